Source: an optimization exercise on an open RTL-to-GDS flow (aim: small area, a short achievable clock period and few clock cycles). Production flows keep margins and buffers that such runs may drop. Where RTL was checked, it was by simulation tests only, not by an equivalence proof against the original. Order is by start time. A run may have started before the one above it ended, and the first run may already hold edits. The series may have gaps, and a smaller design here may also do less where the tests do not look. The RTL of runs 1 to 8, 10, 14, 15, 17 to 22, 28 and 29 was laid out without a check of its function.

==> flow/design.v <==
`timescale 1ps/1ps
module exponent (clock, reset_n, enable, x, a, p, ready); 
    input logic clock, reset_n, enable;
    input logic [31:0] x, a;
    output logic [31:0] p;
    output logic ready;
    logic [31:0] base, exp;
    enum {IDLE, COMPUTE, DONE} state;
    always @(posedge clock) begin
        if (!reset_n) begin
            state <= IDLE;
            p <= 1;
            ready <= 0;
        end else case (state)
            IDLE: begin
                ready <= 1;
                base <= 32'd0;
                exp <= 32'd0;
                if (enable) begin
                    ready <= 0;  
                    state <= COMPUTE;
                    p <= 1;
                    base <= x;
                    exp <= a;
                end else begin
                    state <= IDLE;
                end
            end
            COMPUTE: begin
                if (exp != 0) begin
                    p <= p * base;
                    exp <= exp - 32'd1;
                    state <= COMPUTE;
                end else begin
                    state <= DONE;
                end
            end
            DONE: begin
                if (!ready) begin
                    ready <= 1; 
                    state <= DONE;
                end else begin
                    state <= IDLE;
                end 
            end
        endcase
    end
endmodule
==> flow/run.sh <==
#!/bin/bash
# synth_recipe.tcl (not shown) runs the flow's synth.tcl, then flattens the netlist and writes it again
# the make line also repeats each setting of config.mk as NAME=value (left out here)
make -C /OpenROAD-flow-scripts/flow DESIGN_CONFIG=/design/flow/config.mk WORK_HOME=/design/flow/orfs CLKGATE_MAP_FILE= SYNTH_SCRIPT=/design/flow/synth_recipe.tcl finish
==> flow/config.mk <==
export PLATFORM = sky130hd
export DESIGN_NAME = exponent
export DESIGN_NICKNAME = exponent
export VERILOG_FILES = /design/flow/design.v
export SDC_FILE = /design/flow/constraint.sdc
export NUM_CORES = 4
export LEC_CHECK = 0
export CAP_MARGIN = 20
export CORE_MARGIN = 2
export CORE_UTILIZATION = 40
export PLACE_DENSITY = 0.6
export SLEW_MARGIN = 20
==> flow/constraint.sdc <==
create_clock -name core_clock -period 10.0 [get_ports {clock}]
set_input_delay 2.0000 -clock core_clock [delete_from_list [all_inputs] [get_ports {clock}]]
set_output_delay 2.0000 -clock core_clock [all_outputs]
set_load 0.01 [all_outputs]
==> results of run 1 <==
state kept, by name, summed over array words and instances (netlist names):
register and cells:
base 32, exp 32, p 32, ready 1, state 2
stage by stage:
stage,hold slack [ns],instances,area (um^2),util (%),setup WS (ns)
2_1_floorplan,0.508,2122,20000,-,2.60
3_3_place_gp,0.453,2807,21600,43.5,1.82
3_5_place_dp,0.463,2807,21600,43.5,1.71
4_1_cts,0.475,2823,21900,44.1,1.71
5_1_grt,0.518,2824,22000,44.1,1.32
6_report,0.469,2825,22000,44.1,1.76
final timing paths:
kind | from | end | slack (ns) | depth (start not counted)
setup reg to reg | base[3] | p[30] | 1.76 | 23
setup / recovery | base[3] | p[30] | 1.76 | 23
hold reg to reg | p[5] | p[5] | 0.47 | 2
hold / removal | p[5] | p[5] | 0.47 | 2
area by class of cell:
type / count / area [um^2] / area share (%)
Antenna cell: 1 / 2.50 / 0.0114
Clock buffer: 9 / 225 / 1.03
Clock inverter: 7 / 88.8 / 0.404
Inverter: 388 / 1460 / 6.63
Multi-Input combinational cell: 1523 / 15500 / 70.7
Sequential cell: 99 / 2620 / 11.9
Tap cell: 672 / 841 / 3.83
Timing Repair Buffer: 126 / 1200 / 5.47
placed cells by master (no fill, tap or decap), drive strengths merged, types with 3 or more instances in the layout:
master         netlist  layout
a21boi              22      22
a21o                10      10
a21oi               25      25
a22o                14      14
a31o                 3       3
and2               346     346
and3                 6       6
buf                  7      27
clkbuf             105       9
clkdlybuf4s50        0      99
clkinv               0       5
dfxtp               35      35
edfxtp              64      64
fa                 408     408
ha                 128     128
inv                388     390
nand2              279     279
nand2b               6       6
nand3               23      23
nor2                24      24
nor2b                7       7
nor3                16      16
nor4                 7       7
o21a                 7       7
o21ai               42      42
o21bai               3       3
or3                  4       4
or4                  4       4
xnor2               85      85
xor2                26      26
cells by family (layout without fill, tap and decap cells):
family,count (synthesis),after routing,synth area share [%]
muxes,2,2,0.0999
xor gates and xnor gates,111,111,4.85
and+or+nand+nor,732,732,19.1
other,0,1,0
buffers and inverters,500,530,9.43
DFF,99,99,13.1
AOI/OAI and AO/OA,142,142,4.67
adders and majority gates,536,536,48.7
layer usage:
metal	track usage, %	share of wire [%]	routed length (um)
met5	0	0	0
met4	9.35	4.2	2350
met3	3.56	6.0	3330
met2	38.5	49	27100
met1	29.0	41	23100
worst max-delay path: stages, from the launching register on:
cell and delay [ns]:
edfxtp_1 1.03, and2_1 0.27, fa_1 0.42, inv_1 0.08, fa_1 0.42, fa_1 0.47
fa_1 0.54, inv_1 0.05, fa_1 0.50, inv_1 0.06, fa_1 0.53, inv_1 0.05
fa_1 0.49, fa_1 0.41, ha_1 0.34, and3_1 0.23, a221o_1 0.29, a31o_2 0.25
a221oi_1 0.66, o21ai_0 0.28, a21oi_1 0.27, o21ai_0 0.14, xor2_1 0.15, a22o_1 0.19
==> impl_metrics.json, run 1 <==
{
  "firstDrtPassIters": 5,
  "worst_setup_path_start_kind": "register",
  "coreArea_um2": 49800,
  "totalNegativeSetupSlack_ns": 0,
  "async_reset_ff_share_pct": 0,
  "ctsResizeCount": 0,
  "dieWidth_um": 228,
  "numClockSinks": 99,
  "antenna_found_initial": 1,
  "post_cts_buffers": 0,
  "cap_violations": 0,
  "gp_congestion": 0.898,
  "num_rows": 82,
  "outcome": "timing/DRC/antenna clean",
  "grt_pass1_vias": 16100,
  "path_class": "register to register",
  "drc_errors": 0,
  "synthCells": 2122,
  "cts_tree": "built",
  "synth_most_common_cell": "fa_1",
  "clk_latency_ns": 0.40,
  "place.port_buffers": 99,
  "grt.total_usage_pct": 22.7,
  "grt_pass1_wl_um": 90700,
  "yosys.area.top_type_share_pct": 40.8,
  "avgRoutedWirePerCell_um": 19.8,
  "grt_overflow": 0,
  "arrival_ns": 8.53,
  "required_ns": 10.29,
  "final_antenna_net_count": 0,
  "final.min_clock_period_ns": 8.24,
  "cp_max_fo": 29,
  "dr.first_iter.drc_count": 812,
  "drive_gt1_share_pct": 2.56,
  "synth_top_cell_by_area": "fa_1",
  "synth_area_leaders": "fa_1 (41%), and2_1 (11%), edfxtp_1 (9.6%), ha_1 (8.0%), inv_1 (7.3%)",
  "slew-limit-headroom_pct": 24.6,
  "cp-end-kind": "register",
  "route.vias.total": 14300,
  "die_y_um": 228,
  "dieArea_um2": 51900,
  "hpwl_um": 43900,
  "synth_cell_type_count": 54,
  "maxSlewViolCount": 0,
  "clockBufferDepth": 2,
  "cts_hold_buffers": 0,
  "setup_viol": 0,
  "grt_setup_unrepaired": "no",
  "fill_cells": 4820,
  "synthToLayoutAreaGrowth_pct": 9.61,
  "start_util_pct": 40.3,
  "avgSynthCellArea_um2": 9.44,
  "fmax_mhz": 121,
  "syn-cell-area_um2": 20000,
  "synth_edf_count": 64,
  "ios": 100,
  "yosys-top-cells-count": "fa_1 (408), inv_1 (388), and2_1 (346), nand2_1 (279), ha_1 (128)",
  "clkSlewWorstSetupHoldPaths_ns": 0.08,
  "ys_seq_area_share_pct": 13.1,
  "fin_crit_sh_pct": 82.4,
  "holdCritPathClass": "register to register",
  "yosys_warnings": 1,
  "cts_buffers": 9,
  "cts.htree.levels": 3,
  "layout.nets": 2750,
  "hold_viol_final": 0,
  "clock_skew_ns": 0.0197,
  "grt_max_degree": 38,
  "ys_ff_latch": 99,
  "vias_per_cell": 5.05,
  "max_slew.worst_pin.slew_ns": 1.13,
  "ys.flop_type": "edfxtp_1",
  "wl_um": 55900,
  "cts_root_buf": "clkbuf_16"
}
Power of run 1 is not shown: the default activity estimate is doubtful for this run.
==> run 2, diff against run 1 <==
==> flow/design.v (replaced) <==
`timescale 1ps/1ps
module exponent (clock, reset_n, enable, x, a, p, ready);
    input logic clock, reset_n, enable;
    input logic [31:0] x, a;
    output logic [31:0] p;
    output logic ready;
    logic [31:0] b;       
    logic [30:0] e;       
    logic busy, mulph;
    wire [31:0] m = (mulph ? p : b) * b;
    always @(posedge clock) begin
        if (!reset_n) begin
            busy <= 1'b0;
            ready <= 1'b0;
        end else if (busy) begin
            if (mulph) begin
                p <= m;
                e <= e >> 1;
                mulph <= 1'b0;
                if (e[30:1] == 31'd0) begin
                    busy <= 1'b0;
                    ready <= 1'b1;
                end
            end else if (e == 31'd0) begin
                busy <= 1'b0;
                ready <= 1'b1;
            end else begin
                b <= m;
                if (e[0]) mulph <= 1'b1;
                else e <= e >> 1;
            end
        end else if (!ready) begin
            ready <= 1'b1;
        end else if (enable) begin
            ready <= 1'b0;
            busy <= 1'b1;
            mulph <= 1'b0;
            p <= a[0] ? x : 32'd1;
            b <= x;
            e <= a[31:1];
        end
    end
endmodule
==> impl_metrics.json, run 2 <==
{
  "coreArea_um2": 50200,
  "layout.nets": 2723,
  "cap_violations": 0,
  "required_ns": 10.11,
  "synth_most_common_cell": "fa_1",
  "dpl_cell_area_um2": 22000,
  "met3_usage_pct": 3.60,
  "vias_per_cell": 5.17,
  "final_antenna_net_count": 0,
  "cts.htree.levels": 3,
  "whs_ns": 0.482,
  "post_cts_buffers": 0,
  "synthToLayoutAreaGrowth_pct": 9.63,
  "critPathMaxStageDelay_ns": 0.85,
  "path_class": "register to register",
  "startpoint": "mulph",
  "arrival_ns": 8.97,
  "cts_root_buf": "clkbuf_16",
  "design_area_um2": 22300,
  "avgSynthCellArea_um2": 9.71,
  "clock_skew_ns": 0.0129,
  "worst-r2r-cell-count": 23,
  "totalNegativeSetupSlack_ns": 0,
  "largest_registers": "b x32, p x32, e x31",
  "crit_slowest_cell": "edfxtp_1",
  "final_cells": 2804,
  "final_common_cell": "fa_1",
  "ys_ff_latch": 98,
  "worst_setup_path_start_kind": "register",
  "worstReg2RegStart": "mulph",
  "synth_top_cell_by_area": "fa_1",
  "cp_max_fo": 30,
  "clkSlewWorstSetupHoldPaths_ns": 0.08,
  "fmax_mhz": 113,
  "hold_viol_final": 0,
  "multi_input_area_um2": 15500,
  "cp_num_buf_inv": 3,
  "async_reset_ff_share_pct": 0,
  "cp-end-kind": "register",
  "grtUsageMet2_pct": 38.6,
  "worstReg2RegEnd": "b[23]",
  "cts_tree": "built",
  "cpMostUsedCell": "fa_1",
  "fill_cells": 4855,
  "syn-cell-area_um2": 20400,
  "grt_setup_unrepaired": "no",
  "ys.flop_type": "edfxtp_1",
  "avgRoutedWirePerCell_um": 21.4,
  "synthCells": 2096,
  "grt_max_degree": 57,
  "setup_viol": 0,
  "grt_busiest_layer": "met2",
  "cp.depth": 23,
  "firstDrtPassIters": 5,
  "reg2reg_slack_ns": 1.13,
  "fin_crit_sh_pct": 88.7,
  "ios": 100,
  "ctsResizeCount": 0,
  "cp_top_family": "adder cells",
  "cts_buffers": 9,
  "final.min_clock_period_ns": 8.87,
  "ys_seq_area_share_pct": 14.4,
  "maxSlewViolCount": 0,
  "start_util_pct": 40.6,
  "crit_path_cell_trace": "buf_4 -> mux2_2 -> and2_1 -> fa_1 -> fa_1 -> inv_1 -> fa_1 -> fa_1 -> inv_1 -> ha_1 -> ha_1 -> fa_1 -> fa_1 -> ha_1 -> a21o_1 -> a221oi_1 -> nand2_1 -> nor2_1 -> o21ai_0 -> a21boi_0 -> o21ai_0 -> xnor2_1 -> o21ai_0",
  "dr.first_iter.drc_count": 1096,
  "slew-limit-headroom_pct": 39.7,
  "outcome": "timing/DRC/antenna clean",
  "num_rows": 82,
  "clk_latency_ns": 0.36,
  "dieWidth_um": 230,
  "die_y_um": 230,
  "critPathCapture": "b[23]",
  "yosys.area.top_type_share_pct": 40.1,
  "yosys_warnings": 1,
  "grt_pass1_wl_um": 94600,
  "synth_edf_count": 96,
  "synth_area_leaders": "fa_1 (40%), edfxtp_1 (14%), and2_1 (9.3%), ha_1 (7.6%), inv_1 (7.4%)",
  "max_slew.worst_pin.slew_ns": 0.904,
  "cts_hold_buffers": 0,
  "place.port_buffers": 99,
  "holdCritPathClass": "register to register",
  "synth_cell_type_count": 57,
  "grt.total_usage_pct": 23.7,
  "dieArea_um2": 52700,
  "drive_gt1_share_pct": 4.32,
  "yosys-top-cells-count": "fa_1 (408), inv_1 (402), and2_1 (302), nand2_1 (274), ha_1 (123)",
  "dp.cells": 2786,
  "grt_overflow": 0,
  "hpwl_um": 45800,
  "seqCellArea_um2": 2930,
  "wl_um": 60100,
  "drc_errors": 0,
  "clockBufferDepth": 2,
  "gp_congestion": 0.921,
  "final_cell_mix": "fa_1 (408), inv_1 (402), and2_1 (302)",
  "grtUsageMet1_pct": 33.2,
  "route.vias.total": 14500,
  "antenna_found_initial": 3,
  "grt_pass1_vias": 15800,
  "numClockSinks": 98
}
==> run 2: cell types whose count changed in the layout (fill, tap and decap cells not counted), moves of 15 or more <==
cell	previous run	this run
xnor2_1	85	63
nor2_1	24	45
mux2i_1	2	30
and2_1	346	302
mux2_2	0	30
a21boi_0	22	1
edfxtp_1	64	96
inv_1	387	402
dfxtp_1	35	1
==> run 2: final cells by class <==
class | instances | share of cell area, %
Tap cell | 672 | 3.77
Clock buffer | 9 | 1.01
Antenna cell | 2 | 0.0224
Inverter | 404 | 6.80
Clock inverter | 7 | 0.426
Multi-Input combinational cell | 1490 | 69.5
Sequential cell | 98 | 13.1
Timing Repair Buffer | 122 | 5.33
==> run 2: kinds of logic (layout without fill, tap and decap cells) <==
kind of cell	after synthesis	after routing	share of synthesized area, %
and+or+nand+nor	669	669	16.6
adders and majority gates	531	531	47.7
other	0	2	0
buffers and inverters	508	542	9.51
DFF	98	98	14.4
AOI/OAI and AO/OA	140	140	4.51
muxes	66	66	3.58
xor gates and xnor gates	84	84	3.76
==> run 2: per-stage QoR <==
| step | setup WS (ns) | utilization [%] |
|---|---|---|
| after floorplan | 2.59 | - |
| after global placement | 1.49 | 43.8 |
| after detailed placement | 1.37 | 43.8 |
| after CTS | 1.31 | 44.5 |
| after global routing | 0.954 | 44.5 |
| final | 1.13 | 44.5 |
==> run 2: metal layers <==
layer | vias up | wire, um
met2 | 548 | 27700
li1 | 6365 | -
met4 | 2 | 1520
met5 | - | 13
met1 | 7506 | 26400
met3 | 88 | 4500
==> run 2: worst min-delay path, stage by stage (launching register included) <==
cell	delay, ns
dfxtp_1	0.34
inv_1	0.05
a21oi_1	0.05
==> run 2: worst min path at each step <==
| stage | start | endpoint | slack (ns) | cells past startpoint |
|---|---|---|---|---|
| after CTS | ready | ready | 0.49 | 2 |
| after global routing | ready | ready | 0.51 | 2 |
| after global placement | ready | ready | 0.47 | 2 |
| after floorplan | ready | ready | 0.48 | 2 |
| final | ready | ready | 0.48 | 2 |
| after detailed placement | ready | ready | 0.47 | 2 |
Power of run 2 is not shown: default switching activity piles up to over one toggle a cycle in this logic, so the estimate is an artifact.
==> run 3, diff against run 2 <==
==> flow/design.v (replaced) <==
`timescale 1ps/1ps
module exponent (clock, reset_n, enable, x, a, p, ready);
    input logic clock, reset_n, enable;
    input logic [31:0] x, a;
    output logic [31:0] p;
    output logic ready;
    logic [31:0] b;       
    logic [30:0] e;       
    logic busy;
    wire [31:0] sq_in = busy ? b : x;
    wire [31:0] sq = sq_in * sq_in;
    wire [31:0] pr = p * b;
    always @(posedge clock) begin
        if (!reset_n) begin
            busy <= 1'b0;
            ready <= 1'b0;
        end else if (busy) begin
            if (e[0]) p <= pr;
            b <= sq;
            e <= e >> 1;
            if (e[30:1] == 31'd0) begin
                busy <= 1'b0;
                ready <= 1'b1;
            end
        end else if (!ready) begin
            ready <= 1'b1;
        end else if (enable) begin
            ready <= 1'b0;
            busy <= 1'b1;
            p <= a[0] ? x : 32'd1;
            b <= sq;
            e <= a[31:1];
        end
    end
endmodule
==> impl_metrics.json, run 3 <==
{
  "cp-end-kind": "register",
  "vias_per_cell": 5.02,
  "largest_register_ffs": 32,
  "cts_buffers": 9,
  "cts_hold_buffers": 0,
  "synth_top_cell_by_area": "fa_1",
  "n_antenna_cell": 0,
  "min_delay_worst_endpoint": "e[8]",
  "holdCritPathClass": "register to register",
  "grt_setup_unrepaired": "no",
  "synthToLayoutAreaGrowth_pct": 9.35,
  "clockBufferDepth": 2,
  "clk_latency_ns": 0.37,
  "largest_registers": "p x32, b x31, e x31",
  "fmax_mhz": 104,
  "antenna_found_initial": 3,
  "crit_slowest_cell": "fa_1",
  "avgSynthCellArea_um2": 9.68,
  "gp_congestion": 0.929,
  "synth_most_common_cell": "inv_1",
  "wl_um": 92200,
  "clock_skew_ns": 0.0195,
  "reg2reg_slack_ns": 1.54,
  "ys_ff_latch": 96,
  "arrival_ns": 9.70,
  "whs_path_depth": 1,
  "cpMostUsedCell": "fa_1",
  "required_ns": 10.11,
  "yosys-top-cells-count": "inv_1 (836), fa_1 (747), nand2_1 (327), and2_1 (322), ha_1 (273)",
  "ys_seq_area_share_pct": 8.87,
  "cp_top_family": "adder cells",
  "regMostFlops": "p",
  "clkSlewWorstSetupHoldPaths_ns": 0.08,
  "ys.flop_type": "edfxtp_1",
  "drive_gt1_share_pct": 5.85,
  "slew-limit-headroom_pct": 28.3,
  "setup_viol": 0,
  "multi_input_area_um2": 25800,
  "worst-r2r-cell-count": 25,
  "seqCellArea_um2": 2870,
  "final_antenna_net_count": 0,
  "cts.htree.levels": 3,
  "grt_overflow": 0,
  "path_class": "primary input to register",
  "whs_ns": 0.581,
  "ios": 100,
  "cp_num_buf_inv": 7,
  "max_slew.worst_pin.slew_ns": 1.07,
  "critPathMaxStageDelay_ns": 0.54,
  "grt_pass1_wl_um": 147000,
  "layout.nets": 4517,
  "drc_errors": 0,
  "worstReg2RegEnd": "b[31]",
  "totalNegativeSetupSlack_ns": 0,
  "worst_setup_path_start_kind": "primary input",
  "synthCells": 3333,
  "die_y_um": 288,
  "maxSlewViolCount": 0,
  "grt.total_usage_pct": 23.4,
  "numClockSinks": 96,
  "firstDrtPassIters": 7,
  "post_cts_buffers": 0,
  "cap_violations": 0,
  "dr.first_iter.drc_count": 1497,
  "grt_max_degree": 63,
  "syn-cell-area_um2": 32300,
  "yosys.area.top_type_share_pct": 46.3,
  "yosys_warnings": 1,
  "cp_max_fo": 6,
  "worstReg2RegStart": "busy",
  "synth_cell_type_count": 66,
  "dieArea_um2": 83000,
  "start_util_pct": 40.3,
  "fill_cells": 7926,
  "synth_edf_count": 94,
  "avgRoutedWirePerCell_um": 20.5,
  "synth_area_leaders": "fa_1 (46%), ha_1 (11%), inv_1 (9.7%), edfxtp_1 (8.7%), and2_1 (6.2%)",
  "dieWidth_um": 288,
  "ctsResizeCount": 0,
  "final_cell_mix": "inv_1 (835), fa_1 (747), nand2_1 (327)",
  "async_reset_ff_share_pct": 0,
  "hpwl_um": 77100,
  "outcome": "timing/DRC/antenna clean",
  "fin_crit_sh_pct": 95.9,
  "final.min_clock_period_ns": 9.59,
  "final_common_cell": "inv_1",
  "place.port_buffers": 99,
  "cts_root_buf": "clkbuf_16",
  "hold_start": "e[9]",
  "num_rows": 104,
  "grt_pass1_vias": 24700,
  "route.vias.total": 22600,
  "coreArea_um2": 80200,
  "cts_tree": "built",
  "hold_viol_final": 0
}
run 3: cell types whose count changed after synthesis, sizes merged, moves of 20 or more:
cell	previous run	this run
fa	408	747
and2	302	322
nor2	46	139
inv	403	836
nand2	276	327
ha	123	273
xnor2	63	106
run 3: layout make-up:
type	count	share of cell area, %
Clock inverter	7	0.230
Sequential cell	96	8.12
Timing Repair Buffer	209	5.20
Clock buffer	9	0.638
Tap cell	1060	3.76
Multi-Input combinational cell	2270	73.1
Inverter	844	8.98
run 3: logic make-up (layout without fill, tap and decap cells):
logic type                 after synthesis  count (layout)  share of synthesized area, %
AOI/OAI and AO/OA                      182             182                          3.92
xor gates and xnor gates               136             136                          3.69
adders and majority gates             1020            1020                          56.9
buffers and inverters                  967            1069                          11.3
DFF                                     96              96                          8.87
muxes                                   64              64                          2.14
other                                    2               2                        0.0233
and+or+nand+nor                        866             866                          13.2
run 3: metal layers:
layer  vias to the layer above  GRT usage (%)  share of wire (%)
li1                      10000              -                  -
met1                     11700           33.5                 45
met2                       781           38.3                 46
met3                        97           2.70                6.9
met4                         0           5.49                2.2
met5                         -              0                  0
run 3: worst register-to-register path: cells and delay by family (launching register included):
family | cells | cell delay, ns
adder cells (fa/ha/maj) | 9 | 4.24
AO/OA/AOI/OAI | 6 | 1.23
flip-flops | 1 | 0.88
buffers and inverters | 5 | 0.60
multiplexers | 1 | 0.60
AND/OR/NAND/NOR | 3 | 0.58
XOR/XNOR | 1 | 0.08
run 3: worst max path at each step:
stage / start / endpoint / slack, ns / depth (start not counted)
after floorplan: x[6] / b[31] / 0.96 / 25
after global placement: x[17] / b[31] / 0.18 / 25
after detailed placement: x[6] / b[31] / 0.09 / 28
after CTS: x[6] / b[31] / 0.46 / 28
after global routing: x[6] / b[31] / 0.03 / 28
final: x[6] / b[31] / 0.41 / 28
run 3: through the flow:
step / utilization, % / instance area (um^2) / setup slack, ns / cells
after floorplan: - / 32300 / 0.962 / 3333
after global placement: 43.6 / 35000 / 0.179 / 4478
after detailed placement: 43.6 / 35000 / 0.0930 / 4478
after CTS: 44.0 / 35300 / 0.459 / 4494
after global routing: 44.0 / 35300 / 0.0331 / 4495
final: 44.0 / 35300 / 0.406 / 4495
Power of run 3 is left out for the same reason.
==> run 4, diff against run 3 <==
--- a/flow/design.v
+++ b/flow/design.v
@@ -7,9 +7,41 @@
     logic [31:0] b;       
     logic [30:0] e;       
     logic busy;
-    wire [31:0] sq_in = busy ? b : x;
-    wire [31:0] sq = sq_in * sq_in;
-    wire [31:0] pr = p * b;
+    wire [31:0] s = busy ? b : x;
+    logic [31:0] sq_diag;
+    logic [31:0] sq_rows [0:14];
+    logic [31:0] sq;
+    always_comb begin
+        for (int i = 0; i < 16; i++) begin
+            sq_diag[2*i] = s[i];
+            sq_diag[2*i+1] = 1'b0;
+        end
+        for (int i = 0; i < 15; i++) sq_rows[i] = ((s >> (i+1)) & {32{s[i]}}) << (2*i+2);
+        sq = sq_diag;
+        for (int i = 0; i < 15; i++) sq = sq + sq_rows[i];
+    end
+    logic [31:0] pr_rows [0:15];
+    logic [31:0] pr_neg;
+    logic [31:0] pr;
+    always_comb begin
+        pr_neg = 32'd0;
+        for (int k = 0; k < 16; k++) begin
+            logic [2:0] d;
+            logic [31:0] m;
+            d = {b[2*k+1], b[2*k], (k == 0) ? 1'b0 : b[2*k-1]};
+            case (d)
+                3'b001, 3'b010: m = p;
+                3'b011:         m = p << 1;
+                3'b100:         m = ~(p << 1);
+                3'b101, 3'b110: m = ~p;
+                default:        m = 32'd0;
+            endcase
+            pr_rows[k] = m << (2*k);
+            pr_neg[2*k] = d[2] & ~(d[1] & d[0]);
+        end
+        pr = pr_neg;
+        for (int k = 0; k < 16; k++) pr = pr + pr_rows[k];
+    end
     always @(posedge clock) begin
         if (!reset_n) begin
             busy <= 1'b0;
==> impl_metrics.json, run 4 <==
{
  "outcome": "timing/DRC/antenna clean",
  "grt_overflow": 0,
  "clockBufferDepth": 2,
  "numClockSinks": 96,
  "die_y_um": 254,
  "required_ns": 10.12,
  "ys.flop_type": "edfxtp_1",
  "ys_ff_latch": 96,
  "hold_start": "e[13]",
  "final_cell_mix": "fa_1 (378), inv_1 (359), nand2_1 (338)",
  "drc_errors": 0,
  "synthCells": 2780,
  "avgRoutedWirePerCell_um": 23.0,
  "ys_seq_area_share_pct": 11.5,
  "post_cts_buffers": 0,
  "dieArea_um2": 64500,
  "dr.first_iter.drc_count": 1845,
  "async_reset_ff_share_pct": 0,
  "largest_register_ffs": 32,
  "worst_setup_path_start_kind": "primary input",
  "wl_um": 82100,
  "min_delay_worst_endpoint": "e[12]",
  "reg2reg_slack_ns": 1.63,
  "clk_latency_ns": 0.36,
  "yosys_warnings": 3,
  "cap_violations": 0,
  "yosys.area.top_type_share_pct": 30.3,
  "dieWidth_um": 254,
  "drive_gt1_share_pct": 8.34,
  "synth_cell_type_count": 70,
  "path_class": "primary input to register",
  "synth_most_common_cell": "fa_1",
  "max_slew.worst_pin.slew_ns": 1.15,
  "largest_registers": "p x32, b x31, e x31",
  "arrival_ns": 9.18,
  "gp_congestion": 0.943,
  "hpwl_um": 63700,
  "cp-end-kind": "register",
  "grt_pass1_wl_um": 128000,
  "holdCritPathClass": "register to register",
  "clkSlewWorstSetupHoldPaths_ns": 0.07,
  "antenna_found_initial": 1,
  "syn-cell-area_um2": 25000,
  "layout.nets": 3360,
  "final_antenna_net_count": 0,
  "synth_area_leaders": "fa_1 (30%), edfxtp_1 (11%), ha_1 (9.3%), xnor2_1 (7.1%), inv_1 (5.4%)",
  "ctsResizeCount": 0,
  "start_util_pct": 40.5,
  "slew-limit-headroom_pct": 23.2,
  "worstReg2RegEnd": "b[31]",
  "cts_buffers": 9,
  "worst-r2r-cell-count": 21,
  "totalNegativeSetupSlack_ns": 0,
  "final.min_clock_period_ns": 9.06,
  "grt_pass1_vias": 20900,
  "whs_path_depth": 1,
  "hold_viol_final": 0,
  "clock_skew_ns": 0.0125,
  "maxSlewViolCount": 0,
  "final_common_cell": "fa_1",
  "synth_top_cell_by_area": "fa_1",
  "synthToLayoutAreaGrowth_pct": 8.16,
  "regMostFlops": "p",
  "route.vias.total": 20200,
  "grt.total_usage_pct": 26.1,
  "setup_viol": 0,
  "avgSynthCellArea_um2": 8.99,
  "fin_crit_sh_pct": 90.6,
  "cts_tree": "built",
  "place.port_buffers": 99,
  "fmax_mhz": 110,
  "grt_setup_unrepaired": "no",
  "vias_per_cell": 5.67,
  "firstDrtPassIters": 7,
  "cts.htree.levels": 3,
  "yosys-top-cells-count": "fa_1 (378), inv_1 (360), nand2_1 (339), xnor2_1 (202), ha_1 (186)",
  "cp_max_fo": 10,
  "cts_root_buf": "clkbuf_16",
  "cts_hold_buffers": 0,
  "grt_max_degree": 70,
  "coreArea_um2": 61700,
  "n_antenna_cell": 0,
  "num_rows": 91,
  "synth_edf_count": 94,
  "ios": 100,
  "fin_util_pct": 43.8,
  "worstReg2RegStart": "busy"
}
## run 4: stage by stage
step / hold WS, ns / instances / setup WS [ns] / instance area [um^2]
floorplan: 0.551 / 2780 / 2.11 / 25000
global placement: 0.559 / 3553 / 0.691 / 26700
detailed placement: 0.564 / 3553 / 0.640 / 26700
CTS: 0.588 / 3569 / 1.03 / 27000
global route: 0.609 / 3571 / 0.646 / 27000
finish: 0.582 / 3571 / 0.937 / 27000
## run 4: worst max-delay path by stage
| stage | from | end |
|---|---|---|
| detailed placement | x[13] | b[31] |
| floorplan | x[7] | b[31] |
| global placement | x[13] | b[31] |
| CTS | x[13] | b[31] |
| global route | x[13] | b[31] |
| finish | x[13] | b[31] |
## run 4: area by class of cell
class / count / area, um^2
clock inverters: 6 / 73.8
inverters: 368 / 1380
well taps: 837 / 1050
repair buffers: 161 / 1500
fillers: 6097 / 34700
multi-input cells: 2093 / 19900
flip-flops and latches: 96 / 2870
clock buffers: 10 / 229
## run 4: per-layer routing
layer	routed length [um]	track usage [%]	up-vias
li1	-	-	9060
met1	35200	36.0	10200
met2	38400	42.9	824
met3	6260	3.31	122
met4	2270	7.45	0
met5	0	0	-
## run 4: cell families (layout without fill, tap and decap cells)
family                   count (synthesis)  after routing  synth area share (%)
AND/OR/NAND/NOR                        704            704                  12.5
buffers and inverters                  591            545                  9.09
adder cells (fa/ha/maj)                564            564                  39.6
AO/OA/AOI/OAI                          480            480                  14.8
XOR/XNOR                               301            301                  10.7
flip-flops                              96             96                  11.5
multiplexers                            44             44                  1.93
## run 4: critical path, stage by stage
cell             delay [ns]
clkdlybuf4s50_1        0.48
nor2b_1                0.20
a21oi_2                0.62
clkinv_1               0.67
nand2_1                0.27
fa_1                   0.48
fa_1                   0.50
fa_1                   0.50
fa_1                   0.51
inv_1                  0.05
fa_1                   0.44
ha_1                   0.30
ha_1                   0.37
a2111oi_0              0.45
o311ai_0               0.28
a31o_2                 0.31
a21o_1                 0.19
nand2_1                0.13
a31o_2                 0.18
o21ai_0                0.10
xnor2_1                0.13
Power of run 4 is left out for the same reason.
==> run 5, diff against run 4 <==
==> flow/design.v (replaced) <==
`timescale 1ps/1ps
module exponent (clock, reset_n, enable, x, a, p, ready);
    input logic clock, reset_n, enable;
    input logic [31:0] x, a;
    output logic [31:0] p;
    output logic ready;
    logic [31:0] b;       
    logic [30:0] e;       
    logic busy, mulph;
    wire [31:0] mi = mulph ? p : b;
    logic [31:0] m_o_rows [0:15];
    logic [31:0] m_o_neg;
    logic [31:0] m_o;
    always_comb begin
        m_o_neg = 32'd0;
        for (int k = 0; k < 16; k++) begin
            logic [2:0] d;
            logic [31:0] m;
            d = {b[2*k+1], b[2*k], (k == 0) ? 1'b0 : b[2*k-1]};
            case (d)
                3'b001, 3'b010: m = mi;
                3'b011:         m = mi << 1;
                3'b100:         m = ~(mi << 1);
                3'b101, 3'b110: m = ~mi;
                default:        m = 32'd0;
            endcase
            m_o_rows[k] = m << (2*k);
            m_o_neg[2*k] = d[2] & ~(d[1] & d[0]);
        end
        m_o = m_o_neg;
        for (int k = 0; k < 16; k++) m_o = m_o + m_o_rows[k];
    end
    always @(posedge clock) begin
        if (!reset_n) begin
            busy <= 1'b0;
            ready <= 1'b0;
        end else if (busy) begin
            if (mulph) begin
                p <= m_o;
                e <= e >> 1;
                mulph <= 1'b0;
                if (e[30:1] == 31'd0) begin
                    busy <= 1'b0;
                    ready <= 1'b1;
                end
            end else if (e == 31'd0) begin
                busy <= 1'b0;
                ready <= 1'b1;
            end else begin
                b <= m_o;
                if (e[0]) mulph <= 1'b1;
                else e <= e >> 1;
            end
        end else if (!ready) begin
            ready <= 1'b1;
        end else if (enable) begin
            ready <= 1'b0;
            busy <= 1'b1;
            mulph <= 1'b0;
            p <= a[0] ? x : 32'd1;
            b <= x;
            e <= a[31:1];
        end
    end
endmodule
==> impl_metrics.json, run 5 <==
{
  "dr.first_iter.drc_count": 1746,
  "yosys-top-cells-count": "nor2_1 (238), xnor2_1 (219), inv_1 (204), fa_1 (202), clkbuf_1 (175)",
  "slew-limit-headroom_pct": 23.2,
  "crit_slowest_cell": "mux2i_4",
  "fin_util_pct": 44.9,
  "final_antenna_net_count": 0,
  "cpMostUsedCell": "fa_1",
  "synth_most_common_cell": "nor2_1",
  "totalNegativeSetupSlack_ns": 0,
  "ctsResizeCount": 0,
  "synthToLayoutAreaGrowth_pct": 10.7,
  "drive_gt1_share_pct": 7.12,
  "drc_errors": 0,
  "grt_overflow": 0,
  "yosys.area.top_type_share_pct": 21.5,
  "grt.total_usage_pct": 26.4,
  "vias_per_cell": 6.03,
  "synth_edf_count": 96,
  "gp_congestion": 0.901,
  "syn-cell-area_um2": 18800,
  "fmax_mhz": 126,
  "setup_viol": 0,
  "critPathMaxStageDelay_ns": 0.93,
  "final.min_clock_period_ns": 7.95,
  "synth_cell_type_count": 65,
  "arrival_ns": 8.07,
  "grt_setup_unrepaired": "no",
  "hpwl_um": 47600,
  "firstDrtPassIters": 8,
  "holdCritPathClass": "register to register",
  "ys_ff_latch": 98,
  "wl_um": 64200,
  "cp_top_family": "adder cells",
  "clockBufferDepth": 2,
  "coreArea_um2": 46500,
  "ios": 100,
  "max_slew.worst_pin.slew_ns": 1.14,
  "cts_tree": "built",
  "final_cell_mix": "nor2_1 (236), xnor2_1 (217), inv_1 (204)",
  "ys.flop_type": "edfxtp_1",
  "ys_seq_area_share_pct": 15.5,
  "synth_area_leaders": "fa_1 (21%), edfxtp_1 (15%), xnor2_1 (10%), a221oi_1 (6.7%), ha_1 (6.6%)",
  "place.port_buffers": 99,
  "grt_max_degree": 75,
  "worst_setup_path_start_kind": "register",
  "synth_top_cell_by_area": "fa_1",
  "maxSlewViolCount": 0,
  "antenna_found_initial": 0,
  "numClockSinks": 98,
  "yosys_warnings": 2,
  "clkSlewWorstSetupHoldPaths_ns": 0.08,
  "start_util_pct": 40.5,
  "whs_ns": 0.497,
  "cts_root_buf": "clkbuf_16",
  "cp_max_fo": 20,
  "avgRoutedWirePerCell_um": 24.0,
  "outcome": "timing/DRC/antenna clean",
  "cts.htree.levels": 3,
  "num_rows": 79,
  "avgSynthCellArea_um2": 8.99,
  "largest_registers": "b x32, p x32, e x31",
  "cap_violations": 0,
  "path_class": "register to register",
  "hold_viol_final": 0,
  "async_reset_ff_share_pct": 0,
  "clk_latency_ns": 0.37,
  "cp_num_buf_inv": 2,
  "route.vias.total": 16100,
  "dieWidth_um": 221,
  "layout.nets": 2429,
  "required_ns": 10.12,
  "dieArea_um2": 48800,
  "final_common_cell": "nor2_1",
  "die_y_um": 221,
  "synthCells": 2093,
  "cts_buffers": 9,
  "grt_pass1_wl_um": 99800,
  "cp-end-kind": "register",
  "clock_skew_ns": 0.0160,
  "fin_crit_sh_pct": 79.5,
  "crit_path_cell_trace": "mux2i_4 -> buf_4 -> xnor2_1 -> a221oi_1 -> fa_1 -> fa_1 -> fa_1 -> inv_1 -> fa_1 -> fa_1 -> ha_1 -> ha_1 -> a21o_1 -> a21o_1 -> a221o_1 -> a21oi_1 -> o21ai_0 -> a21oi_1 -> or4_1 -> nand3_1",
  "grt_pass1_vias": 16200,
  "cts_hold_buffers": 0,
  "post_cts_buffers": 0
}
==> run 5: changes by cell type in the layout (fill, tap and decap cells not counted), sizes merged, moves of 24 or more <==
cell    previous run  this run
a21oi             70        46
o221a             90         0
nor2             172       238
mux2i             11        82
nand2            339       134
and2              39        10
fa               378       202
ha               186       100
a221oi            44       149
nor2b             44         5
inv              364       207
a22oi             29         5
==> run 5: worst reg2reg max path, cell delays in order (launching register included) <==
cell and delay (ns):
edfxtp_1 0.84, mux2i_4 0.94, buf_4 0.41, xnor2_1 0.11
a221oi_1 0.37, fa_1 0.51, fa_1 0.46, fa_1 0.51
inv_1 0.06, fa_1 0.56, fa_1 0.43, ha_1 0.29
ha_1 0.40, a21o_1 0.20, a21o_1 0.16, a221o_1 0.34
a21oi_1 0.45, o21ai_0 0.23, a21oi_1 0.23, or4_1 0.15
nand3_1 0.07
==> run 5: area by class of cell <==
| cell class | count | area (um^2) |
|---|---|---|
| diodes | 1 | 2.50 |
| clock buffers | 11 | 243 |
| clock inverters | 5 | 85.1 |
| fillers | 4484 | 25600 |
| inverters | 205 | 769 |
| multi-input cells | 1585 | 14500 |
| flip-flops and latches | 98 | 2930 |
| well taps | 607 | 759 |
| repair buffers | 161 | 1510 |
==> run 5: through the flow <==
stage,area [um^2],setup WS [ns],instances
global route,20800,1.77,2672
detailed placement,20500,2.15,2655
CTS,20800,2.13,2671
global placement,20500,2.24,2655
finish,20800,2.05,2673
floorplan,18800,3.05,2093
==> run 5: cell families after synthesis <==
logic type,share of synthesized area (%)
simple gates,10.5
compound gates,17.2
buf+inv,8.48
fa+ha+maj,28.1
xor+xnor,14.1
mux,6.06
flops,15.5
==> run 5: per-layer routing <==
metal  part of all wire [%]  global-route usage [%]  vias to the layer above
met5                      0                       0                        -
met4                    4.1                    10.3                        0
met3                    8.8                    3.85                      173
met2                     46                    41.8                      906
met1                     41                    36.3                     7882
li1                       -                       -                     7170
==> run 5: final timing paths <==
check	to	start	slack, ns	depth (start not counted)
max	p[29]	b[7]	2.05	20
min	ready	ready	0.50	2
max reg2reg	p[29]	b[7]	2.05	20
min reg2reg	ready	ready	0.50	2
Power of run 5 is left out for the same reason.
## Run 6: large edit since run 5, in outline
flow/design.v: 65 -> 2649 lines; modules unchanged: 0
  exponent: edited, 64 -> 2648 lines, shown in part
==> module exponent, changes in run 6, first 77 of 2683 lines <==
@@ -5,59 +5,2643 @@
     output logic ready;
     logic [31:0] b;       
     logic [30:0] e;       
-    logic busy, mulph;
-    wire [31:0] mi = mulph ? p : b;
-    logic [31:0] m_o_rows [0:15];
-    logic [31:0] m_o_neg;
-    logic [31:0] m_o;
-    always_comb begin
-        m_o_neg = 32'd0;
-        for (int k = 0; k < 16; k++) begin
-            logic [2:0] d;
-            logic [31:0] m;
-            d = {b[2*k+1], b[2*k], (k == 0) ? 1'b0 : b[2*k-1]};
-            case (d)
-                3'b001, 3'b010: m = mi;
-                3'b011:         m = mi << 1;
-                3'b100:         m = ~(mi << 1);
-                3'b101, 3'b110: m = ~mi;
-                default:        m = 32'd0;
-            endcase
-            m_o_rows[k] = m << (2*k);
-            m_o_neg[2*k] = d[2] & ~(d[1] & d[0]);
-        end
-        m_o = m_o_neg;
-        for (int k = 0; k < 16; k++) m_o = m_o + m_o_rows[k];
-    end
+    logic busy;
+    wire [31:0] s = busy ? b : x;
+    wire [31:0] sq;       
+    wire [31:0] pr;       
+    wire sq_1;
+    wire sq_2;
+    wire sq_3;
+    wire sq_4;
+    wire sq_5;
+    wire sq_6;
+    wire sq_7;
+    wire sq_8;
+    wire sq_9;
+    wire sq_10;
+    wire sq_11;
+    wire sq_12;
+    wire sq_13;
+    wire sq_14;
+    wire sq_15;
+    wire sq_16;
+    wire sq_17;
+    wire sq_18;
+    wire sq_19;
+    wire sq_20;
+    wire sq_21;
+    wire sq_22;
+    wire sq_23;
+    wire sq_24;
+    wire sq_25;
+    wire sq_26;
+    wire sq_27;
+    wire sq_28;
+    wire sq_29;
+    wire sq_30;
+    wire sq_31;
+    wire sq_32;
+    wire sq_33;
+    wire sq_34;
+    wire sq_35;
+    wire sq_36;
+    wire sq_37;
+    wire sq_38;
+    wire sq_39;
+    wire sq_40;
+    wire sq_41;
+    wire sq_42;
+    wire sq_43;
+    wire sq_44;
+    wire sq_45;
==> impl_metrics.json, run 6 <==
{
  "outcome": "finished with violations",
  "check-failures": "negative setup slack",
  "max_slew.worst_pin.slew_ns": 0.872,
  "final_antenna_net_count": 0,
  "path_class": "primary input to register",
  "grt_pass1_vias": 20300,
  "ios": 100,
  "dp.cells": 3458,
  "cts_tree": "built",
  "ys_ff_latch": 96,
  "min_delay_worst_endpoint": "e[3]",
  "syn-cell-area_um2": 24100,
  "cap_violations": 0,
  "clock_skew_ns": 0.00712,
  "numClockSinks": 96,
  "yosys_warnings": 1,
  "synthToLayoutAreaGrowth_pct": 16.2,
  "firstDrtPassIters": 5,
  "synthCells": 2477,
  "final.min_clock_period_ns": 12.18,
  "reg2reg_slack_ns": -1.05,
  "cts_buffers": 9,
  "synth_area_leaders": "fa_1 (50%), edfxtp_1 (12%), and2_1 (9.3%), inv_1 (9.0%), nand2_1 (3.8%)",
  "dpl_cell_area_um2": 27400,
  "synth_edf_count": 94,
  "hold_start": "e[4]",
  "gp_congestion": 0.950,
  "place_ws_ns": -3.19,
  "drive_gt1_share_pct": 15.1,
  "crit_slowest_cell": "fa_2",
  "hpwl_um": 65900,
  "fin_crit_sh_pct": 122,
  "cts_hold_buffers": 0,
  "final_cell_mix": "inv_1 (564), fa_1 (548), and2_1 (358)",
  "largest_register_ffs": 32,
  "antenna_found_initial": 4,
  "grt_pass1_wl_um": 125000,
  "clkSlewWorstSetupHoldPaths_ns": 0.08,
  "avgSynthCellArea_um2": 9.74,
  "critPathMaxStageDelay_ns": 0.39,
  "grt_setup_unrepaired": "yes",
  "whs_path_depth": 1,
  "cts.htree.levels": 3,
  "setup_slack_ns": -2.18,
  "clockBufferDepth": 2,
  "fill_cells": 5692,
  "required_ns": 10.12,
  "async_reset_ff_share_pct": 0,
  "cp_max_fo": 2,
  "fmax_mhz": 82.1,
  "final_cells": 3505,
  "synth_most_common_cell": "fa_1",
  "worstReg2RegEnd": "b[31]",
  "yosys-top-cells-count": "fa_1 (601), inv_1 (581), and2_1 (360), nand2_1 (245), nor2_1 (154)",
  "holdCritPathClass": "register to register",
  "worst_setup_path_start_kind": "primary input",
  "largest_registers": "p x32, b x31, e x31",
  "vias_per_cell": 5.08,
  "hold_viol_final": 0,
  "wl_um": 79900,
  "grt_overflow": 0,
  "start_util_pct": 40.2,
  "synth_cell_type_count": 42,
  "slew-limit-headroom_pct": 41.9,
  "worst-r2r-cell-count": 49,
  "avgRoutedWirePerCell_um": 22.8,
  "grt.total_usage_pct": 26.9,
  "layout.nets": 3416,
  "dieArea_um2": 62300,
  "die_y_um": 250,
  "yosys.area.top_type_share_pct": 49.9,
  "cpMostUsedCell": "fa_2",
  "synth_top_cell_by_area": "fa_1",
  "design_area_um2": 28000,
  "whs_ns": 0.584,
  "maxSlewViolCount": 0,
  "clk_latency_ns": 0.37,
  "worstReg2RegStart": "b[3]",
  "num_rows": 90,
  "regMostFlops": "p",
  "ys.flop_type": "edfxtp_1",
  "cp-end-kind": "register",
  "setup_viol": 7,
  "arrival_ns": 12.29,
  "ys_seq_area_share_pct": 11.9,
  "route.vias.total": 17800,
  "final_common_cell": "inv_1",
  "grt_max_degree": 64,
  "dieWidth_um": 250,
  "cts_root_buf": "clkbuf_16",
  "dr.first_iter.drc_count": 1338,
  "drc_errors": 0,
  "place.port_buffers": 99,
  "coreArea_um2": 60000
}
## run 6: cell count changes after synthesis, moves of 43 or more
cell / change
fa_1: +399
inv_1: +377
and2_1: +350
a221oi_1: -143
xnor2_1: -133
nand2_1: +111
nor2_1: -84
clkbuf_1: -71
ha_1: -69
mux2i_1: -53
o221ai_1: -51
xor2_1: -51
o21ai_0: -43
## run 6: critical path: cells and delay by family
family / cells / cell delay, ns
XOR/XNOR: 6 / 0.94
buffers and inverters: 13 / 0.75
adder cells (fa/ha/maj): 27 / 8.17
AO/OA/AOI/OAI: 1 / 0.13
AND/OR/NAND/NOR: 1 / 0.03
multiplexers: 1 / 0.28
## run 6: through the flow
step | setup TNS, ns | utilization, %
finish | -7.97 | 46.7
global route | -10.08 | 46.7
CTS | -7.94 | 46.5
detailed placement | -16.00 | 45.6
global placement | -14.49 | 45.6
floorplan | -7.55 | -
## run 6: kinds of logic after synthesis
family          after synthesis  share of synthesized area (%)
mux                          55                           2.58
simple gates                822                           17.2
fa+ha+maj                   632                           51.5
xor+xnor                    115                           4.23
compound gates               50                           1.45
flops                        96                           11.9
buf+inv                     707                           11.2
## run 6: layout make-up
type / count / area, um^2 / area share (%)
Timing Repair Buffer: 347 / 2890 / 10.3
Antenna cell: 1 / 2.50 / 0.00892
Inverter: 589 / 2210 / 7.90
Clock inverter: 7 / 73.8 / 0.263
Tap cell: 782 / 978 / 3.49
Multi-Input combinational cell: 1674 / 18800 / 67.0
Sequential cell: 96 / 2870 / 10.2
Clock buffer: 9 / 225 / 0.803
## run 6: how the worst max path moves through the flow
stage / from / to / depth (start not counted)
2_1_floorplan: x[3] / b[31] / 49
3_3_place_gp: x[0] / b[31] / 47
3_5_place_dp: x[0] / b[31] / 47
4_1_cts: x[3] / b[31] / 49
5_1_grt: x[3] / b[31] / 49
6_report: x[3] / b[31] / 49
## run 6: timing repair
action	4_1_cts	5_1_grt
buffers inserted	20	12
resized for setup	53	23
gates cloned	0	1
setup endpoints to repair	11	9
pin swaps	16	5
## run 6: metal layers
metal	GRT usage (%)	wire, um	up-vias
li1	-	-	7551
met1	36.1	33100	9385
met2	45.3	38600	746
met3	4.08	5840	134
met4	7.88	2330	2
met5	0	13	-
Power of run 6 is left out for the same reason.
==> run 7, diff against run 6 <==
--- a/flow/design.v
+++ b/flow/design.v
@@ -822,7 +822,262 @@
     assign sq_404 = sq_401 ^ sq_402 ^ sq_386;
     assign sq_405 = sq_403 ^ sq_388 ^ sq_404;
     assign sq_406 = sq_390 ^ sq_405 ^ sq_392;
-    assign sq = {sq_406, sq_391, sq_363, sq_337, sq_311, sq_287, sq_263, sq_241, sq_219, sq_199, sq_179, sq_161, sq_143, sq_127, sq_111, sq_97, sq_83, sq_71, sq_59, sq_49, sq_39, sq_31, sq_23, sq_17, sq_11, sq_7, sq_3, sq_1, (s[0] & s[2]), s[1], 1'b0, s[0]} + {1'b0, 1'b0, 1'b0, 1'b0, 1'b0, 1'b0, 1'b0, 1'b0, 1'b0, 1'b0, 1'b0, 1'b0, 1'b0, 1'b0, 1'b0, 1'b0, 1'b0, 1'b0, 1'b0, 1'b0, 1'b0, 1'b0, 1'b0, 1'b0, 1'b0, 1'b0, 1'b0, 1'b0, 1'b0, (s[0] & s[1]), 1'b0, 1'b0};
+    wire sq_g0_0 = s[0] & 1'b0;
+    wire sq_p0_0 = s[0] ^ 1'b0;
+    wire sq_g0_1 = 1'b0 & 1'b0;
+    wire sq_p0_1 = 1'b0 ^ 1'b0;
+    wire sq_g0_2 = s[1] & (s[0] & s[1]);
+    wire sq_p0_2 = s[1] ^ (s[0] & s[1]);
+    wire sq_g0_3 = (s[0] & s[2]) & 1'b0;
+    wire sq_p0_3 = (s[0] & s[2]) ^ 1'b0;
+    wire sq_g0_4 = sq_1 & 1'b0;
+    wire sq_p0_4 = sq_1 ^ 1'b0;
+    wire sq_g0_5 = sq_3 & 1'b0;
+    wire sq_p0_5 = sq_3 ^ 1'b0;
+    wire sq_g0_6 = sq_7 & 1'b0;
+    wire sq_p0_6 = sq_7 ^ 1'b0;
+    wire sq_g0_7 = sq_11 & 1'b0;
+    wire sq_p0_7 = sq_11 ^ 1'b0;
+    wire sq_g0_8 = sq_17 & 1'b0;
+    wire sq_p0_8 = sq_17 ^ 1'b0;
+    wire sq_g0_9 = sq_23 & 1'b0;
+    wire sq_p0_9 = sq_23 ^ 1'b0;
+    wire sq_g0_10 = sq_31 & 1'b0;
+    wire sq_p0_10 = sq_31 ^ 1'b0;
+    wire sq_g0_11 = sq_39 & 1'b0;
+    wire sq_p0_11 = sq_39 ^ 1'b0;
+    wire sq_g0_12 = sq_49 & 1'b0;
+    wire sq_p0_12 = sq_49 ^ 1'b0;
+    wire sq_g0_13 = sq_59 & 1'b0;
+    wire sq_p0_13 = sq_59 ^ 1'b0;
+    wire sq_g0_14 = sq_71 & 1'b0;
+    wire sq_p0_14 = sq_71 ^ 1'b0;
+    wire sq_g0_15 = sq_83 & 1'b0;
+    wire sq_p0_15 = sq_83 ^ 1'b0;
+    wire sq_g0_16 = sq_97 & 1'b0;
+    wire sq_p0_16 = sq_97 ^ 1'b0;
+    wire sq_g0_17 = sq_111 & 1'b0;
+    wire sq_p0_17 = sq_111 ^ 1'b0;
+    wire sq_g0_18 = sq_127 & 1'b0;
+    wire sq_p0_18 = sq_127 ^ 1'b0;
+    wire sq_g0_19 = sq_143 & 1'b0;
+    wire sq_p0_19 = sq_143 ^ 1'b0;
+    wire sq_g0_20 = sq_161 & 1'b0;
+    wire sq_p0_20 = sq_161 ^ 1'b0;
+    wire sq_g0_21 = sq_179 & 1'b0;
+    wire sq_p0_21 = sq_179 ^ 1'b0;
+    wire sq_g0_22 = sq_199 & 1'b0;
+    wire sq_p0_22 = sq_199 ^ 1'b0;
+    wire sq_g0_23 = sq_219 & 1'b0;
+    wire sq_p0_23 = sq_219 ^ 1'b0;
+    wire sq_g0_24 = sq_241 & 1'b0;
+    wire sq_p0_24 = sq_241 ^ 1'b0;
+    wire sq_g0_25 = sq_263 & 1'b0;
+    wire sq_p0_25 = sq_263 ^ 1'b0;
+    wire sq_g0_26 = sq_287 & 1'b0;
+    wire sq_p0_26 = sq_287 ^ 1'b0;
+    wire sq_g0_27 = sq_311 & 1'b0;
+    wire sq_p0_27 = sq_311 ^ 1'b0;
+    wire sq_g0_28 = sq_337 & 1'b0;
+    wire sq_p0_28 = sq_337 ^ 1'b0;
+    wire sq_g0_29 = sq_363 & 1'b0;
+    wire sq_p0_29 = sq_363 ^ 1'b0;
+    wire sq_g0_30 = sq_391 & 1'b0;
+    wire sq_p0_30 = sq_391 ^ 1'b0;
+    wire sq_g0_31 = sq_406 & 1'b0;
+    wire sq_p0_31 = sq_406 ^ 1'b0;
+    wire sq_g1_1 = sq_g0_1 | (sq_p0_1 & sq_g0_0);
+    wire sq_pp1_1 = sq_p0_1 & sq_p0_0;
+    wire sq_g1_3 = sq_g0_3 | (sq_p0_3 & sq_g0_2);
+    wire sq_pp1_3 = sq_p0_3 & sq_p0_2;
+    wire sq_g1_5 = sq_g0_5 | (sq_p0_5 & sq_g0_4);
+    wire sq_pp1_5 = sq_p0_5 & sq_p0_4;
+    wire sq_g1_7 = sq_g0_7 | (sq_p0_7 & sq_g0_6);
+    wire sq_pp1_7 = sq_p0_7 & sq_p0_6;
+    wire sq_g1_9 = sq_g0_9 | (sq_p0_9 & sq_g0_8);
+    wire sq_pp1_9 = sq_p0_9 & sq_p0_8;
+    wire sq_g1_11 = sq_g0_11 | (sq_p0_11 & sq_g0_10);
+    wire sq_pp1_11 = sq_p0_11 & sq_p0_10;
+    wire sq_g1_13 = sq_g0_13 | (sq_p0_13 & sq_g0_12);
+    wire sq_pp1_13 = sq_p0_13 & sq_p0_12;
+    wire sq_g1_15 = sq_g0_15 | (sq_p0_15 & sq_g0_14);
+    wire sq_pp1_15 = sq_p0_15 & sq_p0_14;
+    wire sq_g1_17 = sq_g0_17 | (sq_p0_17 & sq_g0_16);
+    wire sq_pp1_17 = sq_p0_17 & sq_p0_16;
+    wire sq_g1_19 = sq_g0_19 | (sq_p0_19 & sq_g0_18);
+    wire sq_pp1_19 = sq_p0_19 & sq_p0_18;
+    wire sq_g1_21 = sq_g0_21 | (sq_p0_21 & sq_g0_20);
+    wire sq_pp1_21 = sq_p0_21 & sq_p0_20;
+    wire sq_g1_23 = sq_g0_23 | (sq_p0_23 & sq_g0_22);
+    wire sq_pp1_23 = sq_p0_23 & sq_p0_22;
+    wire sq_g1_25 = sq_g0_25 | (sq_p0_25 & sq_g0_24);
+    wire sq_pp1_25 = sq_p0_25 & sq_p0_24;
+    wire sq_g1_27 = sq_g0_27 | (sq_p0_27 & sq_g0_26);
+    wire sq_pp1_27 = sq_p0_27 & sq_p0_26;
+    wire sq_g1_29 = sq_g0_29 | (sq_p0_29 & sq_g0_28);
+    wire sq_pp1_29 = sq_p0_29 & sq_p0_28;
+    wire sq_g1_31 = sq_g0_31 | (sq_p0_31 & sq_g0_30);
+    wire sq_pp1_31 = sq_p0_31 & sq_p0_30;
+    wire sq_g2_2 = sq_g0_2 | (sq_p0_2 & sq_g1_1);
+    wire sq_pp2_2 = sq_p0_2 & sq_pp1_1;
+    wire sq_g2_3 = sq_g1_3 | (sq_pp1_3 & sq_g1_1);
+    wire sq_pp2_3 = sq_pp1_3 & sq_pp1_1;
+    wire sq_g2_6 = sq_g0_6 | (sq_p0_6 & sq_g1_5);
+    wire sq_pp2_6 = sq_p0_6 & sq_pp1_5;
+    wire sq_g2_7 = sq_g1_7 | (sq_pp1_7 & sq_g1_5);
+    wire sq_pp2_7 = sq_pp1_7 & sq_pp1_5;
+    wire sq_g2_10 = sq_g0_10 | (sq_p0_10 & sq_g1_9);
+    wire sq_pp2_10 = sq_p0_10 & sq_pp1_9;
+    wire sq_g2_11 = sq_g1_11 | (sq_pp1_11 & sq_g1_9);
+    wire sq_pp2_11 = sq_pp1_11 & sq_pp1_9;
+    wire sq_g2_14 = sq_g0_14 | (sq_p0_14 & sq_g1_13);
+    wire sq_pp2_14 = sq_p0_14 & sq_pp1_13;
+    wire sq_g2_15 = sq_g1_15 | (sq_pp1_15 & sq_g1_13);
+    wire sq_pp2_15 = sq_pp1_15 & sq_pp1_13;
+    wire sq_g2_18 = sq_g0_18 | (sq_p0_18 & sq_g1_17);
+    wire sq_pp2_18 = sq_p0_18 & sq_pp1_17;
+    wire sq_g2_19 = sq_g1_19 | (sq_pp1_19 & sq_g1_17);
+    wire sq_pp2_19 = sq_pp1_19 & sq_pp1_17;
+    wire sq_g2_22 = sq_g0_22 | (sq_p0_22 & sq_g1_21);
+    wire sq_pp2_22 = sq_p0_22 & sq_pp1_21;
+    wire sq_g2_23 = sq_g1_23 | (sq_pp1_23 & sq_g1_21);
+    wire sq_pp2_23 = sq_pp1_23 & sq_pp1_21;
+    wire sq_g2_26 = sq_g0_26 | (sq_p0_26 & sq_g1_25);
+    wire sq_pp2_26 = sq_p0_26 & sq_pp1_25;
+    wire sq_g2_27 = sq_g1_27 | (sq_pp1_27 & sq_g1_25);
+    wire sq_pp2_27 = sq_pp1_27 & sq_pp1_25;
+    wire sq_g2_30 = sq_g0_30 | (sq_p0_30 & sq_g1_29);
+    wire sq_pp2_30 = sq_p0_30 & sq_pp1_29;
+    wire sq_g2_31 = sq_g1_31 | (sq_pp1_31 & sq_g1_29);
+    wire sq_pp2_31 = sq_pp1_31 & sq_pp1_29;
+    wire sq_g3_4 = sq_g0_4 | (sq_p0_4 & sq_g2_3);
+    wire sq_pp3_4 = sq_p0_4 & sq_pp2_3;
+    wire sq_g3_5 = sq_g1_5 | (sq_pp1_5 & sq_g2_3);
+    wire sq_pp3_5 = sq_pp1_5 & sq_pp2_3;
+    wire sq_g3_6 = sq_g2_6 | (sq_pp2_6 & sq_g2_3);
+    wire sq_pp3_6 = sq_pp2_6 & sq_pp2_3;
+    wire sq_g3_7 = sq_g2_7 | (sq_pp2_7 & sq_g2_3);
+    wire sq_pp3_7 = sq_pp2_7 & sq_pp2_3;
+    wire sq_g3_12 = sq_g0_12 | (sq_p0_12 & sq_g2_11);
+    wire sq_pp3_12 = sq_p0_12 & sq_pp2_11;
+    wire sq_g3_13 = sq_g1_13 | (sq_pp1_13 & sq_g2_11);
+    wire sq_pp3_13 = sq_pp1_13 & sq_pp2_11;
+    wire sq_g3_14 = sq_g2_14 | (sq_pp2_14 & sq_g2_11);
+    wire sq_pp3_14 = sq_pp2_14 & sq_pp2_11;
+    wire sq_g3_15 = sq_g2_15 | (sq_pp2_15 & sq_g2_11);
+    wire sq_pp3_15 = sq_pp2_15 & sq_pp2_11;
+    wire sq_g3_20 = sq_g0_20 | (sq_p0_20 & sq_g2_19);
+    wire sq_pp3_20 = sq_p0_20 & sq_pp2_19;
+    wire sq_g3_21 = sq_g1_21 | (sq_pp1_21 & sq_g2_19);
+    wire sq_pp3_21 = sq_pp1_21 & sq_pp2_19;
+    wire sq_g3_22 = sq_g2_22 | (sq_pp2_22 & sq_g2_19);
+    wire sq_pp3_22 = sq_pp2_22 & sq_pp2_19;
+    wire sq_g3_23 = sq_g2_23 | (sq_pp2_23 & sq_g2_19);
+    wire sq_pp3_23 = sq_pp2_23 & sq_pp2_19;
+    wire sq_g3_28 = sq_g0_28 | (sq_p0_28 & sq_g2_27);
+    wire sq_pp3_28 = sq_p0_28 & sq_pp2_27;
+    wire sq_g3_29 = sq_g1_29 | (sq_pp1_29 & sq_g2_27);
+    wire sq_pp3_29 = sq_pp1_29 & sq_pp2_27;
+    wire sq_g3_30 = sq_g2_30 | (sq_pp2_30 & sq_g2_27);
+    wire sq_pp3_30 = sq_pp2_30 & sq_pp2_27;
+    wire sq_g3_31 = sq_g2_31 | (sq_pp2_31 & sq_g2_27);
+    wire sq_pp3_31 = sq_pp2_31 & sq_pp2_27;
+    wire sq_g4_8 = sq_g0_8 | (sq_p0_8 & sq_g3_7);
+    wire sq_pp4_8 = sq_p0_8 & sq_pp3_7;
+    wire sq_g4_9 = sq_g1_9 | (sq_pp1_9 & sq_g3_7);
+    wire sq_pp4_9 = sq_pp1_9 & sq_pp3_7;
+    wire sq_g4_10 = sq_g2_10 | (sq_pp2_10 & sq_g3_7);
+    wire sq_pp4_10 = sq_pp2_10 & sq_pp3_7;
+    wire sq_g4_11 = sq_g2_11 | (sq_pp2_11 & sq_g3_7);
+    wire sq_pp4_11 = sq_pp2_11 & sq_pp3_7;
+    wire sq_g4_12 = sq_g3_12 | (sq_pp3_12 & sq_g3_7);
+    wire sq_pp4_12 = sq_pp3_12 & sq_pp3_7;
+    wire sq_g4_13 = sq_g3_13 | (sq_pp3_13 & sq_g3_7);
+    wire sq_pp4_13 = sq_pp3_13 & sq_pp3_7;
+    wire sq_g4_14 = sq_g3_14 | (sq_pp3_14 & sq_g3_7);
+    wire sq_pp4_14 = sq_pp3_14 & sq_pp3_7;
+    wire sq_g4_15 = sq_g3_15 | (sq_pp3_15 & sq_g3_7);
+    wire sq_pp4_15 = sq_pp3_15 & sq_pp3_7;
+    wire sq_g4_24 = sq_g0_24 | (sq_p0_24 & sq_g3_23);
+    wire sq_pp4_24 = sq_p0_24 & sq_pp3_23;
+    wire sq_g4_25 = sq_g1_25 | (sq_pp1_25 & sq_g3_23);
+    wire sq_pp4_25 = sq_pp1_25 & sq_pp3_23;
+    wire sq_g4_26 = sq_g2_26 | (sq_pp2_26 & sq_g3_23);
+    wire sq_pp4_26 = sq_pp2_26 & sq_pp3_23;
+    wire sq_g4_27 = sq_g2_27 | (sq_pp2_27 & sq_g3_23);
+    wire sq_pp4_27 = sq_pp2_27 & sq_pp3_23;
+    wire sq_g4_28 = sq_g3_28 | (sq_pp3_28 & sq_g3_23);
+    wire sq_pp4_28 = sq_pp3_28 & sq_pp3_23;
+    wire sq_g4_29 = sq_g3_29 | (sq_pp3_29 & sq_g3_23);
+    wire sq_pp4_29 = sq_pp3_29 & sq_pp3_23;
+    wire sq_g4_30 = sq_g3_30 | (sq_pp3_30 & sq_g3_23);
+    wire sq_pp4_30 = sq_pp3_30 & sq_pp3_23;
+    wire sq_g4_31 = sq_g3_31 | (sq_pp3_31 & sq_g3_23);
+    wire sq_pp4_31 = sq_pp3_31 & sq_pp3_23;
+    wire sq_g5_16 = sq_g0_16 | (sq_p0_16 & sq_g4_15);
+    wire sq_pp5_16 = sq_p0_16 & sq_pp4_15;
+    wire sq_g5_17 = sq_g1_17 | (sq_pp1_17 & sq_g4_15);
+    wire sq_pp5_17 = sq_pp1_17 & sq_pp4_15;
+    wire sq_g5_18 = sq_g2_18 | (sq_pp2_18 & sq_g4_15);
+    wire sq_pp5_18 = sq_pp2_18 & sq_pp4_15;
+    wire sq_g5_19 = sq_g2_19 | (sq_pp2_19 & sq_g4_15);
+    wire sq_pp5_19 = sq_pp2_19 & sq_pp4_15;
+    wire sq_g5_20 = sq_g3_20 | (sq_pp3_20 & sq_g4_15);
+    wire sq_pp5_20 = sq_pp3_20 & sq_pp4_15;
+    wire sq_g5_21 = sq_g3_21 | (sq_pp3_21 & sq_g4_15);
+    wire sq_pp5_21 = sq_pp3_21 & sq_pp4_15;
+    wire sq_g5_22 = sq_g3_22 | (sq_pp3_22 & sq_g4_15);
+    wire sq_pp5_22 = sq_pp3_22 & sq_pp4_15;
+    wire sq_g5_23 = sq_g3_23 | (sq_pp3_23 & sq_g4_15);
+    wire sq_pp5_23 = sq_pp3_23 & sq_pp4_15;
+    wire sq_g5_24 = sq_g4_24 | (sq_pp4_24 & sq_g4_15);
+    wire sq_pp5_24 = sq_pp4_24 & sq_pp4_15;
+    wire sq_g5_25 = sq_g4_25 | (sq_pp4_25 & sq_g4_15);
+    wire sq_pp5_25 = sq_pp4_25 & sq_pp4_15;
+    wire sq_g5_26 = sq_g4_26 | (sq_pp4_26 & sq_g4_15);
+    wire sq_pp5_26 = sq_pp4_26 & sq_pp4_15;
+    wire sq_g5_27 = sq_g4_27 | (sq_pp4_27 & sq_g4_15);
+    wire sq_pp5_27 = sq_pp4_27 & sq_pp4_15;
+    wire sq_g5_28 = sq_g4_28 | (sq_pp4_28 & sq_g4_15);
+    wire sq_pp5_28 = sq_pp4_28 & sq_pp4_15;
+    wire sq_g5_29 = sq_g4_29 | (sq_pp4_29 & sq_g4_15);
+    wire sq_pp5_29 = sq_pp4_29 & sq_pp4_15;
+    wire sq_g5_30 = sq_g4_30 | (sq_pp4_30 & sq_g4_15);
+    wire sq_pp5_30 = sq_pp4_30 & sq_pp4_15;
+    wire sq_g5_31 = sq_g4_31 | (sq_pp4_31 & sq_g4_15);
+    wire sq_pp5_31 = sq_pp4_31 & sq_pp4_15;
+    assign sq[0] = sq_p0_0;
+    assign sq[1] = sq_p0_1 ^ sq_g0_0;
+    assign sq[2] = sq_p0_2 ^ sq_g1_1;
+    assign sq[3] = sq_p0_3 ^ sq_g2_2;
+    assign sq[4] = sq_p0_4 ^ sq_g2_3;
+    assign sq[5] = sq_p0_5 ^ sq_g3_4;
+    assign sq[6] = sq_p0_6 ^ sq_g3_5;
+    assign sq[7] = sq_p0_7 ^ sq_g3_6;
+    assign sq[8] = sq_p0_8 ^ sq_g3_7;
+    assign sq[9] = sq_p0_9 ^ sq_g4_8;
+    assign sq[10] = sq_p0_10 ^ sq_g4_9;
+    assign sq[11] = sq_p0_11 ^ sq_g4_10;
+    assign sq[12] = sq_p0_12 ^ sq_g4_11;
+    assign sq[13] = sq_p0_13 ^ sq_g4_12;
+    assign sq[14] = sq_p0_14 ^ sq_g4_13;
+    assign sq[15] = sq_p0_15 ^ sq_g4_14;
+    assign sq[16] = sq_p0_16 ^ sq_g4_15;
+    assign sq[17] = sq_p0_17 ^ sq_g5_16;
+    assign sq[18] = sq_p0_18 ^ sq_g5_17;
+    assign sq[19] = sq_p0_19 ^ sq_g5_18;
+    assign sq[20] = sq_p0_20 ^ sq_g5_19;
+    assign sq[21] = sq_p0_21 ^ sq_g5_20;
+    assign sq[22] = sq_p0_22 ^ sq_g5_21;
+    assign sq[23] = sq_p0_23 ^ sq_g5_22;
+    assign sq[24] = sq_p0_24 ^ sq_g5_23;
+    assign sq[25] = sq_p0_25 ^ sq_g5_24;
+    assign sq[26] = sq_p0_26 ^ sq_g5_25;
+    assign sq[27] = sq_p0_27 ^ sq_g5_26;
+    assign sq[28] = sq_p0_28 ^ sq_g5_27;
+    assign sq[29] = sq_p0_29 ^ sq_g5_28;
+    assign sq[30] = sq_p0_30 ^ sq_g5_29;
+    assign sq[31] = sq_p0_31 ^ sq_g5_30;
     wire pm_1;
     wire pm_2;
     wire pm_3;
@@ -2623,7 +2878,262 @@
     assign pm_898 = pm_862 ^ pm_896 ^ pm_864;
     assign pm_899 = pm_897 ^ pm_866 ^ pm_898;
     assign pm_900 = pm_868 ^ pm_899 ^ pm_870;
-    assign pr = {pm_900, pm_869, pm_811, pm_755, pm_701, pm_649, pm_599, pm_551, pm_505, pm_461, pm_419, pm_379, pm_341, pm_305, pm_271, pm_239, pm_209, pm_181, pm_155, pm_131, pm_109, pm_89, pm_71, pm_55, pm_41, pm_29, pm_19, pm_11, pm_5, pm_1, (p[1] & b[0]), (p[0] & b[0])} + {1'b0, 1'b0, 1'b0, 1'b0, 1'b0, 1'b0, 1'b0, 1'b0, 1'b0, 1'b0, 1'b0, 1'b0, 1'b0, 1'b0, 1'b0, 1'b0, 1'b0, 1'b0, 1'b0, 1'b0, 1'b0, 1'b0, 1'b0, 1'b0, 1'b0, 1'b0, 1'b0, 1'b0, 1'b0, 1'b0, (p[0] & b[1]), 1'b0};
+    wire pm_g0_0 = (p[0] & b[0]) & 1'b0;
+    wire pm_p0_0 = (p[0] & b[0]) ^ 1'b0;
+    wire pm_g0_1 = (p[1] & b[0]) & (p[0] & b[1]);
+    wire pm_p0_1 = (p[1] & b[0]) ^ (p[0] & b[1]);
+    wire pm_g0_2 = pm_1 & 1'b0;
+    wire pm_p0_2 = pm_1 ^ 1'b0;
+    wire pm_g0_3 = pm_5 & 1'b0;
+    wire pm_p0_3 = pm_5 ^ 1'b0;
+    wire pm_g0_4 = pm_11 & 1'b0;
+    wire pm_p0_4 = pm_11 ^ 1'b0;
+    wire pm_g0_5 = pm_19 & 1'b0;
+    wire pm_p0_5 = pm_19 ^ 1'b0;
+    wire pm_g0_6 = pm_29 & 1'b0;
+    wire pm_p0_6 = pm_29 ^ 1'b0;
+    wire pm_g0_7 = pm_41 & 1'b0;
+    wire pm_p0_7 = pm_41 ^ 1'b0;
+    wire pm_g0_8 = pm_55 & 1'b0;
+    wire pm_p0_8 = pm_55 ^ 1'b0;
+    wire pm_g0_9 = pm_71 & 1'b0;
+    wire pm_p0_9 = pm_71 ^ 1'b0;
+    wire pm_g0_10 = pm_89 & 1'b0;
+    wire pm_p0_10 = pm_89 ^ 1'b0;
+    wire pm_g0_11 = pm_109 & 1'b0;
+    wire pm_p0_11 = pm_109 ^ 1'b0;
+    wire pm_g0_12 = pm_131 & 1'b0;
+    wire pm_p0_12 = pm_131 ^ 1'b0;
+    wire pm_g0_13 = pm_155 & 1'b0;
+    wire pm_p0_13 = pm_155 ^ 1'b0;
+    wire pm_g0_14 = pm_181 & 1'b0;
+    wire pm_p0_14 = pm_181 ^ 1'b0;
+    wire pm_g0_15 = pm_209 & 1'b0;
+    wire pm_p0_15 = pm_209 ^ 1'b0;
+    wire pm_g0_16 = pm_239 & 1'b0;
+    wire pm_p0_16 = pm_239 ^ 1'b0;
+    wire pm_g0_17 = pm_271 & 1'b0;
+    wire pm_p0_17 = pm_271 ^ 1'b0;
+    wire pm_g0_18 = pm_305 & 1'b0;
+    wire pm_p0_18 = pm_305 ^ 1'b0;
+    wire pm_g0_19 = pm_341 & 1'b0;
+    wire pm_p0_19 = pm_341 ^ 1'b0;
+    wire pm_g0_20 = pm_379 & 1'b0;
+    wire pm_p0_20 = pm_379 ^ 1'b0;
+    wire pm_g0_21 = pm_419 & 1'b0;
+    wire pm_p0_21 = pm_419 ^ 1'b0;
+    wire pm_g0_22 = pm_461 & 1'b0;
+    wire pm_p0_22 = pm_461 ^ 1'b0;
+    wire pm_g0_23 = pm_505 & 1'b0;
+    wire pm_p0_23 = pm_505 ^ 1'b0;
+    wire pm_g0_24 = pm_551 & 1'b0;
+    wire pm_p0_24 = pm_551 ^ 1'b0;
+    wire pm_g0_25 = pm_599 & 1'b0;
+    wire pm_p0_25 = pm_599 ^ 1'b0;
+    wire pm_g0_26 = pm_649 & 1'b0;
+    wire pm_p0_26 = pm_649 ^ 1'b0;
+    wire pm_g0_27 = pm_701 & 1'b0;
+    wire pm_p0_27 = pm_701 ^ 1'b0;
+    wire pm_g0_28 = pm_755 & 1'b0;
+    wire pm_p0_28 = pm_755 ^ 1'b0;
+    wire pm_g0_29 = pm_811 & 1'b0;
+    wire pm_p0_29 = pm_811 ^ 1'b0;
+    wire pm_g0_30 = pm_869 & 1'b0;
+    wire pm_p0_30 = pm_869 ^ 1'b0;
+    wire pm_g0_31 = pm_900 & 1'b0;
+    wire pm_p0_31 = pm_900 ^ 1'b0;
+    wire pm_g1_1 = pm_g0_1 | (pm_p0_1 & pm_g0_0);
+    wire pm_pp1_1 = pm_p0_1 & pm_p0_0;
+    wire pm_g1_3 = pm_g0_3 | (pm_p0_3 & pm_g0_2);
+    wire pm_pp1_3 = pm_p0_3 & pm_p0_2;
+    wire pm_g1_5 = pm_g0_5 | (pm_p0_5 & pm_g0_4);
+    wire pm_pp1_5 = pm_p0_5 & pm_p0_4;
+    wire pm_g1_7 = pm_g0_7 | (pm_p0_7 & pm_g0_6);
+    wire pm_pp1_7 = pm_p0_7 & pm_p0_6;
+    wire pm_g1_9 = pm_g0_9 | (pm_p0_9 & pm_g0_8);
+    wire pm_pp1_9 = pm_p0_9 & pm_p0_8;
+    wire pm_g1_11 = pm_g0_11 | (pm_p0_11 & pm_g0_10);
+    wire pm_pp1_11 = pm_p0_11 & pm_p0_10;
+    wire pm_g1_13 = pm_g0_13 | (pm_p0_13 & pm_g0_12);
+    wire pm_pp1_13 = pm_p0_13 & pm_p0_12;
+    wire pm_g1_15 = pm_g0_15 | (pm_p0_15 & pm_g0_14);
+    wire pm_pp1_15 = pm_p0_15 & pm_p0_14;
+    wire pm_g1_17 = pm_g0_17 | (pm_p0_17 & pm_g0_16);
+    wire pm_pp1_17 = pm_p0_17 & pm_p0_16;
+    wire pm_g1_19 = pm_g0_19 | (pm_p0_19 & pm_g0_18);
+    wire pm_pp1_19 = pm_p0_19 & pm_p0_18;
+    wire pm_g1_21 = pm_g0_21 | (pm_p0_21 & pm_g0_20);
+    wire pm_pp1_21 = pm_p0_21 & pm_p0_20;
+    wire pm_g1_23 = pm_g0_23 | (pm_p0_23 & pm_g0_22);
+    wire pm_pp1_23 = pm_p0_23 & pm_p0_22;
+    wire pm_g1_25 = pm_g0_25 | (pm_p0_25 & pm_g0_24);
+    wire pm_pp1_25 = pm_p0_25 & pm_p0_24;
+    wire pm_g1_27 = pm_g0_27 | (pm_p0_27 & pm_g0_26);
+    wire pm_pp1_27 = pm_p0_27 & pm_p0_26;
+    wire pm_g1_29 = pm_g0_29 | (pm_p0_29 & pm_g0_28);
+    wire pm_pp1_29 = pm_p0_29 & pm_p0_28;
+    wire pm_g1_31 = pm_g0_31 | (pm_p0_31 & pm_g0_30);
+    wire pm_pp1_31 = pm_p0_31 & pm_p0_30;
+    wire pm_g2_2 = pm_g0_2 | (pm_p0_2 & pm_g1_1);
+    wire pm_pp2_2 = pm_p0_2 & pm_pp1_1;
+    wire pm_g2_3 = pm_g1_3 | (pm_pp1_3 & pm_g1_1);
+    wire pm_pp2_3 = pm_pp1_3 & pm_pp1_1;
+    wire pm_g2_6 = pm_g0_6 | (pm_p0_6 & pm_g1_5);
+    wire pm_pp2_6 = pm_p0_6 & pm_pp1_5;
+    wire pm_g2_7 = pm_g1_7 | (pm_pp1_7 & pm_g1_5);
+    wire pm_pp2_7 = pm_pp1_7 & pm_pp1_5;
+    wire pm_g2_10 = pm_g0_10 | (pm_p0_10 & pm_g1_9);
+    wire pm_pp2_10 = pm_p0_10 & pm_pp1_9;
+    wire pm_g2_11 = pm_g1_11 | (pm_pp1_11 & pm_g1_9);
+    wire pm_pp2_11 = pm_pp1_11 & pm_pp1_9;
+    wire pm_g2_14 = pm_g0_14 | (pm_p0_14 & pm_g1_13);
+    wire pm_pp2_14 = pm_p0_14 & pm_pp1_13;
+    wire pm_g2_15 = pm_g1_15 | (pm_pp1_15 & pm_g1_13);
+    wire pm_pp2_15 = pm_pp1_15 & pm_pp1_13;
+    wire pm_g2_18 = pm_g0_18 | (pm_p0_18 & pm_g1_17);
+    wire pm_pp2_18 = pm_p0_18 & pm_pp1_17;
+    wire pm_g2_19 = pm_g1_19 | (pm_pp1_19 & pm_g1_17);
+    wire pm_pp2_19 = pm_pp1_19 & pm_pp1_17;
+    wire pm_g2_22 = pm_g0_22 | (pm_p0_22 & pm_g1_21);
+    wire pm_pp2_22 = pm_p0_22 & pm_pp1_21;
+    wire pm_g2_23 = pm_g1_23 | (pm_pp1_23 & pm_g1_21);
+    wire pm_pp2_23 = pm_pp1_23 & pm_pp1_21;
+    wire pm_g2_26 = pm_g0_26 | (pm_p0_26 & pm_g1_25);
+    wire pm_pp2_26 = pm_p0_26 & pm_pp1_25;
+    wire pm_g2_27 = pm_g1_27 | (pm_pp1_27 & pm_g1_25);
+    wire pm_pp2_27 = pm_pp1_27 & pm_pp1_25;
+    wire pm_g2_30 = pm_g0_30 | (pm_p0_30 & pm_g1_29);
+    wire pm_pp2_30 = pm_p0_30 & pm_pp1_29;
+    wire pm_g2_31 = pm_g1_31 | (pm_pp1_31 & pm_g1_29);
+    wire pm_pp2_31 = pm_pp1_31 & pm_pp1_29;
+    wire pm_g3_4 = pm_g0_4 | (pm_p0_4 & pm_g2_3);
+    wire pm_pp3_4 = pm_p0_4 & pm_pp2_3;
+    wire pm_g3_5 = pm_g1_5 | (pm_pp1_5 & pm_g2_3);
+    wire pm_pp3_5 = pm_pp1_5 & pm_pp2_3;
+    wire pm_g3_6 = pm_g2_6 | (pm_pp2_6 & pm_g2_3);
+    wire pm_pp3_6 = pm_pp2_6 & pm_pp2_3;
+    wire pm_g3_7 = pm_g2_7 | (pm_pp2_7 & pm_g2_3);
+    wire pm_pp3_7 = pm_pp2_7 & pm_pp2_3;
+    wire pm_g3_12 = pm_g0_12 | (pm_p0_12 & pm_g2_11);
+    wire pm_pp3_12 = pm_p0_12 & pm_pp2_11;
+    wire pm_g3_13 = pm_g1_13 | (pm_pp1_13 & pm_g2_11);
+    wire pm_pp3_13 = pm_pp1_13 & pm_pp2_11;
+    wire pm_g3_14 = pm_g2_14 | (pm_pp2_14 & pm_g2_11);
+    wire pm_pp3_14 = pm_pp2_14 & pm_pp2_11;
+    wire pm_g3_15 = pm_g2_15 | (pm_pp2_15 & pm_g2_11);
+    wire pm_pp3_15 = pm_pp2_15 & pm_pp2_11;
+    wire pm_g3_20 = pm_g0_20 | (pm_p0_20 & pm_g2_19);
+    wire pm_pp3_20 = pm_p0_20 & pm_pp2_19;
+    wire pm_g3_21 = pm_g1_21 | (pm_pp1_21 & pm_g2_19);
+    wire pm_pp3_21 = pm_pp1_21 & pm_pp2_19;
+    wire pm_g3_22 = pm_g2_22 | (pm_pp2_22 & pm_g2_19);
+    wire pm_pp3_22 = pm_pp2_22 & pm_pp2_19;
+    wire pm_g3_23 = pm_g2_23 | (pm_pp2_23 & pm_g2_19);
+    wire pm_pp3_23 = pm_pp2_23 & pm_pp2_19;
+    wire pm_g3_28 = pm_g0_28 | (pm_p0_28 & pm_g2_27);
+    wire pm_pp3_28 = pm_p0_28 & pm_pp2_27;
+    wire pm_g3_29 = pm_g1_29 | (pm_pp1_29 & pm_g2_27);
+    wire pm_pp3_29 = pm_pp1_29 & pm_pp2_27;
+    wire pm_g3_30 = pm_g2_30 | (pm_pp2_30 & pm_g2_27);
+    wire pm_pp3_30 = pm_pp2_30 & pm_pp2_27;
+    wire pm_g3_31 = pm_g2_31 | (pm_pp2_31 & pm_g2_27);
+    wire pm_pp3_31 = pm_pp2_31 & pm_pp2_27;
+    wire pm_g4_8 = pm_g0_8 | (pm_p0_8 & pm_g3_7);
+    wire pm_pp4_8 = pm_p0_8 & pm_pp3_7;
+    wire pm_g4_9 = pm_g1_9 | (pm_pp1_9 & pm_g3_7);
+    wire pm_pp4_9 = pm_pp1_9 & pm_pp3_7;
+    wire pm_g4_10 = pm_g2_10 | (pm_pp2_10 & pm_g3_7);
+    wire pm_pp4_10 = pm_pp2_10 & pm_pp3_7;
+    wire pm_g4_11 = pm_g2_11 | (pm_pp2_11 & pm_g3_7);
+    wire pm_pp4_11 = pm_pp2_11 & pm_pp3_7;
+    wire pm_g4_12 = pm_g3_12 | (pm_pp3_12 & pm_g3_7);
+    wire pm_pp4_12 = pm_pp3_12 & pm_pp3_7;
+    wire pm_g4_13 = pm_g3_13 | (pm_pp3_13 & pm_g3_7);
+    wire pm_pp4_13 = pm_pp3_13 & pm_pp3_7;
+    wire pm_g4_14 = pm_g3_14 | (pm_pp3_14 & pm_g3_7);
+    wire pm_pp4_14 = pm_pp3_14 & pm_pp3_7;
+    wire pm_g4_15 = pm_g3_15 | (pm_pp3_15 & pm_g3_7);
+    wire pm_pp4_15 = pm_pp3_15 & pm_pp3_7;
+    wire pm_g4_24 = pm_g0_24 | (pm_p0_24 & pm_g3_23);
+    wire pm_pp4_24 = pm_p0_24 & pm_pp3_23;
+    wire pm_g4_25 = pm_g1_25 | (pm_pp1_25 & pm_g3_23);
+    wire pm_pp4_25 = pm_pp1_25 & pm_pp3_23;
+    wire pm_g4_26 = pm_g2_26 | (pm_pp2_26 & pm_g3_23);
+    wire pm_pp4_26 = pm_pp2_26 & pm_pp3_23;
+    wire pm_g4_27 = pm_g2_27 | (pm_pp2_27 & pm_g3_23);
+    wire pm_pp4_27 = pm_pp2_27 & pm_pp3_23;
+    wire pm_g4_28 = pm_g3_28 | (pm_pp3_28 & pm_g3_23);
+    wire pm_pp4_28 = pm_pp3_28 & pm_pp3_23;
+    wire pm_g4_29 = pm_g3_29 | (pm_pp3_29 & pm_g3_23);
+    wire pm_pp4_29 = pm_pp3_29 & pm_pp3_23;
+    wire pm_g4_30 = pm_g3_30 | (pm_pp3_30 & pm_g3_23);
+    wire pm_pp4_30 = pm_pp3_30 & pm_pp3_23;
+    wire pm_g4_31 = pm_g3_31 | (pm_pp3_31 & pm_g3_23);
+    wire pm_pp4_31 = pm_pp3_31 & pm_pp3_23;
+    wire pm_g5_16 = pm_g0_16 | (pm_p0_16 & pm_g4_15);
+    wire pm_pp5_16 = pm_p0_16 & pm_pp4_15;
+    wire pm_g5_17 = pm_g1_17 | (pm_pp1_17 & pm_g4_15);
+    wire pm_pp5_17 = pm_pp1_17 & pm_pp4_15;
+    wire pm_g5_18 = pm_g2_18 | (pm_pp2_18 & pm_g4_15);
+    wire pm_pp5_18 = pm_pp2_18 & pm_pp4_15;
+    wire pm_g5_19 = pm_g2_19 | (pm_pp2_19 & pm_g4_15);
+    wire pm_pp5_19 = pm_pp2_19 & pm_pp4_15;
+    wire pm_g5_20 = pm_g3_20 | (pm_pp3_20 & pm_g4_15);
+    wire pm_pp5_20 = pm_pp3_20 & pm_pp4_15;
+    wire pm_g5_21 = pm_g3_21 | (pm_pp3_21 & pm_g4_15);
+    wire pm_pp5_21 = pm_pp3_21 & pm_pp4_15;
+    wire pm_g5_22 = pm_g3_22 | (pm_pp3_22 & pm_g4_15);
+    wire pm_pp5_22 = pm_pp3_22 & pm_pp4_15;
+    wire pm_g5_23 = pm_g3_23 | (pm_pp3_23 & pm_g4_15);
+    wire pm_pp5_23 = pm_pp3_23 & pm_pp4_15;
+    wire pm_g5_24 = pm_g4_24 | (pm_pp4_24 & pm_g4_15);
+    wire pm_pp5_24 = pm_pp4_24 & pm_pp4_15;
+    wire pm_g5_25 = pm_g4_25 | (pm_pp4_25 & pm_g4_15);
+    wire pm_pp5_25 = pm_pp4_25 & pm_pp4_15;
+    wire pm_g5_26 = pm_g4_26 | (pm_pp4_26 & pm_g4_15);
+    wire pm_pp5_26 = pm_pp4_26 & pm_pp4_15;
+    wire pm_g5_27 = pm_g4_27 | (pm_pp4_27 & pm_g4_15);
+    wire pm_pp5_27 = pm_pp4_27 & pm_pp4_15;
+    wire pm_g5_28 = pm_g4_28 | (pm_pp4_28 & pm_g4_15);
+    wire pm_pp5_28 = pm_pp4_28 & pm_pp4_15;
+    wire pm_g5_29 = pm_g4_29 | (pm_pp4_29 & pm_g4_15);
+    wire pm_pp5_29 = pm_pp4_29 & pm_pp4_15;
+    wire pm_g5_30 = pm_g4_30 | (pm_pp4_30 & pm_g4_15);
+    wire pm_pp5_30 = pm_pp4_30 & pm_pp4_15;
+    wire pm_g5_31 = pm_g4_31 | (pm_pp4_31 & pm_g4_15);
+    wire pm_pp5_31 = pm_pp4_31 & pm_pp4_15;
+    assign pr[0] = pm_p0_0;
+    assign pr[1] = pm_p0_1 ^ pm_g0_0;
+    assign pr[2] = pm_p0_2 ^ pm_g1_1;
+    assign pr[3] = pm_p0_3 ^ pm_g2_2;
+    assign pr[4] = pm_p0_4 ^ pm_g2_3;
+    assign pr[5] = pm_p0_5 ^ pm_g3_4;
+    assign pr[6] = pm_p0_6 ^ pm_g3_5;
+    assign pr[7] = pm_p0_7 ^ pm_g3_6;
+    assign pr[8] = pm_p0_8 ^ pm_g3_7;
+    assign pr[9] = pm_p0_9 ^ pm_g4_8;
+    assign pr[10] = pm_p0_10 ^ pm_g4_9;
+    assign pr[11] = pm_p0_11 ^ pm_g4_10;
+    assign pr[12] = pm_p0_12 ^ pm_g4_11;
+    assign pr[13] = pm_p0_13 ^ pm_g4_12;
+    assign pr[14] = pm_p0_14 ^ pm_g4_13;
+    assign pr[15] = pm_p0_15 ^ pm_g4_14;
+    assign pr[16] = pm_p0_16 ^ pm_g4_15;
+    assign pr[17] = pm_p0_17 ^ pm_g5_16;
+    assign pr[18] = pm_p0_18 ^ pm_g5_17;
+    assign pr[19] = pm_p0_19 ^ pm_g5_18;
+    assign pr[20] = pm_p0_20 ^ pm_g5_19;
+    assign pr[21] = pm_p0_21 ^ pm_g5_20;
+    assign pr[22] = pm_p0_22 ^ pm_g5_21;
+    assign pr[23] = pm_p0_23 ^ pm_g5_22;
+    assign pr[24] = pm_p0_24 ^ pm_g5_23;
+    assign pr[25] = pm_p0_25 ^ pm_g5_24;
+    assign pr[26] = pm_p0_26 ^ pm_g5_25;
+    assign pr[27] = pm_p0_27 ^ pm_g5_26;
+    assign pr[28] = pm_p0_28 ^ pm_g5_27;
+    assign pr[29] = pm_p0_29 ^ pm_g5_28;
+    assign pr[30] = pm_p0_30 ^ pm_g5_29;
+    assign pr[31] = pm_p0_31 ^ pm_g5_30;
     always @(posedge clock) begin
         if (!reset_n) begin
             busy <= 1'b0;
==> impl_metrics.json, run 7 <==
{
  "final.min_clock_period_ns": 12.73,
  "cp-end-kind": "register",
  "ys.flop_type": "edfxtp_1",
  "cts.htree.levels": 3,
  "critPathMaxStageDelay_ns": 0.56,
  "final_common_cell": "inv_1",
  "place.port_buffers": 99,
  "path_class": "primary input to register",
  "numClockSinks": 96,
  "final_antenna_net_count": 0,
  "dp.cells": 3428,
  "route.vias.total": 17500,
  "synth_edf_count": 94,
  "coreArea_um2": 60000,
  "dieArea_um2": 62400,
  "drive_gt1_share_pct": 14.3,
  "synth_cell_type_count": 47,
  "clockBufferDepth": 2,
  "outcome": "finished with violations",
  "wl_um": 78600,
  "worst_setup_path_start_kind": "primary input",
  "drc_errors": 0,
  "start_util_pct": 40.3,
  "cts_root_buf": "clkbuf_16",
  "n_antenna_cell": 0,
  "avgSynthCellArea_um2": 9.78,
  "firstDrtPassIters": 5,
  "die_y_um": 250,
  "hpwl_um": 63100,
  "grt_max_degree": 63,
  "antenna_found_initial": 1,
  "worstReg2RegEnd": "b[31]",
  "grt_setup_unrepaired": "yes",
  "cp_max_fo": 5,
  "vias_per_cell": 5.06,
  "ios": 100,
  "setup_slack_ns": -2.73,
  "check-failures": "negative setup slack",
  "crit_slowest_cell": "fa_2",
  "yosys_warnings": 1,
  "final_cells": 3457,
  "layout.nets": 3372,
  "setup_viol": 10,
  "worstReg2RegStart": "busy",
  "fin_crit_sh_pct": 127,
  "cp_num_buf_inv": 3,
  "arrival_ns": 12.85,
  "yosys.area.top_type_share_pct": 49.8,
  "avgRoutedWirePerCell_um": 22.7,
  "required_ns": 10.12,
  "min_delay_worst_endpoint": "e[16]",
  "hold_start": "e[17]",
  "synth_top_cell_by_area": "fa_1",
  "grt_pass1_vias": 20200,
  "grt_pass1_wl_um": 123000,
  "num_rows": 90,
  "cts_tree": "built",
  "ys_ff_latch": 96,
  "synthCells": 2473,
  "cpMostUsedCell": "fa_2",
  "cp_top_family": "adder cells",
  "ys_seq_area_share_pct": 11.8,
  "maxSlewViolCount": 0,
  "synth_area_leaders": "fa_1 (50%), edfxtp_1 (12%), and2_1 (9.9%), inv_1 (9.2%), nand2_1 (3.0%)",
  "worst-r2r-cell-count": 37,
  "clkSlewWorstSetupHoldPaths_ns": 0.09,
  "grt_overflow": 0,
  "clk_latency_ns": 0.38,
  "yosys-top-cells-count": "fa_1 (601), inv_1 (595), and2_1 (384), nand2_1 (196), nor2_1 (164)",
  "hold_viol_final": 0,
  "holdCritPathClass": "register to register",
  "clock_skew_ns": 0.0177,
  "reg2reg_slack_ns": -1.73,
  "syn-cell-area_um2": 24200,
  "cts_buffers": 9,
  "dieWidth_um": 250,
  "dr.first_iter.drc_count": 1229,
  "slew-limit-headroom_pct": 41.9,
  "dpl_cell_area_um2": 27300,
  "fmax_mhz": 78.6,
  "async_reset_ff_share_pct": 0,
  "grt.total_usage_pct": 26.4,
  "max_slew.worst_pin.slew_ns": 0.871,
  "final_cell_mix": "inv_1 (584), fa_1 (546), and2_1 (381)",
  "whs_path_depth": 1,
  "cap_violations": 0,
  "synth_most_common_cell": "fa_1",
  "regMostFlops": "p",
  "synthToLayoutAreaGrowth_pct": 15.5,
  "design_area_um2": 27900,
  "largest_register_ffs": 32,
  "largest_registers": "p x32, b x31, e x31",
  "gp_congestion": 0.923
}
## run 7: changes by cell type after synthesis, moves of 4 or more
cell      delta
nand2_1     -49
and2_1      +24
inv_1       +14
nor2_1      +10
or2_2        +7
mux2i_1      +6
nand3_1      -6
xnor2_1      -6
and3_1       -5
clkbuf_1     +4
clkinv_1     -4
mux2_2       -4
## run 7: repair_timing
action	in CTS	in global routing
endpoints found under the setup margin	14	14
gates cloned	1	0
setup buffers	11	3
hold buffers	0	0
gates resized for setup	65	14
hold endpoints to repair	0	0
pin swaps	20	14
## run 7: kinds of logic (layout without fill, tap and decap cells)
kind of cell,after synthesis,in the layout,share of synthesized area [%]
xor gates and xnor gates,109,109,4.09
adders and majority gates,635,635,51.5
and+or+nand+nor,809,809,17.4
buffers and inverters,719,921,11.3
muxes,53,53,2.37
DFF,96,96,11.8
AOI/OAI and AO/OA,52,52,1.50
## run 7: how the worst max path moves through the flow
stage / startpoint / end / cells after the start
finish: x[0] / b[31] / 37
global route: x[0] / b[31] / 37
CTS: x[3] / b[31] / 37
detailed placement: x[0] / b[31] / 40
global placement: x[0] / b[31] / 40
floorplan: x[0] / b[31] / 37
## run 7: final cells by class
type	instances	area, um^2
clock inverter	7	98.8
fill	5721	32100
timing repair buffer	307	2630
inverter	598	2240
tap	782	978
clock buffer	9	225
sequential	96	2870
multi-input combinational	1658	18900
## run 7: routing by layer
layer / up-vias / share of wire (%) / global-route usage (%)
met5: - / 0.017 / 0
met4: 2 / 2.7 / 7.04
met3: 122 / 6.6 / 3.64
met2: 652 / 48 / 44.0
met1: 9293 / 43 / 36.2
li1: 7435 / - / -
## run 7: stage by stage
step                      setup slack (ns)  hold WS (ns)  TNS, ns  utilization [%]
after floorplan                      -2.68         0.551    -9.32                -
after global placement               -3.59         0.557   -19.43             45.5
after detailed placement             -3.60         0.562   -19.73             45.5
after CTS                            -2.70         0.583   -10.64             46.4
after global routing                 -3.08         0.607   -13.49             46.5
final                                -2.73         0.582   -10.77             46.5
Power of run 7 is left out for the same reason.
## Run 8: large edit since run 7, in outline
flow/design.v: 3159 -> 2100 lines; modules unchanged: 0
  exponent: edited, 3158 -> 2099 lines, shown in part
==> module exponent as of run 8, first 103 of 2099 lines <==
module exponent (clock, reset_n, enable, x, a, p, ready);
    input logic clock, reset_n, enable;
    input logic [31:0] x, a;
    output logic [31:0] p;
    output logic ready;
    logic [31:0] b;       
    logic [30:0] e;       
    logic busy, mulph;
    wire [31:0] mi = mulph ? p : b;
    wire [31:0] m;        
    wire pm_1;
    wire pm_2;
    wire pm_3;
    wire pm_4;
    wire pm_5;
    wire pm_6;
    wire pm_7;
    wire pm_8;
    wire pm_9;
    wire pm_10;
    wire pm_11;
    wire pm_12;
    wire pm_13;
    wire pm_14;
    wire pm_15;
    wire pm_16;
    wire pm_17;
    wire pm_18;
    wire pm_19;
    wire pm_20;
    wire pm_21;
    wire pm_22;
    wire pm_23;
    wire pm_24;
    wire pm_25;
    wire pm_26;
    wire pm_27;
    wire pm_28;
    wire pm_29;
    wire pm_30;
    wire pm_31;
    wire pm_32;
    wire pm_33;
    wire pm_34;
    wire pm_35;
    wire pm_36;
    wire pm_37;
    wire pm_38;
    wire pm_39;
    wire pm_40;
    wire pm_41;
    wire pm_42;
    wire pm_43;
    wire pm_44;
    wire pm_45;
    wire pm_46;
    wire pm_47;
    wire pm_48;
    wire pm_49;
    wire pm_50;
    wire pm_51;
    wire pm_52;
    wire pm_53;
    wire pm_54;
    wire pm_55;
    wire pm_56;
    wire pm_57;
    wire pm_58;
    wire pm_59;
    wire pm_60;
    wire pm_61;
    wire pm_62;
    wire pm_63;
    wire pm_64;
    wire pm_65;
    wire pm_66;
    wire pm_67;
    wire pm_68;
    wire pm_69;
    wire pm_70;
    wire pm_71;
    wire pm_72;
    wire pm_73;
    wire pm_74;
    wire pm_75;
    wire pm_76;
    wire pm_77;
    wire pm_78;
    wire pm_79;
    wire pm_80;
    wire pm_81;
    wire pm_82;
    wire pm_83;
    wire pm_84;
    wire pm_85;
    wire pm_86;
    wire pm_87;
    wire pm_88;
    wire pm_89;
    wire pm_90;
    wire pm_91;
    wire pm_92;
    wire pm_93;
==> impl_metrics.json, run 8 <==
{
  "hold_start": "ready",
  "worstReg2RegStart": "mulph",
  "firstDrtPassIters": 5,
  "setup_slack_ns": -2.05,
  "cap_violations": 0,
  "vias_per_cell": 5.28,
  "min_delay_worst_endpoint": "ready",
  "synth_most_common_cell": "fa_1",
  "dr.first_iter.drc_count": 1282,
  "cp_num_buf_inv": 12,
  "antenna_found_initial": 1,
  "worst-r2r-cell-count": 51,
  "synthCells": 1978,
  "arrival_ns": 12.15,
  "place.port_buffers": 99,
  "grt_max_degree": 57,
  "holdCritPathClass": "register to register",
  "ys.flop_type": "edfxtp_1",
  "ys_ff_latch": 98,
  "cts_hold_buffers": 0,
  "numClockSinks": 98,
  "start_util_pct": 40.4,
  "largest_registers": "b x32, p x32, e x31",
  "slew-limit-headroom_pct": 38.9,
  "path_class": "register to register",
  "synthToLayoutAreaGrowth_pct": 16.6,
  "grt_pass1_vias": 16300,
  "required_ns": 10.11,
  "cp-end-kind": "register",
  "startpoint": "mulph",
  "synth_top_cell_by_area": "fa_1",
  "die_y_um": 223,
  "cp_top_family": "adder cells",
  "synth_area_leaders": "fa_1 (45%), edfxtp_1 (15%), inv_1 (8.5%), and2_1 (5.0%), nor2_1 (3.9%)",
  "met3_usage_pct": 7.27,
  "ys_seq_area_share_pct": 15.2,
  "worstReg2RegEnd": "b[31]",
  "final.min_clock_period_ns": 12.05,
  "yosys-top-cells-count": "fa_1 (435), inv_1 (433), nor2_1 (200), nand2_1 (192), and2_1 (153)",
  "async_reset_ff_share_pct": 0,
  "synth_edf_count": 96,
  "grtUsageMet2_pct": 43.1,
  "cts_buffers": 9,
  "final_antenna_net_count": 0,
  "clock_skew_ns": 0.0122,
  "clockBufferDepth": 2,
  "layout.nets": 2657,
  "outcome": "finished with violations",
  "grt_busiest_layer": "met2",
  "yosys.area.top_type_share_pct": 45.4,
  "cp_max_fo": 7,
  "avgSynthCellArea_um2": 9.70,
  "yosys_warnings": 1,
  "crit_slowest_cell": "fa_2",
  "drive_gt1_share_pct": 14.0,
  "route.vias.total": 14600,
  "gp_congestion": 0.943,
  "reg2reg_slack_ns": -2.05,
  "dieWidth_um": 223,
  "synth_cell_type_count": 52,
  "maxSlewViolCount": 0,
  "dieArea_um2": 49700,
  "clkSlewWorstSetupHoldPaths_ns": 0.08,
  "setup_viol": 12,
  "worst_setup_path_start_kind": "register",
  "cts_root_buf": "clkbuf_16",
  "final_cell_mix": "inv_1 (422), fa_1 (403), nor2_1 (195)",
  "fin_crit_sh_pct": 120,
  "grt_pass1_wl_um": 101000,
  "num_rows": 80,
  "hpwl_um": 52700,
  "fmax_mhz": 83.0,
  "hold_viol_final": 0,
  "n_antenna_cell": 0,
  "check-failures": "negative setup slack",
  "drc_errors": 0,
  "grt_overflow": 0,
  "final_common_cell": "inv_1",
  "dp.cells": 2747,
  "cts.htree.levels": 3,
  "cts_tree": "built",
  "syn-cell-area_um2": 19200,
  "whs_path_depth": 2,
  "grt.total_usage_pct": 27.7,
  "clk_latency_ns": 0.38,
  "coreArea_um2": 47500,
  "critPathMaxStageDelay_ns": 0.47,
  "final_cells": 2770,
  "avgRoutedWirePerCell_um": 23.9,
  "ios": 100,
  "grt_setup_unrepaired": "yes",
  "cpMostUsedCell": "fa_2",
  "grtUsageMet1_pct": 36.1,
  "wl_um": 66100,
  "max_slew.worst_pin.slew_ns": 0.913
}
## run 8: cell types whose count changed in the layout (fill, tap and decap cells not counted), moves of 23 or more
cell | before | now
buf_4 | 194 | 148
ha_1 | 34 | 5
nor2_1 | 160 | 195
and2_1 | 381 | 152
xnor2_1 | 74 | 38
mux2i_1 | 17 | 54
inv_1 | 584 | 422
fa_2 | 55 | 32
fa_1 | 546 | 403
nor2b_1 | 9 | 47
## run 8: worst reg2reg max path, delay by kind of cell, from the launching register on
kind	cells	cell delay (ns)
xor gates and xnor gates	6	1.04
buffers and inverters	12	0.79
and+or+nand+nor	1	0.12
AOI/OAI and AO/OA	2	0.26
muxes	1	0.19
DFF	1	0.42
adders and majority gates	29	8.96
## run 8: what timing repair did
item	CTS	global route
gates resized for setup	24	21
pin swaps	12	7
setup buffers	4	1
endpoints found under the setup margin	14	17
## run 8: cell type report
class	count	area (um^2)
multi-input cells	1347	14500
repair buffers	259	2280
inverters	435	1640
clock buffers	9	225
well taps	615	769
clock inverters	7	81.3
flip-flops and latches	98	2930
fillers	4511	25200
## run 8: how the worst max path moves through the flow
stage               cells past startpoint  slack (ns)     to
finish                                 51       -2.05  b[31]
global route                           51       -2.46  b[31]
CTS                                    51       -2.09  p[31]
detailed placement                     50       -2.25  p[31]
global placement                       51       -2.06  b[31]
floorplan                              55       -1.91  b[31]
## run 8: metrics by stage
step	util, %	TNS [ns]	setup WS, ns	hold slack [ns]	instance area [um^2]
after global placement	45.9	-15.81	-2.06	0.458	21800
after global routing	47.1	-19.32	-2.46	0.515	22400
after detailed placement	45.9	-17.15	-2.25	0.464	21800
after CTS	46.8	-15.10	-2.09	0.481	22200
after floorplan	-	-12.20	-1.91	0.479	19400
final	47.1	-15.08	-2.05	0.482	22400
## run 8: logic make-up (layout without fill, tap and decap cells)
group                      Yosys count  in the layout  share of synthesized area (%)
and+or+nand+nor                    640            640                           15.9
buffers and inverters              533            710                           10.9
DFF                                 98             98                           15.2
xor gates and xnor gates            54             54                           2.50
muxes                               95             95                           5.18
adders and majority gates          440            440                           45.7
AOI/OAI and AO/OA                  118            118                           4.64
## run 8: per-layer routing
metal / wire, um / vias up
met5: 0 / -
met4: 3930 / 0
met3: 6860 / 209
met2: 29200 / 763
met1: 26100 / 7435
li1: - / 6216
Power of run 8 is left out for the same reason.
## Run 9: large edit since run 8, in outline
flow/design.v: 2100 -> 2927 lines; modules unchanged: 0
  exponent: edited, 2099 -> 2926 lines, shown in part
==> module exponent, changes in run 9, first 99 of 3124 lines <==
@@ -5,9 +5,1078 @@
     output logic ready;
     logic [31:0] b;       
     logic [30:0] e;       
-    logic busy, mulph;
-    wire [31:0] mi = mulph ? p : b;
-    wire [31:0] m;        
+    logic busy;
+    wire [31:0] s = busy ? b : x;
+    wire [31:0] sq;       
+    wire [31:0] pr;       
+    wire sq_1;
+    wire sq_2;
+    wire sq_3;
+    wire sq_4;
+    wire sq_5;
+    wire sq_6;
+    wire sq_7;
+    wire sq_8;
+    wire sq_9;
+    wire sq_10;
+    wire sq_11;
+    wire sq_12;
+    wire sq_13;
+    wire sq_14;
+    wire sq_15;
+    wire sq_16;
+    wire sq_17;
+    wire sq_18;
+    wire sq_19;
+    wire sq_20;
+    wire sq_21;
+    wire sq_22;
+    wire sq_23;
+    wire sq_24;
+    wire sq_25;
+    wire sq_26;
+    wire sq_27;
+    wire sq_28;
+    wire sq_29;
+    wire sq_30;
+    wire sq_31;
+    wire sq_32;
+    wire sq_33;
+    wire sq_34;
+    wire sq_35;
+    wire sq_36;
+    wire sq_37;
+    wire sq_38;
+    wire sq_39;
+    wire sq_40;
+    wire sq_41;
+    wire sq_42;
+    wire sq_43;
+    wire sq_44;
+    wire sq_45;
+    wire sq_46;
+    wire sq_47;
+    wire sq_48;
+    wire sq_49;
+    wire sq_50;
+    wire sq_51;
+    wire sq_52;
+    wire sq_53;
+    wire sq_54;
+    wire sq_55;
+    wire sq_56;
+    wire sq_57;
+    wire sq_58;
+    wire sq_59;
+    wire sq_60;
+    wire sq_61;
+    wire sq_62;
+    wire sq_63;
+    wire sq_64;
+    wire sq_65;
+    wire sq_66;
+    wire sq_67;
+    wire sq_68;
+    wire sq_69;
+    wire sq_70;
+    wire sq_71;
+    wire sq_72;
+    wire sq_73;
+    wire sq_74;
+    wire sq_75;
+    wire sq_76;
+    wire sq_77;
+    wire sq_78;
+    wire sq_79;
+    wire sq_80;
+    wire sq_81;
+    wire sq_82;
+    wire sq_83;
+    wire sq_84;
+    wire sq_85;
+    wire sq_86;
+    wire sq_87;
+    wire sq_88;
==> impl_metrics.json, run 9 <==
{
  "final_cells": 3321,
  "cp_num_buf_inv": 4,
  "largest_register_ffs": 32,
  "hold_viol_final": 0,
  "avgRoutedWirePerCell_um": 24.1,
  "min_delay_worst_endpoint": "e[6]",
  "syn-cell-area_um2": 23400,
  "setup_viol": 0,
  "coreArea_um2": 57800,
  "crit_slowest_cell": "fa_1",
  "grt_pass1_wl_um": 123000,
  "final.min_clock_period_ns": 7.47,
  "clk_latency_ns": 0.38,
  "worst_setup_path_start_kind": "primary input",
  "dieWidth_um": 246,
  "required_ns": 10.27,
  "yosys_warnings": 1,
  "route.vias.total": 17900,
  "antenna_found_initial": 4,
  "layout.nets": 3253,
  "place.port_buffers": 99,
  "cap_violations": 0,
  "final_cell_mix": "inv_1 (526), fa_1 (526), and2_1 (326)",
  "met3_usage_pct": 5.00,
  "ys_seq_area_share_pct": 9.57,
  "design_area_um2": 25700,
  "grt.total_usage_pct": 27.7,
  "post_cts_buffers": 0,
  "grt_pass1_vias": 19800,
  "fmax_mhz": 134,
  "maxSlewViolCount": 0,
  "synth_top_cell_by_area": "fa_1",
  "cts_root_buf": "clkbuf_16",
  "start_util_pct": 40.5,
  "critPathMaxStageDelay_ns": 0.53,
  "gp_congestion": 0.990,
  "drive_gt1_share_pct": 5.75,
  "synthAdderAreaFrac_pct": 50.8,
  "regMostFlops": "p",
  "firstDrtPassIters": 6,
  "drc_errors": 0,
  "final_antenna_net_count": 0,
  "whs_path_depth": 1,
  "arrival_ns": 7.75,
  "grt_max_degree": 52,
  "ios": 100,
  "wl_um": 80100,
  "ys.flop_type": "dfxtp_1",
  "yosys.area.top_type_share_pct": 44.9,
  "reg2reg_slack_ns": 2.75,
  "cts.htree.levels": 3,
  "worstReg2RegEnd": "p[29]",
  "clkSlewWorstSetupHoldPaths_ns": 0.09,
  "vias_per_cell": 5.39,
  "synth-xor-area-share_pct": 4.82,
  "num_rows": 88,
  "cp_max_fo": 28,
  "cp-end-kind": "register",
  "crit_path_cell_trace": "clkdlybuf4s50_1 -> mux2i_4 -> buf_4 -> nor2_1 -> fa_1 -> fa_1 -> inv_1 -> fa_1 -> fa_1 -> fa_1 -> inv_1 -> ha_1 -> a21o_1 -> a21oi_1 -> and2b_1 -> a311oi_2 -> o21ai_1 -> o21ba_4 -> nor2_2 -> a2111oi_4 -> xnor2_1",
  "dp.cells": 3304,
  "grt_overflow": 0,
  "grt_setup_unrepaired": "no",
  "grtUsageMet1_pct": 37.8,
  "whs_ns": 0.486,
  "synth-compound-area-share_pct": 4.42,
  "yosys.area_share.simple_pct": 16.6,
  "synth_edf_count": 32,
  "synth_area_leaders": "fa_1 (45%), and2_1 (8.7%), inv_1 (8.4%), ha_1 (5.9%), dfxtp_1 (5.5%)",
  "cpMostUsedCell": "fa_1",
  "cts_hold_buffers": 0,
  "totalNegativeSetupSlack_ns": 0,
  "ys_ff_latch": 96,
  "dieArea_um2": 60500,
  "synthToLayoutAreaGrowth_pct": 9.70,
  "slew-limit-headroom_pct": 26.5,
  "clock_skew_ns": 0.0113,
  "fin_crit_sh_pct": 74.7,
  "dr.first_iter.drc_count": 1542,
  "ctsResizeCount": 0,
  "synth_cell_type_count": 64,
  "outcome": "timing/DRC/antenna clean",
  "dpl_cell_area_um2": 25400,
  "cts_buffers": 9,
  "worst-r2r-cell-count": 20,
  "clockBufferDepth": 2,
  "cts_tree": "built",
  "avgSynthCellArea_um2": 9.39,
  "grt_busiest_layer": "met2",
  "path_class": "primary input to register",
  "hold_start": "e[7]",
  "synthCells": 2497,
  "die_y_um": 246,
  "numClockSinks": 96,
  "worstReg2RegStart": "b[4]",
  "grtUsageMet2_pct": 43.6,
  "hpwl_um": 60400,
  "fill_cells": 5658,
  "async_reset_ff_share_pct": 0,
  "largest_registers": "p x32, b x31, e x31",
  "holdCritPathClass": "register to register",
  "max_slew.worst_pin.slew_ns": 1.10,
  "cp_top_family": "adder cells",
  "synthMuxAreaShare_pct": 3.26,
  "yosys-top-cells-count": "fa_1 (526), inv_1 (526), and2_1 (326), nand2_1 (210), nor2_1 (184)",
  "synth_top_family_by_area": "adder cells",
  "cp.depth": 21
}
## run 9: cell count changes after synthesis, sizes merged, moves of 19 or more
cell	previous run	this run
fa	435	526
nand2	192	211
and2	155	326
a22oi	0	19
ha	5	110
edfxtp	96	32
inv	434	527
mux2i	61	28
dfxtp	2	64
clkbuf	85	110
xnor2	43	102
nor2b	50	7
## run 9: cell type report
| type | instances | area (um^2) | share of cell area, % |
|---|---|---|---|
| multi-input cells | 1753 | 18700 | 72.9 |
| flip-flops and latches | 96 | 2250 | 8.74 |
| inverters | 528 | 1980 | 7.71 |
| repair buffers | 162 | 1460 | 5.69 |
| well taps | 765 | 957 | 3.72 |
| clock buffers | 9 | 225 | 0.876 |
| clock inverters | 7 | 88.8 | 0.346 |
| diodes | 1 | 2.50 | 0.00973 |
## run 9: worst max path at each step
stage,startpoint,to,slack [ns]
global route,x[2],b[30],2.25
detailed placement,x[2],b[30],2.12
CTS,x[2],b[30],2.52
global placement,x[0],b[31],2.23
floorplan,x[1],b[31],2.89
finish,x[0],b[31],2.53
## run 9: metrics by stage
stage | setup WS [ns] | util [%]
5_1_grt | 2.25 | 44.5
2_1_floorplan | 2.89 | -
4_1_cts | 2.52 | 44.5
6_report | 2.53 | 44.5
3_5_place_dp | 2.12 | 43.9
3_3_place_gp | 2.23 | 43.9
## run 9: worst reg2reg max path, cell delays in order, from the launching register on
cell and delay [ns]:
dfxtp_1 1.05, buf_4 0.41, nand2_1 0.11, fa_1 0.52, inv_1 0.06, fa_1 0.53
inv_1 0.05, fa_1 0.47, inv_1 0.05, fa_1 0.38, fa_1 0.56, fa_1 0.45
ha_1 0.35, a21oi_1 0.17, o21ai_0 0.16, a221oi_1 0.50, o22ai_1 0.15, or3_1 0.42
a21oi_1 0.19, xor2_1 0.33, o21ai_1 0.09
## run 9: metal layers
metal  up-vias  wire [um]
met3       214       7960
met4         0       3610
li1       7452          -
met1      9303      32100
met2       936      36400
met5         -          0
## run 9: cell families (layout without fill, tap and decap cells)
logic type / after synthesis / after routing
compound gates: 145 / 145
flops: 96 / 96
mux: 62 / 62
buf+inv: 648 / 706
fa+ha+maj: 636 / 636
xor+xnor: 129 / 129
other cells: 0 / 1
simple gates: 781 / 781
Testbench counts for the RTL of run 9, summed over its fixed seeds: cycles 3,115.
Power of run 9 is left out for the same reason.
--- run 10: outline of the changes from run 9 ---
flow/design.v: 2927 -> 2100 lines; modules unchanged: 0
  exponent: edited, 2926 -> 2099 lines, shown in part
==> module exponent as of run 10, first 103 of 2099 lines <==
module exponent (clock, reset_n, enable, x, a, p, ready);
    input logic clock, reset_n, enable;
    input logic [31:0] x, a;
    output logic [31:0] p;
    output logic ready;
    logic [31:0] b;       
    logic [30:0] e;       
    logic busy, mulph;
    wire [31:0] mi = mulph ? p : b;
    wire [31:0] m;        
    wire pm_1;
    wire pm_2;
    wire pm_3;
    wire pm_4;
    wire pm_5;
    wire pm_6;
    wire pm_7;
    wire pm_8;
    wire pm_9;
    wire pm_10;
    wire pm_11;
    wire pm_12;
    wire pm_13;
    wire pm_14;
    wire pm_15;
    wire pm_16;
    wire pm_17;
    wire pm_18;
    wire pm_19;
    wire pm_20;
    wire pm_21;
    wire pm_22;
    wire pm_23;
    wire pm_24;
    wire pm_25;
    wire pm_26;
    wire pm_27;
    wire pm_28;
    wire pm_29;
    wire pm_30;
    wire pm_31;
    wire pm_32;
    wire pm_33;
    wire pm_34;
    wire pm_35;
    wire pm_36;
    wire pm_37;
    wire pm_38;
    wire pm_39;
    wire pm_40;
    wire pm_41;
    wire pm_42;
    wire pm_43;
    wire pm_44;
    wire pm_45;
    wire pm_46;
    wire pm_47;
    wire pm_48;
    wire pm_49;
    wire pm_50;
    wire pm_51;
    wire pm_52;
    wire pm_53;
    wire pm_54;
    wire pm_55;
    wire pm_56;
    wire pm_57;
    wire pm_58;
    wire pm_59;
    wire pm_60;
    wire pm_61;
    wire pm_62;
    wire pm_63;
    wire pm_64;
    wire pm_65;
    wire pm_66;
    wire pm_67;
    wire pm_68;
    wire pm_69;
    wire pm_70;
    wire pm_71;
    wire pm_72;
    wire pm_73;
    wire pm_74;
    wire pm_75;
    wire pm_76;
    wire pm_77;
    wire pm_78;
    wire pm_79;
    wire pm_80;
    wire pm_81;
    wire pm_82;
    wire pm_83;
    wire pm_84;
    wire pm_85;
    wire pm_86;
    wire pm_87;
    wire pm_88;
    wire pm_89;
    wire pm_90;
    wire pm_91;
    wire pm_92;
    wire pm_93;
==> impl_metrics.json, run 10 <==
{
  "min_delay_worst_endpoint": "ready",
  "numClockSinks": 98,
  "grt.total_usage_pct": 26.1,
  "synthToLayoutAreaGrowth_pct": 10.1,
  "max_slew.worst_pin.slew_ns": 1.03,
  "drive_gt1_share_pct": 4.93,
  "clock_skew_ns": 0.0108,
  "grt_max_degree": 65,
  "fin_crit_sh_pct": 84.5,
  "firstDrtPassIters": 6,
  "num_rows": 80,
  "n_antenna_cell": 0,
  "fmax_mhz": 118,
  "clockBufferDepth": 2,
  "grt_pass1_wl_um": 96600,
  "clkSlewWorstSetupHoldPaths_ns": 0.08,
  "final_common_cell": "fa_1",
  "synth_edf_count": 96,
  "arrival_ns": 8.57,
  "yosys.area.top_type_share_pct": 42.3,
  "grt_overflow": 0,
  "worst_setup_path_start_kind": "register",
  "cts_root_buf": "clkbuf_16",
  "synth_top_cell_by_area": "fa_1",
  "synth-compound-area-share_pct": 3.54,
  "path_class": "register to register",
  "yosys.area_share.simple_pct": 18.0,
  "synth_top_family_by_area": "adder cells",
  "grt_setup_unrepaired": "no",
  "final_cell_mix": "fa_1 (410), inv_1 (382), and2_1 (257)",
  "avgSynthCellArea_um2": 9.89,
  "outcome": "timing/DRC/antenna clean",
  "final_antenna_net_count": 0,
  "synthCells": 1964,
  "dieArea_um2": 50300,
  "route.vias.total": 14000,
  "start_util_pct": 40.6,
  "syn-cell-area_um2": 19400,
  "reg2reg_slack_ns": 1.55,
  "cts_hold_buffers": 0,
  "synth_most_common_cell": "fa_1",
  "hpwl_um": 46100,
  "die_y_um": 224,
  "worst-r2r-cell-count": 22,
  "largest_registers": "b x32, p x32, e x31",
  "cp_num_buf_inv": 3,
  "synth_cell_type_count": 53,
  "dr.first_iter.drc_count": 1097,
  "cts_tree": "built",
  "holdCritPathClass": "register to register",
  "required_ns": 10.13,
  "coreArea_um2": 47800,
  "cap_violations": 0,
  "gp_congestion": 0.908,
  "clk_latency_ns": 0.37,
  "hold_viol_final": 0,
  "antenna_found_initial": 5,
  "crit_slowest_cell": "mux2i_1",
  "cts.htree.levels": 3,
  "totalNegativeSetupSlack_ns": 0,
  "synth_area_leaders": "fa_1 (42%), edfxtp_1 (15%), and2_1 (8.3%), inv_1 (7.4%), ha_1 (3.8%)",
  "async_reset_ff_share_pct": 0,
  "worstReg2RegStart": "mulph",
  "layout.nets": 2540,
  "cts_buffers": 9,
  "post_cts_buffers": 0,
  "vias_per_cell": 5.33,
  "ctsResizeCount": 0,
  "yosys-top-cells-count": "fa_1 (410), inv_1 (382), and2_1 (257), nand2_1 (190), edfxtp_1 (96)",
  "grt_pass1_vias": 15600,
  "setup_viol": 0,
  "dieWidth_um": 224,
  "cp_top_family": "adder cells",
  "ios": 100,
  "worstReg2RegEnd": "b[30]",
  "avgRoutedWirePerCell_um": 23.9,
  "ys_ff_latch": 98,
  "slew-limit-headroom_pct": 29.7,
  "synthAdderAreaFrac_pct": 46.1,
  "maxSlewViolCount": 0,
  "wl_um": 62800,
  "ys_seq_area_share_pct": 15.0,
  "whs_path_depth": 2,
  "cp-end-kind": "register",
  "fill_cells": 4554,
  "hold_start": "ready",
  "synthMuxAreaShare_pct": 4.23,
  "ys.flop_type": "edfxtp_1",
  "yosys_warnings": 1,
  "critPathMaxStageDelay_ns": 0.81,
  "synth-xor-area-share_pct": 3.58,
  "place.port_buffers": 99,
  "drc_errors": 0,
  "final.min_clock_period_ns": 8.45,
  "cpMostUsedCell": "fa_1",
  "cp_max_fo": 25,
  "crit_path_cell_trace": "buf_4 -> mux2i_1 -> and2b_1 -> fa_1 -> inv_1 -> fa_1 -> fa_1 -> fa_1 -> inv_1 -> fa_1 -> fa_1 -> fa_1 -> ha_1 -> nand3_1 -> nor3_1 -> o21ai_0 -> a31oi_1 -> nor2_1 -> o21ai_0 -> a21oi_1 -> xnor2_1 -> mux2_2"
}
run 10: per-layer routing:
layer  up-vias  track usage, %  wire [um]
li1       5928               -          -
met3       154            5.50       5230
met2       665            42.9      29600
met4         6            10.1       2840
met1      7239            33.8      25100
met5         -               0         37
run 10: worst max path at each step:
stage,startpoint,end,cells past startpoint,slack [ns]
after floorplan,mulph,b[31],25,3.26
after global placement,mulph,b[30],22,1.67
after detailed placement,mulph,b[30],22,1.60
after CTS,mulph,b[30],22,1.57
after global routing,mulph,b[30],22,1.21
final,mulph,b[30],22,1.55
run 10: logic make-up after synthesis:
family                   Yosys count
buffers and inverters            484
multiplexers                      75
AND/OR/NAND/NOR                  656
AO/OA/AOI/OAI                    105
XOR/XNOR                          77
adder cells (fa/ha/maj)          469
flip-flops                        98
run 10: layout make-up:
class	count	area (um^2)	area share [%]
Clock buffer	9	225	1.05
Clock inverter	7	93.8	0.439
Inverter	382	1430	6.71
Multi-Input combinational cell	1382	14700	68.6
Sequential cell	98	2930	13.7
Tap cell	615	769	3.60
Timing Repair Buffer	131	1260	5.91
run 10: per-stage QoR:
step,hold slack (ns),cells,utilization (%),cell area (um^2),worst slack (ns)
3_5_place_dp,0.464,2606,43.9,21000,1.60
5_1_grt,0.518,2624,44.7,21400,1.21
2_1_floorplan,0.479,1964,-,19400,3.26
3_3_place_gp,0.451,2606,43.9,21000,1.67
6_report,0.486,2624,44.7,21400,1.55
4_1_cts,0.484,2622,44.6,21300,1.57
run 10: worst min-delay path, cell delays in order (launching register included):
cell	delay (ns)
dfxtp_1	0.33
inv_1	0.06
a21oi_1	0.06
Power of run 10 is left out for the same reason.
==> run 11, diff against run 10 <==
==> flow/design.v: back to that of run 9 <==
--- a/flow/config.mk
+++ b/flow/config.mk
@@ -5,8 +5,10 @@
 export SDC_FILE = /design/flow/constraint.sdc
 export NUM_CORES = 4
 export LEC_CHECK = 0
+export ABC_CLOCK_PERIOD_IN_PS = 5000
 export CAP_MARGIN = 20
 export CORE_MARGIN = 2
 export CORE_UTILIZATION = 40
 export PLACE_DENSITY = 0.6
+export SETUP_SLACK_MARGIN = 3.5
 export SLEW_MARGIN = 20
==> impl_metrics.json, run 11 <==
{
  "outcome": "timing/DRC/antenna clean",
  "drc_errors": 0,
  "final_common_cell": "inv_1",
  "syn-cell-area_um2": 23400,
  "avgRoutedWirePerCell_um": 24.4,
  "layout.nets": 3377,
  "vias_per_cell": 5.43,
  "ys_ff_latch": 96,
  "synthCells": 2497,
  "gp_congestion": 0.985,
  "route.vias.total": 18700,
  "cp-end-kind": "register",
  "coreArea_um2": 57800,
  "place.port_buffers": 99,
  "clk_latency_ns": 0.38,
  "yosys.area.top_type_share_pct": 44.9,
  "arrival_ns": 6.81,
  "antenna_found_initial": 4,
  "final_cell_mix": "inv_1 (511), fa_1 (494), and2_1 (325)",
  "crit_slowest_cell": "fa_1",
  "clock_skew_ns": 0.0132,
  "regMostFlops": "p",
  "hold_start": "e[4]",
  "final.min_clock_period_ns": 6.52,
  "largest_registers": "p x32, b x31, e x31",
  "grt_pass1_wl_um": 126000,
  "grt.total_usage_pct": 28.5,
  "crit_path_cell_trace": "dlygate4sd2_1 -> mux2i_4 -> buf_8 -> clkinvlp_4 -> nand2_1 -> fa_1 -> fa_2 -> fa_1 -> fa_1 -> fa_1 -> inv_1 -> ha_4 -> a21o_1 -> a21o_1 -> a21oi_2 -> o21ai_1 -> o21ba_4 -> nor2_4 -> a2111oi_4 -> xnor2_1",
  "wl_um": 84000,
  "cp_num_buf_inv": 4,
  "cts_buffers": 9,
  "fin_crit_sh_pct": 65.2,
  "cts.htree.levels": 3,
  "setup_viol": 0,
  "path_class": "primary input to register",
  "synth_cell_type_count": 64,
  "maxSlewViolCount": 0,
  "grt_overflow": 0,
  "cts_tree": "built",
  "cp_max_fo": 5,
  "clockBufferDepth": 2,
  "hold_viol_final": 0,
  "slew-limit-headroom_pct": 27.1,
  "ys_seq_area_share_pct": 9.57,
  "fin_util_pct": 47.8,
  "hpwl_um": 58100,
  "async_reset_ff_share_pct": 0,
  "required_ns": 10.29,
  "drive_gt1_share_pct": 14.4,
  "critPathMaxStageDelay_ns": 0.50,
  "cpMostUsedCell": "fa_1",
  "grt_pass1_vias": 20600,
  "die_y_um": 246,
  "firstDrtPassIters": 6,
  "synth_edf_count": 32,
  "dr.first_iter.drc_count": 1783,
  "yosys_warnings": 1,
  "totalNegativeSetupSlack_ns": 0,
  "avgSynthCellArea_um2": 9.39,
  "grt_setup_unrepaired": "yes",
  "synth_area_leaders": "fa_1 (45%), and2_1 (8.7%), inv_1 (8.4%), ha_1 (5.9%), dfxtp_1 (5.5%)",
  "ys.flop_type": "dfxtp_1",
  "n_antenna_cell": 0,
  "startpoint": "x[6]",
  "dieArea_um2": 60500,
  "num_rows": 88,
  "largest_register_ffs": 32,
  "fmax_mhz": 153,
  "cap_violations": 0,
  "final_antenna_net_count": 0,
  "clkSlewWorstSetupHoldPaths_ns": 0.08,
  "dieWidth_um": 246,
  "yosys-top-cells-count": "fa_1 (526), inv_1 (526), and2_1 (326), nand2_1 (210), nor2_1 (184)",
  "holdCritPathClass": "register to register",
  "grt_max_degree": 59,
  "start_util_pct": 40.5,
  "cts_root_buf": "clkbuf_16",
  "synthToLayoutAreaGrowth_pct": 18.0,
  "cp_top_family": "adder cells",
  "ios": 100,
  "worstReg2RegStart": "busy",
  "worst_setup_path_start_kind": "primary input",
  "max_slew.worst_pin.slew_ns": 1.09,
  "numClockSinks": 96,
  "synth_top_cell_by_area": "fa_1"
}
[run 11: cell count changes after synthesis, sizes merged, moves of 20 or more]
cell / delta
fa: +116
and2: +69
nand2: +20
nor2: +132
edfxtp: -64
inv: +145
xnor2: +38
ha: +51
dfxtp: +62
nor2b: -87
[run 11: worst register-to-register path, cell delays in order, from the launching register on]
cell,delay [ns]
dfxtp_4,0.79
buf_6,0.64
mux2i_4,0.61
buf_4,0.19
nor2_1,0.04
ha_1,0.30
fa_2,0.55
inv_2,0.04
fa_2,0.38
fa_1,0.47
fa_1,0.56
inv_2,0.05
ha_4,0.25
a21oi_4,0.14
and2b_1,0.19
a311oi_2,0.28
o21ai_1,0.09
o21ba_4,0.30
nor2_4,0.07
a2111oi_4,0.19
xnor2_1,0.17
[run 11: per-stage QoR]
step                area, um^2  hold WS [ns]  setup slack (ns)  cells
finish                   27700         0.487              3.48   3444
detailed placement       25400         0.471              1.86   3297
CTS                      27200         0.488              3.42   3415
global placement         25400         0.464              2.07   3297
floorplan                23600         0.457              3.40   2497
global route             27700         0.507              3.35   3444
[run 11: timing repair]
item	4_1_cts	5_1_grt
hold buffers	0	0
cloned	6	1
setup endpoints to repair	26	15
pin swaps	25	42
hold endpoints to repair	0	0
buffers inserted	96	28
resized for setup	175	76
[run 11: logic make-up after synthesis]
logic type / after synthesis / share of synthesized area, %
buf+inv: 648 / 10.6
fa+ha+maj: 636 / 50.8
flops: 96 / 9.57
simple gates: 781 / 16.6
xor+xnor: 129 / 4.82
mux: 62 / 3.26
compound gates: 145 / 4.42
[run 11: cell type report]
class | count | area, um^2
Clock buffer | 9 | 225
Sequential cell | 96 | 2260
Tap cell | 765 | 957
Multi-Input combinational cell | 1755 | 19300
Inverter | 528 | 2010
Clock inverter | 7 | 91.3
Timing Repair Buffer | 284 | 2820
Fill cell | 5389 | 30200
[run 11: worst paths after layout]
check / endpoint / slack (ns) / cells past startpoint
setup reg to reg: b[31] / 3.60 / 20
hold reg to reg: e[3] / 0.49 / 1
hold / removal: e[3] / 0.49 / 1
setup / recovery: b[31] / 3.48 / 20
[run 11: metal layers]
metal,part of all wire (%),up-vias,track usage [%]
met2,45,1131,44.7
met1,38,9566,36.8
li1,-,7722,-
met4,5.3,2,13.1
met5,0.020,-,0
met3,11,288,7.35
Testbench counts for the RTL of run 11, summed over its fixed seeds: cycles 3,115.
Power of run 11 is left out for the same reason.
==> run 12, diff against run 11 <==
==> flow/config.mk (replaced) <==
export PLATFORM = sky130hd
export DESIGN_NAME = exponent
export DESIGN_NICKNAME = exponent
export VERILOG_FILES = /design/flow/design.v
export SDC_FILE = /design/flow/constraint.sdc
export NUM_CORES = 4
export LEC_CHECK = 0
export CAP_MARGIN = 20
export CORE_MARGIN = 2
export CORE_UTILIZATION = 40
export PLACE_DENSITY = 0.6
export SETUP_SLACK_MARGIN = 4.5
export SLEW_MARGIN = 20
==> impl_metrics.json, run 12 <==
{
  "outcome": "timing/DRC/antenna clean",
  "cts_root_buf": "clkbuf_16",
  "layout.nets": 3497,
  "gp_congestion": 0.957,
  "num_rows": 88,
  "ys.flop_type": "dfxtp_1",
  "drive_gt1_share_pct": 24.3,
  "place.port_buffers": 99,
  "drc_errors": 0,
  "numClockSinks": 96,
  "synth_cell_type_count": 64,
  "ys_ff_latch": 96,
  "cts_hold_buffers": 0,
  "hold_viol_final": 0,
  "cts.htree.levels": 3,
  "grt_setup_unrepaired": "yes",
  "slew-limit-headroom_pct": 29.9,
  "dr.first_iter.drc_count": 1853,
  "fmax_mhz": 153,
  "totalNegativeSetupSlack_ns": 0,
  "synth_area_leaders": "fa_1 (45%), and2_1 (8.7%), inv_1 (8.4%), ha_1 (5.9%), dfxtp_1 (5.5%)",
  "async_reset_ff_share_pct": 0,
  "synthToLayoutAreaGrowth_pct": 28.5,
  "synthCells": 2497,
  "largest_register_ffs": 32,
  "final.min_clock_period_ns": 6.54,
  "hpwl_um": 57600,
  "final_antenna_net_count": 0,
  "clock_skew_ns": 0.0101,
  "firstDrtPassIters": 6,
  "grt_max_degree": 34,
  "holdCritPathClass": "register to register",
  "cp-end-kind": "register",
  "clk_latency_ns": 0.38,
  "die_y_um": 246,
  "avgSynthCellArea_um2": 9.39,
  "yosys_warnings": 1,
  "yosys.area.top_type_share_pct": 44.9,
  "cp_max_fo": 5,
  "fin_crit_sh_pct": 65.4,
  "antenna_found_initial": 7,
  "path_class": "primary input to register",
  "max_slew.worst_pin.slew_ns": 1.05,
  "grt_pass1_wl_um": 134000,
  "maxSlewViolCount": 0,
  "fill_cells": 5142,
  "route.vias.total": 19400,
  "synth_edf_count": 32,
  "ys_seq_area_share_pct": 9.57,
  "cts_buffers": 9,
  "final_common_cell": "inv_1",
  "syn-cell-area_um2": 23400,
  "vias_per_cell": 5.45,
  "required_ns": 10.28,
  "clkSlewWorstSetupHoldPaths_ns": 0.09,
  "start_util_pct": 40.5,
  "avgRoutedWirePerCell_um": 25.1,
  "dieArea_um2": 60500,
  "worst_setup_path_start_kind": "primary input",
  "dieWidth_um": 246,
  "arrival_ns": 6.81,
  "cap_violations": 0,
  "cts_tree": "built",
  "grt.total_usage_pct": 30.4,
  "ios": 100,
  "setup_viol": 0,
  "grt_overflow": 0,
  "synth_top_cell_by_area": "fa_1",
  "regMostFlops": "p",
  "grt_pass1_vias": 21200,
  "yosys-top-cells-count": "fa_1 (526), inv_1 (526), and2_1 (326), nand2_1 (210), nor2_1 (184)",
  "largest_registers": "p x32, b x31, e x31",
  "clockBufferDepth": 2,
  "wl_um": 89700,
  "coreArea_um2": 57800,
  "final_cell_mix": "inv_1 (482), fa_1 (450), and2_1 (303)"
}
-- run 12: changes by cell type in the layout (fill, tap and decap cells not counted), moves of 22 or more --
cell | previous run | this run
buf_4 | 128 | 174
fa_1 | 494 | 450
fa_2 | 32 | 76
buf_6 | 29 | 68
inv_2 | 9 | 39
inv_1 | 511 | 482
buf_12 | 20 | 45
and2_1 | 325 | 303
and2_4 | 1 | 23
-- run 12: path summary, 6_finish.rpt --
| path | startpoint | endpoint | slack [ns] | cells past startpoint |
|---|---|---|---|---|
| worst max-delay path | x[0] | b[30] | 3.46 | 20 |
| worst min-delay path | e[18] | e[17] | 0.49 | 1 |
| worst max register to register | busy | b[30] | 3.68 | 20 |
| worst min register to register | e[18] | e[17] | 0.49 | 1 |
-- run 12: final cells by class --
class                           count  area, um^2  share of cell area [%]
Antenna cell                        3        7.51                  0.0249
Clock buffer                        9         225                   0.748
Clock inverter                      7        91.3                   0.303
Inverter                          528        2010                    6.69
Multi-Input combinational cell   1754       20100                    66.8
Sequential cell                    96        2270                    7.53
Tap cell                          765         957                    3.18
Timing Repair Buffer              405        4430                    14.7
-- run 12: cell families (layout without fill, tap and decap cells) --
family / count (synthesis) / count (layout) / synth area share, %
and+or+nand+nor: 781 / 782 / 16.6
muxes: 62 / 62 / 3.26
other: 0 / 3 / 0
buffers and inverters: 648 / 949 / 10.6
adders and majority gates: 636 / 636 / 50.8
AOI/OAI and AO/OA: 145 / 145 / 4.42
DFF: 96 / 96 / 9.57
xor gates and xnor gates: 129 / 129 / 4.82
-- run 12: repair_timing --
item,in CTS,in global routing
endpoints found under the hold margin,0,0
endpoints found under the setup margin,36,36
pin swaps,141,117
gates resized for setup,377,122
buffers inserted,200,38
cloned,13,0
-- run 12: through the flow --
stage	util (%)	hold WS [ns]	setup slack (ns)	cell area, um^2	std cells
3_5_place_dp	44.5	0.469	2.22	25700	3297
3_3_place_gp	44.5	0.465	2.33	25700	3297
5_1_grt	52.1	0.506	3.33	30100	3564
6_report	52.1	0.494	3.46	30100	3567
4_1_cts	50.9	0.493	3.31	29400	3526
2_1_floorplan	-	0.457	3.40	24200	2497
-- run 12: per-layer routing --
metal	share of wire [%]	global-route usage (%)	vias up	wire length, um
met5	0.067	0	-	60
met4	6.1	15.3	10	5500
met3	12	8.41	327	10400
met2	44	46.9	1164	39800
met1	38	39.1	9962	33900
li1	-	-	7970	-
-- run 12: critical path, stage by stage --
cell      delay [ns]
buf_8           0.08
mux2i_4         0.06
buf_12          0.16
buf_6           0.11
buf_6           0.12
or2_4           0.22
fa_1            0.49
fa_2            0.36
fa_1            0.58
fa_1            0.45
fa_1            0.53
inv_2           0.05
ha_4            0.28
nand3_2         0.05
or4_1           0.40
o22a_1          0.25
o21ba_4         0.28
o21bai_4        0.14
a21oi_2         0.08
xnor2_1         0.12
Power of run 12 is left out for the same reason.
==> run 13, diff against run 12 <==
--- a/flow/config.mk
+++ b/flow/config.mk
@@ -9,5 +9,5 @@
 export CORE_MARGIN = 2
 export CORE_UTILIZATION = 40
 export PLACE_DENSITY = 0.6
-export SETUP_SLACK_MARGIN = 4.5
+export SETUP_SLACK_MARGIN = 5
 export SLEW_MARGIN = 20
==> impl_metrics.json, run 13 <==
{
  "outcome": "timing/DRC/antenna clean",
  "cts_hold_buffers": 0,
  "syn-cell-area_um2": 23400,
  "drc_errors": 0,
  "grt_overflow": 0,
  "die_y_um": 246,
  "async_reset_ff_share_pct": 0,
  "ys_ff_latch": 96,
  "worstReg2RegEnd": "p[29]",
  "cap_violations": 0,
  "met3_usage_pct": 6.51,
  "max_slew.worst_pin.slew_ns": 0.863,
  "dp.cells": 3296,
  "worst-r2r-cell-count": 19,
  "largest_registers": "p x32, b x31, e x31",
  "worst_setup_path_start_kind": "primary input",
  "slew-limit-headroom_pct": 42.4,
  "dieArea_um2": 60500,
  "yosys.area.top_type_share_pct": 44.9,
  "route.vias.total": 18800,
  "wl_um": 86100,
  "num_rows": 88,
  "grt_max_degree": 32,
  "grt_busiest_layer": "met2",
  "drive_gt1_share_pct": 19.8,
  "clock_skew_ns": 0.0111,
  "critPathCapture": "b[30]",
  "totalNegativeSetupSlack_ns": 0,
  "synth_edf_count": 32,
  "cts_buffers": 9,
  "synthCells": 2497,
  "final_antenna_net_count": 0,
  "clockBufferDepth": 2,
  "cp_max_fo": 5,
  "worstReg2RegStart": "b[0]",
  "dieWidth_um": 246,
  "synth_cell_type_count": 64,
  "clkSlewWorstSetupHoldPaths_ns": 0.08,
  "firstDrtPassIters": 5,
  "grtUsageMet2_pct": 46.3,
  "place.port_buffers": 99,
  "yosys-top-cells-count": "fa_1 (526), inv_1 (526), and2_1 (326), nand2_1 (210), nor2_1 (184)",
  "vias_per_cell": 5.38,
  "hold_viol_final": 0,
  "arrival_ns": 6.83,
  "numClockSinks": 96,
  "grt.total_usage_pct": 29.0,
  "ios": 100,
  "gp_congestion": 0.999,
  "synthToLayoutAreaGrowth_pct": 22.3,
  "cts.htree.levels": 3,
  "synth_top_cell_by_area": "fa_1",
  "fin_crit_sh_pct": 65.7,
  "antenna_found_initial": 2,
  "dpl_cell_area_um2": 25800,
  "final_common_cell": "inv_1",
  "path_class": "primary input to register",
  "start_util_pct": 40.5,
  "final_cell_mix": "inv_1 (501), fa_1 (472), and2_1 (311)",
  "yosys_warnings": 1,
  "grt_setup_unrepaired": "yes",
  "reg2reg_slack_ns": 3.60,
  "final_cells": 3492,
  "cts_tree": "built",
  "avgSynthCellArea_um2": 9.39,
  "ys.flop_type": "dfxtp_1",
  "ys_seq_area_share_pct": 9.57,
  "grtUsageMet1_pct": 37.8,
  "hpwl_um": 60200,
  "holdCritPathClass": "register to register",
  "grt_pass1_vias": 20700,
  "fin_util_pct": 49.6,
  "largest_register_ffs": 32,
  "clk_latency_ns": 0.37,
  "coreArea_um2": 57800,
  "regMostFlops": "p",
  "required_ns": 10.26,
  "synth_area_leaders": "fa_1 (45%), and2_1 (8.7%), inv_1 (8.4%), ha_1 (5.9%), dfxtp_1 (5.5%)",
  "cp-end-kind": "register",
  "final.min_clock_period_ns": 6.57,
  "setup_viol": 0,
  "design_area_um2": 28700,
  "avgRoutedWirePerCell_um": 24.7,
  "fmax_mhz": 152,
  "startpoint": "x[0]",
  "cts_root_buf": "clkbuf_16",
  "dr.first_iter.drc_count": 1591,
  "grt_pass1_wl_um": 129000,
  "layout.nets": 3424,
  "maxSlewViolCount": 0
}
## run 13: final cells by class
class	instances	area (um^2)
well taps	765	957
clock buffers	9	225
inverters	528	2010
flip-flops and latches	96	2250
multi-input cells	1754	19800
diodes	1	2.50
clock inverters	7	88.8
repair buffers	332	3290
fillers	5360	29200
## run 13: what timing repair did
action	4_1_cts	5_1_grt
setup buffers	142	35
resized for setup	208	120
pin swaps	41	67
endpoints found under the setup margin	44	40
cloned	2	0
## run 13: worst min path at each step
stage	startpoint	end	slack, ns	cells after the start
floorplan	e[26]	e[25]	0.46	1
global placement	e[9]	e[8]	0.46	1
detailed placement	e[4]	e[3]	0.48	1
CTS	e[4]	e[3]	0.50	1
global route	e[4]	e[3]	0.51	1
finish	e[4]	e[3]	0.49	1
## run 13: critical path, cell delays in order
cell and delay, ns:
buf_4 0.13, mux2i_4 0.21, buf_8 0.17, nor2_2 0.05, fa_1 0.49, fa_2 0.55
inv_2 0.04, fa_2 0.32, fa_1 0.48, fa_1 0.56, inv_2 0.04, ha_4 0.26
buf_4 0.13, nand3_2 0.10, or4_1 0.42, o22a_1 0.24, o21ba_4 0.27, o21bai_4 0.15
a21oi_2 0.08, xnor2_1 0.12
## run 13: through the flow
step | worst slack, ns | hold slack, ns
after floorplan | 3.40 | 0.457
after global placement | 2.14 | 0.464
after detailed placement | 2.02 | 0.476
after CTS | 3.37 | 0.496
after global routing | 3.34 | 0.508
final | 3.43 | 0.492
## run 13: logic make-up (layout without fill, tap and decap cells)
kind of cell | Yosys count | after routing | synth area share, %
simple gates | 781 | 782 | 16.6
buf+inv | 648 | 876 | 10.6
fa+ha+maj | 636 | 636 | 50.8
compound gates | 145 | 145 | 4.42
xor+xnor | 129 | 129 | 4.82
flops | 96 | 96 | 9.57
mux | 62 | 62 | 3.26
other cells | 0 | 1 | 0
## run 13: per-layer routing
metal | vias to the layer above | part of all wire [%]
li1 | 7817 | -
met3 | 252 | 10
met4 | 2 | 5.1
met1 | 9683 | 39
met5 | - | 0.013
met2 | 1027 | 46
Power of run 13 is left out for the same reason.
==> run 14, diff against run 13 <==
--- a/flow/design.v
+++ b/flow/design.v
@@ -7,7 +7,9 @@
     logic [31:0] b;       
     logic [30:0] e;       
     logic busy;
-    wire [31:0] s = busy ? b : x;
+    wire [31:0] s = b | (x & {32{~busy}});
+    wire last = (e[30:1] == 31'd0);
+    wire keep = reset_n & (busy ? ~last : (ready & enable));
     wire [31:0] sq;       
     wire [31:0] pr;       
     wire sq_1;
@@ -2903,7 +2905,7 @@
     assign pr[30] = pm_p0_30 ^ pm_g5_29;
     assign pr[31] = pm_p0_31 ^ pm_g5_30;
     always @(posedge clock) begin
-        b <= sq;
+        b <= sq & {32{keep}};
         e <= busy ? (e >> 1) : a[31:1];
     end
     always @(posedge clock) begin
@@ -2912,7 +2914,7 @@
             ready <= 1'b0;
         end else if (busy) begin
             if (e[0]) p <= pr;
-            if (e[30:1] == 31'd0) begin
+            if (last) begin
                 busy <= 1'b0;
                 ready <= 1'b1;
             end
--- a/flow/config.mk
+++ b/flow/config.mk
@@ -9,5 +9,4 @@
 export CORE_MARGIN = 2
 export CORE_UTILIZATION = 40
 export PLACE_DENSITY = 0.6
-export SETUP_SLACK_MARGIN = 5
 export SLEW_MARGIN = 20
==> impl_metrics.json, run 14 <==
{
  "outcome": "timing/DRC/antenna clean",
  "drive_gt1_share_pct": 5.06,
  "whs_path_depth": 1,
  "grt_max_degree": 44,
  "reg2reg_slack_ns": 2.69,
  "synth_most_common_cell": "fa_1",
  "worst-r2r-cell-count": 19,
  "hold_viol_final": 0,
  "start_util_pct": 40.3,
  "cts_tree": "built",
  "synth_edf_count": 32,
  "post_cts_buffers": 0,
  "hpwl_um": 58400,
  "drc_errors": 0,
  "ys_ff_latch": 96,
  "hold_start": "e[20]",
  "cp-end-kind": "register",
  "ys_seq_area_share_pct": 9.68,
  "cts_hold_buffers": 0,
  "dieArea_um2": 59800,
  "setup_viol": 0,
  "final_antenna_net_count": 0,
  "wl_um": 77400,
  "yosys_warnings": 1,
  "cts_root_buf": "clkbuf_16",
  "num_rows": 88,
  "path_class": "primary input to register",
  "largest_register_ffs": 32,
  "cp_max_fo": 9,
  "die_y_um": 245,
  "synth_cell_type_count": 53,
  "crit_path_cell_trace": "clkdlybuf4s50_1 -> a21o_1 -> clkinv_1 -> nor2_1 -> fa_1 -> fa_1 -> fa_1 -> fa_1 -> ha_1 -> and3_1 -> nor2b_1 -> a221oi_1 -> nand3_1 -> nand3_1 -> a21oi_1 -> nor3_1 -> a21oi_1 -> nor3_1",
  "clock_skew_ns": 0.00856,
  "whs_ns": 0.486,
  "synthToLayoutAreaGrowth_pct": 9.83,
  "regMostFlops": "p",
  "synth_area_leaders": "fa_1 (45%), inv_1 (8.0%), and2_1 (7.9%), ha_1 (5.9%), dfxtp_1 (5.5%)",
  "gp_congestion": 0.944,
  "grt_pass1_vias": 19400,
  "holdCritPathClass": "register to register",
  "clockBufferDepth": 2,
  "grt_pass1_wl_um": 119000,
  "maxSlewViolCount": 0,
  "place.port_buffers": 99,
  "yosys.area.top_type_share_pct": 45.5,
  "cpMostUsedCell": "fa_1",
  "crit_slowest_cell": "fa_1",
  "fmax_mhz": 131,
  "grt_overflow": 0,
  "arrival_ns": 7.91,
  "antenna_found_initial": 4,
  "clkSlewWorstSetupHoldPaths_ns": 0.07,
  "critPathMaxStageDelay_ns": 0.53,
  "dieWidth_um": 245,
  "final_common_cell": "fa_1",
  "yosys-top-cells-count": "fa_1 (526), inv_1 (495), and2_1 (293), nand2_1 (243), nor2_1 (204)",
  "final.min_clock_period_ns": 7.64,
  "coreArea_um2": 57500,
  "ios": 100,
  "avgRoutedWirePerCell_um": 23.2,
  "worst_setup_path_start_kind": "primary input",
  "synth_top_cell_by_area": "fa_1",
  "synthCells": 2518,
  "grt_setup_unrepaired": "no",
  "final_cell_mix": "fa_1 (526), inv_1 (495), and2_1 (293)",
  "clk_latency_ns": 0.35,
  "dr.first_iter.drc_count": 1729,
  "cap_violations": 0,
  "totalNegativeSetupSlack_ns": 0,
  "grt.total_usage_pct": 26.7,
  "syn-cell-area_um2": 23200,
  "max_slew.worst_pin.slew_ns": 1.11,
  "vias_per_cell": 5.33,
  "worstReg2RegEnd": "p[30]",
  "largest_registers": "p x32, b x31, e x31",
  "fill_cells": 5606,
  "ys.flop_type": "dfxtp_1",
  "route.vias.total": 17800,
  "async_reset_ff_share_pct": 0,
  "cts.htree.levels": 3,
  "worstReg2RegStart": "b[8]",
  "avgSynthCellArea_um2": 9.20,
  "numClockSinks": 96,
  "min_delay_worst_endpoint": "e[19]",
  "layout.nets": 3268,
  "cts_buffers": 9,
  "ctsResizeCount": 0,
  "fin_crit_sh_pct": 76.4,
  "firstDrtPassIters": 6,
  "slew-limit-headroom_pct": 26.1,
  "required_ns": 10.27
}
## run 14: cell count changes after synthesis, moves of 8 or more
cell	change
nand2b_1	+12
nor3_1	+10
inv_1	-31
xnor2_1	-8
and2_1	-33
mux2i_1	-16
nor2_1	+20
nand2_1	+33
o21ai_0	+12
a21oi_1	+24
## run 14: logic make-up after synthesis
kind of cell,after synthesis,synth area share (%)
AO/OA/AOI/OAI,175,4.99
AND/OR/NAND/NOR,829,17.4
buffers and inverters,627,10.2
flip-flops,96,9.68
XOR/XNOR,125,4.82
multiplexers,30,1.46
adder cells (fa/ha/maj),636,51.4
## run 14: through the flow
step                      cell area (um^2)  worst slack (ns)  std cells  util, %
final                                25400              2.36       3335     44.2
after global routing                 25400              2.17       3334     44.2
after CTS                            25400              2.46       3334     44.2
after detailed placement             25100              2.11       3319     43.7
after global placement               25100              2.20       3319     43.7
after floorplan                      23200              3.18       2518        -
## run 14: how the worst max path moves through the flow
stage,cells after the start,to,from,slack [ns]
finish,18,b[30],x[15],2.36
global route,18,b[29],x[15],2.17
CTS,18,b[30],x[15],2.46
detailed placement,18,b[30],x[15],2.11
global placement,18,b[30],x[15],2.20
floorplan,20,b[31],x[4],3.18
## run 14: layer usage
| layer | track usage, % | vias up | share of wire [%] |
|---|---|---|---|
| met4 | 9.88 | 2 | 4.1 |
| met5 | 0 | - | 0.017 |
| met1 | 35.6 | 9149 | 40 |
| li1 | - | 7535 | - |
| met3 | 5.44 | 189 | 10 |
| met2 | 42.9 | 897 | 46 |
## run 14: area by class of cell
cell class	count	area [um^2]	area share (%)
Tap cell	765	957	3.76
Clock buffer	10	250	0.984
Inverter	504	1890	7.44
Timing Repair Buffer	159	1440	5.67
Antenna cell	1	2.50	0.00984
Clock inverter	5	60.1	0.236
Sequential cell	96	2240	8.83
Multi-Input combinational cell	1795	18600	73.1
## run 14: worst max-delay path: cells and delay by family
kind	cells	cell delay, ns
fa+ha+maj	5	2.24
simple gates	7	1.61
compound gates	4	1.11
buf+inv	2	0.94
Power of run 14 is not shown: the default activity estimate is doubtful for this run.
==> run 15, diff against run 14 <==
--- a/flow/config.mk
+++ b/flow/config.mk
@@ -9,4 +9,5 @@
 export CORE_MARGIN = 2
 export CORE_UTILIZATION = 40
 export PLACE_DENSITY = 0.6
+export SETUP_SLACK_MARGIN = 3.5
 export SLEW_MARGIN = 20
==> impl_metrics.json, run 15 <==
{
  "cp_max_fo": 9,
  "clock_skew_ns": 0.00739,
  "clockBufferDepth": 2,
  "dr.first_iter.drc_count": 1665,
  "grt_overflow": 0,
  "synth_area_leaders": "fa_1 (45%), inv_1 (8.0%), and2_1 (7.9%), ha_1 (5.9%), dfxtp_1 (5.5%)",
  "outcome": "timing/DRC/antenna clean",
  "layout.nets": 3402,
  "hold_start": "e[3]",
  "yosys_warnings": 1,
  "multi_input_area_um2": 19300,
  "worst-r2r-cell-count": 24,
  "largest_registers": "p x32, b x31, e x31",
  "async_reset_ff_share_pct": 0,
  "die_y_um": 245,
  "cpMostUsedCell": "xnor2_1",
  "synth_cell_type_count": 53,
  "ys.flop_type": "dfxtp_1",
  "grt_pass1_vias": 20700,
  "ys_ff_latch": 96,
  "start_util_pct": 40.3,
  "grt_setup_unrepaired": "yes",
  "crit_slowest_cell": "fa_1",
  "yosys-top-cells-count": "fa_1 (526), inv_1 (495), and2_1 (293), nand2_1 (243), nor2_1 (204)",
  "num_rows": 88,
  "path_class": "primary input to register",
  "min_delay_worst_endpoint": "e[2]",
  "avgSynthCellArea_um2": 9.20,
  "critPathMaxStageDelay_ns": 0.56,
  "arrival_ns": 6.86,
  "cts_buffers": 9,
  "worstReg2RegStart": "busy",
  "cts_root_buf": "clkbuf_16",
  "avgRoutedWirePerCell_um": 25.0,
  "whs_path_depth": 1,
  "gp_congestion": 1.00,
  "antenna_found_initial": 6,
  "route.vias.total": 18900,
  "dieArea_um2": 59800,
  "grt_max_degree": 50,
  "final_antenna_net_count": 0,
  "synthToLayoutAreaGrowth_pct": 19.6,
  "ios": 100,
  "numClockSinks": 96,
  "grt_pass1_wl_um": 129000,
  "fill_cells": 5392,
  "coreArea_um2": 57500,
  "cts.htree.levels": 3,
  "cp-end-kind": "register",
  "cts_tree": "built",
  "slew-limit-headroom_pct": 35.6,
  "setup_viol": 0,
  "hpwl_um": 59100,
  "grt.total_usage_pct": 29.3,
  "hold_viol_final": 0,
  "worstReg2RegEnd": "b[31]",
  "final.min_clock_period_ns": 6.65,
  "vias_per_cell": 5.43,
  "totalNegativeSetupSlack_ns": 0,
  "firstDrtPassIters": 7,
  "synthCells": 2518,
  "dieWidth_um": 245,
  "crit_path_cell_trace": "clkdlybuf4s15_1 -> a21o_4 -> clkinv_4 -> fa_1 -> inv_1 -> fa_1 -> inv_1 -> fa_1 -> inv_1 -> fa_1 -> inv_1 -> fa_2 -> xor2_1 -> xnor2_1 -> xnor2_1 -> xnor2_1 -> xnor2_1 -> xnor3_1 -> xnor2_2 -> xnor2_1 -> nor2_1",
  "final_cell_mix": "fa_1 (504), inv_1 (482), and2_1 (291)",
  "largest_register_ffs": 32,
  "required_ns": 10.21,
  "maxSlewViolCount": 0,
  "fmax_mhz": 150,
  "drive_gt1_share_pct": 15.2,
  "holdCritPathClass": "register to register",
  "synth_top_cell_by_area": "fa_1",
  "synth_most_common_cell": "fa_1",
  "cap_violations": 0,
  "reg2reg_slack_ns": 3.51,
  "place.port_buffers": 99,
  "synth_edf_count": 32,
  "max_slew.worst_pin.slew_ns": 0.963,
  "final_common_cell": "fa_1",
  "fin_crit_sh_pct": 66.5,
  "ys_seq_area_share_pct": 9.68,
  "clkSlewWorstSetupHoldPaths_ns": 0.07,
  "syn-cell-area_um2": 23200,
  "clk_latency_ns": 0.36,
  "worst_setup_path_start_kind": "primary input",
  "regMostFlops": "p",
  "drc_errors": 0,
  "wl_um": 86800,
  "seqCellArea_um2": 2270,
  "yosys.area.top_type_share_pct": 45.5
}
==> run 15: cell counts after synthesis <==
No cell type changed its count.
==> run 15: layer usage <==
metal | wire length (um) | vias to the layer above | part of all wire (%) | global-route usage (%)
li1 | - | 7832 | - | -
met1 | 32700 | 9617 | 38 | 37.7
met2 | 39300 | 1109 | 45 | 46.2
met3 | 9820 | 305 | 11 | 7.24
met4 | 5030 | 2 | 5.8 | 14.0
met5 | 13 | - | 0.015 | 0
==> run 15: per-stage QoR <==
stage	instance area, um^2	util [%]	std cells	hold slack [ns]	setup WS, ns
after detailed placement	25100	43.7	3314	0.474	2.00
final	27700	48.2	3472	0.485	3.35
after CTS	26800	46.7	3436	0.491	3.43
after global routing	27700	48.2	3469	0.500	3.14
after global placement	25100	43.7	3314	0.467	2.09
after floorplan	23200	-	2518	0.457	3.50
==> run 15: final cells by class <==
cell class                 count  area share, %
multi-input combinational   1801           69.7
timing repair buffer         287           10.6
sequential                    96           8.20
inverter                     504           7.01
tap                          765           3.46
clock buffer                  10          0.827
clock inverter                 6          0.185
antenna                        3         0.0271
==> run 15: critical path, delay by kind of cell <==
family | cells | cell delay [ns]
compound gates | 1 | 0.18
xor+xnor | 8 | 1.46
fa+ha+maj | 5 | 2.51
buf+inv | 6 | 0.64
simple gates | 1 | 0.05
==> run 15: how the worst max path moves through the flow <==
stage                     startpoint  endpoint  slack (ns)  depth (start not counted)
after floorplan                x[19]     b[30]        3.50                         17
after global placement          x[0]     b[31]        2.09                         21
after detailed placement        x[0]     b[31]        2.00                         21
after CTS                       x[0]     b[31]        3.43                         21
after global routing           x[15]     b[31]        3.14                         21
final                          x[15]     b[31]        3.35                         21
==> run 15: logic make-up after synthesis <==
logic type | count (synthesis) | share of synthesized area, %
mux | 30 | 1.46
simple gates | 829 | 17.4
fa+ha+maj | 636 | 51.4
compound gates | 175 | 4.99
xor+xnor | 125 | 4.82
buf+inv | 627 | 10.2
flops | 96 | 9.68
==> run 15: repair_timing <==
item,4_1_cts,5_1_grt
gates resized for setup,202,143
endpoints found under the setup margin,28,21
hold buffers,0,0
pin swaps,43,73
cloned,7,5
setup buffers,99,27
Power of run 15 is not shown: the default activity estimate is doubtful for this run.
==> run 16, diff against run 15 <==
--- a/flow/design.v
+++ b/flow/design.v
@@ -7,9 +7,7 @@
     logic [31:0] b;       
     logic [30:0] e;       
     logic busy;
-    wire [31:0] s = b | (x & {32{~busy}});
-    wire last = (e[30:1] == 31'd0);
-    wire keep = reset_n & (busy ? ~last : (ready & enable));
+    wire [31:0] s = busy ? b : x;
     wire [31:0] sq;       
     wire [31:0] pr;       
     wire sq_1;
@@ -2905,7 +2903,7 @@
     assign pr[30] = pm_p0_30 ^ pm_g5_29;
     assign pr[31] = pm_p0_31 ^ pm_g5_30;
     always @(posedge clock) begin
-        b <= sq & {32{keep}};
+        b <= sq;
         e <= busy ? (e >> 1) : a[31:1];
     end
     always @(posedge clock) begin
@@ -2914,7 +2912,7 @@
             ready <= 1'b0;
         end else if (busy) begin
             if (e[0]) p <= pr;
-            if (last) begin
+            if (e[30:1] == 31'd0) begin
                 busy <= 1'b0;
                 ready <= 1'b1;
             end
==> impl_metrics.json, run 16 <==
{
  "num_rows": 88,
  "cts.htree.levels": 3,
  "synthToLayoutAreaGrowth_pct": 18.0,
  "route.vias.total": 18700,
  "worst-r2r-cell-count": 20,
  "drc_errors": 0,
  "critPathMaxStageDelay_ns": 0.50,
  "ys.flop_type": "dfxtp_1",
  "whs_path_depth": 1,
  "worstReg2RegEnd": "b[31]",
  "crit_path_cell_trace": "dlygate4sd2_1 -> mux2i_4 -> buf_8 -> clkinvlp_4 -> nand2_1 -> fa_1 -> fa_2 -> fa_1 -> fa_1 -> fa_1 -> inv_1 -> ha_4 -> a21o_1 -> a21o_1 -> a21oi_2 -> o21ai_1 -> o21ba_4 -> nor2_4 -> a2111oi_4 -> xnor2_1",
  "setup_slack_ns": 3.48,
  "yosys.area.top_type_share_pct": 44.9,
  "yosys_warnings": 1,
  "dr.max_layer_used": "met5",
  "dieWidth_um": 246,
  "cts_root_buf": "clkbuf_16",
  "crit_slowest_cell": "fa_1",
  "die_y_um": 246,
  "ios": 100,
  "fmax_mhz": 153,
  "coreArea_um2": 57800,
  "min_delay_worst_endpoint": "e[3]",
  "grt_pass1_vias": 20600,
  "layout.nets": 3377,
  "synthCells": 2497,
  "ys_seq_area_share_pct": 9.57,
  "slew-limit-headroom_pct": 27.1,
  "async_reset_ff_share_pct": 0,
  "totalNegativeSetupSlack_ns": 0,
  "numClockSinks": 96,
  "hpwl_um": 58100,
  "dr.first_iter.drc_count": 1783,
  "synth_top_cell_by_area": "fa_1",
  "worst_setup_path_start_kind": "primary input",
  "place_ws_ns": 1.86,
  "largest_register_ffs": 32,
  "worstReg2RegStart": "busy",
  "wl_um": 84000,
  "setup_viol": 0,
  "maxSlewViolCount": 0,
  "yosys-top-cells-count": "fa_1 (526), inv_1 (526), and2_1 (326), nand2_1 (210), nor2_1 (184)",
  "wl_met3_um": 9300,
  "n_antenna_cell": 0,
  "final_common_cell": "inv_1",
  "synth_area_leaders": "fa_1 (45%), and2_1 (8.7%), inv_1 (8.4%), ha_1 (5.9%), dfxtp_1 (5.5%)",
  "synth_edf_count": 32,
  "cts_buffers": 9,
  "ys_ff_latch": 96,
  "final_antenna_net_count": 0,
  "clkSlewWorstSetupHoldPaths_ns": 0.08,
  "syn-cell-area_um2": 23400,
  "grt_setup_unrepaired": "yes",
  "path_class": "primary input to register",
  "startpoint": "x[6]",
  "hold_start": "e[4]",
  "cap_violations": 0,
  "avgSynthCellArea_um2": 9.39,
  "required_ns": 10.29,
  "wl_met2_um": 38200,
  "largest_registers": "p x32, b x31, e x31",
  "fin_crit_sh_pct": 65.2,
  "place.port_buffers": 99,
  "vias_per_cell": 5.43,
  "dieArea_um2": 60500,
  "reg2reg_slack_ns": 3.60,
  "start_util_pct": 40.5,
  "clock_skew_ns": 0.0132,
  "cp_max_fo": 5,
  "grt_pass1_wl_um": 126000,
  "hold_viol_final": 0,
  "grt_overflow": 0,
  "antenna_found_initial": 4,
  "cts_hold_buffers": 0,
  "cpMostUsedCell": "fa_1",
  "final_cell_mix": "inv_1 (511), fa_1 (494), and2_1 (325)",
  "gp_congestion": 0.985,
  "clockBufferDepth": 2,
  "avgRoutedWirePerCell_um": 24.4,
  "clk_latency_ns": 0.38,
  "drive_gt1_share_pct": 14.4,
  "max_slew.worst_pin.slew_ns": 1.09,
  "outcome": "timing/DRC/antenna clean",
  "firstDrtPassIters": 6,
  "regMostFlops": "p",
  "cp-end-kind": "register",
  "holdCritPathClass": "register to register",
  "grt_max_degree": 59,
  "arrival_ns": 6.81,
  "cts_tree": "built",
  "final.min_clock_period_ns": 6.52,
  "grt.total_usage_pct": 28.5,
  "synth_cell_type_count": 64,
  "wl_met1_um": 32100
}
==> run 16: changes by cell type in the layout (fill, tap and decap cells not counted), moves of 16 or more <==
cell	delta
nor2_1	-17
a21oi_4	-16
mux2i_4	+21
and2_1	+34
inv_1	+29
nand2_1	-32
==> run 16: cell type report <==
class | count | area (um^2)
inverter | 528 | 2010
multi-input combinational | 1755 | 19300
tap | 765 | 957
clock inverter | 7 | 91.3
sequential | 96 | 2260
fill | 5389 | 30200
clock buffer | 9 | 225
timing repair buffer | 284 | 2820
==> run 16: layer usage <==
metal / vias to the layer above / GRT usage [%]
li1: 7722 / -
met1: 9566 / 36.8
met2: 1131 / 44.7
met3: 288 / 7.35
met4: 2 / 13.1
met5: - / 0
==> run 16: repair_timing <==
| item | in CTS | in global routing |
|---|---|---|
| gates cloned | 6 | 1 |
| pin swaps | 25 | 42 |
| resized for setup | 175 | 76 |
| setup endpoints to repair | 26 | 15 |
| setup buffers | 96 | 28 |
==> run 16: kinds of logic after synthesis <==
group,share of synthesized area [%]
AO/OA/AOI/OAI,4.42
XOR/XNOR,4.82
adder cells (fa/ha/maj),50.8
buffers and inverters,10.6
flip-flops,9.57
multiplexers,3.26
AND/OR/NAND/NOR,16.6
==> run 16: worst max path at each step <==
stage               slack (ns)     to  depth (start not counted)
global placement          2.07  b[30]                         20
floorplan                 3.40  b[30]                         21
global route              3.35  b[31]                         21
detailed placement        1.86  b[30]                         20
CTS                       3.42  b[31]                         20
finish                    3.48  b[31]                         20
==> run 16: worst max-delay path: cells and delay by family <==
kind	cells	cell delay [ns]
xor+xnor	1	0.17
compound gates	6	1.08
simple gates	2	0.19
mux	1	0.20
fa+ha+maj	6	2.45
buf+inv	4	0.70
==> run 16: metrics by stage <==
stage / util (%) / instance area [um^2] / hold WS [ns] / instances
after floorplan: - / 23600 / 0.457 / 2497
final: 47.8 / 27700 / 0.487 / 3444
after detailed placement: 44.0 / 25400 / 0.471 / 3297
after CTS: 47.0 / 27200 / 0.488 / 3415
after global routing: 47.8 / 27700 / 0.507 / 3444
after global placement: 44.0 / 25400 / 0.464 / 3297
Testbench counts for the RTL of run 16, summed over its fixed seeds: cycles 3,115.
Power of run 16 is left out: the tool's default activity adds up to more than one toggle a clock period on the data nets, which glitch-free logic cannot reach.
--- run 17: outline of the changes from run 16 ---
flow/design.v: 2927 -> 3777 lines; modules unchanged: 0
  exponent: edited, 2926 -> 3768 lines, shown in part
  exp_fa: new, 4 lines
  exp_ha: new, 4 lines
==> module exponent as of run 17, first 98 of 3768 lines <==
module exponent (clock, reset_n, enable, x, a, p, ready);
    input logic clock, reset_n, enable;
    input logic [31:0] x, a;
    output logic [31:0] p;
    output logic ready;
    logic [31:0] b;       
    logic [30:0] e;       
    logic busy;
    wire [31:0] s = b | (x & {32{~busy}});
    wire last = (e[30:1] == 31'd0);
    wire keep = reset_n & (busy ? ~last : (ready & enable));
    wire [31:0] sq;       
    wire [31:0] pr;       
    wire sq_1;
    wire sq_2;
    wire sq_3;
    wire sq_4;
    wire sq_5;
    wire sq_6;
    wire sq_7;
    wire sq_8;
    wire sq_9;
    wire sq_10;
    wire sq_11;
    wire sq_12;
    wire sq_13;
    wire sq_14;
    wire sq_15;
    wire sq_16;
    wire sq_17;
    wire sq_18;
    wire sq_19;
    wire sq_20;
    wire sq_21;
    wire sq_22;
    wire sq_23;
    wire sq_24;
    wire sq_25;
    wire sq_26;
    wire sq_27;
    wire sq_28;
    wire sq_29;
    wire sq_30;
    wire sq_31;
    wire sq_32;
    wire sq_33;
    wire sq_34;
    wire sq_35;
    wire sq_36;
    wire sq_37;
    wire sq_38;
    wire sq_39;
    wire sq_40;
    wire sq_41;
    wire sq_42;
    wire sq_43;
    wire sq_44;
    wire sq_45;
    wire sq_46;
    wire sq_47;
    wire sq_48;
    wire sq_49;
    wire sq_50;
    wire sq_51;
    wire sq_52;
    wire sq_53;
    wire sq_54;
    wire sq_55;
    wire sq_56;
    wire sq_57;
    wire sq_58;
    wire sq_59;
    wire sq_60;
    wire sq_61;
    wire sq_62;
    wire sq_63;
    wire sq_64;
    wire sq_65;
    wire sq_66;
    wire sq_67;
    wire sq_68;
    wire sq_69;
    wire sq_70;
    wire sq_71;
    wire sq_72;
    wire sq_73;
    wire sq_74;
    wire sq_75;
    wire sq_76;
    wire sq_77;
    wire sq_78;
    wire sq_79;
    wire sq_80;
    wire sq_81;
    wire sq_82;
    wire sq_83;
    wire sq_84;
    wire sq_85;
==> module exp_fa as of run 17 <==
module exp_fa (input a, input b, input c, output s, output co);
    assign s = a ^ b ^ c;
    assign co = (a & b) | (a & c) | (b & c);
endmodule
==> module exp_ha as of run 17 <==
module exp_ha (input a, input b, output s, output co);
    assign s = a ^ b;
    assign co = a & b;
endmodule
--- a/flow/config.mk
+++ b/flow/config.mk
@@ -11,3 +11,4 @@
 export PLACE_DENSITY = 0.6
 export SETUP_SLACK_MARGIN = 3.5
 export SLEW_MARGIN = 20
+export SYNTH_HIERARCHICAL = 1
==> impl_metrics.json, run 17 <==
{
  "outcome": "timing/DRC/antenna clean",
  "final_antenna_net_count": 0,
  "ys_ff_latch": 96,
  "synth_cell_type_count": 64,
  "cts_tree": "built",
  "synth_edf_count": 32,
  "vias_per_cell": 5.76,
  "route.vias.total": 16700,
  "clock_skew_ns": 0.00993,
  "antenna_found_initial": 3,
  "firstDrtPassIters": 6,
  "slew-limit-headroom_pct": 25.7,
  "yosys.area.top_type_share_pct": 48.4,
  "die_y_um": 237,
  "hpwl_um": 54000,
  "synthToLayoutAreaGrowth_pct": 17.6,
  "grt_busiest_layer": "met2",
  "ys.flop_type": "dfxtp_1",
  "drive_gt1_share_pct": 15.0,
  "cp_max_fo": 5,
  "cap_violations": 0,
  "maxSlewViolCount": 0,
  "fin_util_pct": 47.5,
  "gp_congestion": 0.951,
  "startpoint": "x[18]",
  "grt_pass1_vias": 18600,
  "yosys-top-cells-count": "fa_1 (526), and2_1 (407), nor2_1 (283), clkbuf_1 (123), ha_1 (110)",
  "totalNegativeSetupSlack_ns": 0,
  "yosys_warnings": 7,
  "avgSynthCellArea_um2": 10.6,
  "drc_errors": 0,
  "largest_registers": "p x32, b x31, e x31",
  "synthCells": 2054,
  "clkSlewWorstSetupHoldPaths_ns": 0.08,
  "synth_top_cell_by_area": "fa_1",
  "hold_viol_final": 0,
  "hold_start": "e[9]",
  "setup_viol": 0,
  "regMostFlops": "p",
  "grt_max_degree": 62,
  "synth_area_leaders": "fa_1 (48%), and2_1 (12%), ha_1 (6.3%), dfxtp_1 (5.9%), nor2_1 (4.9%)",
  "cts.htree.levels": 3,
  "grt_overflow": 0,
  "path_class": "primary input to register",
  "dieWidth_um": 237,
  "cts_buffers": 9,
  "clockBufferDepth": 2,
  "fill_cells": 4884,
  "layout.nets": 2894,
  "fmax_mhz": 152,
  "grt.total_usage_pct": 28.3,
  "met3_usage_pct": 5.84,
  "clk_latency_ns": 0.36,
  "max_slew.worst_pin.slew_ns": 1.11,
  "async_reset_ff_share_pct": 0,
  "avgRoutedWirePerCell_um": 27.0,
  "dieArea_um2": 56200,
  "dr.first_iter.drc_count": 1490,
  "numClockSinks": 96,
  "grtUsageMet1_pct": 37.7,
  "required_ns": 10.25,
  "place.port_buffers": 99,
  "grtUsageMet2_pct": 45.3,
  "holdCritPathClass": "register to register",
  "cp-end-kind": "register",
  "synth_most_common_cell": "fa_1",
  "coreArea_um2": 53800,
  "syn-cell-area_um2": 21700,
  "fin_crit_sh_pct": 65.7,
  "final_common_cell": "fa_1",
  "ios": 100,
  "largest_register_ffs": 32,
  "arrival_ns": 6.81,
  "final.min_clock_period_ns": 6.57,
  "worst_setup_path_start_kind": "primary input",
  "final_cell_mix": "fa_1 (504), and2_1 (407), nor2_1 (270)",
  "worstReg2RegStart": "p[20]",
  "wl_um": 78300,
  "ys_seq_area_share_pct": 10.3,
  "cts_root_buf": "clkbuf_16",
  "num_rows": 85,
  "grt_setup_unrepaired": "yes",
  "grt_pass1_wl_um": 117000,
  "start_util_pct": 40.4
}
[run 17: what timing repair did]
item,CTS,global route
pin swaps,39,53
buffers inserted,72,26
resized for setup,117,117
endpoints found under the setup margin,24,16
hold buffers,0,0
gates cloned,5,0
[run 17: area by class of cell]
cell class	count	area (um^2)	area share, %
Multi-Input combinational cell	1790	19400	76.0
Timing Repair Buffer	259	2560	10.0
Clock inverter	6	62.6	0.245
Antenna cell	4	10.0	0.0392
Inverter	35	134	0.524
Tap cell	696	871	3.41
Sequential cell	96	2260	8.83
Clock buffer	10	229	0.896
[run 17: cell families after synthesis]
| kind of cell | count (synthesis) | synth area share (%) |
|---|---|---|
| and+or+nand+nor | 818 | 19.4 |
| adders and majority gates | 636 | 54.8 |
| DFF | 96 | 10.3 |
| buffers and inverters | 169 | 3.09 |
| muxes | 30 | 1.55 |
| AOI/OAI and AO/OA | 182 | 5.88 |
| xor gates and xnor gates | 123 | 5.02 |
[run 17: final timing paths]
kind	depth (start not counted)	slack, ns	endpoint
max reg2reg	18	3.72	p[31]
min	1	0.49	e[8]
max	20	3.43	b[28]
min reg2reg	1	0.49	e[8]
[run 17: critical path, stage by stage]
cell           delay, ns
dlygate4sd2_1       0.27
a21oi_1             0.21
buf_6               0.17
nor2_4              0.04
fa_1                0.49
fa_2                0.36
fa_1                0.55
fa_1                0.45
fa_1                0.59
ha_4                0.22
a21oi_2             0.16
nor2b_1             0.07
o21ai_1             0.13
o211ai_1            0.15
o2111ai_2           0.32
buf_4               0.17
nand2_1             0.06
a21oi_1             0.17
xor2_1              0.17
nor2_1              0.05
[run 17: per-layer routing]
metal	wire length, um	vias up
met5	8	-
met4	3650	2
met3	7090	196
met2	36100	942
met1	31400	8737
li1	-	6803
[run 17: per-module statistics from Yosys (local to each module, per instance)]
module,cells inside,times used
exp_fa,1,520
exp_ha,1,54
exponent,1480,1
[run 17: stage by stage]
| step | instances | area, um^2 | setup WS, ns | hold slack (ns) |
|---|---|---|---|---|
| 2_1_floorplan | 2054 | 21800 | 3.45 | 0.457 |
| 3_3_place_gp | 2773 | 23600 | 2.17 | 0.463 |
| 3_5_place_dp | 2773 | 23600 | 2.13 | 0.467 |
| 4_1_cts | 2866 | 25000 | 3.45 | 0.490 |
| 5_1_grt | 2892 | 25500 | 3.30 | 0.504 |
| 6_report | 2896 | 25600 | 3.43 | 0.489 |
Power of run 17 is not shown: the default activity estimate is doubtful for this run.
==> run 18, diff against run 17 <==
--- a/flow/config.mk
+++ b/flow/config.mk
@@ -7,8 +7,8 @@
 export LEC_CHECK = 0
 export CAP_MARGIN = 20
 export CORE_MARGIN = 2
-export CORE_UTILIZATION = 40
-export PLACE_DENSITY = 0.6
+export CORE_UTILIZATION = 60
+export PLACE_DENSITY = 0.75
 export SETUP_SLACK_MARGIN = 3.5
 export SLEW_MARGIN = 20
 export SYNTH_HIERARCHICAL = 1
==> impl_metrics.json, run 18 <==
{
  "clk_latency_ns": 0.37,
  "ys.flop_type": "dfxtp_1",
  "clock_skew_ns": 0.0179,
  "regMostFlops": "p",
  "final_cell_mix": "fa_1 (506), and2_1 (407), nor2_1 (271)",
  "synth-compound-area-share_pct": 5.88,
  "crit_path_cell_trace": "dlygate4sd2_1 -> a21oi_4 -> buf_4 -> buf_2 -> nor2_1 -> ha_1 -> fa_1 -> fa_1 -> fa_1 -> ha_1 -> nand4_1 -> nor2_1 -> nand3_2 -> a211oi_4 -> o2111ai_2 -> a31oi_4 -> a31oi_2 -> xnor2_1 -> nor2_1",
  "clkSlewWorstSetupHoldPaths_ns": 0.07,
  "antenna_found_initial": 4,
  "ys_seq_area_share_pct": 10.3,
  "grt_pass1_vias": 18900,
  "grt_setup_unrepaired": "yes",
  "clockBufferDepth": 2,
  "worst-r2r-cell-count": 18,
  "async_reset_ff_share_pct": 0,
  "drive_gt1_share_pct": 16.0,
  "synth_edf_count": 32,
  "cts_tree": "built",
  "synthToLayoutAreaGrowth_pct": 17.5,
  "wl_um": 75600,
  "final_common_cell": "fa_1",
  "grt_busiest_layer": "met2",
  "hpwl_um": 50300,
  "layout.nets": 2910,
  "yosys_warnings": 7,
  "grtUsageMet1_pct": 51.3,
  "numClockSinks": 96,
  "crit_slowest_cell": "fa_1",
  "cp_max_fo": 10,
  "cts.htree.levels": 3,
  "required_ns": 10.24,
  "whs_ns": 0.485,
  "cp-end-kind": "register",
  "cp_top_family": "adder cells",
  "fill_cells": 2467,
  "firstDrtPassIters": 22,
  "outcome": "timing/DRC/antenna clean",
  "num_rows": 69,
  "grt.total_usage_pct": 40.0,
  "final_cells": 2674,
  "synth_top_family_by_area": "adder cells",
  "dr.first_iter.drc_count": 1829,
  "critPathMaxStageDelay_ns": 0.53,
  "synth_most_common_cell": "fa_1",
  "synth_cell_type_count": 64,
  "ys_ff_latch": 96,
  "max_slew.worst_pin.slew_ns": 1.14,
  "die_y_um": 194,
  "grtUsageMet2_pct": 62.2,
  "route.vias.total": 17600,
  "synthCells": 2054,
  "yosys-top-cells-count": "fa_1 (526), and2_1 (407), nor2_1 (283), clkbuf_1 (123), ha_1 (110)",
  "slew-limit-headroom_pct": 24.3,
  "synth_top_cell_by_area": "fa_1",
  "holdCritPathClass": "register to register",
  "cap_violations": 0,
  "synthMuxAreaShare_pct": 1.55,
  "cp.depth": 19,
  "largest_registers": "p x32, b x31, e x31",
  "synth_area_leaders": "fa_1 (48%), and2_1 (12%), ha_1 (6.3%), dfxtp_1 (5.9%), nor2_1 (4.9%)",
  "vias_per_cell": 6.60,
  "setup_viol": 0,
  "grt_overflow": 0,
  "final_antenna_net_count": 0,
  "cts_buffers": 9,
  "coreArea_um2": 35700,
  "fmax_mhz": 153,
  "dpl_cell_area_um2": 23200,
  "final.min_clock_period_ns": 6.54,
  "dieArea_um2": 37800,
  "cts_root_buf": "clkbuf_16",
  "synthAdderAreaFrac_pct": 54.8,
  "fin_crit_sh_pct": 65.4,
  "ios": 100,
  "maxSlewViolCount": 0,
  "place.port_buffers": 99,
  "hold_viol_final": 0,
  "syn-cell-area_um2": 21700,
  "synth-xor-area-share_pct": 5.02,
  "dp.cells": 2533,
  "cp_num_buf_inv": 3,
  "largest_register_ffs": 32,
  "yosys.area_share.simple_pct": 19.4,
  "grt_pass1_wl_um": 113000,
  "arrival_ns": 6.78,
  "avgSynthCellArea_um2": 10.6,
  "drc_errors": 0,
  "yosys.area.top_type_share_pct": 48.4,
  "cts_hold_buffers": 0,
  "start_util_pct": 61.0,
  "dieWidth_um": 194,
  "avgRoutedWirePerCell_um": 28.3,
  "grt_max_degree": 61,
  "gp_congestion": 0.998,
  "path_class": "primary input to register",
  "design_area_um2": 25500,
  "totalNegativeSetupSlack_ns": 0,
  "worst_setup_path_start_kind": "primary input",
  "met3_usage_pct": 12.1,
  "whs_path_depth": 1
}
==> run 18: cell counts after synthesis <==
No cell type changed its count.
==> run 18: per-stage QoR <==
step	setup slack, ns	utilization [%]
after floorplan	3.45	-
after global placement	2.20	65.1
after detailed placement	2.34	65.1
after CTS	3.47	69.3
after global routing	3.41	71.6
final	3.46	71.6
==> run 18: cell type report <==
class	instances	area (um^2)	area share [%]
multi-input combinational	1789	19500	76.2
timing repair buffer	276	2810	11.0
sequential	96	2270	8.90
tap	461	577	2.26
clock buffer	12	246	0.965
inverter	35	134	0.524
clock inverter	4	27.5	0.108
antenna	1	2.50	0.00980
==> run 18: metal layers <==
layer,vias up,wire (um)
met3,385,10200
met1,8923,26600
met2,1495,34100
li1,6838,-
met5,-,11
met4,2,4750
==> run 18: modules after synthesis (local to each module, per instance) <==
module	cells	copies in the design	flip-flops and latches	cell area, um^2
exp_ha	1	54	0	12.5
exponent	1480	1	96	10700
exp_fa	1	520	0	20.0
==> run 18: path summary, 6_finish.rpt <==
path / slack, ns / start / end
setup / recovery: 3.46 / x[11] / b[31]
hold / removal: 0.48 / e[7] / e[6]
setup reg to reg: 3.55 / p[8] / p[26]
hold reg to reg: 0.48 / e[7] / e[6]
==> run 18: cell families after synthesis <==
family	count (synthesis)
flip-flops	96
multiplexers	30
AND/OR/NAND/NOR	818
XOR/XNOR	123
AO/OA/AOI/OAI	182
buffers and inverters	169
adder cells (fa/ha/maj)	636
==> run 18: timing repair <==
| action | 4_1_cts | 5_1_grt |
|---|---|---|
| resized for setup | 130 | 126 |
| cloned | 4 | 7 |
| pin swaps | 49 | 63 |
| endpoints found under the setup margin | 23 | 17 |
| buffers inserted | 80 | 33 |
Power of run 18 is not shown: the default activity estimate is doubtful for this run.
==> run 19, diff against run 18 <==
--- a/flow/config.mk
+++ b/flow/config.mk
@@ -7,8 +7,8 @@
 export LEC_CHECK = 0
 export CAP_MARGIN = 20
 export CORE_MARGIN = 2
-export CORE_UTILIZATION = 60
-export PLACE_DENSITY = 0.75
-export SETUP_SLACK_MARGIN = 3.5
+export CORE_UTILIZATION = 40
+export PLACE_DENSITY = 0.6
+export SETUP_SLACK_MARGIN = 2.5
 export SLEW_MARGIN = 20
 export SYNTH_HIERARCHICAL = 1
==> impl_metrics.json, run 19 <==
{
  "cp_max_fo": 11,
  "arrival_ns": 7.60,
  "clk_latency_ns": 0.37,
  "drc_errors": 0,
  "n_antenna_cell": 0,
  "hold_viol_final": 0,
  "ios": 100,
  "synth_most_common_cell": "fa_1",
  "yosys-top-cells-count": "fa_1 (526), and2_1 (407), nor2_1 (283), clkbuf_1 (123), ha_1 (110)",
  "dieArea_um2": 56200,
  "largest_registers": "p x32, b x31, e x31",
  "required_ns": 10.25,
  "ys_seq_area_share_pct": 10.3,
  "avgSynthCellArea_um2": 10.6,
  "final_cells": 2793,
  "layout.nets": 2795,
  "multi_input_area_um2": 18900,
  "regMostFlops": "p",
  "fmax_mhz": 136,
  "largest_register_ffs": 32,
  "num_rows": 85,
  "gp_congestion": 0.924,
  "grt_setup_unrepaired": "yes",
  "route.vias.total": 16200,
  "ys_ff_latch": 96,
  "wl_met2_um": 34400,
  "dpl_cell_area_um2": 23500,
  "seqCellArea_um2": 2250,
  "clkSlewWorstSetupHoldPaths_ns": 0.08,
  "grt_pass1_wl_um": 112000,
  "vias_per_cell": 5.80,
  "design_area_um2": 23900,
  "critPathMaxStageDelay_ns": 0.66,
  "cts_root_buf": "clkbuf_16",
  "dr.max_layer_used": "met4",
  "synth_area_leaders": "fa_1 (48%), and2_1 (12%), ha_1 (6.3%), dfxtp_1 (5.9%), nor2_1 (4.9%)",
  "yosys.area.top_type_share_pct": 48.4,
  "maxSlewViolCount": 0,
  "dieWidth_um": 237,
  "clock_skew_ns": 0.0103,
  "ys.flop_type": "dfxtp_1",
  "cp-end-kind": "register",
  "max_slew.worst_pin.slew_ns": 1.09,
  "wl_met1_um": 30700,
  "path_class": "primary input to register",
  "cts_tree": "built",
  "cts_hold_buffers": 0,
  "holdCritPathClass": "register to register",
  "die_y_um": 237,
  "drive_gt1_share_pct": 6.91,
  "cap_violations": 0,
  "crit_slowest_cell": "a21oi_2",
  "grt_max_degree": 61,
  "fill_cells": 5062,
  "yosys_warnings": 7,
  "fin_crit_sh_pct": 73.5,
  "cpMostUsedCell": "fa_1",
  "synthCells": 2054,
  "coreArea_um2": 53800,
  "synth_edf_count": 32,
  "clockBufferDepth": 2,
  "final.min_clock_period_ns": 7.35,
  "antenna_found_initial": 0,
  "worst_setup_path_start_kind": "primary input",
  "place.port_buffers": 99,
  "final_antenna_net_count": 0,
  "synthToLayoutAreaGrowth_pct": 10.2,
  "synth_top_cell_by_area": "fa_1",
  "dr.first_iter.drc_count": 1451,
  "grt.total_usage_pct": 26.9,
  "start_util_pct": 40.4,
  "final_common_cell": "fa_1",
  "wl_met3_um": 6500,
  "numClockSinks": 96,
  "hpwl_um": 53900,
  "outcome": "timing/DRC/antenna clean",
  "firstDrtPassIters": 5,
  "dp.cells": 2770,
  "grt_pass1_vias": 17900,
  "final_cell_mix": "fa_1 (526), and2_1 (407), nor2_1 (283)",
  "wl_um": 74100,
  "cts.htree.levels": 3,
  "slew-limit-headroom_pct": 27.4,
  "totalNegativeSetupSlack_ns": 0,
  "synth_cell_type_count": 64,
  "crit_path_cell_trace": "clkdlybuf4s50_1 -> a21oi_2 -> nor2_1 -> fa_1 -> fa_1 -> fa_1 -> fa_1 -> fa_1 -> ha_1 -> nor2b_1 -> o21ai_0 -> o211ai_1 -> o2111ai_1 -> a31oi_1 -> a21oi_1 -> xor2_1 -> nor2_1",
  "grt_overflow": 0,
  "reg2reg_slack_ns": 2.95,
  "cts_buffers": 9,
  "avgRoutedWirePerCell_um": 26.5,
  "syn-cell-area_um2": 21700,
  "async_reset_ff_share_pct": 0,
  "setup_viol": 0
}
-- run 19: area by class of cell --
cell class	count	area share [%]
Timing Repair Buffer	161	6.28
Sequential cell	96	9.39
Multi-Input combinational cell	1789	78.9
Tap cell	696	3.64
Clock buffer	9	0.940
Clock inverter	7	0.340
Inverter	35	0.559
-- run 19: stage by stage --
stage	util, %	hold slack (ns)	worst slack (ns)
6_report	44.5	0.490	2.65
5_1_grt	44.5	0.505	2.41
4_1_cts	44.3	0.491	2.54
3_5_place_dp	43.7	0.471	1.95
3_3_place_gp	43.7	0.467	2.03
2_1_floorplan	-	0.457	3.09
-- run 19: what timing repair did --
item | CTS | global route
setup buffers | 0 | 6
pin swaps | 0 | 1
gates resized for setup | 1 | 9
endpoints found under the setup margin | 3 | 14
-- run 19: routing by layer --
metal	track usage (%)	vias up
met2	43.1	832
li1	-	6597
met3	6.18	144
met4	8.92	0
met1	36.2	8619
met5	0	-
-- run 19: Yosys stat by module, one instance, submodules excluded --
| module | cells | flip-flops and latches | times used | area, um^2 |
|---|---|---|---|---|
| exp_fa | 1 | 0 | 520 | 20.0 |
| exponent | 1480 | 96 | 1 | 10700 |
| exp_ha | 1 | 0 | 54 | 12.5 |
-- run 19: path summary, 6_finish.rpt --
kind	startpoint	end	depth (start not counted)
setup / recovery	x[20]	b[30]	17
hold / removal	e[19]	e[18]	1
setup reg to reg	b[3]	p[28]	19
hold reg to reg	e[19]	e[18]	1
-- run 19: worst max-delay path, delay by kind of cell --
kind                       cells  cell delay, ns
AOI/OAI and AO/OA              6            1.82
xor gates and xnor gates       1            0.16
and+or+nand+nor                3            0.35
adders and majority gates      6            2.72
buffers and inverters          1            0.55
-- run 19: cells by family (layout without fill, tap and decap cells) --
logic type	Yosys count	count (layout)	share of synthesized area, %
buffers and inverters	169	212	3.09
muxes	30	30	1.55
xor gates and xnor gates	123	123	5.02
DFF	96	96	10.3
and+or+nand+nor	818	818	19.4
adders and majority gates	636	636	54.8
AOI/OAI and AO/OA	182	182	5.88
Power of run 19 is not shown: the default activity estimate is doubtful for this run.
==> run 20, diff against run 19 <==
--- a/flow/config.mk
+++ b/flow/config.mk
@@ -9,6 +9,6 @@
 export CORE_MARGIN = 2
 export CORE_UTILIZATION = 40
 export PLACE_DENSITY = 0.6
-export SETUP_SLACK_MARGIN = 2.5
+export SETUP_SLACK_MARGIN = 4.0
 export SLEW_MARGIN = 20
 export SYNTH_HIERARCHICAL = 1
==> impl_metrics.json, run 20 <==
{
  "place.port_buffers": 99,
  "hold_viol_final": 0,
  "cap_violations": 0,
  "whs_path_depth": 1,
  "grt_pass1_vias": 19000,
  "final.min_clock_period_ns": 6.45,
  "avgRoutedWirePerCell_um": 26.6,
  "fill_cells": 4765,
  "layout.nets": 2960,
  "cts_root_buf": "clkbuf_16",
  "yosys_warnings": 7,
  "drc_errors": 0,
  "dr.first_iter.drc_count": 1704,
  "largest_registers": "p x32, b x31, e x31",
  "synthToLayoutAreaGrowth_pct": 23.1,
  "coreArea_um2": 53800,
  "regMostFlops": "p",
  "final_antenna_net_count": 0,
  "cp-end-kind": "register",
  "vias_per_cell": 5.78,
  "max_slew.worst_pin.slew_ns": 0.973,
  "critPathMaxStageDelay_ns": 0.55,
  "die_y_um": 237,
  "route.vias.total": 17100,
  "setup_viol": 0,
  "crit_slowest_cell": "fa_1",
  "dieWidth_um": 237,
  "gp_congestion": 0.913,
  "fmax_mhz": 155,
  "cts_hold_buffers": 0,
  "yosys.area.top_type_share_pct": 48.4,
  "ys_ff_latch": 96,
  "numClockSinks": 96,
  "grt_overflow": 0,
  "slew-limit-headroom_pct": 35.1,
  "final_common_cell": "fa_1",
  "required_ns": 10.26,
  "cp_top_family": "adder cells",
  "synth_cell_type_count": 64,
  "wl_um": 78700,
  "antenna_found_initial": 4,
  "drive_gt1_share_pct": 21.4,
  "start_util_pct": 40.4,
  "cts_tree": "built",
  "hpwl_um": 54800,
  "cts_buffers": 9,
  "worst_setup_path_start_kind": "primary input",
  "clk_latency_ns": 0.38,
  "cts.htree.levels": 3,
  "grt_max_degree": 65,
  "final_cell_mix": "fa_1 (476), and2_1 (400), nor2_1 (264)",
  "maxSlewViolCount": 0,
  "worst-r2r-cell-count": 20,
  "ys.flop_type": "dfxtp_1",
  "firstDrtPassIters": 6,
  "synth_area_leaders": "fa_1 (48%), and2_1 (12%), ha_1 (6.3%), dfxtp_1 (5.9%), nor2_1 (4.9%)",
  "grt_pass1_wl_um": 118000,
  "largest_register_ffs": 32,
  "yosys-top-cells-count": "fa_1 (526), and2_1 (407), nor2_1 (283), clkbuf_1 (123), ha_1 (110)",
  "outcome": "timing/DRC/antenna clean",
  "cp.depth": 21,
  "crit_path_cell_trace": "buf_6 -> a21oi_4 -> buf_4 -> buf_6 -> buf_4 -> buf_12 -> nor2_4 -> fa_2 -> fa_1 -> fa_1 -> fa_1 -> ha_4 -> nand4_1 -> nor2_1 -> nand3_2 -> a211oi_2 -> o2111ai_2 -> a31oi_4 -> a31oi_1 -> xnor2_1 -> nor2_1",
  "clock_skew_ns": 0.0109,
  "path_class": "primary input to register",
  "async_reset_ff_share_pct": 0,
  "cp_num_buf_inv": 5,
  "synth_top_cell_by_area": "fa_1",
  "ios": 100,
  "grt.total_usage_pct": 28.5,
  "grt_setup_unrepaired": "yes",
  "synth_edf_count": 32,
  "synth_most_common_cell": "fa_1",
  "dieArea_um2": 56200,
  "arrival_ns": 6.71,
  "fin_crit_sh_pct": 64.5,
  "syn-cell-area_um2": 21700,
  "clkSlewWorstSetupHoldPaths_ns": 0.08,
  "totalNegativeSetupSlack_ns": 0,
  "clockBufferDepth": 2,
  "synthCells": 2054,
  "cp_max_fo": 10,
  "num_rows": 85,
  "holdCritPathClass": "register to register",
  "avgSynthCellArea_um2": 10.6,
  "cpMostUsedCell": "fa_1",
  "ys_seq_area_share_pct": 10.3
}
-- run 20: path summary, 6_finish.rpt --
kind         slack [ns]    end  startpoint
max reg2reg        3.71  p[31]       p[16]
max                3.55  b[31]        x[0]
min                0.49  e[29]       e[30]
min reg2reg        0.49  e[29]       e[30]
-- run 20: metal layers --
layer | vias to the layer above | GRT usage, % | part of all wire (%)
met5 | - | 1.13 | 0.14
met4 | 6 | 10.1 | 3.5
met3 | 223 | 7.23 | 10
met2 | 1051 | 45.8 | 46
met1 | 8871 | 37.5 | 40
li1 | 6963 | - | -
-- run 20: kinds of logic after synthesis --
| family | share of synthesized area (%) |
|---|---|
| flip-flops | 10.3 |
| XOR/XNOR | 5.02 |
| AO/OA/AOI/OAI | 5.88 |
| multiplexers | 1.55 |
| adder cells (fa/ha/maj) | 54.8 |
| AND/OR/NAND/NOR | 19.4 |
| buffers and inverters | 3.09 |
-- run 20: cell type report --
cell class | count | area [um^2] | area share, %
multi-input combinational | 1793 | 19900 | 74.4
timing repair buffer | 322 | 3240 | 12.1
clock buffer | 9 | 225 | 0.842
inverter | 35 | 136 | 0.510
sequential | 96 | 2270 | 8.48
clock inverter | 7 | 91.3 | 0.341
antenna | 2 | 5.00 | 0.0187
tap | 696 | 871 | 3.25
-- run 20: Yosys stat by module (local to each module, per instance) --
module	times used	flip-flops and latches
exponent	1	96
exp_fa	520	0
exp_ha	54	0
-- run 20: through the flow --
stage | std cells | utilization (%) | worst slack, ns | hold slack [ns] | area [um^2]
2_1_floorplan | 2054 | - | 3.55 | 0.457 | 22100
6_report | 2960 | 49.7 | 3.55 | 0.493 | 26800
5_1_grt | 2958 | 49.7 | 3.39 | 0.508 | 26800
3_3_place_gp | 2761 | 43.9 | 2.33 | 0.463 | 23600
4_1_cts | 2917 | 48.4 | 3.61 | 0.495 | 26000
3_5_place_dp | 2761 | 43.9 | 2.27 | 0.478 | 23600
-- run 20: repair_timing --
action | 4_1_cts | 5_1_grt
gates resized for setup | 256 | 96
buffers inserted | 132 | 38
setup endpoints to repair | 33 | 23
pin swaps | 90 | 87
cloned | 8 | 3
Power of run 20 is not shown: the default activity estimate is doubtful for this run.
==> run 21, diff against run 20 <==
--- a/flow/design.v
+++ b/flow/design.v
@@ -7,6 +7,9 @@
     logic [31:0] b;       
     logic [30:0] e;       
     logic busy;
+    logic [31:0] np, nb;
+    assign p = ~np;
+    assign b = ~nb;
     wire [31:0] s = b | (x & {32{~busy}});
     wire last = (e[30:1] == 31'd0);
     wire keep = reset_n & (busy ? ~last : (ready & enable));
@@ -3745,7 +3748,7 @@
     assign pr[30] = pm_p0_30 ^ pm_g5_29;
     assign pr[31] = pm_p0_31 ^ pm_g5_30;
     always @(posedge clock) begin
-        b <= sq & {32{keep}};
+        nb <= ~(sq & {32{keep}});
         e <= busy ? (e >> 1) : a[31:1];
     end
     always @(posedge clock) begin
@@ -3753,7 +3756,7 @@
             busy <= 1'b0;
             ready <= 1'b0;
         end else if (busy) begin
-            if (e[0]) p <= pr;
+            if (e[0]) np <= ~pr;
             if (last) begin
                 busy <= 1'b0;
                 ready <= 1'b1;
@@ -3763,7 +3766,7 @@
         end else if (enable) begin
             ready <= 1'b0;
             busy <= 1'b1;
-            p <= a[0] ? x : 32'd1;
+            np <= ~(a[0] ? x : 32'd1);
         end
     end
 endmodule
--- a/flow/config.mk
+++ b/flow/config.mk
@@ -9,6 +9,6 @@
 export CORE_MARGIN = 2
 export CORE_UTILIZATION = 40
 export PLACE_DENSITY = 0.6
-export SETUP_SLACK_MARGIN = 4.0
+export SETUP_SLACK_MARGIN = 3.5
 export SLEW_MARGIN = 20
 export SYNTH_HIERARCHICAL = 1
==> impl_metrics.json, run 21 <==
{
  "cts_buffers": 9,
  "drive_gt1_share_pct": 16.8,
  "cts_tree": "built",
  "ys_ff_latch": 96,
  "cp-end-kind": "register",
  "final_common_cell": "nor2_1",
  "coreArea_um2": 51500,
  "synthToLayoutAreaGrowth_pct": 19.8,
  "wl_um": 78500,
  "die_y_um": 233,
  "ys.flop_type": "dfxtp_1",
  "ios": 100,
  "numClockSinks": 96,
  "syn-cell-area_um2": 21000,
  "gp_congestion": 0.922,
  "n_antenna_cell": 0,
  "synthMuxAreaShare_pct": 1.61,
  "met3_usage_pct": 7.40,
  "synthAdderAreaFrac_pct": 56.8,
  "drc_errors": 0,
  "start_util_pct": 40.7,
  "cts_root_buf": "clkbuf_16",
  "synth_top_family_by_area": "adder cells",
  "largest_register_ffs": 32,
  "fin_crit_sh_pct": 64.8,
  "clk_latency_ns": 0.36,
  "regMostFlops": "np",
  "hpwl_um": 52500,
  "ys_seq_area_share_pct": 10.7,
  "synth_edf_count": 32,
  "synth_most_common_cell": "nor2_1",
  "design_area_um2": 25100,
  "clockBufferDepth": 2,
  "grt_setup_unrepaired": "yes",
  "holdCritPathClass": "register to register",
  "required_ns": 10.24,
  "dieWidth_um": 233,
  "synthCells": 2093,
  "antenna_found_initial": 2,
  "maxSlewViolCount": 0,
  "slew-limit-headroom_pct": 38.2,
  "yosys-top-cells-count": "nor2_1 (687), fa_1 (526), clkbuf_1 (128), ha_1 (110), xnor2_1 (82)",
  "cap_violations": 0,
  "yosys.area_share.simple_pct": 15.2,
  "totalNegativeSetupSlack_ns": 0,
  "final.min_clock_period_ns": 6.48,
  "grt_pass1_vias": 18900,
  "worst_setup_path_start_kind": "primary input",
  "synth-compound-area-share_pct": 6.65,
  "yosys.area.top_type_share_pct": 50.2,
  "grt_pass1_wl_um": 116000,
  "path_class": "primary input to register",
  "synth_cell_type_count": 57,
  "dieArea_um2": 54200,
  "grtUsageMet2_pct": 45.2,
  "grt_max_degree": 37,
  "grt_busiest_layer": "met2",
  "cts_hold_buffers": 0,
  "max_slew.worst_pin.slew_ns": 0.926,
  "place.port_buffers": 99,
  "outcome": "timing/DRC/antenna clean",
  "synth_top_cell_by_area": "fa_1",
  "num_rows": 83,
  "final_antenna_net_count": 0,
  "route.vias.total": 17600,
  "yosys_warnings": 7,
  "clock_skew_ns": 0.00807,
  "fmax_mhz": 154,
  "dr.first_iter.drc_count": 2110,
  "largest_registers": "np x32, e x31, nb x31",
  "dpl_cell_area_um2": 22700,
  "grt.total_usage_pct": 28.9,
  "vias_per_cell": 6.00,
  "cts.htree.levels": 3,
  "grtUsageMet1_pct": 38.1,
  "layout.nets": 2954,
  "arrival_ns": 6.72,
  "hold_viol_final": 0,
  "final_cell_mix": "nor2_1 (670), fa_1 (492), buf_4 (151)",
  "cp_max_fo": 6,
  "synth-xor-area-share_pct": 4.92,
  "setup_viol": 0,
  "grt_overflow": 0,
  "firstDrtPassIters": 8,
  "synth_area_leaders": "fa_1 (50%), nor2_1 (12%), ha_1 (6.6%), dfxtp_1 (6.1%), edfxtp_1 (4.6%)",
  "avgRoutedWirePerCell_um": 26.7,
  "clkSlewWorstSetupHoldPaths_ns": 0.08,
  "avgSynthCellArea_um2": 10.0,
  "async_reset_ff_share_pct": 0
}
## run 21: cell types whose count changed after synthesis, sizes merged, moves of 21 or more
cell / change
a21boi: +26
a22o: -32
and2: -403
inv: +38
nand2: -36
nor2: +404
o21ai: -21
o22ai: +29
## run 21: repair_timing
| action | CTS | global route |
|---|---|---|
| pin swaps | 35 | 67 |
| gates resized for setup | 117 | 112 |
| buffers inserted | 91 | 39 |
| gates cloned | 7 | 6 |
| endpoints found under the setup margin | 22 | 17 |
## run 21: per-module statistics from Yosys (local to each module, per instance)
module	cell area, um^2	cells inside	flip-flops and latches
exponent	9870	1519	96
exp_fa	20.0	1	0
exp_ha	12.5	1	0
## run 21: path summary, 6_finish.rpt
kind | start | endpoint | slack, ns | depth (start not counted)
setup / recovery | x[12] | nb[28] | 3.52 | 19
hold / removal | e[30] | e[29] | 0.49 | 1
setup reg to reg | nb[19] | np[29] | 3.66 | 15
hold reg to reg | e[30] | e[29] | 0.49 | 1
## run 21: logic make-up (layout without fill, tap and decap cells)
family	count (synthesis)	count (layout)
AOI/OAI and AO/OA	199	200
DFF	96	96
and+or+nand+nor	796	798
xor gates and xnor gates	110	110
adders and majority gates	636	636
muxes	30	30
buffers and inverters	226	386
## run 21: stage by stage
stage / utilization [%] / setup WS, ns / hold WS (ns) / instances
2_1_floorplan: - / 3.49 / 0.457 / 2093
3_3_place_gp: 44.1 / 2.00 / 0.462 / 2777
3_5_place_dp: 44.1 / 2.17 / 0.468 / 2777
4_1_cts: 47.3 / 3.49 / 0.486 / 2891
5_1_grt: 48.7 / 3.39 / 0.504 / 2936
6_report: 48.7 / 3.52 / 0.485 / 2936
## run 21: cell type report
cell class / instances / area (um^2)
Clock buffer: 10 / 250
Clock inverter: 6 / 65.1
Fill cell: 4673 / 26400
Inverter: 73 / 278
Multi-Input combinational cell: 1774 / 18500
Sequential cell: 96 / 2250
Tap cell: 680 / 851
Timing Repair Buffer: 296 / 2930
Timing Repair inverter: 1 / 5.00
## run 21: critical path, stage by stage
cell and delay, ns:
dlygate4sd2_1 0.27, a21boi_4 0.22, buf_8 0.15, buf_12 0.11, nor2_1 0.05, fa_2 0.36, fa_2 0.55, fa_1 0.45
fa_2 0.52, ha_4 0.31, nand4_1 0.22, o211ai_1 0.42, buf_4 0.18, o211ai_1 0.09, buf_4 0.17, a21oi_4 0.24
o21a_1 0.19, nor3_1 0.05, nand3b_1 0.15
## run 21: layer usage
| metal | wire (um) | part of all wire [%] | vias to the layer above |
|---|---|---|---|
| met3 | 9630 | 12 | 253 |
| met2 | 35400 | 45 | 1331 |
| met5 | 0 | 0 | - |
| met4 | 3600 | 4.6 | 0 |
| li1 | - | - | 6964 |
| met1 | 29900 | 38 | 9066 |
Power of run 21 is not shown: the default activity estimate is doubtful for this run.
==> run 22, diff against run 21 <==
--- a/flow/design.v
+++ b/flow/design.v
@@ -13,6 +13,21 @@
     wire [31:0] s = b | (x & {32{~busy}});
     wire last = (e[30:1] == 31'd0);
     wire keep = reset_n & (busy ? ~last : (ready & enable));
+    wire a_ge32 = |a[31:5];
+    wire a_ge16 = |a[31:4];
+    wire a_ge11 = a_ge16 | (a[3] & (a[2] | (a[1] & a[0])));
+    wire a_ge8 = |a[31:3];
+    wire a_ge7 = a_ge8 | (&a[2:0]);
+    wire a_ge6 = a_ge8 | (&a[2:1]);
+    wire a_ge5 = a_ge8 | (a[2] & (a[1] | a[0]));
+    wire a_ge4 = |a[31:2];
+    wire a_ge3 = a_ge4 | (&a[1:0]);
+    wire a_ge2 = |a[31:1];
+    wire a_ge1 = |a;
+    wire zero = (~x[0] & a_ge32) | (~|x[1:0] & a_ge16) | (~|x[2:0] & a_ge11)
+              | (~|x[3:0] & a_ge8) | (~|x[4:0] & a_ge7) | (~|x[5:0] & a_ge6)
+              | (~|x[6:0] & a_ge5) | (~|x[7:0] & a_ge4) | (~|x[10:0] & a_ge3)
+              | (~|x[15:0] & a_ge2) | (~|x & a_ge1);
     wire [31:0] sq;       
     wire [31:0] pr;       
     wire sq_1;
@@ -3765,8 +3780,8 @@
             ready <= 1'b1;
         end else if (enable) begin
             ready <= 1'b0;
-            busy <= 1'b1;
-            np <= ~(a[0] ? x : 32'd1);
+            busy <= ~zero;
+            np <= ~(zero ? 32'd0 : a[0] ? x : 32'd1);
         end
     end
 endmodule
==> impl_metrics.json, run 22 <==
{
  "outcome": "timing/DRC/antenna clean",
  "worstReg2RegEnd": "np[27]",
  "avgSynthCellArea_um2": 9.96,
  "path_class": "primary input to register",
  "synth_most_common_cell": "nor2_1",
  "layout.nets": 2964,
  "cts_hold_buffers": 0,
  "cts_root_buf": "clkbuf_16",
  "grt_max_degree": 62,
  "fin_crit_sh_pct": 64.4,
  "cap_violations": 0,
  "antenna_found_initial": 0,
  "avgRoutedWirePerCell_um": 26.0,
  "syn-cell-area_um2": 21100,
  "coreArea_um2": 52400,
  "drive_gt1_share_pct": 14.2,
  "ys_ff_latch": 96,
  "hpwl_um": 51800,
  "max_slew.worst_pin.slew_ns": 0.904,
  "fmax_mhz": 155,
  "regMostFlops": "np",
  "worst_setup_path_start_kind": "primary input",
  "ios": 100,
  "reg2reg_slack_ns": 3.78,
  "whs_path_depth": 1,
  "vias_per_cell": 5.89,
  "wl_um": 76800,
  "synth_cell_type_count": 61,
  "synthCells": 2123,
  "cts.htree.levels": 3,
  "cts_buffers": 9,
  "setup_viol": 0,
  "numClockSinks": 96,
  "cp_max_fo": 4,
  "min_delay_worst_endpoint": "e[14]",
  "die_y_um": 234,
  "synth_edf_count": 32,
  "grt_pass1_vias": 19100,
  "arrival_ns": 6.67,
  "dieArea_um2": 54700,
  "clock_skew_ns": 0.0112,
  "totalNegativeSetupSlack_ns": 0,
  "yosys_warnings": 7,
  "synthToLayoutAreaGrowth_pct": 17.8,
  "synth_area_leaders": "fa_1 (50%), nor2_1 (12%), ha_1 (6.5%), dfxtp_1 (6.1%), edfxtp_1 (4.5%)",
  "drc_errors": 0,
  "ys.flop_type": "dfxtp_1",
  "required_ns": 10.24,
  "grt.total_usage_pct": 28.7,
  "clk_latency_ns": 0.36,
  "num_rows": 84,
  "ys_seq_area_share_pct": 10.6,
  "holdCritPathClass": "register to register",
  "worst-r2r-cell-count": 18,
  "grt_overflow": 0,
  "slew-limit-headroom_pct": 39.7,
  "cts_tree": "built",
  "final.min_clock_period_ns": 6.44,
  "clockBufferDepth": 2,
  "dieWidth_um": 234,
  "cp-end-kind": "register",
  "largest_register_ffs": 32,
  "worstReg2RegStart": "nb[4]",
  "place.port_buffers": 99,
  "firstDrtPassIters": 5,
  "async_reset_ff_share_pct": 0,
  "dr.first_iter.drc_count": 1756,
  "hold_viol_final": 0,
  "hold_start": "e[15]",
  "grt_setup_unrepaired": "yes",
  "synth_top_cell_by_area": "fa_1",
  "start_util_pct": 40.3,
  "maxSlewViolCount": 0,
  "yosys-top-cells-count": "nor2_1 (689), fa_1 (526), clkbuf_1 (122), ha_1 (110), xnor2_1 (102)",
  "final_cell_mix": "nor2_1 (681), fa_1 (510), buf_4 (135)",
  "route.vias.total": 17400,
  "grt_pass1_wl_um": 116000,
  "yosys.area.top_type_share_pct": 49.8,
  "gp_congestion": 0.936,
  "final_common_cell": "nor2_1",
  "clkSlewWorstSetupHoldPaths_ns": 0.08,
  "final_antenna_net_count": 0,
  "n_antenna_cell": 0,
  "largest_registers": "np x32, e x31, nb x31"
}
## run 22: changes by cell type in the layout (fill, tap and decap cells not counted), sizes merged, moves of 5 or more
cell,change
dlygate4sd2,+7
nor3,+6
and2,-5
nor4,+8
nand2,+10
xnor2,+20
dlymetal6s2s,-9
buf,-12
## run 22: cell type report
type | count | area [um^2]
Timing Repair Buffer | 279 | 2830
Tap cell | 688 | 861
Sequential cell | 96 | 2250
Fill cell | 4794 | 27500
Multi-Input combinational cell | 1801 | 18400
Clock inverter | 6 | 55.1
Clock buffer | 10 | 239
Inverter | 74 | 280
## run 22: cell families after synthesis
group	Yosys count	share of synthesized area, %
buf+inv	227	4.17
xor+xnor	124	5.20
fa+ha+maj	636	56.3
simple gates	808	15.2
compound gates	202	6.96
flops	96	10.6
mux	30	1.60
## run 22: Yosys stat by module (local to each module, per instance)
module	cells	flip-flops and latches	copies in the design
exp_fa	1	0	520
exp_ha	1	0	54
exponent	1549	96	1
## run 22: metrics by stage
step / hold slack, ns / instances / area, um^2 / util [%] / setup WS, ns
floorplan: 0.457 / 2123 / 21200 / - / 3.52
global placement: 0.465 / 2813 / 22900 / 43.6 / 2.46
detailed placement: 0.469 / 2814 / 22900 / 43.7 / 2.40
CTS: 0.484 / 2914 / 24400 / 46.5 / 3.49
global route: 0.494 / 2954 / 24900 / 47.5 / 3.40
finish: 0.482 / 2954 / 24900 / 47.5 / 3.56
## run 22: worst max-delay path by stage
stage               slack [ns]     end  start  cells past startpoint
floorplan                 3.52  nb[31]  x[20]                     16
global placement          2.46  nb[31]  x[14]                     18
detailed placement        2.40  nb[31]   x[3]                     19
CTS                       3.49  nb[31]   x[2]                     19
global route              3.40  nb[30]   x[9]                     19
finish                    3.56  nb[31]  x[19]                     17
## run 22: routing by layer
layer	vias to the layer above	part of all wire, %	GRT usage, %
li1	7023	-	-
met1	8879	38	36.7
met2	1225	46	46.1
met3	271	11	7.20
met4	0	5.1	12.6
met5	-	0	0
## run 22: repair_timing
action                     in CTS  in global routing
setup endpoints to repair      22                 13
gates cloned                    7                  4
pin swaps                      23                 24
gates resized for setup       105                 81
setup buffers                  77                 36
## run 22: worst max-delay path, cell delays in order
cell and delay, ns:
buf_2 0.20, a21boi_2 0.09, buf_4 0.20, nor2_1 0.14, fa_1 0.49, fa_1 0.51, fa_2 0.42, fa_1 0.55
fa_1 0.47, ha_4 0.32, and3_1 0.15, nand3_1 0.07, o31a_1 0.39, o21a_1 0.26, a21o_1 0.18, xnor2_1 0.15
nand2_1 0.06
Power of run 22 is not shown: the default activity estimate is doubtful for this run.
==> run 23, diff against run 22 <==
--- a/flow/design.v
+++ b/flow/design.v
@@ -5,13 +5,13 @@
     output logic [31:0] p;
     output logic ready;
     logic [31:0] b;       
-    logic [30:0] e;       
+    logic [28:0] e;       
     logic busy;
     logic [31:0] np, nb;
     assign p = ~np;
     assign b = ~nb;
     wire [31:0] s = b | (x & {32{~busy}});
-    wire last = (e[30:1] == 31'd0);
+    wire last = (e[28:1] == 28'd0);
     wire keep = reset_n & (busy ? ~last : (ready & enable));
     wire a_ge32 = |a[31:5];
     wire a_ge16 = |a[31:4];
@@ -3764,7 +3764,7 @@
     assign pr[31] = pm_p0_31 ^ pm_g5_30;
     always @(posedge clock) begin
         nb <= ~(sq & {32{keep}});
-        e <= busy ? (e >> 1) : a[31:1];
+        e <= busy ? (e >> 1) : a[29:1];
     end
     always @(posedge clock) begin
         if (!reset_n) begin
==> impl_metrics.json, run 23 <==
{
  "async_reset_ff_share_pct": 0,
  "grt_pass1_wl_um": 118000,
  "drive_gt1_share_pct": 16.7,
  "grt.total_usage_pct": 29.2,
  "cts_root_buf": "clkbuf_16",
  "synthMuxAreaShare_pct": 1.44,
  "avgRoutedWirePerCell_um": 26.4,
  "dieArea_um2": 54600,
  "n_antenna_cell": 0,
  "synth_most_common_cell": "nor2_1",
  "avgSynthCellArea_um2": 9.94,
  "place.port_buffers": 99,
  "maxSlewViolCount": 0,
  "worst-r2r-cell-count": 17,
  "synthToLayoutAreaGrowth_pct": 20.3,
  "reg2reg_slack_ns": 3.52,
  "num_rows": 84,
  "numClockSinks": 94,
  "totalNegativeSetupSlack_ns": 0,
  "min_delay_worst_endpoint": "e[9]",
  "synth_top_cell_by_area": "fa_1",
  "final_antenna_net_count": 0,
  "outcome": "timing/DRC/antenna clean",
  "final_cell_mix": "nor2_1 (683), fa_1 (490), buf_4 (132)",
  "clkSlewWorstSetupHoldPaths_ns": 0.08,
  "antenna_found_initial": 0,
  "startpoint": "x[12]",
  "route.vias.total": 17600,
  "whs_path_depth": 1,
  "ys_seq_area_share_pct": 10.4,
  "cts.htree.levels": 3,
  "arrival_ns": 6.74,
  "wl_um": 78500,
  "vias_per_cell": 5.92,
  "grt_overflow": 0,
  "largest_registers": "np x32, nb x31, e x29",
  "cts_hold_buffers": 0,
  "yosys-top-cells-count": "nor2_1 (692), fa_1 (526), clkbuf_1 (121), ha_1 (110), xnor2_1 (100)",
  "grt_pass1_vias": 19000,
  "fin_crit_sh_pct": 65.0,
  "cap_violations": 0,
  "path_class": "primary input to register",
  "grt_max_degree": 62,
  "synth-compound-area-share_pct": 6.78,
  "final_common_cell": "nor2_1",
  "yosys.area.top_type_share_pct": 49.9,
  "synth-xor-area-share_pct": 5.34,
  "slew-limit-headroom_pct": 25.7,
  "final.min_clock_period_ns": 6.50,
  "coreArea_um2": 52300,
  "yosys_warnings": 7,
  "synthCells": 2121,
  "cp_max_fo": 4,
  "clockBufferDepth": 2,
  "synth_top_family_by_area": "adder cells",
  "cts_tree": "built",
  "required_ns": 10.25,
  "cts_buffers": 9,
  "firstDrtPassIters": 8,
  "worst_setup_path_start_kind": "primary input",
  "hpwl_um": 53500,
  "hold_start": "e[10]",
  "synth_area_leaders": "fa_1 (50%), nor2_1 (12%), ha_1 (6.5%), dfxtp_1 (5.9%), edfxtp_1 (4.6%)",
  "layout.nets": 2979,
  "regMostFlops": "np",
  "clk_latency_ns": 0.36,
  "cp-end-kind": "register",
  "setup_viol": 0,
  "yosys.area_share.simple_pct": 15.3,
  "drc_errors": 0,
  "ios": 100,
  "synth_cell_type_count": 64,
  "start_util_pct": 40.3,
  "clock_skew_ns": 0.00792,
  "gp_congestion": 0.993,
  "holdCritPathClass": "register to register",
  "max_slew.worst_pin.slew_ns": 1.11,
  "largest_register_ffs": 32,
  "worstReg2RegStart": "np[17]",
  "ys_ff_latch": 94,
  "hold_viol_final": 0,
  "dr.first_iter.drc_count": 1997,
  "fmax_mhz": 154,
  "die_y_um": 234,
  "syn-cell-area_um2": 21100,
  "grt_setup_unrepaired": "yes",
  "dieWidth_um": 234,
  "worstReg2RegEnd": "np[31]",
  "ys.flop_type": "dfxtp_1",
  "synth_edf_count": 32,
  "synthAdderAreaFrac_pct": 56.5
}
[run 23: cell families (layout without fill, tap and decap cells)]
group | count (synthesis) | in the layout
AND/OR/NAND/NOR | 814 | 814
adder cells (fa/ha/maj) | 636 | 636
buffers and inverters | 225 | 383
AO/OA/AOI/OAI | 198 | 200
XOR/XNOR | 127 | 127
flip-flops | 94 | 94
multiplexers | 27 | 27
[run 23: worst max-delay path, stage by stage]
cell and delay [ns]:
clkdlybuf4s15_1 0.25, a21boi_4 0.19, buf_12 0.15, inv_1 0.06, fa_1 0.58, fa_2 0.47
fa_2 0.38, fa_1 0.47, fa_1 0.56, ha_4 0.22, a21o_1 0.18, a21o_1 0.20
a21o_1 0.19, a21oi_2 0.12, inv_1 0.08, or3_1 0.32, o22ai_2 0.11, xnor2_1 0.13
nand2_1 0.06
[run 23: area by class of cell]
cell class / instances / area (um^2)
Clock inverter: 5 / 42.5
Multi-Input combinational cell: 1804 / 18600
Sequential cell: 94 / 2220
Timing Repair Buffer: 295 / 3100
Clock buffer: 11 / 264
Tap cell: 688 / 861
Fill cell: 4762 / 27000
Inverter: 72 / 270
[run 23: Yosys stat by module (local to each module, per instance)]
module	area, um^2	flops+latches	copies in the design
exp_ha	12.5	0	54
exp_fa	20.0	0	520
exponent	10000	94	1
[run 23: worst max path at each step]
stage                  end  depth (start not counted)
floorplan           nb[31]                         18
global placement    nb[28]                         18
detailed placement  nb[27]                         18
CTS                 nb[31]                         20
global route        np[31]                         17
finish              nb[31]                         19
[run 23: per-layer routing]
| layer | GRT usage (%) | part of all wire (%) | wire (um) | up-vias |
|---|---|---|---|---|
| met1 | 40.0 | 40 | 31200 | 9055 |
| li1 | - | - | - | 7039 |
| met5 | 0 | 0 | 0 | - |
| met3 | 7.12 | 12 | 9170 | 199 |
| met4 | 11.9 | 4.2 | 3260 | 0 |
| met2 | 44.5 | 44 | 34800 | 1284 |
[run 23: per-stage QoR]
step / instances / util, % / instance area [um^2] / hold slack [ns] / setup slack [ns]
after floorplan: 2121 / - / 21400 / 0.429 / 3.50
after global placement: 2806 / 43.7 / 22900 / 0.463 / 2.15
after detailed placement: 2806 / 43.7 / 22900 / 0.472 / 2.05
after CTS: 2924 / 47.1 / 24700 / 0.491 / 3.50
after global routing: 2969 / 48.5 / 25400 / 0.501 / 3.34
final: 2969 / 48.5 / 25400 / 0.489 / 3.50
[run 23: what timing repair did]
action	CTS	global route
gates resized for setup	166	97
pin swaps	43	64
setup buffers	95	41
setup endpoints to repair	23	15
gates cloned	7	3
Testbench counts for the RTL of run 23, summed over its fixed seeds: cycles 2,126.
Power of run 23 is not shown: the default activity estimate is doubtful for this run.
==> run 24, diff against run 23 <==
--- a/flow/config.mk
+++ b/flow/config.mk
@@ -12,3 +12,4 @@
 export SETUP_SLACK_MARGIN = 3.5
 export SLEW_MARGIN = 20
 export SYNTH_HIERARCHICAL = 1
+export TNS_END_PERCENT = 100
==> impl_metrics.json, run 24 <==
{
  "synth_edf_count": 32,
  "grt.total_usage_pct": 29.2,
  "synthToLayoutAreaGrowth_pct": 20.3,
  "final.min_clock_period_ns": 6.50,
  "place.port_buffers": 99,
  "gp_congestion": 0.993,
  "grt_pass1_vias": 19000,
  "grt_setup_unrepaired": "yes",
  "cp-end-kind": "register",
  "synth_most_common_cell": "nor2_1",
  "dp.cells": 2806,
  "fmax_mhz": 154,
  "layout.nets": 2979,
  "largest_registers": "np x32, nb x31, e x29",
  "antenna_found_initial": 0,
  "largest_register_ffs": 32,
  "clkSlewWorstSetupHoldPaths_ns": 0.08,
  "synth_cell_type_count": 64,
  "slew-limit-headroom_pct": 25.7,
  "synth_top_cell_by_area": "fa_1",
  "hold_viol_final": 0,
  "ios": 100,
  "required_ns": 10.25,
  "grt_max_degree": 62,
  "cts_hold_buffers": 0,
  "wl_um": 78500,
  "cp_top_family": "adder cells",
  "setup_viol": 0,
  "final_cell_mix": "nor2_1 (683), fa_1 (490), buf_4 (132)",
  "worst_setup_path_start_kind": "primary input",
  "cts.htree.levels": 3,
  "numClockSinks": 94,
  "dr.first_iter.drc_count": 1997,
  "arrival_ns": 6.74,
  "clock_skew_ns": 0.00792,
  "ys_seq_area_share_pct": 10.4,
  "dieWidth_um": 234,
  "cts_tree": "built",
  "synthCells": 2121,
  "regMostFlops": "np",
  "ys_ff_latch": 94,
  "grt_overflow": 0,
  "clockBufferDepth": 2,
  "cp_num_buf_inv": 4,
  "syn-cell-area_um2": 21100,
  "dieArea_um2": 54600,
  "final_cells": 2969,
  "vias_per_cell": 5.92,
  "n_antenna_cell": 0,
  "cts_root_buf": "clkbuf_16",
  "maxSlewViolCount": 0,
  "reg2reg_slack_ns": 3.52,
  "final_antenna_net_count": 0,
  "avgRoutedWirePerCell_um": 26.4,
  "crit_path_cell_trace": "clkdlybuf4s15_1 -> a21boi_4 -> buf_12 -> inv_1 -> fa_1 -> fa_2 -> fa_2 -> fa_1 -> fa_1 -> ha_4 -> a21o_1 -> a21o_1 -> a21o_1 -> a21oi_2 -> inv_1 -> or3_1 -> o22ai_2 -> xnor2_1 -> nand2_1",
  "num_rows": 84,
  "critPathMaxStageDelay_ns": 0.58,
  "grt_pass1_wl_um": 118000,
  "yosys.area.top_type_share_pct": 49.9,
  "route.vias.total": 17600,
  "final_common_cell": "nor2_1",
  "totalNegativeSetupSlack_ns": 0,
  "yosys-top-cells-count": "nor2_1 (692), fa_1 (526), clkbuf_1 (121), ha_1 (110), xnor2_1 (100)",
  "async_reset_ff_share_pct": 0,
  "avgSynthCellArea_um2": 9.94,
  "firstDrtPassIters": 8,
  "ys.flop_type": "dfxtp_1",
  "drive_gt1_share_pct": 16.7,
  "die_y_um": 234,
  "max_slew.worst_pin.slew_ns": 1.11,
  "outcome": "timing/DRC/antenna clean",
  "coreArea_um2": 52300,
  "yosys_warnings": 7,
  "drc_errors": 0,
  "whs_ns": 0.489,
  "hpwl_um": 53500,
  "cp_max_fo": 4,
  "fin_util_pct": 48.5,
  "cts_buffers": 9,
  "holdCritPathClass": "register to register",
  "start_util_pct": 40.3,
  "cap_violations": 0,
  "synth_area_leaders": "fa_1 (50%), nor2_1 (12%), ha_1 (6.5%), dfxtp_1 (5.9%), edfxtp_1 (4.6%)",
  "crit_slowest_cell": "fa_1",
  "clk_latency_ns": 0.36,
  "path_class": "primary input to register",
  "fin_crit_sh_pct": 65.0
}
[run 24: cell counts in the layout (fill, tap and decap cells not counted)]
Identical to the previous run, type by type.
[run 24: stage by stage]
step,worst slack [ns],area [um^2]
floorplan,3.50,21400
global placement,2.15,22900
detailed placement,2.05,22900
CTS,3.50,24700
global route,3.34,25400
finish,3.50,25400
[run 24: layout make-up]
cell class | count | area [um^2]
timing repair buffer | 295 | 3100
clock buffer | 11 | 264
clock inverter | 5 | 42.5
multi-input combinational | 1804 | 18600
tap | 688 | 861
inverter | 72 | 270
sequential | 94 | 2220
fill | 4762 | 27000
[run 24: Yosys stat by module, one instance, submodules excluded]
module	flops+latches	cell area, um^2
exp_ha	0	12.5
exp_fa	0	20.0
exponent	94	10000
[run 24: kinds of logic (layout without fill, tap and decap cells)]
kind of cell | after synthesis | after routing | share of synthesized area [%]
flops | 94 | 94 | 10.4
compound gates | 198 | 200 | 6.78
fa+ha+maj | 636 | 636 | 56.5
xor+xnor | 127 | 127 | 5.34
mux | 27 | 27 | 1.44
buf+inv | 225 | 383 | 4.21
simple gates | 814 | 814 | 15.3
[run 24: per-layer routing]
layer | global-route usage, % | wire (um) | up-vias
met5 | 0 | 0 | -
met4 | 11.9 | 3260 | 0
met3 | 7.12 | 9170 | 199
met2 | 44.5 | 34800 | 1284
met1 | 40.0 | 31200 | 9055
li1 | - | - | 7039
[run 24: path summary, 6_finish.rpt]
path,start,cells past startpoint,to
setup / recovery,x[12],19,nb[31]
hold / removal,e[10],1,e[9]
setup reg to reg,np[17],17,np[31]
hold reg to reg,e[10],1,e[9]
[run 24: worst reg2reg max path, stage by stage (launching register included)]
cell and delay (ns):
edfxtp_1 0.86, nor2_1 0.18, fa_1 0.53, fa_1 0.43
fa_1 0.59, fa_1 0.44, fa_1 0.40, fa_1 0.54
fa_1 0.44, ha_1 0.37, a21o_1 0.18, a21o_1 0.19
a21o_1 0.19, a21oi_1 0.15, o21ai_1 0.15, a31o_2 0.29
xnor2_1 0.18, a22oi_1 0.09
[run 24: timing repair]
item / in CTS / in global routing
gates cloned: 7 / 3
pin swaps: 43 / 64
setup endpoints to repair: 23 / 15
setup buffers: 95 / 41
resized for setup: 166 / 97
Power of run 24 is not shown: the default activity estimate is doubtful for this run.
==> run 25, diff against run 24 <==
--- a/flow/config.mk
+++ b/flow/config.mk
@@ -9,7 +9,6 @@
 export CORE_MARGIN = 2
 export CORE_UTILIZATION = 40
 export PLACE_DENSITY = 0.6
-export SETUP_SLACK_MARGIN = 3.5
+export SETUP_SLACK_MARGIN = 3.0
 export SLEW_MARGIN = 20
 export SYNTH_HIERARCHICAL = 1
-export TNS_END_PERCENT = 100
==> impl_metrics.json, run 25 <==
{
  "worst-r2r-cell-count": 17,
  "avgSynthCellArea_um2": 9.94,
  "hpwl_um": 52700,
  "clockBufferDepth": 2,
  "cts.htree.levels": 3,
  "synth_cell_type_count": 64,
  "yosys.area.top_type_share_pct": 49.9,
  "clk_latency_ns": 0.36,
  "reg2reg_slack_ns": 3.20,
  "cap_violations": 0,
  "worstReg2RegStart": "np[15]",
  "synth_most_common_cell": "nor2_1",
  "design_area_um2": 23800,
  "wl_um": 73300,
  "path_class": "primary input to register",
  "drive_gt1_share_pct": 8.48,
  "fin_crit_sh_pct": 70.6,
  "final.min_clock_period_ns": 7.06,
  "cts_tree": "built",
  "avgRoutedWirePerCell_um": 25.6,
  "startpoint": "x[7]",
  "firstDrtPassIters": 7,
  "dr.first_iter.drc_count": 1954,
  "yosys_warnings": 7,
  "grt_max_degree": 62,
  "dieArea_um2": 54600,
  "final_antenna_net_count": 0,
  "ios": 100,
  "maxSlewViolCount": 0,
  "whs_path_depth": 2,
  "dpl_cell_area_um2": 22800,
  "drc_errors": 0,
  "fmax_mhz": 142,
  "fin_util_pct": 45.5,
  "coreArea_um2": 52300,
  "yosys-top-cells-count": "nor2_1 (692), fa_1 (526), clkbuf_1 (121), ha_1 (110), xnor2_1 (100)",
  "grt_setup_unrepaired": "yes",
  "outcome": "timing/DRC/antenna clean",
  "final_common_cell": "nor2_1",
  "numClockSinks": 94,
  "setup_viol": 0,
  "regMostFlops": "np",
  "vias_per_cell": 5.85,
  "synth_edf_count": 32,
  "max_slew.worst_pin.slew_ns": 1.14,
  "synth_top_cell_by_area": "fa_1",
  "hold_start": "e[1]",
  "cts_buffers": 9,
  "antenna_found_initial": 1,
  "cp-end-kind": "register",
  "holdCritPathClass": "register to register",
  "cts_hold_buffers": 0,
  "gp_congestion": 0.898,
  "largest_registers": "np x32, nb x31, e x29",
  "worstReg2RegEnd": "np[31]",
  "ys_ff_latch": 94,
  "hold_viol_final": 0,
  "worst_setup_path_start_kind": "primary input",
  "required_ns": 10.24,
  "min_delay_worst_endpoint": "e[0]",
  "grt.total_usage_pct": 27.6,
  "ys_seq_area_share_pct": 10.4,
  "place.port_buffers": 99,
  "start_util_pct": 40.3,
  "grt_overflow": 0,
  "clock_skew_ns": 0.00951,
  "synthCells": 2121,
  "final_cell_mix": "nor2_1 (691), fa_1 (523), ha_1 (110)",
  "async_reset_ff_share_pct": 0,
  "grt_pass1_wl_um": 112000,
  "slew-limit-headroom_pct": 24.3,
  "totalNegativeSetupSlack_ns": 0,
  "route.vias.total": 16800,
  "layout.nets": 2880,
  "syn-cell-area_um2": 21100,
  "num_rows": 84,
  "dieWidth_um": 234,
  "die_y_um": 234,
  "synth_area_leaders": "fa_1 (50%), nor2_1 (12%), ha_1 (6.5%), dfxtp_1 (5.9%), edfxtp_1 (4.6%)",
  "clkSlewWorstSetupHoldPaths_ns": 0.08,
  "synthToLayoutAreaGrowth_pct": 13.0,
  "ys.flop_type": "dfxtp_1",
  "cp_max_fo": 4,
  "cts_root_buf": "clkbuf_16",
  "grt_pass1_vias": 18100,
  "largest_register_ffs": 32,
  "arrival_ns": 7.30,
  "n_antenna_cell": 0
}
## run 25: cell count changes in the layout (fill, tap and decap cells not counted), sizes merged, moves of 3 or more
| cell | before | now |
|---|---|---|
| buf | 204 | 96 |
| clkdlybuf4s50 | 69 | 81 |
| clkbuf | 21 | 11 |
| dlygate4sd2 | 6 | 12 |
| dlymetal6s2s | 0 | 6 |
| clkinv | 1 | 6 |
| bufbuf | 4 | 1 |
| inv | 76 | 73 |
## run 25: what timing repair did
item / 4_1_cts / 5_1_grt
gates cloned: 1 / 2
setup buffers: 32 / 3
endpoints found under the setup margin: 12 / 12
pin swaps: 14 / 6
resized for setup: 55 / 14
## run 25: critical path, stage by stage
cell and delay (ns):
clkdlybuf4s50_1 0.52, a21boi_4 0.28, buf_4 0.24, nor2_1 0.08
fa_1 0.47, fa_1 0.51, fa_1 0.42, fa_1 0.54
fa_1 0.42, ha_1 0.35, a21o_1 0.21, a21o_1 0.21
a21o_1 0.18, a21oi_1 0.14, inv_1 0.07, or3_1 0.30
o22ai_1 0.16, xnor2_1 0.14, nand2_1 0.07
## run 25: kinds of logic after synthesis
logic type      after synthesis  synth area share [%]
simple gates                814                  15.3
fa+ha+maj                   636                  56.5
buf+inv                     225                  4.21
compound gates              198                  6.78
xor+xnor                    127                  5.34
flops                        94                  10.4
mux                          27                  1.44
## run 25: how the worst max path moves through the flow
stage	to	slack, ns
6_report	nb[31]	2.94
5_1_grt	nb[31]	2.76
4_1_cts	nb[31]	2.99
3_5_place_dp	nb[31]	2.00
3_3_place_gp	nb[31]	2.02
2_1_floorplan	nb[31]	3.07
## run 25: modules after synthesis (local to each module, per instance)
| module | area [um^2] | cells inside | flops+latches | copies in the design |
|---|---|---|---|---|
| exponent | 10000 | 1547 | 94 | 1 |
| exp_fa | 20.0 | 1 | 0 | 520 |
| exp_ha | 12.5 | 1 | 0 | 54 |
## run 25: layout make-up
class	count	area, um^2
clock buffer	9	225
clock inverter	7	91.3
fill	4877	28500
inverter	72	272
multi-input combinational	1802	18200
sequential	94	2210
tap	688	861
timing repair buffer	198	1980
## run 25: metal layers
layer	track usage, %	vias to the layer above	part of all wire, %
met5	0	-	0
met4	10.9	0	4.2
met1	37.3	8663	40
met2	42.9	1084	45
met3	6.47	222	11
li1	-	6833	-
## run 25: through the flow
step / setup WS (ns) / cells / hold slack [ns]
floorplan: 3.07 / 2121 / 0.429
global placement: 2.02 / 2814 / 0.454
detailed placement: 2.00 / 2814 / 0.458
CTS: 2.99 / 2863 / 0.470
global route: 2.76 / 2870 / 0.487
finish: 2.94 / 2870 / 0.467
Power of run 25 is not shown: the default activity estimate is doubtful for this run.
==> run 26, diff against run 25 <==
--- a/flow/config.mk
+++ b/flow/config.mk
@@ -9,6 +9,6 @@
 export CORE_MARGIN = 2
 export CORE_UTILIZATION = 40
 export PLACE_DENSITY = 0.6
-export SETUP_SLACK_MARGIN = 3.0
+export SETUP_SLACK_MARGIN = 3.75
 export SLEW_MARGIN = 20
 export SYNTH_HIERARCHICAL = 1
==> impl_metrics.json, run 26 <==
{
  "final_cell_mix": "nor2_1 (671), fa_1 (483), buf_4 (159)",
  "clk_latency_ns": 0.37,
  "wl_um": 78300,
  "cap_violations": 0,
  "outcome": "timing/DRC/antenna clean",
  "grt_pass1_wl_um": 118000,
  "ys.flop_type": "dfxtp_1",
  "avgSynthCellArea_um2": 9.94,
  "fin_crit_sh_pct": 64.6,
  "place.port_buffers": 99,
  "synthToLayoutAreaGrowth_pct": 21.1,
  "final.min_clock_period_ns": 6.46,
  "cts_hold_buffers": 0,
  "worst-r2r-cell-count": 18,
  "ys_seq_area_share_pct": 10.4,
  "final_cells": 2994,
  "synth_most_common_cell": "nor2_1",
  "grt_max_degree": 63,
  "cp_max_fo": 4,
  "crit_slowest_cell": "fa_1",
  "synth_edf_count": 32,
  "route.vias.total": 17600,
  "cts_root_buf": "clkbuf_16",
  "clock_skew_ns": 0.0132,
  "arrival_ns": 6.71,
  "largest_registers": "np x32, nb x31, e x29",
  "dieWidth_um": 234,
  "start_util_pct": 40.3,
  "whs_path_depth": 1,
  "yosys.area_share.simple_pct": 15.3,
  "cp_top_family": "adder cells",
  "cts_tree": "built",
  "cp-end-kind": "register",
  "layout.nets": 3002,
  "hold_viol_final": 0,
  "setup_slack_ns": 3.54,
  "die_y_um": 234,
  "syn-cell-area_um2": 21100,
  "cts_buffers": 9,
  "fmax_mhz": 155,
  "antenna_found_initial": 2,
  "numClockSinks": 94,
  "ys_ff_latch": 94,
  "worstReg2RegStart": "nb[4]",
  "crit_path_cell_trace": "dlygate4sd2_1 -> a21boi_4 -> nor2_1 -> fa_1 -> fa_1 -> fa_1 -> fa_1 -> fa_1 -> ha_4 -> a21o_1 -> a21o_1 -> a21oi_2 -> inv_1 -> or3_1 -> o22ai_2 -> xnor2_1 -> nand2_1",
  "synthCells": 2121,
  "critPathMaxStageDelay_ns": 0.59,
  "reg2reg_slack_ns": 3.58,
  "yosys-top-cells-count": "nor2_1 (692), fa_1 (526), clkbuf_1 (121), ha_1 (110), xnor2_1 (100)",
  "final_antenna_net_count": 0,
  "totalNegativeSetupSlack_ns": 0,
  "startpoint": "x[24]",
  "grt_overflow": 0,
  "ios": 100,
  "cp_num_buf_inv": 2,
  "design_area_um2": 25500,
  "regMostFlops": "np",
  "yosys.area.top_type_share_pct": 49.9,
  "grt.total_usage_pct": 29.5,
  "grt_pass1_vias": 19200,
  "async_reset_ff_share_pct": 0,
  "gp_congestion": 0.969,
  "cpMostUsedCell": "fa_1",
  "yosys_warnings": 7,
  "coreArea_um2": 52300,
  "dpl_cell_area_um2": 22900,
  "dr.first_iter.drc_count": 2027,
  "synthAdderAreaFrac_pct": 56.5,
  "worst_setup_path_start_kind": "primary input",
  "path_class": "primary input to register",
  "synth_area_leaders": "fa_1 (50%), nor2_1 (12%), ha_1 (6.5%), dfxtp_1 (5.9%), edfxtp_1 (4.6%)",
  "cts.htree.levels": 3,
  "dieArea_um2": 54600,
  "hpwl_um": 53200,
  "final_common_cell": "nor2_1",
  "holdCritPathClass": "register to register",
  "dp.cells": 2806,
  "max_slew.worst_pin.slew_ns": 0.965,
  "num_rows": 84,
  "synth-compound-area-share_pct": 6.78,
  "setup_viol": 0,
  "vias_per_cell": 5.89,
  "required_ns": 10.25,
  "hold_start": "e[7]",
  "grt_setup_unrepaired": "yes",
  "synth_top_family_by_area": "adder cells",
  "largest_register_ffs": 32,
  "place_ws_ns": 2.17,
  "worstReg2RegEnd": "np[31]",
  "firstDrtPassIters": 7,
  "synth-xor-area-share_pct": 5.34,
  "slew-limit-headroom_pct": 35.7,
  "drive_gt1_share_pct": 19.0,
  "synth_top_cell_by_area": "fa_1",
  "min_delay_worst_endpoint": "e[6]",
  "clkSlewWorstSetupHoldPaths_ns": 0.08,
  "clockBufferDepth": 2,
  "drc_errors": 0,
  "avgRoutedWirePerCell_um": 26.2,
  "maxSlewViolCount": 0,
  "synthMuxAreaShare_pct": 1.44,
  "synth_cell_type_count": 64
}
==> run 26: metal layers <==
| layer | vias up | track usage [%] | share of wire (%) | routed length (um) |
|---|---|---|---|---|
| met3 | 274 | 6.45 | 11 | 8500 |
| met1 | 9099 | 39.9 | 39 | 30600 |
| met5 | - | 0 | 0 | 0 |
| li1 | 7082 | - | - | - |
| met2 | 1179 | 45.1 | 45 | 34900 |
| met4 | 0 | 14.2 | 5.5 | 4330 |
==> run 26: cells by family after synthesis <==
| family | after synthesis |
|---|---|
| compound gates | 198 |
| xor+xnor | 127 |
| fa+ha+maj | 636 |
| buf+inv | 225 |
| flops | 94 |
| mux | 27 |
| simple gates | 814 |
==> run 26: final cells by class <==
type | instances | area (um^2)
Antenna cell | 2 | 5.00
Clock buffer | 9 | 225
Clock inverter | 7 | 67.6
Fill cell | 4729 | 26800
Inverter | 72 | 273
Multi-Input combinational cell | 1804 | 18700
Sequential cell | 94 | 2220
Tap cell | 688 | 861
Timing Repair Buffer | 318 | 3150
==> run 26: worst register-to-register path, stage by stage, from the launching register on <==
cell,delay (ns)
dfxtp_2,0.68
buf_4,0.43
nor2_1,0.11
fa_1,0.58
fa_1,0.45
fa_1,0.54
fa_1,0.44
fa_1,0.40
fa_1,0.48
fa_1,0.42
xor2_1,0.17
xnor2_1,0.20
xnor2_1,0.12
xnor2_1,0.28
xnor2_1,0.13
xnor2_1,0.29
xnor2_1,0.17
xnor2_1,0.16
a22oi_1,0.09
==> run 26: how the worst max path moves through the flow <==
stage	endpoint	slack, ns	cells past startpoint
6_report	nb[31]	3.54	17
5_1_grt	nb[31]	3.38	20
4_1_cts	nb[31]	3.52	19
3_5_place_dp	nb[31]	2.17	18
3_3_place_gp	nb[31]	2.15	18
2_1_floorplan	nb[31]	3.53	18
==> run 26: what timing repair did <==
item,CTS,global route
cloned,7,0
gates resized for setup,222,72
setup buffers,150,12
endpoints found under the setup margin,28,25
pin swaps,69,42
==> run 26: metrics by stage <==
stage	hold WS, ns	utilization, %
floorplan	0.429	-
global placement	0.462	43.8
detailed placement	0.471	43.8
CTS	0.490	48.2
global route	0.501	48.8
finish	0.490	48.8
==> run 26: Yosys stat by module, one instance, submodules excluded <==
| module | cells | flip-flops and latches |
|---|---|---|
| exponent | 1547 | 94 |
| exp_fa | 1 | 0 |
| exp_ha | 1 | 0 |
Power of run 26 is not shown: the default activity estimate is doubtful for this run.
==> run 27, diff against run 26 <==
--- a/flow/config.mk
+++ b/flow/config.mk
@@ -7,8 +7,8 @@
 export LEC_CHECK = 0
 export CAP_MARGIN = 20
 export CORE_MARGIN = 2
-export CORE_UTILIZATION = 40
-export PLACE_DENSITY = 0.6
-export SETUP_SLACK_MARGIN = 3.75
+export CORE_UTILIZATION = 50
+export PLACE_DENSITY = 0.65
+export SETUP_SLACK_MARGIN = 3.5
 export SLEW_MARGIN = 20
 export SYNTH_HIERARCHICAL = 1
==> impl_metrics.json, run 27 <==
{
  "outcome": "timing/DRC/antenna clean",
  "route.vias.total": 17900,
  "avgRoutedWirePerCell_um": 27.7,
  "slew-limit-headroom_pct": 34.9,
  "largest_registers": "np x32, nb x31, e x29",
  "grt_max_degree": 63,
  "vias_per_cell": 6.34,
  "yosys.area_share.simple_pct": 15.3,
  "numClockSinks": 94,
  "fmax_mhz": 153,
  "final_cell_mix": "nor2_1 (684), fa_1 (483), buf_4 (131)",
  "final_cells": 2815,
  "ys_seq_area_share_pct": 10.4,
  "die_y_um": 209,
  "clkSlewWorstSetupHoldPaths_ns": 0.07,
  "cts_buffers": 9,
  "start_util_pct": 50.5,
  "firstDrtPassIters": 6,
  "layout.nets": 2972,
  "hold_viol_final": 0,
  "regMostFlops": "np",
  "async_reset_ff_share_pct": 0,
  "dpl_cell_area_um2": 22700,
  "dieArea_um2": 43800,
  "grt_overflow": 0,
  "clockBufferDepth": 2,
  "wl_um": 78000,
  "gp_congestion": 1.01,
  "dp.cells": 2655,
  "arrival_ns": 6.77,
  "clock_skew_ns": 0.0101,
  "avgSynthCellArea_um2": 9.94,
  "yosys.area.top_type_share_pct": 49.9,
  "cp-end-kind": "register",
  "hpwl_um": 51200,
  "drive_gt1_share_pct": 16.4,
  "clk_latency_ns": 0.37,
  "synth_top_cell_by_area": "fa_1",
  "cap_violations": 0,
  "totalNegativeSetupSlack_ns": 0,
  "dr.first_iter.drc_count": 2228,
  "num_rows": 75,
  "synth-xor-area-share_pct": 5.34,
  "final_common_cell": "nor2_1",
  "ys_ff_latch": 94,
  "setup_viol": 0,
  "synthToLayoutAreaGrowth_pct": 18.5,
  "synthCells": 2121,
  "synth_area_leaders": "fa_1 (50%), nor2_1 (12%), ha_1 (6.5%), dfxtp_1 (5.9%), edfxtp_1 (4.6%)",
  "holdCritPathClass": "register to register",
  "synth_most_common_cell": "nor2_1",
  "path_class": "primary input to register",
  "max_slew.worst_pin.slew_ns": 0.977,
  "design_area_um2": 25000,
  "yosys_warnings": 7,
  "cts_root_buf": "clkbuf_16",
  "grt_pass1_wl_um": 118000,
  "grt_setup_unrepaired": "yes",
  "synth_top_family_by_area": "adder cells",
  "place.port_buffers": 99,
  "synth_edf_count": 32,
  "cp_max_fo": 5,
  "worst_setup_path_start_kind": "primary input",
  "grt_pass1_vias": 19400,
  "maxSlewViolCount": 0,
  "cts.htree.levels": 3,
  "ios": 100,
  "antenna_found_initial": 2,
  "final_antenna_net_count": 0,
  "required_ns": 10.24,
  "fill_cells": 3484,
  "dieWidth_um": 209,
  "synth-compound-area-share_pct": 6.78,
  "fin_crit_sh_pct": 65.2,
  "synthAdderAreaFrac_pct": 56.5,
  "grt.total_usage_pct": 36.5,
  "drc_errors": 0,
  "synth_cell_type_count": 64,
  "final.min_clock_period_ns": 6.52,
  "synthMuxAreaShare_pct": 1.44,
  "cts_tree": "built",
  "largest_register_ffs": 32,
  "ys.flop_type": "dfxtp_1",
  "syn-cell-area_um2": 21100,
  "coreArea_um2": 41800,
  "yosys-top-cells-count": "nor2_1 (692), fa_1 (526), clkbuf_1 (121), ha_1 (110), xnor2_1 (100)"
}
==> run 27: logic make-up (layout without fill, tap and decap cells) <==
group / count (synthesis) / in the layout
other: 0 / 2
buffers and inverters: 225 / 376
multiplexers: 27 / 27
flip-flops: 94 / 94
XOR/XNOR: 127 / 127
AND/OR/NAND/NOR: 814 / 814
AO/OA/AOI/OAI: 198 / 200
adder cells (fa/ha/maj): 636 / 636
==> run 27: per-layer routing <==
layer / vias to the layer above / track usage, % / wire, um
met2: 1400 / 55.4 / 34700
met5: - / 0 / 25
met1: 9114 / 48.4 / 29100
met4: 2 / 18.4 / 4550
met3: 317 / 10.1 / 9670
li1: 7027 / - / -
==> run 27: final timing paths <==
check                            start     end  slack [ns]  cells past startpoint
worst min-delay path             e[27]   e[26]        0.49                      1
worst min register to register   e[27]   e[26]        0.49                      1
worst max-delay path              x[0]  nb[28]        3.48                     20
worst max register to register  np[21]  np[31]        3.66                     16
==> run 27: cell type report <==
class / count / area, um^2 / share of cell area [%]
diodes: 2 / 5.00 / 0.0200
multi-input cells: 1804 / 18600 / 74.4
flip-flops and latches: 94 / 2210 / 8.84
well taps: 539 / 674 / 2.70
clock buffers: 10 / 229 / 0.916
clock inverters: 6 / 50.0 / 0.200
inverters: 72 / 273 / 1.09
repair buffers: 288 / 2950 / 11.8
==> run 27: through the flow <==
stage | util (%) | worst slack [ns] | hold WS (ns)
3_3_place_gp | 54.3 | 2.17 | 0.463
6_report | 59.8 | 3.48 | 0.485
5_1_grt | 59.8 | 3.33 | 0.492
2_1_floorplan | - | 3.50 | 0.429
4_1_cts | 59.0 | 3.50 | 0.485
3_5_place_dp | 54.3 | 2.09 | 0.471
==> run 27: worst max-delay path: stages <==
cell	delay, ns
buf_6	0.12
a21boi_4	0.20
buf_12	0.18
buf_12	0.12
nor2_2	0.04
ha_1	0.31
fa_2	0.37
fa_1	0.53
fa_1	0.43
fa_1	0.55
ha_4	0.22
a21o_1	0.21
a2111oi_4	0.29
nand2_1	0.14
a31oi_4	0.25
o21ai_4	0.12
a211o_1	0.30
a31oi_2	0.20
xnor2_1	0.14
nand2_1	0.06
==> run 27: per-module statistics from Yosys, one instance, submodules excluded <==
module / cell area [um^2] / times used / cells / flip-flops and latches
exponent: 10000 / 1 / 1547 / 94
exp_ha: 12.5 / 54 / 1 / 0
exp_fa: 20.0 / 520 / 1 / 0
==> run 27: timing repair <==
| action | CTS | global route |
|---|---|---|
| pin swaps | 46 | 32 |
| cloned | 9 | 1 |
| buffers inserted | 118 | 13 |
| setup endpoints to repair | 21 | 12 |
| hold buffers | 0 | 0 |
| gates resized for setup | 157 | 97 |
Power of run 27 is not shown: the default activity estimate is doubtful for this run.
--- run 28: outline of the changes from run 27 ---
flow/design.v: 3795 -> 3950 lines; modules unchanged: 2
  exponent: edited, 3786 -> 3934 lines, shown in part
  exp_gp: new, 4 lines
  exp_g: new, 3 lines
==> module exponent, changes in run 28, first 46 of 1186 lines <==
@@ -1125,262 +1125,336 @@
     exp_fa sq_642_fa (.a(sq_533), .b(sq_586), .c(sq_587), .s(sq_642), .co(sq_643));
     exp_fa sq_644_fa (.a(sq_537), .b(sq_588), .c(sq_589), .s(sq_644), .co(sq_645));
     assign sq_646 = sq_540 ^ sq_590 ^ sq_591;
-    wire sq_g0_0 = s[0] & 1'b0;
-    wire sq_p0_0 = s[0] ^ 1'b0;
-    wire sq_g0_1 = 1'b0 & 1'b0;
-    wire sq_p0_1 = 1'b0 ^ 1'b0;
-    wire sq_g0_2 = s[1] & sq_1;
-    wire sq_p0_2 = s[1] ^ sq_1;
-    wire sq_g0_3 = sq_2 & 1'b0;
-    wire sq_p0_3 = sq_2 ^ 1'b0;
-    wire sq_g0_4 = sq_31 & sq_592;
-    wire sq_p0_4 = sq_31 ^ sq_592;
-    wire sq_g0_5 = sq_593 & sq_594;
-    wire sq_p0_5 = sq_593 ^ sq_594;
-    wire sq_g0_6 = sq_595 & sq_596;
-    wire sq_p0_6 = sq_595 ^ sq_596;
-    wire sq_g0_7 = sq_597 & sq_598;
-    wire sq_p0_7 = sq_597 ^ sq_598;
-    wire sq_g0_8 = sq_599 & sq_600;
-    wire sq_p0_8 = sq_599 ^ sq_600;
-    wire sq_g0_9 = sq_601 & sq_602;
-    wire sq_p0_9 = sq_601 ^ sq_602;
-    wire sq_g0_10 = sq_603 & sq_604;
-    wire sq_p0_10 = sq_603 ^ sq_604;
-    wire sq_g0_11 = sq_605 & sq_606;
-    wire sq_p0_11 = sq_605 ^ sq_606;
-    wire sq_g0_12 = sq_607 & sq_608;
-    wire sq_p0_12 = sq_607 ^ sq_608;
-    wire sq_g0_13 = sq_609 & sq_610;
-    wire sq_p0_13 = sq_609 ^ sq_610;
-    wire sq_g0_14 = sq_611 & sq_612;
-    wire sq_p0_14 = sq_611 ^ sq_612;
-    wire sq_g0_15 = sq_613 & sq_614;
-    wire sq_p0_15 = sq_613 ^ sq_614;
-    wire sq_g0_16 = sq_615 & sq_616;
-    wire sq_p0_16 = sq_615 ^ sq_616;
-    wire sq_g0_17 = sq_617 & sq_618;
-    wire sq_p0_17 = sq_617 ^ sq_618;
-    wire sq_g0_18 = sq_619 & sq_620;
-    wire sq_p0_18 = sq_619 ^ sq_620;
-    wire sq_g0_19 = sq_621 & sq_622;
-    wire sq_p0_19 = sq_621 ^ sq_622;
-    wire sq_g0_20 = sq_623 & sq_624;
-    wire sq_p0_20 = sq_623 ^ sq_624;
==> module exp_gp as of run 28 <==
module exp_gp (input gh, input ph, input gl, input pl, output g, output p);
    assign g = gh | (ph & gl);
    assign p = ph & pl;
endmodule
==> module exp_g as of run 28 <==
module exp_g (input gh, input ph, input gl, output g);
    assign g = gh | (ph & gl);
endmodule
--- a/flow/config.mk
+++ b/flow/config.mk
@@ -7,8 +7,8 @@
 export LEC_CHECK = 0
 export CAP_MARGIN = 20
 export CORE_MARGIN = 2
-export CORE_UTILIZATION = 50
-export PLACE_DENSITY = 0.65
+export CORE_UTILIZATION = 40
+export PLACE_DENSITY = 0.6
 export SETUP_SLACK_MARGIN = 3.5
 export SLEW_MARGIN = 20
 export SYNTH_HIERARCHICAL = 1
==> impl_metrics.json, run 28 <==
{
  "outcome": "timing/DRC/antenna clean",
  "largest_register_ffs": 32,
  "dieArea_um2": 59900,
  "synthCells": 2407,
  "avgSynthCellArea_um2": 9.63,
  "grt_overflow": 0,
  "drc_errors": 0,
  "slew-limit-headroom_pct": 32.5,
  "holdCritPathClass": "register to register",
  "max_slew.worst_pin.slew_ns": 1.01,
  "cp-end-kind": "register",
  "cts_root_buf": "clkbuf_16",
  "antenna_found_initial": 6,
  "totalNegativeSetupSlack_ns": 0,
  "fin_crit_sh_pct": 65.0,
  "place.port_buffers": 99,
  "coreArea_um2": 57500,
  "clockBufferDepth": 2,
  "setup_viol": 0,
  "largest_registers": "np x32, nb x31, e x29",
  "layout.nets": 3234,
  "fill_cells": 5333,
  "cts_hold_buffers": 0,
  "hpwl_um": 59500,
  "worst_setup_path_start_kind": "primary input",
  "dr.first_iter.drc_count": 1924,
  "clk_latency_ns": 0.37,
  "final_common_cell": "nor2_1",
  "cp_max_fo": 6,
  "route.vias.total": 19600,
  "cap_violations": 0,
  "path_class": "primary input to register",
  "final.min_clock_period_ns": 6.50,
  "final_cell_mix": "nor2_1 (661), fa_1 (478), a21o_1 (231)",
  "yosys_warnings": 7,
  "gp_congestion": 0.917,
  "required_ns": 10.23,
  "syn-cell-area_um2": 23200,
  "grt_max_degree": 61,
  "synthToLayoutAreaGrowth_pct": 17.8,
  "hold_viol_final": 0,
  "place_ws_ns": 2.07,
  "clock_skew_ns": 0.0128,
  "cts_buffers": 9,
  "final_antenna_net_count": 0,
  "ios": 100,
  "grt.total_usage_pct": 28.9,
  "regMostFlops": "np",
  "numClockSinks": 94,
  "fmax_mhz": 154,
  "drive_gt1_share_pct": 15.8,
  "clkSlewWorstSetupHoldPaths_ns": 0.07,
  "wl_um": 86000,
  "firstDrtPassIters": 8,
  "dieWidth_um": 245,
  "num_rows": 88,
  "arrival_ns": 6.74,
  "grt_setup_unrepaired": "yes",
  "cts.htree.levels": 3,
  "start_util_pct": 40.3,
  "avgRoutedWirePerCell_um": 26.0,
  "maxSlewViolCount": 0,
  "cts_tree": "built",
  "die_y_um": 245,
  "grt_pass1_wl_um": 130000,
  "setup_slack_ns": 3.50,
  "grt_pass1_vias": 21500,
  "vias_per_cell": 5.91
}
-- run 28: cell types whose count changed in the layout (fill, tap and decap cells not counted), moves of 17 or more --
cell      before  now
a21o_1        17  231
and2_1         0  158
xor2_1        26   62
nor2b_4        0   35
xnor2_1       98   64
a21boi_4      26    2
nor2_1       684  661
a21oi_1       29    7
a22oi_1       25    3
a32oi_1        3   25
and2_4         0   17
-- run 28: final cells by class --
cell class | instances | area, um^2 | share of cell area [%]
inverter | 55 | 206 | 0.756
sequential | 94 | 2230 | 8.16
clock buffer | 10 | 239 | 0.875
antenna | 6 | 15.0 | 0.0550
tap | 765 | 957 | 3.50
clock inverter | 6 | 62.6 | 0.229
multi-input combinational | 2094 | 20900 | 76.4
timing repair buffer | 281 | 2750 | 10.1
-- run 28: per-stage QoR --
step | instance area [um^2] | utilization [%] | hold WS (ns) | std cells
after detailed placement | 25000 | 43.4 | 0.470 | 3158
final | 27300 | 47.5 | 0.485 | 3311
after global routing | 27300 | 47.5 | 0.504 | 3310
after floorplan | 23300 | - | 0.457 | 2412
after CTS | 26800 | 46.7 | 0.489 | 3280
after global placement | 25000 | 43.4 | 0.461 | 3158
-- run 28: per-layer routing --
layer	track usage, %	vias to the layer above	wire [um]
li1	-	7965	-
met1	36.2	9950	32700
met2	47.3	1295	40300
met3	6.00	357	8110
met4	15.2	0	4900
met5	0	-	0
-- run 28: path summary, 6_finish.rpt --
kind	start	endpoint	slack (ns)	cells past startpoint
max	x[21]	nb[26]	3.50	18
min	e[10]	e[9]	0.48	1
max reg2reg	np[10]	np[26]	3.60	16
min reg2reg	e[10]	e[9]	0.48	1
-- run 28: critical path, cell delays in order --
cell	delay [ns]
dlygate4sd2_1	0.28
nor2b_2	0.19
nor2b_2	0.17
buf_6	0.16
nor2_1	0.07
fa_1	0.50
fa_2	0.41
fa_2	0.55
fa_2	0.44
fa_2	0.63
ha_4	0.23
and2_1	0.16
a21o_1	0.23
a21o_1	0.17
a21o_1	0.15
a21o_1	0.17
xor2_1	0.15
nand2_1	0.09
-- run 28: repair_timing --
action,4_1_cts,5_1_grt
cloned,6,2
pin swaps,64,42
endpoints found under the setup margin,25,18
setup buffers,100,22
gates resized for setup,234,69
Power of run 28 is not shown: the default activity estimate is doubtful for this run.
--- run 29: outline of the changes from run 28 ---
flow/design.v: 3950 -> 3384 lines; modules unchanged: 2
  exponent: edited, 3934 -> 3375 lines, shown in part
  removed: exp_gp, exp_g
==> module exponent, changes in run 29, first 66 of 2214 lines <==
@@ -29,6 +29,22 @@
               | (~|x[15:0] & a_ge2) | (~|x & a_ge1);
     wire [31:0] sq;       
     wire [31:0] pr;       
+    wire sq_one0 = s[0] ^ 1'b0;
+    wire sq_two0 = (s[1] & ~s[0] & ~1'b0) | (~s[1] & s[0] & 1'b0);
+    wire sq_one1 = s[2] ^ s[1];
+    wire sq_two1 = (s[3] & ~s[2] & ~s[1]) | (~s[3] & s[2] & s[1]);
+    wire sq_one2 = s[4] ^ s[3];
+    wire sq_two2 = (s[5] & ~s[4] & ~s[3]) | (~s[5] & s[4] & s[3]);
+    wire sq_one3 = s[6] ^ s[5];
+    wire sq_two3 = (s[7] & ~s[6] & ~s[5]) | (~s[7] & s[6] & s[5]);
+    wire sq_one4 = s[8] ^ s[7];
+    wire sq_two4 = (s[9] & ~s[8] & ~s[7]) | (~s[9] & s[8] & s[7]);
+    wire sq_one5 = s[10] ^ s[9];
+    wire sq_two5 = (s[11] & ~s[10] & ~s[9]) | (~s[11] & s[10] & s[9]);
+    wire sq_one6 = s[12] ^ s[11];
+    wire sq_two6 = (s[13] & ~s[12] & ~s[11]) | (~s[13] & s[12] & s[11]);
+    wire sq_one7 = s[14] ^ s[13];
+    wire sq_two7 = (s[15] & ~s[14] & ~s[13]) | (~s[15] & s[14] & s[13]);
     wire sq_1;
     wire sq_2;
     wire sq_3;
@@ -409,1052 +425,551 @@
     wire sq_378;
     wire sq_379;
     wire sq_380;
-    wire sq_381;
-    wire sq_382;
-    wire sq_383;
-    wire sq_384;
-    wire sq_385;
-    wire sq_386;
-    wire sq_387;
-    wire sq_388;
-    wire sq_389;
-    wire sq_390;
-    wire sq_391;
-    wire sq_392;
-    wire sq_393;
-    wire sq_394;
-    wire sq_395;
-    wire sq_396;
-    wire sq_397;
-    wire sq_398;
-    wire sq_399;
-    wire sq_400;
-    wire sq_401;
-    wire sq_402;
-    wire sq_403;
-    wire sq_404;
-    wire sq_405;
-    wire sq_406;
-    wire sq_407;
-    wire sq_408;
-    wire sq_409;
-    wire sq_410;
-    wire sq_411;
-    wire sq_412;
-    wire sq_413;
-    wire sq_414;
-    wire sq_415;
-    wire sq_416;
-    wire sq_417;
-    wire sq_418;
-    wire sq_419;
==> impl_metrics.json, run 29 <==
{
  "syn-cell-area_um2": 23700,
  "wl_um": 101000,
  "grt_pass1_vias": 23700,
  "synth_area_leaders": "fa_1 (37%), nor2_1 (8.0%), ha_1 (5.9%), dfxtp_1 (5.2%), a21oi_1 (4.6%)",
  "synthCells": 2747,
  "dr.first_iter.drc_count": 3141,
  "arrival_ns": 6.74,
  "drc_errors": 0,
  "place_ws_ns": 1.93,
  "critPathCapture": "nb[29]",
  "num_rows": 89,
  "holdCritPathClass": "register to register",
  "route.vias.total": 23500,
  "yosys_warnings": 7,
  "synthToLayoutAreaGrowth_pct": 16.1,
  "grt.total_usage_pct": 32.3,
  "n_antenna_cell": 0,
  "firstDrtPassIters": 8,
  "ys_seq_area_share_pct": 9.30,
  "crit_path_cell_trace": "clkdlybuf4s15_1 -> a21boi_2 -> buf_6 -> nor3_1 -> a311oi_1 -> o22ai_1 -> fa_1 -> fa_1 -> fa_1 -> ha_4 -> a21o_1 -> a21o_1 -> a21o_1 -> a31o_2 -> o21ai_4 -> a21boi_2 -> or3_1 -> nand3_1",
  "required_ns": 10.30,
  "largest_register_ffs": 32,
  "final_common_cell": "nor2_1",
  "yosys.area.top_type_share_pct": 36.9,
  "setup_slack_ns": 3.55,
  "avgSynthCellArea_um2": 8.62,
  "grtUsageMet2_pct": 50.4,
  "gp_congestion": 0.951,
  "crit_slowest_cell": "fa_1",
  "clkSlewWorstSetupHoldPaths_ns": 0.07,
  "fin_crit_sh_pct": 64.5,
  "regMostFlops": "np",
  "worstReg2RegStart": "np[21]",
  "cp_max_fo": 21,
  "clk_latency_ns": 0.36,
  "avgRoutedWirePerCell_um": 28.4,
  "start_util_pct": 40.3,
  "maxSlewViolCount": 0,
  "synth_edf_count": 32,
  "cts.htree.levels": 3,
  "hold_viol_final": 0,
  "grt_pass1_wl_um": 148000,
  "setup_viol": 0,
  "path_class": "primary input to register",
  "largest_registers": "np x32, nb x31, e x29",
  "synth_most_common_cell": "nor2_1",
  "cts_buffers": 9,
  "whs_path_depth": 2,
  "startpoint": "x[16]",
  "synth_top_cell_by_area": "fa_1",
  "async_reset_ff_share_pct": 0,
  "dieWidth_um": 247,
  "grt_busiest_layer": "met2",
  "worst-r2r-cell-count": 17,
  "grt_max_degree": 64,
  "worst_setup_path_start_kind": "primary input",
  "vias_per_cell": 6.64,
  "final.min_clock_period_ns": 6.45,
  "hpwl_um": 64400,
  "die_y_um": 247,
  "cts_root_buf": "clkbuf_16",
  "slew-limit-headroom_pct": 31.6,
  "fill_cells": 5540,
  "ys.flop_type": "dfxtp_1",
  "yosys-top-cells-count": "nor2_1 (504), fa_1 (436), a21oi_1 (220), clkbuf_1 (219), inv_1 (141)",
  "clock_skew_ns": 0.0141,
  "final_cell_mix": "nor2_1 (499), fa_1 (433), a21oi_1 (217)",
  "cp-end-kind": "register",
  "clockBufferDepth": 2,
  "grtUsageMet1_pct": 40.8,
  "ios": 100,
  "cts_tree": "built",
  "place.port_buffers": 99,
  "fmax_mhz": 155,
  "met3_usage_pct": 8.80,
  "totalNegativeSetupSlack_ns": 0,
  "ys_ff_latch": 94,
  "critPathMaxStageDelay_ns": 0.57,
  "final_antenna_net_count": 0,
  "worstReg2RegEnd": "np[30]",
  "numClockSinks": 94,
  "synth_cell_type_count": 80,
  "layout.nets": 3375,
  "max_slew.worst_pin.slew_ns": 1.02,
  "dieArea_um2": 61200,
  "drive_gt1_share_pct": 13.0,
  "coreArea_um2": 58800,
  "antenna_found_initial": 1,
  "grt_setup_unrepaired": "yes",
  "reg2reg_slack_ns": 3.71,
  "grt_overflow": 0,
  "outcome": "timing/DRC/antenna clean",
  "cap_violations": 0
}
run 29: stage by stage:
step / area, um^2 / cells / utilization (%) / hold WS (ns)
2_1_floorplan: 23700 / 2747 / - / 0.429
3_3_place_gp: 25300 / 3423 / 43.1 / 0.462
5_1_grt: 27500 / 3539 / 46.8 / 0.504
4_1_cts: 26700 / 3499 / 45.5 / 0.481
3_5_place_dp: 25300 / 3423 / 43.1 / 0.463
6_report: 27500 / 3539 / 46.8 / 0.475
run 29: logic make-up after synthesis:
kind of cell | Yosys count | share of synthesized area (%)
fa+ha+maj | 548 | 42.8
flops | 94 | 9.30
simple gates | 799 | 14.6
mux | 32 | 1.49
compound gates | 736 | 20.5
xor+xnor | 110 | 4.30
buf+inv | 428 | 7.07
run 29: how the worst min path moves through the flow:
stage / start / slack, ns / endpoint
after floorplan: e[1] / 0.43 / e[0]
after global placement: e[25] / 0.46 / e[24]
after detailed placement: e[1] / 0.46 / e[0]
after CTS: e[1] / 0.48 / e[0]
after global routing: e[1] / 0.50 / e[0]
final: e[1] / 0.48 / e[0]
run 29: critical path, delay by kind of cell:
family	cells	cell delay, ns
buffers and inverters	2	0.64
adders and majority gates	4	1.79
AOI/OAI and AO/OA	9	1.81
and+or+nand+nor	3	0.46
run 29: per-layer routing:
layer	wire length [um]	vias up
met2	44600	1863
met1	36400	11700
met3	13200	432
li1	-	9536
met5	12	-
met4	6330	2
run 29: layout make-up:
class                   instances  area, um^2  share of cell area (%)
clock inverters                 6         100                   0.364
well taps                     773         967                    3.52
inverters                     143         552                    2.01
repair buffers                275        2910                    10.6
clock buffers                  10         229                   0.833
multi-input cells            2238       20500                    74.6
flip-flops and latches         94        2230                    8.10
run 29: what timing repair did:
action | 4_1_cts | 5_1_grt
hold buffers | 0 | 0
gates cloned | 17 | 7
gates resized for setup | 143 | 104
setup endpoints to repair | 23 | 19
buffers inserted | 43 | 32
pin swaps | 24 | 20
run 29: per-module statistics from Yosys (local to each module, per instance):
module,flops+latches,cells inside,copies in the design
exp_fa,0,1,431
exp_ha,0,1,38
exponent,94,2278,1
Power of run 29 is not shown: the default activity estimate is doubtful for this run.
==> run 30, diff against run 29 <==
==> flow/design.v: back to that of run 23 <==
--- a/flow/config.mk
+++ b/flow/config.mk
@@ -5,6 +5,7 @@
 export SDC_FILE = /design/flow/constraint.sdc
 export NUM_CORES = 4
 export LEC_CHECK = 0
+export ABC_AREA = 1
 export CAP_MARGIN = 20
 export CORE_MARGIN = 2
 export CORE_UTILIZATION = 40
==> impl_metrics.json, run 30 <==
{
  "yosys-top-cells-count": "nand2_1 (637), nor2_1 (529), fa_1 (526), inv_1 (446), ha_1 (110)",
  "arrival_ns": 6.63,
  "avgRoutedWirePerCell_um": 22.3,
  "synth_edf_count": 32,
  "yosys_warnings": 7,
  "layout.nets": 3758,
  "fill_cells": 5543,
  "seqCellArea_um2": 2220,
  "firstDrtPassIters": 7,
  "hold_viol_final": 0,
  "grt_max_degree": 58,
  "place.port_buffers": 99,
  "antenna_found_initial": 5,
  "final_antenna_net_count": 0,
  "final_cell_mix": "nand2_1 (623), nor2_1 (519), fa_1 (492)",
  "dieWidth_um": 245,
  "hpwl_um": 59200,
  "place_ws_ns": 2.07,
  "synth-compound-area-share_pct": 4.60,
  "synth_top_cell_by_area": "fa_1",
  "regMostFlops": "np",
  "yosys.area.top_type_share_pct": 45.2,
  "dieArea_um2": 60200,
  "gp_congestion": 0.931,
  "clockBufferDepth": 2,
  "fin_crit_sh_pct": 64.1,
  "cts_hold_buffers": 0,
  "dpl_cell_area_um2": 25100,
  "clkSlewWorstSetupHoldPaths_ns": 0.07,
  "largest_register_ffs": 32,
  "start_util_pct": 40.4,
  "grt_overflow": 0,
  "drc_errors": 0,
  "cp_top_family": "adder cells",
  "synth-xor-area-share_pct": 1.91,
  "grt.total_usage_pct": 29.1,
  "crit_path_cell_trace": "dlygate4sd2_1 -> inv_1 -> o21ai_4 -> buf_6 -> buf_2 -> nand2_1 -> inv_1 -> fa_1 -> fa_1 -> fa_1 -> fa_1 -> ha_1 -> a21oi_2 -> o21ai_2 -> a211oi_4 -> a21boi_4 -> nor2_2 -> nand2_1 -> nand4_1",
  "final_common_cell": "nand2_1",
  "clk_latency_ns": 0.37,
  "drive_gt1_share_pct": 12.3,
  "ys_seq_area_share_pct": 9.45,
  "synth_most_common_cell": "nand2_1",
  "synthAdderAreaFrac_pct": 51.1,
  "largest_registers": "np x32, nb x31, e x29",
  "clock_skew_ns": 0.0244,
  "cp_num_buf_inv": 5,
  "crit_slowest_cell": "fa_1",
  "cts.htree.levels": 3,
  "cp_max_fo": 6,
  "holdCritPathClass": "register to register",
  "synthMuxAreaShare_pct": 0,
  "dr.first_iter.drc_count": 2042,
  "coreArea_um2": 57700,
  "cts_root_buf": "clkbuf_16",
  "synth_top_family_by_area": "adder cells",
  "grt_setup_unrepaired": "yes",
  "synth_area_leaders": "fa_1 (45%), nand2_1 (10%), nor2_1 (8.5%), inv_1 (7.2%), ha_1 (5.9%)",
  "slew-limit-headroom_pct": 30.2,
  "maxSlewViolCount": 0,
  "setup_slack_ns": 3.59,
  "syn-cell-area_um2": 23300,
  "async_reset_ff_share_pct": 0,
  "ys.flop_type": "dfxtp_1",
  "totalNegativeSetupSlack_ns": 0,
  "outcome": "timing/DRC/antenna clean",
  "ios": 100,
  "synth_cell_type_count": 43,
  "final.min_clock_period_ns": 6.41,
  "ys_ff_latch": 94,
  "die_y_um": 245,
  "critPathMaxStageDelay_ns": 0.55,
  "setup_viol": 0,
  "cap_violations": 0,
  "path_class": "primary input to register",
  "required_ns": 10.22,
  "multi_input_area_um2": 19300,
  "synthCells": 2913,
  "num_rows": 88,
  "fmax_mhz": 156,
  "cts_tree": "built",
  "design_area_um2": 27400,
  "vias_per_cell": 5.44,
  "numClockSinks": 94,
  "cpMostUsedCell": "fa_1",
  "wl_um": 85500,
  "synthToLayoutAreaGrowth_pct": 17.4,
  "max_slew.worst_pin.slew_ns": 1.05,
  "cp-end-kind": "register",
  "grt_pass1_wl_um": 133000,
  "grt_pass1_vias": 22000,
  "avgSynthCellArea_um2": 8.00,
  "worst_setup_path_start_kind": "primary input",
  "route.vias.total": 20800,
  "yosys.area_share.simple_pct": 22.9,
  "cts_buffers": 9
}
==> run 30: area by class of cell <==
cell class / count / area share, %
Sequential cell: 94 / 8.09
Clock buffer: 10 / 0.914
Inverter: 450 / 6.23
Tap cell: 765 / 3.50
Antenna cell: 5 / 0.0457
Timing Repair Buffer: 293 / 10.3
Clock inverter: 6 / 0.247
Multi-Input combinational cell: 2206 / 70.6
Timing Repair inverter: 1 / 0.0320
==> run 30: stage by stage <==
step / utilization, % / instances / hold WS [ns]
5_1_grt: 47.4 / 3830 / 0.483
3_3_place_gp: 43.4 / 3668 / 0.435
4_1_cts: 46.9 / 3800 / 0.456
2_1_floorplan: - / 2913 / 0.423
6_report: 47.4 / 3830 / 0.453
3_5_place_dp: 43.5 / 3670 / 0.443
==> run 30: kinds of logic after synthesis <==
kind of cell    after synthesis
simple gates               1337
fa+ha+maj                   636
buf+inv                     613
compound gates              184
flops                        94
xor+xnor                     49
==> run 30: worst paths after layout <==
kind,start,end,slack (ns),cells after the start
max reg2reg,np[11],np[31],3.76,20
max,x[11],nb[25],3.59,19
min reg2reg,e[26],e[25],0.45,2
min,e[26],e[25],0.45,2
==> run 30: modules after synthesis (local to each module, per instance) <==
| module | copies in the design | area, um^2 |
|---|---|---|
| exp_ha | 54 | 12.5 |
| exp_fa | 520 | 20.0 |
| exponent | 1 | 12200 |
==> run 30: worst register-to-register path, stage by stage, from the launching register on <==
cell and delay [ns]:
edfxtp_1 0.66, buf_16 0.28, nor2_1 0.18, fa_1 0.46, fa_1 0.43, fa_1 0.59
fa_1 0.47, fa_1 0.43, fa_1 0.55, fa_1 0.44, ha_1 0.34, a21oi_1 0.25
o21ai_0 0.17, nand2_1 0.09, nand3_1 0.08, a21oi_2 0.20, inv_1 0.06, nand3_1 0.08
nand2_1 0.09, nand2_1 0.07, nand2_1 0.07
==> run 30: timing repair <==
item                       in CTS  in global routing
pin swaps                      65                 54
buffers inserted              108                 24
setup endpoints to repair      17                 14
gates cloned                    6                  0
gates resized for setup       195                 74
==> run 30: layer usage <==
| metal | part of all wire (%) | vias up | wire (um) | GRT usage (%) |
|---|---|---|---|---|
| met5 | 0 | - | 0 | 0 |
| met3 | 9.8 | 206 | 8410 | 5.84 |
| met1 | 40 | 10400 | 34600 | 39.2 |
| met2 | 46 | 1238 | 39400 | 46.6 |
| li1 | - | 9003 | - | - |
| met4 | 3.5 | 0 | 3000 | 10.6 |
Testbench counts for the RTL of run 30, summed over its fixed seeds: cycles 2,126.
Power of run 30 is not shown: the default activity estimate is doubtful for this run.
==> run 31, diff against run 30 <==
==> flow/flow/run.sh (new file) <==
#!/bin/bash
# The standard layout (standard.sh, unchanged synthesis), except that
# buffer_ports is told to use buf_2 for the port buffers instead of the
# delay-type buffer it picks on its own. Each step's output goes to its log.
set -euo pipefail
bash standard.sh synth > synth.log 2>&1
BUFFER_PORTS_ARGS="-buffer_cell sky130_fd_sc_hd__buf_2" bash standard.sh finish > finish.log 2>&1
==> flow/standard.sh (new file) <==
#!/bin/bash
# synth_recipe.tcl (not shown) runs the flow's synth.tcl, then flattens the netlist and writes it again
# the make line also repeats each setting of config.mk as NAME=value (left out here)
make -C /OpenROAD-flow-scripts/flow DESIGN_CONFIG=/design/flow/config.mk WORK_HOME=/design/flow/orfs CLKGATE_MAP_FILE= SYNTH_SCRIPT=/design/flow/synth_recipe.tcl "${@:-finish}"
--- a/flow/config.mk
+++ b/flow/config.mk
@@ -5,7 +5,6 @@
 export SDC_FILE = /design/flow/constraint.sdc
 export NUM_CORES = 4
 export LEC_CHECK = 0
-export ABC_AREA = 1
 export CAP_MARGIN = 20
 export CORE_MARGIN = 2
 export CORE_UTILIZATION = 40
removed: flow/run.sh
==> impl_metrics.json, run 31 <==
{
  "outcome": "timing/DRC/antenna clean",
  "synth_most_common_cell": "nor2_1",
  "holdCritPathClass": "register to register",
  "avgRoutedWirePerCell_um": 25.5,
  "maxSlewViolCount": 0,
  "synth_top_cell_by_area": "fa_1",
  "whs_ns": 0.488,
  "grt_setup_unrepaired": "yes",
  "final_cell_mix": "nor2_1 (690), fa_1 (508), buf_4 (112)",
  "fin_crit_sh_pct": 65.5,
  "async_reset_ff_share_pct": 0,
  "clkSlewWorstSetupHoldPaths_ns": 0.07,
  "worst-r2r-cell-count": 18,
  "arrival_ns": 6.79,
  "grt.total_usage_pct": 28.2,
  "reg2reg_slack_ns": 3.57,
  "slew-limit-headroom_pct": 48.3,
  "cts_hold_buffers": 0,
  "cts_root_buf": "clkbuf_16",
  "clk_latency_ns": 0.36,
  "path_class": "primary input to register",
  "synthCells": 2121,
  "worstReg2RegEnd": "np[31]",
  "ys.flop_type": "dfxtp_1",
  "cap_violations": 0,
  "yosys-top-cells-count": "nor2_1 (692), fa_1 (526), clkbuf_1 (121), ha_1 (110), xnor2_1 (100)",
  "cpMostUsedCell": "fa_1",
  "grt_overflow": 0,
  "coreArea_um2": 52300,
  "yosys_warnings": 7,
  "grt_max_degree": 63,
  "ys_seq_area_share_pct": 10.4,
  "final.min_clock_period_ns": 6.55,
  "whs_path_depth": 1,
  "avgSynthCellArea_um2": 9.94,
  "largest_registers": "np x32, nb x31, e x29",
  "clockBufferDepth": 2,
  "final_common_cell": "nor2_1",
  "grt_pass1_wl_um": 114000,
  "firstDrtPassIters": 5,
  "ys_ff_latch": 94,
  "min_delay_worst_endpoint": "e[1]",
  "dr.first_iter.drc_count": 1813,
  "critPathMaxStageDelay_ns": 0.56,
  "largest_register_ffs": 32,
  "totalNegativeSetupSlack_ns": 0,
  "crit_slowest_cell": "fa_1",
  "worstReg2RegStart": "nb[4]",
  "cp-end-kind": "register",
  "ios": 100,
  "clock_skew_ns": 0.0115,
  "crit_path_cell_trace": "buf_2 -> a21boi_4 -> buf_6 -> nor2_1 -> fa_1 -> fa_1 -> fa_1 -> fa_1 -> fa_1 -> ha_4 -> a21o_1 -> a21o_1 -> a21o_1 -> a21oi_1 -> inv_1 -> or3_1 -> o22ai_1 -> xnor2_1 -> nand2_1",
  "hold_start": "e[2]",
  "route.vias.total": 17100,
  "layout.nets": 2930,
  "setup_viol": 0,
  "synthToLayoutAreaGrowth_pct": 13.8,
  "required_ns": 10.23,
  "hpwl_um": 51700,
  "drc_errors": 0,
  "syn-cell-area_um2": 21100,
  "yosys.area.top_type_share_pct": 49.9,
  "vias_per_cell": 5.85,
  "wl_um": 74300,
  "cp_num_buf_inv": 3,
  "gp_congestion": 0.903,
  "cp_top_family": "adder cells",
  "cts_buffers": 9,
  "place.port_buffers": 99,
  "drive_gt1_share_pct": 16.1,
  "die_y_um": 234,
  "worst_setup_path_start_kind": "primary input",
  "antenna_found_initial": 2,
  "max_slew.worst_pin.slew_ns": 0.776,
  "synth_cell_type_count": 64,
  "synth_edf_count": 32,
  "dieWidth_um": 234,
  "fmax_mhz": 153,
  "hold_viol_final": 0,
  "start_util_pct": 40.3,
  "cts.htree.levels": 3,
  "cp_max_fo": 5,
  "cts_tree": "built",
  "synth_area_leaders": "fa_1 (50%), nor2_1 (12%), ha_1 (6.5%), dfxtp_1 (5.9%), edfxtp_1 (4.6%)",
  "dieArea_um2": 54600,
  "numClockSinks": 94,
  "regMostFlops": "np",
  "grt_pass1_vias": 18900,
  "num_rows": 84,
  "final_antenna_net_count": 0
}
run 31: cell types whose count changed after synthesis, moves of 14 or more:
cell	change
nand2_1	-592
a21o_1	+15
o21ai_0	-39
xnor2_1	+82
mux2_2	+27
a22oi_1	+25
clkbuf_1	+14
nand3_1	-88
nand3b_1	-24
a21oi_1	-21
buf_1	-16
nor2_1	+163
inv_1	-375
run 31: cell type report:
| type | count | area [um^2] |
|---|---|---|
| multi-input cells | 1802 | 18300 |
| inverters | 72 | 273 |
| well taps | 688 | 861 |
| repair buffers | 248 | 2030 |
| fillers | 4969 | 28300 |
| clock inverters | 3 | 28.8 |
| flip-flops and latches | 94 | 2210 |
| diodes | 1 | 2.50 |
| clock buffers | 12 | 300 |
run 31: kinds of logic after synthesis:
| kind of cell | after synthesis | synth area share, % |
|---|---|---|
| simple gates | 814 | 15.3 |
| fa+ha+maj | 636 | 56.5 |
| buf+inv | 225 | 4.21 |
| compound gates | 198 | 6.78 |
| xor+xnor | 127 | 5.34 |
| flops | 94 | 10.4 |
| mux | 27 | 1.44 |
run 31: timing repair:
action                                  in CTS  in global routing
pin swaps                                   20                  2
setup buffers                               60                 31
gates resized for setup                     47                 15
cloned                                       4                  0
endpoints found under the setup margin      15                 18
run 31: stage by stage:
step           setup WS [ns]  utilization [%]  cell area (um^2)  cells
6_report                3.45             45.8             24000   2920
3_5_place_dp            2.36             42.8             22400   2808
3_3_place_gp            2.42             42.7             22400   2807
5_1_grt                 3.29             45.8             24000   2920
2_1_floorplan           3.50                -             21400   2121
4_1_cts                 3.50             45.2             23600   2887
run 31: worst max path at each step:
stage,start,endpoint,slack [ns],cells after the start
floorplan,x[19],nb[31],3.50,18
global placement,x[2],nb[28],2.42,18
detailed placement,x[2],nb[27],2.36,18
CTS,x[4],nb[31],3.50,19
global route,x[17],nb[31],3.29,19
finish,x[17],nb[31],3.45,19
run 31: Yosys stat by module (local to each module, per instance):
module    cells  flip-flops and latches  times used
exponent   1547                      94           1
exp_fa        1                       0         520
exp_ha        1                       0          54
run 31: metal layers:
| layer | global-route usage (%) | wire (um) | up-vias |
|---|---|---|---|
| met4 | 11.1 | 2910 | 2 |
| met3 | 7.37 | 8160 | 202 |
| met5 | 0 | 13 | - |
| met1 | 37.6 | 29800 | 8934 |
| met2 | 43.7 | 33400 | 1037 |
| li1 | - | - | 6921 |
Power of run 31 is not shown: the default activity estimate is doubtful for this run.
==> run 32, diff against run 31 <==
--- a/flow/config.mk
+++ b/flow/config.mk
@@ -9,6 +9,6 @@
 export CORE_MARGIN = 2
 export CORE_UTILIZATION = 40
 export PLACE_DENSITY = 0.6
-export SETUP_SLACK_MARGIN = 3.5
+export SETUP_SLACK_MARGIN = 3.25
 export SLEW_MARGIN = 20
 export SYNTH_HIERARCHICAL = 1
==> impl_metrics.json, run 32 <==
{
  "grt_pass1_wl_um": 113000,
  "hpwl_um": 53000,
  "grt_pass1_vias": 18400,
  "grt_setup_unrepaired": "yes",
  "cts_hold_buffers": 0,
  "yosys-top-cells-count": "nor2_1 (692), fa_1 (526), clkbuf_1 (121), ha_1 (110), xnor2_1 (100)",
  "path_class": "primary input to register",
  "reg2reg_slack_ns": 3.48,
  "start_util_pct": 40.3,
  "clkSlewWorstSetupHoldPaths_ns": 0.09,
  "dieWidth_um": 234,
  "cts_buffers": 9,
  "dpl_cell_area_um2": 22300,
  "cp-end-kind": "register",
  "design_area_um2": 23700,
  "n_antenna_cell": 0,
  "final_cell_mix": "nor2_1 (691), fa_1 (515), buf_4 (108)",
  "dp.cells": 2814,
  "regMostFlops": "np",
  "worst_setup_path_start_kind": "primary input",
  "outcome": "timing/DRC/antenna clean",
  "worst-r2r-cell-count": 17,
  "syn-cell-area_um2": 21100,
  "coreArea_um2": 52300,
  "slew-limit-headroom_pct": 29.3,
  "clock_skew_ns": 0.0210,
  "required_ns": 10.23,
  "arrival_ns": 6.86,
  "crit_path_cell_trace": "buf_8 -> a21boi_4 -> buf_6 -> buf_12 -> nor2_1 -> ha_1 -> fa_1 -> fa_1 -> fa_1 -> fa_1 -> ha_4 -> a21o_1 -> a2111oi_2 -> nand2_1 -> a31oi_4 -> o21ai_4 -> a211o_1 -> a31oi_1 -> xnor2_1 -> nand2_1",
  "layout.nets": 2916,
  "vias_per_cell": 5.86,
  "route.vias.total": 17000,
  "final_common_cell": "nor2_1",
  "cts_tree": "built",
  "grt_max_degree": 62,
  "largest_register_ffs": 32,
  "antenna_found_initial": 0,
  "ys.flop_type": "dfxtp_1",
  "drive_gt1_share_pct": 15.3,
  "holdCritPathClass": "register to register",
  "grt_overflow": 0,
  "ios": 100,
  "die_y_um": 234,
  "firstDrtPassIters": 6,
  "clk_latency_ns": 0.36,
  "synth_edf_count": 32,
  "critPathMaxStageDelay_ns": 0.57,
  "grt.total_usage_pct": 27.7,
  "dr.first_iter.drc_count": 2092,
  "final.min_clock_period_ns": 6.63,
  "cap_violations": 0,
  "final_antenna_net_count": 0,
  "fmax_mhz": 151,
  "clockBufferDepth": 2,
  "cp_max_fo": 4,
  "gp_congestion": 0.923,
  "avgRoutedWirePerCell_um": 25.5,
  "crit_slowest_cell": "fa_1",
  "avgSynthCellArea_um2": 9.94,
  "num_rows": 84,
  "synthCells": 2121,
  "cts.htree.levels": 3,
  "cpMostUsedCell": "fa_1",
  "wl_um": 74200,
  "ys_seq_area_share_pct": 10.4,
  "dieArea_um2": 54600,
  "critPathCapture": "nb[28]",
  "setup_viol": 0,
  "maxSlewViolCount": 0,
  "numClockSinks": 94,
  "final_cells": 2906,
  "synth_most_common_cell": "nor2_1",
  "totalNegativeSetupSlack_ns": 0,
  "place.port_buffers": 99,
  "synthToLayoutAreaGrowth_pct": 12.4,
  "cts_root_buf": "clkbuf_16",
  "synth_area_leaders": "fa_1 (50%), nor2_1 (12%), ha_1 (6.5%), dfxtp_1 (5.9%), edfxtp_1 (4.6%)",
  "fin_crit_sh_pct": 66.3,
  "yosys.area.top_type_share_pct": 49.9,
  "fill_cells": 4892,
  "ys_ff_latch": 94,
  "hold_viol_final": 0,
  "yosys_warnings": 7,
  "worstReg2RegStart": "np[17]",
  "max_slew.worst_pin.slew_ns": 1.06,
  "async_reset_ff_share_pct": 0,
  "drc_errors": 0,
  "synth_cell_type_count": 64,
  "worstReg2RegEnd": "np[31]",
  "fin_util_pct": 45.3,
  "largest_registers": "np x32, nb x31, e x29",
  "startpoint": "x[0]",
  "synth_top_cell_by_area": "fa_1"
}
-- run 32: critical path, delay by kind of cell --
kind                       cells  cell delay [ns]
adders and majority gates      6             2.46
AOI/OAI and AO/OA              7             1.63
buffers and inverters          3             0.36
and+or+nand+nor                3             0.26
xor gates and xnor gates       1             0.13
-- run 32: cell type report --
type | count | area (um^2) | area share (%)
Clock inverter | 6 | 62.6 | 0.264
Multi-Input combinational cell | 1804 | 18300 | 77.3
Sequential cell | 94 | 2220 | 9.35
Tap cell | 688 | 861 | 3.63
Clock buffer | 10 | 239 | 1.01
Inverter | 72 | 272 | 1.15
Timing Repair Buffer | 232 | 1740 | 7.34
-- run 32: kinds of logic (layout without fill, tap and decap cells) --
| logic type | count (synthesis) | after routing | share of synthesized area, % |
|---|---|---|---|
| AOI/OAI and AO/OA | 198 | 200 | 6.78 |
| xor gates and xnor gates | 127 | 127 | 5.34 |
| adders and majority gates | 636 | 636 | 56.5 |
| buffers and inverters | 225 | 320 | 4.21 |
| DFF | 94 | 94 | 10.4 |
| muxes | 27 | 27 | 1.44 |
| and+or+nand+nor | 814 | 814 | 15.3 |
-- run 32: timing repair --
item	in CTS	in global routing
gates resized for setup	15	68
gates cloned	2	1
setup endpoints to repair	13	16
pin swaps	9	24
setup buffers	29	44
-- run 32: worst min-delay path by stage --
stage | start | slack, ns | cells after the start | end
global placement | e[1] | 0.45 | 2 | e[0]
floorplan | e[1] | 0.43 | 2 | e[0]
detailed placement | e[10] | 0.47 | 1 | e[9]
finish | e[14] | 0.48 | 1 | e[13]
global route | e[14] | 0.49 | 1 | e[13]
CTS | e[17] | 0.47 | 1 | e[16]
-- run 32: metrics by stage --
step                      hold slack, ns  worst slack, ns
after floorplan                    0.429             3.26
after global placement             0.450             2.58
after detailed placement           0.467             2.52
after CTS                          0.474             3.26
after global routing               0.494             3.19
final                              0.477             3.37
-- run 32: per-layer routing --
metal / GRT usage, % / vias up / part of all wire, %
li1: - / 6909 / -
met1: 37.9 / 8846 / 40
met2: 43.7 / 1100 / 46
met3: 5.91 / 183 / 10
met4: 9.71 / 0 / 3.8
met5: 0 / - / 0
-- run 32: modules after synthesis, one instance, submodules excluded --
module | flops+latches | area (um^2)
exp_fa | 0 | 20.0
exp_ha | 0 | 12.5
exponent | 94 | 10000
Power of run 32 is not shown: the default activity estimate is doubtful for this run.
==> run 33, diff against run 32 <==
--- a/flow/config.mk
+++ b/flow/config.mk
@@ -9,6 +9,6 @@
 export CORE_MARGIN = 2
 export CORE_UTILIZATION = 40
 export PLACE_DENSITY = 0.6
-export SETUP_SLACK_MARGIN = 3.25
+export SETUP_SLACK_MARGIN = 3.75
 export SLEW_MARGIN = 20
 export SYNTH_HIERARCHICAL = 1
==> impl_metrics.json, run 33 <==
{
  "outcome": "timing/DRC/antenna clean",
  "cts_buffers": 9,
  "path_class": "primary input to register",
  "synth_most_common_cell": "nor2_1",
  "final_antenna_net_count": 0,
  "slew-limit-headroom_pct": 14.6,
  "vias_per_cell": 5.84,
  "yosys.area_share.simple_pct": 15.3,
  "route.vias.total": 17100,
  "cp_max_fo": 5,
  "fin_crit_sh_pct": 65.1,
  "arrival_ns": 6.73,
  "num_rows": 84,
  "layout.nets": 2939,
  "synthToLayoutAreaGrowth_pct": 16.3,
  "holdCritPathClass": "register to register",
  "fmax_mhz": 154,
  "clock_skew_ns": 0.00589,
  "grt_overflow": 0,
  "numClockSinks": 94,
  "yosys-top-cells-count": "nor2_1 (692), fa_1 (526), clkbuf_1 (121), ha_1 (110), xnor2_1 (100)",
  "async_reset_ff_share_pct": 0,
  "dieWidth_um": 234,
  "die_y_um": 234,
  "final.min_clock_period_ns": 6.51,
  "grt_pass1_vias": 18700,
  "grt_max_degree": 63,
  "final_cell_mix": "nor2_1 (684), fa_1 (487), buf_4 (103)",
  "clockBufferDepth": 2,
  "synth_edf_count": 32,
  "coreArea_um2": 52300,
  "synthAdderAreaFrac_pct": 56.5,
  "totalNegativeSetupSlack_ns": 0,
  "largest_registers": "np x32, nb x31, e x29",
  "wl_um": 75100,
  "largest_register_ffs": 32,
  "cts_tree": "built",
  "yosys_warnings": 7,
  "clkSlewWorstSetupHoldPaths_ns": 0.07,
  "synthMuxAreaShare_pct": 1.44,
  "gp_congestion": 0.900,
  "clk_latency_ns": 0.35,
  "cts.htree.levels": 3,
  "final_common_cell": "nor2_1",
  "yosys.area.top_type_share_pct": 49.9,
  "drc_errors": 0,
  "cts_root_buf": "clkbuf_16",
  "grt_pass1_wl_um": 115000,
  "ys_seq_area_share_pct": 10.4,
  "required_ns": 10.23,
  "regMostFlops": "np",
  "hpwl_um": 52000,
  "synthCells": 2121,
  "synth-compound-area-share_pct": 6.78,
  "dieArea_um2": 54600,
  "max_slew.worst_pin.slew_ns": 1.27,
  "worst_setup_path_start_kind": "primary input",
  "cap_violations": 0,
  "dr.first_iter.drc_count": 1855,
  "hold_viol_final": 0,
  "synth-xor-area-share_pct": 5.34,
  "grt.total_usage_pct": 28.5,
  "setup_viol": 0,
  "synth_cell_type_count": 64,
  "ys.flop_type": "dfxtp_1",
  "syn-cell-area_um2": 21100,
  "avgSynthCellArea_um2": 9.94,
  "firstDrtPassIters": 9,
  "maxSlewViolCount": 0,
  "synth_top_cell_by_area": "fa_1",
  "antenna_found_initial": 0,
  "synth_top_family_by_area": "adder cells",
  "place.port_buffers": 99,
  "cp-end-kind": "register",
  "ios": 100,
  "drive_gt1_share_pct": 18.7,
  "avgRoutedWirePerCell_um": 25.6,
  "ys_ff_latch": 94,
  "synth_area_leaders": "fa_1 (50%), nor2_1 (12%), ha_1 (6.5%), dfxtp_1 (5.9%), edfxtp_1 (4.6%)",
  "grt_setup_unrepaired": "yes",
  "start_util_pct": 40.3
}
run 33: final timing paths:
kind              startpoint     end  slack (ns)  cells after the start
setup / recovery        x[0]  nb[31]        3.49                     19
hold / removal          e[1]    e[0]        0.47                      2
setup reg to reg        busy  nb[31]        3.64                     20
hold reg to reg         e[1]    e[0]        0.47                      2
run 33: through the flow:
step	setup slack (ns)	util, %	instances	instance area [um^2]	hold slack, ns
3_5_place_dp	2.58	42.9	2806	22400	0.457
3_3_place_gp	2.67	42.9	2806	22400	0.455
2_1_floorplan	3.53	-	2121	21500	0.429
4_1_cts	3.56	46.2	2912	24200	0.474
5_1_grt	3.34	46.8	2929	24500	0.500
6_report	3.49	46.8	2930	24500	0.472
run 33: layout make-up:
type | instances | area (um^2)
antenna | 1 | 2.50
clock buffer | 12 | 258
clock inverter | 4 | 53.8
fill | 4800 | 27800
inverter | 72 | 273
multi-input combinational | 1802 | 18500
sequential | 94 | 2230
tap | 688 | 861
timing repair buffer | 257 | 2310
run 33: worst max-delay path, stage by stage:
cell and delay [ns]:
buf_8 0.10, a21boi_4 0.20, buf_12 0.16, a21oi_4 0.03
fa_1 0.53, fa_1 0.53, fa_2 0.46, fa_2 0.37
fa_1 0.49, fa_2 0.36, xor2_1 0.15, xnor2_1 0.17
xnor2_1 0.17, xnor2_1 0.16, xnor2_1 0.14, xnor3_1 0.27
xnor2_2 0.23, xnor2_1 0.14, nand2_1 0.06
run 33: repair_timing:
| item | 4_1_cts | 5_1_grt |
|---|---|---|
| pin swaps | 26 | 25 |
| setup endpoints to repair | 23 | 20 |
| buffers inserted | 83 | 14 |
| gates resized for setup | 92 | 50 |
| hold buffers | 0 | 0 |
| cloned | 7 | 2 |
run 33: per-layer routing:
layer	vias up	wire length [um]	global-route usage [%]	share of wire, %
li1	6957	-	-	-
met1	8950	30200	38.2	40
met2	1025	34200	44.8	46
met3	187	7960	7.13	11
met4	0	2740	9.99	3.6
met5	-	0	0	0
run 33: cells by family (layout without fill, tap and decap cells):
family / count (synthesis) / in the layout
simple gates: 814 / 814
xor+xnor: 127 / 127
other cells: 0 / 1
compound gates: 198 / 198
fa+ha+maj: 636 / 636
mux: 27 / 27
buf+inv: 225 / 345
flops: 94 / 94
run 33: per-module statistics from Yosys (local to each module, per instance):
| module | flops+latches | cells inside | cell area [um^2] |
|---|---|---|---|
| exponent | 94 | 1547 | 10000 |
| exp_fa | 0 | 1 | 20.0 |
| exp_ha | 0 | 1 | 12.5 |
Power of run 33 is not shown: the default activity estimate is doubtful for this run.
==> run 34, diff against run 33 <==
==> flow/flow/run.sh (replaced) <==
#!/bin/bash
# The standard layout (standard.sh, unchanged synthesis), except that
# buffer_ports is told to use buf_1 for the port buffers instead of the
# delay-type buffer it picks on its own. Each step's output goes to its log.
set -euo pipefail
bash standard.sh synth > synth.log 2>&1
BUFFER_PORTS_ARGS="-buffer_cell sky130_fd_sc_hd__buf_1" bash standard.sh finish > finish.log 2>&1
--- a/flow/config.mk
+++ b/flow/config.mk
@@ -9,6 +9,6 @@
 export CORE_MARGIN = 2
 export CORE_UTILIZATION = 40
 export PLACE_DENSITY = 0.6
-export SETUP_SLACK_MARGIN = 3.75
+export SETUP_SLACK_MARGIN = 3.5
 export SLEW_MARGIN = 20
 export SYNTH_HIERARCHICAL = 1
==> impl_metrics.json, run 34 <==
{
  "holdCritPathClass": "register to register",
  "design_area_um2": 24300,
  "grt_overflow": 0,
  "final_antenna_net_count": 0,
  "seqCellArea_um2": 2220,
  "synthCells": 2121,
  "ios": 100,
  "whs_path_depth": 1,
  "max_slew.worst_pin.slew_ns": 0.818,
  "final_cells": 2931,
  "wl_um": 75700,
  "synth_top_cell_by_area": "fa_1",
  "fin_util_pct": 46.4,
  "yosys_warnings": 7,
  "crit_path_cell_trace": "buf_2 -> a21boi_2 -> buf_6 -> nor2_1 -> fa_1 -> fa_1 -> fa_1 -> fa_1 -> fa_1 -> ha_4 -> a21o_1 -> a21o_1 -> a21o_1 -> a21oi_1 -> inv_1 -> or3_1 -> o22ai_2 -> xnor2_1 -> nand2_1",
  "slew-limit-headroom_pct": 45.4,
  "numClockSinks": 94,
  "ys_seq_area_share_pct": 10.4,
  "clock_skew_ns": 0.00989,
  "avgRoutedWirePerCell_um": 25.8,
  "coreArea_um2": 52300,
  "clk_latency_ns": 0.36,
  "largest_register_ffs": 32,
  "hpwl_um": 51200,
  "cp.depth": 19,
  "grt_pass1_vias": 18600,
  "synth_most_common_cell": "nor2_1",
  "route.vias.total": 17200,
  "grtUsageMet1_pct": 38.8,
  "vias_per_cell": 5.88,
  "path_class": "primary input to register",
  "num_rows": 84,
  "die_y_um": 234,
  "cts_root_buf": "clkbuf_16",
  "grt.total_usage_pct": 28.3,
  "cts_tree": "built",
  "clockBufferDepth": 2,
  "avgSynthCellArea_um2": 9.94,
  "final_common_cell": "nor2_1",
  "crit_slowest_cell": "fa_1",
  "hold_viol_final": 0,
  "met3_usage_pct": 6.09,
  "cts_buffers": 9,
  "ys.flop_type": "dfxtp_1",
  "largest_registers": "np x32, nb x31, e x29",
  "drive_gt1_share_pct": 13.7,
  "dr.first_iter.drc_count": 1868,
  "regMostFlops": "np",
  "totalNegativeSetupSlack_ns": 0,
  "dpl_cell_area_um2": 22300,
  "clkSlewWorstSetupHoldPaths_ns": 0.07,
  "synth_area_leaders": "fa_1 (50%), nor2_1 (12%), ha_1 (6.5%), dfxtp_1 (5.9%), edfxtp_1 (4.6%)",
  "ys_ff_latch": 94,
  "dieArea_um2": 54600,
  "dp.cells": 2810,
  "layout.nets": 2940,
  "cpMostUsedCell": "fa_1",
  "start_util_pct": 40.3,
  "synth_edf_count": 32,
  "critPathMaxStageDelay_ns": 0.57,
  "final.min_clock_period_ns": 6.59,
  "fin_crit_sh_pct": 65.9,
  "gp_congestion": 0.923,
  "grt_busiest_layer": "met2",
  "cp-end-kind": "register",
  "grt_max_degree": 63,
  "fmax_mhz": 152,
  "drc_errors": 0,
  "async_reset_ff_share_pct": 0,
  "multi_input_area_um2": 18400,
  "synthToLayoutAreaGrowth_pct": 15.2,
  "fill_cells": 4867,
  "cap_violations": 0,
  "cp_max_fo": 11,
  "arrival_ns": 6.82,
  "outcome": "timing/DRC/antenna clean",
  "setup_viol": 0,
  "syn-cell-area_um2": 21100,
  "synth_cell_type_count": 64,
  "grt_pass1_wl_um": 115000,
  "firstDrtPassIters": 5,
  "yosys-top-cells-count": "nor2_1 (692), fa_1 (526), clkbuf_1 (121), ha_1 (110), xnor2_1 (100)",
  "final_cell_mix": "nor2_1 (689), fa_1 (504), buf_4 (111)",
  "cts_hold_buffers": 0,
  "cp_num_buf_inv": 3,
  "dieWidth_um": 234,
  "worst-r2r-cell-count": 20,
  "worst_setup_path_start_kind": "primary input",
  "maxSlewViolCount": 0,
  "antenna_found_initial": 2,
  "grtUsageMet2_pct": 44.2,
  "cp_top_family": "adder cells",
  "required_ns": 10.23,
  "yosys.area.top_type_share_pct": 49.9,
  "grt_setup_unrepaired": "yes",
  "place.port_buffers": 99,
  "cts.htree.levels": 3
}
run 34: cell types whose count changed in the layout (fill, tap and decap cells not counted), sizes merged:
cell / previous run / this run
buf: 248 / 243
clkbuf: 15 / 18
inv: 74 / 76
clkinv: 1 / 2
run 34: area by class of cell:
cell class / instances / share of cell area, %
diodes: 1 / 0.0103
clock buffers: 9 / 0.927
clock inverters: 7 / 0.402
inverters: 72 / 1.12
multi-input cells: 1802 / 75.9
flip-flops and latches: 94 / 9.13
well taps: 688 / 3.54
repair buffers: 258 / 9.00
run 34: kinds of logic (layout without fill, tap and decap cells):
kind of cell             Yosys count  after routing  synth area share (%)
adder cells (fa/ha/maj)          636            636                  56.5
buffers and inverters            225            346                  4.21
multiplexers                      27             27                  1.44
AND/OR/NAND/NOR                  814            814                  15.3
flip-flops                        94             94                  10.4
AO/OA/AOI/OAI                    198            198                  6.78
other                              0              1                     0
XOR/XNOR                         127            127                  5.34
run 34: path summary, 6_finish.rpt:
check / start / slack, ns / to
worst max register to register: busy / 3.62 / nb[31]
worst max-delay path: x[16] / 3.41 / nb[31]
worst min-delay path: e[6] / 0.49 / e[5]
worst min register to register: e[6] / 0.49 / e[5]
run 34: per-layer routing:
layer	share of wire (%)	routed length (um)
met1	39	29400
met2	46	34600
met3	12	8870
met4	3.7	2830
met5	0	0
run 34: through the flow:
stage               worst slack [ns]  hold WS [ns]
finish                          3.41         0.490
global route                    3.28         0.504
CTS                             3.47         0.492
detailed placement              2.49         0.472
global placement                2.50         0.464
floorplan                       3.50         0.429
run 34: per-module statistics from Yosys, one instance, submodules excluded:
module	flops+latches	cell area, um^2	cells
exp_fa	0	20.0	1
exponent	94	10000	1547
exp_ha	0	12.5	1
run 34: repair_timing:
item,CTS,global route
pin swaps,23,33
buffers inserted,57,37
endpoints found under the setup margin,16,17
cloned,6,3
gates resized for setup,69,59
Power of run 34 is not shown: the default activity estimate is doubtful for this run.

## static timing again, ports no longer ideal
No port has a modelled driver above. Below, the same layouts with a new extraction and two added sets of constraints.
Step 1 sets driving cells, clkbuf_16 on the clock port and buf_2 on the other inputs (assumed; they add their load-dependent delay and slew).
Step 2, shift: input delay + t, output delay - t, t = (earliest + latest rising clock arrival at the registers) / 2. This alone moves slack from input paths to output paths.
Three values: no drivers, after step 1, after step 2; two values: the first two.
run	t (ns)	setup slack, ns	worst hold slack (ns)
run 1	0.450	1.760 / 1.760 / 1.760	0.469 / 0.469 / 0.469
run 2	0.396	1.133 / 1.133 / 1.133	0.482 / 0.482 / 0.482
run 3	0.414	0.406 / 0.406 / -0.009	0.581 / 0.581 / 0.581
run 4	0.412	0.937 / 0.961 / 0.549	0.582 / 0.582 / 0.582
run 5	0.410	2.045 / 2.045 / 2.045	0.497 / 0.497 / 0.497
run 6	0.420	-2.175 / -2.209 / -2.629	0.584 / 0.584 / 0.584
run 7	0.424	-2.726 / -2.718 / -3.142	0.582 / 0.582 / 0.582
run 8	0.414	-2.046 / -2.046 / -2.046	0.482 / 0.482 / 0.482
run 9	0.425	2.525 / 2.549 / 2.124	0.486 / 0.486 / 0.486
run 10	0.412	1.553 / 1.553 / 1.553	0.486 / 0.486 / 0.486
run 11	0.420	3.480 / 3.489 / 3.069	0.487 / 0.487 / 0.487
run 12	0.425	3.463 / 3.462 / 3.037	0.494 / 0.494 / 0.494
run 13	0.414	3.433 / 3.442 / 3.028	0.492 / 0.492 / 0.492
run 14	0.395	2.360 / 2.375 / 1.980	0.486 / 0.486 / 0.486
run 15	0.395	3.349 / 3.365 / 2.970	0.485 / 0.485 / 0.485
run 16	0.420	3.480 / 3.489 / 3.069	0.487 / 0.487 / 0.487
run 17	0.405	3.435 / 3.443 / 3.038	0.489 / 0.489 / 0.489
run 18	0.412	3.457 / 3.415 / 3.003	0.485 / 0.485 / 0.485
run 19	0.405	2.654 / 2.677 / 2.272	0.490 / 0.490 / 0.490
run 20	0.434	3.549 / 3.575 / 3.140	0.493 / 0.493 / 0.493
run 21	0.404	3.519 / 3.519 / 3.115	0.485 / 0.485 / 0.485
run 22	0.409	3.563 / 3.572 / 3.162	0.482 / 0.482 / 0.482
run 23	0.405	3.505 / 3.483 / 3.078	0.489 / 0.489 / 0.489
run 24	0.405	3.505 / 3.483 / 3.078	0.489 / 0.489 / 0.489
run 25	0.399	2.942 / 2.938 / 2.539	0.467 / 0.467 / 0.467
run 26	0.406	3.539 / 3.518 / 3.112	0.490 / 0.490 / 0.490
run 27	0.408	3.478 / 3.475 / 3.067	0.485 / 0.485 / 0.485
run 28	0.411	3.495 / 3.507 / 3.096	0.485 / 0.485 / 0.485
run 29	0.399	3.551 / 3.566 / 3.167	0.475 / 0.475 / 0.475
run 30	0.408	3.592 / 3.553 / 3.144	0.453 / 0.453 / 0.453
run 31	0.400	3.448 / 3.468 / 3.068	0.488 / 0.488 / 0.488
run 32	0.396	3.366 / 3.355 / 2.958	0.477 / 0.477 / 0.477
run 33	0.393	3.494 / 3.495 / 3.102	0.472 / 0.472 / 0.472
run 34	0.399	3.410 / 3.427 / 3.029	0.490 / 0.490 / 0.490
Met with ideal ports but missed after step 2: setup timing in run 3.
